This design comes from an exercise in tuning for small area on the open sky130 flow, not from production work. At most, simulation tests tie the RTL to the original design; equivalence was not proved. The runs stand in the order in which they began. Some may have run side by side, so a run need not build on the results above it, and the first need not be the original design. The series may have gaps, and a smaller design here may also do less where the tests do not look. For runs 3 to 5, only the layout was checked, not whether the RTL still works. In runs 8 and 13 to 16 the design's own scripts or RTL, not TritonCTS, make the clock network. No driver is modelled on the clock port, so clock power and skew are understated where the tree is cut down; a real chip needs a root buffer or a tree. Power is estimated from default activity; no workload was simulated.

===== flow/design.v =====
`timescale 1ns/1ns 
module CRC32(rst_n, clk, sof, eof, data_v, data, full, err);
    parameter BUS_WIDTH = 8;
	 parameter CRC_BITS = 32;
    input rst_n;
    input clk;
	 input sof;
	 input eof;
	 input data_v;
	 input [BUS_WIDTH-1:0] data;
	 output reg full;
	 output reg err;
	 parameter [1:0] INITIAL = 2'b00;
	 parameter [1:0] READY = 2'b01;
	 parameter [1:0] CALCULATE = 2'b11;
	 parameter [1:0] DONE = 2'b10;
	 reg crc_check;
	 reg [2:0] counter_full; 
	 reg [1:0] state_now, state_next;
	 always @ (posedge clk or negedge rst_n) begin
	     if (!rst_n)
		      begin
				    state_now <= INITIAL;
				end
		  else 
		      begin
				    state_now <= state_next;
			   end
  	end
	 always @ (*) begin
	     case (state_now)
		      INITIAL:
				    if (sof)
		              begin
				            state_next = CALCULATE;
						      crc_check = 1'b0;		
					     end			
				    else begin
					     state_next = state_now;
						  crc_check = 1'b0;	
					 end
			   READY:
				    if(sof) 
					     begin
								state_next = CALCULATE;
								crc_check = 1'b0;
					     end 
					 else begin
					     state_next = state_now;
						  crc_check = 1'b0;	
					 end
				CALCULATE:
					 if (eof)
					     begin
					         state_next = DONE;
								crc_check = 1'b0;	
						  end	
				    else begin
						  state_next = state_now;
						  crc_check = 1'b0;	
					 end
				DONE:
		          if (sof)
					     begin
					         state_next = CALCULATE;
								crc_check = 1'b1;	
				        end
				    else begin
					     state_next = READY;
						  crc_check = 1'b1;	
					 end
				default:
		          begin
					     state_next = state_now;
						  crc_check = 1'b0;
				    end	 
	     endcase    
	 end
	 always @(posedge clk or negedge rst_n) begin
		  if(!rst_n)
			   begin
				    counter_full <= 3'd0;
				    full <= 1'b0;
			   end
		  else
			   begin
				    counter_full <= counter_full+ 3'd1;					
				    if (counter_full== 3'd3)
					     full <= 1'b1;
				    else
					     full <= 1'b0;
			   end
    end    
    parameter INITIAL_CRC = 32'hffffffff;
	 parameter INITIAL_IN_DATA = 8'h00;
	 reg [(BUS_WIDTH*4)-1:0] in_data;
	 reg [(CRC_BITS*4)-1:0] crc_shift_last_4;
	 reg [CRC_BITS-1:0] crc_now;
	 wire [CRC_BITS-1:0] crc_reflected;
	 wire [CRC_BITS-1:0] crc_next;
	 wire [BUS_WIDTH-1:0] in_data_reflected; 
	 wire compare;
	 assign compare = (crc_shift_last_4[(CRC_BITS*4)-1:(CRC_BITS*3)] == in_data) ? 1'b1 : 1'b0;	 
	 assign in_data_reflected[BUS_WIDTH-1] = in_data[(BUS_WIDTH-8)];
	 assign in_data_reflected[BUS_WIDTH-2] = in_data[(BUS_WIDTH-7)];
	 assign in_data_reflected[BUS_WIDTH-3] = in_data[(BUS_WIDTH-6)];
	 assign in_data_reflected[BUS_WIDTH-4] = in_data[(BUS_WIDTH-5)];
	 assign in_data_reflected[BUS_WIDTH-5] = in_data[(BUS_WIDTH-4)];
	 assign in_data_reflected[BUS_WIDTH-6] = in_data[(BUS_WIDTH-3)];
	 assign in_data_reflected[BUS_WIDTH-7] = in_data[(BUS_WIDTH-2)];
	 assign in_data_reflected[BUS_WIDTH-8] = in_data[(BUS_WIDTH-1)];
    assign crc_next[CRC_BITS-32] = in_data_reflected[6] ^ in_data_reflected[0] ^ crc_now[24] ^ crc_now[30];
    assign crc_next[CRC_BITS-31] = in_data_reflected[7] ^ in_data_reflected[6] ^ in_data_reflected[1] ^ in_data_reflected[0] ^ crc_now[24] ^ crc_now[25] ^ crc_now[30] ^ crc_now[31];
    assign crc_next[CRC_BITS-30] = in_data_reflected[7] ^ in_data_reflected[6] ^ in_data_reflected[2] ^ in_data_reflected[1] ^ in_data_reflected[0] ^ crc_now[24] ^ crc_now[25] ^ crc_now[26] ^ crc_now[30] ^ crc_now[31];
    assign crc_next[CRC_BITS-29] = in_data_reflected[7] ^ in_data_reflected[3] ^ in_data_reflected[2] ^ in_data_reflected[1] ^ crc_now[25] ^ crc_now[26] ^ crc_now[27] ^ crc_now[31];
    assign crc_next[CRC_BITS-28] = in_data_reflected[6] ^ in_data_reflected[4] ^ in_data_reflected[3] ^ in_data_reflected[2] ^ in_data_reflected[0] ^ crc_now[24] ^ crc_now[26] ^ crc_now[27] ^ crc_now[28] ^ crc_now[30];
    assign crc_next[CRC_BITS-27] = in_data_reflected[7] ^ in_data_reflected[6] ^ in_data_reflected[5] ^ in_data_reflected[4] ^ in_data_reflected[3] ^ in_data_reflected[1] ^ in_data_reflected[0] ^ crc_now[24] ^ crc_now[25] ^ crc_now[27] ^ crc_now[28] ^ crc_now[29] ^ crc_now[30] ^ crc_now[31];
    assign crc_next[CRC_BITS-26] = in_data_reflected[7] ^ in_data_reflected[6] ^ in_data_reflected[5] ^ in_data_reflected[4] ^ in_data_reflected[2] ^ in_data_reflected[1] ^ crc_now[25] ^ crc_now[26] ^ crc_now[28] ^ crc_now[29] ^ crc_now[30] ^ crc_now[31];
    assign crc_next[CRC_BITS-25] = in_data_reflected[7] ^ in_data_reflected[5] ^ in_data_reflected[3] ^ in_data_reflected[2] ^ in_data_reflected[0] ^ crc_now[24] ^ crc_now[26] ^ crc_now[27] ^ crc_now[29] ^ crc_now[31];
    assign crc_next[CRC_BITS-24] = in_data_reflected[4] ^ in_data_reflected[3] ^ in_data_reflected[1] ^ in_data_reflected[0] ^ crc_now[0] ^ crc_now[24] ^ crc_now[25] ^ crc_now[27] ^ crc_now[28];
    assign crc_next[CRC_BITS-23] = in_data_reflected[5] ^ in_data_reflected[4] ^ in_data_reflected[2] ^ in_data_reflected[1] ^ crc_now[1] ^ crc_now[25] ^ crc_now[26] ^ crc_now[28] ^ crc_now[29];
    assign crc_next[CRC_BITS-22] = in_data_reflected[5] ^ in_data_reflected[3] ^ in_data_reflected[2] ^ in_data_reflected[0] ^ crc_now[2] ^ crc_now[24] ^ crc_now[26] ^ crc_now[27] ^ crc_now[29];
    assign crc_next[CRC_BITS-21] = in_data_reflected[4] ^ in_data_reflected[3] ^ in_data_reflected[1] ^ in_data_reflected[0] ^ crc_now[3] ^ crc_now[24] ^ crc_now[25] ^ crc_now[27] ^ crc_now[28];
    assign crc_next[CRC_BITS-20] = in_data_reflected[6] ^ in_data_reflected[5] ^ in_data_reflected[4] ^ in_data_reflected[2] ^ in_data_reflected[1] ^ in_data_reflected[0] ^ crc_now[4] ^ crc_now[24] ^ crc_now[25] ^ crc_now[26] ^ crc_now[28] ^ crc_now[29] ^ crc_now[30];
    assign crc_next[CRC_BITS-19] = in_data_reflected[7] ^ in_data_reflected[6] ^ in_data_reflected[5] ^ in_data_reflected[3] ^ in_data_reflected[2] ^ in_data_reflected[1] ^ crc_now[5] ^ crc_now[25] ^ crc_now[26] ^ crc_now[27] ^ crc_now[29] ^ crc_now[30] ^ crc_now[31];
    assign crc_next[CRC_BITS-18] = in_data_reflected[7] ^ in_data_reflected[6] ^ in_data_reflected[4] ^ in_data_reflected[3] ^ in_data_reflected[2] ^ crc_now[6] ^ crc_now[26] ^ crc_now[27] ^ crc_now[28] ^ crc_now[30] ^ crc_now[31];
	 assign crc_next[CRC_BITS-17] = in_data_reflected[7] ^ in_data_reflected[5] ^ in_data_reflected[4] ^ in_data_reflected[3] ^ crc_now[7] ^ crc_now[27] ^ crc_now[28] ^ crc_now[29] ^ crc_now[31];
    assign crc_next[CRC_BITS-16] = in_data_reflected[5] ^ in_data_reflected[4] ^ in_data_reflected[0] ^ crc_now[8] ^ crc_now[24] ^ crc_now[28] ^ crc_now[29];
    assign crc_next[CRC_BITS-15] = in_data_reflected[6] ^ in_data_reflected[5] ^ in_data_reflected[1] ^ crc_now[9] ^ crc_now[25] ^ crc_now[29] ^ crc_now[30];
    assign crc_next[CRC_BITS-14] = in_data_reflected[7] ^ in_data_reflected[6] ^ in_data_reflected[2] ^ crc_now[10] ^ crc_now[26] ^ crc_now[30] ^ crc_now[31];
    assign crc_next[CRC_BITS-13] = in_data_reflected[7] ^ in_data_reflected[3] ^ crc_now[11] ^ crc_now[27] ^ crc_now[31];
    assign crc_next[CRC_BITS-12] = in_data_reflected[4] ^ crc_now[12] ^ crc_now[28];
    assign crc_next[CRC_BITS-11] = in_data_reflected[5] ^ crc_now[13] ^ crc_now[29];
    assign crc_next[CRC_BITS-10] = in_data_reflected[0] ^ crc_now[14] ^ crc_now[24];
    assign crc_next[CRC_BITS-9] = in_data_reflected[6] ^ in_data_reflected[1] ^ in_data_reflected[0] ^ crc_now[15] ^ crc_now[24] ^ crc_now[25] ^ crc_now[30];
    assign crc_next[CRC_BITS-8] = in_data_reflected[7] ^ in_data_reflected[2] ^ in_data_reflected[1] ^ crc_now[16] ^ crc_now[25] ^ crc_now[26] ^ crc_now[31];
    assign crc_next[CRC_BITS-7] = in_data_reflected[3] ^ in_data_reflected[2] ^ crc_now[17] ^ crc_now[26] ^ crc_now[27];
    assign crc_next[CRC_BITS-6] = in_data_reflected[6] ^ in_data_reflected[4] ^ in_data_reflected[3] ^ in_data_reflected[0] ^ crc_now[18] ^ crc_now[24] ^ crc_now[27] ^ crc_now[28] ^ crc_now[30];
    assign crc_next[CRC_BITS-5] = in_data_reflected[7] ^ in_data_reflected[5] ^ in_data_reflected[4] ^ in_data_reflected[1] ^ crc_now[19] ^ crc_now[25] ^ crc_now[28] ^ crc_now[29] ^ crc_now[31];
    assign crc_next[CRC_BITS-4] = in_data_reflected[6] ^ in_data_reflected[5] ^ in_data_reflected[2] ^ crc_now[20] ^ crc_now[26] ^ crc_now[29] ^ crc_now[30];
    assign crc_next[CRC_BITS-3] = in_data_reflected[7] ^ in_data_reflected[6] ^ in_data_reflected[3] ^ crc_now[21] ^ crc_now[27] ^ crc_now[30] ^ crc_now[31];
    assign crc_next[CRC_BITS-2] = in_data_reflected[7] ^ in_data_reflected[4] ^ crc_now[22] ^ crc_now[28] ^ crc_now[31];
    assign crc_next[CRC_BITS-1] = in_data_reflected[5] ^ crc_now[23] ^ crc_now[29];
	 assign crc_reflected[CRC_BITS-1] = crc_next[CRC_BITS-32] ^ 1'b1;
  	 assign crc_reflected[CRC_BITS-2] = crc_next[CRC_BITS-31] ^ 1'b1;
	 assign crc_reflected[CRC_BITS-3] = crc_next[CRC_BITS-30] ^ 1'b1;
	 assign crc_reflected[CRC_BITS-4] = crc_next[CRC_BITS-29] ^ 1'b1;
	 assign crc_reflected[CRC_BITS-5] = crc_next[CRC_BITS-28] ^ 1'b1;
	 assign crc_reflected[CRC_BITS-6] = crc_next[CRC_BITS-27] ^ 1'b1;
	 assign crc_reflected[CRC_BITS-7] = crc_next[CRC_BITS-26] ^ 1'b1;
	 assign crc_reflected[CRC_BITS-8] = crc_next[CRC_BITS-25] ^ 1'b1;
    assign crc_reflected[CRC_BITS-9] = crc_next[CRC_BITS-24] ^ 1'b1;
	 assign crc_reflected[CRC_BITS-10] = crc_next[CRC_BITS-23] ^ 1'b1;
	 assign crc_reflected[CRC_BITS-11] = crc_next[CRC_BITS-22] ^ 1'b1;
	 assign crc_reflected[CRC_BITS-12] = crc_next[CRC_BITS-21] ^ 1'b1;
	 assign crc_reflected[CRC_BITS-13] = crc_next[CRC_BITS-20] ^ 1'b1;
	 assign crc_reflected[CRC_BITS-14] = crc_next[CRC_BITS-19] ^ 1'b1;
	 assign crc_reflected[CRC_BITS-15] = crc_next[CRC_BITS-18] ^ 1'b1;
	 assign crc_reflected[CRC_BITS-16] = crc_next[CRC_BITS-17] ^ 1'b1;	
	 assign crc_reflected[CRC_BITS-17] = crc_next[CRC_BITS-16] ^ 1'b1;
	 assign crc_reflected[CRC_BITS-18] = crc_next[CRC_BITS-15] ^ 1'b1;
	 assign crc_reflected[CRC_BITS-19] = crc_next[CRC_BITS-14] ^ 1'b1;
	 assign crc_reflected[CRC_BITS-20] = crc_next[CRC_BITS-13] ^ 1'b1;
	 assign crc_reflected[CRC_BITS-21] = crc_next[CRC_BITS-12] ^ 1'b1;
	 assign crc_reflected[CRC_BITS-22] = crc_next[CRC_BITS-11] ^ 1'b1;
	 assign crc_reflected[CRC_BITS-23] = crc_next[CRC_BITS-10] ^ 1'b1;
	 assign crc_reflected[CRC_BITS-24] = crc_next[CRC_BITS-9] ^ 1'b1;
	 assign crc_reflected[CRC_BITS-25] = crc_next[CRC_BITS-8] ^ 1'b1;
	 assign crc_reflected[CRC_BITS-26] = crc_next[CRC_BITS-7] ^ 1'b1;
	 assign crc_reflected[CRC_BITS-27] = crc_next[CRC_BITS-6] ^ 1'b1;
	 assign crc_reflected[CRC_BITS-28] = crc_next[CRC_BITS-5] ^ 1'b1;
	 assign crc_reflected[CRC_BITS-29] = crc_next[CRC_BITS-4] ^ 1'b1;
	 assign crc_reflected[CRC_BITS-30] = crc_next[CRC_BITS-3] ^ 1'b1;
	 assign crc_reflected[CRC_BITS-31] = crc_next[CRC_BITS-2] ^ 1'b1;
	 assign crc_reflected[CRC_BITS-32] = crc_next[CRC_BITS-1] ^ 1'b1;
	 always @ (posedge clk or negedge rst_n)
	     begin
		      if(!rst_n)
			      begin
			  	       err <= 1'b0;
			      end
		  else if (crc_check)
		      begin
				    if (compare)
					     err <= 1'b0;
					 else
					     err <= 1'b1;    
			   end			
		  else begin
		      err <= 1'b0;
		  end
    end 
	 always @ (posedge clk or negedge rst_n) begin
	     if (!rst_n)
		      begin
				    in_data[((BUS_WIDTH*4)-1):0] <= 32'b0;
				end
		  else if ((sof) && (data_v))
		      begin
					 in_data[((BUS_WIDTH*4)-1):0] <= {in_data[((BUS_WIDTH*3)-1):0], data[(BUS_WIDTH-1):0]};
			   end
		  else if ((sof == 1'b0) && (data_v))
		      begin
					 in_data[((BUS_WIDTH*4)-1):0] <= {in_data[((BUS_WIDTH*3)-1):0], data[(BUS_WIDTH-1):0]};
		      end
		  else if ((eof) && (data_v))
		      begin
					 in_data[((BUS_WIDTH*4)-1):0] <= {in_data[((BUS_WIDTH*3)-1):0], data[(BUS_WIDTH-1):0]};
			   end
		  else begin
		      in_data <= in_data;			
		  end
	 end
	 always @ (posedge clk) begin
	     if (!rst_n)
		      begin
				end
		  else if ((sof) && (data_v))
		      begin
                crc_now <= INITIAL_CRC;
			   end
		  else if ((sof == 1'b0) && (data_v))
		      begin
                crc_now <= crc_next;
		      end
		  else if ((eof) && (data_v))
		      begin
                crc_now <= crc_next;
			   end
		  else begin
		  end
	 end
	 always @ (posedge clk or negedge rst_n) begin
	     if (!rst_n)
		      begin
					 crc_shift_last_4[(CRC_BITS*4)-1:0] <= 128'b0;
				end
		  else if ((sof) && (data_v))
		      begin
					 crc_shift_last_4[(CRC_BITS*4)-1:0] <= {crc_shift_last_4[95:0], crc_reflected[7:0], crc_reflected[15:8], crc_reflected[23:16], crc_reflected[31:24]};
			   end
		  else if ((sof == 1'b0) && (data_v))
		      begin
					 crc_shift_last_4[(CRC_BITS*4)-1:0] <= {crc_shift_last_4[95:0], crc_reflected[7:0], crc_reflected[15:8], crc_reflected[23:16], crc_reflected[31:24]};
		      end
		  else if ((eof) && (data_v))
		      begin
					 crc_shift_last_4[(CRC_BITS*4)-1:0] <= {crc_shift_last_4[95:0], crc_reflected[7:0], crc_reflected[15:8], crc_reflected[23:16], crc_reflected[31:24]};
			   end
		  else begin
            crc_shift_last_4 <= crc_shift_last_4;				
		  end
	 end
endmodule

===== flow/run.sh =====
#!/bin/bash
# synth_recipe.tcl (not shown) runs the flow's synth.tcl, then flattens the netlist and writes it again
# the make line also repeats each setting of config.mk as NAME=value (left out here)
make -C /OpenROAD-flow-scripts/flow DESIGN_CONFIG=/design/flow/config.mk WORK_HOME=/design/flow/orfs CLKGATE_MAP_FILE= SYNTH_SCRIPT=/design/flow/synth_recipe.tcl finish

===== flow/config.mk =====
export PLATFORM = sky130hd
export DESIGN_NAME = CRC32
export DESIGN_NICKNAME = CRC32
export VERILOG_FILES = /design/flow/design.v
export SDC_FILE = /design/flow/constraint.sdc
export NUM_CORES = 4
export LEC_CHECK = 0
export CAP_MARGIN = 20
export CORE_MARGIN = 2
export CORE_UTILIZATION = 40
export SLEW_MARGIN = 20

===== flow/constraint.sdc =====
create_clock -name core_clock -period 5.0 [get_ports {clk}]
set_input_delay 1.0000 -clock core_clock [delete_from_list [all_inputs] [get_ports {clk}]]
set_output_delay 1.0000 -clock core_clock [all_outputs]
set_load 0.01 [all_outputs]

==> summary.txt, run 1 <==
Outcome: timing/DRC/antenna clean
DR pass1 iterations: 4
Post-synthesis cell type count: 25
Final setup violating endpoints: 0
CP max stage delay: 630 ps
VDD IR-drop max: 0.2832 mV
CTS Hold Bufs: 0
Largest family of logic cells by synthesized area: multiplexers
CTS tree: done
GR Layer Usage met2: 23.72%
Pre-CTS setup slack: 1900 ps
Number of vias per cell: 4.948
Slowest CP cell: buf_4
Area leader, netlist: dfrtp_1
Initial Util: 40.61%
Worst hold slack: 431.4 ps
P_leak: 0.003843 uW
YS warnings: 1
Global route hottest layer: met2
Reg clk slew, reported paths: 70 ps
Max clock buf depth: 2
PwrDens: 668.6 nW/um^2
Worst-Margin Slew: 944.5 ps
Crit path cell chain: buf_6, buf_4, nand2_1, nand2b_1
Die X: 149.6 um
WP data arrival: 2930 ps
CTS Root Buffer Type: clkbuf_16
Sequential area share after synthesis: 60.59%
Routed wire length: 14,950 um
Core area: 20,890 sq um
Fmax: 376.7 MHz
Placer Congestion: 0.7663
Seq cells post-synth: 199
Met3 usage: 3.110%
Die Ht: 149.6 um
Total power: 6350 uW
DRC: 0
Most frequent cell after synthesis: dfrtp_1
Buf/Inv on CP: 2
Post-DP HPWL: 9992 um
Slew Limit Fails: 0
Worst-skew pair later-pin latency: 430 ps
R2R Path End: crc_shift_last_4[2]$_DFFE_PN0N_
Gr ovfl total: 0
First-pass GRT wire length: 24,760 um
CP startpoint: data_v
End of the critical path: crc_now[9]$_SDFFCE_PP1P_
WP data required: 5270 ps
# placed instances: 827
Delay-heaviest family, CP: buffers and inverters
Routed len/inst: 17.41 um
R2r worst-path depth: 4
Synth Area in Compound Gates: 2.463%
Nets: 586
Synthesized area per cell: 15.20 sq um
Vias in the first global route: 4,446
Final cell count without fillers: 859
Max-Cap Viols: 0
Fin crit share: 53.10%
Post-synthesis xor/xnor area fraction: 13.75%
Startpoint Class: primary input
GRT Util Overall: 14.56%
Syn_nets: 573
Clock Sinks: 199
Die area: 22,390 sq um
Pin count of the biggest net entering global routing: 85
I/O pin total: 15
Post-CTS Resized: 0
Post-synth EDFFs: 32
Most used flip-flop cell after synthesis: dfrtp_1
PortBufs: 14
H-tree Lvls: 4
Met1 Usage GRT: 19.83%
Hold WC Path Type: reg2reg
Layout area overhead: 11.96%
Synthesized cell area: 8483 sq um
Simple-Gate Fraction of Synth Area: 2.994%
Via count: 4,250
Maximum net fanout on the critical path: 58
TritonCTS Buffers: 17
Reg2Reg Setup Slack: 2540 ps
Initial drt markers: 209
FF-to-FF Start: in_data[3]$_DFFE_PN0N_
Fin worst setup slack: 2345 ps
# diodes: 0
Post-Syn Instances: 558
Fin. Hold Viols: 0
Most common library cells after synthesis: dfrtp_1, mux2_2, xnor2_1
Initial antenna violation count: 0
CP endpoint kind: register
Mux cell area share after synthesis: 18.67%
Skew final: 8.145 ps
Postcts setup bufs: 0
Synth area leaders: dfrtp_1, mux2_2, edfxtp_1
CP Class: in2reg
Critical path depth: 4
Slew HR: 37.04%
Share of cells above drive strength 1: 32.71%
Final ANT Viol Nets: 0
Shortest period the worst path allows: 2655 ps
Adder-Cell Fraction of Synth Area: 0.2950%
Num rows: 53
RSZ-0062 raised after global routing: false
Area share of the largest cell type after synthesis: 49.26%
Asr flop ratio synth: 83.92%
Setup TNS: 0 ps
## worst reg2reg max path, cell delays in order, from the launching register on
cell and delay [ps]:
dfrtp_1 500, xnor2_2 620, xnor3_2 550, xnor3_1 400, mux2_4 270
## how the worst min path moves through the flow
| stage | start | cells after the start | endpoint | slack (ps) |
|---|---|---|---|---|
| 2_1_floorplan | counter_full[0]$_DFF_PN0_ | 1 | counter_full[0]$_DFF_PN0_ | 400 |
| 3_3_place_gp | counter_full[0]$_DFF_PN0_ | 1 | counter_full[0]$_DFF_PN0_ | 410 |
| 3_5_place_dp | counter_full[0]$_DFF_PN0_ | 1 | counter_full[0]$_DFF_PN0_ | 420 |
| 4_1_cts | counter_full[0]$_DFF_PN0_ | 1 | counter_full[0]$_DFF_PN0_ | 430 |
| 5_1_grt | counter_full[0]$_DFF_PN0_ | 1 | counter_full[0]$_DFF_PN0_ | 450 |
| 6_report | counter_full[0]$_DFF_PN0_ | 1 | counter_full[0]$_DFF_PN0_ | 430 |
## metal layers
metal  share of wire [%]  vias to the layer above  wire length, um
met1                  47                     2227             6986
met4                0.98                        0              146
met3                 2.7                       11              401
met2                  50                       41             7417
met5                   0                        -                0
li1                    -                     1971                -
## registers in the layout, summed over array words and instances (netlist names)
name              count
counter_full          3
full                  1
in_data              32
crc_shift_last_4    128
crc_now              32
state_now             2
err                   1
## final cells by class
type	instances	area, sq um
fillers	1850	11390
flip-flops and latches	199	5140
multi-input cells	331	3238
clock buffers	19	442.9
well taps	275	344.1
repair buffers	19	180.2
clock inverters	13	141.4
inverters	3	11.26
## logic make-up (layout without fill, tap and decap cells)
| kind of cell | count (synthesis) | in the layout |
|---|---|---|
| xor+xnor | 100 | 100 |
| mux | 140 | 140 |
| buf+inv | 28 | 54 |
| flops | 199 | 199 |
| simple gates | 54 | 54 |
| compound gates | 35 | 35 |
| fa+ha+maj | 2 | 2 |
## metrics by stage
step                      util, %  area, sq um
after CTS                   45.47         9498
after detailed placement    42.67         8914
after global routing        45.47         9498
after floorplan                 -         8483
after global placement      42.67         8914
final                       45.47         9498
## report_power, final
group	internal (uW)	total, uW	switching (uW)
Clock	757	1370	613
Combinational	1240	2190	949
Sequential	2410	2790	381
## cell usage in the layout (no fill, tap or decap), types with 10 or more instances in the layout
| cell type | netlist | final |
|---|---|---|
| clkbuf_16 | 0 | 17 |
| xnor2_1 | 68 | 68 |
| nand2_1 | 13 | 13 |
| xor2_1 | 10 | 10 |
| a21o_1 | 13 | 13 |
| nor2_1 | 20 | 20 |
| clkdlybuf4s50_1 | 0 | 12 |
| mux2_2 | 138 | 138 |
| a21oi_1 | 21 | 21 |
| edfxtp_1 | 32 | 32 |
| dfrtp_1 | 167 | 167 |
==> inputs of run 2 (changes only) <==
==> flow/design.v (replaced) <==
module CRC32(rst_n, clk, sof, eof, data_v, data, full, err);
    input rst_n;
    input clk;
    input sof;
    input eof;
    input data_v;
    input [7:0] data;
    output full;
    output err;
    reg [31:0] crc;
    reg        pend;
    reg        err;
    reg [2:0]  cnt;
    function [31:0] crc_byte(input [31:0] c, input [7:0] d);
        integer k;
        reg [31:0] r;
        begin
            r = c ^ {24'd0, d};
            for (k = 0; k < 8; k = k + 1)
                r = r[0] ? ((r >> 1) ^ 32'hEDB88320) : (r >> 1);
            crc_byte = r;
        end
    endfunction
    wire [31:0] crc_in = sof ? 32'hFFFFFFFF : crc;
    always @(posedge clk)
        if (data_v) crc <= crc_byte(crc_in, data);
    always @(posedge clk or negedge rst_n)
        if (!rst_n) begin
            pend <= 1'b0;
            err  <= 1'b0;
            cnt  <= 3'd0;
        end else begin
            pend <= eof;
            err  <= pend & (crc != 32'hDEBB20E3);
            cnt  <= cnt + 3'd1;
        end
    assign full = (cnt == 3'd4);
endmodule
==> run 2 against run 1 <==
Net effect:
- die area fell by 70%
- register-to-register slack improved by 210 ps
- synthesized cell count fell by 63%
- final cell count fell by 66%
==> summary.txt, run 2 <==
PortBufs: 14 (unchanged)
Post-synth EDFFs: 32 (unchanged)
Worst-skew pair later-pin latency: 290 ps (was 430 ps)
Fin. Hold Viols: 0 (unchanged)
Num rows: 28 (was 53)
Post-synthesis cell type count: 27 (was 25)
DR pass1 iterations: 4 (unchanged)
Syn_nets: 222 (was 573)
GR Layer Usage met2: 25.40% (was 23.72%)
H-tree Lvls: 2 (was 4)
Fin crit share: 57.86% (was 53.10%)
CTS Hold Bufs: 0 (unchanged)
RSZ-0062 raised after global routing: false (unchanged)
Final ANT Viol Nets: 0 (unchanged)
Setup TNS: 0 ps (unchanged)
Worst-Margin Slew: 614.8 ps (was 944.5 ps)
Post-DP HPWL: 3731 um (was 9992 um)
Reg2Reg Setup Slack: 2750 ps (was 2540 ps)
# diodes: 0 (unchanged)
CP max stage delay: 600 ps (was 630 ps)
Outcome: timing/DRC/antenna clean (unchanged)
FF-to-FF Start: crc[5]$_DFFE_PP_ (was in_data[3]$_DFFE_PN0N_)
Synth area leaders: edfxtp_1, xnor2_1, xor2_1 (was dfrtp_1, mux2_2, edfxtp_1)
Met3 usage: 4.239% (was 3.110%)
TritonCTS Buffers: 5 (was 17)
Placer Congestion: 0.7896 (was 0.7663)
Routed wire length: 5009 um (was 14,950 um)
Commonest cells after routing, fill and taps aside: xnor2_1, nor2_1, edfxtp_1 (was dfrtp_1, mux2_2, xnor2_1)
Max-Cap Viols: 0 (unchanged)
WP data arrival: 2930 ps (about the same)
Global route hottest layer: met2 (unchanged)
CP startpoint: data[0] (was data_v)
Startpoint Class: primary input (unchanged)
CTS tree: done (unchanged)
Initial drt markers: 133 (was 209)
Die X: 82.52 um (was 149.6 um)
Die Ht: 82.52 um (was 149.6 um)
Die area: 6810 sq um (was 22,390 sq um)
WP data required: 5040 ps (was 5270 ps)
Top Registers: crc x32, cnt x3 (was crc_shift_last_4 x128, crc_now x32, in_data x32)
R2r worst-path depth: 5 (was 4)
Pin count of the biggest net entering global routing: 33 (was 85)
Gr ovfl total: 0 (unchanged)
Initial Util: 41.41% (was 40.61%)
DRC: 0 (unchanged)
Slowest CP cell: clkdlybuf4s50_1 (was buf_4)
I/O pin total: 15 (unchanged)
Area share of the largest cell type after synthesis: 38.96% (was 49.26%)
Max clock buf depth: 2 (unchanged)
Met1 Usage GRT: 23.91% (was 19.83%)
Sequential area share after synthesis: 44.04% (was 60.59%)
R2R Path End: crc[22]$_DFFE_PP_ (was crc_shift_last_4[2]$_DFFE_PN0N_)
YS warnings: 1 (unchanged)
Clock Sinks: 37 (was 199)
Largest register FFs: 32 (was 128)
Share of cells above drive strength 1: 8.295% (was 32.71%)
Synthesized area per cell: 11.91 sq um (was 15.20 sq um)
PwrDens: 750.2 nW/um^2 (was 668.6 nW/um^2)
Seq cells post-synth: 37 (was 199)
Vias in the first global route: 1,417 (was 4,446)
End of the critical path: crc[20]$_DFFE_PP_ (was crc_now[9]$_SDFFCE_PP1P_)
Most common cell after layout, fill and taps aside: xnor2_1 (was dfrtp_1)
Synthesized cell area: 2466 sq um (was 8483 sq um)
Most flops, register: crc (was crc_shift_last_4)
Shortest period the worst path allows: 2893 ps (was 2655 ps)
Reg clk slew, reported paths: 70 ps (about the same)
Most used flip-flop cell after synthesis: edfxtp_1 (was dfrtp_1)
Number of vias per cell: 4.842 (was 4.948)
Initial antenna violation count: 0 (unchanged)
CP Class: in2reg (unchanged)
Post-Syn Instances: 207 (was 558)
First-pass GRT wire length: 7969 um (was 24,760 um)
Most frequent cell after synthesis: xnor2_1 (was dfrtp_1)
Postcts setup bufs: 0 (unchanged)
Asr flop ratio synth: 13.51% (was 83.92%)
Crit path cell chain: clkdlybuf4s50_1, xor2_1, xnor2_1, xnor2_1, xnor3_1 (was buf_6, buf_4, nand2_1, nand2b_1)
Maximum net fanout on the critical path: 5 (was 58)
Total power: 2070 uW (was 6350 uW)
Layout area overhead: 11.87% (was 11.96%)
Hold WC Path Type: reg2reg (unchanged)
Nets: 231 (was 586)
Slew HR: 58.88% (was 37.04%)
Final setup violating endpoints: 0 (unchanged)
Fmax: 345.7 MHz (was 376.7 MHz)
Skew final: 4.392 ps (was 8.145 ps)
P_leak: 0.0009933 uW (was 0.003843 uW)
VDD IR-drop max: 0.2488 mV (was 0.2832 mV)
Via count: 1,414 (was 4,250)
GRT Util Overall: 16.92% (was 14.56%)
Placed Area: 2643 sq um (was 8914 sq um)
Most used cell, CP: xnor2_1
Slew Limit Fails: 0 (unchanged)
Core area: 5956 sq um (was 20,890 sq um)
Most common library cells after synthesis: xnor2_1, nor2_1, edfxtp_1 (was dfrtp_1, mux2_2, xnor2_1)
CP endpoint kind: register (unchanged)
Post-CTS Resized: 0 (unchanged)
Final non-filler cell area: 2759 sq um (was 9498 sq um)
Routed len/inst: 17.15 um (was 17.41 um)
Area leader, netlist: edfxtp_1 (was dfrtp_1)
CTS Root Buffer Type: clkbuf_8 (was clkbuf_16)
==> run 2: cell types whose count changed in the layout (fill, tap and decap cells not counted), sizes merged, moves of 13 or more <==
cell / change
dfrtp: -162
mux2: -140
a21oi: -21
nor2: +16
a21o: -13
nand2: -13
xor2: +13
==> run 2: report_power, final <==
| group | switching [uW] | internal [uW] |
|---|---|---|
| logic | 454 | 593 |
| clock network | 107 | 163 |
| registers | 165 | 588 |
==> run 2: final cells by class <==
| type | count | area (sq um) |
|---|---|---|
| repair buffers | 17 | 162.7 |
| multi-input cells | 152 | 1289 |
| well taps | 75 | 93.84 |
| clock inverters | 1 | 30.03 |
| inverters | 3 | 11.26 |
| clock buffers | 7 | 86.33 |
| fillers | 543 | 3197 |
| flip-flops and latches | 37 | 1086 |
==> run 2: metrics by stage <==
step | utilization [%] | setup WS, ps | instances | hold slack (ps)
3_5_place_dp | 44.37 | 1787 | 284 | 441.8
5_1_grt | 46.32 | 1997 | 292 | 478.4
6_report | 46.32 | 2107 | 292 | 449.2
3_3_place_gp | 44.37 | 1806 | 284 | 428.2
4_1_cts | 46.32 | 2096 | 292 | 452.5
2_1_floorplan | - | 2443 | 207 | 418.2
==> run 2: worst min path at each step <==
stage,startpoint,endpoint,slack (ps),cells after the start
2_1_floorplan,cnt[0]$_DFF_PN0_,cnt[0]$_DFF_PN0_,420,1
3_3_place_gp,cnt[0]$_DFF_PN0_,cnt[0]$_DFF_PN0_,430,1
3_5_place_dp,cnt[0]$_DFF_PN0_,cnt[0]$_DFF_PN0_,440,1
4_1_cts,cnt[0]$_DFF_PN0_,cnt[0]$_DFF_PN0_,450,1
5_1_grt,cnt[0]$_DFF_PN0_,cnt[0]$_DFF_PN0_,480,1
6_report,cnt[0]$_DFF_PN0_,cnt[0]$_DFF_PN0_,450,1
==> run 2: kinds of logic (layout without fill, tap and decap cells) <==
group	count (synthesis)	after routing	share of synthesized area [%]
XOR/XNOR	102	102	41.70
AND/OR/NAND/NOR	47	47	9.235
flip-flops	37	37	44.04
buffers and inverters	18	28	3.704
adder cells (fa/ha/maj)	2	2	1.015
AO/OA/AOI/OAI	1	1	0.3045
==> run 2: critical path: cells and delay by family <==
kind	cells	cell delay (ps)
buf+inv	1	600
xor+xnor	4	1320
==> run 2: metal layers <==
| metal | vias to the layer above | wire length, um |
|---|---|---|
| met4 | 0 | 97 |
| met3 | 7 | 274 |
| met1 | 688 | 2399 |
| met5 | - | 0 |
| li1 | 685 | - |
| met2 | 34 | 2237 |
==> inputs of run 3 (changes only) <==
==> flow/design.v (replaced) <==
module CRC32(rst_n, clk, sof, eof, data_v, data, full, err);
    input rst_n;
    input clk;
    input sof;
    input eof;
    input data_v;
    input [7:0] data;
    output full;
    output err;
    reg [31:0] s;      
    reg        pend;   
    reg        err;
    reg [2:0]  c;      
    wire ld = data_v & ~sof;
    wire st = data_v & sof;
    wire nv = ~data_v;
    wire [7:0] fs;
    assign fs[0] = s[2] ^ s[9] ^ s[14] ^ s[15] ^ s[16] ^ s[18] ^ s[19] ^ s[20] ^ s[24] ^ s[26] ^ s[28] ^ s[29] ^ s[31];
    assign fs[1] = s[0] ^ s[3] ^ s[15] ^ s[16] ^ s[17] ^ s[19] ^ s[20] ^ s[21] ^ s[24] ^ s[25] ^ s[26] ^ s[27] ^ s[29] ^ s[30];
    assign fs[2] = s[0] ^ s[1] ^ s[4] ^ s[10] ^ s[16] ^ s[17] ^ s[18] ^ s[20] ^ s[21] ^ s[22] ^ s[24] ^ s[25] ^ s[26] ^ s[27] ^ s[28] ^ s[30] ^ s[31];
    assign fs[3] = s[1] ^ s[2] ^ s[5] ^ s[11] ^ s[17] ^ s[18] ^ s[19] ^ s[21] ^ s[22] ^ s[23] ^ s[25] ^ s[27] ^ s[28] ^ s[29] ^ s[31];
    assign fs[4] = s[0] ^ s[2] ^ s[3] ^ s[6] ^ s[8] ^ s[12] ^ s[19] ^ s[20] ^ s[22] ^ s[23] ^ s[24] ^ s[28] ^ s[29] ^ s[30];
    assign fs[5] = s[1] ^ s[3] ^ s[4] ^ s[7] ^ s[8] ^ s[9] ^ s[13] ^ s[18] ^ s[20] ^ s[21] ^ s[23] ^ s[24] ^ s[25] ^ s[29] ^ s[30] ^ s[31];
    assign fs[6] = s[4] ^ s[5] ^ s[9] ^ s[10] ^ s[14] ^ s[18] ^ s[19] ^ s[21] ^ s[22] ^ s[24] ^ s[25] ^ s[30] ^ s[31];
    assign fs[7] = s[0] ^ s[5] ^ s[6] ^ s[10] ^ s[11] ^ s[15] ^ s[19] ^ s[20] ^ s[22] ^ s[23] ^ s[25] ^ s[31];
    wire [7:0] dd;
    assign dd[0] = data[0];
    assign dd[1] = data[1];
    assign dd[2] = data[2];
    assign dd[3] = data[3];
    assign dd[4] = data[4];
    assign dd[5] = data[5];
    assign dd[6] = data[6];
    assign dd[7] = data[7];
    wire [7:0] hd = dd ^ (sof ? 8'h26 : (fs ^ 8'h33));
    always @(posedge clk)
        if (data_v) s[7:0] <= hd;
    always @(posedge clk)
        s[31:8] <= (s[23:0] & {24{ld}}) | (24'h584900 & {24{st}}) | (s[31:8] & {24{nv}});
    always @(posedge clk or negedge rst_n)
        if (!rst_n) begin
            pend <= 1'b0;
            err  <= 1'b0;
            c    <= 3'd0;
        end else begin
            pend <= eof;
            err  <= pend & (s != 32'h26ABD934);
            c    <= {c[1], c[2] ^ c[0], ~(c[1] ? c[0] : c[2])};
        end
    assign full = &c;
endmodule
==> flow/flow/run.sh (new file) <==
#!/bin/bash
# Standard synthesis, then the hand-mapped netlist (flow/net.v, generated by gen/gen3.py) in its
# place when it holds the same flip-flops, then the standard layout with small port buffers and
# no CTS dummy loads.
set -uo pipefail
R=orfs/results/${FLOW_PLATFORM}/CRC32/base
bash standard.sh synth > synth.log 2>&1 || exit 1
cp $R/1_2_yosys.v std_1_2_yosys.v
if python3 flow/swap.py $R/1_2_yosys.v flow/net.v > swap.log 2>&1; then
  rm -f $R/1_synth.odb $R/1_synth.sdc
  bash standard.sh synth > synth_odb.log 2>&1 || exit 1
fi
bash standard.sh \
  BUFFER_PORTS_ARGS="-buffer_cell sky130_fd_sc_hd__buf_1" \
  CTS_ARGS="-sink_clustering_enable -repair_clock_nets -dont_use_dummy_load" \
  finish > finish.log 2>&1 || exit 1
==> flow/flow/net.v (new file) <==
module CRC32(rst_n, clk, sof, eof, data_v, data, full, err);
  input rst_n;
  input clk;
  input sof;
  input eof;
  input data_v;
  input [7:0] data;
  output full;
  output err;
  wire pend;
  wire \s[0] ;
  wire \s[1] ;
  wire \s[2] ;
  wire \s[3] ;
  wire \s[4] ;
  wire \s[5] ;
  wire \s[6] ;
  wire \s[7] ;
  wire \s[8] ;
  wire \s[9] ;
  wire \s[10] ;
  wire \s[11] ;
  wire \s[12] ;
  wire \s[13] ;
  wire \s[14] ;
  wire \s[15] ;
  wire \s[16] ;
  wire \s[17] ;
  wire \s[18] ;
  wire \s[19] ;
  wire \s[20] ;
  wire \s[21] ;
  wire \s[22] ;
  wire \s[23] ;
  wire \s[24] ;
  wire \s[25] ;
  wire \s[26] ;
  wire \s[27] ;
  wire \s[28] ;
  wire \s[29] ;
  wire \s[30] ;
  wire \s[31] ;
  wire \c[0] ;
  wire \c[1] ;
  wire \c[2] ;
  wire e225;
  wire n1;
  wire n11;
  wire n13;
  wire n15;
  wire n17;
  wire n173;
  wire n175;
  wire n177;
  wire n179;
  wire n181;
  wire n183;
  wire n185;
  wire n187;
  wire n189;
  wire n19;
  wire n191;
  wire n193;
  wire n195;
  wire n197;
  wire n199;
  wire n2;
  wire n201;
  wire n203;
  wire n21;
  wire n229;
  wire n23;
  wire n230;
  wire n25;
  wire n27;
  wire n29;
  wire n31;
  wire n33;
  wire n35;
  wire n37;
  wire n39;
  wire n41;
  wire n43;
  wire n45;
  wire n47;
  wire n49;
  wire n5;
  wire n51;
  wire n53;
  wire n7;
  wire n9;
  wire q205;
  wire q207;
  wire q209;
  wire q211;
  wire q213;
  wire q215;
  wire q217;
  wire q219;
  wire r221;
  wire r223;
  wire r226;
  wire x101;
  wire x103;
  wire x105;
  wire x107;
  wire x109;
  wire x111;
  wire x113;
  wire x115;
  wire x117;
  wire x119;
  wire x121;
  wire x123;
  wire x125;
  wire x127;
  wire x129;
  wire x131;
  wire x133;
  wire x135;
  wire x137;
  wire x139;
  wire x141;
  wire x143;
  wire x145;
  wire x147;
  wire x149;
  wire x151;
  wire x153;
  wire x155;
  wire x157;
  wire x159;
  wire x161;
  wire x163;
  wire x165;
  wire x167;
  wire x169;
  wire x171;
  wire x55;
  wire x57;
  wire x59;
  wire x61;
  wire x63;
  wire x65;
  wire x67;
  wire x69;
  wire x71;
  wire x73;
  wire x75;
  wire x77;
  wire x79;
  wire x81;
  wire x83;
  wire x85;
  wire x87;
  wire x89;
  wire x91;
  wire x93;
  wire x95;
  wire x97;
  wire x99;
  sky130_fd_sc_hd__edfxtp_1 \s[0]$_DFFE_PP_  (.CLK(clk), .D(n175), .DE(data_v), .Q(\s[0] ));
  sky130_fd_sc_hd__edfxtp_1 \s[1]$_DFFE_PP_  (.CLK(clk), .D(n179), .DE(data_v), .Q(\s[1] ));
  sky130_fd_sc_hd__edfxtp_1 \s[2]$_DFFE_PP_  (.CLK(clk), .D(n183), .DE(data_v), .Q(\s[2] ));
  sky130_fd_sc_hd__edfxtp_1 \s[3]$_DFFE_PP_  (.CLK(clk), .D(n187), .DE(data_v), .Q(\s[3] ));
  sky130_fd_sc_hd__edfxtp_1 \s[4]$_DFFE_PP_  (.CLK(clk), .D(n191), .DE(data_v), .Q(\s[4] ));
  sky130_fd_sc_hd__edfxtp_1 \s[5]$_DFFE_PP_  (.CLK(clk), .D(n195), .DE(data_v), .Q(\s[5] ));
  sky130_fd_sc_hd__edfxtp_1 \s[6]$_DFFE_PP_  (.CLK(clk), .D(n199), .DE(data_v), .Q(\s[6] ));
  sky130_fd_sc_hd__edfxtp_1 \s[7]$_DFFE_PP_  (.CLK(clk), .D(n203), .DE(data_v), .Q(\s[7] ));
  sky130_fd_sc_hd__dfxtp_1 \s[8]$_DFF_P_  (.CLK(clk), .D(n7), .Q(\s[8] ));
  sky130_fd_sc_hd__dfxtp_1 \s[9]$_DFF_P_  (.CLK(clk), .D(n9), .Q(\s[9] ));
  sky130_fd_sc_hd__dfxtp_1 \s[10]$_DFF_P_  (.CLK(clk), .D(n11), .Q(\s[10] ));
  sky130_fd_sc_hd__dfxtp_1 \s[11]$_DFF_P_  (.CLK(clk), .D(n13), .Q(\s[11] ));
  sky130_fd_sc_hd__dfxtp_1 \s[12]$_DFF_P_  (.CLK(clk), .D(n15), .Q(\s[12] ));
  sky130_fd_sc_hd__dfxtp_1 \s[13]$_DFF_P_  (.CLK(clk), .D(n17), .Q(\s[13] ));
  sky130_fd_sc_hd__dfxtp_1 \s[14]$_DFF_P_  (.CLK(clk), .D(n19), .Q(\s[14] ));
  sky130_fd_sc_hd__dfxtp_1 \s[15]$_DFF_P_  (.CLK(clk), .D(n21), .Q(\s[15] ));
  sky130_fd_sc_hd__dfxtp_1 \s[16]$_DFF_P_  (.CLK(clk), .D(n23), .Q(\s[16] ));
  sky130_fd_sc_hd__dfxtp_1 \s[17]$_DFF_P_  (.CLK(clk), .D(n25), .Q(\s[17] ));
  sky130_fd_sc_hd__dfxtp_1 \s[18]$_DFF_P_  (.CLK(clk), .D(n27), .Q(\s[18] ));
  sky130_fd_sc_hd__dfxtp_1 \s[19]$_DFF_P_  (.CLK(clk), .D(n29), .Q(\s[19] ));
  sky130_fd_sc_hd__dfxtp_1 \s[20]$_DFF_P_  (.CLK(clk), .D(n31), .Q(\s[20] ));
  sky130_fd_sc_hd__dfxtp_1 \s[21]$_DFF_P_  (.CLK(clk), .D(n33), .Q(\s[21] ));
  sky130_fd_sc_hd__dfxtp_1 \s[22]$_DFF_P_  (.CLK(clk), .D(n35), .Q(\s[22] ));
  sky130_fd_sc_hd__dfxtp_1 \s[23]$_DFF_P_  (.CLK(clk), .D(n37), .Q(\s[23] ));
  sky130_fd_sc_hd__dfxtp_1 \s[24]$_DFF_P_  (.CLK(clk), .D(n39), .Q(\s[24] ));
  sky130_fd_sc_hd__dfxtp_1 \s[25]$_DFF_P_  (.CLK(clk), .D(n41), .Q(\s[25] ));
  sky130_fd_sc_hd__dfxtp_1 \s[26]$_DFF_P_  (.CLK(clk), .D(n43), .Q(\s[26] ));
  sky130_fd_sc_hd__dfxtp_1 \s[27]$_DFF_P_  (.CLK(clk), .D(n45), .Q(\s[27] ));
  sky130_fd_sc_hd__dfxtp_1 \s[28]$_DFF_P_  (.CLK(clk), .D(n47), .Q(\s[28] ));
  sky130_fd_sc_hd__dfxtp_1 \s[29]$_DFF_P_  (.CLK(clk), .D(n49), .Q(\s[29] ));
  sky130_fd_sc_hd__dfxtp_1 \s[30]$_DFF_P_  (.CLK(clk), .D(n51), .Q(\s[30] ));
  sky130_fd_sc_hd__dfxtp_1 \s[31]$_DFF_P_  (.CLK(clk), .D(n53), .Q(\s[31] ));
  sky130_fd_sc_hd__dfrtp_1 \c[0]$_DFF_PN0_  (.CLK(clk), .D(n230), .Q(\c[0] ), .RESET_B(rst_n));
  sky130_fd_sc_hd__dfrtp_1 \c[1]$_DFF_PN0_  (.CLK(clk), .D(n229), .Q(\c[1] ), .RESET_B(rst_n));
  sky130_fd_sc_hd__dfrtp_1 \c[2]$_DFF_PN0_  (.CLK(clk), .D(\c[1] ), .Q(\c[2] ), .RESET_B(rst_n));
  sky130_fd_sc_hd__dfrtp_1 \pend$_DFF_PN0_  (.CLK(clk), .D(eof), .Q(pend), .RESET_B(rst_n));
  sky130_fd_sc_hd__dfrtp_1 \err$_DFF_PN0_  (.CLK(clk), .D(e225), .Q(err), .RESET_B(rst_n));
  sky130_fd_sc_hd__nor2b_1 g3 (.A(sof), .B_N(data_v), .Y(n1));
  sky130_fd_sc_hd__inv_1 g4 (.A(data_v), .Y(n2));
  sky130_fd_sc_hd__and2_1 g6 (.A(data_v), .B(sof), .X(n5));
  sky130_fd_sc_hd__a22o_1 g8 (.A1(n1), .A2(\s[0] ), .B1(n2), .B2(\s[8] ), .X(n7));
  sky130_fd_sc_hd__a22o_1 g10 (.A1(n1), .A2(\s[1] ), .B1(n2), .B2(\s[9] ), .X(n9));
  sky130_fd_sc_hd__a22o_1 g12 (.A1(n1), .A2(\s[2] ), .B1(n2), .B2(\s[10] ), .X(n11));
  sky130_fd_sc_hd__a22o_1 g14 (.A1(n1), .A2(\s[3] ), .B1(n2), .B2(\s[11] ), .X(n13));
  sky130_fd_sc_hd__a22o_1 g16 (.A1(n1), .A2(\s[4] ), .B1(n2), .B2(\s[12] ), .X(n15));
  sky130_fd_sc_hd__a22o_1 g18 (.A1(n1), .A2(\s[5] ), .B1(n2), .B2(\s[13] ), .X(n17));
  sky130_fd_sc_hd__a22o_1 g20 (.A1(n1), .A2(\s[6] ), .B1(n2), .B2(\s[14] ), .X(n19));
  sky130_fd_sc_hd__a22o_1 g22 (.A1(n1), .A2(\s[7] ), .B1(n2), .B2(\s[15] ), .X(n21));
  sky130_fd_sc_hd__a221o_1 g24 (.A1(n1), .A2(\s[8] ), .B1(n2), .B2(\s[16] ), .C1(n5), .X(n23));
  sky130_fd_sc_hd__a22o_1 g26 (.A1(n1), .A2(\s[9] ), .B1(n2), .B2(\s[17] ), .X(n25));
  sky130_fd_sc_hd__a22o_1 g28 (.A1(n1), .A2(\s[10] ), .B1(n2), .B2(\s[18] ), .X(n27));
  sky130_fd_sc_hd__a221o_1 g30 (.A1(n1), .A2(\s[11] ), .B1(n2), .B2(\s[19] ), .C1(n5), .X(n29));
  sky130_fd_sc_hd__a22o_1 g32 (.A1(n1), .A2(\s[12] ), .B1(n2), .B2(\s[20] ), .X(n31));
  sky130_fd_sc_hd__a22o_1 g34 (.A1(n1), .A2(\s[13] ), .B1(n2), .B2(\s[21] ), .X(n33));
  sky130_fd_sc_hd__a221o_1 g36 (.A1(n1), .A2(\s[14] ), .B1(n2), .B2(\s[22] ), .C1(n5), .X(n35));
  sky130_fd_sc_hd__a22o_1 g38 (.A1(n1), .A2(\s[15] ), .B1(n2), .B2(\s[23] ), .X(n37));
  sky130_fd_sc_hd__a22o_1 g40 (.A1(n1), .A2(\s[16] ), .B1(n2), .B2(\s[24] ), .X(n39));
  sky130_fd_sc_hd__a22o_1 g42 (.A1(n1), .A2(\s[17] ), .B1(n2), .B2(\s[25] ), .X(n41));
  sky130_fd_sc_hd__a22o_1 g44 (.A1(n1), .A2(\s[18] ), .B1(n2), .B2(\s[26] ), .X(n43));
  sky130_fd_sc_hd__a221o_1 g46 (.A1(n1), .A2(\s[19] ), .B1(n2), .B2(\s[27] ), .C1(n5), .X(n45));
  sky130_fd_sc_hd__a221o_1 g48 (.A1(n1), .A2(\s[20] ), .B1(n2), .B2(\s[28] ), .C1(n5), .X(n47));
  sky130_fd_sc_hd__a22o_1 g50 (.A1(n1), .A2(\s[21] ), .B1(n2), .B2(\s[29] ), .X(n49));
  sky130_fd_sc_hd__a221o_1 g52 (.A1(n1), .A2(\s[22] ), .B1(n2), .B2(\s[30] ), .C1(n5), .X(n51));
  sky130_fd_sc_hd__a22o_1 g54 (.A1(n1), .A2(\s[23] ), .B1(n2), .B2(\s[31] ), .X(n53));
  sky130_fd_sc_hd__xor2_1 g56 (.A(\s[18] ), .B(\s[31] ), .X(x55));
  sky130_fd_sc_hd__xor2_1 g58 (.A(\s[24] ), .B(\s[30] ), .X(x57));
  sky130_fd_sc_hd__xor2_1 g60 (.A(\s[21] ), .B(\s[25] ), .X(x59));
  sky130_fd_sc_hd__xor2_1 g62 (.A(\s[0] ), .B(\s[20] ), .X(x61));
  sky130_fd_sc_hd__xor2_1 g64 (.A(\s[19] ), .B(\s[22] ), .X(x63));
  sky130_fd_sc_hd__xor2_1 g66 (.A(x55), .B(x59), .X(x65));
  sky130_fd_sc_hd__xor2_1 g68 (.A(\s[29] ), .B(x57), .X(x67));
  sky130_fd_sc_hd__xor2_1 g70 (.A(\s[1] ), .B(x65), .X(x69));
  sky130_fd_sc_hd__xor2_1 g72 (.A(\s[2] ), .B(\s[28] ), .X(x71));
  sky130_fd_sc_hd__xor2_1 g74 (.A(\s[3] ), .B(x67), .X(x73));
  sky130_fd_sc_hd__xor2_1 g76 (.A(\s[17] ), .B(\s[27] ), .X(x75));
  sky130_fd_sc_hd__xor2_1 g78 (.A(\s[5] ), .B(x63), .X(x77));
  sky130_fd_sc_hd__xor2_1 g80 (.A(\s[16] ), .B(\s[26] ), .X(x79));
  sky130_fd_sc_hd__xor2_1 g82 (.A(\s[8] ), .B(\s[23] ), .X(x81));
  sky130_fd_sc_hd__xor2_1 g84 (.A(x73), .B(x81), .X(x83));
  sky130_fd_sc_hd__xor2_1 g86 (.A(\s[10] ), .B(x57), .X(x85));
  sky130_fd_sc_hd__xor2_1 g88 (.A(x69), .B(x75), .X(x87));
  sky130_fd_sc_hd__xor2_1 g90 (.A(\s[19] ), .B(x79), .X(x89));
  sky130_fd_sc_hd__xor2_1 g92 (.A(\s[11] ), .B(x77), .X(x91));
  sky130_fd_sc_hd__xor2_1 g94 (.A(\s[9] ), .B(\s[20] ), .X(x93));
  sky130_fd_sc_hd__xor2_1 g96 (.A(\s[6] ), .B(x61), .X(x95));
  sky130_fd_sc_hd__xor2_1 g98 (.A(\s[29] ), .B(x71), .X(x97));
  sky130_fd_sc_hd__xor2_1 g100 (.A(\s[15] ), .B(x89), .X(x99));
  sky130_fd_sc_hd__xor2_1 g102 (.A(\s[4] ), .B(x85), .X(x101));
  sky130_fd_sc_hd__xor2_1 g104 (.A(\s[23] ), .B(x91), .X(x103));
  sky130_fd_sc_hd__xor2_1 g106 (.A(\s[24] ), .B(x55), .X(x105));
  sky130_fd_sc_hd__xor2_1 g108 (.A(x83), .B(x93), .X(x107));
  sky130_fd_sc_hd__xor2_1 g110 (.A(\s[28] ), .B(x87), .X(x109));
  sky130_fd_sc_hd__xor2_1 g112 (.A(\s[13] ), .B(x69), .X(x111));
  sky130_fd_sc_hd__xor2_1 g114 (.A(\s[25] ), .B(\s[31] ), .X(x113));
  sky130_fd_sc_hd__xor2_1 g116 (.A(\s[4] ), .B(\s[7] ), .X(x115));
  sky130_fd_sc_hd__xor2_1 g118 (.A(x87), .B(x103), .X(x117));
  sky130_fd_sc_hd__xor2_1 g120 (.A(x59), .B(x75), .X(x119));
  sky130_fd_sc_hd__xor2_1 g122 (.A(x93), .B(x97), .X(x121));
  sky130_fd_sc_hd__xor2_1 g124 (.A(x65), .B(x77), .X(x123));
  sky130_fd_sc_hd__xor2_1 g126 (.A(\s[15] ), .B(x103), .X(x125));
  sky130_fd_sc_hd__xor2_1 g128 (.A(\s[14] ), .B(x121), .X(x127));
  sky130_fd_sc_hd__xor2_1 g130 (.A(x71), .B(x83), .X(x129));
  sky130_fd_sc_hd__xor2_1 g132 (.A(x111), .B(x115), .X(x131));
  sky130_fd_sc_hd__xor2_1 g134 (.A(\s[22] ), .B(x109), .X(x133));
  sky130_fd_sc_hd__xor2_1 g136 (.A(x61), .B(x133), .X(x135));
  sky130_fd_sc_hd__xnor2_1 g138 (.A(x97), .B(x117), .Y(x137));
  sky130_fd_sc_hd__xor2_1 g140 (.A(\s[10] ), .B(x125), .X(x139));
  sky130_fd_sc_hd__xor2_1 g142 (.A(x63), .B(x129), .X(x141));
  sky130_fd_sc_hd__xor2_1 g144 (.A(\s[12] ), .B(x95), .X(x143));
  sky130_fd_sc_hd__xor2_1 g146 (.A(\s[9] ), .B(x123), .X(x145));
  sky130_fd_sc_hd__xor2_1 g148 (.A(x101), .B(x135), .X(x147));
  sky130_fd_sc_hd__xor2_1 g150 (.A(x73), .B(x99), .X(x149));
  sky130_fd_sc_hd__xor2_1 g152 (.A(x61), .B(x119), .X(x151));
  sky130_fd_sc_hd__xor2_1 g154 (.A(x141), .B(x143), .X(x153));
  sky130_fd_sc_hd__xor2_1 g156 (.A(x95), .B(x139), .X(x155));
  sky130_fd_sc_hd__xnor2_1 g158 (.A(x113), .B(x155), .Y(x157));
  sky130_fd_sc_hd__xor2_1 g160 (.A(x99), .B(x127), .X(x159));
  sky130_fd_sc_hd__xor2_1 g162 (.A(x79), .B(x147), .X(x161));
  sky130_fd_sc_hd__xor2_1 g164 (.A(x105), .B(x159), .X(x163));
  sky130_fd_sc_hd__xor2_1 g166 (.A(\s[14] ), .B(x145), .X(x165));
  sky130_fd_sc_hd__xnor2_1 g168 (.A(x149), .B(x151), .Y(x167));
  sky130_fd_sc_hd__xnor2_1 g170 (.A(x107), .B(x131), .Y(x169));
  sky130_fd_sc_hd__xnor2_1 g172 (.A(x101), .B(x165), .Y(x171));
  sky130_fd_sc_hd__nor2_1 g174 (.A(x163), .B(sof), .Y(n173));
  sky130_fd_sc_hd__xor2_1 g176 (.A(data[0]), .B(n173), .X(n175));
  sky130_fd_sc_hd__nor2_1 g178 (.A(x167), .B(sof), .Y(n177));
  sky130_fd_sc_hd__xnor2_1 g180 (.A(data[1]), .B(n177), .Y(n179));
  sky130_fd_sc_hd__nor2_1 g182 (.A(x161), .B(sof), .Y(n181));
  sky130_fd_sc_hd__xnor2_1 g184 (.A(data[2]), .B(n181), .Y(n183));
  sky130_fd_sc_hd__nor2_1 g186 (.A(x137), .B(sof), .Y(n185));
  sky130_fd_sc_hd__xor2_1 g188 (.A(data[3]), .B(n185), .X(n187));
  sky130_fd_sc_hd__nor2_1 g190 (.A(x153), .B(sof), .Y(n189));
  sky130_fd_sc_hd__xor2_1 g192 (.A(data[4]), .B(n189), .X(n191));
  sky130_fd_sc_hd__nor2_1 g194 (.A(x169), .B(sof), .Y(n193));
  sky130_fd_sc_hd__xnor2_1 g196 (.A(data[5]), .B(n193), .Y(n195));
  sky130_fd_sc_hd__nor2_1 g198 (.A(x171), .B(sof), .Y(n197));
  sky130_fd_sc_hd__xor2_1 g200 (.A(data[6]), .B(n197), .X(n199));
  sky130_fd_sc_hd__nor2_1 g202 (.A(x157), .B(sof), .Y(n201));
  sky130_fd_sc_hd__xor2_1 g204 (.A(data[7]), .B(n201), .X(n203));
  sky130_fd_sc_hd__nand4_1 g206 (.A(\s[2] ), .B(\s[4] ), .C(\s[5] ), .D(\s[8] ), .Y(q205));
  sky130_fd_sc_hd__nand4_1 g208 (.A(\s[11] ), .B(\s[12] ), .C(\s[14] ), .D(\s[15] ), .Y(q207));
  sky130_fd_sc_hd__nand4_1 g210 (.A(\s[16] ), .B(\s[17] ), .C(\s[19] ), .D(\s[21] ), .Y(q209));
  sky130_fd_sc_hd__nand4_1 g212 (.A(\s[23] ), .B(\s[25] ), .C(\s[26] ), .D(\s[29] ), .Y(q211));
  sky130_fd_sc_hd__nor4_1 g214 (.A(\s[0] ), .B(\s[1] ), .C(\s[3] ), .D(\s[6] ), .Y(q213));
  sky130_fd_sc_hd__nor4_1 g216 (.A(\s[7] ), .B(\s[9] ), .C(\s[10] ), .D(\s[13] ), .Y(q215));
  sky130_fd_sc_hd__nor4_1 g218 (.A(\s[18] ), .B(\s[20] ), .C(\s[22] ), .D(\s[24] ), .Y(q217));
  sky130_fd_sc_hd__nor4_1 g220 (.A(\s[27] ), .B(\s[28] ), .C(\s[30] ), .D(\s[31] ), .Y(q219));
  sky130_fd_sc_hd__nand4_1 g222 (.A(q213), .B(q215), .C(q217), .D(q219), .Y(r221));
  sky130_fd_sc_hd__nor4_1 g224 (.A(q205), .B(q207), .C(q209), .D(q211), .Y(r223));
  sky130_fd_sc_hd__nor2b_1 g227 (.A(r221), .B_N(r223), .Y(r226));
  sky130_fd_sc_hd__nor2b_1 g228 (.A(r226), .B_N(pend), .Y(e225));
  sky130_fd_sc_hd__xor2_1 g231 (.A(\c[2] ), .B(\c[0] ), .X(n229));
  sky130_fd_sc_hd__mux2i_1 g232 (.A0(\c[2] ), .A1(\c[0] ), .S(\c[1] ), .Y(n230));
  sky130_fd_sc_hd__and3_1 g233 (.A(\c[2] ), .B(\c[1] ), .C(\c[0] ), .X(full));
endmodule
==> flow/flow/swap.py (new file) <==
# Put the hand-mapped netlist in place of the standard synthesis netlist, if both hold the same
# flip-flops (instance names and cell types) and the same ports; otherwise leave it as it is.
import re, sys
std_path, mine_path = sys.argv[1], sys.argv[2]
std = open(std_path).read()
mine = open(mine_path).read()
FF = re.compile(r'^\s*(sky130_fd_sc_hd__\w*df\w*)\s+(\\\S+\s|\w+)\s*\(', re.M)
def flops(t):
    return sorted((m.group(1), m.group(2).strip()) for m in FF.finditer(t))
def header(t):
    m = re.search(r'module\s+CRC32\s*\(([^)]*)\)', t)
    return re.sub(r'\s+', '', m.group(1)) if m else None
fs, fm = flops(std), flops(mine)
print('standard flops:', len(fs), 'hand netlist flops:', len(fm))
if fs != fm or header(std) != header(mine):
    print('MISMATCH; keeping the standard netlist')
    for a, b in zip(fs, fm):
        if a != b: print(' ', a, b)
    sys.exit(1)
open(std_path, 'w').write(mine)
print('hand netlist in place')
==> flow/standard.sh (new file) <==
#!/bin/bash
# synth_recipe.tcl (not shown) runs the flow's synth.tcl, then flattens the netlist and writes it again
# the make line also repeats each setting of config.mk as NAME=value (left out here)
make -C /OpenROAD-flow-scripts/flow DESIGN_CONFIG=/design/flow/config.mk WORK_HOME=/design/flow/orfs CLKGATE_MAP_FILE= SYNTH_SCRIPT=/design/flow/synth_recipe.tcl "${@:-finish}"
removed: flow/run.sh
==> run 3 against run 2 <==
Net effect:
- final cell count down 23%
- largest power group unchanged
- global-route usage increased by 0.074 points
- power is 28% lower
- combinational power is 25% lower
- sequential power shrank 32%
- still clean
- critical endpoint is now s[2]$_DFFE_PP_
- die area fell by 26%
- area after synthesis decreased by 27%
- worst hold slack lost 23 ps
- core utilization decreased by 0.61 points
==> summary.txt, run 3 <==
Outcome: timing/DRC/antenna clean (unchanged)
Setup TNS: 0 ps (unchanged)
Hold WC Path Type: reg2reg (unchanged)
Largest register FFs: 32 (unchanged)
Syn_nets: 167 (was 222)
Postcts setup bufs: 0 (unchanged)
Worst-Margin Slew: 790.5 ps (was 614.8 ps)
Fin crit share: 59.64% (was 57.86%)
Clock Sinks: 37 (unchanged)
YS warnings: 1 (unchanged)
GRT Util Overall: 17.00% (was 16.92%)
Die Ht: 71.02 um (was 82.52 um)
Routed len/inst: 17.37 um (was 17.15 um)
Worst hold slack: 426.5 ps (was 449.2 ps)
Post-Syn Instances: 154 (was 207)
Slew Limit Fails: 0 (unchanged)
PortBufs: 14 (unchanged)
CTS Hold Bufs: 0 (unchanged)
Initial drt markers: 99 (was 133)
DRC: 0 (unchanged)
Initial antenna violation count: 0 (unchanged)
CP endpoint kind: register (unchanged)
Commonest cells after routing, fill and taps aside: xor2_1, dfxtp_1, a22o_1 (was xnor2_1, nor2_1, edfxtp_1)
Pin count of the biggest net entering global routing: 25 (was 33)
Initial Util: 41.26% (was 41.41%)
CP Class: reg2reg (was in2reg)
Final non-filler cell area: 1991 sq um (was 2759 sq um)
Final setup violating endpoints: 0 (unchanged)
I/O pin total: 15 (unchanged)
Synthesized area per cell: 11.67 sq um (was 11.91 sq um)
Placer Congestion: 0.8799 (was 0.7896)
Die area: 5044 sq um (was 6810 sq um)
Max clock buf depth: 2 (unchanged)
WP data arrival: 3010 ps (was 2930 ps)
Most common cell after layout, fill and taps aside: xor2_1 (was xnor2_1)
Synthesized cell area: 1797 sq um (was 2466 sq um)
H-tree Lvls: 2 (unchanged)
Share of cells above drive strength 1: 3.448% (was 8.295%)
Reg clk slew, reported paths: 70 ps (about the same)
PwrDens: 746.2 nW/um^2 (was 750.2 nW/um^2)
Num rows: 24 (was 28)
Most flops, register: s (was crc)
Worst-skew pair later-pin latency: 290 ps (about the same)
Crit path cell chain: xor2_1, xor2_1, xor2_1, xor2_1, xor2_1, xor2_1, xor2_1, xor2_1, xor2_1, nor2_1, xnor2_1 (was clkdlybuf4s50_1, xor2_1, xnor2_1, xnor2_1, xnor3_1)
Max-Cap Viols: 0 (unchanged)
WP data required: 5030 ps (was 5040 ps)
TritonCTS Buffers: 5 (unchanged)
Skew final: 13.64 ps (was 4.392 ps)
VDD IR-drop max: 0.3706 mV (was 0.2488 mV)
Fmax: 335.3 MHz (was 345.7 MHz)
Final core utilization: 45.72% (was 46.32%)
Delay-heaviest family, CP: XOR/XNOR gates (unchanged)
Number of vias per cell: 5.310 (was 4.842)
CTS Root Buffer Type: clkbuf_8 (unchanged)
First-pass GRT wire length: 6472 um (was 7969 um)
Placed Area: 1922 sq um (was 2643 sq um)
Post-CTS Resized: 0 (unchanged)
P_leak: 0.0008480 uW (was 0.0009933 uW)
Die X: 71.02 um (was 82.52 um)
Vias in the first global route: 1,234 (was 1,417)
Top Registers: s x32, c x3 (was crc x32, cnt x3)
Maximum net fanout on the critical path: 4 (was 5)
Slew HR: 47.24% (was 58.88%)
Layout area overhead: 10.79% (was 11.87%)
Gr ovfl total: 0 (unchanged)
Via count: 1,200 (was 1,414)
Core area: 4354 sq um (was 5956 sq um)
Routed wire length: 3925 um (was 5009 um)
CP max stage delay: 410 ps (was 600 ps)
Slowest CP cell: dfxtp_1 (was clkdlybuf4s50_1)
Startpoint Class: register (was primary input)
Fin. Hold Viols: 0 (unchanged)
DR pass1 iterations: 4 (unchanged)
RSZ-0062 raised after global routing: false (unchanged)
Post-DP HPWL: 2834 um (was 3731 um)
Filler Cells Inserted: 415 (was 543)
Final ANT Viol Nets: 0 (unchanged)
Buf/Inv on CP: 0 (was 1)
Nets: 189 (was 231)
# diodes: 0 (unchanged)
Most used cell, CP: xor2_1 (was xnor2_1)
Shortest period the worst path allows: 2982 ps (was 2893 ps)
CTS tree: done (unchanged)
## run 3: power breakdown
part	leakage, uW	total [uW]	internal (uW)	switching (uW)
Clock	0.0000359	183	89.6	93.8
Sequential	0.000338	511	412	99.1
Combinational	0.000474	791	375	416
## run 3: per-stage QoR
stage          instances  total power (uW)  worst slack (ps)
2_1_floorplan        154              1157              2348
3_3_place_gp         221              1293              2145
3_5_place_dp         221              1303              2097
4_1_cts              226              1498              2030
5_1_grt              226              1611              1731
6_report             226              1486              2018
## run 3: area by class of cell
cell class | count | area (sq um) | share of cell area, %
flip-flops and latches | 37 | 845.8 | 42.49
multi-input cells | 116 | 947.2 | 47.58
well taps | 52 | 65.06 | 3.268
inverters | 1 | 3.754 | 0.1886
clock buffers | 5 | 68.82 | 3.457
repair buffers | 15 | 60.06 | 3.017
## run 3: worst paths after layout
check                      slack (ps)            from        endpoint  depth (start not counted)
max in group asynchronous        4240           rst_n   err$_DFF_PN0_                          1
hold reg to reg                   430  c[1]$_DFF_PN0_  c[2]$_DFF_PN0_                          0
min in group asynchronous         550           rst_n  c[0]$_DFF_PN0_                          1
setup reg to reg                 2020   s[31]$_DFF_P_  s[2]$_DFFE_PP_                         11
setup / recovery                 2020   s[31]$_DFF_P_  s[2]$_DFFE_PP_                         11
hold / removal                    430  c[1]$_DFF_PN0_  c[2]$_DFF_PN0_                          0
## run 3: worst register-to-register path: cells and delay by family, from the launching register on
family                    cells  cell delay, ps
xor gates and xnor gates     10            2240
DFF                           1             410
and+or+nand+nor               1              80
## run 3: layer usage
| layer | share of wire, % | global-route usage, % | up-vias | wire length [um] |
|---|---|---|---|---|
| li1 | - | - | 587 | - |
| met1 | 48 | 22.95 | 584 | 1889 |
| met2 | 47 | 26.90 | 25 | 1829 |
| met3 | 4.5 | 5.698 | 4 | 175 |
| met4 | 0.79 | 3.145 | 0 | 31 |
| met5 | 0 | 0 | - | 0 |
==> inputs of run 4 (changes only) <==
==> flow/design.v (replaced) <==
module CRC32(rst_n, clk, sof, eof, data_v, data, full, err);
    input rst_n;
    input clk;
    input sof;
    input eof;
    input data_v;
    input [7:0] data;
    output full;
    output err;
    reg [31:0] s;      
    reg        pend;   
    reg        err;
    reg [2:0]  c;      
    wire ld = data_v & ~sof;
    wire st = data_v & sof;
    wire nv = ~data_v;
    wire [7:0] fs;
    assign fs[0] = s[2] ^ s[3] ^ s[4] ^ s[6] ^ s[8] ^ s[16] ^ s[20] ^ s[30];
    assign fs[1] = s[0] ^ s[3] ^ s[10] ^ s[12] ^ s[16] ^ s[19] ^ s[20] ^ s[25] ^ s[29] ^ s[31];
    assign fs[2] = s[0] ^ s[1] ^ s[3] ^ s[5] ^ s[6] ^ s[8] ^ s[10] ^ s[18] ^ s[23] ^ s[24] ^ s[25] ^ s[27];
    assign fs[3] = s[1] ^ s[3] ^ s[6] ^ s[10] ^ s[17] ^ s[21] ^ s[23] ^ s[24] ^ s[25] ^ s[27] ^ s[31];
    assign fs[4] = s[1] ^ s[7] ^ s[10] ^ s[12] ^ s[13] ^ s[19] ^ s[23] ^ s[24] ^ s[28];
    assign fs[5] = s[1] ^ s[3] ^ s[6] ^ s[7] ^ s[10] ^ s[13] ^ s[16] ^ s[19] ^ s[20] ^ s[21] ^ s[23] ^ s[24] ^ s[26] ^ s[27] ^ s[28] ^ s[29];
    assign fs[6] = s[0] ^ s[3] ^ s[4] ^ s[6] ^ s[8] ^ s[10] ^ s[15] ^ s[16] ^ s[20] ^ s[23] ^ s[29];
    assign fs[7] = s[3] ^ s[4] ^ s[6] ^ s[8] ^ s[14] ^ s[16] ^ s[18] ^ s[20] ^ s[21] ^ s[23] ^ s[24] ^ s[26] ^ s[27] ^ s[29];
    wire [7:0] dd;
    assign dd[0] = data[2] ^ data[3];
    assign dd[1] = data[4];
    assign dd[2] = data[2] ^ data[7];
    assign dd[3] = data[0] ^ data[6];
    assign dd[4] = data[0] ^ data[2] ^ data[4] ^ data[7];
    assign dd[5] = data[1] ^ data[3] ^ data[6];
    assign dd[6] = data[0] ^ data[2] ^ data[5] ^ data[6];
    assign dd[7] = data[0] ^ data[1] ^ data[3] ^ data[5];
    wire [7:0] hd = dd ^ (sof ? 8'h35 : (fs ^ 8'hAA));
    always @(posedge clk)
        if (data_v) s[7:0] <= hd;
    always @(posedge clk)
        s[31:8] <= (s[23:0] & {24{ld}}) | (24'hDB1100 & {24{st}}) | (s[31:8] & {24{nv}});
    always @(posedge clk or negedge rst_n)
        if (!rst_n) begin
            pend <= 1'b0;
            err  <= 1'b0;
            c    <= 3'd0;
        end else begin
            pend <= eof;
            err  <= pend & (s != 32'h350D1787);
            c    <= {c[1], c[2] ^ c[0], ~(c[1] ? c[0] : c[2])};
        end
    assign full = &c;
endmodule
--- a/flow/flow/run.sh
+++ b/flow/flow/run.sh
@@ -13,4 +13,4 @@
 bash standard.sh \
   BUFFER_PORTS_ARGS="-buffer_cell sky130_fd_sc_hd__buf_1" \
-  CTS_ARGS="-sink_clustering_enable -repair_clock_nets -dont_use_dummy_load" \
+  CTS_ARGS="-sink_clustering_enable -sink_clustering_size 50 -sink_clustering_max_diameter 500 -root_buf sky130_fd_sc_hd__clkbuf_8 -buf_list sky130_fd_sc_hd__clkbuf_8 -repair_clock_nets -dont_use_dummy_load" \
   finish > finish.log 2>&1 || exit 1
==> flow/flow/net.v (replaced) <==
module CRC32(rst_n, clk, sof, eof, data_v, data, full, err);
  input rst_n;
  input clk;
  input sof;
  input eof;
  input data_v;
  input [7:0] data;
  output full;
  output err;
  wire pend;
  wire \s[0] ;
  wire \s[1] ;
  wire \s[2] ;
  wire \s[3] ;
  wire \s[4] ;
  wire \s[5] ;
  wire \s[6] ;
  wire \s[7] ;
  wire \s[8] ;
  wire \s[9] ;
  wire \s[10] ;
  wire \s[11] ;
  wire \s[12] ;
  wire \s[13] ;
  wire \s[14] ;
  wire \s[15] ;
  wire \s[16] ;
  wire \s[17] ;
  wire \s[18] ;
  wire \s[19] ;
  wire \s[20] ;
  wire \s[21] ;
  wire \s[22] ;
  wire \s[23] ;
  wire \s[24] ;
  wire \s[25] ;
  wire \s[26] ;
  wire \s[27] ;
  wire \s[28] ;
  wire \s[29] ;
  wire \s[30] ;
  wire \s[31] ;
  wire \c[0] ;
  wire \c[1] ;
  wire \c[2] ;
  wire e217;
  wire n1;
  wire n11;
  wire n13;
  wire n15;
  wire n165;
  wire n167;
  wire n169;
  wire n17;
  wire n171;
  wire n173;
  wire n175;
  wire n177;
  wire n179;
  wire n181;
  wire n183;
  wire n185;
  wire n187;
  wire n189;
  wire n19;
  wire n191;
  wire n193;
  wire n195;
  wire n2;
  wire n21;
  wire n221;
  wire n222;
  wire n23;
  wire n25;
  wire n27;
  wire n29;
  wire n31;
  wire n33;
  wire n35;
  wire n37;
  wire n39;
  wire n41;
  wire n43;
  wire n45;
  wire n47;
  wire n49;
  wire n5;
  wire n51;
  wire n53;
  wire n7;
  wire n9;
  wire q197;
  wire q199;
  wire q201;
  wire q203;
  wire q205;
  wire q207;
  wire q209;
  wire q211;
  wire r213;
  wire r215;
  wire r218;
  wire x101;
  wire x103;
  wire x105;
  wire x107;
  wire x109;
  wire x111;
  wire x113;
  wire x115;
  wire x117;
  wire x119;
  wire x121;
  wire x123;
  wire x125;
  wire x127;
  wire x129;
  wire x131;
  wire x133;
  wire x135;
  wire x137;
  wire x139;
  wire x141;
  wire x143;
  wire x145;
  wire x147;
  wire x149;
  wire x151;
  wire x153;
  wire x155;
  wire x157;
  wire x159;
  wire x161;
  wire x163;
  wire x55;
  wire x57;
  wire x59;
  wire x61;
  wire x63;
  wire x65;
  wire x67;
  wire x69;
  wire x71;
  wire x73;
  wire x75;
  wire x77;
  wire x79;
  wire x81;
  wire x83;
  wire x85;
  wire x87;
  wire x89;
  wire x91;
  wire x93;
  wire x95;
  wire x97;
  wire x99;
  sky130_fd_sc_hd__edfxtp_1 \s[0]$_DFFE_PP_  (.CLK(clk), .D(n167), .DE(data_v), .Q(\s[0] ));
  sky130_fd_sc_hd__edfxtp_1 \s[1]$_DFFE_PP_  (.CLK(clk), .D(n171), .DE(data_v), .Q(\s[1] ));
  sky130_fd_sc_hd__edfxtp_1 \s[2]$_DFFE_PP_  (.CLK(clk), .D(n175), .DE(data_v), .Q(\s[2] ));
  sky130_fd_sc_hd__edfxtp_1 \s[3]$_DFFE_PP_  (.CLK(clk), .D(n179), .DE(data_v), .Q(\s[3] ));
  sky130_fd_sc_hd__edfxtp_1 \s[4]$_DFFE_PP_  (.CLK(clk), .D(n183), .DE(data_v), .Q(\s[4] ));
  sky130_fd_sc_hd__edfxtp_1 \s[5]$_DFFE_PP_  (.CLK(clk), .D(n187), .DE(data_v), .Q(\s[5] ));
  sky130_fd_sc_hd__edfxtp_1 \s[6]$_DFFE_PP_  (.CLK(clk), .D(n191), .DE(data_v), .Q(\s[6] ));
  sky130_fd_sc_hd__edfxtp_1 \s[7]$_DFFE_PP_  (.CLK(clk), .D(n195), .DE(data_v), .Q(\s[7] ));
  sky130_fd_sc_hd__dfxtp_1 \s[8]$_DFF_P_  (.CLK(clk), .D(n7), .Q(\s[8] ));
  sky130_fd_sc_hd__dfxtp_1 \s[9]$_DFF_P_  (.CLK(clk), .D(n9), .Q(\s[9] ));
  sky130_fd_sc_hd__dfxtp_1 \s[10]$_DFF_P_  (.CLK(clk), .D(n11), .Q(\s[10] ));
  sky130_fd_sc_hd__dfxtp_1 \s[11]$_DFF_P_  (.CLK(clk), .D(n13), .Q(\s[11] ));
  sky130_fd_sc_hd__dfxtp_1 \s[12]$_DFF_P_  (.CLK(clk), .D(n15), .Q(\s[12] ));
  sky130_fd_sc_hd__dfxtp_1 \s[13]$_DFF_P_  (.CLK(clk), .D(n17), .Q(\s[13] ));
  sky130_fd_sc_hd__dfxtp_1 \s[14]$_DFF_P_  (.CLK(clk), .D(n19), .Q(\s[14] ));
  sky130_fd_sc_hd__dfxtp_1 \s[15]$_DFF_P_  (.CLK(clk), .D(n21), .Q(\s[15] ));
  sky130_fd_sc_hd__dfxtp_1 \s[16]$_DFF_P_  (.CLK(clk), .D(n23), .Q(\s[16] ));
  sky130_fd_sc_hd__dfxtp_1 \s[17]$_DFF_P_  (.CLK(clk), .D(n25), .Q(\s[17] ));
  sky130_fd_sc_hd__dfxtp_1 \s[18]$_DFF_P_  (.CLK(clk), .D(n27), .Q(\s[18] ));
  sky130_fd_sc_hd__dfxtp_1 \s[19]$_DFF_P_  (.CLK(clk), .D(n29), .Q(\s[19] ));
  sky130_fd_sc_hd__dfxtp_1 \s[20]$_DFF_P_  (.CLK(clk), .D(n31), .Q(\s[20] ));
  sky130_fd_sc_hd__dfxtp_1 \s[21]$_DFF_P_  (.CLK(clk), .D(n33), .Q(\s[21] ));
  sky130_fd_sc_hd__dfxtp_1 \s[22]$_DFF_P_  (.CLK(clk), .D(n35), .Q(\s[22] ));
  sky130_fd_sc_hd__dfxtp_1 \s[23]$_DFF_P_  (.CLK(clk), .D(n37), .Q(\s[23] ));
  sky130_fd_sc_hd__dfxtp_1 \s[24]$_DFF_P_  (.CLK(clk), .D(n39), .Q(\s[24] ));
  sky130_fd_sc_hd__dfxtp_1 \s[25]$_DFF_P_  (.CLK(clk), .D(n41), .Q(\s[25] ));
  sky130_fd_sc_hd__dfxtp_1 \s[26]$_DFF_P_  (.CLK(clk), .D(n43), .Q(\s[26] ));
  sky130_fd_sc_hd__dfxtp_1 \s[27]$_DFF_P_  (.CLK(clk), .D(n45), .Q(\s[27] ));
  sky130_fd_sc_hd__dfxtp_1 \s[28]$_DFF_P_  (.CLK(clk), .D(n47), .Q(\s[28] ));
  sky130_fd_sc_hd__dfxtp_1 \s[29]$_DFF_P_  (.CLK(clk), .D(n49), .Q(\s[29] ));
  sky130_fd_sc_hd__dfxtp_1 \s[30]$_DFF_P_  (.CLK(clk), .D(n51), .Q(\s[30] ));
  sky130_fd_sc_hd__dfxtp_1 \s[31]$_DFF_P_  (.CLK(clk), .D(n53), .Q(\s[31] ));
  sky130_fd_sc_hd__dfrtp_1 \c[0]$_DFF_PN0_  (.CLK(clk), .D(n222), .Q(\c[0] ), .RESET_B(rst_n));
  sky130_fd_sc_hd__dfrtp_1 \c[1]$_DFF_PN0_  (.CLK(clk), .D(n221), .Q(\c[1] ), .RESET_B(rst_n));
  sky130_fd_sc_hd__dfrtp_1 \c[2]$_DFF_PN0_  (.CLK(clk), .D(\c[1] ), .Q(\c[2] ), .RESET_B(rst_n));
  sky130_fd_sc_hd__dfrtp_1 \pend$_DFF_PN0_  (.CLK(clk), .D(eof), .Q(pend), .RESET_B(rst_n));
  sky130_fd_sc_hd__dfrtp_1 \err$_DFF_PN0_  (.CLK(clk), .D(e217), .Q(err), .RESET_B(rst_n));
  sky130_fd_sc_hd__nor2b_1 g3 (.A(sof), .B_N(data_v), .Y(n1));
  sky130_fd_sc_hd__inv_1 g4 (.A(data_v), .Y(n2));
  sky130_fd_sc_hd__and2_1 g6 (.A(data_v), .B(sof), .X(n5));
  sky130_fd_sc_hd__a22o_1 g8 (.A1(n1), .A2(\s[0] ), .B1(n2), .B2(\s[8] ), .X(n7));
  sky130_fd_sc_hd__a22o_1 g10 (.A1(n1), .A2(\s[1] ), .B1(n2), .B2(\s[9] ), .X(n9));
  sky130_fd_sc_hd__a22o_1 g12 (.A1(n1), .A2(\s[2] ), .B1(n2), .B2(\s[10] ), .X(n11));
  sky130_fd_sc_hd__a22o_1 g14 (.A1(n1), .A2(\s[3] ), .B1(n2), .B2(\s[11] ), .X(n13));
  sky130_fd_sc_hd__a22o_1 g16 (.A1(n1), .A2(\s[4] ), .B1(n2), .B2(\s[12] ), .X(n15));
  sky130_fd_sc_hd__a22o_1 g18 (.A1(n1), .A2(\s[5] ), .B1(n2), .B2(\s[13] ), .X(n17));
  sky130_fd_sc_hd__a22o_1 g20 (.A1(n1), .A2(\s[6] ), .B1(n2), .B2(\s[14] ), .X(n19));
  sky130_fd_sc_hd__a22o_1 g22 (.A1(n1), .A2(\s[7] ), .B1(n2), .B2(\s[15] ), .X(n21));
  sky130_fd_sc_hd__a221o_1 g24 (.A1(n1), .A2(\s[8] ), .B1(n2), .B2(\s[16] ), .C1(n5), .X(n23));
  sky130_fd_sc_hd__a22o_1 g26 (.A1(n1), .A2(\s[9] ), .B1(n2), .B2(\s[17] ), .X(n25));
  sky130_fd_sc_hd__a22o_1 g28 (.A1(n1), .A2(\s[10] ), .B1(n2), .B2(\s[18] ), .X(n27));
  sky130_fd_sc_hd__a22o_1 g30 (.A1(n1), .A2(\s[11] ), .B1(n2), .B2(\s[19] ), .X(n29));
  sky130_fd_sc_hd__a221o_1 g32 (.A1(n1), .A2(\s[12] ), .B1(n2), .B2(\s[20] ), .C1(n5), .X(n31));
  sky130_fd_sc_hd__a22o_1 g34 (.A1(n1), .A2(\s[13] ), .B1(n2), .B2(\s[21] ), .X(n33));
  sky130_fd_sc_hd__a22o_1 g36 (.A1(n1), .A2(\s[14] ), .B1(n2), .B2(\s[22] ), .X(n35));
  sky130_fd_sc_hd__a22o_1 g38 (.A1(n1), .A2(\s[15] ), .B1(n2), .B2(\s[23] ), .X(n37));
  sky130_fd_sc_hd__a221o_1 g40 (.A1(n1), .A2(\s[16] ), .B1(n2), .B2(\s[24] ), .C1(n5), .X(n39));
  sky130_fd_sc_hd__a221o_1 g42 (.A1(n1), .A2(\s[17] ), .B1(n2), .B2(\s[25] ), .C1(n5), .X(n41));
  sky130_fd_sc_hd__a22o_1 g44 (.A1(n1), .A2(\s[18] ), .B1(n2), .B2(\s[26] ), .X(n43));
  sky130_fd_sc_hd__a221o_1 g46 (.A1(n1), .A2(\s[19] ), .B1(n2), .B2(\s[27] ), .C1(n5), .X(n45));
  sky130_fd_sc_hd__a221o_1 g48 (.A1(n1), .A2(\s[20] ), .B1(n2), .B2(\s[28] ), .C1(n5), .X(n47));
  sky130_fd_sc_hd__a22o_1 g50 (.A1(n1), .A2(\s[21] ), .B1(n2), .B2(\s[29] ), .X(n49));
  sky130_fd_sc_hd__a221o_1 g52 (.A1(n1), .A2(\s[22] ), .B1(n2), .B2(\s[30] ), .C1(n5), .X(n51));
  sky130_fd_sc_hd__a221o_1 g54 (.A1(n1), .A2(\s[23] ), .B1(n2), .B2(\s[31] ), .C1(n5), .X(n53));
  sky130_fd_sc_hd__xor2_1 g56 (.A(\s[3] ), .B(\s[6] ), .X(x55));
  sky130_fd_sc_hd__xor2_1 g58 (.A(\s[23] ), .B(\s[24] ), .X(x57));
  sky130_fd_sc_hd__xor2_1 g60 (.A(\s[16] ), .B(\s[20] ), .X(x59));
  sky130_fd_sc_hd__xor2_1 g62 (.A(x55), .B(x57), .X(x61));
  sky130_fd_sc_hd__xor2_1 g64 (.A(\s[27] ), .B(x61), .X(x63));
  sky130_fd_sc_hd__xor2_1 g66 (.A(\s[1] ), .B(\s[10] ), .X(x65));
  sky130_fd_sc_hd__xor2_1 g68 (.A(\s[29] ), .B(x59), .X(x67));
  sky130_fd_sc_hd__xor2_1 g70 (.A(\s[21] ), .B(x63), .X(x69));
  sky130_fd_sc_hd__xor2_1 g72 (.A(\s[4] ), .B(\s[8] ), .X(x71));
  sky130_fd_sc_hd__xor2_1 g74 (.A(\s[7] ), .B(\s[13] ), .X(x73));
  sky130_fd_sc_hd__xor2_1 g76 (.A(\s[0] ), .B(\s[10] ), .X(x75));
  sky130_fd_sc_hd__xor2_1 g78 (.A(\s[26] ), .B(x67), .X(x77));
  sky130_fd_sc_hd__xor2_1 g80 (.A(\s[12] ), .B(\s[19] ), .X(x79));
  sky130_fd_sc_hd__xor2_1 g82 (.A(\s[28] ), .B(x73), .X(x81));
  sky130_fd_sc_hd__xor2_1 g84 (.A(x69), .B(x77), .X(x83));
  sky130_fd_sc_hd__xor2_1 g86 (.A(\s[25] ), .B(\s[31] ), .X(x85));
  sky130_fd_sc_hd__xor2_1 g88 (.A(x55), .B(x71), .X(x87));
  sky130_fd_sc_hd__xor2_1 g90 (.A(x65), .B(x81), .X(x89));
  sky130_fd_sc_hd__xor2_1 g92 (.A(x67), .B(x75), .X(x91));
  sky130_fd_sc_hd__xor2_1 g94 (.A(x57), .B(x79), .X(x93));
  sky130_fd_sc_hd__xor2_1 g96 (.A(x65), .B(x85), .X(x95));
  sky130_fd_sc_hd__xor2_1 g98 (.A(\s[18] ), .B(x83), .X(x97));
  sky130_fd_sc_hd__xor2_1 g100 (.A(\s[8] ), .B(\s[25] ), .X(x99));
  sky130_fd_sc_hd__xor2_1 g102 (.A(\s[30] ), .B(x87), .X(x101));
  sky130_fd_sc_hd__xor2_1 g104 (.A(x87), .B(x91), .X(x103));
  sky130_fd_sc_hd__xor2_1 g106 (.A(\s[14] ), .B(x97), .X(x105));
  sky130_fd_sc_hd__xor2_1 g108 (.A(\s[5] ), .B(\s[18] ), .X(x107));
  sky130_fd_sc_hd__xor2_1 g110 (.A(x99), .B(x107), .X(x109));
  sky130_fd_sc_hd__xor2_1 g112 (.A(x59), .B(x101), .X(x111));
  sky130_fd_sc_hd__xor2_1 g114 (.A(\s[0] ), .B(x65), .X(x113));
  sky130_fd_sc_hd__xor2_1 g116 (.A(\s[17] ), .B(x95), .X(x115));
  sky130_fd_sc_hd__xor2_1 g118 (.A(x109), .B(x113), .X(x117));
  sky130_fd_sc_hd__xor2_1 g120 (.A(\s[3] ), .B(x91), .X(x119));
  sky130_fd_sc_hd__xor2_1 g122 (.A(\s[19] ), .B(x83), .X(x121));
  sky130_fd_sc_hd__xor2_1 g124 (.A(x63), .B(x117), .X(x123));
  sky130_fd_sc_hd__xor2_1 g126 (.A(x79), .B(x85), .X(x125));
  sky130_fd_sc_hd__xor2_1 g128 (.A(\s[2] ), .B(x111), .X(x127));
  sky130_fd_sc_hd__xor2_1 g130 (.A(\s[15] ), .B(\s[23] ), .X(x129));
  sky130_fd_sc_hd__xor2_1 g132 (.A(x119), .B(x125), .X(x131));
  sky130_fd_sc_hd__xor2_1 g134 (.A(x71), .B(x105), .X(x133));
  sky130_fd_sc_hd__xor2_1 g136 (.A(x69), .B(x115), .X(x135));
  sky130_fd_sc_hd__xor2_1 g138 (.A(x89), .B(x93), .X(x137));
  sky130_fd_sc_hd__xnor2_1 g140 (.A(x103), .B(x129), .Y(x139));
  sky130_fd_sc_hd__xnor2_1 g142 (.A(x89), .B(x121), .Y(x141));
  sky130_fd_sc_hd__xor2_1 g144 (.A(data[2]), .B(data[7]), .X(x143));
  sky130_fd_sc_hd__xor2_1 g146 (.A(data[0]), .B(data[6]), .X(x145));
  sky130_fd_sc_hd__xor2_1 g148 (.A(data[1]), .B(data[3]), .X(x147));
  sky130_fd_sc_hd__xor2_1 g150 (.A(data[2]), .B(data[3]), .X(x149));
  sky130_fd_sc_hd__xor2_1 g152 (.A(data[0]), .B(data[4]), .X(x151));
  sky130_fd_sc_hd__xor2_1 g154 (.A(x143), .B(x151), .X(x153));
  sky130_fd_sc_hd__xor2_1 g156 (.A(data[6]), .B(x147), .X(x155));
  sky130_fd_sc_hd__xor2_1 g158 (.A(data[2]), .B(data[5]), .X(x157));
  sky130_fd_sc_hd__xor2_1 g160 (.A(x145), .B(x157), .X(x159));
  sky130_fd_sc_hd__xor2_1 g162 (.A(data[0]), .B(data[5]), .X(x161));
  sky130_fd_sc_hd__xor2_1 g164 (.A(x147), .B(x161), .X(x163));
  sky130_fd_sc_hd__nor2_1 g166 (.A(x127), .B(sof), .Y(n165));
  sky130_fd_sc_hd__xnor2_1 g168 (.A(x149), .B(n165), .Y(n167));
  sky130_fd_sc_hd__nor2_1 g170 (.A(x131), .B(sof), .Y(n169));
  sky130_fd_sc_hd__xor2_1 g172 (.A(data[4]), .B(n169), .X(n171));
  sky130_fd_sc_hd__nor2_1 g174 (.A(x123), .B(sof), .Y(n173));
  sky130_fd_sc_hd__xnor2_1 g176 (.A(x143), .B(n173), .Y(n175));
  sky130_fd_sc_hd__nor2_1 g178 (.A(x135), .B(sof), .Y(n177));
  sky130_fd_sc_hd__xor2_1 g180 (.A(x145), .B(n177), .X(n179));
  sky130_fd_sc_hd__nor2_1 g182 (.A(x137), .B(sof), .Y(n181));
  sky130_fd_sc_hd__xnor2_1 g184 (.A(x153), .B(n181), .Y(n183));
  sky130_fd_sc_hd__nor2_1 g186 (.A(x141), .B(sof), .Y(n185));
  sky130_fd_sc_hd__xnor2_1 g188 (.A(x155), .B(n185), .Y(n187));
  sky130_fd_sc_hd__nor2_1 g190 (.A(x139), .B(sof), .Y(n189));
  sky130_fd_sc_hd__xor2_1 g192 (.A(x159), .B(n189), .X(n191));
  sky130_fd_sc_hd__nor2_1 g194 (.A(x133), .B(sof), .Y(n193));
  sky130_fd_sc_hd__xor2_1 g196 (.A(x163), .B(n193), .X(n195));
  sky130_fd_sc_hd__nand4_1 g198 (.A(\s[0] ), .B(\s[1] ), .C(\s[2] ), .D(\s[7] ), .Y(q197));
  sky130_fd_sc_hd__nand4_1 g200 (.A(\s[8] ), .B(\s[9] ), .C(\s[10] ), .D(\s[12] ), .Y(q199));
  sky130_fd_sc_hd__nand4_1 g202 (.A(\s[16] ), .B(\s[18] ), .C(\s[19] ), .D(\s[24] ), .Y(q201));
  sky130_fd_sc_hd__nor4_1 g204 (.A(\s[3] ), .B(\s[4] ), .C(\s[5] ), .D(\s[6] ), .Y(q203));
  sky130_fd_sc_hd__nor4_1 g206 (.A(\s[11] ), .B(\s[13] ), .C(\s[14] ), .D(\s[15] ), .Y(q205));
  sky130_fd_sc_hd__nor4_1 g208 (.A(\s[17] ), .B(\s[20] ), .C(\s[21] ), .D(\s[22] ), .Y(q207));
  sky130_fd_sc_hd__nor4_1 g210 (.A(\s[23] ), .B(\s[25] ), .C(\s[27] ), .D(\s[30] ), .Y(q209));
  sky130_fd_sc_hd__nand4b_1 g212 (.A_N(\s[31] ), .B(\s[26] ), .C(\s[28] ), .D(\s[29] ), .Y(q211));
  sky130_fd_sc_hd__nand4_1 g214 (.A(q203), .B(q205), .C(q207), .D(q209), .Y(r213));
  sky130_fd_sc_hd__nor4_1 g216 (.A(q197), .B(q199), .C(q201), .D(q211), .Y(r215));
  sky130_fd_sc_hd__nor2b_1 g219 (.A(r213), .B_N(r215), .Y(r218));
  sky130_fd_sc_hd__nor2b_1 g220 (.A(r218), .B_N(pend), .Y(e217));
  sky130_fd_sc_hd__xor2_1 g223 (.A(\c[2] ), .B(\c[0] ), .X(n221));
  sky130_fd_sc_hd__mux2i_1 g224 (.A0(\c[2] ), .A1(\c[0] ), .S(\c[1] ), .Y(n222));
  sky130_fd_sc_hd__and3_1 g225 (.A(\c[2] ), .B(\c[1] ), .C(\c[0] ), .X(full));
endmodule
==> run 4 against run 3 <==
Net effect:
- global-route usage decreased by 0.69 points
- design area decreased by 1.5%
- wire length decreased by 2.3%
- register-to-register slack improved by 140 ps
- die area decreased by 1.6%
- maximum frequency increased by 5.1%
- synthesized cell count decreased by 2.6%
- count of clock-buffer cells in the layout unchanged
- sequential power decreased by 1%
- critical path type unchanged
- largest cell class unchanged
==> summary.txt, run 4 <==
Outcome: timing/DRC/antenna clean (unchanged)
Worst hold slack: 429.5 ps (was 426.5 ps)
I/O pin total: 15 (unchanged)
Final non-filler cell area: 1961 sq um (was 1991 sq um)
Fin crit share: 56.76% (was 59.64%)
Nets: 185 (was 189)
Met3 wire length: 172 um (was 175 um)
Routed wire length: 3834 um (was 3925 um)
Vias in the first global route: 1,186 (was 1,234)
Die X: 70.46 um (was 71.02 um)
Most used cell, CP: xor2_1 (unchanged)
Slowest CP cell: edfxtp_1 (was dfxtp_1)
Pin count of the biggest net entering global routing: 25 (unchanged)
Largest register FFs: 32 (unchanged)
Worst-Margin Slew: 732.8 ps (was 790.5 ps)
Maximum net fanout on the critical path: 4 (unchanged)
YS warnings: 1 (unchanged)
DR pass1 iterations: 4 (unchanged)
Crit path cell chain: xor2_1, xor2_1, xor2_1, xor2_1, xor2_1, xor2_1, xor2_1, xor2_1, nor2_1, xor2_1 (was xor2_1, xor2_1, xor2_1, xor2_1, xor2_1, xor2_1, xor2_1, xor2_1, xor2_1, nor2_1, xnor2_1)
Initial Util: 41.14% (was 41.26%)
Fmax: 352.4 MHz (was 335.3 MHz)
Initial antenna violation count: 0 (unchanged)
Post-DP HPWL: 2762 um (was 2834 um)
Setup TNS: 0 ps (unchanged)
Post-Syn Instances: 150 (was 154)
DRC: 0 (unchanged)
Skew final: 15.80 ps (was 13.64 ps)
Clock Sinks: 37 (unchanged)
Placed Area: 1892 sq um (was 1922 sq um)
CTS tree: done (unchanged)
Top sig layer: met4 (unchanged)
Postcts setup bufs: 0 (unchanged)
Num rows: 24 (unchanged)
Max clock buf depth: 2 (unchanged)
WL met2: 1841 um (was 1829 um)
Synthesized area per cell: 11.78 sq um (was 11.67 sq um)
WP data required: 5030 ps (about the same)
Post-CTS Resized: 0 (unchanged)
H-tree Lvls: 2 (unchanged)
Most common cell after layout, fill and taps aside: xor2_1 (unchanged)
First-pass GRT wire length: 6147 um (was 6472 um)
Slew Limit Fails: 0 (unchanged)
Top Registers: s x32, c x3 (unchanged)
PortBufs: 14 (unchanged)
CP endpoint kind: register (unchanged)
Worst-skew pair later-pin latency: 290 ps (about the same)
Gr ovfl total: 0 (unchanged)
Number of vias per cell: 5.446 (was 5.310)
Synthesized cell area: 1767 sq um (was 1797 sq um)
Most flops, register: s (unchanged)
CP max stage delay: 450 ps (was 410 ps)
CTS Hold Bufs: 0 (unchanged)
Max-Cap Viols: 0 (unchanged)
Commonest cells after routing, fill and taps aside: xor2_1, dfxtp_1, a22o_1 (unchanged)
Core area: 4294 sq um (was 4354 sq um)
Routed len/inst: 17.27 um (was 17.37 um)
Syn_nets: 163 (was 167)
Startpoint Class: register (unchanged)
Layout area overhead: 10.98% (was 10.79%)
PwrDens: 727.4 nW/um^2 (was 746.2 nW/um^2)
P_leak: 0.0008080 uW (was 0.0008480 uW)
Share of cells above drive strength 1: 3.529% (was 3.448%)
Fin. Hold Viols: 0 (unchanged)
Hold WC Path Type: reg2reg (unchanged)
GRT Util Overall: 16.31% (was 17.00%)
Via count: 1,209 (was 1,200)
TritonCTS Buffers: 5 (unchanged)
Placer Congestion: 0.9168 (was 0.8799)
VDD IR-drop max: 0.2633 mV (was 0.3706 mV)
CP Class: reg2reg (unchanged)
CTS Root Buffer Type: clkbuf_8 (unchanged)
Reg clk slew, reported paths: 70 ps (about the same)
Final ANT Viol Nets: 0 (unchanged)
WL met1: 1729 um (was 1889 um)
WP data arrival: 2870 ps (was 3010 ps)
Die Ht: 70.46 um (was 71.02 um)
Shortest period the worst path allows: 2838 ps (was 2982 ps)
RSZ-0062 raised after global routing: false (unchanged)
Final setup violating endpoints: 0 (unchanged)
Initial drt markers: 88 (was 99)
# diodes: 0 (unchanged)
Slew HR: 51.09% (was 47.24%)
Die area: 4965 sq um (was 5044 sq um)
run 4: layout make-up:
type / count / area, sq um
inverter: 1 / 3.754
fill: 416 / 2333
clock buffer: 5 / 68.82
sequential: 37 / 845.8
multi-input combinational: 112 / 917.1
tap: 52 / 65.06
timing repair buffer: 15 / 60.06
run 4: critical path: cells and delay by family (launching register included):
family	cells	cell delay, ps
flops	1	450
simple gates	1	70
xor+xnor	9	2070
run 4: routing by layer:
metal	track usage (%)	up-vias
met1	20.09	582
met3	4.185	10
met5	0	-
met2	26.52	39
met4	7.692	0
li1	-	578
run 4: where the power goes:
group	internal, uW	total (uW)	switching, uW	leakage (uW)
combinational	326	741	415	0.000434
sequential	414	504	90.0	0.000338
clock	89.7	182	92.1	0.0000359
total	829	1430	597	0.000808
run 4: path summary, 6_finish.rpt:
check                               start              to  slack (ps)  cells past startpoint
min                        c[1]$_DFF_PN0_  c[2]$_DFF_PN0_         430                      0
min in group asynchronous           rst_n  pend$_DFF_PN0_         550                      1
max in group asynchronous           rst_n  c[0]$_DFF_PN0_        4250                      1
min reg2reg                c[1]$_DFF_PN0_  c[2]$_DFF_PN0_         430                      0
max reg2reg                s[3]$_DFFE_PP_  s[7]$_DFFE_PP_        2160                     10
max                        s[3]$_DFFE_PP_  s[7]$_DFFE_PP_        2160                     10
run 4: per-stage QoR:
| step | std cells | utilization [%] | worst slack, ps | power (uW) |
|---|---|---|---|---|
| global placement | 217 | 44.06 | 2303 | 1230 |
| floorplan | 150 | - | 2433 | 1070 |
| detailed placement | 217 | 44.06 | 2225 | 1232 |
| global route | 222 | 45.66 | 1944 | 1517 |
| CTS | 222 | 45.66 | 2189 | 1425 |
| finish | 222 | 45.66 | 2162 | 1426 |
==> inputs of run 5 (changes only) <==
--- a/flow/flow/run.sh
+++ b/flow/flow/run.sh
@@ -13,4 +13,4 @@
 bash standard.sh \
   BUFFER_PORTS_ARGS="-buffer_cell sky130_fd_sc_hd__buf_1" \
-  CTS_ARGS="-sink_clustering_enable -sink_clustering_size 50 -sink_clustering_max_diameter 500 -root_buf sky130_fd_sc_hd__clkbuf_8 -buf_list sky130_fd_sc_hd__clkbuf_8 -repair_clock_nets -dont_use_dummy_load" \
+  CTS_ARGS="-sink_clustering_enable -sink_clustering_size 20 -sink_clustering_max_diameter 500 -root_buf sky130_fd_sc_hd__clkbuf_4 -buf_list sky130_fd_sc_hd__clkbuf_4 -repair_clock_nets -dont_use_dummy_load" \
   finish > finish.log 2>&1 || exit 1
==> run 5 against run 4 <==
Net effect:
- still clean
- power is 3.8% lower
- global-route usage shrank 0.15 points
- core utilization shrank 0.73 points
- sequential share of layout area up 0.70 points
- wire length shrank 1.5%
- register-to-register slack improved by 40 ps
- final cell count unchanged
- count of clock-buffer cells in the layout stayed put
==> summary.txt, run 5 <==
CTS Hold Bufs: 0 (unchanged)
VDD IR-drop max: 0.2613 mV (was 0.2633 mV)
CP startpoint: s[3]$_DFFE_PP_ (unchanged)
Pin count of the biggest net entering global routing: 25 (unchanged)
Placer Congestion: 0.9168 (unchanged)
Fin crit share: 55.96% (was 56.76%)
Syn_nets: 163 (unchanged)
Reg clk slew, reported paths: 120 ps (was 70 ps)
Top Registers: s x32, c x3 (unchanged)
P_leak: 0.0007950 uW (was 0.0008080 uW)
Layout area overhead: 9.207% (was 10.98%)
Reg2Reg Setup Slack: 2200 ps (was 2160 ps)
Die X: 70.46 um (unchanged)
Num rows: 24 (unchanged)
Startpoint Class: register (unchanged)
Synthesized cell area: 1767 sq um (unchanged)
Initial Util: 41.14% (unchanged)
Die Ht: 70.46 um (unchanged)
Final ANT Viol Nets: 0 (unchanged)
Initial antenna violation count: 0 (unchanged)
Clock Sinks: 37 (unchanged)
Maximum net fanout on the critical path: 4 (unchanged)
Max-Cap Viols: 0 (unchanged)
Skew final: 31.69 ps (was 15.80 ps)
Largest register FFs: 32 (unchanged)
R2R Path End: s[7]$_DFFE_PP_ (unchanged)
Post-CTS Resized: 0 (unchanged)
GRT Util Overall: 16.16% (was 16.31%)
Routed wire length: 3776 um (was 3834 um)
CTS tree: done (unchanged)
Fin. Hold Viols: 0 (unchanged)
Fin worst setup slack: 2202 ps (was 2162 ps)
Max clock buf depth: 2 (unchanged)
Post-DP HPWL: 2762 um (unchanged)
Gr ovfl total: 0 (unchanged)
Number of vias per cell: 5.468 (was 5.446)
Core area: 4294 sq um (unchanged)
Nets: 185 (unchanged)
Final setup violating endpoints: 0 (unchanged)
Worst-Margin Slew: 749.1 ps (was 732.8 ps)
TritonCTS Buffers: 5 (unchanged)
Pre-CTS setup slack: 2225 ps (unchanged)
Postcts setup bufs: 0 (unchanged)
End of the critical path: s[7]$_DFFE_PP_ (unchanged)
RSZ-0062 raised after global routing: false (unchanged)
Worst-skew pair later-pin latency: 350 ps (was 290 ps)
Hold WC Path Type: reg2reg (unchanged)
Die area: 4965 sq um (unchanged)
Most common cell after layout, fill and taps aside: xor2_1 (unchanged)
H-tree Lvls: 2 (unchanged)
PortBufs: 14 (unchanged)
Setup TNS: 0 ps (unchanged)
Shortest period the worst path allows: 2798 ps (was 2838 ps)
Worst hold slack: 439.7 ps (was 429.5 ps)
Synthesized area per cell: 11.78 sq um (unchanged)
Vias in the first global route: 1,190 (was 1,186)
DR pass1 iterations: 4 (unchanged)
DRC: 0 (unchanged)
YS warnings: 1 (unchanged)
WP data arrival: 2890 ps (was 2870 ps)
CP Class: reg2reg (unchanged)
Initial drt markers: 64 (was 88)
Slew HR: 50.01% (was 51.09%)
Fmax: 357.4 MHz (was 352.4 MHz)
Routed len/inst: 17.01 um (was 17.27 um)
R2r worst-path depth: 10 (unchanged)
WP data required: 5100 ps (was 5030 ps)
Via count: 1,214 (was 1,209)
First-pass GRT wire length: 6113 um (was 6147 um)
Commonest cells after routing, fill and taps aside: xor2_1, dfxtp_1, a22o_1 (unchanged)
CTS Root Buffer Type: clkbuf_4 (was clkbuf_8)
Share of cells above drive strength 1: 3.529% (unchanged)
FF-to-FF Start: s[3]$_DFFE_PP_ (unchanged)
CP endpoint kind: register (unchanged)
Post-Syn Instances: 150 (unchanged)
Outcome: timing/DRC/antenna clean (unchanged)
PwrDens: 710.7 nW/um^2 (was 727.4 nW/um^2)
# diodes: 0 (unchanged)
Most flops, register: s (unchanged)
Slew Limit Fails: 0 (unchanged)
I/O pin total: 15 (unchanged)
==> run 5: worst min path at each step <==
| stage | from | to | slack [ps] | cells after the start |
|---|---|---|---|---|
| 2_1_floorplan | c[1]$_DFF_PN0_ | c[2]$_DFF_PN0_ | 390 | 0 |
| 3_3_place_gp | c[1]$_DFF_PN0_ | c[2]$_DFF_PN0_ | 400 | 0 |
| 3_5_place_dp | c[1]$_DFF_PN0_ | c[2]$_DFF_PN0_ | 420 | 0 |
| 4_1_cts | c[1]$_DFF_PN0_ | c[2]$_DFF_PN0_ | 450 | 0 |
| 5_1_grt | c[1]$_DFF_PN0_ | c[2]$_DFF_PN0_ | 470 | 0 |
| 6_report | c[1]$_DFF_PN0_ | c[2]$_DFF_PN0_ | 440 | 0 |
==> run 5: area by class of cell <==
cell class	count	area (sq um)
timing repair buffer	15	60.06
multi-input combinational	112	917.1
inverter	1	3.754
clock buffer	5	37.54
fill	416	2365
tap	52	65.06
sequential	37	845.8
==> run 5: through the flow <==
stage | total power [uW] | instance area (sq um) | utilization, % | cells
finish | 1371 | 1929 | 44.93 | 222
global route | 1468 | 1929 | 44.93 | 222
floorplan | 1070 | 1767 | - | 150
detailed placement | 1232 | 1892 | 44.06 | 217
CTS | 1376 | 1929 | 44.93 | 222
global placement | 1230 | 1892 | 44.06 | 217
==> run 5: worst max-delay path: stages, from the launching register on <==
cell	delay, ps
edfxtp_1	460
xor2_1	280
xor2_1	190
xor2_1	260
xor2_1	290
xor2_1	280
xor2_1	220
xor2_1	190
xor2_1	160
nor2_1	70
xor2_1	150
==> run 5: layer usage <==
layer / global-route usage, % / part of all wire, % / up-vias
met2: 26.42 / 49 / 38
met5: 0 / 0 / -
met3: 4.185 / 4.3 / 9
met4: 7.051 / 2.5 / 0
met1: 20.00 / 45 / 585
li1: - / - / 582
==> run 5: power by group <==
| group | internal [uW] | switching [uW] |
|---|---|---|
| clock network | 47.0 | 87.3 |
| registers | 413 | 89.6 |
| logic | 326 | 408 |
| total | 786 | 585 |
==> inputs of run 6 (changes only) <==
--- a/flow/design.v
+++ b/flow/design.v
@@ -33,9 +33,9 @@
     assign dd[6] = data[0] ^ data[2] ^ data[5] ^ data[6];
     assign dd[7] = data[0] ^ data[1] ^ data[3] ^ data[5];
-    wire [7:0] hd = dd ^ (sof ? 8'h35 : (fs ^ 8'hAA));
+    wire [7:0] hd = dd ^ (sof ? 8'h24 : (fs ^ 8'h67));
     always @(posedge clk)
         if (data_v) s[7:0] <= hd;
     always @(posedge clk)
-        s[31:8] <= (s[23:0] & {24{ld}}) | (24'hDB1100 & {24{st}}) | (s[31:8] & {24{nv}});
+        s[31:8] <= (s[23:0] & {24{ld}}) | (24'hCA0011 & {24{st}}) | (s[31:8] & {24{nv}});
     always @(posedge clk or negedge rst_n)
         if (!rst_n) begin
@@ -45,5 +45,5 @@
         end else begin
             pend <= eof;
-            err  <= pend & (s != 32'h350D1787);
+            err  <= pend & (s != 32'h241C0696);
             c    <= {c[1], c[2] ^ c[0], ~(c[1] ? c[0] : c[2])};
         end
==> flow/flow/net.v (replaced) <==
module CRC32(rst_n, clk, sof, eof, data_v, data, full, err);
  input rst_n;
  input clk;
  input sof;
  input eof;
  input data_v;
  input [7:0] data;
  output full;
  output err;
  wire pend;
  wire \s[0] ;
  wire \s[1] ;
  wire \s[2] ;
  wire \s[3] ;
  wire \s[4] ;
  wire \s[5] ;
  wire \s[6] ;
  wire \s[7] ;
  wire \s[8] ;
  wire \s[9] ;
  wire \s[10] ;
  wire \s[11] ;
  wire \s[12] ;
  wire \s[13] ;
  wire \s[14] ;
  wire \s[15] ;
  wire \s[16] ;
  wire \s[17] ;
  wire \s[18] ;
  wire \s[19] ;
  wire \s[20] ;
  wire \s[21] ;
  wire \s[22] ;
  wire \s[23] ;
  wire \s[24] ;
  wire \s[25] ;
  wire \s[26] ;
  wire \s[27] ;
  wire \s[28] ;
  wire \s[29] ;
  wire \s[30] ;
  wire \s[31] ;
  wire \c[0] ;
  wire \c[1] ;
  wire \c[2] ;
  wire ck224;
  wire e217;
  wire n1;
  wire n11;
  wire n13;
  wire n15;
  wire n165;
  wire n167;
  wire n169;
  wire n17;
  wire n171;
  wire n173;
  wire n175;
  wire n177;
  wire n179;
  wire n181;
  wire n183;
  wire n185;
  wire n187;
  wire n189;
  wire n19;
  wire n191;
  wire n193;
  wire n195;
  wire n2;
  wire n21;
  wire n219;
  wire n220;
  wire n23;
  wire n25;
  wire n27;
  wire n29;
  wire n31;
  wire n33;
  wire n35;
  wire n37;
  wire n39;
  wire n41;
  wire n43;
  wire n45;
  wire n47;
  wire n49;
  wire n5;
  wire n51;
  wire n53;
  wire n7;
  wire n9;
  wire q197;
  wire q199;
  wire q201;
  wire q203;
  wire q205;
  wire q207;
  wire q209;
  wire q211;
  wire r213;
  wire r215;
  wire x101;
  wire x103;
  wire x105;
  wire x107;
  wire x109;
  wire x111;
  wire x113;
  wire x115;
  wire x117;
  wire x119;
  wire x121;
  wire x123;
  wire x125;
  wire x127;
  wire x129;
  wire x131;
  wire x133;
  wire x135;
  wire x137;
  wire x139;
  wire x141;
  wire x143;
  wire x145;
  wire x147;
  wire x149;
  wire x151;
  wire x153;
  wire x155;
  wire x157;
  wire x159;
  wire x161;
  wire x163;
  wire x55;
  wire x57;
  wire x59;
  wire x61;
  wire x63;
  wire x65;
  wire x67;
  wire x69;
  wire x71;
  wire x73;
  wire x75;
  wire x77;
  wire x79;
  wire x81;
  wire x83;
  wire x85;
  wire x87;
  wire x89;
  wire x91;
  wire x93;
  wire x95;
  wire x97;
  wire x99;
  sky130_fd_sc_hd__edfxtp_1 \s[0]$_DFFE_PP_  (.CLK(ck224), .D(n167), .DE(data_v), .Q(\s[0] ));
  sky130_fd_sc_hd__edfxtp_1 \s[1]$_DFFE_PP_  (.CLK(ck224), .D(n171), .DE(data_v), .Q(\s[1] ));
  sky130_fd_sc_hd__edfxtp_1 \s[2]$_DFFE_PP_  (.CLK(ck224), .D(n175), .DE(data_v), .Q(\s[2] ));
  sky130_fd_sc_hd__edfxtp_1 \s[3]$_DFFE_PP_  (.CLK(ck224), .D(n179), .DE(data_v), .Q(\s[3] ));
  sky130_fd_sc_hd__edfxtp_1 \s[4]$_DFFE_PP_  (.CLK(ck224), .D(n183), .DE(data_v), .Q(\s[4] ));
  sky130_fd_sc_hd__edfxtp_1 \s[5]$_DFFE_PP_  (.CLK(ck224), .D(n187), .DE(data_v), .Q(\s[5] ));
  sky130_fd_sc_hd__edfxtp_1 \s[6]$_DFFE_PP_  (.CLK(ck224), .D(n191), .DE(data_v), .Q(\s[6] ));
  sky130_fd_sc_hd__edfxtp_1 \s[7]$_DFFE_PP_  (.CLK(ck224), .D(n195), .DE(data_v), .Q(\s[7] ));
  sky130_fd_sc_hd__dfxtp_1 \s[8]$_DFF_P_  (.CLK(ck224), .D(n7), .Q(\s[8] ));
  sky130_fd_sc_hd__dfxtp_1 \s[9]$_DFF_P_  (.CLK(ck224), .D(n9), .Q(\s[9] ));
  sky130_fd_sc_hd__dfxtp_1 \s[10]$_DFF_P_  (.CLK(ck224), .D(n11), .Q(\s[10] ));
  sky130_fd_sc_hd__dfxtp_1 \s[11]$_DFF_P_  (.CLK(ck224), .D(n13), .Q(\s[11] ));
  sky130_fd_sc_hd__dfxtp_1 \s[12]$_DFF_P_  (.CLK(ck224), .D(n15), .Q(\s[12] ));
  sky130_fd_sc_hd__dfxtp_1 \s[13]$_DFF_P_  (.CLK(ck224), .D(n17), .Q(\s[13] ));
  sky130_fd_sc_hd__dfxtp_1 \s[14]$_DFF_P_  (.CLK(ck224), .D(n19), .Q(\s[14] ));
  sky130_fd_sc_hd__dfxtp_1 \s[15]$_DFF_P_  (.CLK(ck224), .D(n21), .Q(\s[15] ));
  sky130_fd_sc_hd__dfxtp_1 \s[16]$_DFF_P_  (.CLK(ck224), .D(n23), .Q(\s[16] ));
  sky130_fd_sc_hd__dfxtp_1 \s[17]$_DFF_P_  (.CLK(ck224), .D(n25), .Q(\s[17] ));
  sky130_fd_sc_hd__dfxtp_1 \s[18]$_DFF_P_  (.CLK(ck224), .D(n27), .Q(\s[18] ));
  sky130_fd_sc_hd__dfxtp_1 \s[19]$_DFF_P_  (.CLK(ck224), .D(n29), .Q(\s[19] ));
  sky130_fd_sc_hd__dfxtp_1 \s[20]$_DFF_P_  (.CLK(ck224), .D(n31), .Q(\s[20] ));
  sky130_fd_sc_hd__dfxtp_1 \s[21]$_DFF_P_  (.CLK(ck224), .D(n33), .Q(\s[21] ));
  sky130_fd_sc_hd__dfxtp_1 \s[22]$_DFF_P_  (.CLK(ck224), .D(n35), .Q(\s[22] ));
  sky130_fd_sc_hd__dfxtp_1 \s[23]$_DFF_P_  (.CLK(ck224), .D(n37), .Q(\s[23] ));
  sky130_fd_sc_hd__dfxtp_1 \s[24]$_DFF_P_  (.CLK(ck224), .D(n39), .Q(\s[24] ));
  sky130_fd_sc_hd__dfxtp_1 \s[25]$_DFF_P_  (.CLK(ck224), .D(n41), .Q(\s[25] ));
  sky130_fd_sc_hd__dfxtp_1 \s[26]$_DFF_P_  (.CLK(ck224), .D(n43), .Q(\s[26] ));
  sky130_fd_sc_hd__dfxtp_1 \s[27]$_DFF_P_  (.CLK(ck224), .D(n45), .Q(\s[27] ));
  sky130_fd_sc_hd__dfxtp_1 \s[28]$_DFF_P_  (.CLK(ck224), .D(n47), .Q(\s[28] ));
  sky130_fd_sc_hd__dfxtp_1 \s[29]$_DFF_P_  (.CLK(ck224), .D(n49), .Q(\s[29] ));
  sky130_fd_sc_hd__dfxtp_1 \s[30]$_DFF_P_  (.CLK(ck224), .D(n51), .Q(\s[30] ));
  sky130_fd_sc_hd__dfxtp_1 \s[31]$_DFF_P_  (.CLK(ck224), .D(n53), .Q(\s[31] ));
  sky130_fd_sc_hd__dfrtp_1 \c[0]$_DFF_PN0_  (.CLK(ck224), .D(n220), .Q(\c[0] ), .RESET_B(rst_n));
  sky130_fd_sc_hd__dfrtp_1 \c[1]$_DFF_PN0_  (.CLK(ck224), .D(n219), .Q(\c[1] ), .RESET_B(rst_n));
  sky130_fd_sc_hd__dfrtp_1 \c[2]$_DFF_PN0_  (.CLK(ck224), .D(\c[1] ), .Q(\c[2] ), .RESET_B(rst_n));
  sky130_fd_sc_hd__dfrtp_1 \pend$_DFF_PN0_  (.CLK(ck224), .D(eof), .Q(pend), .RESET_B(rst_n));
  sky130_fd_sc_hd__dfrtp_1 \err$_DFF_PN0_  (.CLK(ck224), .D(e217), .Q(err), .RESET_B(rst_n));
  sky130_fd_sc_hd__nor2b_1 g3 (.A(sof), .B_N(data_v), .Y(n1));
  sky130_fd_sc_hd__inv_1 g4 (.A(data_v), .Y(n2));
  sky130_fd_sc_hd__and2_1 g6 (.A(data_v), .B(sof), .X(n5));
  sky130_fd_sc_hd__a221o_1 g8 (.A1(n1), .A2(\s[0] ), .B1(n2), .B2(\s[8] ), .C1(n5), .X(n7));
  sky130_fd_sc_hd__a22o_1 g10 (.A1(n1), .A2(\s[1] ), .B1(n2), .B2(\s[9] ), .X(n9));
  sky130_fd_sc_hd__a22o_1 g12 (.A1(n1), .A2(\s[2] ), .B1(n2), .B2(\s[10] ), .X(n11));
  sky130_fd_sc_hd__a22o_1 g14 (.A1(n1), .A2(\s[3] ), .B1(n2), .B2(\s[11] ), .X(n13));
  sky130_fd_sc_hd__a221o_1 g16 (.A1(n1), .A2(\s[4] ), .B1(n2), .B2(\s[12] ), .C1(n5), .X(n15));
  sky130_fd_sc_hd__a22o_1 g18 (.A1(n1), .A2(\s[5] ), .B1(n2), .B2(\s[13] ), .X(n17));
  sky130_fd_sc_hd__a22o_1 g20 (.A1(n1), .A2(\s[6] ), .B1(n2), .B2(\s[14] ), .X(n19));
  sky130_fd_sc_hd__a22o_1 g22 (.A1(n1), .A2(\s[7] ), .B1(n2), .B2(\s[15] ), .X(n21));
  sky130_fd_sc_hd__a22o_1 g24 (.A1(n1), .A2(\s[8] ), .B1(n2), .B2(\s[16] ), .X(n23));
  sky130_fd_sc_hd__a22o_1 g26 (.A1(n1), .A2(\s[9] ), .B1(n2), .B2(\s[17] ), .X(n25));
  sky130_fd_sc_hd__a22o_1 g28 (.A1(n1), .A2(\s[10] ), .B1(n2), .B2(\s[18] ), .X(n27));
  sky130_fd_sc_hd__a22o_1 g30 (.A1(n1), .A2(\s[11] ), .B1(n2), .B2(\s[19] ), .X(n29));
  sky130_fd_sc_hd__a22o_1 g32 (.A1(n1), .A2(\s[12] ), .B1(n2), .B2(\s[20] ), .X(n31));
  sky130_fd_sc_hd__a22o_1 g34 (.A1(n1), .A2(\s[13] ), .B1(n2), .B2(\s[21] ), .X(n33));
  sky130_fd_sc_hd__a22o_1 g36 (.A1(n1), .A2(\s[14] ), .B1(n2), .B2(\s[22] ), .X(n35));
  sky130_fd_sc_hd__a22o_1 g38 (.A1(n1), .A2(\s[15] ), .B1(n2), .B2(\s[23] ), .X(n37));
  sky130_fd_sc_hd__a22o_1 g40 (.A1(n1), .A2(\s[16] ), .B1(n2), .B2(\s[24] ), .X(n39));
  sky130_fd_sc_hd__a221o_1 g42 (.A1(n1), .A2(\s[17] ), .B1(n2), .B2(\s[25] ), .C1(n5), .X(n41));
  sky130_fd_sc_hd__a22o_1 g44 (.A1(n1), .A2(\s[18] ), .B1(n2), .B2(\s[26] ), .X(n43));
  sky130_fd_sc_hd__a221o_1 g46 (.A1(n1), .A2(\s[19] ), .B1(n2), .B2(\s[27] ), .C1(n5), .X(n45));
  sky130_fd_sc_hd__a22o_1 g48 (.A1(n1), .A2(\s[20] ), .B1(n2), .B2(\s[28] ), .X(n47));
  sky130_fd_sc_hd__a22o_1 g50 (.A1(n1), .A2(\s[21] ), .B1(n2), .B2(\s[29] ), .X(n49));
  sky130_fd_sc_hd__a221o_1 g52 (.A1(n1), .A2(\s[22] ), .B1(n2), .B2(\s[30] ), .C1(n5), .X(n51));
  sky130_fd_sc_hd__a221o_1 g54 (.A1(n1), .A2(\s[23] ), .B1(n2), .B2(\s[31] ), .C1(n5), .X(n53));
  sky130_fd_sc_hd__xor2_1 g56 (.A(\s[3] ), .B(\s[6] ), .X(x55));
  sky130_fd_sc_hd__xor2_1 g58 (.A(\s[23] ), .B(\s[24] ), .X(x57));
  sky130_fd_sc_hd__xor2_1 g60 (.A(\s[16] ), .B(\s[20] ), .X(x59));
  sky130_fd_sc_hd__xor2_1 g62 (.A(x55), .B(x57), .X(x61));
  sky130_fd_sc_hd__xor2_1 g64 (.A(\s[27] ), .B(x61), .X(x63));
  sky130_fd_sc_hd__xor2_1 g66 (.A(\s[1] ), .B(\s[10] ), .X(x65));
  sky130_fd_sc_hd__xor2_1 g68 (.A(\s[29] ), .B(x59), .X(x67));
  sky130_fd_sc_hd__xor2_1 g70 (.A(\s[21] ), .B(x63), .X(x69));
  sky130_fd_sc_hd__xor2_1 g72 (.A(\s[4] ), .B(\s[8] ), .X(x71));
  sky130_fd_sc_hd__xor2_1 g74 (.A(\s[7] ), .B(\s[13] ), .X(x73));
  sky130_fd_sc_hd__xor2_1 g76 (.A(\s[0] ), .B(\s[10] ), .X(x75));
  sky130_fd_sc_hd__xor2_1 g78 (.A(\s[26] ), .B(x67), .X(x77));
  sky130_fd_sc_hd__xor2_1 g80 (.A(\s[12] ), .B(\s[19] ), .X(x79));
  sky130_fd_sc_hd__xor2_1 g82 (.A(\s[28] ), .B(x73), .X(x81));
  sky130_fd_sc_hd__xor2_1 g84 (.A(x69), .B(x77), .X(x83));
  sky130_fd_sc_hd__xor2_1 g86 (.A(\s[25] ), .B(\s[31] ), .X(x85));
  sky130_fd_sc_hd__xor2_1 g88 (.A(x55), .B(x71), .X(x87));
  sky130_fd_sc_hd__xor2_1 g90 (.A(x65), .B(x81), .X(x89));
  sky130_fd_sc_hd__xor2_1 g92 (.A(x67), .B(x75), .X(x91));
  sky130_fd_sc_hd__xor2_1 g94 (.A(x57), .B(x79), .X(x93));
  sky130_fd_sc_hd__xor2_1 g96 (.A(x65), .B(x85), .X(x95));
  sky130_fd_sc_hd__xor2_1 g98 (.A(\s[18] ), .B(x83), .X(x97));
  sky130_fd_sc_hd__xor2_1 g100 (.A(\s[8] ), .B(\s[25] ), .X(x99));
  sky130_fd_sc_hd__xor2_1 g102 (.A(\s[30] ), .B(x87), .X(x101));
  sky130_fd_sc_hd__xor2_1 g104 (.A(x87), .B(x91), .X(x103));
  sky130_fd_sc_hd__xor2_1 g106 (.A(\s[14] ), .B(x97), .X(x105));
  sky130_fd_sc_hd__xor2_1 g108 (.A(\s[5] ), .B(\s[18] ), .X(x107));
  sky130_fd_sc_hd__xor2_1 g110 (.A(x99), .B(x107), .X(x109));
  sky130_fd_sc_hd__xor2_1 g112 (.A(x59), .B(x101), .X(x111));
  sky130_fd_sc_hd__xor2_1 g114 (.A(\s[0] ), .B(x65), .X(x113));
  sky130_fd_sc_hd__xor2_1 g116 (.A(\s[17] ), .B(x95), .X(x115));
  sky130_fd_sc_hd__xor2_1 g118 (.A(x109), .B(x113), .X(x117));
  sky130_fd_sc_hd__xor2_1 g120 (.A(\s[3] ), .B(x91), .X(x119));
  sky130_fd_sc_hd__xor2_1 g122 (.A(\s[19] ), .B(x83), .X(x121));
  sky130_fd_sc_hd__xnor2_1 g124 (.A(x63), .B(x117), .Y(x123));
  sky130_fd_sc_hd__xor2_1 g126 (.A(x79), .B(x85), .X(x125));
  sky130_fd_sc_hd__xor2_1 g128 (.A(\s[2] ), .B(x111), .X(x127));
  sky130_fd_sc_hd__xor2_1 g130 (.A(\s[15] ), .B(\s[23] ), .X(x129));
  sky130_fd_sc_hd__xor2_1 g132 (.A(x119), .B(x125), .X(x131));
  sky130_fd_sc_hd__xnor2_1 g134 (.A(x71), .B(x105), .Y(x133));
  sky130_fd_sc_hd__xnor2_1 g136 (.A(x69), .B(x115), .Y(x135));
  sky130_fd_sc_hd__xnor2_1 g138 (.A(x89), .B(x93), .Y(x137));
  sky130_fd_sc_hd__xor2_1 g140 (.A(x103), .B(x129), .X(x139));
  sky130_fd_sc_hd__xnor2_1 g142 (.A(x89), .B(x121), .Y(x141));
  sky130_fd_sc_hd__xor2_1 g144 (.A(data[2]), .B(data[7]), .X(x143));
  sky130_fd_sc_hd__xor2_1 g146 (.A(data[0]), .B(data[6]), .X(x145));
  sky130_fd_sc_hd__xor2_1 g148 (.A(data[1]), .B(data[3]), .X(x147));
  sky130_fd_sc_hd__xor2_1 g150 (.A(data[2]), .B(data[3]), .X(x149));
  sky130_fd_sc_hd__xor2_1 g152 (.A(data[0]), .B(data[4]), .X(x151));
  sky130_fd_sc_hd__xor2_1 g154 (.A(x143), .B(x151), .X(x153));
  sky130_fd_sc_hd__xor2_1 g156 (.A(data[6]), .B(x147), .X(x155));
  sky130_fd_sc_hd__xor2_1 g158 (.A(data[2]), .B(data[5]), .X(x157));
  sky130_fd_sc_hd__xor2_1 g160 (.A(x145), .B(x157), .X(x159));
  sky130_fd_sc_hd__xor2_1 g162 (.A(data[0]), .B(data[5]), .X(x161));
  sky130_fd_sc_hd__xor2_1 g164 (.A(x147), .B(x161), .X(x163));
  sky130_fd_sc_hd__nor2_1 g166 (.A(x127), .B(sof), .Y(n165));
  sky130_fd_sc_hd__xor2_1 g168 (.A(x149), .B(n165), .X(n167));
  sky130_fd_sc_hd__nor2_1 g170 (.A(x131), .B(sof), .Y(n169));
  sky130_fd_sc_hd__xor2_1 g172 (.A(data[4]), .B(n169), .X(n171));
  sky130_fd_sc_hd__nor2_1 g174 (.A(x123), .B(sof), .Y(n173));
  sky130_fd_sc_hd__xnor2_1 g176 (.A(x143), .B(n173), .Y(n175));
  sky130_fd_sc_hd__nor2_1 g178 (.A(x135), .B(sof), .Y(n177));
  sky130_fd_sc_hd__xor2_1 g180 (.A(x145), .B(n177), .X(n179));
  sky130_fd_sc_hd__nor2_1 g182 (.A(x137), .B(sof), .Y(n181));
  sky130_fd_sc_hd__xor2_1 g184 (.A(x153), .B(n181), .X(n183));
  sky130_fd_sc_hd__nor2_1 g186 (.A(x141), .B(sof), .Y(n185));
  sky130_fd_sc_hd__xnor2_1 g188 (.A(x155), .B(n185), .Y(n187));
  sky130_fd_sc_hd__nor2_1 g190 (.A(x139), .B(sof), .Y(n189));
  sky130_fd_sc_hd__xor2_1 g192 (.A(x159), .B(n189), .X(n191));
  sky130_fd_sc_hd__nor2_1 g194 (.A(x133), .B(sof), .Y(n193));
  sky130_fd_sc_hd__xor2_1 g196 (.A(x163), .B(n193), .X(n195));
  sky130_fd_sc_hd__nand4_1 g198 (.A(\s[1] ), .B(\s[2] ), .C(\s[4] ), .D(\s[7] ), .Y(q197));
  sky130_fd_sc_hd__nand4_1 g200 (.A(\s[9] ), .B(\s[10] ), .C(\s[18] ), .D(\s[19] ), .Y(q199));
  sky130_fd_sc_hd__nor4_1 g202 (.A(\s[0] ), .B(\s[3] ), .C(\s[5] ), .D(\s[6] ), .Y(q201));
  sky130_fd_sc_hd__nor4_1 g204 (.A(\s[8] ), .B(\s[11] ), .C(\s[12] ), .D(\s[13] ), .Y(q203));
  sky130_fd_sc_hd__nor4_1 g206 (.A(\s[14] ), .B(\s[15] ), .C(\s[16] ), .D(\s[17] ), .Y(q205));
  sky130_fd_sc_hd__nor4_1 g208 (.A(\s[21] ), .B(\s[22] ), .C(\s[23] ), .D(\s[24] ), .Y(q207));
  sky130_fd_sc_hd__nor4_1 g210 (.A(\s[25] ), .B(\s[27] ), .C(\s[28] ), .D(\s[30] ), .Y(q209));
  sky130_fd_sc_hd__nand4b_1 g212 (.A_N(\s[31] ), .B(\s[20] ), .C(\s[26] ), .D(\s[29] ), .Y(q211));
  sky130_fd_sc_hd__nand4_1 g214 (.A(q201), .B(q203), .C(q205), .D(q207), .Y(r213));
  sky130_fd_sc_hd__nor4_1 g216 (.A(q197), .B(q199), .C(q211), .D(r213), .Y(r215));
  sky130_fd_sc_hd__a21boi_0 g218 (.A1(q209), .A2(r215), .B1_N(pend), .Y(e217));
  sky130_fd_sc_hd__xor2_1 g221 (.A(\c[2] ), .B(\c[0] ), .X(n219));
  sky130_fd_sc_hd__mux2i_1 g222 (.A0(\c[2] ), .A1(\c[0] ), .S(\c[1] ), .Y(n220));
  sky130_fd_sc_hd__and3_1 g223 (.A(\c[2] ), .B(\c[1] ), .C(\c[0] ), .X(full));
  sky130_fd_sc_hd__clkbuf_8 clkbuf_a (.A(clk), .X(ck224));
endmodule
==> run 6 against run 5 <==
Net effect:
- combinational power is 2% lower
- global-route usage is 0.15 points higher
- sequential share of layout area is 0.17 points higher
- area after synthesis is 0.35% higher
- maximum frequency is 3.7% lower
- still clean on timing, DRC and antenna
- core utilization is 0.49 points lower
- clock power hardly changed
- critical path type unchanged
- die area is 0.33% higher
- non-clock buffer count stayed put
- largest cell class unchanged
==> summary.txt, run 6 <==
Most flops, register: s (unchanged)
Layout area overhead: 8.398% (was 9.207%)
Synthesized area per cell: 11.82 sq um (was 11.78 sq um)
RSZ-0062 raised after global routing: false (unchanged)
Final non-filler cell area: 1922 sq um (was 1929 sq um)
Initial antenna violation count: 0 (unchanged)
I/O pin total: 15 (unchanged)
PwrDens: 704.0 nW/um^2 (was 710.7 nW/um^2)
Setup TNS: 0 ps (unchanged)
Reg clk slew, reported paths: 100 ps (was 120 ps)
Die area: 4981 sq um (was 4965 sq um)
Total power: 1353 uW (was 1371 uW)
Seq pwr share: 36.9% (was 36.7%)
Routed len/inst: 16.99 um (was 17.01 um)
Fin. Hold Viols: 0 (unchanged)
Fin crit share: 58.13% (was 55.96%)
Share of cells above drive strength 1: 3.550% (was 3.529%)
Delay-heaviest family, CP: XOR/XNOR gates (unchanged)
CTS Hold Bufs: 0 (unchanged)
Initial drt markers: 80 (was 64)
Pin count of the biggest net entering global routing: 25 (unchanged)
CP max stage delay: 470 ps (was 460 ps)
# placed instances: 216 (was 217)
Postcts setup bufs: 0 (unchanged)
Hold WC Path Type: reg2reg (unchanged)
# diodes: 0 (unchanged)
Final cell count without fillers: 221 (was 222)
Post-CTS Resized: 0 (unchanged)
H-tree Lvls: 2 (unchanged)
Clock Sinks: 37 (unchanged)
Die Ht: 70.58 um (was 70.46 um)
Slew Limit Fails: 0 (unchanged)
Initial Util: 41.00% (was 41.14%)
Via count: 1,207 (was 1,214)
Slowest CP cell: edfxtp_1 (unchanged)
Syn_nets: 163 (unchanged)
Commonest cells after routing, fill and taps aside: xor2_1, dfxtp_1, a22o_1 (unchanged)
Number of vias per cell: 5.462 (was 5.468)
Routed wire length: 3755 um (was 3776 um)
Num rows: 24 (unchanged)
Skew final: 13.49 ps (was 31.69 ps)
Int Power: 784.6 uW (was 786.0 uW)
YS warnings: 1 (unchanged)
Slew HR: 49.25% (was 50.01%)
First-pass GRT wire length: 6230 um (was 6113 um)
WP data arrival: 2990 ps (was 2890 ps)
Sw Share: 42.01% (was 42.68%)
Pre-CTS setup slack: 2148 ps (was 2225 ps)
PortBufs: 14 (unchanged)
CP Class: reg2reg (unchanged)
Outcome: timing/DRC/antenna clean (unchanged)
Top Registers: s x32, c x3 (unchanged)
Crit path cell chain: xor2_1, xor2_1, xor2_1, xor2_1, xor2_1, xor2_1, xor2_1, xnor2_1, nor2_1, xor2_1 (was xor2_1, xor2_1, xor2_1, xor2_1, xor2_1, xor2_1, xor2_1, xor2_1, nor2_1, xor2_1)
Comb pwr share: 53.3% (was 53.5%)
Filler Cells Inserted: 426 (was 416)
DR pass1 iterations: 4 (unchanged)
CP endpoint kind: register (unchanged)
Final setup violating endpoints: 0 (unchanged)
Maximum net fanout on the critical path: 4 (unchanged)
Nets: 184 (was 185)
Post-Syn Instances: 150 (unchanged)
VDD IR-drop max: 0.2980 mV (was 0.2613 mV)
Placer Congestion: 0.8840 (was 0.9168)
Most common cell after layout, fill and taps aside: xor2_1 (unchanged)
CTS Root Buffer Type: clkbuf_4 (unchanged)
DRC: 0 (unchanged)
P_leak: 0.0008011 uW (was 0.0007950 uW)
Largest register FFs: 32 (unchanged)
Fmax: 344.1 MHz (was 357.4 MHz)
Switching power total: 568.4 uW (was 585.3 uW)
Die X: 70.58 um (was 70.46 um)
Most used cell, CP: xor2_1 (unchanged)
Buf/Inv on CP: 0 (unchanged)
Gr ovfl total: 0 (unchanged)
Post-DP HPWL: 2786 um (was 2762 um)
Max clock buf depth: 2 (unchanged)
CTS tree: done (unchanged)
Shortest period the worst path allows: 2906 ps (was 2798 ps)
Final ANT Viol Nets: 0 (unchanged)
Reg2Reg Setup Slack: 2090 ps (was 2200 ps)
Synthesized cell area: 1773 sq um (was 1767 sq um)
Core area: 4324 sq um (was 4294 sq um)
Worst-skew pair later-pin latency: 330 ps (was 350 ps)
Vias in the first global route: 1,280 (was 1,190)
TritonCTS Buffers: 5 (unchanged)
WP data required: 5080 ps (was 5100 ps)
Clock Power Share: 9.7% (was 9.8%)
Max-Cap Viols: 0 (unchanged)
Placed Area: 1884 sq um (was 1892 sq um)
GRT Util Overall: 16.31% (was 16.16%)
Startpoint Class: register (unchanged)
Fin worst setup slack: 2094 ps (was 2202 ps)
Worst-Margin Slew: 760.4 ps (was 749.1 ps)
-- run 6: worst reg2reg max path: stages, from the launching register on --
cell      delay, ps
edfxtp_1        470
xor2_1          300
xor2_1          220
xor2_1          260
xor2_1          300
xor2_1          310
xor2_1          220
xor2_1          210
xnor2_1         140
nor2_1           70
xor2_1          150
-- run 6: power by group through the flow --
stage	Combinational [uW]	Clock (uW)	Sequential (uW)
2_1_floorplan	585	63.7	475
3_3_place_gp	708	0	504
3_5_place_dp	708	0	505
4_1_cts	721	137	498
5_1_grt	797	147	509
6_report	722	132	499
-- run 6: final cells by class --
cell class	count	area (sq um)	area share [%]
clock buffer	5	37.54	1.953
sequential	37	845.8	44.01
tap	52	65.06	3.385
timing repair buffer	15	60.06	3.125
inverter	1	3.754	0.1953
multi-input combinational	111	909.6	47.33
-- run 6: through the flow --
| step | utilization, % | hold slack (ps) |
|---|---|---|
| 6_report | 44.44 | 444.5 |
| 5_1_grt | 44.44 | 463.7 |
| 4_1_cts | 44.44 | 448.0 |
| 3_5_place_dp | 43.58 | 428.6 |
| 3_3_place_gp | 43.58 | 399.3 |
| 2_1_floorplan | - | 387.3 |
-- run 6: per-layer routing --
layer | vias up | wire length [um] | GRT usage (%) | share of wire (%)
met5 | - | 0 | 0 | 0
met4 | 0 | 97 | 7.547 | 2.6
met3 | 10 | 230 | 3.419 | 6.1
met2 | 43 | 1664 | 25.47 | 44
met1 | 580 | 1763 | 21.85 | 47
li1 | 574 | - | - | -
-- run 6: final timing paths --
kind,endpoint,from,cells past startpoint
max in group asynchronous,err$_DFF_PN0_,rst_n,1
setup reg to reg,s[7]$_DFFE_PP_,s[3]$_DFFE_PP_,10
hold / removal,c[2]$_DFF_PN0_,c[1]$_DFF_PN0_,0
min in group asynchronous,pend$_DFF_PN0_,rst_n,1
setup / recovery,s[7]$_DFFE_PP_,s[3]$_DFFE_PP_,10
hold reg to reg,c[2]$_DFF_PN0_,c[1]$_DFF_PN0_,0
==> inputs of run 7 (changes only) <==
--- a/flow/flow/run.sh
+++ b/flow/flow/run.sh
@@ -12,5 +12,5 @@
 fi
 bash standard.sh \
-  BUFFER_PORTS_ARGS="-buffer_cell sky130_fd_sc_hd__buf_1" \
+  GPL_TIMING_DRIVEN=0 BUFFER_PORTS_ARGS="-buffer_cell sky130_fd_sc_hd__buf_1" \
   CTS_ARGS="-sink_clustering_enable -sink_clustering_size 20 -sink_clustering_max_diameter 500 -root_buf sky130_fd_sc_hd__clkbuf_4 -buf_list sky130_fd_sc_hd__clkbuf_4 -repair_clock_nets -dont_use_dummy_load" \
   finish > finish.log 2>&1 || exit 1
==> run 7 against run 6 <==
Net effect:
- still clean
- design area rose by 1.0%
- worst hold slack got worse by 68 ps
- final cell count rose by 0.45%
- count of clock-buffer cells in the layout did not move
- die area did not move
- synthesized cell count did not move
- register-to-register slack barely moved
- critical path type unchanged
- highest routed layer unchanged
==> summary.txt, run 7 <==
I/O pin total: 15 (unchanged)
Number of vias per cell: 5.369 (was 5.462)
Worst-skew pair later-pin latency: 450 ps (was 330 ps)
Routed len/inst: 16.07 um (was 16.99 um)
Worst-Margin Slew: 735.2 ps (was 760.4 ps)
Total power: 1375 uW (was 1353 uW)
Pin count of the biggest net entering global routing: 25 (unchanged)
Commonest cells after routing, fill and taps aside: xor2_1, dfxtp_1, a22o_1 (unchanged)
Hold WC Path Type: in2async (was reg2reg)
Num rows: 24 (unchanged)
CP Class: reg2reg (unchanged)
DR pass1 iterations: 4 (unchanged)
Startpoint Class: register (unchanged)
Pre-CTS setup slack: 2131 ps (was 2148 ps)
DRC: 0 (unchanged)
Via count: 1,192 (was 1,207)
Post-DP HPWL: 2650 um (was 2786 um)
First-pass GRT wire length: 5996 um (was 6230 um)
Multi-input logic area: 912.1 sq um (was 909.6 sq um)
Layout area overhead: 9.527% (was 8.398%)
Largest register FFs: 32 (unchanged)
Die Ht: 70.58 um (unchanged)
Register Area: 845.8 sq um (unchanged)
Post-CTS Resized: 0 (unchanged)
Initial antenna violation count: 0 (unchanged)
Skew final: 6.457 ps (was 13.49 ps)
Fin crit share: 57.86% (was 58.13%)
Fmax: 345.7 MHz (was 344.1 MHz)
Most flops, register: s (unchanged)
Final setup violating endpoints: 0 (unchanged)
YS warnings: 1 (unchanged)
GRT Util Overall: 16.10% (was 16.31%)
WP data required: 5210 ps (was 5080 ps)
Postcts setup bufs: 0 (unchanged)
Final non-filler cell area: 1942 sq um (was 1922 sq um)
Max-Cap Viols: 0 (unchanged)
TritonCTS Buffers: 5 (unchanged)
CTS Hold Bufs: 0 (unchanged)
Slew HR: 50.93% (was 49.25%)
CP endpoint kind: register (unchanged)
Fin worst setup slack: 2107 ps (was 2094 ps)
Filler Cells Inserted: 440 (was 426)
Shortest period the worst path allows: 2893 ps (was 2906 ps)
Final ANT Viol Nets: 0 (unchanged)
RSZ-0062 raised after global routing: false (unchanged)
PwrDens: 708.2 nW/um^2 (was 704.0 nW/um^2)
Initial Util: 41.00% (unchanged)
P_leak: 0.0008103 uW (was 0.0008011 uW)
Placed Area: 1904 sq um (was 1884 sq um)
Initial drt markers: 80 (unchanged)
Nets: 185 (was 184)
Most common cell after layout, fill and taps aside: xor2_1 (unchanged)
Synthesized area per cell: 11.82 sq um (unchanged)
Share of cells above drive strength 1: 4.706% (was 3.550%)
Setup TNS: 0 ps (unchanged)
Die area: 4981 sq um (unchanged)
Top Registers: s x32, c x3 (unchanged)
WP data arrival: 3100 ps (was 2990 ps)
# diodes: 0 (unchanged)
Slew Limit Fails: 0 (unchanged)
Synthesized cell area: 1773 sq um (unchanged)
Max clock buf depth: 2 (unchanged)
Routed wire length: 3567 um (was 3755 um)
Gr ovfl total: 0 (unchanged)
Maximum net fanout on the critical path: 5 (was 4)
CTS Root Buffer Type: clkbuf_4 (unchanged)
Core area: 4324 sq um (unchanged)
CTS tree: done (unchanged)
Post-Syn Instances: 150 (unchanged)
Clock Sinks: 37 (unchanged)
H-tree Lvls: 2 (unchanged)
Vias in the first global route: 1,171 (was 1,280)
Outcome: timing/DRC/antenna clean (unchanged)
Reg clk slew, reported paths: 100 ps (about the same)
Syn_nets: 163 (unchanged)
PortBufs: 14 (unchanged)
VDD IR-drop max: 0.2590 mV (was 0.2980 mV)
Die X: 70.58 um (unchanged)
Placer Congestion: 0.8125 (was 0.8840)
Fin. Hold Viols: 0 (unchanged)
==> run 7: critical path, stage by stage, from the launching register on <==
cell and delay [ps]:
dfxtp_1 460, xor2_1 320, xor2_1 200, xor2_1 260, xor2_1 280, xor2_1 290, xor2_1 220, xor2_1 210
xnor2_1 170, nor2_1 90, xor2_1 160
==> run 7: metrics by stage <==
step	instances	hold WS, ps	utilization [%]
floorplan	150	387.3	-
global placement	216	399.3	43.72
detailed placement	217	424.3	44.04
CTS	222	363.2	44.91
global route	222	371.1	44.91
finish	222	376.6	44.91
==> run 7: per-layer routing <==
metal	vias up	GRT usage (%)	share of wire, %
met3	8	5.698	5.6
met1	566	21.29	46
met5	-	0	0
met4	0	7.757	2.1
li1	582	-	-
met2	36	23.58	46
==> run 7: layout make-up <==
type | instances | share of cell area (%)
buffer | 1 | 0.7088
inverter | 1 | 0.1933
timing repair buffer | 15 | 3.286
clock buffer | 5 | 1.933
tap | 52 | 3.351
sequential | 37 | 43.56
multi-input combinational | 111 | 46.97
==> run 7: final timing paths <==
kind,cells after the start,end,slack [ps],start
max,10,s[7]$_DFFE_PP_,2110,s[23]$_DFF_P_
min,1,pend$_DFF_PN0_,380,rst_n
max reg2reg,10,s[7]$_DFFE_PP_,2110,s[23]$_DFF_P_
min reg2reg,0,c[2]$_DFF_PN0_,440,c[1]$_DFF_PN0_
max in group asynchronous,1,err$_DFF_PN0_,4420,rst_n
min in group core_clock,0,c[2]$_DFF_PN0_,440,c[1]$_DFF_PN0_
==> run 7: power by group <==
group / switching [uW] / internal (uW)
Clock: 92.6 / 64.1
Combinational: 392 / 328
Sequential: 88.7 / 410
==> inputs of run 8 (changes only) <==
--- a/flow/flow/run.sh
+++ b/flow/flow/run.sh
@@ -12,5 +12,5 @@
 fi
 bash standard.sh \
-  GPL_TIMING_DRIVEN=0 BUFFER_PORTS_ARGS="-buffer_cell sky130_fd_sc_hd__buf_1" \
+  GPL_TIMING_DRIVEN=0 PRE_CTS_TCL=$PWD/flow/pre_cts.tcl BUFFER_PORTS_ARGS="-buffer_cell sky130_fd_sc_hd__buf_1" \
   CTS_ARGS="-sink_clustering_enable -sink_clustering_size 20 -sink_clustering_max_diameter 500 -root_buf sky130_fd_sc_hd__clkbuf_4 -buf_list sky130_fd_sc_hd__clkbuf_4 -repair_clock_nets -dont_use_dummy_load" \
   finish > finish.log 2>&1 || exit 1
--- a/flow/flow/net.v
+++ b/flow/flow/net.v
@@ -305,4 +305,4 @@
   sky130_fd_sc_hd__mux2i_1 g222 (.A0(\c[2] ), .A1(\c[0] ), .S(\c[1] ), .Y(n220));
   sky130_fd_sc_hd__and3_1 g223 (.A(\c[2] ), .B(\c[1] ), .C(\c[0] ), .X(full));
-  sky130_fd_sc_hd__clkbuf_8 clkbuf_a (.A(clk), .X(ck224));
+  sky130_fd_sc_hd__clkbuf_16 clkbuf_a (.A(clk), .X(ck224));
 endmodule
==> flow/flow/pre_cts.tcl (new file) <==
# The netlist already brings its clock buffer (one buffer between the clock port and all
# flip-flops), so the clock tree step builds nothing more.
proc clock_tree_synthesis {args} { puts "clock_tree_synthesis skipped: the netlist holds its clock buffer" }
==> run 8 against run 7 <==
Net effect:
- maximum frequency increased by 0.55%
- first-iteration DRC count decreased by 2.5%
- power fell by 4.3%
- largest power group unchanged
==> summary.txt, run 8 <==
Synthesized cell area: 1784 sq um (was 1773 sq um)
Core area: 4324 sq um (unchanged)
Post-Syn Instances: 150 (unchanged)
Initial drt markers: 78 (was 80)
Synthesized area per cell: 11.89 sq um (was 11.82 sq um)
YS warnings: 1 (unchanged)
Max-Cap Viols: 0 (unchanged)
Worst-skew pair later-pin latency: 180 ps (was 450 ps)
Via count: 1,148 (was 1,192)
Top Registers: s x32, c x3 (unchanged)
First-pass GRT wire length: 5761 um (was 5996 um)
Die Ht: 70.79 um (was 70.58 um)
Pin count of the biggest net entering global routing: 38 (was 25)
GRT Util Overall: 13.74% (was 16.10%)
Vias in the first global route: 1,156 (was 1,171)
Outcome: timing/DRC/antenna clean (unchanged)
WP data required: 4950 ps (was 5210 ps)
VDD IR-drop max: 0.2608 mV (was 0.2590 mV)
Routed len/inst: 15.78 um (was 16.07 um)
Placer Congestion: 0.8315 (was 0.8125)
Largest register FFs: 32 (unchanged)
Startpoint Class: register (unchanged)
Buf/Inv on CP: 0 (unchanged)
R2R Path End: s[7]$_DFFE_PP_ (unchanged)
Int Power: 775.7 uW (was 802.3 uW)
Hold path start: c[1]$_DFF_PN0_
Fin. Hold Viols: 0 (unchanged)
Comb pwr share: 53.8% (was 52.3%)
Most used cell, CP: xor2_1 (unchanged)
Crit path cell chain: xor2_1, xor2_1, xor2_1, xor2_1, xor2_1, xor2_1, xor2_1, xnor2_1, nor2_1, xor2_1 (unchanged)
Register Area: 845.8 sq um (unchanged)
Switching power total: 540.8 uW (was 573.0 uW)
I/O pin total: 15 (unchanged)
Number of vias per cell: 5.290 (was 5.369)
Nets: 180 (was 185)
Fmax: 347.6 MHz (was 345.7 MHz)
Clock Power Share: 8.3% (was 11.4%)
Multi-input logic area: 912.1 sq um (unchanged)
FF-to-FF Start: s[23]$_DFF_P_ (unchanged)
Slowest CP cell: dfxtp_1 (unchanged)
Shortest period the worst path allows: 2877 ps (was 2893 ps)
Slew Limit Fails: 0 (unchanged)
Most flops, register: s (unchanged)
Initial antenna violation count: 0 (unchanged)
Postcts setup bufs: 0 (unchanged)
Post-DP HPWL: 2638 um (was 2650 um)
Hold Path Depth: 0
RSZ-0062 raised after global routing: false (unchanged)
Slew HR: 50.45% (was 50.93%)
Reg clk slew, reported paths: 130 ps (was 100 ps)
CP endpoint kind: register (unchanged)
R2r worst-path depth: 10 (unchanged)
Hold WC Path Type: reg2reg (was in2async)
CP Class: reg2reg (unchanged)
Fin worst setup slack: 2123 ps (was 2107 ps)
Delay-heaviest family, CP: XOR/XNOR gates (unchanged)
Filler Cells Inserted: 420 (was 440)
CTS Hold Bufs: 0 (unchanged)
PortBufs: 14 (unchanged)
Fin crit share: 57.54% (was 57.86%)
Sw Share: 41.08% (was 41.66%)
Share of cells above drive strength 1: 1.818% (was 4.706%)
Pre-CTS setup slack: 2140 ps (was 2131 ps)
Num rows: 24 (unchanged)
Commonest cells after routing, fill and taps aside: xor2_1, dfxtp_1, a22o_1 (unchanged)
WHS Endpoint: c[2]$_DFF_PN0_
DR pass1 iterations: 4 (unchanged)
Worst-Margin Slew: 742.5 ps (was 735.2 ps)
Die area: 5011 sq um (was 4981 sq um)
P_leak: 0.0007924 uW (was 0.0008103 uW)
Layout area overhead: 7.363% (was 9.527%)
Routed wire length: 3425 um (was 3567 um)
Final setup violating endpoints: 0 (unchanged)
Maximum net fanout on the critical path: 5 (unchanged)
Skew final: 5.450 ps (was 6.457 ps)
Seq pwr share: 37.8% (was 36.3%)
Most common cell after layout, fill and taps aside: xor2_1 (unchanged)
Syn_nets: 163 (unchanged)
Final ANT Viol Nets: 0 (unchanged)
Setup TNS: 0 ps (unchanged)
Reg2Reg Setup Slack: 2120 ps (was 2110 ps)
Gr ovfl total: 0 (unchanged)
DRC: 0 (unchanged)
Die X: 70.79 um (was 70.58 um)
WP data arrival: 2830 ps (was 3100 ps)
Post-CTS Resized: 0 (unchanged)
Initial Util: 41.26% (was 41.00%)
PwrDens: 687.2 nW/um^2 (was 708.2 nW/um^2)
# diodes: 0 (unchanged)
CP max stage delay: 460 ps (about the same)
Worst hold slack: 440.0 ps (was 376.6 ps)
run 8: power by group through the flow:
stage	Combinational, uW	Clock, uW	Sequential, uW
global placement	707	81.4	504
floorplan	585	81.4	475
CTS	712	81.4	505
detailed placement	701	81.4	504
global route	785	122	509
finish	708	110	498
run 8: routing by layer:
layer	routed length [um]	global-route usage [%]	up-vias	part of all wire (%)
met4	23	0.8386	0	0.67
met5	0	0	-	0
met2	1596	23.68	27	47
met1	1699	20.56	551	50
met3	106	0	2	3.1
li1	-	-	568	-
run 8: metrics by stage:
stage          total power [uW]  utilization (%)  cell area [sq um]  std cells
6_report                   1316            44.30               1916        217
3_3_place_gp               1292            43.98               1902        216
2_1_floorplan              1141                -               1784        150
4_1_cts                    1299            44.30               1916        217
5_1_grt                    1416            44.30               1916        217
3_5_place_dp               1286            44.30               1916        217
run 8: worst max path at each step:
stage / start / endpoint / slack, ps / depth (start not counted)
6_report: s[23]$_DFF_P_ / s[7]$_DFFE_PP_ / 2120 / 10
5_1_grt: s[23]$_DFF_P_ / s[7]$_DFFE_PP_ / 1960 / 10
4_1_cts: s[23]$_DFF_P_ / s[7]$_DFFE_PP_ / 2110 / 10
3_5_place_dp: s[23]$_DFF_P_ / s[7]$_DFFE_PP_ / 2140 / 10
3_3_place_gp: data_v / s[27]$_DFF_P_ / 1950 / 3
2_1_floorplan: s[3]$_DFFE_PP_ / s[7]$_DFFE_PP_ / 2450 / 10
run 8: area by class of cell:
class | instances | area share [%]
multi-input cells | 111 | 47.62
flip-flops and latches | 37 | 44.15
well taps | 52 | 3.396
repair buffers | 15 | 3.331
plain buffers | 1 | 1.306
inverters | 1 | 0.1960
run 8: worst register-to-register path, cell delays in order, from the launching register on:
cell	delay (ps)
dfxtp_1	460
xor2_1	330
xor2_1	200
xor2_1	270
xor2_1	280
xor2_1	300
xor2_1	220
xor2_1	200
xnor2_1	150
nor2_1	80
xor2_1	150
==> inputs of run 9 (changes only) <==
--- a/flow/flow/run.sh
+++ b/flow/flow/run.sh
@@ -2,5 +2,5 @@
 # Standard synthesis, then the hand-mapped netlist (flow/net.v, generated by gen/gen3.py) in its
 # place when it holds the same flip-flops, then the standard layout with small port buffers and
-# no CTS dummy loads.
+# clock tree built from clkbuf_4 without dummy loads.
 set -uo pipefail
 R=orfs/results/${FLOW_PLATFORM}/CRC32/base
@@ -12,5 +12,5 @@
 fi
 bash standard.sh \
-  GPL_TIMING_DRIVEN=0 PRE_CTS_TCL=$PWD/flow/pre_cts.tcl BUFFER_PORTS_ARGS="-buffer_cell sky130_fd_sc_hd__buf_1" \
+  BUFFER_PORTS_ARGS="-buffer_cell sky130_fd_sc_hd__buf_1" \
   CTS_ARGS="-sink_clustering_enable -sink_clustering_size 20 -sink_clustering_max_diameter 500 -root_buf sky130_fd_sc_hd__clkbuf_4 -buf_list sky130_fd_sc_hd__clkbuf_4 -repair_clock_nets -dont_use_dummy_load" \
   finish > finish.log 2>&1 || exit 1
--- a/flow/flow/net.v
+++ b/flow/flow/net.v
@@ -44,5 +44,4 @@
   wire \c[1] ;
   wire \c[2] ;
-  wire ck224;
   wire e217;
   wire n1;
@@ -156,41 +155,41 @@
   wire x97;
   wire x99;
-  sky130_fd_sc_hd__edfxtp_1 \s[0]$_DFFE_PP_  (.CLK(ck224), .D(n167), .DE(data_v), .Q(\s[0] ));
-  sky130_fd_sc_hd__edfxtp_1 \s[1]$_DFFE_PP_  (.CLK(ck224), .D(n171), .DE(data_v), .Q(\s[1] ));
-  sky130_fd_sc_hd__edfxtp_1 \s[2]$_DFFE_PP_  (.CLK(ck224), .D(n175), .DE(data_v), .Q(\s[2] ));
-  sky130_fd_sc_hd__edfxtp_1 \s[3]$_DFFE_PP_  (.CLK(ck224), .D(n179), .DE(data_v), .Q(\s[3] ));
-  sky130_fd_sc_hd__edfxtp_1 \s[4]$_DFFE_PP_  (.CLK(ck224), .D(n183), .DE(data_v), .Q(\s[4] ));
-  sky130_fd_sc_hd__edfxtp_1 \s[5]$_DFFE_PP_  (.CLK(ck224), .D(n187), .DE(data_v), .Q(\s[5] ));
-  sky130_fd_sc_hd__edfxtp_1 \s[6]$_DFFE_PP_  (.CLK(ck224), .D(n191), .DE(data_v), .Q(\s[6] ));
-  sky130_fd_sc_hd__edfxtp_1 \s[7]$_DFFE_PP_  (.CLK(ck224), .D(n195), .DE(data_v), .Q(\s[7] ));
-  sky130_fd_sc_hd__dfxtp_1 \s[8]$_DFF_P_  (.CLK(ck224), .D(n7), .Q(\s[8] ));
-  sky130_fd_sc_hd__dfxtp_1 \s[9]$_DFF_P_  (.CLK(ck224), .D(n9), .Q(\s[9] ));
-  sky130_fd_sc_hd__dfxtp_1 \s[10]$_DFF_P_  (.CLK(ck224), .D(n11), .Q(\s[10] ));
-  sky130_fd_sc_hd__dfxtp_1 \s[11]$_DFF_P_  (.CLK(ck224), .D(n13), .Q(\s[11] ));
-  sky130_fd_sc_hd__dfxtp_1 \s[12]$_DFF_P_  (.CLK(ck224), .D(n15), .Q(\s[12] ));
-  sky130_fd_sc_hd__dfxtp_1 \s[13]$_DFF_P_  (.CLK(ck224), .D(n17), .Q(\s[13] ));
-  sky130_fd_sc_hd__dfxtp_1 \s[14]$_DFF_P_  (.CLK(ck224), .D(n19), .Q(\s[14] ));
-  sky130_fd_sc_hd__dfxtp_1 \s[15]$_DFF_P_  (.CLK(ck224), .D(n21), .Q(\s[15] ));
-  sky130_fd_sc_hd__dfxtp_1 \s[16]$_DFF_P_  (.CLK(ck224), .D(n23), .Q(\s[16] ));
-  sky130_fd_sc_hd__dfxtp_1 \s[17]$_DFF_P_  (.CLK(ck224), .D(n25), .Q(\s[17] ));
-  sky130_fd_sc_hd__dfxtp_1 \s[18]$_DFF_P_  (.CLK(ck224), .D(n27), .Q(\s[18] ));
-  sky130_fd_sc_hd__dfxtp_1 \s[19]$_DFF_P_  (.CLK(ck224), .D(n29), .Q(\s[19] ));
-  sky130_fd_sc_hd__dfxtp_1 \s[20]$_DFF_P_  (.CLK(ck224), .D(n31), .Q(\s[20] ));
-  sky130_fd_sc_hd__dfxtp_1 \s[21]$_DFF_P_  (.CLK(ck224), .D(n33), .Q(\s[21] ));
-  sky130_fd_sc_hd__dfxtp_1 \s[22]$_DFF_P_  (.CLK(ck224), .D(n35), .Q(\s[22] ));
-  sky130_fd_sc_hd__dfxtp_1 \s[23]$_DFF_P_  (.CLK(ck224), .D(n37), .Q(\s[23] ));
-  sky130_fd_sc_hd__dfxtp_1 \s[24]$_DFF_P_  (.CLK(ck224), .D(n39), .Q(\s[24] ));
-  sky130_fd_sc_hd__dfxtp_1 \s[25]$_DFF_P_  (.CLK(ck224), .D(n41), .Q(\s[25] ));
-  sky130_fd_sc_hd__dfxtp_1 \s[26]$_DFF_P_  (.CLK(ck224), .D(n43), .Q(\s[26] ));
-  sky130_fd_sc_hd__dfxtp_1 \s[27]$_DFF_P_  (.CLK(ck224), .D(n45), .Q(\s[27] ));
-  sky130_fd_sc_hd__dfxtp_1 \s[28]$_DFF_P_  (.CLK(ck224), .D(n47), .Q(\s[28] ));
-  sky130_fd_sc_hd__dfxtp_1 \s[29]$_DFF_P_  (.CLK(ck224), .D(n49), .Q(\s[29] ));
-  sky130_fd_sc_hd__dfxtp_1 \s[30]$_DFF_P_  (.CLK(ck224), .D(n51), .Q(\s[30] ));
-  sky130_fd_sc_hd__dfxtp_1 \s[31]$_DFF_P_  (.CLK(ck224), .D(n53), .Q(\s[31] ));
-  sky130_fd_sc_hd__dfrtp_1 \c[0]$_DFF_PN0_  (.CLK(ck224), .D(n220), .Q(\c[0] ), .RESET_B(rst_n));
-  sky130_fd_sc_hd__dfrtp_1 \c[1]$_DFF_PN0_  (.CLK(ck224), .D(n219), .Q(\c[1] ), .RESET_B(rst_n));
-  sky130_fd_sc_hd__dfrtp_1 \c[2]$_DFF_PN0_  (.CLK(ck224), .D(\c[1] ), .Q(\c[2] ), .RESET_B(rst_n));
-  sky130_fd_sc_hd__dfrtp_1 \pend$_DFF_PN0_  (.CLK(ck224), .D(eof), .Q(pend), .RESET_B(rst_n));
-  sky130_fd_sc_hd__dfrtp_1 \err$_DFF_PN0_  (.CLK(ck224), .D(e217), .Q(err), .RESET_B(rst_n));
+  sky130_fd_sc_hd__edfxtp_1 \s[0]$_DFFE_PP_  (.CLK(clk), .D(n167), .DE(data_v), .Q(\s[0] ));
+  sky130_fd_sc_hd__edfxtp_1 \s[1]$_DFFE_PP_  (.CLK(clk), .D(n171), .DE(data_v), .Q(\s[1] ));
+  sky130_fd_sc_hd__edfxtp_1 \s[2]$_DFFE_PP_  (.CLK(clk), .D(n175), .DE(data_v), .Q(\s[2] ));
+  sky130_fd_sc_hd__edfxtp_1 \s[3]$_DFFE_PP_  (.CLK(clk), .D(n179), .DE(data_v), .Q(\s[3] ));
+  sky130_fd_sc_hd__edfxtp_1 \s[4]$_DFFE_PP_  (.CLK(clk), .D(n183), .DE(data_v), .Q(\s[4] ));
+  sky130_fd_sc_hd__edfxtp_1 \s[5]$_DFFE_PP_  (.CLK(clk), .D(n187), .DE(data_v), .Q(\s[5] ));
+  sky130_fd_sc_hd__edfxtp_1 \s[6]$_DFFE_PP_  (.CLK(clk), .D(n191), .DE(data_v), .Q(\s[6] ));
+  sky130_fd_sc_hd__edfxtp_1 \s[7]$_DFFE_PP_  (.CLK(clk), .D(n195), .DE(data_v), .Q(\s[7] ));
+  sky130_fd_sc_hd__dfxtp_1 \s[8]$_DFF_P_  (.CLK(clk), .D(n7), .Q(\s[8] ));
+  sky130_fd_sc_hd__dfxtp_1 \s[9]$_DFF_P_  (.CLK(clk), .D(n9), .Q(\s[9] ));
+  sky130_fd_sc_hd__dfxtp_1 \s[10]$_DFF_P_  (.CLK(clk), .D(n11), .Q(\s[10] ));
+  sky130_fd_sc_hd__dfxtp_1 \s[11]$_DFF_P_  (.CLK(clk), .D(n13), .Q(\s[11] ));
+  sky130_fd_sc_hd__dfxtp_1 \s[12]$_DFF_P_  (.CLK(clk), .D(n15), .Q(\s[12] ));
+  sky130_fd_sc_hd__dfxtp_1 \s[13]$_DFF_P_  (.CLK(clk), .D(n17), .Q(\s[13] ));
+  sky130_fd_sc_hd__dfxtp_1 \s[14]$_DFF_P_  (.CLK(clk), .D(n19), .Q(\s[14] ));
+  sky130_fd_sc_hd__dfxtp_1 \s[15]$_DFF_P_  (.CLK(clk), .D(n21), .Q(\s[15] ));
+  sky130_fd_sc_hd__dfxtp_1 \s[16]$_DFF_P_  (.CLK(clk), .D(n23), .Q(\s[16] ));
+  sky130_fd_sc_hd__dfxtp_1 \s[17]$_DFF_P_  (.CLK(clk), .D(n25), .Q(\s[17] ));
+  sky130_fd_sc_hd__dfxtp_1 \s[18]$_DFF_P_  (.CLK(clk), .D(n27), .Q(\s[18] ));
+  sky130_fd_sc_hd__dfxtp_1 \s[19]$_DFF_P_  (.CLK(clk), .D(n29), .Q(\s[19] ));
+  sky130_fd_sc_hd__dfxtp_1 \s[20]$_DFF_P_  (.CLK(clk), .D(n31), .Q(\s[20] ));
+  sky130_fd_sc_hd__dfxtp_1 \s[21]$_DFF_P_  (.CLK(clk), .D(n33), .Q(\s[21] ));
+  sky130_fd_sc_hd__dfxtp_1 \s[22]$_DFF_P_  (.CLK(clk), .D(n35), .Q(\s[22] ));
+  sky130_fd_sc_hd__dfxtp_1 \s[23]$_DFF_P_  (.CLK(clk), .D(n37), .Q(\s[23] ));
+  sky130_fd_sc_hd__dfxtp_1 \s[24]$_DFF_P_  (.CLK(clk), .D(n39), .Q(\s[24] ));
+  sky130_fd_sc_hd__dfxtp_1 \s[25]$_DFF_P_  (.CLK(clk), .D(n41), .Q(\s[25] ));
+  sky130_fd_sc_hd__dfxtp_1 \s[26]$_DFF_P_  (.CLK(clk), .D(n43), .Q(\s[26] ));
+  sky130_fd_sc_hd__dfxtp_1 \s[27]$_DFF_P_  (.CLK(clk), .D(n45), .Q(\s[27] ));
+  sky130_fd_sc_hd__dfxtp_1 \s[28]$_DFF_P_  (.CLK(clk), .D(n47), .Q(\s[28] ));
+  sky130_fd_sc_hd__dfxtp_1 \s[29]$_DFF_P_  (.CLK(clk), .D(n49), .Q(\s[29] ));
+  sky130_fd_sc_hd__dfxtp_1 \s[30]$_DFF_P_  (.CLK(clk), .D(n51), .Q(\s[30] ));
+  sky130_fd_sc_hd__dfxtp_1 \s[31]$_DFF_P_  (.CLK(clk), .D(n53), .Q(\s[31] ));
+  sky130_fd_sc_hd__dfrtp_1 \c[0]$_DFF_PN0_  (.CLK(clk), .D(n220), .Q(\c[0] ), .RESET_B(rst_n));
+  sky130_fd_sc_hd__dfrtp_1 \c[1]$_DFF_PN0_  (.CLK(clk), .D(n219), .Q(\c[1] ), .RESET_B(rst_n));
+  sky130_fd_sc_hd__dfrtp_1 \c[2]$_DFF_PN0_  (.CLK(clk), .D(\c[1] ), .Q(\c[2] ), .RESET_B(rst_n));
+  sky130_fd_sc_hd__dfrtp_1 \pend$_DFF_PN0_  (.CLK(clk), .D(eof), .Q(pend), .RESET_B(rst_n));
+  sky130_fd_sc_hd__dfrtp_1 \err$_DFF_PN0_  (.CLK(clk), .D(e217), .Q(err), .RESET_B(rst_n));
   sky130_fd_sc_hd__nor2b_1 g3 (.A(sof), .B_N(data_v), .Y(n1));
   sky130_fd_sc_hd__inv_1 g4 (.A(data_v), .Y(n2));
@@ -305,4 +304,3 @@
   sky130_fd_sc_hd__mux2i_1 g222 (.A0(\c[2] ), .A1(\c[0] ), .S(\c[1] ), .Y(n220));
   sky130_fd_sc_hd__and3_1 g223 (.A(\c[2] ), .B(\c[1] ), .C(\c[0] ), .X(full));
-  sky130_fd_sc_hd__clkbuf_16 clkbuf_a (.A(clk), .X(ck224));
 endmodule
removed: flow/flow/pre_cts.tcl
==> run 9 against run 8 <==
Net effect:
- still clean
- maximum frequency rose by 3.4%
- setup slack gained 95 ps
- area after synthesis is 1.4% lower
- first-iteration DRC count rose by 65%
- combinational power is 2% higher
- global-route usage increased by 1.6 points
- core utilization grew 0.46 points
- critical path depth unchanged
- sequential cell count stayed put
- power increased by 2.5%
- sequential share of layout area decreased by 0.14 points
- die area decreased by 1.3%
==> summary.txt, run 9 <==
Outcome: timing/DRC/antenna clean (unchanged)
First-pass GRT wire length: 5823 um (was 5761 um)
Initial antenna violation count: 0 (unchanged)
Met3 usage: 4.329% (was 0%)
GR Layer Usage met2: 24.00% (was 23.68%)
YS warnings: 1 (unchanged)
Startpoint Class: register (unchanged)
Fin. Hold Viols: 0 (unchanged)
Die area: 4944 sq um (was 5011 sq um)
Reg2Reg Setup Slack: 2220 ps (was 2120 ps)
WHS Endpoint: c[2]$_DFF_PN0_ (unchanged)
Number of vias per cell: 5.403 (was 5.290)
P_leak: 0.0008011 uW (was 0.0007924 uW)
CP Class: reg2reg (unchanged)
Slew Limit Fails: 0 (unchanged)
Final setup violating endpoints: 0 (unchanged)
RSZ-0062 raised after global routing: false (unchanged)
Num rows: 24 (unchanged)
Seq pwr share: 37.1% (was 37.8%)
Post-DP HPWL: 2656 um (was 2638 um)
Hold path start: c[1]$_DFF_PN0_ (unchanged)
DR pass1 iterations: 4 (unchanged)
Met1 Usage GRT: 19.65% (was 20.56%)
Die X: 70.32 um (was 70.79 um)
Setup TNS: 0 ps (unchanged)
PwrDens: 702.3 nW/um^2 (was 687.2 nW/um^2)
Fin crit share: 55.64% (was 57.54%)
Nets: 184 (was 180)
Post-CTS Resized: 0 (unchanged)
Vias in the first global route: 1,201 (was 1,156)
Initial drt markers: 129 (was 78)
Skew final: 18.04 ps (was 5.450 ps)
VDD IR-drop max: 0.3073 mV (was 0.2608 mV)
TritonCTS Buffers: 5
Shortest period the worst path allows: 2782 ps (was 2877 ps)
CP endpoint kind: register (unchanged)
GRT Util Overall: 15.35% (was 13.74%)
Top Registers: s x32, c x3 (unchanged)
Hold WC Path Type: reg2reg (unchanged)
Most flops, register: s (unchanged)
Worst-Margin Slew: 682.5 ps (was 742.5 ps)
H-tree Lvls: 2
Via count: 1,194 (was 1,148)
Max clock buf depth: 2
Share of cells above drive strength 1: 3.550% (was 1.818%)
Clock Sinks: 37
Comb pwr share: 53.3% (was 53.8%)
Postcts setup bufs: 0 (unchanged)
Initial Util: 40.97% (was 41.26%)
Final non-filler cell area: 1922 sq um (was 1916 sq um)
R2r worst-path depth: 10 (unchanged)
Int Power: 785.0 uW (was 775.7 uW)
Placed Area: 1884 sq um (was 1916 sq um)
Final ANT Viol Nets: 0 (unchanged)
I/O pin total: 15 (unchanged)
Fmax: 359.4 MHz (was 347.6 MHz)
PortBufs: 14 (unchanged)
FF-to-FF Start: s[3]$_DFFE_PP_ (was s[23]$_DFF_P_)
Routed wire length: 3511 um (was 3425 um)
WP data required: 5080 ps (was 4950 ps)
Syn_nets: 162 (was 163)
Largest register FFs: 32 (unchanged)
Die Ht: 70.32 um (was 70.79 um)
Max-Cap Viols: 0 (unchanged)
Gr ovfl total: 0 (unchanged)
R2R Path End: s[7]$_DFFE_PP_ (unchanged)
Clock Power Share: 9.6% (was 8.3%)
WP data arrival: 2870 ps (was 2830 ps)
Worst-skew pair later-pin latency: 340 ps (was 180 ps)
Maximum net fanout on the critical path: 4 (was 5)
Reg clk slew, reported paths: 100 ps (was 130 ps)
Hold Path Depth: 0 (unchanged)
Layout area overhead: 9.246% (was 7.363%)
Placer Congestion: 0.9548 (was 0.8315)
Commonest cells after routing, fill and taps aside: xor2_1, dfxtp_1, a22o_1 (unchanged)
Most common cell after layout, fill and taps aside: xor2_1 (unchanged)
# diodes: 0 (unchanged)
CTS Root Buffer Type: clkbuf_4
Pin count of the biggest net entering global routing: 25 (was 38)
Sw Share: 41.84% (was 41.08%)
Slew HR: 54.45% (was 50.45%)
Synthesized cell area: 1759 sq um (was 1784 sq um)
CTS Hold Bufs: 0 (unchanged)
Core area: 4294 sq um (was 4324 sq um)
DRC: 0 (unchanged)
Global route hottest layer: met2 (unchanged)
Post-Syn Instances: 149 (was 150)
CTS tree: done
Switching power total: 564.7 uW (was 540.8 uW)
Synthesized area per cell: 11.81 sq um (was 11.89 sq um)
Routed len/inst: 15.89 um (was 15.78 um)
-- run 9: worst max path at each step --
stage	slack (ps)	from	endpoint	depth (start not counted)
finish	2220	s[3]$_DFFE_PP_	s[7]$_DFFE_PP_	10
CTS	2230	s[3]$_DFFE_PP_	s[7]$_DFFE_PP_	10
detailed placement	2260	s[3]$_DFFE_PP_	s[7]$_DFFE_PP_	10
global placement	2310	s[3]$_DFFE_PP_	s[7]$_DFFE_PP_	10
floorplan	2450	s[3]$_DFFE_PP_	s[7]$_DFFE_PP_	10
global route	2000	s[23]$_DFF_P_	s[7]$_DFFE_PP_	10
-- run 9: power by group through the flow --
stage	Clock (uW)	Sequential, uW	Combinational [uW]
final	130	500	720
after global routing	146	508	786
after CTS	139	498	716
after detailed placement	0	504	705
after global placement	0	505	711
after floorplan	0	475	585
-- run 9: critical path, cell delays in order, from the launching register on --
cell and delay [ps]:
edfxtp_1 460, xor2_1 280, xor2_1 200, xor2_1 260
xor2_1 290, xor2_1 290, xor2_1 200, xor2_1 200
xnor2_1 140, nor2_1 70, xor2_1 150
-- run 9: final cells by class --
type | instances | area [sq um]
Fill cell | 411 | 2372
Clock buffer | 5 | 37.54
Tap cell | 52 | 65.06
Sequential cell | 37 | 845.8
Multi-Input combinational cell | 111 | 909.6
Timing Repair Buffer | 15 | 60.06
Inverter | 1 | 3.754
-- run 9: per-layer routing --
| metal | part of all wire, % | vias up |
|---|---|---|
| met5 | 0 | - |
| met4 | 2.1 | 0 |
| met3 | 3.8 | 9 |
| met2 | 46 | 27 |
| met1 | 48 | 583 |
| li1 | - | 575 |
-- run 9: metrics by stage --
stage / setup slack [ps] / hold WS, ps / std cells / total power, uW / utilization [%]
after floorplan: 2447 / 387.3 / 149 / 1060 / -
after global placement: 2306 / 399.5 / 216 / 1216 / 43.88
after detailed placement: 2263 / 411.0 / 216 / 1209 / 43.88
after CTS: 2227 / 437.1 / 221 / 1353 / 44.76
after global routing: 1997 / 450.3 / 221 / 1441 / 44.76
final: 2218 / 435.6 / 221 / 1350 / 44.76
==> inputs of run 10 (changes only) <==
==> flow/design.v (replaced) <==
module CRC32(rst_n, clk, sof, eof, data_v, data, full, err);
    input rst_n;
    input clk;
    input sof;
    input eof;
    input data_v;
    input [7:0] data;
    output full;
    output err;
    reg [31:0] s;      
    reg        pend;   
    reg        err;
    reg [2:0]  c;      
    wire ld = data_v & ~sof;
    wire st = data_v & sof;
    wire nv = ~data_v;
    wire [7:0] fs;
    assign fs[0] = s[0] ^ s[5] ^ s[6] ^ s[7] ^ s[8] ^ s[22] ^ s[23] ^ s[26] ^ s[28] ^ s[30];
    assign fs[1] = s[4] ^ s[11] ^ s[14] ^ s[16] ^ s[19] ^ s[27] ^ s[28] ^ s[29];
    assign fs[2] = s[0] ^ s[1] ^ s[2] ^ s[10] ^ s[11] ^ s[12] ^ s[14] ^ s[15] ^ s[18] ^ s[20] ^ s[21] ^ s[22] ^ s[23] ^ s[24] ^ s[29] ^ s[30];
    assign fs[3] = s[2] ^ s[3] ^ s[5] ^ s[7] ^ s[14] ^ s[18] ^ s[20] ^ s[21] ^ s[22] ^ s[25] ^ s[26] ^ s[28] ^ s[29] ^ s[30];
    assign fs[4] = s[1] ^ s[2] ^ s[5] ^ s[12] ^ s[20] ^ s[21] ^ s[22] ^ s[24] ^ s[30];
    assign fs[5] = s[3] ^ s[5] ^ s[7] ^ s[8] ^ s[10] ^ s[11] ^ s[16] ^ s[17] ^ s[18] ^ s[22] ^ s[26] ^ s[30];
    assign fs[6] = s[3] ^ s[14] ^ s[15] ^ s[23] ^ s[29] ^ s[31];
    assign fs[7] = s[0] ^ s[1] ^ s[2] ^ s[5] ^ s[8] ^ s[11] ^ s[14] ^ s[16] ^ s[19] ^ s[20] ^ s[21] ^ s[26] ^ s[28] ^ s[29];
    wire [7:0] dd;
    assign dd[0] = data[2] ^ data[3];
    assign dd[1] = data[0];
    assign dd[2] = data[1] ^ data[4] ^ data[5] ^ data[7];
    assign dd[3] = data[0] ^ data[4];
    assign dd[4] = data[2];
    assign dd[5] = data[5] ^ data[7];
    assign dd[6] = data[0] ^ data[1] ^ data[4] ^ data[6] ^ data[7];
    assign dd[7] = data[1] ^ data[3] ^ data[6];
    wire [7:0] hd = dd ^ (sof ? 8'hF8 : (fs ^ 8'h33));
    always @(posedge clk)
        s[7:0] <= ((dd ^ fs ^ 8'h33) & {8{ld}}) | ((dd ^ 8'hF8) & {8{st}}) | (s[7:0] & {8{nv}});
    always @(posedge clk)
        s[31:8] <= (s[23:0] & {24{ld}}) | (24'h040209 & {24{st}}) | (s[31:8] & {24{nv}});
    always @(posedge clk or negedge rst_n)
        if (!rst_n) begin
            pend <= 1'b0;
            err  <= 1'b0;
            c    <= 3'd0;
        end else begin
            pend <= eof;
            err  <= pend & (s != 32'hF8462A70);
            c    <= {c[1], c[2] ^ c[0], ~(c[1] ? c[0] : c[2])};
        end
    assign full = &c;
endmodule
==> flow/flow/net.v (replaced) <==
module CRC32(rst_n, clk, sof, eof, data_v, data, full, err);
  input rst_n;
  input clk;
  input sof;
  input eof;
  input data_v;
  input [7:0] data;
  output full;
  output err;
  wire pend;
  wire \s[0] ;
  wire \s[1] ;
  wire \s[2] ;
  wire \s[3] ;
  wire \s[4] ;
  wire \s[5] ;
  wire \s[6] ;
  wire \s[7] ;
  wire \s[8] ;
  wire \s[9] ;
  wire \s[10] ;
  wire \s[11] ;
  wire \s[12] ;
  wire \s[13] ;
  wire \s[14] ;
  wire \s[15] ;
  wire \s[16] ;
  wire \s[17] ;
  wire \s[18] ;
  wire \s[19] ;
  wire \s[20] ;
  wire \s[21] ;
  wire \s[22] ;
  wire \s[23] ;
  wire \s[24] ;
  wire \s[25] ;
  wire \s[26] ;
  wire \s[27] ;
  wire \s[28] ;
  wire \s[29] ;
  wire \s[30] ;
  wire \s[31] ;
  wire \c[0] ;
  wire \c[1] ;
  wire \c[2] ;
  wire e229;
  wire n1;
  wire n11;
  wire n13;
  wire n15;
  wire n161;
  wire n163;
  wire n164;
  wire n167;
  wire n169;
  wire n17;
  wire n170;
  wire n173;
  wire n175;
  wire n176;
  wire n179;
  wire n181;
  wire n182;
  wire n185;
  wire n187;
  wire n188;
  wire n19;
  wire n191;
  wire n193;
  wire n194;
  wire n197;
  wire n199;
  wire n2;
  wire n200;
  wire n203;
  wire n205;
  wire n206;
  wire n21;
  wire n23;
  wire n231;
  wire n232;
  wire n25;
  wire n27;
  wire n29;
  wire n31;
  wire n33;
  wire n35;
  wire n37;
  wire n39;
  wire n41;
  wire n43;
  wire n45;
  wire n47;
  wire n49;
  wire n5;
  wire n51;
  wire n53;
  wire n7;
  wire n9;
  wire q209;
  wire q211;
  wire q213;
  wire q215;
  wire q217;
  wire q219;
  wire q221;
  wire q223;
  wire r225;
  wire r227;
  wire x101;
  wire x103;
  wire x105;
  wire x107;
  wire x109;
  wire x111;
  wire x113;
  wire x115;
  wire x117;
  wire x119;
  wire x121;
  wire x123;
  wire x125;
  wire x127;
  wire x129;
  wire x131;
  wire x133;
  wire x135;
  wire x137;
  wire x139;
  wire x141;
  wire x143;
  wire x145;
  wire x147;
  wire x149;
  wire x151;
  wire x153;
  wire x155;
  wire x157;
  wire x159;
  wire x55;
  wire x57;
  wire x59;
  wire x61;
  wire x63;
  wire x65;
  wire x67;
  wire x69;
  wire x71;
  wire x73;
  wire x75;
  wire x77;
  wire x79;
  wire x81;
  wire x83;
  wire x85;
  wire x87;
  wire x89;
  wire x91;
  wire x93;
  wire x95;
  wire x97;
  wire x99;
  sky130_fd_sc_hd__dfxtp_1 \s[0]$_DFF_P_  (.CLK(clk), .D(n163), .Q(\s[0] ));
  sky130_fd_sc_hd__dfxtp_1 \s[1]$_DFF_P_  (.CLK(clk), .D(n169), .Q(\s[1] ));
  sky130_fd_sc_hd__dfxtp_1 \s[2]$_DFF_P_  (.CLK(clk), .D(n175), .Q(\s[2] ));
  sky130_fd_sc_hd__dfxtp_1 \s[3]$_DFF_P_  (.CLK(clk), .D(n181), .Q(\s[3] ));
  sky130_fd_sc_hd__dfxtp_1 \s[4]$_DFF_P_  (.CLK(clk), .D(n187), .Q(\s[4] ));
  sky130_fd_sc_hd__dfxtp_1 \s[5]$_DFF_P_  (.CLK(clk), .D(n193), .Q(\s[5] ));
  sky130_fd_sc_hd__dfxtp_1 \s[6]$_DFF_P_  (.CLK(clk), .D(n199), .Q(\s[6] ));
  sky130_fd_sc_hd__dfxtp_1 \s[7]$_DFF_P_  (.CLK(clk), .D(n205), .Q(\s[7] ));
  sky130_fd_sc_hd__dfxtp_1 \s[8]$_DFF_P_  (.CLK(clk), .D(n7), .Q(\s[8] ));
  sky130_fd_sc_hd__dfxtp_1 \s[9]$_DFF_P_  (.CLK(clk), .D(n9), .Q(\s[9] ));
  sky130_fd_sc_hd__dfxtp_1 \s[10]$_DFF_P_  (.CLK(clk), .D(n11), .Q(\s[10] ));
  sky130_fd_sc_hd__dfxtp_1 \s[11]$_DFF_P_  (.CLK(clk), .D(n13), .Q(\s[11] ));
  sky130_fd_sc_hd__dfxtp_1 \s[12]$_DFF_P_  (.CLK(clk), .D(n15), .Q(\s[12] ));
  sky130_fd_sc_hd__dfxtp_1 \s[13]$_DFF_P_  (.CLK(clk), .D(n17), .Q(\s[13] ));
  sky130_fd_sc_hd__dfxtp_1 \s[14]$_DFF_P_  (.CLK(clk), .D(n19), .Q(\s[14] ));
  sky130_fd_sc_hd__dfxtp_1 \s[15]$_DFF_P_  (.CLK(clk), .D(n21), .Q(\s[15] ));
  sky130_fd_sc_hd__dfxtp_1 \s[16]$_DFF_P_  (.CLK(clk), .D(n23), .Q(\s[16] ));
  sky130_fd_sc_hd__dfxtp_1 \s[17]$_DFF_P_  (.CLK(clk), .D(n25), .Q(\s[17] ));
  sky130_fd_sc_hd__dfxtp_1 \s[18]$_DFF_P_  (.CLK(clk), .D(n27), .Q(\s[18] ));
  sky130_fd_sc_hd__dfxtp_1 \s[19]$_DFF_P_  (.CLK(clk), .D(n29), .Q(\s[19] ));
  sky130_fd_sc_hd__dfxtp_1 \s[20]$_DFF_P_  (.CLK(clk), .D(n31), .Q(\s[20] ));
  sky130_fd_sc_hd__dfxtp_1 \s[21]$_DFF_P_  (.CLK(clk), .D(n33), .Q(\s[21] ));
  sky130_fd_sc_hd__dfxtp_1 \s[22]$_DFF_P_  (.CLK(clk), .D(n35), .Q(\s[22] ));
  sky130_fd_sc_hd__dfxtp_1 \s[23]$_DFF_P_  (.CLK(clk), .D(n37), .Q(\s[23] ));
  sky130_fd_sc_hd__dfxtp_1 \s[24]$_DFF_P_  (.CLK(clk), .D(n39), .Q(\s[24] ));
  sky130_fd_sc_hd__dfxtp_1 \s[25]$_DFF_P_  (.CLK(clk), .D(n41), .Q(\s[25] ));
  sky130_fd_sc_hd__dfxtp_1 \s[26]$_DFF_P_  (.CLK(clk), .D(n43), .Q(\s[26] ));
  sky130_fd_sc_hd__dfxtp_1 \s[27]$_DFF_P_  (.CLK(clk), .D(n45), .Q(\s[27] ));
  sky130_fd_sc_hd__dfxtp_1 \s[28]$_DFF_P_  (.CLK(clk), .D(n47), .Q(\s[28] ));
  sky130_fd_sc_hd__dfxtp_1 \s[29]$_DFF_P_  (.CLK(clk), .D(n49), .Q(\s[29] ));
  sky130_fd_sc_hd__dfxtp_1 \s[30]$_DFF_P_  (.CLK(clk), .D(n51), .Q(\s[30] ));
  sky130_fd_sc_hd__dfxtp_1 \s[31]$_DFF_P_  (.CLK(clk), .D(n53), .Q(\s[31] ));
  sky130_fd_sc_hd__dfrtp_1 \c[0]$_DFF_PN0_  (.CLK(clk), .D(n232), .Q(\c[0] ), .RESET_B(rst_n));
  sky130_fd_sc_hd__dfrtp_1 \c[1]$_DFF_PN0_  (.CLK(clk), .D(n231), .Q(\c[1] ), .RESET_B(rst_n));
  sky130_fd_sc_hd__dfrtp_1 \c[2]$_DFF_PN0_  (.CLK(clk), .D(\c[1] ), .Q(\c[2] ), .RESET_B(rst_n));
  sky130_fd_sc_hd__dfrtp_1 \pend$_DFF_PN0_  (.CLK(clk), .D(eof), .Q(pend), .RESET_B(rst_n));
  sky130_fd_sc_hd__dfrtp_1 \err$_DFF_PN0_  (.CLK(clk), .D(e229), .Q(err), .RESET_B(rst_n));
  sky130_fd_sc_hd__nor2b_1 g3 (.A(sof), .B_N(data_v), .Y(n1));
  sky130_fd_sc_hd__inv_1 g4 (.A(data_v), .Y(n2));
  sky130_fd_sc_hd__and2_1 g6 (.A(data_v), .B(sof), .X(n5));
  sky130_fd_sc_hd__a221o_1 g8 (.A1(n1), .A2(\s[0] ), .B1(n2), .B2(\s[8] ), .C1(n5), .X(n7));
  sky130_fd_sc_hd__a22o_1 g10 (.A1(n1), .A2(\s[1] ), .B1(n2), .B2(\s[9] ), .X(n9));
  sky130_fd_sc_hd__a22o_1 g12 (.A1(n1), .A2(\s[2] ), .B1(n2), .B2(\s[10] ), .X(n11));
  sky130_fd_sc_hd__a221o_1 g14 (.A1(n1), .A2(\s[3] ), .B1(n2), .B2(\s[11] ), .C1(n5), .X(n13));
  sky130_fd_sc_hd__a22o_1 g16 (.A1(n1), .A2(\s[4] ), .B1(n2), .B2(\s[12] ), .X(n15));
  sky130_fd_sc_hd__a22o_1 g18 (.A1(n1), .A2(\s[5] ), .B1(n2), .B2(\s[13] ), .X(n17));
  sky130_fd_sc_hd__a22o_1 g20 (.A1(n1), .A2(\s[6] ), .B1(n2), .B2(\s[14] ), .X(n19));
  sky130_fd_sc_hd__a22o_1 g22 (.A1(n1), .A2(\s[7] ), .B1(n2), .B2(\s[15] ), .X(n21));
  sky130_fd_sc_hd__a22o_1 g24 (.A1(n1), .A2(\s[8] ), .B1(n2), .B2(\s[16] ), .X(n23));
  sky130_fd_sc_hd__a221o_1 g26 (.A1(n1), .A2(\s[9] ), .B1(n2), .B2(\s[17] ), .C1(n5), .X(n25));
  sky130_fd_sc_hd__a22o_1 g28 (.A1(n1), .A2(\s[10] ), .B1(n2), .B2(\s[18] ), .X(n27));
  sky130_fd_sc_hd__a22o_1 g30 (.A1(n1), .A2(\s[11] ), .B1(n2), .B2(\s[19] ), .X(n29));
  sky130_fd_sc_hd__a22o_1 g32 (.A1(n1), .A2(\s[12] ), .B1(n2), .B2(\s[20] ), .X(n31));
  sky130_fd_sc_hd__a22o_1 g34 (.A1(n1), .A2(\s[13] ), .B1(n2), .B2(\s[21] ), .X(n33));
  sky130_fd_sc_hd__a22o_1 g36 (.A1(n1), .A2(\s[14] ), .B1(n2), .B2(\s[22] ), .X(n35));
  sky130_fd_sc_hd__a22o_1 g38 (.A1(n1), .A2(\s[15] ), .B1(n2), .B2(\s[23] ), .X(n37));
  sky130_fd_sc_hd__a22o_1 g40 (.A1(n1), .A2(\s[16] ), .B1(n2), .B2(\s[24] ), .X(n39));
  sky130_fd_sc_hd__a22o_1 g42 (.A1(n1), .A2(\s[17] ), .B1(n2), .B2(\s[25] ), .X(n41));
  sky130_fd_sc_hd__a221o_1 g44 (.A1(n1), .A2(\s[18] ), .B1(n2), .B2(\s[26] ), .C1(n5), .X(n43));
  sky130_fd_sc_hd__a22o_1 g46 (.A1(n1), .A2(\s[19] ), .B1(n2), .B2(\s[27] ), .X(n45));
  sky130_fd_sc_hd__a22o_1 g48 (.A1(n1), .A2(\s[20] ), .B1(n2), .B2(\s[28] ), .X(n47));
  sky130_fd_sc_hd__a22o_1 g50 (.A1(n1), .A2(\s[21] ), .B1(n2), .B2(\s[29] ), .X(n49));
  sky130_fd_sc_hd__a22o_1 g52 (.A1(n1), .A2(\s[22] ), .B1(n2), .B2(\s[30] ), .X(n51));
  sky130_fd_sc_hd__a22o_1 g54 (.A1(n1), .A2(\s[23] ), .B1(n2), .B2(\s[31] ), .X(n53));
  sky130_fd_sc_hd__xor2_1 g56 (.A(\s[14] ), .B(\s[29] ), .X(x55));
  sky130_fd_sc_hd__xor2_1 g58 (.A(\s[22] ), .B(\s[30] ), .X(x57));
  sky130_fd_sc_hd__xor2_1 g60 (.A(\s[2] ), .B(\s[20] ), .X(x59));
  sky130_fd_sc_hd__xor2_1 g62 (.A(\s[21] ), .B(x59), .X(x61));
  sky130_fd_sc_hd__xor2_1 g64 (.A(\s[5] ), .B(\s[26] ), .X(x63));
  sky130_fd_sc_hd__xor2_1 g66 (.A(\s[28] ), .B(x55), .X(x65));
  sky130_fd_sc_hd__xor2_1 g68 (.A(x57), .B(x63), .X(x67));
  sky130_fd_sc_hd__xor2_1 g70 (.A(\s[1] ), .B(x61), .X(x69));
  sky130_fd_sc_hd__xor2_1 g72 (.A(\s[11] ), .B(\s[16] ), .X(x71));
  sky130_fd_sc_hd__xor2_1 g74 (.A(\s[7] ), .B(x67), .X(x73));
  sky130_fd_sc_hd__xor2_1 g76 (.A(\s[23] ), .B(x55), .X(x75));
  sky130_fd_sc_hd__xor2_1 g78 (.A(x65), .B(x71), .X(x77));
  sky130_fd_sc_hd__xor2_1 g80 (.A(\s[24] ), .B(x69), .X(x79));
  sky130_fd_sc_hd__xor2_1 g82 (.A(\s[15] ), .B(x75), .X(x81));
  sky130_fd_sc_hd__xor2_1 g84 (.A(\s[12] ), .B(x57), .X(x83));
  sky130_fd_sc_hd__xor2_1 g86 (.A(\s[19] ), .B(x77), .X(x85));
  sky130_fd_sc_hd__xor2_1 g88 (.A(\s[18] ), .B(x73), .X(x87));
  sky130_fd_sc_hd__xor2_1 g90 (.A(\s[0] ), .B(\s[8] ), .X(x89));
  sky130_fd_sc_hd__xor2_1 g92 (.A(x79), .B(x83), .X(x91));
  sky130_fd_sc_hd__xor2_1 g94 (.A(\s[3] ), .B(x87), .X(x93));
  sky130_fd_sc_hd__xor2_1 g96 (.A(\s[0] ), .B(x81), .X(x95));
  sky130_fd_sc_hd__xor2_1 g98 (.A(x63), .B(x89), .X(x97));
  sky130_fd_sc_hd__xor2_1 g100 (.A(x61), .B(x65), .X(x99));
  sky130_fd_sc_hd__xor2_1 g102 (.A(\s[17] ), .B(x71), .X(x101));
  sky130_fd_sc_hd__xor2_1 g104 (.A(\s[11] ), .B(x95), .X(x103));
  sky130_fd_sc_hd__xor2_1 g106 (.A(x73), .B(x89), .X(x105));
  sky130_fd_sc_hd__xor2_1 g108 (.A(x91), .B(x103), .X(x107));
  sky130_fd_sc_hd__xor2_1 g110 (.A(x69), .B(x97), .X(x109));
  sky130_fd_sc_hd__xor2_1 g112 (.A(\s[27] ), .B(x85), .X(x111));
  sky130_fd_sc_hd__xor2_1 g114 (.A(\s[8] ), .B(x93), .X(x113));
  sky130_fd_sc_hd__xor2_1 g116 (.A(\s[28] ), .B(x105), .X(x115));
  sky130_fd_sc_hd__xor2_1 g118 (.A(\s[3] ), .B(\s[31] ), .X(x117));
  sky130_fd_sc_hd__xor2_1 g120 (.A(\s[6] ), .B(x115), .X(x119));
  sky130_fd_sc_hd__xor2_1 g122 (.A(\s[18] ), .B(x107), .X(x121));
  sky130_fd_sc_hd__xor2_1 g124 (.A(\s[10] ), .B(x113), .X(x123));
  sky130_fd_sc_hd__xor2_1 g126 (.A(\s[4] ), .B(x111), .X(x125));
  sky130_fd_sc_hd__xnor2_1 g128 (.A(x101), .B(x123), .Y(x127));
  sky130_fd_sc_hd__xnor2_1 g130 (.A(\s[10] ), .B(x121), .Y(x129));
  sky130_fd_sc_hd__xor2_1 g132 (.A(\s[25] ), .B(x99), .X(x131));
  sky130_fd_sc_hd__xor2_1 g134 (.A(\s[23] ), .B(x119), .X(x133));
  sky130_fd_sc_hd__xor2_1 g136 (.A(x85), .B(x109), .X(x135));
  sky130_fd_sc_hd__xor2_1 g138 (.A(x93), .B(x131), .X(x137));
  sky130_fd_sc_hd__xnor2_1 g140 (.A(\s[5] ), .B(x91), .Y(x139));
  sky130_fd_sc_hd__xor2_1 g142 (.A(x81), .B(x117), .X(x141));
  sky130_fd_sc_hd__xor2_1 g144 (.A(data[5]), .B(data[7]), .X(x143));
  sky130_fd_sc_hd__xor2_1 g146 (.A(data[1]), .B(data[6]), .X(x145));
  sky130_fd_sc_hd__xor2_1 g148 (.A(data[0]), .B(data[4]), .X(x147));
  sky130_fd_sc_hd__xor2_1 g150 (.A(x145), .B(x147), .X(x149));
  sky130_fd_sc_hd__xor2_1 g152 (.A(data[3]), .B(x145), .X(x151));
  sky130_fd_sc_hd__xor2_1 g154 (.A(data[2]), .B(data[3]), .X(x153));
  sky130_fd_sc_hd__xor2_1 g156 (.A(data[1]), .B(x143), .X(x155));
  sky130_fd_sc_hd__xor2_1 g158 (.A(data[7]), .B(x149), .X(x157));
  sky130_fd_sc_hd__xor2_1 g160 (.A(data[4]), .B(x155), .X(x159));
  sky130_fd_sc_hd__nor2_1 g162 (.A(x133), .B(sof), .Y(n161));
  sky130_fd_sc_hd__xor2_1 g165 (.A(x153), .B(n161), .X(n164));
  sky130_fd_sc_hd__a22o_1 g166 (.A1(data_v), .A2(n164), .B1(n2), .B2(\s[0] ), .X(n163));
  sky130_fd_sc_hd__nor2_1 g168 (.A(x125), .B(sof), .Y(n167));
  sky130_fd_sc_hd__xor2_1 g171 (.A(data[0]), .B(n167), .X(n170));
  sky130_fd_sc_hd__a22o_1 g172 (.A1(data_v), .A2(n170), .B1(n2), .B2(\s[1] ), .X(n169));
  sky130_fd_sc_hd__nor2_1 g174 (.A(x129), .B(sof), .Y(n173));
  sky130_fd_sc_hd__xor2_1 g177 (.A(x159), .B(n173), .X(n176));
  sky130_fd_sc_hd__a22o_1 g178 (.A1(data_v), .A2(n176), .B1(n2), .B2(\s[2] ), .X(n175));
  sky130_fd_sc_hd__nor2_1 g180 (.A(x137), .B(sof), .Y(n179));
  sky130_fd_sc_hd__xnor2_1 g183 (.A(x147), .B(n179), .Y(n182));
  sky130_fd_sc_hd__a22o_1 g184 (.A1(data_v), .A2(n182), .B1(n2), .B2(\s[3] ), .X(n181));
  sky130_fd_sc_hd__nor2_1 g186 (.A(x139), .B(sof), .Y(n185));
  sky130_fd_sc_hd__xnor2_1 g189 (.A(data[2]), .B(n185), .Y(n188));
  sky130_fd_sc_hd__a22o_1 g190 (.A1(data_v), .A2(n188), .B1(n2), .B2(\s[4] ), .X(n187));
  sky130_fd_sc_hd__nor2_1 g192 (.A(x127), .B(sof), .Y(n191));
  sky130_fd_sc_hd__xnor2_1 g195 (.A(x143), .B(n191), .Y(n194));
  sky130_fd_sc_hd__a22o_1 g196 (.A1(data_v), .A2(n194), .B1(n2), .B2(\s[5] ), .X(n193));
  sky130_fd_sc_hd__nor2_1 g198 (.A(x141), .B(sof), .Y(n197));
  sky130_fd_sc_hd__xnor2_1 g201 (.A(x157), .B(n197), .Y(n200));
  sky130_fd_sc_hd__a22o_1 g202 (.A1(data_v), .A2(n200), .B1(n2), .B2(\s[6] ), .X(n199));
  sky130_fd_sc_hd__nor2_1 g204 (.A(x135), .B(sof), .Y(n203));
  sky130_fd_sc_hd__xnor2_1 g207 (.A(x151), .B(n203), .Y(n206));
  sky130_fd_sc_hd__a22o_1 g208 (.A1(data_v), .A2(n206), .B1(n2), .B2(\s[7] ), .X(n205));
  sky130_fd_sc_hd__nand4_1 g210 (.A(\s[4] ), .B(\s[5] ), .C(\s[6] ), .D(\s[9] ), .Y(q209));
  sky130_fd_sc_hd__nand4_1 g212 (.A(\s[11] ), .B(\s[13] ), .C(\s[17] ), .D(\s[18] ), .Y(q211));
  sky130_fd_sc_hd__nand4_1 g214 (.A(\s[22] ), .B(\s[27] ), .C(\s[28] ), .D(\s[29] ), .Y(q213));
  sky130_fd_sc_hd__nor4_1 g216 (.A(\s[0] ), .B(\s[1] ), .C(\s[2] ), .D(\s[3] ), .Y(q215));
  sky130_fd_sc_hd__nor4_1 g218 (.A(\s[7] ), .B(\s[8] ), .C(\s[10] ), .D(\s[12] ), .Y(q217));
  sky130_fd_sc_hd__nor4_1 g220 (.A(\s[14] ), .B(\s[15] ), .C(\s[16] ), .D(\s[19] ), .Y(q219));
  sky130_fd_sc_hd__nor4_1 g222 (.A(\s[20] ), .B(\s[21] ), .C(\s[23] ), .D(\s[24] ), .Y(q221));
  sky130_fd_sc_hd__nor4bb_1 g224 (.A(\s[25] ), .B(\s[26] ), .C_N(\s[30] ), .D_N(\s[31] ), .Y(q223));
  sky130_fd_sc_hd__nand4_1 g226 (.A(q215), .B(q217), .C(q219), .D(q221), .Y(r225));
  sky130_fd_sc_hd__nor4_1 g228 (.A(q209), .B(q211), .C(q213), .D(r225), .Y(r227));
  sky130_fd_sc_hd__a21boi_0 g230 (.A1(q223), .A2(r227), .B1_N(pend), .Y(e229));
  sky130_fd_sc_hd__xor2_1 g233 (.A(\c[2] ), .B(\c[0] ), .X(n231));
  sky130_fd_sc_hd__mux2i_1 g234 (.A0(\c[2] ), .A1(\c[0] ), .S(\c[1] ), .Y(n232));
  sky130_fd_sc_hd__and3_1 g235 (.A(\c[2] ), .B(\c[1] ), .C(\c[0] ), .X(full));
endmodule
==> run 10 against run 9 <==
Net effect:
- still clean
- clock power increased by 4%
- setup slack got worse by 87 ps
- design area decreased by 1.6%
- sequential power decreased by 7.2%
- maximum frequency decreased by 3.0%
- final cell count increased by 1.8%
- worst hold slack improved by 7.4 ps
- register-to-register slack got worse by 90 ps
- global-route usage increased by 1.4 points
- largest cell class unchanged
==> summary.txt, run 10 <==
Most common cell after layout, fill and taps aside: xor2_1 (unchanged)
Hold WC Path Type: reg2reg (unchanged)
Final non-filler cell area: 1891 sq um (was 1922 sq um)
Final ANT Viol Nets: 0 (unchanged)
Top Registers: s x32, c x3 (unchanged)
First-pass GRT wire length: 6417 um (was 5823 um)
CP endpoint kind: register (unchanged)
R2R Path End: s[5]$_DFF_P_ (was s[7]$_DFFE_PP_)
WHS Endpoint: c[2]$_DFF_PN0_ (unchanged)
Share of cells above drive strength 1: 3.429% (was 3.550%)
GR Layer Usage met2: 25.08% (was 24.00%)
DR pass1 iterations: 4 (unchanged)
WP data required: 5230 ps (was 5080 ps)
Delay-heaviest family, CP: XOR/XNOR gates (unchanged)
I/O pin total: 15 (unchanged)
Pin count of the biggest net entering global routing: 33 (was 25)
Hold path start: c[1]$_DFF_PN0_ (unchanged)
FF-to-FF Start: s[5]$_DFF_P_ (was s[3]$_DFFE_PP_)
TritonCTS Buffers: 5 (unchanged)
Critical path depth: 11 (was 10)
Final setup violating endpoints: 0 (unchanged)
DRC: 0 (unchanged)
Initial Util: 42.35% (was 40.97%)
CP Class: reg2reg (unchanged)
Via count: 1,256 (was 1,194)
Maximum net fanout on the critical path: 5 (was 4)
Post-Syn Instances: 155 (was 149)
Core area: 4086 sq um (was 4294 sq um)
P_leak: 0.0008249 uW (was 0.0008011 uW)
Max clock buf depth: 2 (unchanged)
Die Ht: 69.77 um (was 70.32 um)
Slew Limit Fails: 0 (unchanged)
PwrDens: 696.5 nW/um^2 (was 702.3 nW/um^2)
Slowest CP cell: dfxtp_1 (was edfxtp_1)
Die area: 4868 sq um (was 4944 sq um)
Startpoint Class: register (unchanged)
Most used cell, CP: xor2_1 (unchanged)
Fin crit share: 57.38% (was 55.64%)
Outcome: timing/DRC/antenna clean (unchanged)
Routed wire length: 3772 um (was 3511 um)
Placer Congestion: 0.8270 (was 0.9548)
Final cell count without fillers: 225 (was 221)
Vias in the first global route: 1,285 (was 1,201)
Layout area overhead: 9.255% (was 9.246%)
VDD IR-drop max: 0.2126 mV (was 0.3073 mV)
Slew HR: 34.19% (was 54.45%)
CTS tree: done (unchanged)
Met1 Usage GRT: 22.57% (was 19.65%)
Num rows: 23 (was 24)
Synthesized area per cell: 11.16 sq um (was 11.81 sq um)
# placed instances: 220 (was 216)
Met3 usage: 5.233% (was 4.329%)
H-tree Lvls: 2 (unchanged)
Buf/Inv on CP: 0 (unchanged)
RSZ-0062 raised after global routing: false (unchanged)
Most flops, register: s (unchanged)
Setup TNS: 0 ps (unchanged)
Initial drt markers: 64 (was 129)
Post-DP HPWL: 2769 um (was 2656 um)
CP max stage delay: 480 ps (was 460 ps)
Initial antenna violation count: 0 (unchanged)
Number of vias per cell: 5.582 (was 5.403)
Worst hold slack: 443.0 ps (was 435.6 ps)
# diodes: 0 (unchanged)
Shortest period the worst path allows: 2869 ps (was 2782 ps)
Die X: 69.77 um (was 70.32 um)
Worst-skew pair later-pin latency: 340 ps (about the same)
Syn_nets: 168 (was 162)
Fmax: 348.6 MHz (was 359.4 MHz)
CTS Hold Bufs: 0 (unchanged)
Skew final: 14.06 ps (was 18.04 ps)
Reg clk slew, reported paths: 110 ps (was 100 ps)
PortBufs: 14 (unchanged)
Synthesized cell area: 1730 sq um (was 1759 sq um)
Total power: 1317 uW (was 1350 uW)
Placed Area: 1853 sq um (was 1884 sq um)
Commonest cells after routing, fill and taps aside: xor2_1, dfxtp_1, a22o_1 (unchanged)
Hold Path Depth: 0 (unchanged)
Post-CTS Resized: 0 (unchanged)
Worst-Margin Slew: 986.0 ps (was 682.5 ps)
Filler Cells Inserted: 384 (was 411)
Reg2Reg Setup Slack: 2130 ps (was 2220 ps)
YS warnings: 1 (unchanged)
Fin. Hold Viols: 0 (unchanged)
Global route hottest layer: met2 (unchanged)
R2r worst-path depth: 11 (was 10)
Gr ovfl total: 0 (unchanged)
Routed len/inst: 16.76 um (was 15.89 um)
Postcts setup bufs: 0 (unchanged)
Largest register FFs: 32 (unchanged)
GRT Util Overall: 16.74% (was 15.35%)
Max-Cap Viols: 0 (unchanged)
CTS Root Buffer Type: clkbuf_4 (unchanged)
Crit path cell chain: xor2_1, xor2_1, xor2_1, xor2_1, xor2_1, xor2_1, xor2_1, xnor2_1, nor2_1, xnor2_1, a22o_1 (was xor2_1, xor2_1, xor2_1, xor2_1, xor2_1, xor2_1, xor2_1, xnor2_1, nor2_1, xor2_1)
Nets: 190 (was 184)
WP data arrival: 3100 ps (was 2870 ps)
Clock Sinks: 37 (unchanged)
## run 10: worst max path at each step
stage	from	to	slack, ps
floorplan	s[5]$_DFF_P_	s[5]$_DFF_P_	2520
global placement	s[5]$_DFF_P_	s[5]$_DFF_P_	2210
detailed placement	s[5]$_DFF_P_	s[5]$_DFF_P_	2170
CTS	s[5]$_DFF_P_	s[5]$_DFF_P_	2140
global route	s[5]$_DFF_P_	s[5]$_DFF_P_	1910
finish	s[5]$_DFF_P_	s[5]$_DFF_P_	2130
## run 10: cell type report
class                           instances  area, sq um  share of cell area (%)
Clock buffer                            5        37.54                   1.985
Multi-Input combinational cell        117        960.9                   50.83
Tap cell                               50        62.56                   3.309
Inverter                                1        3.754                  0.1985
Sequential cell                        37        765.7                   40.50
Timing Repair Buffer                   15        60.06                   3.177
## run 10: layer usage
layer	share of wire, %	wire length, um
met5	0	0
met4	2.0	75
met3	3.4	129
met2	45	1698
met1	50	1868
## run 10: per-stage QoR
| step | worst slack (ps) | utilization [%] |
|---|---|---|
| global placement | 2206 | 45.35 |
| global route | 1907 | 46.26 |
| finish | 2131 | 46.26 |
| CTS | 2140 | 46.26 |
| detailed placement | 2166 | 45.35 |
| floorplan | 2515 | - |
## run 10: power breakdown
| part | internal (uW) | switching [uW] | leakage, uW | total [uW] |
|---|---|---|---|---|
| registers | 364 | 99.8 | 0.000326 | 464 |
| clock network | 47.0 | 88.3 | 0.0000230 | 135 |
| logic | 356 | 362 | 0.000476 | 718 |
## run 10: worst register-to-register path, cell delays in order (launching register included)
cell	delay, ps
dfxtp_1	480
xor2_1	320
xor2_1	200
xor2_1	330
xor2_1	220
xor2_1	260
xor2_1	210
xor2_1	180
xnor2_1	140
nor2_1	80
xnor2_1	140
a22o_1	220
==> inputs of run 11 (changes only) <==
==> flow/flow/net.v (replaced) <==
module CRC32(rst_n, clk, sof, eof, data_v, data, full, err);
  input rst_n;
  input clk;
  input sof;
  input eof;
  input data_v;
  input [7:0] data;
  output full;
  output err;
  wire pend;
  wire \s[0] ;
  wire \s[1] ;
  wire \s[2] ;
  wire \s[3] ;
  wire \s[4] ;
  wire \s[5] ;
  wire \s[6] ;
  wire \s[7] ;
  wire \s[8] ;
  wire \s[9] ;
  wire \s[10] ;
  wire \s[11] ;
  wire \s[12] ;
  wire \s[13] ;
  wire \s[14] ;
  wire \s[15] ;
  wire \s[16] ;
  wire \s[17] ;
  wire \s[18] ;
  wire \s[19] ;
  wire \s[20] ;
  wire \s[21] ;
  wire \s[22] ;
  wire \s[23] ;
  wire \s[24] ;
  wire \s[25] ;
  wire \s[26] ;
  wire \s[27] ;
  wire \s[28] ;
  wire \s[29] ;
  wire \s[30] ;
  wire \s[31] ;
  wire \c[0] ;
  wire \c[1] ;
  wire \c[2] ;
  wire e233;
  wire n1;
  wire n11;
  wire n13;
  wire n15;
  wire n165;
  wire n167;
  wire n168;
  wire n17;
  wire n171;
  wire n173;
  wire n174;
  wire n177;
  wire n179;
  wire n180;
  wire n183;
  wire n185;
  wire n186;
  wire n189;
  wire n19;
  wire n191;
  wire n192;
  wire n195;
  wire n197;
  wire n198;
  wire n2;
  wire n201;
  wire n203;
  wire n204;
  wire n207;
  wire n209;
  wire n21;
  wire n210;
  wire n23;
  wire n235;
  wire n236;
  wire n25;
  wire n27;
  wire n29;
  wire n3;
  wire n31;
  wire n33;
  wire n35;
  wire n37;
  wire n39;
  wire n4;
  wire n41;
  wire n43;
  wire n45;
  wire n47;
  wire n49;
  wire n51;
  wire n53;
  wire n55;
  wire n57;
  wire n9;
  wire q213;
  wire q215;
  wire q217;
  wire q219;
  wire q221;
  wire q223;
  wire q225;
  wire q227;
  wire r229;
  wire r231;
  wire x101;
  wire x103;
  wire x105;
  wire x107;
  wire x109;
  wire x111;
  wire x113;
  wire x115;
  wire x117;
  wire x119;
  wire x121;
  wire x123;
  wire x125;
  wire x127;
  wire x129;
  wire x131;
  wire x133;
  wire x135;
  wire x137;
  wire x139;
  wire x141;
  wire x143;
  wire x145;
  wire x147;
  wire x149;
  wire x151;
  wire x153;
  wire x155;
  wire x157;
  wire x159;
  wire x161;
  wire x163;
  wire x59;
  wire x61;
  wire x63;
  wire x65;
  wire x67;
  wire x69;
  wire x71;
  wire x73;
  wire x75;
  wire x77;
  wire x79;
  wire x81;
  wire x83;
  wire x85;
  wire x87;
  wire x89;
  wire x91;
  wire x93;
  wire x95;
  wire x97;
  wire x99;
  sky130_fd_sc_hd__dfxtp_1 \s[0]$_DFF_P_  (.CLK(clk), .D(n167), .Q(\s[0] ));
  sky130_fd_sc_hd__dfxtp_1 \s[1]$_DFF_P_  (.CLK(clk), .D(n173), .Q(\s[1] ));
  sky130_fd_sc_hd__dfxtp_1 \s[2]$_DFF_P_  (.CLK(clk), .D(n179), .Q(\s[2] ));
  sky130_fd_sc_hd__dfxtp_1 \s[3]$_DFF_P_  (.CLK(clk), .D(n185), .Q(\s[3] ));
  sky130_fd_sc_hd__dfxtp_1 \s[4]$_DFF_P_  (.CLK(clk), .D(n191), .Q(\s[4] ));
  sky130_fd_sc_hd__dfxtp_1 \s[5]$_DFF_P_  (.CLK(clk), .D(n197), .Q(\s[5] ));
  sky130_fd_sc_hd__dfxtp_1 \s[6]$_DFF_P_  (.CLK(clk), .D(n203), .Q(\s[6] ));
  sky130_fd_sc_hd__dfxtp_1 \s[7]$_DFF_P_  (.CLK(clk), .D(n209), .Q(\s[7] ));
  sky130_fd_sc_hd__dfxtp_1 \s[8]$_DFF_P_  (.CLK(clk), .D(n11), .Q(\s[8] ));
  sky130_fd_sc_hd__dfxtp_1 \s[9]$_DFF_P_  (.CLK(clk), .D(n13), .Q(\s[9] ));
  sky130_fd_sc_hd__dfxtp_1 \s[10]$_DFF_P_  (.CLK(clk), .D(n15), .Q(\s[10] ));
  sky130_fd_sc_hd__dfxtp_1 \s[11]$_DFF_P_  (.CLK(clk), .D(n17), .Q(\s[11] ));
  sky130_fd_sc_hd__dfxtp_1 \s[12]$_DFF_P_  (.CLK(clk), .D(n19), .Q(\s[12] ));
  sky130_fd_sc_hd__dfxtp_1 \s[13]$_DFF_P_  (.CLK(clk), .D(n21), .Q(\s[13] ));
  sky130_fd_sc_hd__dfxtp_1 \s[14]$_DFF_P_  (.CLK(clk), .D(n23), .Q(\s[14] ));
  sky130_fd_sc_hd__dfxtp_1 \s[15]$_DFF_P_  (.CLK(clk), .D(n25), .Q(\s[15] ));
  sky130_fd_sc_hd__dfxtp_1 \s[16]$_DFF_P_  (.CLK(clk), .D(n27), .Q(\s[16] ));
  sky130_fd_sc_hd__dfxtp_1 \s[17]$_DFF_P_  (.CLK(clk), .D(n29), .Q(\s[17] ));
  sky130_fd_sc_hd__dfxtp_1 \s[18]$_DFF_P_  (.CLK(clk), .D(n31), .Q(\s[18] ));
  sky130_fd_sc_hd__dfxtp_1 \s[19]$_DFF_P_  (.CLK(clk), .D(n33), .Q(\s[19] ));
  sky130_fd_sc_hd__dfxtp_1 \s[20]$_DFF_P_  (.CLK(clk), .D(n35), .Q(\s[20] ));
  sky130_fd_sc_hd__dfxtp_1 \s[21]$_DFF_P_  (.CLK(clk), .D(n37), .Q(\s[21] ));
  sky130_fd_sc_hd__dfxtp_1 \s[22]$_DFF_P_  (.CLK(clk), .D(n39), .Q(\s[22] ));
  sky130_fd_sc_hd__dfxtp_1 \s[23]$_DFF_P_  (.CLK(clk), .D(n41), .Q(\s[23] ));
  sky130_fd_sc_hd__dfxtp_1 \s[24]$_DFF_P_  (.CLK(clk), .D(n43), .Q(\s[24] ));
  sky130_fd_sc_hd__dfxtp_1 \s[25]$_DFF_P_  (.CLK(clk), .D(n45), .Q(\s[25] ));
  sky130_fd_sc_hd__dfxtp_1 \s[26]$_DFF_P_  (.CLK(clk), .D(n47), .Q(\s[26] ));
  sky130_fd_sc_hd__dfxtp_1 \s[27]$_DFF_P_  (.CLK(clk), .D(n49), .Q(\s[27] ));
  sky130_fd_sc_hd__dfxtp_1 \s[28]$_DFF_P_  (.CLK(clk), .D(n51), .Q(\s[28] ));
  sky130_fd_sc_hd__dfxtp_1 \s[29]$_DFF_P_  (.CLK(clk), .D(n53), .Q(\s[29] ));
  sky130_fd_sc_hd__dfxtp_1 \s[30]$_DFF_P_  (.CLK(clk), .D(n55), .Q(\s[30] ));
  sky130_fd_sc_hd__dfxtp_1 \s[31]$_DFF_P_  (.CLK(clk), .D(n57), .Q(\s[31] ));
  sky130_fd_sc_hd__dfrtp_1 \c[0]$_DFF_PN0_  (.CLK(clk), .D(n236), .Q(\c[0] ), .RESET_B(rst_n));
  sky130_fd_sc_hd__dfrtp_1 \c[1]$_DFF_PN0_  (.CLK(clk), .D(n235), .Q(\c[1] ), .RESET_B(rst_n));
  sky130_fd_sc_hd__dfrtp_1 \c[2]$_DFF_PN0_  (.CLK(clk), .D(\c[1] ), .Q(\c[2] ), .RESET_B(rst_n));
  sky130_fd_sc_hd__dfrtp_1 \pend$_DFF_PN0_  (.CLK(clk), .D(eof), .Q(pend), .RESET_B(rst_n));
  sky130_fd_sc_hd__dfrtp_1 \err$_DFF_PN0_  (.CLK(clk), .D(e233), .Q(err), .RESET_B(rst_n));
  sky130_fd_sc_hd__inv_2 g5 (.A(data_v), .Y(n1));
  sky130_fd_sc_hd__nor2_1 g6 (.A(sof), .B(n1), .Y(n3));
  sky130_fd_sc_hd__inv_2 g7 (.A(data_v), .Y(n2));
  sky130_fd_sc_hd__nor2_1 g8 (.A(sof), .B(n2), .Y(n4));
  sky130_fd_sc_hd__and2_1 g10 (.A(data_v), .B(sof), .X(n9));
  sky130_fd_sc_hd__a221o_1 g12 (.A1(n3), .A2(\s[0] ), .B1(n1), .B2(\s[8] ), .C1(n9), .X(n11));
  sky130_fd_sc_hd__a22o_1 g14 (.A1(n4), .A2(\s[1] ), .B1(n2), .B2(\s[9] ), .X(n13));
  sky130_fd_sc_hd__a22o_1 g16 (.A1(n3), .A2(\s[2] ), .B1(n1), .B2(\s[10] ), .X(n15));
  sky130_fd_sc_hd__a221o_1 g18 (.A1(n4), .A2(\s[3] ), .B1(n2), .B2(\s[11] ), .C1(n9), .X(n17));
  sky130_fd_sc_hd__a22o_1 g20 (.A1(n3), .A2(\s[4] ), .B1(n1), .B2(\s[12] ), .X(n19));
  sky130_fd_sc_hd__a22o_1 g22 (.A1(n4), .A2(\s[5] ), .B1(n2), .B2(\s[13] ), .X(n21));
  sky130_fd_sc_hd__a22o_1 g24 (.A1(n3), .A2(\s[6] ), .B1(n1), .B2(\s[14] ), .X(n23));
  sky130_fd_sc_hd__a22o_1 g26 (.A1(n4), .A2(\s[7] ), .B1(n2), .B2(\s[15] ), .X(n25));
  sky130_fd_sc_hd__a22o_1 g28 (.A1(n3), .A2(\s[8] ), .B1(n1), .B2(\s[16] ), .X(n27));
  sky130_fd_sc_hd__a221o_1 g30 (.A1(n4), .A2(\s[9] ), .B1(n2), .B2(\s[17] ), .C1(n9), .X(n29));
  sky130_fd_sc_hd__a22o_1 g32 (.A1(n3), .A2(\s[10] ), .B1(n1), .B2(\s[18] ), .X(n31));
  sky130_fd_sc_hd__a22o_1 g34 (.A1(n4), .A2(\s[11] ), .B1(n2), .B2(\s[19] ), .X(n33));
  sky130_fd_sc_hd__a22o_1 g36 (.A1(n3), .A2(\s[12] ), .B1(n1), .B2(\s[20] ), .X(n35));
  sky130_fd_sc_hd__a22o_1 g38 (.A1(n4), .A2(\s[13] ), .B1(n2), .B2(\s[21] ), .X(n37));
  sky130_fd_sc_hd__a22o_1 g40 (.A1(n3), .A2(\s[14] ), .B1(n1), .B2(\s[22] ), .X(n39));
  sky130_fd_sc_hd__a22o_1 g42 (.A1(n4), .A2(\s[15] ), .B1(n2), .B2(\s[23] ), .X(n41));
  sky130_fd_sc_hd__a22o_1 g44 (.A1(n3), .A2(\s[16] ), .B1(n1), .B2(\s[24] ), .X(n43));
  sky130_fd_sc_hd__a22o_1 g46 (.A1(n4), .A2(\s[17] ), .B1(n2), .B2(\s[25] ), .X(n45));
  sky130_fd_sc_hd__a221o_1 g48 (.A1(n3), .A2(\s[18] ), .B1(n1), .B2(\s[26] ), .C1(n9), .X(n47));
  sky130_fd_sc_hd__a22o_1 g50 (.A1(n4), .A2(\s[19] ), .B1(n2), .B2(\s[27] ), .X(n49));
  sky130_fd_sc_hd__a22o_1 g52 (.A1(n3), .A2(\s[20] ), .B1(n1), .B2(\s[28] ), .X(n51));
  sky130_fd_sc_hd__a22o_1 g54 (.A1(n4), .A2(\s[21] ), .B1(n2), .B2(\s[29] ), .X(n53));
  sky130_fd_sc_hd__a22o_1 g56 (.A1(n3), .A2(\s[22] ), .B1(n1), .B2(\s[30] ), .X(n55));
  sky130_fd_sc_hd__a22o_1 g58 (.A1(n4), .A2(\s[23] ), .B1(n2), .B2(\s[31] ), .X(n57));
  sky130_fd_sc_hd__xor2_1 g60 (.A(\s[14] ), .B(\s[29] ), .X(x59));
  sky130_fd_sc_hd__xor2_1 g62 (.A(\s[22] ), .B(\s[30] ), .X(x61));
  sky130_fd_sc_hd__xor2_1 g64 (.A(\s[2] ), .B(\s[20] ), .X(x63));
  sky130_fd_sc_hd__xor2_1 g66 (.A(\s[21] ), .B(x63), .X(x65));
  sky130_fd_sc_hd__xor2_1 g68 (.A(\s[5] ), .B(\s[26] ), .X(x67));
  sky130_fd_sc_hd__xor2_1 g70 (.A(\s[28] ), .B(x59), .X(x69));
  sky130_fd_sc_hd__xor2_1 g72 (.A(x61), .B(x67), .X(x71));
  sky130_fd_sc_hd__xor2_1 g74 (.A(\s[1] ), .B(x65), .X(x73));
  sky130_fd_sc_hd__xor2_1 g76 (.A(\s[11] ), .B(\s[16] ), .X(x75));
  sky130_fd_sc_hd__xor2_1 g78 (.A(\s[7] ), .B(x71), .X(x77));
  sky130_fd_sc_hd__xor2_1 g80 (.A(\s[23] ), .B(x59), .X(x79));
  sky130_fd_sc_hd__xor2_1 g82 (.A(x69), .B(x75), .X(x81));
  sky130_fd_sc_hd__xor2_1 g84 (.A(\s[24] ), .B(x73), .X(x83));
  sky130_fd_sc_hd__xor2_1 g86 (.A(\s[15] ), .B(x79), .X(x85));
  sky130_fd_sc_hd__xor2_1 g88 (.A(\s[12] ), .B(x61), .X(x87));
  sky130_fd_sc_hd__xor2_1 g90 (.A(\s[19] ), .B(x81), .X(x89));
  sky130_fd_sc_hd__xor2_1 g92 (.A(\s[18] ), .B(x77), .X(x91));
  sky130_fd_sc_hd__xor2_1 g94 (.A(\s[0] ), .B(\s[8] ), .X(x93));
  sky130_fd_sc_hd__xor2_1 g96 (.A(x83), .B(x87), .X(x95));
  sky130_fd_sc_hd__xor2_1 g98 (.A(\s[3] ), .B(x91), .X(x97));
  sky130_fd_sc_hd__xor2_1 g100 (.A(\s[0] ), .B(x85), .X(x99));
  sky130_fd_sc_hd__xor2_1 g102 (.A(x67), .B(x93), .X(x101));
  sky130_fd_sc_hd__xor2_1 g104 (.A(x65), .B(x69), .X(x103));
  sky130_fd_sc_hd__xor2_1 g106 (.A(\s[17] ), .B(x75), .X(x105));
  sky130_fd_sc_hd__xor2_1 g108 (.A(\s[11] ), .B(x99), .X(x107));
  sky130_fd_sc_hd__xor2_1 g110 (.A(x77), .B(x93), .X(x109));
  sky130_fd_sc_hd__xor2_1 g112 (.A(x95), .B(x107), .X(x111));
  sky130_fd_sc_hd__xor2_1 g114 (.A(x73), .B(x101), .X(x113));
  sky130_fd_sc_hd__xor2_1 g116 (.A(\s[27] ), .B(x89), .X(x115));
  sky130_fd_sc_hd__xor2_1 g118 (.A(\s[8] ), .B(x97), .X(x117));
  sky130_fd_sc_hd__xor2_1 g120 (.A(\s[28] ), .B(x109), .X(x119));
  sky130_fd_sc_hd__xor2_1 g122 (.A(\s[3] ), .B(\s[31] ), .X(x121));
  sky130_fd_sc_hd__xor2_1 g124 (.A(\s[6] ), .B(x119), .X(x123));
  sky130_fd_sc_hd__xor2_1 g126 (.A(\s[18] ), .B(x111), .X(x125));
  sky130_fd_sc_hd__xor2_1 g128 (.A(\s[10] ), .B(x117), .X(x127));
  sky130_fd_sc_hd__xor2_1 g130 (.A(\s[4] ), .B(x115), .X(x129));
  sky130_fd_sc_hd__xnor2_1 g132 (.A(x105), .B(x127), .Y(x131));
  sky130_fd_sc_hd__xnor2_1 g134 (.A(\s[10] ), .B(x125), .Y(x133));
  sky130_fd_sc_hd__xor2_1 g136 (.A(\s[25] ), .B(x103), .X(x135));
  sky130_fd_sc_hd__xor2_1 g138 (.A(\s[23] ), .B(x123), .X(x137));
  sky130_fd_sc_hd__xor2_1 g140 (.A(x89), .B(x113), .X(x139));
  sky130_fd_sc_hd__xor2_1 g142 (.A(x97), .B(x135), .X(x141));
  sky130_fd_sc_hd__xnor2_1 g144 (.A(\s[5] ), .B(x95), .Y(x143));
  sky130_fd_sc_hd__xor2_1 g146 (.A(x85), .B(x121), .X(x145));
  sky130_fd_sc_hd__xor2_1 g148 (.A(data[5]), .B(data[7]), .X(x147));
  sky130_fd_sc_hd__xor2_1 g150 (.A(data[1]), .B(data[6]), .X(x149));
  sky130_fd_sc_hd__xor2_1 g152 (.A(data[0]), .B(data[4]), .X(x151));
  sky130_fd_sc_hd__xor2_1 g154 (.A(x149), .B(x151), .X(x153));
  sky130_fd_sc_hd__xor2_1 g156 (.A(data[3]), .B(x149), .X(x155));
  sky130_fd_sc_hd__xor2_1 g158 (.A(data[2]), .B(data[3]), .X(x157));
  sky130_fd_sc_hd__xor2_1 g160 (.A(data[1]), .B(x147), .X(x159));
  sky130_fd_sc_hd__xor2_1 g162 (.A(data[7]), .B(x153), .X(x161));
  sky130_fd_sc_hd__xor2_1 g164 (.A(data[4]), .B(x159), .X(x163));
  sky130_fd_sc_hd__nor2_1 g166 (.A(x137), .B(sof), .Y(n165));
  sky130_fd_sc_hd__xor2_1 g169 (.A(x157), .B(n165), .X(n168));
  sky130_fd_sc_hd__a22o_1 g170 (.A1(data_v), .A2(n168), .B1(n1), .B2(\s[0] ), .X(n167));
  sky130_fd_sc_hd__nor2_1 g172 (.A(x129), .B(sof), .Y(n171));
  sky130_fd_sc_hd__xor2_1 g175 (.A(data[0]), .B(n171), .X(n174));
  sky130_fd_sc_hd__a22o_1 g176 (.A1(data_v), .A2(n174), .B1(n2), .B2(\s[1] ), .X(n173));
  sky130_fd_sc_hd__nor2_1 g178 (.A(x133), .B(sof), .Y(n177));
  sky130_fd_sc_hd__xor2_1 g181 (.A(x163), .B(n177), .X(n180));
  sky130_fd_sc_hd__a22o_1 g182 (.A1(data_v), .A2(n180), .B1(n1), .B2(\s[2] ), .X(n179));
  sky130_fd_sc_hd__nor2_1 g184 (.A(x141), .B(sof), .Y(n183));
  sky130_fd_sc_hd__xnor2_1 g187 (.A(x151), .B(n183), .Y(n186));
  sky130_fd_sc_hd__a22o_1 g188 (.A1(data_v), .A2(n186), .B1(n2), .B2(\s[3] ), .X(n185));
  sky130_fd_sc_hd__nor2_1 g190 (.A(x143), .B(sof), .Y(n189));
  sky130_fd_sc_hd__xnor2_1 g193 (.A(data[2]), .B(n189), .Y(n192));
  sky130_fd_sc_hd__a22o_1 g194 (.A1(data_v), .A2(n192), .B1(n1), .B2(\s[4] ), .X(n191));
  sky130_fd_sc_hd__nor2_1 g196 (.A(x131), .B(sof), .Y(n195));
  sky130_fd_sc_hd__xnor2_1 g199 (.A(x147), .B(n195), .Y(n198));
  sky130_fd_sc_hd__a22o_1 g200 (.A1(data_v), .A2(n198), .B1(n2), .B2(\s[5] ), .X(n197));
  sky130_fd_sc_hd__nor2_1 g202 (.A(x145), .B(sof), .Y(n201));
  sky130_fd_sc_hd__xnor2_1 g205 (.A(x161), .B(n201), .Y(n204));
  sky130_fd_sc_hd__a22o_1 g206 (.A1(data_v), .A2(n204), .B1(n1), .B2(\s[6] ), .X(n203));
  sky130_fd_sc_hd__nor2_1 g208 (.A(x139), .B(sof), .Y(n207));
  sky130_fd_sc_hd__xnor2_1 g211 (.A(x155), .B(n207), .Y(n210));
  sky130_fd_sc_hd__a22o_1 g212 (.A1(data_v), .A2(n210), .B1(n2), .B2(\s[7] ), .X(n209));
  sky130_fd_sc_hd__nand4_1 g214 (.A(\s[4] ), .B(\s[5] ), .C(\s[6] ), .D(\s[9] ), .Y(q213));
  sky130_fd_sc_hd__nand4_1 g216 (.A(\s[11] ), .B(\s[13] ), .C(\s[17] ), .D(\s[18] ), .Y(q215));
  sky130_fd_sc_hd__nand4_1 g218 (.A(\s[22] ), .B(\s[27] ), .C(\s[28] ), .D(\s[29] ), .Y(q217));
  sky130_fd_sc_hd__nor4_1 g220 (.A(\s[0] ), .B(\s[1] ), .C(\s[2] ), .D(\s[3] ), .Y(q219));
  sky130_fd_sc_hd__nor4_1 g222 (.A(\s[7] ), .B(\s[8] ), .C(\s[10] ), .D(\s[12] ), .Y(q221));
  sky130_fd_sc_hd__nor4_1 g224 (.A(\s[14] ), .B(\s[15] ), .C(\s[16] ), .D(\s[19] ), .Y(q223));
  sky130_fd_sc_hd__nor4_1 g226 (.A(\s[20] ), .B(\s[21] ), .C(\s[23] ), .D(\s[24] ), .Y(q225));
  sky130_fd_sc_hd__nor4bb_1 g228 (.A(\s[25] ), .B(\s[26] ), .C_N(\s[30] ), .D_N(\s[31] ), .Y(q227));
  sky130_fd_sc_hd__nand4_1 g230 (.A(q219), .B(q221), .C(q223), .D(q225), .Y(r229));
  sky130_fd_sc_hd__nor4_1 g232 (.A(q213), .B(q215), .C(q217), .D(r229), .Y(r231));
  sky130_fd_sc_hd__a21boi_0 g234 (.A1(q227), .A2(r231), .B1_N(pend), .Y(e233));
  sky130_fd_sc_hd__xor2_1 g237 (.A(\c[2] ), .B(\c[0] ), .X(n235));
  sky130_fd_sc_hd__mux2i_1 g238 (.A0(\c[2] ), .A1(\c[0] ), .S(\c[1] ), .Y(n236));
  sky130_fd_sc_hd__and3_1 g239 (.A(\c[2] ), .B(\c[1] ), .C(\c[0] ), .X(full));
endmodule
==> run 11 against run 10 <==
Net effect:
- area after synthesis up 0.29%
- maximum frequency down 1.7%
- via count grew 2.1%
- synthesized cell count increased by 1.3%
- wire length about the same
- worst hold slack worse by 4.8 ps
- non-clock buffer count is 1 lower
- combinational power is 2% higher
- power grew 1.3%
- die area increased by 0.27%
- largest cell class unchanged
- largest power group unchanged
==> summary.txt, run 11 <==
Outcome: timing/DRC/antenna clean (unchanged)
Setup TNS: 0 ps (unchanged)
CTS Root Buffer Type: clkbuf_4 (unchanged)
Final ANT Viol Nets: 0 (unchanged)
Initial drt markers: 89 (was 64)
Synthesized cell area: 1735 sq um (was 1730 sq um)
PortBufs: 14 (unchanged)
Startpoint Class: register (unchanged)
Vias in the first global route: 1,339 (was 1,285)
Die area: 4881 sq um (was 4868 sq um)
Core area: 4086 sq um (unchanged)
Maximum net fanout on the critical path: 5 (unchanged)
I/O pin total: 15 (unchanged)
Max clock buf depth: 2 (unchanged)
P_leak: 0.0008247 uW (was 0.0008249 uW)
Share of cells above drive strength 1: 3.977% (was 3.429%)
CP endpoint kind: register (unchanged)
Final setup violating endpoints: 0 (unchanged)
Multi-input logic area: 962.2 sq um (was 960.9 sq um)
Placed Area: 1851 sq um (was 1853 sq um)
H-tree Lvls: 2 (unchanged)
FF-to-FF Start: s[5]$_DFF_P_ (unchanged)
Post-DP HPWL: 2814 um (was 2769 um)
Nets: 191 (was 190)
R2r worst-path depth: 11 (unchanged)
Filler Cells Inserted: 398 (was 384)
Max-Cap Viols: 0 (unchanged)
Postcts setup bufs: 0 (unchanged)
Number of vias per cell: 5.673 (was 5.582)
WP data required: 5230 ps (about the same)
WHS Endpoint: c[2]$_DFF_PN0_ (unchanged)
Via count: 1,282 (was 1,256)
GRT Util Overall: 16.79% (was 16.74%)
R2R Path End: s[5]$_DFF_P_ (unchanged)
Hold WC Path Type: reg2reg (unchanged)
YS warnings: 1 (unchanged)
Die X: 69.87 um (was 69.77 um)
RSZ-0062 raised after global routing: false (unchanged)
Placer Congestion: 0.8655 (was 0.8270)
Skew final: 25.29 ps (was 14.06 ps)
Clock Sinks: 37 (unchanged)
Slew Limit Fails: 0 (unchanged)
Fin crit share: 58.34% (was 57.38%)
Routed wire length: 3769 um (was 3772 um)
Layout area overhead: 8.796% (was 9.255%)
Worst-Margin Slew: 762.0 ps (was 986.0 ps)
CTS tree: done (unchanged)
Commonest cells after routing, fill and taps aside: xor2_1, dfxtp_1, a22o_1 (unchanged)
Initial antenna violation count: 0 (unchanged)
Die Ht: 69.87 um (was 69.77 um)
Post-CTS Resized: 0 (unchanged)
Most common cell after layout, fill and taps aside: xor2_1 (unchanged)
# diodes: 0 (unchanged)
Reg2Reg Setup Slack: 2080 ps (was 2130 ps)
Hold Path Depth: 0 (unchanged)
Num rows: 23 (unchanged)
Largest register FFs: 32 (unchanged)
Worst-skew pair later-pin latency: 330 ps (was 340 ps)
Most flops, register: s (unchanged)
Final non-filler cell area: 1888 sq um (was 1891 sq um)
TritonCTS Buffers: 5 (unchanged)
Reg clk slew, reported paths: 110 ps (about the same)
PwrDens: 706.7 nW/um^2 (was 696.5 nW/um^2)
Shortest period the worst path allows: 2917 ps (was 2869 ps)
Pin count of the biggest net entering global routing: 18 (was 33)
Initial Util: 42.47% (was 42.35%)
CTS Hold Bufs: 0 (unchanged)
Gr ovfl total: 0 (unchanged)
Routed len/inst: 16.68 um (was 16.76 um)
DRC: 0 (unchanged)
WP data arrival: 3150 ps (was 3100 ps)
Fin. Hold Viols: 0 (unchanged)
Top Registers: s x32, c x3 (unchanged)
Hold path start: c[1]$_DFF_PN0_ (unchanged)
CP Class: reg2reg (unchanged)
DR pass1 iterations: 4 (unchanged)
Register Area: 765.7 sq um (unchanged)
Synthesized area per cell: 11.05 sq um (was 11.16 sq um)
Fmax: 342.8 MHz (was 348.6 MHz)
Syn_nets: 170 (was 168)
First-pass GRT wire length: 6465 um (was 6417 um)
Post-Syn Instances: 157 (was 155)
VDD IR-drop max: 0.3249 mV (was 0.2126 mV)
Slew HR: 49.02% (was 34.19%)
run 11: final cells by class:
cell class | count | share of cell area [%]
well taps | 50 | 3.313
multi-input cells | 118 | 50.96
repair buffers | 14 | 2.783
clock buffers | 5 | 1.988
inverters | 2 | 0.3976
flip-flops and latches | 37 | 40.56
run 11: worst max-delay path, cell delays in order, from the launching register on:
cell and delay, ps:
dfxtp_1 510, xor2_1 280, xor2_1 190, xor2_1 280, xor2_1 230, xor2_1 270
xor2_1 200, xor2_1 230, xnor2_1 150, nor2_1 80, xnor2_1 150, a22o_1 240
run 11: how the worst max path moves through the flow:
stage                         to         start  slack (ps)
global route        s[5]$_DFF_P_  s[5]$_DFF_P_        1850
floorplan           s[5]$_DFF_P_  s[5]$_DFF_P_        2520
CTS                 s[5]$_DFF_P_  s[5]$_DFF_P_        2090
detailed placement  s[5]$_DFF_P_  s[5]$_DFF_P_        2150
global placement    s[5]$_DFF_P_  s[5]$_DFF_P_        2180
finish              s[5]$_DFF_P_  s[5]$_DFF_P_        2080
run 11: per-stage QoR:
step	hold slack, ps	cells	utilization, %	total power, uW	setup WS, ps
finish	438.1	226	46.20	1334	2083
global route	450.4	226	46.20	1433	1853
CTS	437.9	226	46.20	1334	2087
detailed placement	413.0	221	45.28	1193	2146
global placement	398.9	221	45.28	1187	2180
floorplan	387.3	157	-	1053	2516
run 11: report_power, final:
group | internal (uW) | total, uW | switching (uW) | leakage (uW)
clock network | 47.1 | 132 | 84.6 | 0.0000230
logic | 355 | 733 | 378 | 0.000476
registers | 364 | 470 | 106 | 0.000326
run 11: routing by layer:
metal,track usage [%],routed length (um),up-vias
met5,0,0,-
li1,-,-,605
met2,26.24,1735,21
met3,4.473,109,4
met1,22.52,1875,652
met4,5.556,47,0
==> inputs of run 12 (changes only) <==
--- a/flow/flow/run.sh
+++ b/flow/flow/run.sh
@@ -13,4 +13,4 @@
 bash standard.sh \
   BUFFER_PORTS_ARGS="-buffer_cell sky130_fd_sc_hd__buf_1" \
-  CTS_ARGS="-sink_clustering_enable -sink_clustering_size 20 -sink_clustering_max_diameter 500 -root_buf sky130_fd_sc_hd__clkbuf_4 -buf_list sky130_fd_sc_hd__clkbuf_4 -repair_clock_nets -dont_use_dummy_load" \
+  CTS_ARGS="-sink_clustering_enable -sink_clustering_size 20 -sink_clustering_max_diameter 500 -root_buf sky130_fd_sc_hd__clkbuf_4 -buf_list sky130_fd_sc_hd__clkbuf_2 -repair_clock_nets -dont_use_dummy_load" \
   finish > finish.log 2>&1 || exit 1
==> run 12 against run 11 <==
Net effect:
- non-clock buffer count unchanged
- critical path depth unchanged
- power unchanged
- still clean on timing, DRC and antenna
- clock skew is the same
- clock power barely moved
- global-route usage is the same
- wire length is the same
==> summary.txt, run 12 <==
Outcome: timing/DRC/antenna clean (unchanged)
Post-CTS Resized: 0 (unchanged)
Most common cell after layout, fill and taps aside: xor2_1 (unchanged)
Filler Cells Inserted: 398 (unchanged)
WP data required: 5230 ps (about the same)
WP data arrival: 3150 ps (about the same)
Routed wire length: 3769 um (unchanged)
Clock Sinks: 37 (unchanged)
Number of vias per cell: 5.673 (unchanged)
Hold WC Path Type: reg2reg (unchanged)
Pin count of the biggest net entering global routing: 18 (unchanged)
Die area: 4881 sq um (unchanged)
Most flops, register: s (unchanged)
Final core utilization: 46.20% (unchanged)
Routed len/inst: 16.68 um (unchanged)
Delay-heaviest family, CP: XOR/XNOR gates (unchanged)
DR pass1 iterations: 4 (unchanged)
Skew final: 25.29 ps (unchanged)
Post-Syn Instances: 157 (unchanged)
CTS Root Buffer Type: clkbuf_4 (unchanged)
Share of cells above drive strength 1: 3.977% (unchanged)
CTS tree: done (unchanged)
Initial drt markers: 89 (unchanged)
TritonCTS Buffers: 5 (unchanged)
Commonest cells after routing, fill and taps aside: xor2_1, dfxtp_1, a22o_1 (unchanged)
CTS Hold Bufs: 0 (unchanged)
Final setup violating endpoints: 0 (unchanged)
Maximum net fanout on the critical path: 5 (unchanged)
Setup TNS: 0 ps (unchanged)
Shortest period the worst path allows: 2917 ps (unchanged)
Initial antenna violation count: 0 (unchanged)
RSZ-0062 raised after global routing: false (unchanged)
Worst-skew pair later-pin latency: 330 ps (about the same)
Placer Congestion: 0.8655 (unchanged)
# placed instances: 221 (unchanged)
Nets: 191 (unchanged)
Gr ovfl total: 0 (unchanged)
Slew HR: 49.02% (unchanged)
Startpoint Class: register (unchanged)
Fmax: 342.8 MHz (unchanged)
# diodes: 0 (unchanged)
Top Registers: s x32, c x3 (unchanged)
P_leak: 0.0008247 uW (unchanged)
Largest register FFs: 32 (unchanged)
Max-Cap Viols: 0 (unchanged)
Syn_nets: 170 (unchanged)
Synthesized area per cell: 11.05 sq um (unchanged)
I/O pin total: 15 (unchanged)
Num rows: 23 (unchanged)
Worst-Margin Slew: 762.0 ps (unchanged)
Post-DP HPWL: 2814 um (unchanged)
Multi-input logic area: 962.2 sq um (unchanged)
CP max stage delay: 510 ps (about the same)
YS warnings: 1 (unchanged)
Via count: 1,282 (unchanged)
Vias in the first global route: 1,339 (unchanged)
Final cell count without fillers: 226 (unchanged)
Die Ht: 69.87 um (unchanged)
Register Area: 765.7 sq um (unchanged)
Synthesized cell area: 1735 sq um (unchanged)
Postcts setup bufs: 0 (unchanged)
VDD IR-drop max: 0.3249 mV (unchanged)
Fin. Hold Viols: 0 (unchanged)
Placed Area: 1851 sq um (unchanged)
Die X: 69.87 um (unchanged)
Pre-CTS setup slack: 2146 ps (unchanged)
Final ANT Viol Nets: 0 (unchanged)
Layout area overhead: 8.796% (unchanged)
Slowest CP cell: dfxtp_1 (unchanged)
Max clock buf depth: 2 (unchanged)
Fin worst setup slack: 2083 ps (unchanged)
Buf/Inv on CP: 0 (unchanged)
Initial Util: 42.47% (unchanged)
Reg clk slew, reported paths: 110 ps (about the same)
Most used cell, CP: xor2_1 (unchanged)
GRT Util Overall: 16.79% (unchanged)
CP Class: reg2reg (unchanged)
Slew Limit Fails: 0 (unchanged)
PortBufs: 14 (unchanged)
Core area: 4086 sq um (unchanged)
H-tree Lvls: 2 (unchanged)
DRC: 0 (unchanged)
First-pass GRT wire length: 6465 um (unchanged)
CP endpoint kind: register (unchanged)
PwrDens: 706.7 nW/um^2 (unchanged)
Final non-filler cell area: 1888 sq um (unchanged)
Crit path cell chain: xor2_1, xor2_1, xor2_1, xor2_1, xor2_1, xor2_1, xor2_1, xnor2_1, nor2_1, xnor2_1, a22o_1 (unchanged)
Fin crit share: 58.34% (unchanged)
==> run 12: cell counts in the layout (fill, tap and decap cells not counted) <==
Identical to the previous run, type by type.
==> run 12: metrics by stage <==
stage | hold WS (ps) | total power, uW
final | 438.1 | 1334
after global routing | 450.4 | 1433
after CTS | 437.9 | 1334
after detailed placement | 413.0 | 1193
after global placement | 398.9 | 1187
after floorplan | 387.3 | 1053
==> run 12: layout make-up <==
cell class | instances | share of cell area, %
Inverter | 2 | 0.3976
Sequential cell | 37 | 40.56
Timing Repair Buffer | 14 | 2.783
Tap cell | 50 | 3.313
Clock buffer | 5 | 1.988
Multi-Input combinational cell | 118 | 50.96
==> run 12: final timing paths <==
check	start	to	slack [ps]	cells after the start
worst max-delay path	s[5]$_DFF_P_	s[5]$_DFF_P_	2080	11
worst min-delay path	c[1]$_DFF_PN0_	c[2]$_DFF_PN0_	440	0
min in group asynchronous	rst_n	err$_DFF_PN0_	490	1
worst max register to register	s[5]$_DFF_P_	s[5]$_DFF_P_	2080	11
worst min register to register	c[1]$_DFF_PN0_	c[2]$_DFF_PN0_	440	0
max in group asynchronous	rst_n	pend$_DFF_PN0_	4320	1
==> run 12: worst reg2reg max path, cell delays in order, from the launching register on <==
cell and delay, ps:
dfxtp_1 510, xor2_1 290, xor2_1 190, xor2_1 280, xor2_1 230, xor2_1 270
xor2_1 200, xor2_1 230, xnor2_1 150, nor2_1 80, xnor2_1 160, a22o_1 240
==> run 12: per-layer routing <==
| layer | vias to the layer above | GRT usage, % | share of wire, % |
|---|---|---|---|
| li1 | 605 | - | - |
| met1 | 652 | 22.52 | 50 |
| met2 | 21 | 26.24 | 46 |
| met3 | 4 | 4.473 | 2.9 |
| met4 | 0 | 5.556 | 1.2 |
| met5 | - | 0 | 0 |
==> run 12: power by group <==
group / total (uW) / leakage [uW] / switching, uW / internal [uW]
logic: 733 / 0.000476 / 378 / 355
registers: 470 / 0.000326 / 106 / 364
clock network: 132 / 0.0000230 / 84.6 / 47.1
total: 1330 / 0.000825 / 569 / 766
==> inputs of run 13 (changes only) <==
==> flow/flow/run.sh (replaced) <==
#!/bin/bash
# Standard synthesis, then the hand-mapped netlist (flow/net.v, generated by gen/gen3.py) in its
# place when it holds the same flip-flops, then the standard layout with small port buffers and
# clock buffers placed by flow/pre_cts.tcl in place of the clock tree step.
set -uo pipefail
export CLKB_K=3 CLKB_CELL=sky130_fd_sc_hd__clkbuf_4
R=orfs/results/${FLOW_PLATFORM}/CRC32/base
bash standard.sh synth > synth.log 2>&1 || exit 1
cp $R/1_2_yosys.v std_1_2_yosys.v
if python3 flow/swap.py $R/1_2_yosys.v flow/net.v > swap.log 2>&1; then
  rm -f $R/1_synth.odb $R/1_synth.sdc
  bash standard.sh synth > synth_odb.log 2>&1 || exit 1
fi
bash standard.sh \
  PRE_CTS_TCL=$PWD/flow/pre_cts.tcl BUFFER_PORTS_ARGS="-buffer_cell sky130_fd_sc_hd__buf_1" \
  CTS_ARGS="-sink_clustering_enable -sink_clustering_size 20 -sink_clustering_max_diameter 500 -root_buf sky130_fd_sc_hd__clkbuf_4 -buf_list sky130_fd_sc_hd__clkbuf_4 -repair_clock_nets -dont_use_dummy_load" \
  finish > finish.log 2>&1 || exit 1
==> flow/flow/pre_cts.tcl (new file) <==
# Clock buffering in place of the clock tree step: the flip-flops are split by placement into
# CLKB_K groups (k-means on their positions); each group gets one clock buffer of type
# CLKB_CELL at its centre, driven straight from the clock port.
proc clock_tree_synthesis {args} {
  set K $::env(CLKB_K)
  set cellname $::env(CLKB_CELL)
  set db [ord::get_db]
  set block [ord::get_db_block]
  set clknet [$block findNet clk]
  set sinks {}
  foreach it [$clknet getITerms] {
    set inst [$it getInst]
    set bb [$inst getBBox]
    lappend sinks [list $it [expr {([$bb xMin] + [$bb xMax]) / 2.0}] [expr {([$bb yMin] + [$bb yMax]) / 2.0}]]
  }
  set n [llength $sinks]
  set sorted [lsort -real -index 1 $sinks]
  set cx {}; set cy {}
  for {set k 0} {$k < $K} {incr k} {
    set s [lindex $sorted [expr {int(($k + 0.5) * $n / $K)}]]
    lappend cx [lindex $s 1]; lappend cy [lindex $s 2]
  }
  for {set iter 0} {$iter < 50} {incr iter} {
    set assign {}
    foreach s $sinks {
      set best 0; set bd 1e30
      for {set k 0} {$k < $K} {incr k} {
        set d [expr {abs([lindex $s 1] - [lindex $cx $k]) + abs([lindex $s 2] - [lindex $cy $k])}]
        if {$d < $bd} { set bd $d; set best $k }
      }
      lappend assign $best
    }
    set nx {}; set ny {}
    for {set k 0} {$k < $K} {incr k} {
      set sx 0.0; set sy 0.0; set c 0
      foreach s $sinks a $assign { if {$a == $k} { set sx [expr {$sx + [lindex $s 1]}]; set sy [expr {$sy + [lindex $s 2]}]; incr c } }
      if {$c > 0} { lappend nx [expr {$sx / $c}]; lappend ny [expr {$sy / $c}] } else { lappend nx [lindex $cx $k]; lappend ny [lindex $cy $k] }
    }
    set cx $nx; set cy $ny
  }
  set master [$db findMaster $cellname]
  for {set k 0} {$k < $K} {incr k} {
    set inst [odb::dbInst_create $block $master "clkbuf_k$k"]
    set net [odb::dbNet_create $block "clknet_k$k"]
    $net setSigType CLOCK
    [$inst findITerm A] connect $clknet
    [$inst findITerm X] connect $net
    set c 0
    foreach s $sinks a $assign {
      if {$a == $k} { set it [lindex $s 0]; $it disconnect; $it connect $net; incr c }
    }
    $inst setLocation [expr {int([lindex $cx $k])}] [expr {int([lindex $cy $k])}]
    $inst setPlacementStatus PLACED
    puts "clock buffer $k ($cellname) drives $c flip-flops"
  }
}
==> run 13 against run 12 <==
Net effect:
- sequential power about the same
- highest routed layer unchanged
- final cell count decreased by 0.88%
- die area unchanged
- maximum frequency up 0.31%
- still clean on timing, DRC and antenna
- largest power group unchanged
- sequential cell count stayed put
- clock skew down 17 ps
- via count down 2.7%
- global-route usage is 1.2 points lower
==> summary.txt, run 13 <==
Outcome: timing/DRC/antenna clean (unchanged)
RSZ-0062 raised after global routing: false (unchanged)
CP endpoint kind: register (unchanged)
PwrDens: 694.8 nW/um^2 (was 706.7 nW/um^2)
DR pass1 iterations: 4 (unchanged)
CP max stage delay: 510 ps (about the same)
FF-to-FF Start: s[5]$_DFF_P_ (unchanged)
I/O pin total: 15 (unchanged)
Fmax: 343.9 MHz (was 342.8 MHz)
Top Registers: s x32, c x3 (unchanged)
Fin. Hold Viols: 0 (unchanged)
Slowest CP cell: dfxtp_1 (unchanged)
P_leak: 0.0008155 uW (was 0.0008247 uW)
Gr ovfl total: 0 (unchanged)
Die area: 4881 sq um (unchanged)
Post-DP HPWL: 2814 um (unchanged)
Nets: 189 (was 191)
Total power: 1301 uW (was 1334 uW)
Pin count of the biggest net entering global routing: 18 (unchanged)
Synthesized area per cell: 11.05 sq um (unchanged)
Maximum net fanout on the critical path: 5 (unchanged)
Share of cells above drive strength 1: 2.874% (was 3.977%)
Slew HR: 50.04% (was 49.02%)
Hold WC Path Type: reg2reg (unchanged)
Die X: 69.87 um (unchanged)
WP data required: 5080 ps (was 5230 ps)
Slew Limit Fails: 0 (unchanged)
Post-Syn Instances: 157 (unchanged)
Routed len/inst: 16.66 um (was 16.68 um)
GRT Util Overall: 15.61% (was 16.79%)
Worst-skew pair later-pin latency: 180 ps (was 330 ps)
Setup TNS: 0 ps (unchanged)
Worst-Margin Slew: 746.6 ps (was 762.0 ps)
Layout area overhead: 7.931% (was 8.796%)
VDD IR-drop max: 0.3255 mV (was 0.3249 mV)
First-pass GRT wire length: 6368 um (was 6465 um)
Final setup violating endpoints: 0 (unchanged)
Most common cell after layout, fill and taps aside: xor2_1 (unchanged)
CP Class: reg2reg (unchanged)
WP data arrival: 2990 ps (was 3150 ps)
Crit path cell chain: xor2_1, xor2_1, xor2_1, xor2_1, xor2_1, xor2_1, xor2_1, xnor2_1, nor2_1, xnor2_1, a22o_1 (unchanged)
# diodes: 0 (unchanged)
Initial Util: 42.47% (unchanged)
Delay-heaviest family, CP: XOR/XNOR gates (unchanged)
CTS Hold Bufs: 0 (unchanged)
Startpoint Class: register (unchanged)
Number of vias per cell: 5.567 (was 5.673)
Buf/Inv on CP: 0 (unchanged)
DRC: 0 (unchanged)
Post-CTS Resized: 0 (unchanged)
Syn_nets: 170 (unchanged)
Placer Congestion: 0.8655 (unchanged)
Via count: 1,247 (was 1,282)
Fin crit share: 58.16% (was 58.34%)
Die Ht: 69.87 um (unchanged)
Commonest cells after routing, fill and taps aside: xor2_1, dfxtp_1, a22o_1 (unchanged)
Hold path start: c[1]$_DFF_PN0_ (unchanged)
Largest register FFs: 32 (unchanged)
Max-Cap Viols: 0 (unchanged)
Skew final: 8.570 ps (was 25.29 ps)
Most used cell, CP: xor2_1 (unchanged)
CP startpoint: s[5]$_DFF_P_ (unchanged)
Initial drt markers: 65 (was 89)
Final ANT Viol Nets: 0 (unchanged)
Routed wire length: 3732 um (was 3769 um)
Num rows: 23 (unchanged)
Shortest period the worst path allows: 2908 ps (was 2917 ps)
Most flops, register: s (unchanged)
Synthesized cell area: 1735 sq um (unchanged)
YS warnings: 1 (unchanged)
Vias in the first global route: 1,315 (was 1,339)
PortBufs: 14 (unchanged)
Postcts setup bufs: 0 (unchanged)
Core area: 4086 sq um (unchanged)
Reg clk slew, reported paths: 120 ps (was 110 ps)
Initial antenna violation count: 0 (unchanged)
## run 13: changes by cell type in the layout (fill, tap and decap cells not counted)
| cell | delta |
|---|---|
| clkbuf_4 | -2 |
## run 13: through the flow
| step | setup WS (ps) | instances | hold WS (ps) | utilization (%) | area (sq um) |
|---|---|---|---|---|---|
| floorplan | 2516 | 157 | 387.3 | - | 1735 |
| global placement | 2180 | 221 | 398.9 | 45.28 | 1851 |
| detailed placement | 2146 | 221 | 413.0 | 45.28 | 1851 |
| CTS | 2117 | 224 | 411.1 | 45.84 | 1873 |
| global route | 1869 | 224 | 453.1 | 45.84 | 1873 |
| finish | 2092 | 224 | 436.6 | 45.84 | 1873 |
## run 13: path summary, 6_finish.rpt
kind / end / slack [ps] / cells after the start
max: s[5]$_DFF_P_ / 2090 / 11
min in group asynchronous: c[1]$_DFF_PN0_ / 640 / 1
min: c[2]$_DFF_PN0_ / 440 / 0
min reg2reg: c[2]$_DFF_PN0_ / 440 / 0
max in group asynchronous: err$_DFF_PN0_ / 4170 / 1
max reg2reg: s[5]$_DFF_P_ / 2090 / 11
## run 13: layout make-up
cell class / instances / area (sq um)
Multi-Input combinational cell: 118 / 962.2
Buffer: 3 / 22.52
Inverter: 2 / 7.507
Fill cell: 397 / 2213
Tap cell: 50 / 62.56
Sequential cell: 37 / 765.7
Timing Repair Buffer: 14 / 52.55
## run 13: per-layer routing
layer,share of wire [%],GRT usage (%),up-vias
li1,-,-,601
met2,46,25.93,14
met5,0,0,-
met4,1.7,2.991,0
met3,2.9,1.587,5
met1,49,22.16,627
## run 13: power by group
| part | switching (uW) | internal, uW | total, uW |
|---|---|---|---|
| Combinational | 379 | 355 | 734 |
| Sequential | 106 | 364 | 469 |
| Clock | 69.2 | 28.9 | 98.1 |
==> inputs of run 14 (changes only) <==
--- a/flow/flow/run.sh
+++ b/flow/flow/run.sh
@@ -4,5 +4,5 @@
 # clock buffers placed by flow/pre_cts.tcl in place of the clock tree step.
 set -uo pipefail
-export CLKB_K=3 CLKB_CELL=sky130_fd_sc_hd__clkbuf_4
+export CLKB_K=4 CLKB_CELL=sky130_fd_sc_hd__clkbuf_4
 R=orfs/results/${FLOW_PLATFORM}/CRC32/base
 bash standard.sh synth > synth.log 2>&1 || exit 1
==> run 14 against run 13 <==
Net effect:
- still clean
- wire length grew 0.54%
- maximum frequency is essentially flat
- global-route usage is essentially flat
- register-to-register slack is essentially flat
- die area is the same
- setup slack lost 2.2 ps
- sequential share of layout area shrank 0.16 points
- critical path type unchanged
==> summary.txt, run 14 <==
Worst hold slack: 434.8 ps (was 436.6 ps)
GRT Util Overall: 15.58% (was 15.61%)
# placed instances: 221 (unchanged)
Commonest cells after routing, fill and taps aside: xor2_1, dfxtp_1, a22o_1 (unchanged)
Max-Cap Viols: 0 (unchanged)
Reg2Reg Setup Slack: 2090 ps (about the same)
Num rows: 23 (unchanged)
Skew final: 38.92 ps (was 8.570 ps)
First-pass GRT wire length: 6348 um (was 6368 um)
Top Registers: s x32, c x3 (unchanged)
Via count: 1,270 (was 1,247)
Largest register FFs: 32 (unchanged)
VDD IR-drop max: 0.3314 mV (was 0.3255 mV)
PortBufs: 14 (unchanged)
Die X: 69.87 um (unchanged)
Seq pwr share: 35.9% (was 36.1%)
Int Power: 757.1 uW (was 747.6 uW)
Worst-skew pair later-pin latency: 170 ps (was 180 ps)
Delay-heaviest family, CP: XOR/XNOR gates (unchanged)
CTS Hold Bufs: 0 (unchanged)
Vias in the first global route: 1,309 (was 1,315)
Total power: 1312 uW (was 1301 uW)
Share of cells above drive strength 1: 3.429% (was 2.874%)
Syn_nets: 170 (unchanged)
CP endpoint kind: register (unchanged)
Startpoint Class: register (unchanged)
Post-DP HPWL: 2814 um (unchanged)
Outcome: timing/DRC/antenna clean (unchanged)
Pin count of the biggest net entering global routing: 18 (unchanged)
Buf/Inv on CP: 0 (unchanged)
Fmax: 343.6 MHz (was 343.9 MHz)
Post-Syn Instances: 157 (unchanged)
Comb pwr share: 55.9% (was 56.4%)
Most common cell after layout, fill and taps aside: xor2_1 (unchanged)
# diodes: 0 (unchanged)
Final cell count without fillers: 225 (was 224)
Worst-Margin Slew: 754.8 ps (was 746.6 ps)
Shortest period the worst path allows: 2910 ps (was 2908 ps)
DR pass1 iterations: 4 (unchanged)
CP Class: reg2reg (unchanged)
Synthesized cell area: 1735 sq um (unchanged)
Routed wire length: 3752 um (was 3732 um)
Sw Share: 42.28% (was 42.56%)
Post-CTS Resized: 0 (unchanged)
Fin crit share: 58.21% (was 58.16%)
Slowest CP cell: dfxtp_1 (unchanged)
Core area: 4086 sq um (unchanged)
Initial drt markers: 67 (was 65)
Fin. Hold Viols: 0 (unchanged)
I/O pin total: 15 (unchanged)
Die Ht: 69.87 um (unchanged)
WP data arrival: 2940 ps (was 2990 ps)
Synthesized area per cell: 11.05 sq um (unchanged)
Most flops, register: s (unchanged)
Routed len/inst: 16.68 um (was 16.66 um)
P_leak: 0.0008201 uW (was 0.0008155 uW)
Crit path cell chain: xor2_1, xor2_1, xor2_1, xor2_1, xor2_1, xor2_1, xor2_1, xnor2_1, nor2_1, xnor2_1, a22o_1 (unchanged)
Setup TNS: 0 ps (unchanged)
Nets: 190 (was 189)
Switching power total: 554.5 uW (was 553.9 uW)
Initial antenna violation count: 0 (unchanged)
Gr ovfl total: 0 (unchanged)
CP max stage delay: 500 ps (was 510 ps)
Hold WC Path Type: reg2reg (unchanged)
YS warnings: 1 (unchanged)
Final setup violating endpoints: 0 (unchanged)
Layout area overhead: 8.363% (was 7.931%)
Slew HR: 49.49% (was 50.04%)
Clock Power Share: 8.3% (was 7.5%)
Final ANT Viol Nets: 0 (unchanged)
DRC: 0 (unchanged)
Maximum net fanout on the critical path: 5 (unchanged)
PwrDens: 697.5 nW/um^2 (was 694.8 nW/um^2)
RSZ-0062 raised after global routing: false (unchanged)
Die area: 4881 sq um (unchanged)
Slew Limit Fails: 0 (unchanged)
WP data required: 5030 ps (was 5080 ps)
Number of vias per cell: 5.644 (was 5.567)
Postcts setup bufs: 0 (unchanged)
Initial Util: 42.47% (unchanged)
Most used cell, CP: xor2_1 (unchanged)
Reg clk slew, reported paths: 100 ps (was 120 ps)
Placer Congestion: 0.8655 (unchanged)
-- run 14: area by class of cell --
type                       count  area (sq um)
fill                         395          2206
multi-input combinational    118         962.2
sequential                    37         765.7
tap                           50         62.56
timing repair buffer          14         52.55
buffer                         4         30.03
inverter                       2         7.507
-- run 14: power by group through the flow --
stage               combinational (uW)  clock (uW)  sequential, uW
global route                       804         122             478
detailed placement                 718           0             475
floorplan                          619           0             434
CTS                                729        82.8             475
finish                             733         109             471
global placement                   713           0             475
-- run 14: path summary, 6_finish.rpt --
path,startpoint,endpoint,depth (start not counted)
worst max-delay path,s[5]$_DFF_P_,s[5]$_DFF_P_,11
worst min-delay path,c[1]$_DFF_PN0_,c[2]$_DFF_PN0_,0
worst max register to register,s[5]$_DFF_P_,s[5]$_DFF_P_,11
worst min register to register,c[1]$_DFF_PN0_,c[2]$_DFF_PN0_,0
max in group asynchronous,rst_n,c[2]$_DFF_PN0_,1
min in group asynchronous,rst_n,err$_DFF_PN0_,1
-- run 14: metal layers --
layer	up-vias	routed length [um]	global-route usage, %
met1	631	1862	22.07
met4	0	71	2.991
met3	8	128	1.732
met5	-	0	0
met2	26	1689	25.82
li1	605	-	-
-- run 14: through the flow --
stage | cell area [sq um] | util (%) | setup WS [ps]
global route | 1881 | 46.02 | 1876
detailed placement | 1851 | 45.28 | 2146
global placement | 1851 | 45.28 | 2180
floorplan | 1735 | - | 2516
finish | 1881 | 46.02 | 2090
CTS | 1881 | 46.02 | 2117
==> inputs of run 15 (changes only) <==
--- a/flow/design.v
+++ b/flow/design.v
@@ -13,5 +13,5 @@
     reg [2:0]  c;      
     wire ld = data_v & ~sof;
-    wire st = data_v & sof;
+    wire st = sof;     
     wire nv = ~data_v;
     wire [7:0] fs;
@@ -35,5 +35,5 @@
     wire [7:0] hd = dd ^ (sof ? 8'hF8 : (fs ^ 8'h33));
     always @(posedge clk)
-        s[7:0] <= ((dd ^ fs ^ 8'h33) & {8{ld}}) | ((dd ^ 8'hF8) & {8{st}}) | (s[7:0] & {8{nv}});
+        s[7:0] <= ((dd ^ fs ^ 8'h33) & {8{ld}}) | ((dd ^ 8'hF8) & {8{data_v & sof}}) | (s[7:0] & {8{nv}});
     always @(posedge clk)
         s[31:8] <= (s[23:0] & {24{ld}}) | (24'h040209 & {24{st}}) | (s[31:8] & {24{nv}});
==> flow/flow/net.v (replaced) <==
module CRC32(rst_n, clk, sof, eof, data_v, data, full, err);
  input rst_n;
  input clk;
  input sof;
  input eof;
  input data_v;
  input [7:0] data;
  output full;
  output err;
  wire pend;
  wire \s[0] ;
  wire \s[1] ;
  wire \s[2] ;
  wire \s[3] ;
  wire \s[4] ;
  wire \s[5] ;
  wire \s[6] ;
  wire \s[7] ;
  wire \s[8] ;
  wire \s[9] ;
  wire \s[10] ;
  wire \s[11] ;
  wire \s[12] ;
  wire \s[13] ;
  wire \s[14] ;
  wire \s[15] ;
  wire \s[16] ;
  wire \s[17] ;
  wire \s[18] ;
  wire \s[19] ;
  wire \s[20] ;
  wire \s[21] ;
  wire \s[22] ;
  wire \s[23] ;
  wire \s[24] ;
  wire \s[25] ;
  wire \s[26] ;
  wire \s[27] ;
  wire \s[28] ;
  wire \s[29] ;
  wire \s[30] ;
  wire \s[31] ;
  wire \c[0] ;
  wire \c[1] ;
  wire \c[2] ;
  wire e231;
  wire n1;
  wire n11;
  wire n13;
  wire n15;
  wire n163;
  wire n165;
  wire n166;
  wire n169;
  wire n17;
  wire n171;
  wire n172;
  wire n175;
  wire n177;
  wire n178;
  wire n181;
  wire n183;
  wire n184;
  wire n187;
  wire n189;
  wire n19;
  wire n190;
  wire n193;
  wire n195;
  wire n196;
  wire n199;
  wire n2;
  wire n201;
  wire n202;
  wire n205;
  wire n207;
  wire n208;
  wire n21;
  wire n23;
  wire n233;
  wire n234;
  wire n25;
  wire n27;
  wire n29;
  wire n3;
  wire n31;
  wire n33;
  wire n35;
  wire n37;
  wire n39;
  wire n4;
  wire n41;
  wire n43;
  wire n45;
  wire n47;
  wire n49;
  wire n51;
  wire n53;
  wire n55;
  wire n9;
  wire q211;
  wire q213;
  wire q215;
  wire q217;
  wire q219;
  wire q221;
  wire q223;
  wire q225;
  wire r227;
  wire r229;
  wire x101;
  wire x103;
  wire x105;
  wire x107;
  wire x109;
  wire x111;
  wire x113;
  wire x115;
  wire x117;
  wire x119;
  wire x121;
  wire x123;
  wire x125;
  wire x127;
  wire x129;
  wire x131;
  wire x133;
  wire x135;
  wire x137;
  wire x139;
  wire x141;
  wire x143;
  wire x145;
  wire x147;
  wire x149;
  wire x151;
  wire x153;
  wire x155;
  wire x157;
  wire x159;
  wire x161;
  wire x57;
  wire x59;
  wire x61;
  wire x63;
  wire x65;
  wire x67;
  wire x69;
  wire x71;
  wire x73;
  wire x75;
  wire x77;
  wire x79;
  wire x81;
  wire x83;
  wire x85;
  wire x87;
  wire x89;
  wire x91;
  wire x93;
  wire x95;
  wire x97;
  wire x99;
  sky130_fd_sc_hd__dfxtp_1 \s[0]$_DFF_P_  (.CLK(clk), .D(n165), .Q(\s[0] ));
  sky130_fd_sc_hd__dfxtp_1 \s[1]$_DFF_P_  (.CLK(clk), .D(n171), .Q(\s[1] ));
  sky130_fd_sc_hd__dfxtp_1 \s[2]$_DFF_P_  (.CLK(clk), .D(n177), .Q(\s[2] ));
  sky130_fd_sc_hd__dfxtp_1 \s[3]$_DFF_P_  (.CLK(clk), .D(n183), .Q(\s[3] ));
  sky130_fd_sc_hd__dfxtp_1 \s[4]$_DFF_P_  (.CLK(clk), .D(n189), .Q(\s[4] ));
  sky130_fd_sc_hd__dfxtp_1 \s[5]$_DFF_P_  (.CLK(clk), .D(n195), .Q(\s[5] ));
  sky130_fd_sc_hd__dfxtp_1 \s[6]$_DFF_P_  (.CLK(clk), .D(n201), .Q(\s[6] ));
  sky130_fd_sc_hd__dfxtp_1 \s[7]$_DFF_P_  (.CLK(clk), .D(n207), .Q(\s[7] ));
  sky130_fd_sc_hd__dfxtp_1 \s[8]$_DFF_P_  (.CLK(clk), .D(n9), .Q(\s[8] ));
  sky130_fd_sc_hd__dfxtp_1 \s[9]$_DFF_P_  (.CLK(clk), .D(n11), .Q(\s[9] ));
  sky130_fd_sc_hd__dfxtp_1 \s[10]$_DFF_P_  (.CLK(clk), .D(n13), .Q(\s[10] ));
  sky130_fd_sc_hd__dfxtp_1 \s[11]$_DFF_P_  (.CLK(clk), .D(n15), .Q(\s[11] ));
  sky130_fd_sc_hd__dfxtp_1 \s[12]$_DFF_P_  (.CLK(clk), .D(n17), .Q(\s[12] ));
  sky130_fd_sc_hd__dfxtp_1 \s[13]$_DFF_P_  (.CLK(clk), .D(n19), .Q(\s[13] ));
  sky130_fd_sc_hd__dfxtp_1 \s[14]$_DFF_P_  (.CLK(clk), .D(n21), .Q(\s[14] ));
  sky130_fd_sc_hd__dfxtp_1 \s[15]$_DFF_P_  (.CLK(clk), .D(n23), .Q(\s[15] ));
  sky130_fd_sc_hd__dfxtp_1 \s[16]$_DFF_P_  (.CLK(clk), .D(n25), .Q(\s[16] ));
  sky130_fd_sc_hd__dfxtp_1 \s[17]$_DFF_P_  (.CLK(clk), .D(n27), .Q(\s[17] ));
  sky130_fd_sc_hd__dfxtp_1 \s[18]$_DFF_P_  (.CLK(clk), .D(n29), .Q(\s[18] ));
  sky130_fd_sc_hd__dfxtp_1 \s[19]$_DFF_P_  (.CLK(clk), .D(n31), .Q(\s[19] ));
  sky130_fd_sc_hd__dfxtp_1 \s[20]$_DFF_P_  (.CLK(clk), .D(n33), .Q(\s[20] ));
  sky130_fd_sc_hd__dfxtp_1 \s[21]$_DFF_P_  (.CLK(clk), .D(n35), .Q(\s[21] ));
  sky130_fd_sc_hd__dfxtp_1 \s[22]$_DFF_P_  (.CLK(clk), .D(n37), .Q(\s[22] ));
  sky130_fd_sc_hd__dfxtp_1 \s[23]$_DFF_P_  (.CLK(clk), .D(n39), .Q(\s[23] ));
  sky130_fd_sc_hd__dfxtp_1 \s[24]$_DFF_P_  (.CLK(clk), .D(n41), .Q(\s[24] ));
  sky130_fd_sc_hd__dfxtp_1 \s[25]$_DFF_P_  (.CLK(clk), .D(n43), .Q(\s[25] ));
  sky130_fd_sc_hd__dfxtp_1 \s[26]$_DFF_P_  (.CLK(clk), .D(n45), .Q(\s[26] ));
  sky130_fd_sc_hd__dfxtp_1 \s[27]$_DFF_P_  (.CLK(clk), .D(n47), .Q(\s[27] ));
  sky130_fd_sc_hd__dfxtp_1 \s[28]$_DFF_P_  (.CLK(clk), .D(n49), .Q(\s[28] ));
  sky130_fd_sc_hd__dfxtp_1 \s[29]$_DFF_P_  (.CLK(clk), .D(n51), .Q(\s[29] ));
  sky130_fd_sc_hd__dfxtp_1 \s[30]$_DFF_P_  (.CLK(clk), .D(n53), .Q(\s[30] ));
  sky130_fd_sc_hd__dfxtp_1 \s[31]$_DFF_P_  (.CLK(clk), .D(n55), .Q(\s[31] ));
  sky130_fd_sc_hd__dfrtp_1 \c[0]$_DFF_PN0_  (.CLK(clk), .D(n234), .Q(\c[0] ), .RESET_B(rst_n));
  sky130_fd_sc_hd__dfrtp_1 \c[1]$_DFF_PN0_  (.CLK(clk), .D(n233), .Q(\c[1] ), .RESET_B(rst_n));
  sky130_fd_sc_hd__dfrtp_1 \c[2]$_DFF_PN0_  (.CLK(clk), .D(\c[1] ), .Q(\c[2] ), .RESET_B(rst_n));
  sky130_fd_sc_hd__dfrtp_1 \pend$_DFF_PN0_  (.CLK(clk), .D(eof), .Q(pend), .RESET_B(rst_n));
  sky130_fd_sc_hd__dfrtp_1 \err$_DFF_PN0_  (.CLK(clk), .D(e231), .Q(err), .RESET_B(rst_n));
  sky130_fd_sc_hd__inv_2 g5 (.A(data_v), .Y(n1));
  sky130_fd_sc_hd__nor2_1 g6 (.A(sof), .B(n1), .Y(n3));
  sky130_fd_sc_hd__inv_2 g7 (.A(data_v), .Y(n2));
  sky130_fd_sc_hd__nor2_1 g8 (.A(sof), .B(n2), .Y(n4));
  sky130_fd_sc_hd__a221o_1 g10 (.A1(n3), .A2(\s[0] ), .B1(n1), .B2(\s[8] ), .C1(sof), .X(n9));
  sky130_fd_sc_hd__a22o_1 g12 (.A1(n4), .A2(\s[1] ), .B1(n2), .B2(\s[9] ), .X(n11));
  sky130_fd_sc_hd__a22o_1 g14 (.A1(n3), .A2(\s[2] ), .B1(n1), .B2(\s[10] ), .X(n13));
  sky130_fd_sc_hd__a221o_1 g16 (.A1(n4), .A2(\s[3] ), .B1(n2), .B2(\s[11] ), .C1(sof), .X(n15));
  sky130_fd_sc_hd__a22o_1 g18 (.A1(n3), .A2(\s[4] ), .B1(n1), .B2(\s[12] ), .X(n17));
  sky130_fd_sc_hd__a22o_1 g20 (.A1(n4), .A2(\s[5] ), .B1(n2), .B2(\s[13] ), .X(n19));
  sky130_fd_sc_hd__a22o_1 g22 (.A1(n3), .A2(\s[6] ), .B1(n1), .B2(\s[14] ), .X(n21));
  sky130_fd_sc_hd__a22o_1 g24 (.A1(n4), .A2(\s[7] ), .B1(n2), .B2(\s[15] ), .X(n23));
  sky130_fd_sc_hd__a22o_1 g26 (.A1(n3), .A2(\s[8] ), .B1(n1), .B2(\s[16] ), .X(n25));
  sky130_fd_sc_hd__a221o_1 g28 (.A1(n4), .A2(\s[9] ), .B1(n2), .B2(\s[17] ), .C1(sof), .X(n27));
  sky130_fd_sc_hd__a22o_1 g30 (.A1(n3), .A2(\s[10] ), .B1(n1), .B2(\s[18] ), .X(n29));
  sky130_fd_sc_hd__a22o_1 g32 (.A1(n4), .A2(\s[11] ), .B1(n2), .B2(\s[19] ), .X(n31));
  sky130_fd_sc_hd__a22o_1 g34 (.A1(n3), .A2(\s[12] ), .B1(n1), .B2(\s[20] ), .X(n33));
  sky130_fd_sc_hd__a22o_1 g36 (.A1(n4), .A2(\s[13] ), .B1(n2), .B2(\s[21] ), .X(n35));
  sky130_fd_sc_hd__a22o_1 g38 (.A1(n3), .A2(\s[14] ), .B1(n1), .B2(\s[22] ), .X(n37));
  sky130_fd_sc_hd__a22o_1 g40 (.A1(n4), .A2(\s[15] ), .B1(n2), .B2(\s[23] ), .X(n39));
  sky130_fd_sc_hd__a22o_1 g42 (.A1(n3), .A2(\s[16] ), .B1(n1), .B2(\s[24] ), .X(n41));
  sky130_fd_sc_hd__a22o_1 g44 (.A1(n4), .A2(\s[17] ), .B1(n2), .B2(\s[25] ), .X(n43));
  sky130_fd_sc_hd__a221o_1 g46 (.A1(n3), .A2(\s[18] ), .B1(n1), .B2(\s[26] ), .C1(sof), .X(n45));
  sky130_fd_sc_hd__a22o_1 g48 (.A1(n4), .A2(\s[19] ), .B1(n2), .B2(\s[27] ), .X(n47));
  sky130_fd_sc_hd__a22o_1 g50 (.A1(n3), .A2(\s[20] ), .B1(n1), .B2(\s[28] ), .X(n49));
  sky130_fd_sc_hd__a22o_1 g52 (.A1(n4), .A2(\s[21] ), .B1(n2), .B2(\s[29] ), .X(n51));
  sky130_fd_sc_hd__a22o_1 g54 (.A1(n3), .A2(\s[22] ), .B1(n1), .B2(\s[30] ), .X(n53));
  sky130_fd_sc_hd__a22o_1 g56 (.A1(n4), .A2(\s[23] ), .B1(n2), .B2(\s[31] ), .X(n55));
  sky130_fd_sc_hd__xor2_1 g58 (.A(\s[14] ), .B(\s[29] ), .X(x57));
  sky130_fd_sc_hd__xor2_1 g60 (.A(\s[22] ), .B(\s[30] ), .X(x59));
  sky130_fd_sc_hd__xor2_1 g62 (.A(\s[2] ), .B(\s[20] ), .X(x61));
  sky130_fd_sc_hd__xor2_1 g64 (.A(\s[21] ), .B(x61), .X(x63));
  sky130_fd_sc_hd__xor2_1 g66 (.A(\s[5] ), .B(\s[26] ), .X(x65));
  sky130_fd_sc_hd__xor2_1 g68 (.A(\s[28] ), .B(x57), .X(x67));
  sky130_fd_sc_hd__xor2_1 g70 (.A(x59), .B(x65), .X(x69));
  sky130_fd_sc_hd__xor2_1 g72 (.A(\s[1] ), .B(x63), .X(x71));
  sky130_fd_sc_hd__xor2_1 g74 (.A(\s[11] ), .B(\s[16] ), .X(x73));
  sky130_fd_sc_hd__xor2_1 g76 (.A(\s[7] ), .B(x69), .X(x75));
  sky130_fd_sc_hd__xor2_1 g78 (.A(\s[23] ), .B(x57), .X(x77));
  sky130_fd_sc_hd__xor2_1 g80 (.A(x67), .B(x73), .X(x79));
  sky130_fd_sc_hd__xor2_1 g82 (.A(\s[24] ), .B(x71), .X(x81));
  sky130_fd_sc_hd__xor2_1 g84 (.A(\s[15] ), .B(x77), .X(x83));
  sky130_fd_sc_hd__xor2_1 g86 (.A(\s[12] ), .B(x59), .X(x85));
  sky130_fd_sc_hd__xor2_1 g88 (.A(\s[19] ), .B(x79), .X(x87));
  sky130_fd_sc_hd__xor2_1 g90 (.A(\s[18] ), .B(x75), .X(x89));
  sky130_fd_sc_hd__xor2_1 g92 (.A(\s[0] ), .B(\s[8] ), .X(x91));
  sky130_fd_sc_hd__xor2_1 g94 (.A(x81), .B(x85), .X(x93));
  sky130_fd_sc_hd__xor2_1 g96 (.A(\s[3] ), .B(x89), .X(x95));
  sky130_fd_sc_hd__xor2_1 g98 (.A(\s[0] ), .B(x83), .X(x97));
  sky130_fd_sc_hd__xor2_1 g100 (.A(x65), .B(x91), .X(x99));
  sky130_fd_sc_hd__xor2_1 g102 (.A(x63), .B(x67), .X(x101));
  sky130_fd_sc_hd__xor2_1 g104 (.A(\s[17] ), .B(x73), .X(x103));
  sky130_fd_sc_hd__xor2_1 g106 (.A(\s[11] ), .B(x97), .X(x105));
  sky130_fd_sc_hd__xor2_1 g108 (.A(x75), .B(x91), .X(x107));
  sky130_fd_sc_hd__xor2_1 g110 (.A(x93), .B(x105), .X(x109));
  sky130_fd_sc_hd__xor2_1 g112 (.A(x71), .B(x99), .X(x111));
  sky130_fd_sc_hd__xor2_1 g114 (.A(\s[27] ), .B(x87), .X(x113));
  sky130_fd_sc_hd__xor2_1 g116 (.A(\s[8] ), .B(x95), .X(x115));
  sky130_fd_sc_hd__xor2_1 g118 (.A(\s[28] ), .B(x107), .X(x117));
  sky130_fd_sc_hd__xor2_1 g120 (.A(\s[3] ), .B(\s[31] ), .X(x119));
  sky130_fd_sc_hd__xor2_1 g122 (.A(\s[6] ), .B(x117), .X(x121));
  sky130_fd_sc_hd__xor2_1 g124 (.A(\s[18] ), .B(x109), .X(x123));
  sky130_fd_sc_hd__xor2_1 g126 (.A(\s[10] ), .B(x115), .X(x125));
  sky130_fd_sc_hd__xor2_1 g128 (.A(\s[4] ), .B(x113), .X(x127));
  sky130_fd_sc_hd__xnor2_1 g130 (.A(x103), .B(x125), .Y(x129));
  sky130_fd_sc_hd__xnor2_1 g132 (.A(\s[10] ), .B(x123), .Y(x131));
  sky130_fd_sc_hd__xor2_1 g134 (.A(\s[25] ), .B(x101), .X(x133));
  sky130_fd_sc_hd__xor2_1 g136 (.A(\s[23] ), .B(x121), .X(x135));
  sky130_fd_sc_hd__xor2_1 g138 (.A(x87), .B(x111), .X(x137));
  sky130_fd_sc_hd__xor2_1 g140 (.A(x95), .B(x133), .X(x139));
  sky130_fd_sc_hd__xnor2_1 g142 (.A(\s[5] ), .B(x93), .Y(x141));
  sky130_fd_sc_hd__xor2_1 g144 (.A(x83), .B(x119), .X(x143));
  sky130_fd_sc_hd__xor2_1 g146 (.A(data[5]), .B(data[7]), .X(x145));
  sky130_fd_sc_hd__xor2_1 g148 (.A(data[1]), .B(data[6]), .X(x147));
  sky130_fd_sc_hd__xor2_1 g150 (.A(data[0]), .B(data[4]), .X(x149));
  sky130_fd_sc_hd__xor2_1 g152 (.A(x147), .B(x149), .X(x151));
  sky130_fd_sc_hd__xor2_1 g154 (.A(data[3]), .B(x147), .X(x153));
  sky130_fd_sc_hd__xor2_1 g156 (.A(data[2]), .B(data[3]), .X(x155));
  sky130_fd_sc_hd__xor2_1 g158 (.A(data[1]), .B(x145), .X(x157));
  sky130_fd_sc_hd__xor2_1 g160 (.A(data[7]), .B(x151), .X(x159));
  sky130_fd_sc_hd__xor2_1 g162 (.A(data[4]), .B(x157), .X(x161));
  sky130_fd_sc_hd__nor2_1 g164 (.A(x135), .B(sof), .Y(n163));
  sky130_fd_sc_hd__xor2_1 g167 (.A(x155), .B(n163), .X(n166));
  sky130_fd_sc_hd__a22o_1 g168 (.A1(data_v), .A2(n166), .B1(n1), .B2(\s[0] ), .X(n165));
  sky130_fd_sc_hd__nor2_1 g170 (.A(x127), .B(sof), .Y(n169));
  sky130_fd_sc_hd__xor2_1 g173 (.A(data[0]), .B(n169), .X(n172));
  sky130_fd_sc_hd__a22o_1 g174 (.A1(data_v), .A2(n172), .B1(n2), .B2(\s[1] ), .X(n171));
  sky130_fd_sc_hd__nor2_1 g176 (.A(x131), .B(sof), .Y(n175));
  sky130_fd_sc_hd__xor2_1 g179 (.A(x161), .B(n175), .X(n178));
  sky130_fd_sc_hd__a22o_1 g180 (.A1(data_v), .A2(n178), .B1(n1), .B2(\s[2] ), .X(n177));
  sky130_fd_sc_hd__nor2_1 g182 (.A(x139), .B(sof), .Y(n181));
  sky130_fd_sc_hd__xnor2_1 g185 (.A(x149), .B(n181), .Y(n184));
  sky130_fd_sc_hd__a22o_1 g186 (.A1(data_v), .A2(n184), .B1(n2), .B2(\s[3] ), .X(n183));
  sky130_fd_sc_hd__nor2_1 g188 (.A(x141), .B(sof), .Y(n187));
  sky130_fd_sc_hd__xnor2_1 g191 (.A(data[2]), .B(n187), .Y(n190));
  sky130_fd_sc_hd__a22o_1 g192 (.A1(data_v), .A2(n190), .B1(n1), .B2(\s[4] ), .X(n189));
  sky130_fd_sc_hd__nor2_1 g194 (.A(x129), .B(sof), .Y(n193));
  sky130_fd_sc_hd__xnor2_1 g197 (.A(x145), .B(n193), .Y(n196));
  sky130_fd_sc_hd__a22o_1 g198 (.A1(data_v), .A2(n196), .B1(n2), .B2(\s[5] ), .X(n195));
  sky130_fd_sc_hd__nor2_1 g200 (.A(x143), .B(sof), .Y(n199));
  sky130_fd_sc_hd__xnor2_1 g203 (.A(x159), .B(n199), .Y(n202));
  sky130_fd_sc_hd__a22o_1 g204 (.A1(data_v), .A2(n202), .B1(n1), .B2(\s[6] ), .X(n201));
  sky130_fd_sc_hd__nor2_1 g206 (.A(x137), .B(sof), .Y(n205));
  sky130_fd_sc_hd__xnor2_1 g209 (.A(x153), .B(n205), .Y(n208));
  sky130_fd_sc_hd__a22o_1 g210 (.A1(data_v), .A2(n208), .B1(n2), .B2(\s[7] ), .X(n207));
  sky130_fd_sc_hd__nand4_1 g212 (.A(\s[4] ), .B(\s[5] ), .C(\s[6] ), .D(\s[9] ), .Y(q211));
  sky130_fd_sc_hd__nand4_1 g214 (.A(\s[11] ), .B(\s[13] ), .C(\s[17] ), .D(\s[18] ), .Y(q213));
  sky130_fd_sc_hd__nand4_1 g216 (.A(\s[22] ), .B(\s[27] ), .C(\s[28] ), .D(\s[29] ), .Y(q215));
  sky130_fd_sc_hd__nor4_1 g218 (.A(\s[0] ), .B(\s[1] ), .C(\s[2] ), .D(\s[3] ), .Y(q217));
  sky130_fd_sc_hd__nor4_1 g220 (.A(\s[7] ), .B(\s[8] ), .C(\s[10] ), .D(\s[12] ), .Y(q219));
  sky130_fd_sc_hd__nor4_1 g222 (.A(\s[14] ), .B(\s[15] ), .C(\s[16] ), .D(\s[19] ), .Y(q221));
  sky130_fd_sc_hd__nor4_1 g224 (.A(\s[20] ), .B(\s[21] ), .C(\s[23] ), .D(\s[24] ), .Y(q223));
  sky130_fd_sc_hd__nor4bb_1 g226 (.A(\s[25] ), .B(\s[26] ), .C_N(\s[30] ), .D_N(\s[31] ), .Y(q225));
  sky130_fd_sc_hd__nand4_1 g228 (.A(q217), .B(q219), .C(q221), .D(q223), .Y(r227));
  sky130_fd_sc_hd__nor4_1 g230 (.A(q211), .B(q213), .C(q215), .D(r227), .Y(r229));
  sky130_fd_sc_hd__a21boi_0 g232 (.A1(q225), .A2(r229), .B1_N(pend), .Y(e231));
  sky130_fd_sc_hd__xor2_1 g235 (.A(\c[2] ), .B(\c[0] ), .X(n233));
  sky130_fd_sc_hd__mux2i_1 g236 (.A0(\c[2] ), .A1(\c[0] ), .S(\c[1] ), .Y(n234));
  sky130_fd_sc_hd__and3_1 g237 (.A(\c[2] ), .B(\c[1] ), .C(\c[0] ), .X(full));
endmodule
==> run 15 against run 14 <==
Net effect:
- still clean
- power is 2.7% lower
- wire length is 0.48% higher
- sequential power down 2%
- clock skew shrank 13 ps
- maximum frequency shrank 1.0%
- first-iteration DRC count up 61%
- synthesized cell count is 0.64% lower
- sequential share of layout area rose by 0.14 points
- core utilization is 0.15 points lower
- design area decreased by 0.33%
- critical path depth unchanged
==> summary.txt, run 15 <==
Outcome: timing/DRC/antenna clean (unchanged)
Die X: 69.75 um (was 69.87 um)
Slew Limit Fails: 0 (unchanged)
Worst-skew pair later-pin latency: 170 ps (about the same)
Skew final: 25.83 ps (was 38.92 ps)
Final ANT Viol Nets: 0 (unchanged)
Max-Cap Viols: 0 (unchanged)
Routed wire length: 3770 um (was 3752 um)
Post-CTS Resized: 0 (unchanged)
Via count: 1,246 (was 1,270)
Postcts setup bufs: 0 (unchanged)
Post-DP HPWL: 2798 um (was 2814 um)
Worst-Margin Slew: 798.2 ps (was 754.8 ps)
Core area: 4086 sq um (unchanged)
Maximum net fanout on the critical path: 5 (unchanged)
Slew HR: 46.59% (was 49.49%)
Num rows: 23 (unchanged)
I/O pin total: 15 (unchanged)
YS warnings: 1 (unchanged)
CTS Hold Bufs: 0 (unchanged)
Routed len/inst: 16.83 um (was 16.68 um)
Most common cell after layout, fill and taps aside: xor2_1 (unchanged)
Slowest CP cell: dfxtp_1 (unchanged)
P_leak: 0.0008071 uW (was 0.0008201 uW)
DRC: 0 (unchanged)
Largest register FFs: 32 (unchanged)
Buf/Inv on CP: 0 (unchanged)
Shortest period the worst path allows: 2940 ps (was 2910 ps)
Fin crit share: 58.81% (was 58.21%)
Initial drt markers: 108 (was 67)
Initial antenna violation count: 0 (unchanged)
Die area: 4865 sq um (was 4881 sq um)
WP data required: 5050 ps (was 5030 ps)
Vias in the first global route: 1,309 (unchanged)
Number of vias per cell: 5.563 (was 5.644)
Layout area overhead: 8.394% (was 8.363%)
VDD IR-drop max: 0.3734 mV (was 0.3314 mV)
Fmax: 340.1 MHz (was 343.6 MHz)
Crit path cell chain: xor2_1, xor2_1, xor2_1, xor2_1, xor2_1, xor2_1, xor2_1, xnor2_1, nor2_1, xnor2_1, a22o_1 (unchanged)
Nets: 189 (was 190)
PwrDens: 680.7 nW/um^2 (was 697.5 nW/um^2)
Most flops, register: s (unchanged)
Fin. Hold Viols: 0 (unchanged)
Synthesized area per cell: 11.08 sq um (was 11.05 sq um)
Setup TNS: 0 ps (unchanged)
Reg clk slew, reported paths: 100 ps (about the same)
Die Ht: 69.75 um (was 69.87 um)
PortBufs: 14 (unchanged)
GRT Util Overall: 16.10% (was 15.58%)
RSZ-0062 raised after global routing: false (unchanged)
CP endpoint kind: register (unchanged)
WP data arrival: 2990 ps (was 2940 ps)
Commonest cells after routing, fill and taps aside: xor2_1, dfxtp_1, a22o_1 (unchanged)
Top Registers: s x32, c x3 (unchanged)
Delay-heaviest family, CP: XOR/XNOR gates (unchanged)
DR pass1 iterations: 4 (unchanged)
Most used cell, CP: xor2_1 (unchanged)
Hold WC Path Type: reg2reg (unchanged)
Final setup violating endpoints: 0 (unchanged)
Syn_nets: 169 (was 170)
Pin count of the biggest net entering global routing: 18 (unchanged)
Startpoint Class: register (unchanged)
Share of cells above drive strength 1: 3.448% (was 3.429%)
Synthesized cell area: 1729 sq um (was 1735 sq um)
Post-Syn Instances: 156 (was 157)
Final core utilization: 45.87% (was 46.02%)
CP max stage delay: 490 ps (was 500 ps)
Gr ovfl total: 0 (unchanged)
Total power: 1276 uW (was 1312 uW)
CP Class: reg2reg (unchanged)
Initial Util: 42.31% (was 42.47%)
Placer Congestion: 0.8670 (was 0.8655)
First-pass GRT wire length: 6534 um (was 6348 um)
# diodes: 0 (unchanged)
[run 15: changes by cell type in the layout (fill, tap and decap cells not counted)]
cell    before  now
and2_1       1    0
[run 15: final cells by class]
class,instances,area (sq um)
fillers,397,2212
inverters,2,7.507
plain buffers,4,30.03
flip-flops and latches,37,765.7
well taps,50,62.56
repair buffers,14,52.55
multi-input cells,117,955.9
[run 15: routing by layer]
| metal | GRT usage (%) | vias to the layer above | routed length (um) | share of wire [%] |
|---|---|---|---|---|
| li1 | - | 600 | - | - |
| met4 | 4.487 | 0 | 95 | 2.5 |
| met2 | 26.18 | 28 | 1751 | 46 |
| met5 | 0 | - | 0 | 0 |
| met1 | 22.85 | 610 | 1743 | 46 |
| met3 | 1.453 | 8 | 179 | 4.7 |
[run 15: power breakdown]
group / internal, uW / total [uW] / switching [uW] / leakage [uW]
registers: 361 / 461 / 100 / 0.000326
logic: 340 / 705 / 365 / 0.000463
clock network: 38.3 / 110 / 71.5 / 0.0000184
total: 739 / 1280 / 537 / 0.000807
[run 15: final timing paths]
kind                                startpoint        endpoint  slack [ps]  cells after the start
worst max-delay path              s[5]$_DFF_P_    s[5]$_DFF_P_        2060                     11
worst min-delay path            c[1]$_DFF_PN0_  c[2]$_DFF_PN0_         430                      0
worst max register to register    s[5]$_DFF_P_    s[5]$_DFF_P_        2060                     11
worst min register to register  c[1]$_DFF_PN0_  c[2]$_DFF_PN0_         430                      0
max in group asynchronous                rst_n   err$_DFF_PN0_        4130                      1
min in group asynchronous                rst_n  pend$_DFF_PN0_         670                      1
[run 15: per-stage QoR]
| stage | setup slack, ps | hold WS [ps] | instance area, sq um | std cells |
|---|---|---|---|---|
| 6_report | 2060 | 434.4 | 1874 | 224 |
| 5_1_grt | 1927 | 461.8 | 1874 | 224 |
| 4_1_cts | 2139 | 412.0 | 1874 | 224 |
| 3_5_place_dp | 2162 | 409.9 | 1844 | 220 |
| 3_3_place_gp | 2163 | 398.6 | 1844 | 220 |
| 2_1_floorplan | 2516 | 387.3 | 1729 | 156 |
[run 15: worst register-to-register path: stages, from the launching register on]
cell	delay (ps)
dfxtp_1	490
xor2_1	300
xor2_1	220
xor2_1	290
xor2_1	260
xor2_1	270
xor2_1	190
xor2_1	220
xnor2_1	140
nor2_1	70
xnor2_1	150
a22o_1	240
==> inputs of run 16 (changes only) <==
--- a/flow/flow/run.sh
+++ b/flow/flow/run.sh
@@ -13,5 +13,5 @@
 fi
 bash standard.sh \
-  PRE_CTS_TCL=$PWD/flow/pre_cts.tcl BUFFER_PORTS_ARGS="-buffer_cell sky130_fd_sc_hd__buf_1" \
+  CORE_UTILIZATION=65 PLACE_DENSITY=0.75 PRE_CTS_TCL=$PWD/flow/pre_cts.tcl BUFFER_PORTS_ARGS="-buffer_cell sky130_fd_sc_hd__buf_1" \
   CTS_ARGS="-sink_clustering_enable -sink_clustering_size 20 -sink_clustering_max_diameter 500 -root_buf sky130_fd_sc_hd__clkbuf_4 -buf_list sky130_fd_sc_hd__clkbuf_4 -repair_clock_nets -dont_use_dummy_load" \
   finish > finish.log 2>&1 || exit 1
==> run 16 against run 15 <==
Net effect:
- critical path depth unchanged
- clock skew up 6.8 ps
- sequential share of layout area rose by 0.55 points
==> summary.txt, run 16 <==
Most used cell, CP: xor2_1 (unchanged)
RSZ-0062 raised after global routing: false (unchanged)
Fin. Hold Viols: 0 (unchanged)
Worst-Margin Slew: 793.5 ps (was 798.2 ps)
Slew HR: 46.90% (was 46.59%)
DR pass1 iterations: 4 (unchanged)
Met3 usage: 2.791% (was 1.453%)
Routed len/inst: 17.61 um (was 16.83 um)
Initial drt markers: 53 (was 108)
Shortest period the worst path allows: 2881 ps (was 2940 ps)
Maximum net fanout on the critical path: 5 (unchanged)
VDD IR-drop max: 0.4920 mV (was 0.3734 mV)
Initial Util: 69.17% (was 42.31%)
Vias in the first global route: 1,255 (was 1,309)
DRC: 0 (unchanged)
Total power: 1262 uW (was 1276 uW)
CP max stage delay: 520 ps (was 490 ps)
WP data arrival: 2920 ps (was 2990 ps)
Pin count of the biggest net entering global routing: 18 (unchanged)
Routed wire length: 3592 um (was 3770 um)
Nets: 189 (unchanged)
Gr ovfl total: 0 (unchanged)
Most common cell after layout, fill and taps aside: xor2_1 (unchanged)
Global route hottest layer: met2 (unchanged)
CP Class: reg2reg (unchanged)
Outcome: timing/DRC/antenna clean (unchanged)
P_leak: 0.0008071 uW (unchanged)
Largest register FFs: 32 (unchanged)
Max-Cap Viols: 0 (unchanged)
Most flops, register: s (unchanged)
First-pass GRT wire length: 6134 um (was 6534 um)
Synthesized cell area: 1729 sq um (unchanged)
Share of cells above drive strength 1: 3.448% (unchanged)
Num rows: 18 (was 23)
Startpoint Class: register (unchanged)
GR Layer Usage met2: 40.31% (was 26.18%)
Crit path cell chain: xor2_1, xor2_1, xor2_1, xor2_1, xor2_1, xor2_1, xor2_1, xnor2_1, nor2_1, xnor2_1, a22o_1 (unchanged)
Placer Congestion: 0.9032 (was 0.8670)
Skew final: 32.64 ps (was 25.83 ps)
WP data required: 5040 ps (was 5050 ps)
Final core utilization: 73.97% (was 45.87%)
YS warnings: 1 (unchanged)
Initial antenna violation count: 0 (unchanged)
Post-CTS Resized: 0 (unchanged)
Slowest CP cell: dfxtp_1 (unchanged)
CP endpoint kind: register (unchanged)
Via count: 1,251 (was 1,246)
CTS Hold Bufs: 0 (unchanged)
Final ANT Viol Nets: 0 (unchanged)
Core area: 2500 sq um (was 4086 sq um)
Reg clk slew, reported paths: 90 ps (was 100 ps)
Setup TNS: 0 ps (unchanged)
Synthesized area per cell: 11.08 sq um (unchanged)
Syn_nets: 169 (unchanged)
Slew Limit Fails: 0 (unchanged)
I/O pin total: 15 (unchanged)
Die Ht: 55.58 um (was 69.75 um)
Worst-skew pair later-pin latency: 180 ps (was 170 ps)
Post-Syn Instances: 156 (unchanged)
Commonest cells after routing, fill and taps aside: xor2_1, dfxtp_1, a22o_1 (unchanged)
Top Registers: s x32, c x3 (unchanged)
PwrDens: 682.3 nW/um^2 (was 680.7 nW/um^2)
# diodes: 0 (unchanged)
Number of vias per cell: 6.132 (was 5.563)
Met1 Usage GRT: 34.03% (was 22.85%)
Post-DP HPWL: 2685 um (was 2798 um)
Fmax: 347.1 MHz (was 340.1 MHz)
Layout area overhead: 6.946% (was 8.394%)
Die area: 3089 sq um (was 4865 sq um)
PortBufs: 14 (unchanged)
Fin crit share: 57.63% (was 58.81%)
GRT Util Overall: 24.32% (was 16.10%)
Die X: 55.58 um (was 69.75 um)
Final setup violating endpoints: 0 (unchanged)
Postcts setup bufs: 0 (unchanged)
Hold WC Path Type: reg2reg (unchanged)
==> run 16: per-stage QoR <==
| step | hold slack [ps] | std cells | setup WS [ps] | area (sq um) |
|---|---|---|---|---|
| after floorplan | 387.3 | 156 | 2516 | 1729 |
| after global placement | 399.5 | 200 | 2203 | 1819 |
| after detailed placement | 416.6 | 200 | 2172 | 1819 |
| after CTS | 415.4 | 204 | 2168 | 1849 |
| after global routing | 461.7 | 204 | 1905 | 1849 |
| final | 436.6 | 204 | 2119 | 1849 |
==> run 16: cell type report <==
class                   instances  area [sq um]
plain buffers                   4         30.03
fillers                       186         650.6
inverters                       2         7.507
multi-input cells             117         955.9
flip-flops and latches         37         765.7
well taps                      30         37.54
repair buffers                 14         52.55
==> run 16: path summary, 6_finish.rpt <==
path | from | endpoint | slack [ps] | cells past startpoint
setup / recovery | s[5]$_DFF_P_ | s[5]$_DFF_P_ | 2120 | 11
hold / removal | c[1]$_DFF_PN0_ | c[2]$_DFF_PN0_ | 440 | 0
setup reg to reg | s[5]$_DFF_P_ | s[5]$_DFF_P_ | 2120 | 11
hold reg to reg | c[1]$_DFF_PN0_ | c[2]$_DFF_PN0_ | 440 | 0
max in group asynchronous | rst_n | c[0]$_DFF_PN0_ | 4130 | 1
min in group asynchronous | rst_n | c[2]$_DFF_PN0_ | 670 | 1
==> run 16: worst max-delay path: cells and delay by family (launching register included) <==
| family | cells | cell delay [ps] |
|---|---|---|
| XOR/XNOR | 9 | 1930 |
| AND/OR/NAND/NOR | 1 | 90 |
| flip-flops | 1 | 520 |
| AO/OA/AOI/OAI | 1 | 240 |
==> run 16: metal layers <==
layer	share of wire [%]	up-vias
li1	-	600
met3	5.1	9
met5	0	-
met1	45	608
met2	48	34
met4	1.9	0
==> run 16: power by group <==
| part | leakage [uW] | switching [uW] | internal (uW) |
|---|---|---|---|
| Sequential | 0.000326 | 102 | 361 |
| Clock | 0.0000184 | 70.6 | 38.3 |
| Combinational | 0.000463 | 350 | 340 |

## afterwards: timing with drivers on the ports
In the flow no input, the clock included, has a driving cell. The finished layouts below were timed again as built, in two steps. Step 1 assumes that a clkbuf_16 drives the clock port and a buf_2 every other input. Step 2 adds t to the input delays and takes it off the output delays; t is the mean of the earliest and latest rising clock arrival at the registers after step 1. Input paths then give back, and output paths get back, about the clock's delay inside the block. a / b / c = ideal / step 1 / step 2; a / b = the first two.
run	shift t [ns]	setup slack, ns	worst hold slack (ns)
run 1	0.470	2.345 / 2.350 / 1.881	0.431 / 0.431 / 0.431
run 2	0.320	2.107 / 2.114 / 1.795	0.449 / 0.449 / 0.449
run 3	0.306	2.018 / 2.018 / 2.018	0.427 / 0.427 / 0.427
run 4	0.304	2.162 / 2.162 / 2.162	0.429 / 0.429 / 0.429
run 5	0.352	2.202 / 2.202 / 2.202	0.440 / 0.440 / 0.440
run 6	0.350	2.094 / 2.094 / 2.094	0.445 / 0.445 / 0.445
run 7	0.465	2.107 / 2.107 / 2.107	0.377 / 0.383 / 0.437
run 8	0.203	2.123 / 2.123 / 2.123	0.440 / 0.440 / 0.440
run 9	0.355	2.218 / 2.218 / 2.218	0.436 / 0.436 / 0.436
run 10	0.354	2.131 / 2.131 / 2.131	0.443 / 0.443 / 0.443
run 11	0.341	2.083 / 2.083 / 2.083	0.438 / 0.438 / 0.438
run 12	0.341	2.083 / 2.083 / 2.083	0.438 / 0.438 / 0.438
run 13	0.214	2.092 / 2.092 / 2.092	0.437 / 0.437 / 0.437
run 14	0.198	2.090 / 2.090 / 2.090	0.435 / 0.435 / 0.435
run 15	0.206	2.060 / 2.060 / 2.060	0.434 / 0.434 / 0.434
run 16	0.206	2.119 / 2.118 / 2.118	0.437 / 0.437 / 0.437
After both steps every run listed still meets setup and hold. The setup slack of run 1, which loses most, moves by +0.005 ns with the drivers and by -0.464 ns with both steps.
